This design comes from an exercise in tuning for small area, a short achievable clock period and few clock cycles per item on the open sky130 flow, not from production work. RTL that was checked went through simulation tests only; none was proved equivalent to the original. Order is by start time. A run may have started before the one above it ended, and the first run may already hold edits. The series may have gaps, and a smaller design here may also do less where the tests do not look. Only the layout flow was run in runs 1 to 9, 21 to 24, 30, 35 to 39, 42, 43, 50, 52, 53, 56, 58 to 60, 67 and 68; the RTL was not checked for function there. No driver is modelled on the clock port, so clocking that relies on it looks cheaper here than on a real chip.

==> flow/design.v <==
`default_nettype none
module square_root32_element #(
		parameter P_IN_N = 4,
		parameter P_DFF = 1
	)(
		input wire iCLOCK,
		input wire inRESET,
		input wire iDATA_REQ,
		output wire oDATA_BUSY,
		input wire [P_IN_N/2-1:0] iDATA_P,
		input wire [31:0] iDATA_I,
		output wire oDATA_VALID,
		input wire iDATA_BUSY,
		output wire [P_IN_N/2-1:0] oDATA_P,
		output wire [31:0] oDATA_I
	);
	function [P_IN_N/2-1:0] func_cell_gen;
		input [P_IN_N/2-1:0] func_data_p;
		input [31:0] func_data_i;
		reg [P_IN_N-1:0] func_pri_data;
		begin
			func_pri_data = func_data_p * func_data_p;
			if(func_data_i[31:32-P_IN_N] >= func_pri_data)begin
				func_cell_gen = func_data_p;
			end
			else begin
				func_cell_gen = {func_data_p[P_IN_N/2-1:1], 1'b0};
			end
		end
	endfunction
	generate 
		if(P_DFF)begin
			reg b_buffer_req;
			reg [P_IN_N/2-1:0] b_buffer_p;
			reg [31:0] b_buffer_i;
			always@(posedge iCLOCK or negedge inRESET)begin
				if(!inRESET)begin
					b_buffer_req <= 1'b0;
				end
				else if(iDATA_BUSY)begin
					b_buffer_req <= b_buffer_req;
				end
				else begin
					b_buffer_req <= iDATA_REQ;
				end
			end
			always@(posedge iCLOCK or negedge inRESET)begin
				if(!inRESET)begin
					b_buffer_p <= {P_IN_N/2{1'b0}};
				end
				else if(iDATA_BUSY)begin
					b_buffer_p <= b_buffer_p;
				end
				else begin
					b_buffer_p <= func_cell_gen(iDATA_P, iDATA_I);
				end
			end
			always@(posedge iCLOCK or negedge inRESET)begin
				if(!inRESET)begin
					b_buffer_i <= 32'h0;
				end 
				else if(iDATA_BUSY)begin
					b_buffer_i <= b_buffer_i;
				end
				else begin
					b_buffer_i <= iDATA_I;
				end
			end
			assign oDATA_VALID = b_buffer_req;
			assign oDATA_P = b_buffer_p;
			assign oDATA_I = b_buffer_i;
		end
		else begin
			assign oDATA_VALID = iDATA_REQ;
			assign oDATA_P = func_cell_gen(iDATA_P, iDATA_I);
			assign oDATA_I = iDATA_I;
		end
	endgenerate
	assign oDATA_BUSY = iDATA_BUSY;
endmodule
`default_nettype wire 
`default_nettype none 
module square_root32(
		input wire iCLOCK,
		input wire inRESET,
		input wire iDATA_REQ,
		output wire oDATA_BUSY,
		input wire [31:0] iDATA,
		output wire oDATA_VALID,
		input wire iDATA_BUSY,
		output wire [15:0] oDATA
	);
	localparam P_L_ELEMENTS0_DFF = 0;
	localparam P_L_ELEMENTS1_DFF = 1;
	localparam P_L_ELEMENTS2_DFF = 0;
	localparam P_L_ELEMENTS3_DFF = 1;
	localparam P_L_ELEMENTS4_DFF = 0;
	localparam P_L_ELEMENTS5_DFF = 1;
	localparam P_L_ELEMENTS6_DFF = 0;
	localparam P_L_ELEMENTS7_DFF = 1;
	localparam P_L_ELEMENTS8_DFF = 0;
	localparam P_L_ELEMENTS9_DFF = 1;
	localparam P_L_ELEMENTS10_DFF = 0;
	localparam P_L_ELEMENTS11_DFF = 1;
	localparam P_L_ELEMENTS12_DFF = 0;
	localparam P_L_ELEMENTS13_DFF = 1;
	localparam P_L_ELEMENTS14_DFF = 0;
	localparam P_L_ELEMENTS15_DFF = 1;
	wire [15:0] elements_out_valid;
	wire [15:0] element_out_busy;
	wire [0:0] element_out_p0;
	wire [1:0] element_out_p1;
	wire [2:0] element_out_p2;
	wire [3:0] element_out_p3;
	wire [4:0] element_out_p4;
	wire [5:0] element_out_p5;
	wire [6:0] element_out_p6;
	wire [7:0] element_out_p7;
	wire [8:0] element_out_p8;
	wire [9:0] element_out_p9;
	wire [10:0] element_out_p10;
	wire [11:0] element_out_p11;
	wire [12:0] element_out_p12;
	wire [13:0] element_out_p13;
	wire [14:0] element_out_p14;
	wire [15:0] element_out_p15;
	wire [31:0] element_out_i[0:15];
	square_root32_element #(2, P_L_ELEMENTS0_DFF) SQUARE_ELEMENTS0(
		.iCLOCK(iCLOCK),
		.inRESET(inRESET),
		.iDATA_REQ(iDATA_REQ),
		.oDATA_BUSY(oDATA_BUSY),
		.iDATA_P(1'b1),
		.iDATA_I(iDATA),
		.oDATA_VALID(elements_out_valid[0]),
		.iDATA_BUSY(element_out_busy[0]),
		.oDATA_P(element_out_p0),
		.oDATA_I(element_out_i[0])
	);
	square_root32_element #(4, P_L_ELEMENTS1_DFF) SQUARE_ELEMENTS1(
		.iCLOCK(iCLOCK),
		.inRESET(inRESET),
		.iDATA_REQ(elements_out_valid[0]),
		.oDATA_BUSY(element_out_busy[0]),
		.iDATA_P({element_out_p0, 1'b1}),
		.iDATA_I(element_out_i[0]),
		.oDATA_VALID(elements_out_valid[1]),
		.iDATA_BUSY(element_out_busy[1]),
		.oDATA_P(element_out_p1),
		.oDATA_I(element_out_i[1])
	);
	square_root32_element #(6, P_L_ELEMENTS2_DFF) SQUARE_ELEMENTS2(
		.iCLOCK(iCLOCK),
		.inRESET(inRESET),
		.iDATA_REQ(elements_out_valid[1]),
		.oDATA_BUSY(element_out_busy[1]),
		.iDATA_P({element_out_p1, 1'b1}),
		.iDATA_I(element_out_i[1]),
		.oDATA_VALID(elements_out_valid[2]),
		.iDATA_BUSY(element_out_busy[2]),
		.oDATA_P(element_out_p2),
		.oDATA_I(element_out_i[2])
	);
	square_root32_element #(8, P_L_ELEMENTS3_DFF) SQUARE_ELEMENTS3(
		.iCLOCK(iCLOCK),
		.inRESET(inRESET),
		.iDATA_REQ(elements_out_valid[2]),
		.oDATA_BUSY(element_out_busy[2]),
		.iDATA_P({element_out_p2, 1'b1}),
		.iDATA_I(element_out_i[2]),
		.oDATA_VALID(elements_out_valid[3]),
		.iDATA_BUSY(element_out_busy[3]),
		.oDATA_P(element_out_p3),
		.oDATA_I(element_out_i[3])
	);
	square_root32_element #(10, P_L_ELEMENTS4_DFF) SQUARE_ELEMENTS4(
		.iCLOCK(iCLOCK),
		.inRESET(inRESET),
		.iDATA_REQ(elements_out_valid[3]),
		.oDATA_BUSY(element_out_busy[3]),
		.iDATA_P({element_out_p3, 1'b1}),
		.iDATA_I(element_out_i[3]),
		.oDATA_VALID(elements_out_valid[4]),
		.iDATA_BUSY(element_out_busy[4]),
		.oDATA_P(element_out_p4),
		.oDATA_I(element_out_i[4])
	);
	square_root32_element #(12, P_L_ELEMENTS5_DFF) SQUARE_ELEMENTS5(
		.iCLOCK(iCLOCK),
		.inRESET(inRESET),
		.iDATA_REQ(elements_out_valid[4]),
		.oDATA_BUSY(element_out_busy[4]),
		.iDATA_P({element_out_p4, 1'b1}),
		.iDATA_I(element_out_i[4]),
		.oDATA_VALID(elements_out_valid[5]),
		.iDATA_BUSY(element_out_busy[5]),
		.oDATA_P(element_out_p5),
		.oDATA_I(element_out_i[5])
	);
	square_root32_element #(14, P_L_ELEMENTS6_DFF) SQUARE_ELEMENTS6(
		.iCLOCK(iCLOCK),
		.inRESET(inRESET),
		.iDATA_REQ(elements_out_valid[5]),
		.oDATA_BUSY(element_out_busy[5]),
		.iDATA_P({element_out_p5, 1'b1}),
		.iDATA_I(element_out_i[5]),
		.oDATA_VALID(elements_out_valid[6]),
		.iDATA_BUSY(element_out_busy[6]),
		.oDATA_P(element_out_p6),
		.oDATA_I(element_out_i[6])
	);
	square_root32_element #(16, P_L_ELEMENTS7_DFF) SQUARE_ELEMENTS7(
		.iCLOCK(iCLOCK),
		.inRESET(inRESET),
		.iDATA_REQ(elements_out_valid[6]),
		.oDATA_BUSY(element_out_busy[6]),
		.iDATA_P({element_out_p6, 1'b1}),
		.iDATA_I(element_out_i[6]),
		.oDATA_VALID(elements_out_valid[7]),
		.iDATA_BUSY(element_out_busy[7]),
		.oDATA_P(element_out_p7),
		.oDATA_I(element_out_i[7])
	);
	square_root32_element #(18, P_L_ELEMENTS8_DFF) SQUARE_ELEMENTS8(
		.iCLOCK(iCLOCK),
		.inRESET(inRESET),
		.iDATA_REQ(elements_out_valid[7]),
		.oDATA_BUSY(element_out_busy[7]),
		.iDATA_P({element_out_p7, 1'b1}),
		.iDATA_I(element_out_i[7]),
		.oDATA_VALID(elements_out_valid[8]),
		.iDATA_BUSY(element_out_busy[8]),
		.oDATA_P(element_out_p8),
		.oDATA_I(element_out_i[8])
	);
	square_root32_element #(20, P_L_ELEMENTS9_DFF) SQUARE_ELEMENTS9(
		.iCLOCK(iCLOCK),
		.inRESET(inRESET),
		.iDATA_REQ(elements_out_valid[8]),
		.oDATA_BUSY(element_out_busy[8]),
		.iDATA_P({element_out_p8, 1'b1}),
		.iDATA_I(element_out_i[8]),
		.oDATA_VALID(elements_out_valid[9]),
		.iDATA_BUSY(element_out_busy[9]),
		.oDATA_P(element_out_p9),
		.oDATA_I(element_out_i[9])
	);
	square_root32_element #(22, P_L_ELEMENTS10_DFF) SQUARE_ELEMENTS10(
		.iCLOCK(iCLOCK),
		.inRESET(inRESET),
		.iDATA_REQ(elements_out_valid[9]),
		.oDATA_BUSY(element_out_busy[9]),
		.iDATA_P({element_out_p9, 1'b1}),
		.iDATA_I(element_out_i[9]),
		.oDATA_VALID(elements_out_valid[10]),
		.iDATA_BUSY(element_out_busy[10]),
		.oDATA_P(element_out_p10),
		.oDATA_I(element_out_i[10])
	);
	square_root32_element #(24, P_L_ELEMENTS11_DFF) SQUARE_ELEMENTS11(
		.iCLOCK(iCLOCK),
		.inRESET(inRESET),
		.iDATA_REQ(elements_out_valid[10]),
		.oDATA_BUSY(element_out_busy[10]),
		.iDATA_P({element_out_p10, 1'b1}),
		.iDATA_I(element_out_i[10]),
		.oDATA_VALID(elements_out_valid[11]),
		.iDATA_BUSY(element_out_busy[11]),
		.oDATA_P(element_out_p11),
		.oDATA_I(element_out_i[11])
	);
	square_root32_element #(26, P_L_ELEMENTS12_DFF) SQUARE_ELEMENTS12(
		.iCLOCK(iCLOCK),
		.inRESET(inRESET),
		.iDATA_REQ(elements_out_valid[11]),
		.oDATA_BUSY(element_out_busy[11]),
		.iDATA_P({element_out_p11, 1'b1}),
		.iDATA_I(element_out_i[11]),
		.oDATA_VALID(elements_out_valid[12]),
		.iDATA_BUSY(element_out_busy[12]),
		.oDATA_P(element_out_p12),
		.oDATA_I(element_out_i[12])
	);
	square_root32_element #(28, P_L_ELEMENTS13_DFF) SQUARE_ELEMENTS13(
		.iCLOCK(iCLOCK),
		.inRESET(inRESET),
		.iDATA_REQ(elements_out_valid[12]),
		.oDATA_BUSY(element_out_busy[12]),
		.iDATA_P({element_out_p12, 1'b1}),
		.iDATA_I(element_out_i[12]),
		.oDATA_VALID(elements_out_valid[13]),
		.iDATA_BUSY(element_out_busy[13]),
		.oDATA_P(element_out_p13),
		.oDATA_I(element_out_i[13])
	);
	square_root32_element #(30, P_L_ELEMENTS14_DFF) SQUARE_ELEMENTS14(
		.iCLOCK(iCLOCK),
		.inRESET(inRESET),
		.iDATA_REQ(elements_out_valid[13]),
		.oDATA_BUSY(element_out_busy[13]),
		.iDATA_P({element_out_p13, 1'b1}),
		.iDATA_I(element_out_i[13]),
		.oDATA_VALID(elements_out_valid[14]),
		.iDATA_BUSY(element_out_busy[14]),
		.oDATA_P(element_out_p14),
		.oDATA_I(element_out_i[14])
	);
	square_root32_element #(32, P_L_ELEMENTS15_DFF) SQUARE_ELEMENTS15(
		.iCLOCK(iCLOCK),
		.inRESET(inRESET),
		.iDATA_REQ(elements_out_valid[14]),
		.oDATA_BUSY(element_out_busy[14]),
		.iDATA_P({element_out_p14, 1'b1}),
		.iDATA_I(element_out_i[14]),
		.oDATA_VALID(elements_out_valid[15]),
		.iDATA_BUSY(element_out_busy[15]),
		.oDATA_P(element_out_p15),
		.oDATA_I(element_out_i[15])
	);
	assign oDATA_VALID = elements_out_valid[15];
	assign element_out_busy[15] = iDATA_BUSY;
	assign oDATA = element_out_p15;
endmodule
`default_nettype wire 
==> flow/run.sh <==
#!/bin/bash
# synth_recipe.tcl (not shown) runs the flow's synth.tcl, then flattens the netlist and writes it again
# the make line also repeats each setting of config.mk as NAME=value (left out here)
make -C /OpenROAD-flow-scripts/flow DESIGN_CONFIG=/design/flow/config.mk WORK_HOME=/design/flow/orfs CLKGATE_MAP_FILE= SYNTH_SCRIPT=/design/flow/synth_recipe.tcl finish
==> flow/config.mk <==
export PLATFORM = sky130hd
export DESIGN_NAME = square_root32
export DESIGN_NICKNAME = square_root32
export VERILOG_FILES = /design/flow/design.v
export SDC_FILE = /design/flow/constraint.sdc
export NUM_CORES = 4
export LEC_CHECK = 0
export CAP_MARGIN = 20
export CORE_MARGIN = 2
export CORE_UTILIZATION = 40
export SLEW_MARGIN = 20
==> flow/constraint.sdc <==
create_clock -name core_clock -period 15.0 [get_ports {iCLOCK}]
set_input_delay 3.0000 -clock core_clock [delete_from_list [all_inputs] [get_ports {iCLOCK}]]
set_output_delay 3.0000 -clock core_clock [all_outputs]
set_load 0.01 [all_outputs]
==> results of run 1 <==
[area by class of cell]
cell class | count | area, um2
repair buffers | 132 | 1140
clock inverters | 18 | 226
flip-flops and latches | 304 | 7610
fillers | 11400 | 66400
diodes | 1 | 2.50
clock buffers | 50 | 1060
well taps | 1536 | 1920
multi-input cells | 3438 | 35900
inverters | 973 | 3660
[kinds of logic after synthesis]
logic type | Yosys count | synth area share
buffers and inverters | 1083 | 0.0857
adders and majority gates | 1418 | 0.474
AOI/OAI and AO/OA | 678 | 0.0925
DFF | 304 | 0.160
muxes | 250 | 0.0592
and+or+nand+nor | 849 | 0.0838
xor gates and xnor gates | 243 | 0.0448
[per-stage QoR]
| stage | cells | hold slack [ns] | area (um2) | util |
|---|---|---|---|---|
| 2_1_floorplan | 4825 | 0.475 | 47500 | - |
| 3_3_place_gp | 6374 | 0.469 | 50100 | 0.425 |
| 3_5_place_dp | 6374 | 0.473 | 50100 | 0.425 |
| 4_1_cts | 6442 | 0.486 | 51400 | 0.436 |
| 5_1_grt | 6451 | 0.508 | 51500 | 0.437 |
| 6_report | 6452 | 0.480 | 51500 | 0.437 |
[worst min-delay path, stage by stage, from the launching register on]
cell                      delay, ns
sky130_fd_sc_hd__dfrtp_1       0.34
sky130_fd_sc_hd__nand2_1       0.05
sky130_fd_sc_hd__o21ai_0       0.06
[metal layers]
metal / GRT usage / share of wire
met4: 0.0476 / 0.026
met1: 0.255 / 0.46
met3: 0.0185 / 0.036
met2: 0.324 / 0.48
met5: 0 / 0
[cell usage after synthesis (all sizes together), types with 93 or more instances]
| master | count | area, um2 |
|---|---|---|
| a21oi | 194 | 997 |
| clkbuf | 98 | 368 |
| inv | 959 | 3600 |
| nand2 | 287 | 1080 |
| nor2 | 219 | 822 |
| fa | 639 | 12800 |
| a21o | 107 | 805 |
| xor2 | 93 | 815 |
| dfrtp | 304 | 7610 |
| ha | 779 | 9750 |
| xnor2 | 150 | 1310 |
| o21ai | 166 | 835 |
| mux2 | 248 | 2790 |
[path summary, 6_finish.rpt]
path	startpoint	endpoint	depth (start not counted)
worst max-delay path	SQUARE_ELEMENTS13.genblk1.b_buffer_p[0]$_DFFE_PN0N_	SQUARE_ELEMENTS15.genblk1.b_buffer_p[0]$_DFFE_PN0N_	57
worst min-delay path	SQUARE_ELEMENTS15.genblk1.b_buffer_p[5]$_DFFE_PN0N_	SQUARE_ELEMENTS15.genblk1.b_buffer_p[5]$_DFFE_PN0N_	2
worst max register to register	SQUARE_ELEMENTS13.genblk1.b_buffer_p[0]$_DFFE_PN0N_	SQUARE_ELEMENTS15.genblk1.b_buffer_p[0]$_DFFE_PN0N_	57
worst min register to register	SQUARE_ELEMENTS15.genblk1.b_buffer_p[5]$_DFFE_PN0N_	SQUARE_ELEMENTS15.genblk1.b_buffer_p[5]$_DFFE_PN0N_	2
max in group asynchronous	inRESET	SQUARE_ELEMENTS15.genblk1.b_buffer_p[6]$_DFFE_PN0N_	3
min in group asynchronous	inRESET	SQUARE_ELEMENTS9.genblk1.b_buffer_p[7]$_DFFE_PN0N_	1
[sequential cells by signal (all words and copies together) (netlist names), 8 cells and up]
register / count
SQUARE_ELEMENTS1.genblk1.b_buffer_i: 32
SQUARE_ELEMENTS11.genblk1.b_buffer_i: 32
SQUARE_ELEMENTS13.genblk1.b_buffer_i: 32
SQUARE_ELEMENTS3.genblk1.b_buffer_i: 32
SQUARE_ELEMENTS5.genblk1.b_buffer_i: 32
SQUARE_ELEMENTS7.genblk1.b_buffer_i: 32
SQUARE_ELEMENTS9.genblk1.b_buffer_i: 32
SQUARE_ELEMENTS15.genblk1.b_buffer_p: 16
SQUARE_ELEMENTS13.genblk1.b_buffer_p: 14
SQUARE_ELEMENTS11.genblk1.b_buffer_p: 12
SQUARE_ELEMENTS9.genblk1.b_buffer_p: 10
SQUARE_ELEMENTS7.genblk1.b_buffer_p: 8
[what timing repair did]
action                     CTS  global route
setup buffers                0             9
gates resized for setup      2            28
setup endpoints to repair    1             1
hold buffers                 0             0
cloned                       0             0
pin swaps                    0             7
[cell usage in the layout, fill, tap and decap left out, drive strengths merged, types with 26 or more instances in the layout]
cell,n
inv,962
ha,779
fa,639
dfrtp,304
nand2,287
mux2,248
nor2,219
a21oi,194
o21ai,166
xnor2,150
a21o,107
xor2,93
buf,81
and2,71
o21a,54
clkdlybuf4s50,51
nor3,50
clkbuf,50
nand3,42
nand2b,37
nand4,30
nor2b,28
o21bai,26
==> run summary, run 1 <==
The worst-skew pair later-pin latency is 0.58 ns. Summed over all failing endpoints, the final setup total negative slack is 0 ns. The worst max-slew margin expressed relative to the limit is 0.351. Detailed routing inserted a total of 32800 vias. The count of mapped cells out of synthesis came out at about 4800.

The final setup slack of the worst path is 0.707 ns. In this design, the critical path's most frequently occurring cell is sky130_fd_sc_hd__fa_1. At the worst endpoint, the arrival time is 14.75 ns.

The largest net degree at the start of global routing came out at 102. The detail-routed net length per standard cell came out at 17.3 um. The area of the placeable core is 0.118 mm2. The residual overflow from global routing is 0. For this run, the total global-route usage over all layers was measured as 0.189.

The wire length of the first global-routing pass is 183000 um. The H-tree was split into 2 levels. After synthesis the netlist holds a flip-flop and latch count of ~300. The number of different library cells in the post-synthesis netlist is 88.

The number of maximum-capacitance constraint violations is 0. The initial cell density of the core came out at 0.403. The post-layout net count is 6340. The row count came out at ~130.

The min-delay analysis places its worst path in the category flip-flop to flip-flop. The count of final max-slew check failures is 0. The setup slack after placement came out at -0.00171 ns.

The startpoint-to-endpoint class of the critical path is flip-flop to flip-flop. Among cell families on the critical path, the largest total delay comes from adder cells. The clock transition at the registers of the reported paths is 0.06 ns. The clock passes through at most 3 buffers. Setup slack on the worst reg-to-reg path comes out at 0.71 ns. The final number of hold-violating endpoints came out at 0. Derived from the worst setup path, the maximum achievable clock frequency is 0.0700 GHz.

The final period utilization came out at 0.953. The remaining design rule violation count came out at 0. The mean instance size in the synthesized netlist came out at 9.85 um2. The data required time of the worst path is 15.45 ns.

The number of failing setup endpoints in the final timing report came out at 0. The minimum period implied by the final worst setup slack is 14.29 ns. The count of buffers added on input and output ports is 53. The post-synth design cell area is 0.0475 mm2. Counting flops with an async set or reset pin after synthesis yields a share of 1.00.

The warning count from the yosys run is 18. The sum of buffers and inverters on the critical path came out at 11. The chip width is 349 um. The clock tree from TritonCTS is done. For this run, the slowest stage of the critical path takes 0.62 ns.

The die covers 0.122 mm2. The synthesized netlist net count came out at 6279. The cell type of the slowest stage on the worst timing path is sky130_fd_sc_hd__fa_2. The final setup skew is around 0.023 ns. Among all flip-flop cells after synthesis, the most frequent one is sky130_fd_sc_hd__dfrtp_1. STA classifies the critical path endpoint as a flip-flop. The congestion estimate from routability-driven global placement came to 0.911. After the first detailed-routing iteration, the DRC count stood at 1573. The total half-perimeter wirelength after legalization and detailed placement is 93100 um. The ratio of cells with drive above 1 in the final layout came out at 0.0940. Summed over all layers, the routed wires come to 112000 um. In this run the remaining antenna-violating nets after routing total 0.

The number of clock sinks seen by CTS is 304. The via count of the first global-routing pass came out at 34300. Relative to the synthesized area, the layout overhead comes to 8.42%. STA classifies the critical path startpoint as a flip-flop. In this run the count of I/O pins placed on the die edge is 54. The fraction of the yosys area taken by sequential cells is 0.160. The pre-antenna-repair detailed-routing pass consisted of 5 iterations. The slew at the pin with the worst max-slew slack came out at 0.973 ns.

The maximum net fanout on the critical path is 11. Counting flops with a built-in enable in the synthesized netlist gives 0. Dividing the detail-routed via count by the number of cells gives 5.09. The clock tree root buffer cell is sky130_fd_sc_hd__clkbuf_16. The number of clock buffers inserted by TritonCTS is 37. The flow ran to the end and the layout has no timing, DRC or antenna violations. The height of the die is 349 um. The number of antenna violations at the first check in global routing is 3.
Power of run 1 is left out: the tool's default activity adds up to more than one toggle a clock period on the data nets, which glitch-free logic cannot reach.
==> run 2: changes to the inputs <==
==> flow/design.v (replaced) <==
`default_nettype none
module square_root32(
		input wire iCLOCK,
		input wire inRESET,
		input wire iDATA_REQ,
		output wire oDATA_BUSY,
		input wire [31:0] iDATA,
		output wire oDATA_VALID,
		input wire iDATA_BUSY,
		output wire [15:0] oDATA
	);
	reg b_skid_valid;
	reg [15:0] b_skid_data;
	reg b_out_valid;
	reg [15:0] b_out_data;
	wire adv = !b_skid_valid;
	reg b_v1;
	reg b_v2;
	reg b_v3;
	reg b_v4;
	reg b_v5;
	reg b_v6;
	reg b_v7;
	reg b_v8;
	wire [31:0] x0;
	reg [0:0] q1;
	reg [1:0] r1;
	reg [29:0] x1;
	wire [1:0] q2;
	wire [2:0] r2;
	wire [27:0] x2;
	reg [2:0] q3;
	reg [3:0] r3;
	reg [25:0] x3;
	wire [3:0] q4;
	wire [4:0] r4;
	wire [23:0] x4;
	reg [4:0] q5;
	reg [5:0] r5;
	reg [21:0] x5;
	wire [5:0] q6;
	wire [6:0] r6;
	wire [19:0] x6;
	reg [6:0] q7;
	reg [7:0] r7;
	reg [17:0] x7;
	wire [7:0] q8;
	wire [8:0] r8;
	wire [15:0] x8;
	reg [8:0] q9;
	reg [9:0] r9;
	reg [13:0] x9;
	wire [9:0] q10;
	wire [10:0] r10;
	wire [11:0] x10;
	reg [10:0] q11;
	reg [11:0] r11;
	reg [9:0] x11;
	wire [11:0] q12;
	wire [12:0] r12;
	wire [7:0] x12;
	reg [12:0] q13;
	reg [13:0] r13;
	reg [5:0] x13;
	wire [13:0] q14;
	wire [14:0] r14;
	wire [3:0] x14;
	reg [14:0] q15;
	reg [15:0] r15;
	reg [1:0] x15;
	wire [15:0] q16;
	assign x0 = iDATA;
	wire ge0 = (x0[31:30] != 2'b00);
	always @(posedge iCLOCK) begin
		if (adv) begin
			q1 <= {ge0};
			r1 <= (ge0 ? (x0[31:30] - 2'd1) : x0[31:30]);
			x1 <= x0[29:0];
		end
	end
	wire [3:0] t1 = {r1, x1[29:28]};
	wire [4:0] d1 = {1'b0, t1} - {2'b00, q1, 2'b01};
	wire ge1 = !d1[4];
	assign q2 = {q1, ge1};
	assign r2 = (ge1 ? d1[2:0] : t1[2:0]);
	assign x2 = x1[27:0];
	wire [4:0] t2 = {r2, x2[27:26]};
	wire [5:0] d2 = {1'b0, t2} - {2'b00, q2, 2'b01};
	wire ge2 = !d2[5];
	always @(posedge iCLOCK) begin
		if (adv) begin
			q3 <= {q2, ge2};
			r3 <= (ge2 ? d2[3:0] : t2[3:0]);
			x3 <= x2[25:0];
		end
	end
	wire [5:0] t3 = {r3, x3[25:24]};
	wire [6:0] d3 = {1'b0, t3} - {2'b00, q3, 2'b01};
	wire ge3 = !d3[6];
	assign q4 = {q3, ge3};
	assign r4 = (ge3 ? d3[4:0] : t3[4:0]);
	assign x4 = x3[23:0];
	wire [6:0] t4 = {r4, x4[23:22]};
	wire [7:0] d4 = {1'b0, t4} - {2'b00, q4, 2'b01};
	wire ge4 = !d4[7];
	always @(posedge iCLOCK) begin
		if (adv) begin
			q5 <= {q4, ge4};
			r5 <= (ge4 ? d4[5:0] : t4[5:0]);
			x5 <= x4[21:0];
		end
	end
	wire [7:0] t5 = {r5, x5[21:20]};
	wire [8:0] d5 = {1'b0, t5} - {2'b00, q5, 2'b01};
	wire ge5 = !d5[8];
	assign q6 = {q5, ge5};
	assign r6 = (ge5 ? d5[6:0] : t5[6:0]);
	assign x6 = x5[19:0];
	wire [8:0] t6 = {r6, x6[19:18]};
	wire [9:0] d6 = {1'b0, t6} - {2'b00, q6, 2'b01};
	wire ge6 = !d6[9];
	always @(posedge iCLOCK) begin
		if (adv) begin
			q7 <= {q6, ge6};
			r7 <= (ge6 ? d6[7:0] : t6[7:0]);
			x7 <= x6[17:0];
		end
	end
	wire [9:0] t7 = {r7, x7[17:16]};
	wire [10:0] d7 = {1'b0, t7} - {2'b00, q7, 2'b01};
	wire ge7 = !d7[10];
	assign q8 = {q7, ge7};
	assign r8 = (ge7 ? d7[8:0] : t7[8:0]);
	assign x8 = x7[15:0];
	wire [10:0] t8 = {r8, x8[15:14]};
	wire [11:0] d8 = {1'b0, t8} - {2'b00, q8, 2'b01};
	wire ge8 = !d8[11];
	always @(posedge iCLOCK) begin
		if (adv) begin
			q9 <= {q8, ge8};
			r9 <= (ge8 ? d8[9:0] : t8[9:0]);
			x9 <= x8[13:0];
		end
	end
	wire [11:0] t9 = {r9, x9[13:12]};
	wire [12:0] d9 = {1'b0, t9} - {2'b00, q9, 2'b01};
	wire ge9 = !d9[12];
	assign q10 = {q9, ge9};
	assign r10 = (ge9 ? d9[10:0] : t9[10:0]);
	assign x10 = x9[11:0];
	wire [12:0] t10 = {r10, x10[11:10]};
	wire [13:0] d10 = {1'b0, t10} - {2'b00, q10, 2'b01};
	wire ge10 = !d10[13];
	always @(posedge iCLOCK) begin
		if (adv) begin
			q11 <= {q10, ge10};
			r11 <= (ge10 ? d10[11:0] : t10[11:0]);
			x11 <= x10[9:0];
		end
	end
	wire [13:0] t11 = {r11, x11[9:8]};
	wire [14:0] d11 = {1'b0, t11} - {2'b00, q11, 2'b01};
	wire ge11 = !d11[14];
	assign q12 = {q11, ge11};
	assign r12 = (ge11 ? d11[12:0] : t11[12:0]);
	assign x12 = x11[7:0];
	wire [14:0] t12 = {r12, x12[7:6]};
	wire [15:0] d12 = {1'b0, t12} - {2'b00, q12, 2'b01};
	wire ge12 = !d12[15];
	always @(posedge iCLOCK) begin
		if (adv) begin
			q13 <= {q12, ge12};
			r13 <= (ge12 ? d12[13:0] : t12[13:0]);
			x13 <= x12[5:0];
		end
	end
	wire [15:0] t13 = {r13, x13[5:4]};
	wire [16:0] d13 = {1'b0, t13} - {2'b00, q13, 2'b01};
	wire ge13 = !d13[16];
	assign q14 = {q13, ge13};
	assign r14 = (ge13 ? d13[14:0] : t13[14:0]);
	assign x14 = x13[3:0];
	wire [16:0] t14 = {r14, x14[3:2]};
	wire [17:0] d14 = {1'b0, t14} - {2'b00, q14, 2'b01};
	wire ge14 = !d14[17];
	always @(posedge iCLOCK) begin
		if (adv) begin
			q15 <= {q14, ge14};
			r15 <= (ge14 ? d14[15:0] : t14[15:0]);
			x15 <= x14[1:0];
		end
	end
	wire [17:0] t15 = {r15, x15[1:0]};
	wire [18:0] d15 = {1'b0, t15} - {2'b00, q15, 2'b01};
	wire ge15 = !d15[18];
	wire [15:0] res = {q15, ge15};
	always @(posedge iCLOCK or negedge inRESET) begin
		if (!inRESET) b_v1 <= 1'b0;
		else if (adv) b_v1 <= iDATA_REQ;
	end
	always @(posedge iCLOCK or negedge inRESET) begin
		if (!inRESET) b_v2 <= 1'b0;
		else if (adv) b_v2 <= b_v1;
	end
	always @(posedge iCLOCK or negedge inRESET) begin
		if (!inRESET) b_v3 <= 1'b0;
		else if (adv) b_v3 <= b_v2;
	end
	always @(posedge iCLOCK or negedge inRESET) begin
		if (!inRESET) b_v4 <= 1'b0;
		else if (adv) b_v4 <= b_v3;
	end
	always @(posedge iCLOCK or negedge inRESET) begin
		if (!inRESET) b_v5 <= 1'b0;
		else if (adv) b_v5 <= b_v4;
	end
	always @(posedge iCLOCK or negedge inRESET) begin
		if (!inRESET) b_v6 <= 1'b0;
		else if (adv) b_v6 <= b_v5;
	end
	always @(posedge iCLOCK or negedge inRESET) begin
		if (!inRESET) b_v7 <= 1'b0;
		else if (adv) b_v7 <= b_v6;
	end
	always @(posedge iCLOCK or negedge inRESET) begin
		if (!inRESET) b_v8 <= 1'b0;
		else if (adv) b_v8 <= b_v7;
	end
	wire out_free = !b_out_valid || !iDATA_BUSY;
	always @(posedge iCLOCK or negedge inRESET) begin
		if (!inRESET) begin
			b_out_valid <= 1'b0;
			b_skid_valid <= 1'b0;
		end else if (out_free) begin
			b_out_valid <= b_skid_valid || b_v8;
			b_skid_valid <= 1'b0;
		end else if (!b_skid_valid) begin
			b_skid_valid <= b_v8;
		end
	end
	always @(posedge iCLOCK) begin
		if (out_free) b_out_data <= b_skid_valid ? b_skid_data : res;
		if (!b_skid_valid) b_skid_data <= res;
	end
	assign oDATA_BUSY = b_skid_valid;
	assign oDATA_VALID = b_out_valid;
	assign oDATA = b_out_data;
endmodule
`default_nettype wire
==> run 2 against run 1 <==
Against the previous run: non-clock buffer count down 75; synthesized cell count down 71%; maximum frequency up 140%; count of clock-buffer cells in the layout down 8; global-route usage down 4.2 points; critical path type unchanged; cell area down 64%; clock skew up 0.0087 ns.
==> run summary, run 2 <==
The post-synth design cell area came out at around 0.016 mm2. The largest net degree at the start of global routing came out at about 130. The root buffer cell chosen for the clock tree is sky130_fd_sc_hd__clkbuf_16. The count of final max-slew check failures is 0. The overall fraction of global-route tracks in use is 0.147.

The worst setup path is launched from a flip-flop. The final cell count without fillers is 2041. The cell area after placement came out at 0.0176 mm2. The final setup slack of the worst path is between 9 and 10 ns. The final setup skew came out at 0.0315 ns. Hold is met by 0.403 ns.

The mean instance size in the synthesized netlist came out at 11.7 um2. The setup TNS came out at 0 ns. The remaining antenna violation count is 0. In this run the critical register-to-register path is captured at r15[13]$_DFFE_PN_. Broken down by cell family, the worst path's largest delay share belongs to compound AO/OA/AOI/OAI gates. The clock transition at the registers of the reported paths came out at roughly 0.060 ns.

The synthesized netlist net count came out at approximately 1600. The start of the worst register-to-register path is x13[4]$_DFFE_PN_. The run finished with no timing, DRC or antenna violations.

The H-tree was split into 2 levels. At the pin with the least slew margin, the transition time is 0.922 ns. The cell count after placement is 1977. The worst register-to-register path has a depth of 17. The initialized floorplan defines 74 standard-cell rows. The endpoint of the worst hold-timing path is x3[1]$_DFFE_PN_. The worst hold path startpoint is x1[1]$_DFFE_PN_. The number of maximum-capacitance constraint violations came out at 0. The ratio of cells with drive above 1 in the final layout is 0.0848. Once layout is done, the placed cells without fillers occupy 0.0188 mm2. The maximum net fanout on the critical path came out at 21. The count of mapped cells out of synthesis came out at 1410. The area added between synthesis and finish came out at 13.7%. The total die area is about 0.043 mm2.

For this design, the CTS-stage hold fixing added 0 buffers. The height of the die is 207 um. The remaining design rule violation count came out at 0. The final design utilization is 0.460. The initial utilization of the core area, before any placement, comes to 0.405. The share of synthesized area in the top cell type comes to 0.510.

The final wirelength came out at 31800 um. Dividing the detail-routed via count by the number of cells gives between 5 and 6. The worst hold path belongs to the class flip-flop to flip-flop. Pin placement for this block handled 54 I/O pins. The setup fix buffers added after clock tree synthesis is 0.

For this run, asynchronously set or reset flops after synthesis account for 0.0327. Dividing the detail-routed wire length by the instance count gives 15.6 um. The number of flip-flops in the largest register is 30. The count of port buffers added during placement is 53.
## run 2: metal layers
metal,track usage,vias to the layer above,wire length (um)
met4,0.0544,0,804
met1,0.200,5108,15100
met3,0.0253,56,1260
met5,0,-,0
li1,-,5369,-
met2,0.236,189,14700
## run 2: cells by family (layout without fill, tap and decap cells)
kind of cell / Yosys count / in the layout / synth area share
compound gates: 358 / 358 / 0.148
simple gates: 325 / 325 / 0.0955
flops: 306 / 306 / 0.544
buf+inv: 168 / 267 / 0.0403
fa+ha+maj: 133 / 133 / 0.101
xor+xnor: 79 / 79 / 0.0420
mux: 41 / 41 / 0.0284
## run 2: worst max-delay path by stage
stage                            from  slack (ns)  cells past startpoint                       to
2_1_floorplan  b_skid_valid$_DFF_PN0_        8.05                      5  b_out_data[0]$_DFFE_PN_
3_3_place_gp         x13[4]$_DFFE_PN_        9.29                     17        r15[13]$_DFFE_PN_
3_5_place_dp         x13[4]$_DFFE_PN_        9.25                     17        r15[13]$_DFFE_PN_
4_1_cts              x13[4]$_DFFE_PN_        9.18                     17        r15[13]$_DFFE_PN_
5_1_grt              q13[5]$_DFFE_PN_        8.70                     17        r15[13]$_DFFE_PN_
6_report             x13[4]$_DFFE_PN_        9.15                     17        r15[13]$_DFFE_PN_
## run 2: cell type report
class	instances	area, um2	share of cell area
repair buffers	57	561	0.0299
multi-input cells	936	6850	0.365
clock inverters	22	169	0.00901
inverters	146	568	0.0303
well taps	532	666	0.0355
flip-flops and latches	306	8980	0.479
clock buffers	42	966	0.0515
Power of run 2 is left out for the same reason.
==> run 3: changes to the inputs <==
--- a/flow/config.mk
+++ b/flow/config.mk
@@ -7,2 +7,3 @@
 export LEC_CHECK = 0
+export ABC_CLOCK_PERIOD_IN_PS = 2000
 export CAP_MARGIN = 20
==> run 3 against run 2 <==
Against the previous run: sequential share of layout area stayed put; maximum frequency stayed put; count of clock-buffer cells in the layout stayed put; die area stayed put; critical path type unchanged; still clean on timing, DRC and antenna; area after synthesis stayed put; cell count stayed put.
==> run summary, run 3 <==
The chip width is between 200 and 250 um. Summed over all layers, the global routing overflow is 0. The final number of hold-violating endpoints is 0. The number of antenna violations at the first check in global routing came out at 0. In the final layout, the registers with the most flip-flops are x1 (30), x3 (26), x5 (22).

The cell type of the slowest stage on the worst timing path is sky130_fd_sc_hd__nand2_1. The synthesis-stage register bit count came out at 306. The final period utilization is 0.390. The kind of cell with the highest combined delay on the critical path is compound AO/OA/AOI/OAI gates. The height of the die came out at 207 um.

In this run the cell area measured after placement is about 0.018 mm2. The minimum period implied by the final worst setup slack is between 5 and 6 ns. The type of element launching the critical path is a flip-flop. The area added between synthesis and finish is 13.7%. The number of primary I/O pins came out at 54. The ratio of cells with drive above 1 in the final layout came out at 0.0848. The most common cell in the synthesized netlist is sky130_fd_sc_hd__edfxtp_1.

The worst hold path belongs to the class flip-flop to flip-flop. The maximum single-stage delay on the critical path is 0.60 ns. The worst register-to-register path has a setup slack of 9.15 ns. The highest attainable clock frequency is 0.171 GHz. Of the synthesized area, sequential elements account for 0.544. The synthesized netlist net count is 1579.

The final setup skew is approximately 0.032 ns. The final antenna diode count came out at 0. The number of buffers added to fix hold violations after cts is 0.

The number of maximum-capacitance constraint violations came out at 0. The detail-routed net length per standard cell is 15.6 um. The data arrival time of the critical path is 6.13 ns. The maximum level of the CTS H-tree came out at 2. The slew at the pin with the worst max-slew slack is 0.922 ns. The initial cell density of the core is 0.405. In the synthesized netlist the dominant register cell turns out to be sky130_fd_sc_hd__edfxtp_1. The flow ran to the end and the layout has no timing, DRC or antenna violations. The largest net degree at the start of global routing came out at 129. The number of synthesized flops with an enable pin is 280. The detailed-router iteration count before antenna repair is 5. The number of clock sinks seen by CTS came out at 306.

The worst-skew pair later-pin latency came out at 0.55 ns. The via count of the first global-routing pass came to 10400. The overall fraction of global-route tracks in use is 0.147. In the layout the commonest cells are 280 x sky130_fd_sc_hd__edfxtp_1, 140 x sky130_fd_sc_hd__inv_1, 133 x sky130_fd_sc_hd__ha_1. Summing all flip-flop and latch instances after layout gives 0.00898 mm2.

By area the synthesized netlist is led by sky130_fd_sc_hd__edfxtp_1 51%, sky130_fd_sc_hd__ha_1 10%, sky130_fd_sc_hd__inv_1 3.2%. The final standard cell area without fillers is between 0.015 and 0.02 mm2. The post-layout net count is around 1700. For this run, the number of Yosys warnings is 1.

After detailed routing, the total wire length is 31800 um. The maximum net fanout on the critical path came out at 21.
[run 3: cell counts after synthesis]
No cell type changed its count.
[run 3: area by class of cell]
class | instances | area share
clock buffers | 42 | 0.0515
clock inverters | 22 | 0.00901
inverters | 146 | 0.0303
multi-input cells | 936 | 0.365
flip-flops and latches | 306 | 0.479
well taps | 532 | 0.0355
repair buffers | 57 | 0.0299
[run 3: final timing paths]
path                                   from                      end  cells after the start
setup / recovery           x13[4]$_DFFE_PN_        r15[13]$_DFFE_PN_                     17
hold / removal              x1[1]$_DFFE_PN_          x3[1]$_DFFE_PN_                      0
setup reg to reg           x13[4]$_DFFE_PN_        r15[13]$_DFFE_PN_                     17
hold reg to reg             x1[1]$_DFFE_PN_          x3[1]$_DFFE_PN_                      0
max in group asynchronous           inRESET         b_v7$_DFFE_PN0N_                      1
min in group asynchronous           inRESET  b_out_valid$_DFFE_PN0N_                      1
[run 3: per-stage QoR]
stage	instances	setup slack, ns	utilization
after floorplan	1410	8.05	-
after global placement	1977	9.29	0.433
after detailed placement	1977	9.25	0.433
after CTS	2041	9.18	0.460
after global routing	2041	8.70	0.460
final	2041	9.15	0.460
[run 3: cells by family after synthesis]
group | share of synthesized area
AOI/OAI and AO/OA | 0.148
DFF | 0.544
muxes | 0.0284
adders and majority gates | 0.101
and+or+nand+nor | 0.0955
buffers and inverters | 0.0403
xor gates and xnor gates | 0.0420
[run 3: per-layer routing]
layer	vias to the layer above	global-route usage	routed length [um]
met5	-	0	0
met4	0	0.0544	804
met3	56	0.0253	1260
li1	5369	-	-
met2	189	0.236	14700
met1	5108	0.200	15100
Power of run 3 is left out for the same reason.
==> run 4: changes to the inputs <==
--- a/flow/design.v
+++ b/flow/design.v
@@ -21,5 +21,2 @@
 	reg b_v5;
-	reg b_v6;
-	reg b_v7;
-	reg b_v8;
 	wire [31:0] x0;
@@ -31,11 +28,11 @@
 	wire [27:0] x2;
-	reg [2:0] q3;
-	reg [3:0] r3;
-	reg [25:0] x3;
-	wire [3:0] q4;
-	wire [4:0] r4;
-	wire [23:0] x4;
-	reg [4:0] q5;
-	reg [5:0] r5;
-	reg [21:0] x5;
+	wire [2:0] q3;
+	wire [3:0] r3;
+	wire [25:0] x3;
+	reg [3:0] q4;
+	reg [4:0] r4;
+	reg [23:0] x4;
+	wire [4:0] q5;
+	wire [5:0] r5;
+	wire [21:0] x5;
 	wire [5:0] q6;
@@ -49,11 +46,11 @@
 	wire [15:0] x8;
-	reg [8:0] q9;
-	reg [9:0] r9;
-	reg [13:0] x9;
-	wire [9:0] q10;
-	wire [10:0] r10;
-	wire [11:0] x10;
-	reg [10:0] q11;
-	reg [11:0] r11;
-	reg [9:0] x11;
+	wire [8:0] q9;
+	wire [9:0] r9;
+	wire [13:0] x9;
+	reg [9:0] q10;
+	reg [10:0] r10;
+	reg [11:0] x10;
+	wire [10:0] q11;
+	wire [11:0] r11;
+	wire [9:0] x11;
 	wire [11:0] q12;
@@ -67,5 +64,5 @@
 	wire [3:0] x14;
-	reg [14:0] q15;
-	reg [15:0] r15;
-	reg [1:0] x15;
+	wire [14:0] q15;
+	wire [15:0] r15;
+	wire [1:0] x15;
 	wire [15:0] q16;
@@ -89,9 +86,5 @@
 	wire ge2 = !d2[5];
-	always @(posedge iCLOCK) begin
-		if (adv) begin
-			q3 <= {q2, ge2};
-			r3 <= (ge2 ? d2[3:0] : t2[3:0]);
-			x3 <= x2[25:0];
-		end
-	end
+	assign q3 = {q2, ge2};
+	assign r3 = (ge2 ? d2[3:0] : t2[3:0]);
+	assign x3 = x2[25:0];
 	wire [5:0] t3 = {r3, x3[25:24]};
@@ -99,5 +92,9 @@
 	wire ge3 = !d3[6];
-	assign q4 = {q3, ge3};
-	assign r4 = (ge3 ? d3[4:0] : t3[4:0]);
-	assign x4 = x3[23:0];
+	always @(posedge iCLOCK) begin
+		if (adv) begin
+			q4 <= {q3, ge3};
+			r4 <= (ge3 ? d3[4:0] : t3[4:0]);
+			x4 <= x3[23:0];
+		end
+	end
 	wire [6:0] t4 = {r4, x4[23:22]};
@@ -105,9 +102,5 @@
 	wire ge4 = !d4[7];
-	always @(posedge iCLOCK) begin
-		if (adv) begin
-			q5 <= {q4, ge4};
-			r5 <= (ge4 ? d4[5:0] : t4[5:0]);
-			x5 <= x4[21:0];
-		end
-	end
+	assign q5 = {q4, ge4};
+	assign r5 = (ge4 ? d4[5:0] : t4[5:0]);
+	assign x5 = x4[21:0];
 	wire [7:0] t5 = {r5, x5[21:20]};
@@ -137,9 +130,5 @@
 	wire ge8 = !d8[11];
-	always @(posedge iCLOCK) begin
-		if (adv) begin
-			q9 <= {q8, ge8};
-			r9 <= (ge8 ? d8[9:0] : t8[9:0]);
-			x9 <= x8[13:0];
-		end
-	end
+	assign q9 = {q8, ge8};
+	assign r9 = (ge8 ? d8[9:0] : t8[9:0]);
+	assign x9 = x8[13:0];
 	wire [11:0] t9 = {r9, x9[13:12]};
@@ -147,5 +136,9 @@
 	wire ge9 = !d9[12];
-	assign q10 = {q9, ge9};
-	assign r10 = (ge9 ? d9[10:0] : t9[10:0]);
-	assign x10 = x9[11:0];
+	always @(posedge iCLOCK) begin
+		if (adv) begin
+			q10 <= {q9, ge9};
+			r10 <= (ge9 ? d9[10:0] : t9[10:0]);
+			x10 <= x9[11:0];
+		end
+	end
 	wire [12:0] t10 = {r10, x10[11:10]};
@@ -153,9 +146,5 @@
 	wire ge10 = !d10[13];
-	always @(posedge iCLOCK) begin
-		if (adv) begin
-			q11 <= {q10, ge10};
-			r11 <= (ge10 ? d10[11:0] : t10[11:0]);
-			x11 <= x10[9:0];
-		end
-	end
+	assign q11 = {q10, ge10};
+	assign r11 = (ge10 ? d10[11:0] : t10[11:0]);
+	assign x11 = x10[9:0];
 	wire [13:0] t11 = {r11, x11[9:8]};
@@ -185,9 +174,5 @@
 	wire ge14 = !d14[17];
-	always @(posedge iCLOCK) begin
-		if (adv) begin
-			q15 <= {q14, ge14};
-			r15 <= (ge14 ? d14[15:0] : t14[15:0]);
-			x15 <= x14[1:0];
-		end
-	end
+	assign q15 = {q14, ge14};
+	assign r15 = (ge14 ? d14[15:0] : t14[15:0]);
+	assign x15 = x14[1:0];
 	wire [17:0] t15 = {r15, x15[1:0]};
@@ -216,14 +201,2 @@
 	end
-	always @(posedge iCLOCK or negedge inRESET) begin
-		if (!inRESET) b_v6 <= 1'b0;
-		else if (adv) b_v6 <= b_v5;
-	end
-	always @(posedge iCLOCK or negedge inRESET) begin
-		if (!inRESET) b_v7 <= 1'b0;
-		else if (adv) b_v7 <= b_v6;
-	end
-	always @(posedge iCLOCK or negedge inRESET) begin
-		if (!inRESET) b_v8 <= 1'b0;
-		else if (adv) b_v8 <= b_v7;
-	end
 	wire out_free = !b_out_valid || !iDATA_BUSY;
@@ -234,6 +207,6 @@
 		end else if (out_free) begin
-			b_out_valid <= b_skid_valid || b_v8;
+			b_out_valid <= b_skid_valid || b_v5;
 			b_skid_valid <= 1'b0;
 		end else if (!b_skid_valid) begin
-			b_skid_valid <= b_v8;
+			b_skid_valid <= b_v5;
 		end
==> run 4 against run 3 <==
Against the previous run: still clean on timing, DRC and antenna; routed wire length shrank 13%; maximum frequency shrank 25%; cell area shrank 19%; critical path depth grew 8; synthesized cell count shrank 10%; die area shrank 19%; via count shrank 12%; sequential share of layout area shrank 8.8 points; area after synthesis shrank 20%; register-to-register slack lost 2.0 ns; cell count shrank 12%; critical path type unchanged.
==> run summary, run 4 <==
The run finished with no timing, DRC or antenna violations. The area of the placeable core is 0.0325 mm2. The cell type of the slowest stage on the worst timing path is sky130_fd_sc_hd__a2111oi_4.

The ratio of cells with drive above 1 in the final layout is 0.0845. The height of the die came out at 186 um. Summing every instance area after synthesis gives 0.0132 mm2. Ranked by total cell area, the synthesized netlist is headed by sky130_fd_sc_hd__edfxtp_1 41%, sky130_fd_sc_hd__ha_1 13%, sky130_fd_sc_hd__xnor2_1 4.0%. Among all cell types in the netlist, the one instantiated most often is sky130_fd_sc_hd__edfxtp_1. The final period utilization came out at 0.520.

The final antenna diode count came out at 0. STA puts the critical path data required time at between 15 and 20 ns. The number of failing setup endpoints in the final timing report came out at 0. The cell depth of the worst setup path came out at 25. The final cell count without fillers came out at 1791. The largest registers in the layout are x1 (30), x4 (24), x7 (18).

In the global route stage, met1 resource usage came out at 0.226. The highest metal layer carrying signal wires in the routed design is met4. Summed over all layers, the routed wires come to 27800 um. The total overflow left after global routing is 0. The share of the Yosys chip area taken by registers is 0.448. The share of synthesized area in the top cell type comes to 0.411.

The detail-routed net length per standard cell came out at approximately 16 um. For the worst flop-to-flop path, the logic depth is 25. The biggest area contributor in the post-synthesis netlist is sky130_fd_sc_hd__edfxtp_1. The routability-driven placement congestion ratio is slightly below 0.9.

The count of mapped cells out of synthesis came out at about 1300. The number of antenna violations at the first check in global routing came out at 0. Entering global routing, the biggest net connects 86 pins.

The startpoint-to-endpoint class of the critical path is flip-flop to flip-flop. Detailed routing placed a total of ~960 um of wire on met3. The final setup slack of the worst path is between 7 and 8 ns.

The tightest hold margin is roughly 0.42 ns. For the worst-skew pair, the clock arrives at the later sink with an insertion delay of 0.55 ns. The number of buffers added to fix hold violations after cts came out at 0.

The detailed-router iteration count before antenna repair is 5. STA classifies the critical path endpoint as a flip-flop. The number of clock sinks seen by CTS came out at 204. The maximum net fanout on the critical path came out at 19.

The number of maximum-capacitance constraint violations came out at 0. Leaving out fill and tap cells, the most frequent cell in the layout is sky130_fd_sc_hd__edfxtp_1. The number of nets handed over by synthesis was 1434. The slew at the pin with the worst max-slew slack came out at 1.08 ns. In this run, synthesis inferred 181 flip-flops with an integrated enable. Prior to clock tree synthesis, the placed netlist has a worst setup slack of 7.22 ns.

The number of vias per cell came out at 5.28. The chip width is 186 um. The met2 routed wirelength came out at roughly 13000 um. The highest attainable clock frequency came out at ~0.13 GHz. The worst max-slew margin expressed relative to the limit came out at 0.282.
## run 4: cell types whose count changed in the layout (fill, tap and decap cells not counted), moves of 12 or more
cell	change
sky130_fd_sc_hd__edfxtp_1	-99
sky130_fd_sc_hd__a21o_1	+17
sky130_fd_sc_hd__o31ai_1	-12
sky130_fd_sc_hd__xnor2_1	+18
sky130_fd_sc_hd__o21a_1	-23
sky130_fd_sc_hd__inv_1	-46
## run 4: kinds of logic (layout without fill, tap and decap cells)
family | count (synthesis) | in the layout | share of synthesized area
DFF | 204 | 204 | 0.448
buffers and inverters | 118 | 202 | 0.0339
xor gates and xnor gates | 95 | 95 | 0.0628
muxes | 46 | 46 | 0.0391
AOI/OAI and AO/OA | 339 | 339 | 0.170
adders and majority gates | 133 | 133 | 0.126
and+or+nand+nor | 330 | 330 | 0.120
## run 4: cell type report
cell class	count	area (um2)
clock buffers	32	726
flip-flops and latches	204	5930
fillers	3052	17300
clock inverters	14	174
well taps	442	553
inverters	98	377
repair buffers	58	568
multi-input cells	943	6860
## run 4: path summary, 6_finish.rpt
path	slack [ns]	endpoint	startpoint
min in group asynchronous	2.70	b_v4$_DFFE_PN0N_	inRESET
max in group asynchronous	12.07	b_v3$_DFFE_PN0N_	inRESET
worst max register to register	7.19	r13[11]$_DFFE_PN_	q10[9]$_DFFE_PN_
worst max-delay path	7.19	r13[11]$_DFFE_PN_	q10[9]$_DFFE_PN_
worst min register to register	0.42	x7[0]$_DFFE_PN_	x4[0]$_DFFE_PN_
worst min-delay path	0.42	x7[0]$_DFFE_PN_	x4[0]$_DFFE_PN_
Power of run 4 is left out for the same reason.
==> run 5: changes to the inputs <==
==> flow/design.v: back to that of run 2 <==
==> flow/flow/run.sh (new file) <==
#!/bin/bash
# Standard layout, unchanged; tool output goes to standard.log.
bash standard.sh > standard.log 2>&1
==> flow/standard.sh (new file) <==
#!/bin/bash
# synth_recipe.tcl (not shown) runs the flow's synth.tcl, then flattens the netlist and writes it again
# the make line also repeats each setting of config.mk as NAME=value (left out here)
make -C /OpenROAD-flow-scripts/flow DESIGN_CONFIG=/design/flow/config.mk WORK_HOME=/design/flow/orfs CLKGATE_MAP_FILE= SYNTH_SCRIPT=/design/flow/synth_recipe.tcl "${@:-finish}"
--- a/flow/config.mk
+++ b/flow/config.mk
@@ -7,3 +7,2 @@
 export LEC_CHECK = 0
-export ABC_CLOCK_PERIOD_IN_PS = 2000
 export CAP_MARGIN = 20
removed: flow/run.sh
==> run 5 against run 4 <==
Against the previous run: utilization shrank 0.65 points; worst setup slack gained 2.0 ns; critical path depth shrank 8.
==> run summary, run 5 <==
The run finished with no timing, DRC or antenna violations. The remaining antenna violation count came out at 0. The count of final max-slew check failures is 0. The minimum period implied by the final worst setup slack came out at ~5.9 ns. The fraction of the yosys area taken by sequential cells came out at 0.544.

The area of the placeable core is 0.0407 mm2. The tool flagged a number of max-cap violations equal to 0. On the critical path the largest part of the delay comes from compound AO/OA/AOI/OAI gates. The number of different library cells in the post-synthesis netlist came out at 93. The sum of buffers and inverters on the critical path is 3. The number of design-rule violations left by the first detailed-router iteration is 651. x1 holds more flip-flops than any other register. The worst-skew pair later-pin latency is 0.55 ns. The number of vias per cell came out at 5.25.

The setup TNS is 0 ns. Static timing analysis puts the maximum clock frequency at between 0.15 and 0.2 GHz. The async set or reset register ratio after synthesis came out at 0.0327. The area occupied by multi-input gates is 0.00685 mm2.

The routed length on met1 is roughly 15000 um. The vias after detailed routing came out at 10700. The total half-perimeter wirelength after legalization and detailed placement came out at ~23000 um. STA classifies the critical path startpoint as a flip-flop. After clock tree synthesis, the repair step resized 0 gates. The data arrival time of the critical path is 6.13 ns. The largest net degree at the start of global routing came out at 129. The row count is 74.

Yosys mapped a number of flops with a built-in enable equal to 280. The largest registers in the layout are x1 (30), x3 (26), x5 (22). The area share of the largest cell type after synthesis came out at 0.510.

The die is ~210 um wide. The setup fix buffers added after clock tree synthesis is 0. STA classifies the critical path endpoint as a flip-flop.

The warning count from the yosys run came out at 1. The mean instance size in the synthesized netlist is 11.7 um2. For this run, design rule violations remaining after detail routing come to 0. The maximum level of the CTS H-tree came out at 2. The most used flip-flop cell after synthesis is sky130_fd_sc_hd__edfxtp_1. The tree is rooted in a sky130_fd_sc_hd__clkbuf_16. The number of antenna violations at the first check in global routing came to 0. The cell type of the slowest stage on the worst timing path is sky130_fd_sc_hd__nand2_1. The met3 wirelength from detailed routing came out at around 1300 um.

The area added between synthesis and finish came out at 13.7%. The post-synth design cell area is around 0.016 mm2. For this run, the total global-route usage over all layers was measured as 0.147. The height of the die is 207 um.

Ranked by instance count, the synthesized netlist is headed by 280 x sky130_fd_sc_hd__edfxtp_1, 141 x sky130_fd_sc_hd__inv_1, 133 x sky130_fd_sc_hd__ha_1, 94 x sky130_fd_sc_hd__a21oi_1, 94 x sky130_fd_sc_hd__nand2_1. The count of mapped cells out of synthesis is around 1400. The ratio of cells with drive above 1 in the final layout is 0.0848. The largest total area in the synthesized netlist belongs to sky130_fd_sc_hd__edfxtp_1.
[run 5: final cells by class]
class | count | share of cell area
Sequential cell | 306 | 0.479
Clock inverter | 22 | 0.00901
Timing Repair Buffer | 57 | 0.0299
Tap cell | 532 | 0.0355
Inverter | 146 | 0.0303
Clock buffer | 42 | 0.0515
Multi-Input combinational cell | 936 | 0.365
[run 5: layer usage]
layer  up-vias  global-route usage
li1       5369                   -
met1      5108               0.200
met2       189               0.236
met3        56              0.0253
met4         0              0.0544
met5         -                   0
[run 5: cell families after synthesis]
group | Yosys count | synth area share
DFF | 306 | 0.544
AOI/OAI and AO/OA | 358 | 0.148
adders and majority gates | 133 | 0.101
xor gates and xnor gates | 79 | 0.0420
muxes | 41 | 0.0284
buffers and inverters | 168 | 0.0403
and+or+nand+nor | 325 | 0.0955
[run 5: per-stage QoR]
| step | worst slack [ns] | utilization | cell area (um2) | cells |
|---|---|---|---|---|
| floorplan | 8.05 | - | 16500 | 1410 |
| global placement | 9.29 | 0.433 | 17600 | 1977 |
| detailed placement | 9.25 | 0.433 | 17600 | 1977 |
| CTS | 9.18 | 0.460 | 18800 | 2041 |
| global route | 8.70 | 0.460 | 18800 | 2041 |
| finish | 9.15 | 0.460 | 18800 | 2041 |
[run 5: final timing paths]
check,end,slack (ns),depth (start not counted)
hold / removal,x3[1]$_DFFE_PN_,0.40,0
min in group asynchronous,b_out_valid$_DFFE_PN0N_,2.77,1
hold reg to reg,x3[1]$_DFFE_PN_,0.40,0
setup reg to reg,r15[13]$_DFFE_PN_,9.15,17
setup / recovery,r15[13]$_DFFE_PN_,9.15,17
max in group asynchronous,b_v7$_DFFE_PN0N_,11.93,1
Power of run 5 is left out for the same reason.
==> run 6: changes to the inputs <==
==> flow/flow/run.sh (replaced) <==
#!/bin/bash
# Standard layout with a larger setup margin for ORFS's timing repair, so that
# repair works towards a shorter achieved period; constraints are unchanged.
bash standard.sh SETUP_SLACK_MARGIN=10.5 finish > standard.log 2>&1
==> run 6 against run 5 <==
Against the previous run: critical path type is now flip-flop to output pin; still clean; cell area increased by 3.5%; hold slack better by 0.0062 ns; synthesized cell count unchanged; cell count up 1.7%; global-route usage rose by 0.53 points; sequential share of layout area down 1.6 points; flip-flop and latch count stayed put; via count increased by 1.7%; register-to-register slack improved by 1.5 ns; count of clock-buffer cells in the layout down 1; maximum frequency up 33%.
==> run summary, run 6 <==
The final period utilization came out at 0.293. The final wirelength is 33000 um. The overall fraction of global-route tracks in use came out at 0.152.

The final setup slack of the worst path is about 11 ns. By area, the combinational part of the netlist is dominated by compound AO/OA/AOI/OAI gates. Ranked by total cell area, the synthesized netlist is headed by sky130_fd_sc_hd__edfxtp_1 51%, sky130_fd_sc_hd__ha_1 10%, sky130_fd_sc_hd__inv_1 3.2%.

The critical path in this run is classified as flip-flop to output pin. In this run the most critical hold path is launched from x3[13]$_DFFE_PN_. The number of antenna violations at the first check in global routing was 0. The met2 routed wirelength is approximately 16000 um. The wire length of the first global-routing pass came out at roughly 54000 um. The residual overflow from global routing came out at 0. The synthesized design contains 280 enable-type register cells. The detail-routed net length per standard cell came out at 15.9 um.

The kind of cell with the highest combined delay along the critical path is buffers and inverters. The detailed router finished its first iteration with roughly 520 violations. The setup slack after placement came out at 9.24 ns. The maximum level of the CTS H-tree came out at 2. The count of final max-slew check failures came out at 0.

For the worst setup path, the data arrival time is about 1.4 ns. The vias after detailed routing is 10900. In this design, the stage delay of the slowest critical-path cell is 0.43 ns. The synthesized design spends more area on one cell type than any other, namely sky130_fd_sc_hd__edfxtp_1. The minimum period implied by the final worst setup slack came out at 4.40 ns. The worst register-to-register path ends at r15[13]$_DFFE_PN_. The register ranked first by flip-flop count is x1.

Setup violations remaining at the end of the flow were counted as 0. The post-layout net count is ~1700. The initial cell density of the core came out at 0.405. The height of the die is between 200 and 250 um. The number of nets handed over by synthesis was 1579.

The area added between synthesis and finish is 17.7%. The largest buffer count on any clock path is 3. The routed design uses 1350 um of met3 wire.

The xor and xnor fraction of the mapped netlist area is 0.0420. The routability-driven placement congestion ratio came out at 0.850. The run finished with no timing, DRC or antenna violations. Across all register-to-register paths, the minimum setup slack is ~11 ns. The number of clock sinks seen by CTS is ~310. The area share of the largest cell type after synthesis came out at 0.510. The worst max-slew margin expressed relative to the limit is 0.347. In the final routing, the length of wire on met1 measures 15100 um. The slew at the pin with the worst max-slew slack came out at 0.979 ns. Clock tree synthesis selected as its root buffer the cell sky130_fd_sc_hd__clkbuf_16. The area of the placeable core came out at 0.0407 mm2. The final number of hold-violating endpoints is 0. The setup fix buffers added after clock tree synthesis is 24.

The final design utilization is 0.477. The startpoint identified for the worst register-to-register timing path is q13[0]$_DFFE_PN_.
==> run 6: cell counts after synthesis <==
Identical to the previous run, type by type.
==> run 6: kinds of logic (layout without fill, tap and decap cells) <==
group,Yosys count,in the layout
compound gates,358,358
xor+xnor,79,79
fa+ha+maj,133,133
buf+inv,168,301
flops,306,306
mux,41,41
simple gates,325,326
==> run 6: per-stage QoR <==
stage	instances	cell area, um2	hold WS, ns
global route	2076	19400	0.415
finish	2076	19400	0.409
CTS	2063	19000	0.410
detailed placement	1977	17600	0.405
global placement	1977	17600	0.401
floorplan	1410	16500	0.400
==> run 6: metal layers <==
layer | up-vias | GRT usage
met5 | - | 0
met4 | 0 | 0.0559
met3 | 67 | 0.0291
met2 | 207 | 0.251
met1 | 5177 | 0.200
li1 | 5458 | -
==> run 6: worst max-delay path by stage <==
stage                                 from                 to  slack (ns)  cells after the start
floorplan           b_skid_valid$_DFF_PN0_       q1$_DFFE_PN_        9.97                      3
global placement          x13[4]$_DFFE_PN_  r15[13]$_DFFE_PN_        9.26                     17
detailed placement        x13[4]$_DFFE_PN_  r15[13]$_DFFE_PN_        9.24                     17
CTS                        q7[0]$_DFFE_PN_    r9[3]$_DFFE_PN_       10.50                     15
global route               q7[0]$_DFFE_PN_    r9[4]$_DFFE_PN_       10.47                     18
finish              b_skid_valid$_DFF_PN0_         oDATA_BUSY       10.60                      2
==> run 6: final cells by class <==
cell class                      count  area (um2)  area share
Clock buffer                       41         898      0.0463
Clock inverter                     19         180     0.00928
Inverter                          146         582      0.0300
Multi-Input combinational cell    937        7180       0.370
Sequential cell                   306        8980       0.463
Tap cell                          532         666      0.0343
Timing Repair Buffer               95         923      0.0476
Power of run 6 is left out for the same reason.
==> run 7: changes to the inputs <==
==> flow/flow/run.sh (replaced) <==
#!/bin/bash
# Standard layout with a larger setup margin for ORFS's timing repair, so that
# repair works towards a shorter achieved period; constraints are unchanged.
bash standard.sh SETUP_SLACK_MARGIN=11.0 finish > standard.log 2>&1
==> run 7 against run 6 <==
Against the previous run: first-iteration DRC count is 23% higher; die area stayed put; register-to-register slack better by 0.19 ns; via count is 4.8% higher; count of clock-buffer cells in the layout is 5 higher; routed wire length is 7.2% higher; area after synthesis stayed put; hold slack worse by 0.0069 ns.
==> run summary, run 7 <==
The flow ran to the end and the layout has no timing, DRC or antenna violations. The slew at the pin with the worst max-slew slack is 1.06 ns. The routed length on met1 came out at 15700 um. The async set or reset register ratio after synthesis is 0.0327. The floorplan step defined a die boundary enclosing 0.0429 mm2. The startpoint-to-endpoint class of the critical path is flip-flop to flip-flop. The tightest hold margin is 0.402 ns. CTS placed an instance of sky130_fd_sc_hd__clkbuf_16 at the clock tree root.

The detailed-router iteration count before antenna repair is 5. STA puts the critical path data required time at around 15 ns. The path with the worst hold slack has its endpoint at x7[5]$_DFFE_PN_. TritonCTS built the clock tree.

Along the worst hold path, the cell count comes to 0. The worst min-delay path class is flip-flop to flip-flop. On the critical path, the stage with the largest delay is an instance of sky130_fd_sc_hd__edfxtp_1. The critical path starts at q11[0]$_DFFE_PN_.

The warning count from the yosys run came out at 1. The setup TNS is 0 ns. The worst register-to-register path ends at r13[8]$_DFFE_PN_. The minimum period implied by the final worst setup slack is 4.17 ns. The final setup skew came out at 0.0234 ns.

The minimum setup slack among reg-to-reg paths came out at 10.83 ns. After clock tree synthesis, the clock-pin slew on the worst setup and hold paths is ~0.06 ns. The post-synth design cell area came out at between 0.015 and 0.02 mm2. The type of element launching the critical path is a flip-flop.

The vias after detailed routing is ~11000. The final number of hold-violating endpoints is 0. After detailed routing, the number of remaining DRC violations is 0. Counting instances in the post-synthesis netlist gives the leading cell types as 280 x sky130_fd_sc_hd__edfxtp_1, 141 x sky130_fd_sc_hd__inv_1, 133 x sky130_fd_sc_hd__ha_1, 94 x sky130_fd_sc_hd__a21oi_1, 94 x sky130_fd_sc_hd__nand2_1. The number of design-rule violations left by the first detailed-router iteration is 642. The H-tree was split into 2 levels. The via count of the first global-routing pass is between 10000 and 15000. The initial cell density of the core is 0.405. The synthesized netlist net count is approximately 1600. The top cell types in the final layout, fill and taps aside, are 280 x sky130_fd_sc_hd__edfxtp_1, 127 x sky130_fd_sc_hd__inv_1, 116 x sky130_fd_sc_hd__buf_4. The fraction of the yosys area taken by sequential cells came out at 0.544. 0 antenna diodes ended up in the layout. The detail-routed net length per standard cell came out at 16.2 um. The maximum single-stage delay on the critical path came out at 0.45 ns. The final wirelength came out at 35400 um. The highest attainable clock frequency is 0.240 GHz. After detailed routing, the met2 layer carries 17400 um of wire. The count of final max-slew check failures is 0. The number of clock sinks seen by CTS came out at 306. Yosys mapped a number of flops with a built-in enable equal to 280.

STA classifies the critical path endpoint as a flip-flop. Compared with the post-synthesis result, the final layout area differs by 28.9%. The area of the placeable core came out at 0.0407 mm2. For this run, the leading register cell type out of synthesis is sky130_fd_sc_hd__edfxtp_1.
[run 7: cell counts after synthesis]
No cell type changed its count.
[run 7: cells by family after synthesis]
| logic type | share of synthesized area |
|---|---|
| compound gates | 0.148 |
| simple gates | 0.0955 |
| flops | 0.544 |
| buf+inv | 0.0403 |
| fa+ha+maj | 0.101 |
| xor+xnor | 0.0420 |
| mux | 0.0284 |
[run 7: area by class of cell]
cell class / count / area (um2) / area share
Clock buffer: 46 / 981 / 0.0462
Clock inverter: 19 / 180 / 0.00848
Inverter: 146 / 608 / 0.0286
Multi-Input combinational cell: 938 / 8180 / 0.385
Sequential cell: 306 / 8980 / 0.423
Tap cell: 532 / 666 / 0.0313
Timing Repair Buffer: 192 / 1630 / 0.0765
Timing Repair inverter: 3 / 30.0 / 0.00141
[run 7: what timing repair did]
item,CTS,global route
setup endpoints to repair,77,82
gates resized for setup,198,170
buffers inserted,65,70
gates cloned,4,2
hold buffers,0,0
pin swaps,38,88
hold endpoints to repair,0,0
[run 7: per-layer routing]
| layer | vias up | track usage |
|---|---|---|
| met5 | - | 0 |
| met4 | 0 | 0.0581 |
| li1 | 5669 | - |
| met3 | 71 | 0.0277 |
| met2 | 242 | 0.261 |
| met1 | 5448 | 0.205 |
[run 7: per-stage QoR]
step                instance area, um2  cells  setup slack (ns)  utilization
global route                     21200   2182             10.66        0.522
finish                           21200   2182             10.83        0.522
detailed placement               17700   1976              9.93        0.435
global placement                 17700   1976             10.06        0.435
floorplan                        16700   1410              9.97            -
CTS                              19900   2110             10.85        0.489
Power of run 7 is left out for the same reason.
==> run 8: changes to the inputs <==
==> flow/flow/run.sh (replaced) <==
#!/bin/bash
# Standard layout with a larger setup margin for ORFS's timing repair, so that
# repair works towards a shorter achieved period; constraints are unchanged.
bash standard.sh SETUP_SLACK_MARGIN=11.6 finish > standard.log 2>&1
==> run 8 against run 7 <==
Against the previous run: flip-flop and latch count unchanged; hold slack lost 0.0036 ns; count of clock-buffer cells in the layout grew 4; die area unchanged; routed wire length rose by 6.5%; register-to-register slack got worse by 0.02 ns; clock skew up 0.0056 ns; global-route usage increased by 1.4 points; worst setup slack lost 0.017 ns; maximum frequency is 0.40% lower; via count rose by 3.1%.
==> run summary, run 8 <==
The area share of the largest cell type after synthesis is 0.510. The synthesis-stage register bit count came out at 306. The slew at the pin with the worst max-slew slack came out at 1.14 ns. The die is a little over 200 um wide. The data required time of the worst path is around 15 ns.

The minimum period implied by the final worst setup slack came out at about 4.2 ns. The run finished with no timing, DRC or antenna violations. The number of cells traversed by the worst register-to-register path came out at 18. The final setup slack of the worst path is 10.81 ns. TritonCTS built the clock tree. The number of flip-flops in the largest register is 30. In the final layout, the registers with the most flip-flops are x1 (30), x3 (26), x5 (22). After synthesis, the cell types taking the most area are sky130_fd_sc_hd__edfxtp_1 51%, sky130_fd_sc_hd__ha_1 10%, sky130_fd_sc_hd__inv_1 3.2%. The count of mapped cells out of synthesis came out at 1410. Ranked by flip-flop count, first place goes to x1. The remaining antenna violation count is 0.

The path class of the tightest hold or removal check is flip-flop to flip-flop. The maximum net fanout on the critical path is 6. Before antenna repair, the detailed router went through 5 iterations. The overall fraction of global-route tracks in use is 0.171. The height of the die is 207 um.

The largest buffer count on any clock path came out at 3. The critical path capture point type is a flip-flop. The final antenna diode count is 0. The fraction of the yosys area taken by sequential cells came out at 0.544. The area added between synthesis and finish came out at 33.3%. Prior to clock tree synthesis, the placed netlist has a worst setup slack of 9.80 ns. The critical register-to-register path endpoint is r13[12]$_DFFE_PN_. Summing over every cut layer, the via total after detailed routing is around 12000. Clock skew on the completed layout was measured at 0.0290 ns. The remaining design rule violation count came out at 0. The termination of the worst setup path is r13[12]$_DFFE_PN_. By startpoint and endpoint, the worst setup path is classified as flip-flop to flip-flop. At the end of routability-driven placement, the weighted congestion stood at between 0.8 and 0.9.

Of all the cell area in the finished design, non-clock buffers hold 0.0903. The core region is between 0.04 and 0.05 mm2. The worst-skew pair later-pin latency came out at 0.55 ns. When the netlist entered floorplanning its net count stood at 1579. The multi-input gate share of the layout cell area is 0.391. For this run the aggregate overflow at the end of global routing stands at 0. Setup violations remaining at the end of the flow were counted as 0. The cell depth of the worst setup path is 18. The count of final max-slew check failures is 0. The number of clock buffers inserted by TritonCTS came out at 36. Registers represent a cell area share of 0.408. The clock buffer and inverter area fraction after layout is 0.0511. The start point of the critical path is q11[0]$_DFFE_PN_. The final sequential cell count came out at 306. Ranked by instance count, the synthesized netlist is headed by 280 x sky130_fd_sc_hd__edfxtp_1, 141 x sky130_fd_sc_hd__inv_1, 133 x sky130_fd_sc_hd__ha_1, 94 x sky130_fd_sc_hd__a21oi_1, 94 x sky130_fd_sc_hd__nand2_1.
run 8: cell counts after synthesis:
Identical to the previous run, type by type.
run 8: routing by layer:
layer  vias up  track usage  wire length [um]
li1       5750            -                 -
met4         0       0.0626              1230
met2       308        0.297             18800
met3        91       0.0288              1710
met5         -            0                 0
met1      5635        0.212             16000
run 8: timing repair:
item / 4_1_cts / 5_1_grt
buffers inserted: 134 / 35
gates resized for setup: 307 / 98
hold endpoints to repair: 0 / 0
pin swaps: 103 / 68
endpoints found under the setup margin: 104 / 90
cloned: 10 / 0
run 8: how the worst min path moves through the flow:
| stage | start | end | slack, ns | cells after the start |
|---|---|---|---|---|
| 3_5_place_dp | x9[1]$_DFFE_PN_ | x11[1]$_DFFE_PN_ | 0.40 | 0 |
| 4_1_cts | x3[0]$_DFFE_PN_ | x5[0]$_DFFE_PN_ | 0.40 | 0 |
| 5_1_grt | x1[3]$_DFFE_PN_ | x3[3]$_DFFE_PN_ | 0.41 | 0 |
| 3_3_place_gp | x5[3]$_DFFE_PN_ | x7[3]$_DFFE_PN_ | 0.40 | 0 |
| 6_report | x3[1]$_DFFE_PN_ | x5[1]$_DFFE_PN_ | 0.40 | 0 |
| 2_1_floorplan | x9[0]$_DFFE_PN_ | x11[0]$_DFFE_PN_ | 0.40 | 0 |
run 8: logic make-up after synthesis:
| group | synth area share |
|---|---|
| xor+xnor | 0.0420 |
| mux | 0.0284 |
| simple gates | 0.0955 |
| flops | 0.544 |
| compound gates | 0.148 |
| fa+ha+maj | 0.101 |
| buf+inv | 0.0403 |
Power of run 8 is left out for the same reason.
==> run 9: changes to the inputs <==
==> flow/flow/run.sh (replaced) <==
#!/bin/bash
bash standard.sh SETUP_SLACK_MARGIN=10.5 CORE_UTILIZATION=65 BUFFER_PORTS_ARGS='-buffer_cell sky130_fd_sc_hd__buf_2' finish > standard.log 2>&1
==> run 9 against run 8 <==
Against the previous run: critical path depth unchanged; global-route usage up 7.3 points; clock skew down 0.014 ns; largest cell class unchanged.
==> run summary, run 9 <==
The clock passes through at most 3 buffers. The final setup skew is 0.0152 ns. The final number of hold-violating endpoints came out at 0. The count of port buffers added during placement is 53. The cell depth of the worst setup path came out at 18. The floorplan has 58 rows.

sky130_fd_sc_hd__edfxtp_1 is the most common cell in the netlist. The number of different library cells in the post-synthesis netlist is 93. The maximum net fanout on the critical path came out at 10. Tracing the worst setup path back leads to its startpoint at r9[0]$_DFFE_PN_. The routed design has 32500 um of wire. After floorplanning, the core was sized to cover 0.0250 mm2. The data required time of the worst path is around 15 ns. Relative to the synthesized area, the layout overhead comes to 14.7%. The run finished with no timing, DRC or antenna violations. 54 I/O pins were placed. The termination of the worst setup path is r11[4]$_DFFE_PN_.

The largest total area in the synthesized netlist belongs to sky130_fd_sc_hd__edfxtp_1. For this design, the CTS-stage hold fixing added 0 buffers. The detailed-router iteration count before antenna repair is 5. The synthesized netlist net count came out at 1579. The slew at the pin with the worst max-slew slack came out at ~1.1 ns. The count of mapped cells out of synthesis came out at 1410. The fraction of the yosys area taken by sequential cells is 0.544. The async set or reset register ratio after synthesis is 0.0327. The start of the worst register-to-register path is r9[0]$_DFFE_PN_. TritonCTS built the clock tree. Based on the critical path, the design can be clocked at up to 0.226 GHz.

The cell count after placement is 1776. The die is 163 um tall. The number of filler instances in the final layout is 1634. The library cells used most frequently in the layout, excluding fill and tap cells, are 280 x sky130_fd_sc_hd__edfxtp_1, 136 x sky130_fd_sc_hd__inv_1, 119 x sky130_fd_sc_hd__ha_1. For this run, the total global-route usage over all layers was measured as 0.243. Of the available clock period, the critical path in the final layout requires 0.295.

The remaining antenna violation count came out at 0. The tightest hold margin is 0.414 ns. The count of final max-slew check failures was 0. The post-layout net count is around 1700. In the final routed layout, each cell accounts on average for 17.3 um. For this block, the via count after detailed routing is 11100. Counting flops per register, the top entry is x1. The number of synthesized flops with an enable pin came out at 280. The setup TNS came out at 0 ns. The number of cells traversed by the worst register-to-register path came out at 18.

After detailed routing, the number of remaining DRC violations is 0. The clock transition at the registers of the reported paths is ~0.060 ns. Entering global routing, the biggest net connects 85 pins. The HPWL after detailed placement is 23000 um. The warning count from the yosys run came out at 1.
## run 9: layout make-up
class	instances	area, um2	area share
Sequential cell	306	8980	0.475
Tap cell	330	413	0.0218
Clock buffer	37	830	0.0439
Inverter	146	598	0.0316
Timing Repair Buffer	100	629	0.0333
Multi-Input combinational cell	937	7280	0.385
Clock inverter	19	188	0.00992
## run 9: what timing repair did
item | 4_1_cts | 5_1_grt
endpoints found under the hold margin | 0 | 0
setup buffers | 18 | 24
endpoints found under the setup margin | 49 | 54
pin swaps | 7 | 18
gates resized for setup | 28 | 71
cloned | 0 | 1
## run 9: how the worst min path moves through the flow
stage,from,endpoint,slack [ns],depth (start not counted)
2_1_floorplan,x9[0]$_DFFE_PN_,x11[0]$_DFFE_PN_,0.40,0
3_3_place_gp,x5[2]$_DFFE_PN_,x7[2]$_DFFE_PN_,0.40,0
3_5_place_dp,x11[3]$_DFFE_PN_,x13[3]$_DFFE_PN_,0.40,0
4_1_cts,x5[8]$_DFFE_PN_,x7[8]$_DFFE_PN_,0.42,0
5_1_grt,x9[4]$_DFFE_PN_,x11[4]$_DFFE_PN_,0.42,0
6_report,x7[7]$_DFFE_PN_,x9[7]$_DFFE_PN_,0.41,0
## run 9: kinds of logic after synthesis
kind of cell,after synthesis,synth area share
muxes,41,0.0284
buffers and inverters,168,0.0403
and+or+nand+nor,325,0.0955
adders and majority gates,133,0.101
xor gates and xnor gates,79,0.0420
DFF,306,0.544
AOI/OAI and AO/OA,358,0.148
## run 9: layer usage
layer	global-route usage	up-vias	wire, um
li1	-	5468	-
met1	0.365	5175	15300
met2	0.376	342	14400
met3	0.0356	69	1990
met4	0.0607	0	841
met5	0	-	0
Power of run 9 is left out for the same reason.
==> run 10: changes to the inputs <==
--- a/flow/design.v
+++ b/flow/design.v
@@ -23,13 +23,12 @@
 	reg b_v7;
-	reg b_v8;
 	wire [31:0] x0;
-	reg [0:0] q1;
-	reg [1:0] r1;
-	reg [29:0] x1;
-	wire [1:0] q2;
-	wire [2:0] r2;
-	wire [27:0] x2;
-	reg [2:0] q3;
-	reg [3:0] r3;
-	reg [25:0] x3;
+	wire [0:0] q1;
+	wire [1:0] r1;
+	wire [29:0] x1;
+	reg [1:0] q2;
+	reg [2:0] r2;
+	reg [27:0] x2;
+	wire [2:0] q3;
+	wire [3:0] r3;
+	wire [25:0] x3;
 	wire [3:0] q4;
@@ -73,9 +72,5 @@
 	wire ge0 = (x0[31:30] != 2'b00);
-	always @(posedge iCLOCK) begin
-		if (adv) begin
-			q1 <= {ge0};
-			r1 <= (ge0 ? (x0[31:30] - 2'd1) : x0[31:30]);
-			x1 <= x0[29:0];
-		end
-	end
+	assign q1 = {ge0};
+	assign r1 = (ge0 ? (x0[31:30] - 2'd1) : x0[31:30]);
+	assign x1 = x0[29:0];
 	wire [3:0] t1 = {r1, x1[29:28]};
@@ -83,5 +78,9 @@
 	wire ge1 = !d1[4];
-	assign q2 = {q1, ge1};
-	assign r2 = (ge1 ? d1[2:0] : t1[2:0]);
-	assign x2 = x1[27:0];
+	always @(posedge iCLOCK) begin
+		if (adv) begin
+			q2 <= {q1, ge1};
+			r2 <= (ge1 ? d1[2:0] : t1[2:0]);
+			x2 <= x1[27:0];
+		end
+	end
 	wire [4:0] t2 = {r2, x2[27:26]};
@@ -89,9 +88,5 @@
 	wire ge2 = !d2[5];
-	always @(posedge iCLOCK) begin
-		if (adv) begin
-			q3 <= {q2, ge2};
-			r3 <= (ge2 ? d2[3:0] : t2[3:0]);
-			x3 <= x2[25:0];
-		end
-	end
+	assign q3 = {q2, ge2};
+	assign r3 = (ge2 ? d2[3:0] : t2[3:0]);
+	assign x3 = x2[25:0];
 	wire [5:0] t3 = {r3, x3[25:24]};
@@ -224,6 +219,2 @@
 	end
-	always @(posedge iCLOCK or negedge inRESET) begin
-		if (!inRESET) b_v8 <= 1'b0;
-		else if (adv) b_v8 <= b_v7;
-	end
 	wire out_free = !b_out_valid || !iDATA_BUSY;
@@ -234,6 +225,6 @@
 		end else if (out_free) begin
-			b_out_valid <= b_skid_valid || b_v8;
+			b_out_valid <= b_skid_valid || b_v7;
 			b_skid_valid <= 1'b0;
 		end else if (!b_skid_valid) begin
-			b_skid_valid <= b_v8;
+			b_skid_valid <= b_v7;
 		end
==> flow/flow/run.sh (replaced) <==
#!/bin/bash
bash standard.sh SETUP_SLACK_MARGIN=10.5 finish > standard.log 2>&1
==> run 10 against run 9 <==
Against the previous run: highest routed layer unchanged; area after synthesis decreased by 8.4%; count of clock-buffer cells in the layout unchanged; utilization decreased by 27 points; cell count increased by 5.5%; critical endpoint is now oDATA_BUSY; clock skew decreased by 0.0043 ns; worst setup slack got worse by 0.013 ns; synthesized cell count decreased by 6.0%; critical path depth decreased by 16; non-clock buffer count increased by 6; maximum frequency decreased by 0.29%.
==> run summary, run 10 <==
The row count is 71. The remaining antenna violation count is 0. After detailed routing, the wire length on met1 is approximately 12000 um.

The wire length of the first global-routing pass came out at 47500 um. The minimum period implied by the final worst setup slack is 4.44 ns. The maximum single-stage delay on the critical path came out at 0.42 ns. For this run, the leading register cell type out of synthesis is sky130_fd_sc_hd__edfxtp_1. The total half-perimeter wirelength after legalization and detailed placement came out at 20300 um.

The total die area is 0.0393 mm2. The area share of the largest cell type after synthesis is 0.491. By area the synthesized netlist is led by sky130_fd_sc_hd__edfxtp_1 49%, sky130_fd_sc_hd__ha_1 11%, sky130_fd_sc_hd__xnor2_1 3.8%. The run finished with no timing, DRC or antenna violations. The post-synth design cell area is 0.0151 mm2. The via count of the first global-routing pass is between 9000 and 10000. The most frequent standard cell in the layout excluding fill and tap cells is sky130_fd_sc_hd__edfxtp_1. The kind of cell with the highest combined delay along the critical path is buffers and inverters.

The detailed-router iteration count before antenna repair is 4. The number of primary I/O pins came out at 54. The remaining design rule violation count is 0. The fraction of the yosys area taken by sequential cells came out at 0.527. The met2 routed wirelength is ~15000 um. The worst max-slew margin expressed relative to the limit is 0.262. The core region is ~0.037 mm2. Measured along the y axis, the die boundary spans between 150 and 200 um. The largest net degree at the start of global routing came out at ~180. The number of antenna violations at the first check in global routing came out at 0. The final period utilization is 0.296.

Summed over all instances, the cell type with the most area after synthesis is sky130_fd_sc_hd__edfxtp_1. The worst setup path is of the flip-flop to output pin kind. The final number of hold-violating endpoints came out at 0. In this run, synthesis inferred 247 flip-flops with an integrated enable. CTS built an H-tree with a depth of 1.

The routability-driven placement congestion ratio is around 0.93. Setup total negative slack on the finished layout was measured at 0 ns. TritonCTS built the clock tree.

For the pin with the worst max-slew slack, the measured transition is 1.11 ns. The number of clock buffers inserted by TritonCTS came out at 31. The cell type of the slowest stage on the worst timing path is sky130_fd_sc_hd__dfrtp_2.

For the worst setup path, the data arrival time is 1.44 ns. The highest routing layer actually used is met4. The number of failing setup endpoints in the final timing report is 0. The final antenna diode count came out at 0.

The met2 capacity usage during global routing is 0.275. The worst min-delay path class is flip-flop to flip-flop. The warning count from the yosys run is 1. In this run, post-CTS hold repair placed 0 buffers.

The count of port buffers added during placement came out at 53. By instance count, the leading cell after synthesis is sky130_fd_sc_hd__edfxtp_1. The final setup slack of the worst path is 10.56 ns.
[run 10: repair_timing]
action                                  4_1_cts  5_1_grt
endpoints found under the setup margin       64       61
pin swaps                                    17       17
resized for setup                            49       62
buffers inserted                             28       20
endpoints found under the hold margin         0        0
cloned                                        2        3
[run 10: layout make-up]
cell class              instances  area [um2]
clock buffers                  37         818
clock inverters                19         189
fillers                      3353       19200
inverters                     117         455
multi-input cells             916        7040
flip-flops and latches        272        7960
well taps                     511         639
repair buffers                106        1040
repair inverters                1        6.26
[run 10: metrics by stage]
stage / area [um2] / std cells
5_1_grt: 18200 / 1979
6_report: 18200 / 1979
2_1_floorplan: 15100 / 1325
4_1_cts: 17700 / 1956
3_5_place_dp: 16200 / 1870
3_3_place_gp: 16200 / 1870
[run 10: logic make-up after synthesis]
group,share of synthesized area
flops,0.527
buf+inv,0.0364
simple gates,0.0997
mux,0.0335
fa+ha+maj,0.110
xor+xnor,0.0590
compound gates,0.134
[run 10: path summary, 6_finish.rpt]
| check | startpoint | end | slack, ns | cells after the start |
|---|---|---|---|---|
| hold / removal | x7[4]$_DFFE_PN_ | x9[4]$_DFFE_PN_ | 0.41 | 0 |
| setup / recovery | b_skid_valid$_DFF_PN0_ | oDATA_BUSY | 10.56 | 2 |
| hold reg to reg | x7[4]$_DFFE_PN_ | x9[4]$_DFFE_PN_ | 0.41 | 0 |
| setup reg to reg | x13[4]$_DFFE_PN_ | r15[0]$_DFFE_PN_ | 10.57 | 19 |
| max in group asynchronous | inRESET | b_skid_valid$_DFF_PN0_ | 11.97 | 1 |
| min in group asynchronous | inRESET | b_out_valid$_DFFE_PN0N_ | 2.72 | 1 |
Testbench counts for the RTL of run 10, summed over its fixed seeds: cycles 12,064, items 12,000.
Power of run 10 is left out for the same reason.
==> run 11: changes to the inputs <==
==> flow/flow/run.sh (replaced) <==
#!/bin/bash
bash standard.sh SETUP_SLACK_MARGIN=10.8 CORE_UTILIZATION=65 BUFFER_PORTS_ARGS='-buffer_cell sky130_fd_sc_hd__buf_2' finish > standard.log 2>&1
==> run 11 against run 10 <==
Against the previous run: still clean on timing, DRC and antenna; count of clock-buffer cells in the layout fell by 2; flip-flop and latch count did not move; hold slack improved by 0.00082 ns; global-route usage rose by 10 points; sequential share of layout area fell by 0.27 points; utilization rose by 32 points; critical endpoint is now r15[12]$_DFFE_PN_.
==> run summary, run 11 <==
The final number of hold-violating endpoints is 0. In this run the post-CTS setup repair buffer count came out at 43. STA classifies the critical path startpoint as a flip-flop. Measured on the finished design, the core utilization comes to 0.804.

The largest registers in the layout are x2 (28), x5 (22), x7 (18). The data arrival time of the critical path came out at 4.74 ns. sky130_fd_sc_hd__edfxtp_1 is the most common cell in the netlist. Headroom to the max-slew limit came out at 0.259. For this run, the number of standard cells in the final layout without fillers is roughly 1800.

The initialized floorplan defines between 50 and 60 standard-cell rows. The cell type with the highest aggregate area in the netlist is sky130_fd_sc_hd__edfxtp_1. The total half-perimeter wirelength after legalization and detailed placement is 20700 um. The ratio of cells with drive above 1 in the final layout is 0.256. CTS placed an instance of sky130_fd_sc_hd__clkbuf_16 at the clock tree root. The minimum setup slack among reg-to-reg paths is 10.55 ns. Dividing the detail-routed via count by the number of cells gives 5.99. In this run the critical register-to-register path is captured at r15[12]$_DFFE_PN_. The number of buffers added to fix hold violations after cts came out at 0.

The number of design-rule violations left by the first detailed-router iteration is 656. After clock tree synthesis, the clock-pin slew on the worst setup and hold paths is 0.06 ns. At the end of routability-driven placement, the weighted congestion stood at ~0.9.

The number of clock buffers inserted by TritonCTS is 28. The final antenna diode count is 0. The number of antenna violations at the first check in global routing is 0. The start point of the critical path is x13[4]$_DFFE_PN_.

The synthesized netlist net count came out at approximately 1500. The warning count from the yosys run came out at 1. The termination of the worst setup path is r15[12]$_DFFE_PN_.

In this run the remaining antenna-violating nets after routing total 0. The number of maximum-capacitance constraint violations is 0. The post-cts repair resize count came out at 78. The post-layout net count came out at 1646. The worst-skew pair later-pin latency came out at 0.55 ns. The slew at the pin with the worst max-slew slack came out at 1.11 ns. The count of mapped cells out of synthesis came out at 1325. The floorplan step defined a core boundary enclosing about 0.023 mm2. The synthesis-stage register bit count is 272. The commonest cells after synthesis are 247 x sky130_fd_sc_hd__edfxtp_1, 133 x sky130_fd_sc_hd__ha_1, 113 x sky130_fd_sc_hd__inv_1, 108 x sky130_fd_sc_hd__nand2_1. The remaining design rule violation count is 0. The cell type of the slowest stage on the worst timing path is sky130_fd_sc_hd__edfxtp_1.

The flow ran to the end and the layout has no timing, DRC or antenna violations. For this configuration, the core starts out at a cell density of 0.665. The data required time of the worst path is 15.29 ns.

In this run the worst hold path is classified as flip-flop to flip-flop. The number of different library cells in the post-synthesis netlist came out at 82. The total die area came out at 0.0245 mm2. The minimum period implied by the final worst setup slack came out at 4.45 ns. The startpoint-to-endpoint class of the critical path is flip-flop to flip-flop. The setup slack after placement is a little under 10 ns.
run 11: changes by cell type in the layout (fill, tap and decap cells not counted), sizes merged, moves of 3 or more:
| cell | previous run | this run |
|---|---|---|
| clkdlybuf4s50 | 51 | 0 |
| clkinvlp | 5 | 2 |
| clkinv | 11 | 14 |
| buf | 51 | 142 |
| clkbuf | 38 | 35 |
| inv | 118 | 115 |
run 11: layout make-up:
| class | count | area, um2 | share of cell area |
|---|---|---|---|
| Clock buffer | 35 | 727 | 0.0398 |
| Sequential cell | 272 | 7960 | 0.436 |
| Multi-Input combinational cell | 916 | 7510 | 0.411 |
| Inverter | 117 | 480 | 0.0263 |
| Clock inverter | 17 | 174 | 0.00952 |
| Tap cell | 285 | 357 | 0.0195 |
| Timing Repair Buffer | 142 | 1060 | 0.0580 |
run 11: cells by family (layout without fill, tap and decap cells):
| group | Yosys count | in the layout | synth area share |
|---|---|---|---|
| AOI/OAI and AO/OA | 311 | 312 | 0.134 |
| xor gates and xnor gates | 101 | 101 | 0.0590 |
| adders and majority gates | 133 | 133 | 0.110 |
| buffers and inverters | 139 | 311 | 0.0364 |
| DFF | 272 | 272 | 0.527 |
| muxes | 45 | 45 | 0.0335 |
| and+or+nand+nor | 324 | 325 | 0.0997 |
run 11: routing by layer:
| layer | vias up | GRT usage | part of all wire |
|---|---|---|---|
| met4 | 0 | 0.0743 | 0.039 |
| met3 | 97 | 0.0288 | 0.038 |
| met5 | - | 0 | 0 |
| met2 | 297 | 0.467 | 0.52 |
| li1 | 5148 | - | - |
| met1 | 5137 | 0.303 | 0.40 |
Power of run 11 is left out for the same reason.
==> run 12: changes to the inputs <==
==> flow/flow/run.sh (replaced) <==
#!/bin/bash
bash standard.sh SETUP_SLACK_MARGIN=11.1 CORE_UTILIZATION=65 BUFFER_PORTS_ARGS='-buffer_cell sky130_fd_sc_hd__buf_2' finish > standard.log 2>&1
==> run 12 against run 11 <==
Against the previous run: utilization increased by 5.2 points; non-clock buffer count increased by 59; flip-flop and latch count unchanged; via count rose by 4.2%; count of clock-buffer cells in the layout down 4; worst setup slack gained 0.067 ns; die area did not move; hold slack got worse by 0.019 ns; cell count rose by 3.4%; critical path depth is 1 higher; routed wire length increased by 12%; first-iteration DRC count is 36% higher.
==> run summary, run 12 <==
The worst-skew pair later-pin latency is 0.56 ns. OpenSTA, run right after detailed placement, puts the worst setup slack at 10.09 ns. The final setup slack of the worst path is 10.62 ns. The critical path capture point type is a flip-flop. For the worst setup path, the data required time is 15.30 ns. The setup TNS came out at 0 ns.

The async set or reset register ratio after synthesis came out at 0.0331. The floorplan step set the die width to between 150 and 200 um. For this run, the leading register cell type out of synthesis is sky130_fd_sc_hd__edfxtp_1. The clock transition at the registers of the reported paths came out at 0.07 ns. STA classifies the critical path startpoint as a flip-flop. The largest buffer count on any clock path came out at 3. Leaving out fill and tap cells, the most frequent cell in the layout is sky130_fd_sc_hd__edfxtp_1. The final cell count without fillers came out at around 1800. The synthesized netlist net count came out at 1494.

The warning count from the yosys run is 1. The final design utilization came out at 0.856. The residual overflow from global routing is 0. The number of cells traversed by the worst register-to-register path is 21.

The total die area came out at 0.0245 mm2. The xor and xnor fraction of the mapped netlist area is 0.0590. The clock tree from TritonCTS is done. After clock tree synthesis, the repair step resized 115 gates. The worst max-slew margin expressed relative to the limit is 0.287.

The number of design-rule violations left by the first detailed-router iteration came out at 890. The detailed-router iteration count before antenna repair is 5. The path class of the tightest hold or removal check is flip-flop to flip-flop.

The instance count along the most critical hold path came out at 0. The slew at the pin with the worst max-slew slack is 1.07 ns. The mean instance size in the synthesized netlist came out at roughly 11 um2.

The final layout contains routed wiring with a total length of around 37000 um. The maximum net fanout on the critical path is 7. Across the run, the number of max-cap violations was 0.

Summed over all nets, the half-perimeter wirelength after detailed placement is 20900 um. The via count of the first global-routing pass was 11000. The number of clock sinks seen by CTS came out at 272.

In the final layout, the registers with the most flip-flops are x2 (28), x5 (22), x7 (18). The core region is 0.0227 mm2. The post-layout net count came out at 1707. The count of buffers added on input and output ports is 53. The number of primary I/O pins is between 50 and 60. The remaining design rule violation count is 0. The flow ran to the end and the layout has no timing, DRC or antenna violations. After clock tree synthesis, the setup repair step added 96 buffers. The initial cell density of the core came out at 0.665.

The overall fraction of global-route tracks in use is 0.275. The sum of buffers and inverters on the critical path is 4. The repair_antennas step left the layout with diodes totalling 0. Routability-driven placement finished with a final weighted congestion of around 0.89.
## run 12: cell type report
class                      count  area, um2  share of cell area
multi-input combinational    917       8100               0.417
clock buffer                  31        733              0.0377
timing repair buffer         201       1560              0.0802
inverter                     117        472              0.0243
clock inverter                21        240              0.0124
tap                          285        357              0.0183
timing repair inverter         1       6.26            0.000322
sequential                   272       7960               0.410
## run 12: per-layer routing
metal,global-route usage,vias up,wire (um)
met1,0.302,5342,14000
met3,0.0371,128,1290
met2,0.521,375,19900
met4,0.135,0,1810
met5,0,-,0
li1,-,5280,-
## run 12: cells by family (layout without fill, tap and decap cells)
group           after synthesis  after routing
simple gates                324            325
buf+inv                     139            371
mux                          45             45
flops                       272            272
fa+ha+maj                   133            133
xor+xnor                    101            101
compound gates              311            313
## run 12: worst max path at each step
| stage | from | to | slack (ns) | depth (start not counted) |
|---|---|---|---|---|
| 2_1_floorplan | b_skid_valid$_DFF_PN0_ | q11[0]$_DFFE_PN_ | 10.56 | 2 |
| 3_3_place_gp | x13[4]$_DFFE_PN_ | r15[10]$_DFFE_PN_ | 10.20 | 19 |
| 3_5_place_dp | q13[1]$_DFFE_PN_ | r15[15]$_DFFE_PN_ | 10.09 | 20 |
| 4_1_cts | q13[0]$_DFFE_PN_ | r15[15]$_DFFE_PN_ | 10.67 | 20 |
| 5_1_grt | r13[0]$_DFFE_PN_ | r15[2]$_DFFE_PN_ | 10.51 | 19 |
| 6_report | r13[1]$_DFFE_PN_ | r15[2]$_DFFE_PN_ | 10.62 | 21 |
Power of run 12 is left out for the same reason.
==> run 13: changes to the inputs <==
==> flow/flow/run.sh (replaced) <==
#!/bin/bash
bash standard.sh SETUP_SLACK_MARGIN=10.5 ABC_AREA=1 finish > standard.log 2>&1
==> run 13 against run 12 <==
Against the previous run: count of clock-buffer cells in the layout up 8; maximum frequency down 0.85%; routed wire length down 11%; non-clock buffer count down 142.
==> run summary, run 13 <==
The number of maximum-capacitance constraint violations came out at 0. The xor and xnor fraction of the mapped netlist area came out at 0.0421. The number of antenna violations at the first check in global routing came out at 0. In the layout the commonest cells are 432 x sky130_fd_sc_hd__nand2_1, 247 x sky130_fd_sc_hd__edfxtp_1, 213 x sky130_fd_sc_hd__inv_1.

The worst setup path is captured at an output pin. The residual overflow from global routing is 0. The detail-routed net length per standard cell is 14.3 um. The main combinational cell family by area after synthesis is simple AND/OR/NAND/NOR gates. Dividing the synthesized area by the synthesized cell count gives 9.36 um2. The worst min-delay path class is flip-flop to flip-flop. The worst-skew pair later-pin latency came out at roughly 0.58 ns. The finished cells cover ~0.018 mm2. The final number of hold-violating endpoints is 0. The critical path in this run is classified as flip-flop to output pin. From bottom edge to top edge, the die measures 203 um.

The run finished with no timing, DRC or antenna violations. The count of final max-slew check failures is 0. After synthesis, the most frequently instantiated cells are 432 x sky130_fd_sc_hd__nand2_1, 247 x sky130_fd_sc_hd__edfxtp_1, 215 x sky130_fd_sc_hd__inv_1, 133 x sky130_fd_sc_hd__ha_1, 107 x sky130_fd_sc_hd__nand3_1.

The warning count from the yosys run came out at 1. The setup slack after placement is between 10 and 15 ns. In this run the most critical hold path is launched from x5[13]$_DFFE_PN_. Together, buffers and inverters on the worst path number 1. The vias after detailed routing came out at about 11000.

The largest registers in the layout are x2 (28), x5 (22), x7 (18). The setup TNS is 0 ns. In the post-route analysis, the smallest setup slack over all paths is 10.58 ns. The slowest stage of the critical path belongs to the cell sky130_fd_sc_hd__clkdlybuf4s50_1. The number of cells traversed by the worst register-to-register path is 16. The most used flip-flop cell after synthesis is sky130_fd_sc_hd__edfxtp_1. The final cell count without fillers is ~2300. The chip width came out at between 200 and 250 um. The ratio of cells with drive above 1 in the final layout came out at 0.0605.

The instance count along the most critical hold path came out at 0. For the worst setup path, the data required time is between 10 and 15 ns. The number of clock buffers inserted by TritonCTS came out at 31. The row count is 72. The number of flip-flops in the largest register came out at 28. CTS placed an instance of sky130_fd_sc_hd__clkbuf_16 at the clock tree root. Timing would allow up to 0.226 GHz. The area added between synthesis and finish is 13.2%.

The via count of the first global-routing pass is roughly 11000. The slew at the pin with the worst max-slew slack is a little over 0.9 ns. Yosys mapped a number of flops with a built-in enable equal to 247. Including well taps, the total number of placed cells is 2243. The congestion estimate from routability-driven global placement came to between 0.8 and 0.9. The post-synth design cell area came out at ~0.016 mm2. The clock arrives with approximately 0.0097 ns of skew.

The worst max-slew margin expressed relative to the limit came out at 0.382. The area of the placeable core came out at between 0.03 and 0.04 mm2.
-- run 13: cell types whose count changed after synthesis, moves of 12 or more --
cell,before,now
sky130_fd_sc_hd__nand2_1,108,432
sky130_fd_sc_hd__inv_1,113,215
sky130_fd_sc_hd__nand3_1,13,107
sky130_fd_sc_hd__o21ai_0,58,106
sky130_fd_sc_hd__xnor2_1,65,25
sky130_fd_sc_hd__mux2_2,33,0
sky130_fd_sc_hd__nor2_1,103,80
sky130_fd_sc_hd__o21a_1,26,3
sky130_fd_sc_hd__a21o_1,25,8
sky130_fd_sc_hd__xor2_1,35,51
sky130_fd_sc_hd__nor2b_1,13,0
sky130_fd_sc_hd__nor3_1,24,12
-- run 13: final timing paths --
kind	endpoint	slack [ns]
max	oDATA[11]	10.58
min	x7[13]$_DFFE_PN_	0.41
max reg2reg	r11[0]$_DFFE_PN_	10.84
min reg2reg	x7[13]$_DFFE_PN_	0.41
max in group asynchronous	b_v7$_DFFE_PN0N_	12.01
min in group asynchronous	b_v4$_DFFE_PN0N_	2.71
-- run 13: per-layer routing --
metal,vias to the layer above,track usage,routed length [um]
li1,5908,-,-
met1,5242,0.219,15600
met2,248,0.267,14900
met3,62,0.0270,1550
met4,0,0.0542,882
met5,-,0,0
-- run 13: layout make-up --
class | instances | area [um2]
clock buffers | 39 | 878
repair buffers | 59 | 577
inverters | 223 | 865
multi-input cells | 1174 | 6850
flip-flops and latches | 272 | 7960
clock inverters | 19 | 130
well taps | 518 | 648
fillers | 3699 | 20900
-- run 13: what timing repair did --
action,in CTS,in global routing
setup endpoints to repair,1,10
resized for setup,1,8
cloned,0,0
setup buffers,0,3
Power of run 13 is left out for the same reason.
==> run 14: changes to the inputs <==
==> flow/flow/run.sh (replaced) <==
#!/bin/bash
bash standard.sh SETUP_SLACK_MARGIN=10.5 CORE_UTILIZATION=60 finish > standard.log 2>&1
==> run 14 against run 13 <==
Against the previous run: still clean; count of clock-buffer cells in the layout is 6 higher; largest cell class unchanged; routed wire length is 6.3% lower; cell area is 1.3% higher.
==> run summary, run 14 <==
The run finished with no timing, DRC or antenna violations. The data required time of the worst path is about 15 ns. The count of port buffers added during placement is 53. The cell area after placement is 0.0160 mm2. For this configuration, the core starts out at a cell density of 0.605. The number of flip-flops in the largest register came out at 28.

The area share of the largest cell type after synthesis came out at 0.491. In the final routed layout, each cell accounts on average for 17.0 um. Among all stages on the critical path, the largest delay is contributed by sky130_fd_sc_hd__nor4b_1.

The final setup slack of the worst path is 10.45 ns. TritonCTS built the clock tree. The total die area came out at 0.0265 mm2. For the final routed database, the setup TNS stands at 0 ns.

The final setup skew is roughly 0.011 ns. Ranked by total cell area, the synthesized netlist is headed by sky130_fd_sc_hd__edfxtp_1 49%, sky130_fd_sc_hd__ha_1 11%, sky130_fd_sc_hd__xnor2_1 3.8%. Setup violations remaining at the end of the flow were counted as 0. The total overflow left after global routing is 0.

The via count of the first global-routing pass came out at between 10000 and 15000. The final layout contains routed wiring with a total length of a little over 30000 um. The most used flip-flop cell after synthesis is sky130_fd_sc_hd__edfxtp_1. The worst hold path begins at x7[0]$_DFFE_PN_. The maximum single-stage delay on the critical path came out at roughly 0.57 ns.

Buffers inserted to repair hold after CTS numbered 0. In the routed layout, each cell is associated on average with a via count of 5.68. Among the stages of the critical path, the cell type that occurs most often is sky130_fd_sc_hd__nor2_1. CTS built an H-tree with a depth of 1. Ranked by instance count, the synthesized netlist is headed by 247 x sky130_fd_sc_hd__edfxtp_1, 133 x sky130_fd_sc_hd__ha_1, 113 x sky130_fd_sc_hd__inv_1, 108 x sky130_fd_sc_hd__nand2_1. The largest net degree at the start of global routing came out at 186.

The number of antenna violations at the first check in global routing came to 0. Synthesis produced a netlist whose cell count is 1325. For hold timing, the worst endpoint is x9[0]$_DFFE_PN_.

The number of maximum-capacitance constraint violations came out at 0. The final cell count without fillers came out at about 1800. The post-synth design cell area came out at between 0.015 and 0.02 mm2. For this run, the share of the core covered by cells in the final layout is 0.726.

54 I/O pins were placed. The final period utilization came out at 0.303. The number of clock buffers inserted by TritonCTS is 29.

The synthesis-stage register bit count is 272. The minimum setup slack among reg-to-reg paths is 10.45 ns. The number of different library cells in the post-synthesis netlist is 82.

The maximum net fanout on the critical path is 6. The largest registers in the layout are x2 (28), x5 (22), x7 (18). The overall fraction of global-route tracks in use is 0.220. In the detailed route, the total length drawn on met3 is 1020 um.

The most common cell in the synthesized netlist is sky130_fd_sc_hd__edfxtp_1. The die is between 150 and 200 um tall. The largest buffer count on any clock path came out at 3.

The remaining design rule violation count is 0.
[run 14: kinds of logic (layout without fill, tap and decap cells)]
kind of cell	count (synthesis)	in the layout	synth area share
xor+xnor	101	101	0.0590
mux	45	45	0.0335
buf+inv	139	296	0.0364
compound gates	311	311	0.134
simple gates	324	325	0.0997
flops	272	272	0.527
fa+ha+maj	133	133	0.110
[run 14: metal layers]
layer  vias up  GRT usage
met1      4904      0.254
li1       5099          -
met3        69     0.0239
met5         -          0
met2       219      0.422
met4         0     0.0732
[run 14: area by class of cell]
cell class	instances	area, um2
clock buffer	45	816
timing repair inverter	1	6.26
tap	330	413
inverter	117	469
sequential	272	7960
timing repair buffer	124	1160
multi-input combinational	915	7220
fill	1735	6830
clock inverter	9	87.6
[run 14: how the worst max path moves through the flow]
stage,startpoint,end,cells after the start
6_report,q13[3]$_DFFE_PN_,r15[15]$_DFFE_PN_,20
4_1_cts,q13[1]$_DFFE_PN_,r15[10]$_DFFE_PN_,17
3_5_place_dp,r13[0]$_DFFE_PN_,r15[15]$_DFFE_PN_,18
2_1_floorplan,q13[0]$_DFFE_PN_,r15[10]$_DFFE_PN_,18
3_3_place_gp,r13[0]$_DFFE_PN_,r15[11]$_DFFE_PN_,18
5_1_grt,r13[3]$_DFFE_PN_,r15[15]$_DFFE_PN_,19
[run 14: what timing repair did]
action                                  CTS  global route
buffers inserted                         33            29
gates resized for setup                  63            91
gates cloned                              3             2
pin swaps                                13            24
endpoints found under the setup margin   63            57
Power of run 14 is left out for the same reason.
==> run 15: changes to the inputs <==
==> flow/flow/run.sh (replaced) <==
#!/bin/bash
bash standard.sh SETUP_SLACK_MARGIN=10.2 ABC_AREA=1 finish > standard.log 2>&1
==> run 15 against run 14 <==
Against the previous run: highest routed layer unchanged; utilization shrank 27 points; hold slack lost 0.0019 ns; non-clock buffer count shrank 68; die area grew 55%; global-route usage shrank 5.7 points; clock skew shrank 0.00090 ns; area after synthesis grew 4.7%; count of clock-buffer cells in the layout shrank 6; still clean; sequential share of layout area grew 0.64 points.
==> run summary, run 15 <==
The final number of hold-violating endpoints came out at 0. In this run the cell area measured after placement is 0.0169 mm2. The number of buffers added to fix hold violations after cts came out at 0. The flow ran to the end and the layout has no timing, DRC or antenna violations.

Among cell families on the critical path, the largest total delay comes from buffers and inverters. The number of primary I/O pins is 54. The number of flip-flops in the largest register came out at 28.

The warning count from the yosys run came out at 1. The maximum level of the CTS H-tree is 1. The vias after detailed routing is around 11000. The post-cts repair resize count came out at 0. The complex-gate fraction of the synthesized area was 0.0974.

Of the total synthesized cell area, the portion taken by XOR and XNOR cells is 0.0421. The most common cell in the synthesized netlist is sky130_fd_sc_hd__nand2_1. After synthesis, the largest family of logic cells by area is simple AND/OR/NAND/NOR gates. The worst setup path is launched from a flip-flop. After floorplanning, the core was sized to cover 0.0388 mm2. The root buffer cell chosen for the clock tree is sky130_fd_sc_hd__clkbuf_16. The final standard cell area without fillers came out at roughly 0.018 mm2. The cell type of the slowest stage on the worst timing path is sky130_fd_sc_hd__clkdlybuf4s50_1. The first global-routing pass estimated 54400 um of wire.

The share of synthesized area in the top cell type comes to 0.469. The routability-driven placement congestion ratio is 0.876. For the worst flop-to-flop path, the logic depth is 20. The number of different library cells used by synthesis comes to 59. The first detailed-routing pass ran for 5 iterations.

The clock transition at the registers of the reported paths came out at ~0.060 ns. After synthesis, the cell types taking the most area are sky130_fd_sc_hd__edfxtp_1 47%, sky130_fd_sc_hd__ha_1 11%, sky130_fd_sc_hd__nand2_1 10%. After detailed routing, the number of vias per cell comes to roughly 5. The final setup skew came out at 0.00995 ns. The synthesized netlist net count is about 1900.

The simple-gate share of the synthesized area is 0.188. Measured along the y axis, the die boundary spans 203 um. The count of final max-slew check failures was 0.

The number of design-rule violations left by the first detailed-router iteration is 526. The critical path is of the flip-flop to output pin type. The adder-cell area share of the yosys netlist is 0.105. TritonCTS built the clock tree.

The remaining design rule violation count is 0. In the global route stage, overall resource usage came out at 0.163. After synthesis, the share of flip-flops with an asynchronous set or reset is 0.0331. The mean instance size in the synthesized netlist is 9.36 um2.

The largest net degree at the start of global routing came out at 99. The register ranked first by flip-flop count is x2. In the final routed layout, each cell accounts on average for 14.3 um. The maximum net fanout on the critical path came out at 2. Dividing the final minimum period by the clock period gives 0.298. In the final layout, the registers with the most flip-flops are x2 (28), x5 (22), x7 (18). The setup fix buffers added after clock tree synthesis is 0.
run 15: changes by cell type after synthesis, moves of 33 or more:
cell / change
sky130_fd_sc_hd__inv_1: +102
sky130_fd_sc_hd__mux2_2: -33
sky130_fd_sc_hd__nand2_1: +324
sky130_fd_sc_hd__nand3_1: +94
sky130_fd_sc_hd__o21ai_0: +48
sky130_fd_sc_hd__xnor2_1: -40
run 15: path summary, 6_finish.rpt:
path,slack [ns],to,startpoint
setup / recovery,10.53,oDATA_BUSY,b_skid_valid$_DFF_PN0_
hold / removal,0.41,x7[13]$_DFFE_PN_,x5[13]$_DFFE_PN_
setup reg to reg,10.85,r15[3]$_DFFE_PN_,q13[11]$_DFFE_PN_
hold reg to reg,0.41,x7[13]$_DFFE_PN_,x5[13]$_DFFE_PN_
max in group asynchronous,12.01,b_v7$_DFFE_PN0N_,inRESET
min in group asynchronous,2.71,b_v4$_DFFE_PN0N_,inRESET
run 15: cell type report:
type                    instances  area, um2
fillers                      3697      21000
inverters                     223        857
repair buffers                 56        553
clock buffers                  39        878
multi-input cells            1174       6840
clock inverters                19        130
well taps                     518        648
flip-flops and latches        272       7960
run 15: metrics by stage:
stage | util | setup WS (ns) | instances
floorplan | - | 11.11 | 1690
global placement | 0.434 | 10.59 | 2243
detailed placement | 0.434 | 10.56 | 2243
CTS | 0.460 | 10.48 | 2301
global route | 0.460 | 10.45 | 2301
finish | 0.460 | 10.53 | 2301
run 15: routing by layer:
layer	wire, um	vias to the layer above	track usage
met4	919	0	0.0542
met1	15400	5233	0.219
met2	14800	269	0.267
met3	1670	67	0.0270
li1	-	5901	-
met5	0	-	0
Power of run 15 is left out for the same reason.
==> run 16: changes to the inputs <==
==> flow/flow/run.sh (replaced) <==
#!/bin/bash
bash standard.sh SETUP_SLACK_MARGIN=10.8 ABC_AREA=1 finish > standard.log 2>&1
==> run 16 against run 15 <==
Against the previous run: still clean; routed wire length up 0.91%; die area unchanged; first-iteration DRC count down 1.5%; register-to-register slack better by 0.19 ns; worst setup slack better by 0.32 ns; global-route usage unchanged; cell area up 0.31%.
==> run summary, run 16 <==
The run finished with no timing, DRC or antenna violations. The number of clock sinks seen by CTS is between 200 and 300. The number of failing setup endpoints in the final timing report is 0. The endpoint of the worst hold-timing path is x7[13]$_DFFE_PN_. The worst setup path is captured at an output pin. The area share of the largest cell type after synthesis came out at 0.469. The remaining design rule violation count came out at 0.

The number of cells traversed by the worst register-to-register path came out at 17. The cell depth of the worst setup path is 1. The slew at the pin with the worst max-slew slack came out at 0.928 ns. The height of the die is roughly 200 um.

The via count of the first global-routing pass came out at 11000. The fraction of the yosys area taken by sequential cells came out at 0.503. The number of filler instances in the final layout came out at 3702.

In the layout the commonest cells are 429 x sky130_fd_sc_hd__nand2_1, 247 x sky130_fd_sc_hd__edfxtp_1, 211 x sky130_fd_sc_hd__inv_1. The detail-routed net length per standard cell is roughly 14 um. The number of clock buffers inserted by TritonCTS is 31. The vias after detailed routing came out at 11500. In this run the tool buffered the top-level ports with 53 buffer cells. The detailed-router iteration count before antenna repair is 6. The sum of buffers and inverters on the critical path is 1. Among all stages on the critical path, the largest delay is contributed by sky130_fd_sc_hd__edfxtp_1. The warning count from the yosys run came out at 1. The synthesized netlist net count came out at 1859. The register with the most flip-flops in the final layout is x2. The worst hold path was traced through 0 stages. After detailed routing, the total wire length is 33100 um.

The number of antenna diodes in the final layout is 0. Counting instances in the post-synthesis netlist gives the leading cell types as 432 x sky130_fd_sc_hd__nand2_1, 247 x sky130_fd_sc_hd__edfxtp_1, 215 x sky130_fd_sc_hd__inv_1, 133 x sky130_fd_sc_hd__ha_1, 107 x sky130_fd_sc_hd__nand3_1. The largest registers in the layout are x2 (28), x5 (22), x7 (18). The maximum net fanout on the critical path came out at 1. The highest attainable clock frequency is 0.241 GHz. The number of synthesized flops with an enable pin came out at approximately 250. The final period utilization is 0.276. The cell family contributing the most delay on the critical path is flip-flops.

The chip width came out at 203 um. The tightest hold margin is 0.410 ns. The most common cell in the synthesized netlist is sky130_fd_sc_hd__nand2_1. The final number of hold-violating endpoints is 0. The number of design-rule violations left by the first detailed-router iteration came out at 518. The minimum period implied by the final worst setup slack came out at 4.14 ns. In the synthesized netlist, the number of instances is 1690.

The detail route stage leaves a number of antenna-violating nets equal to 0. The final setup skew came out at 0.00941 ns. The data required time of the worst path is 12.00 ns. The startpoint-to-endpoint class of the critical path is flip-flop to output pin. The maximum level of the CTS H-tree came out at 1. Leaving out fill and tap cells, the most frequent cell in the layout is sky130_fd_sc_hd__nand2_1. At the end of routability-driven placement, the weighted congestion stood at 0.876.
## run 16: cell counts after synthesis
Identical to the previous run, type by type.
## run 16: layer usage
layer,vias up,routed length (um),share of wire,global-route usage
met1,5285,15600,0.47,0.219
met3,68,1580,0.048,0.0270
met4,0,875,0.026,0.0542
met2,254,15100,0.45,0.267
li1,5925,-,-,-
met5,-,0,0,0
## run 16: cells by family (layout without fill, tap and decap cells)
family          count (synthesis)  in the layout  share of synthesized area
simple gates                  692            692                      0.188
fa+ha+maj                     133            133                      0.105
buf+inv                       244            347                     0.0638
flops                         272            272                      0.503
xor+xnor                       76             76                     0.0421
compound gates                273            273                     0.0974
## run 16: layout make-up
class,count,area (um2),share of cell area
sequential,272,7960,0.444
multi-input combinational,1174,6890,0.384
clock buffer,39,878,0.0490
inverter,223,868,0.0484
tap,518,648,0.0361
timing repair buffer,65,549,0.0306
clock inverter,19,130,0.00726
timing repair inverter,1,7.51,0.000419
## run 16: metrics by stage
step           cells  setup WS (ns)  cell area, um2
3_5_place_dp    2243          10.56           16900
5_1_grt         2311          10.77           17900
4_1_cts         2301          10.76           17800
2_1_floorplan   1690          11.11           15800
3_3_place_gp    2243          10.59           16900
6_report        2311          10.86           17900
## run 16: what timing repair did
item                       4_1_cts  5_1_grt
gates resized for setup         60       36
setup endpoints to repair       18       67
setup buffers                    0        9
hold buffers                     0        0
cloned                           0        1
pin swaps                        0        2
Power of run 16 is left out for the same reason.
==> run 17: changes to the inputs <==
==> flow/flow/run.sh (replaced) <==
#!/bin/bash
bash standard.sh SETUP_SLACK_MARGIN=11.0 ABC_AREA=1 finish > standard.log 2>&1
==> run 17 against run 16 <==
Against the previous run: die area stayed put; via count is 0.73% higher; sequential share of layout area is 0.52 points lower; clock skew hardly changed; critical endpoint is now oDATA_BUSY; largest cell class unchanged; highest routed layer unchanged.
==> run summary, run 17 <==
The number of different library cells used by synthesis comes to 59. The residual overflow from global routing is 0. The minimum period implied by the final worst setup slack is 4.09 ns. The multi-input combinational cell count came out at about 1200. Hold timing on the final database bottoms out at a slack of approximately 0.4 ns. The run finished with no timing, DRC or antenna violations.

The number of antenna violations at the first check in global routing came out at 0. The clock buffer and inverter area fraction after layout is 0.0556. The area share of the largest cell type after synthesis came out at 0.469. The cell area after placement is 0.0169 mm2. The number of placed instances, taps included, is 2243. The row count is just over 70. The number of failing setup endpoints in the final timing report came out at 0. The tool flagged a number of max-cap violations equal to 0.

The data arrival time of the critical path is 1.09 ns. The remaining antenna violation count came out at 0. The die covers 0.0411 mm2. The register with the most flip-flops in the final layout is x2. Measured along the y axis, the die boundary spans 203 um. Of all cell types, the one taking the most synthesized area is sky130_fd_sc_hd__edfxtp_1.

The setup slack after placement is 10.56 ns. The async set or reset register ratio after synthesis came out at 0.0331. The register area came out at 0.00796 mm2. The highest attainable clock frequency is between 0.2 and 0.25 GHz. The largest net degree at the start of global routing is 99. The tap cell count is 518. The detail-routed net length per standard cell is 14.4 um. The final setup slack of the worst path is ~11 ns. The area of the placeable core is 0.0388 mm2. The top cell class by occupied area is sequential cells. The final standard cell area without fillers is 0.0181 mm2. The post-layout net count is about 2000. The number of primary I/O pins came out at 54.

The worst-skew pair later-pin latency is between 0.5 and 0.6 ns. The setup fix buffers added after clock tree synthesis is 2. The number of synthesized flops with an enable pin is 247.

The startpoint-to-endpoint class of the critical path is flip-flop to output pin. The worst min-delay path class is flip-flop to flip-flop. The largest buffer count on any clock path came out at 3. By count the netlist is led by 432 x sky130_fd_sc_hd__nand2_1, 247 x sky130_fd_sc_hd__edfxtp_1, 215 x sky130_fd_sc_hd__inv_1, 133 x sky130_fd_sc_hd__ha_1, 107 x sky130_fd_sc_hd__nand3_1. The total half-perimeter wirelength after legalization and detailed placement came out at about 25000 um. Leaving out fill and tap cells, the most frequent cell in the layout is sky130_fd_sc_hd__nand2_1. The number of non-clock inverters came out at 225.

For this configuration, the core starts out at a cell density of 0.407. The number of ordinary and repair buffers in the finished layout is 83. The slew at the pin with the worst max-slew slack came out at 0.932 ns. The count of port buffers added during placement came out at 53. The synthesized netlist net count is 1859. The mean instance size in the synthesized netlist came out at 9.36 um2. The maximum net fanout on the critical path came out at 2. The count of mapped cells out of synthesis came out at 1690. The multi-input gate share of the layout cell area is 0.384. The first global-routing pass estimated approximately 55000 um of wire. The number of design-rule violations left by the first detailed-router iteration is 554. The setup TNS came out at 0 ns.

The final period utilization is 0.273. The final design utilization is 0.467. The clock tree from TritonCTS is done. The critical path capture point type is an output pin.

The number of buffers added to fix hold violations after cts came out at 0. In this design, the largest share of critical-path delay is due to flip-flops. The post-synth design cell area is 0.0158 mm2. The warning count from the yosys run is 1. The slowest stage of the critical path is the sky130_fd_sc_hd__dfrtp_1 cell. The detailed-router iteration count before antenna repair came out at 7. The area occupied by multi-input gates came out at 0.00697 mm2. The overall fraction of global-route tracks in use is 0.163.

The share of the Yosys chip area taken by registers is 0.503. The fraction of final cell area spent on non-clock buffers in this run is 0.0367. The final number of hold-violating endpoints is 0. The ratio of cells with drive above 1 in the final layout is 0.0938.
[run 17: worst paths after layout]
check / startpoint / end / cells after the start / slack [ns]
max: b_skid_valid$_DFF_PN0_ / oDATA_BUSY / 1 / 10.91
min: x5[13]$_DFFE_PN_ / x7[13]$_DFFE_PN_ / 0 / 0.41
max reg2reg: q13[11]$_DFFE_PN_ / r15[3]$_DFFE_PN_ / 18 / 11.17
min reg2reg: x5[13]$_DFFE_PN_ / x7[13]$_DFFE_PN_ / 0 / 0.41
max in group asynchronous: inRESET / b_v7$_DFFE_PN0N_ / 1 / 12.01
min in group asynchronous: inRESET / b_v4$_DFFE_PN0N_ / 1 / 2.71
[run 17: worst register-to-register path, delay by kind of cell (launching register included)]
family | cells | cell delay [ns]
adder cells (fa/ha/maj) | 2 | 0.72
AO/OA/AOI/OAI | 5 | 0.97
buffers and inverters | 3 | 0.47
AND/OR/NAND/NOR | 8 | 1.00
flip-flops | 1 | 0.43
[run 17: logic make-up (layout without fill, tap and decap cells)]
logic type | after synthesis | count (layout) | share of synthesized area
simple gates | 692 | 692 | 0.188
xor+xnor | 76 | 76 | 0.0421
fa+ha+maj | 133 | 133 | 0.105
buf+inv | 244 | 366 | 0.0638
flops | 272 | 272 | 0.503
compound gates | 273 | 273 | 0.0974
[run 17: layer usage]
layer,up-vias,global-route usage,routed length [um]
met5,-,0,0
met4,0,0.0555,968
met3,70,0.0270,1590
met2,239,0.268,15300
met1,5342,0.219,15700
li1,5965,-,-
Power of run 17 is left out for the same reason.
==> run 18: changes to the inputs <==
==> flow/flow/run.sh (replaced) <==
#!/bin/bash
bash standard.sh SETUP_SLACK_MARGIN=11.3 ABC_AREA=1 finish > standard.log 2>&1
==> run 18 against run 17 <==
Against the previous run: global-route usage is 0.36 points higher; register-to-register slack gained 0.24 ns; cell area is 5.2% higher; non-clock buffer count is 36 higher; still clean; die area unchanged; via count up 2.3%; critical endpoint is now oDATA[10]; maximum frequency rose by 1.3%; cell count grew 1.6%; area after synthesis did not move; largest cell class unchanged; worst setup slack better by 0.053 ns; synthesized cell count is the same.
==> run summary, run 18 <==
The die is 203 um tall. The slowest stage of the critical path is the sky130_fd_sc_hd__edfxtp_1 cell. The final antenna diode count is 0.

The ratio of cells with drive above 1 in the final layout is 0.157. Sorting the synthesized cells by how often they occur yields 432 x sky130_fd_sc_hd__nand2_1, 247 x sky130_fd_sc_hd__edfxtp_1, 215 x sky130_fd_sc_hd__inv_1, 133 x sky130_fd_sc_hd__ha_1, 107 x sky130_fd_sc_hd__nand3_1. The area share of the largest cell type after synthesis is 0.469. TritonCTS built the clock tree.

The async set or reset register ratio after synthesis came out at 0.0331. The number of design-rule violations left by the first detailed-router iteration is 620. The tree built by TritonCTS fans out to between 200 and 300 sinks.

The maximum level of the CTS H-tree is 2. In this run the tightest slew margin relative to its limit is 0.316. The wire length of the first global-routing pass is 54800 um. The path with the worst hold slack has its endpoint at x9[5]$_DFFE_PN_. The final cell count without fillers is 2367. The number of antenna violations at the first check in global routing is 0. For this configuration, the core starts out at a cell density of 0.407. The worst-skew pair later-pin latency is 0.54 ns. sky130_fd_sc_hd__edfxtp_1 takes more of the synthesized area than any other cell. For this design the top-level I/O count stands at 54.

Counting flops per register, the top entry is x2. The run finished with no timing, DRC or antenna violations. The largest net degree at the start of global routing came out at approximately 100. The number of filler instances in the final layout is 3583.

The detail-routed net length per standard cell came out at 14.8 um. The critical path capture point type is an output pin. The post-layout net count came out at approximately 2000. The area added between synthesis and finish came out at 20.6%.

Hold is met by about 0.4 ns. The worst hold path was traced through 0 stages. The total half-perimeter wirelength after legalization and detailed placement is 25300 um. The mean instance size in the synthesized netlist is between 9 and 10 um2. The number of synthesized flops with an enable pin came out at 247. The row count came out at 72. The tightest min-delay check is of the flip-flop to flip-flop type. The register with the most flip-flops in the layout has 28 of them. The detailed-router iteration count before antenna repair is 7. Of the total synthesized cell area, the portion taken by full adders, half adders and majority gates is 0.105. The startpoint identified for the worst register-to-register timing path is q11[9]$_DFFE_PN_.

Clock tree synthesis selected as its root buffer the cell sky130_fd_sc_hd__clkbuf_16. Based on the critical path, the design can be clocked at up to 0.248 GHz. The cell family contributing the most delay on the critical path is flip-flops. The number of clock buffers inserted by TritonCTS is 34. After synthesis, the largest family of logic cells by area is simple AND/OR/NAND/NOR gates.

The largest registers in the layout are x2 (28), x5 (22), x7 (18). The final standard cell area without fillers came out at around 0.019 mm2. Summing over every cut layer, the via total after detailed routing is 11900. The multiplexer share of the synthesized area came out at 0. The library cell used most frequently in the layout, excluding fill and tap cells, is sky130_fd_sc_hd__nand2_1.
==> run 18: cell count changes in the layout (fill, tap and decap cells not counted), sizes merged <==
cell,delta
bufinv,+5
dlygate4sd2,+2
clkbuf,+1
nand2,+1
clkdlybuf4s50,-2
buf,+36
clkinv,-6
==> run 18: how the worst max path moves through the flow <==
stage | start | endpoint | slack (ns) | cells past startpoint
CTS | b_out_valid$_DFFE_PN0N_ | oDATA_VALID | 10.92 | 1
detailed placement | iDATA[29] | r2[0]$_DFFE_PN_ | 10.71 | 6
global placement | iDATA[29] | r2[2]$_DFFE_PN_ | 10.71 | 5
global route | b_out_data[5]$_DFFE_PN_ | oDATA[5] | 10.92 | 1
finish | b_out_data[10]$_DFFE_PN_ | oDATA[10] | 10.96 | 1
floorplan | iDATA[28] | r2[0]$_DFFE_PN_ | 11.30 | 5
==> run 18: layout make-up <==
type                       instances  area (um2)  area share
sequential                       272        7960       0.417
multi-input combinational       1175        7460       0.391
timing repair buffer             119         946      0.0496
clock buffer                      40         905      0.0474
inverter                         223         882      0.0462
tap                              518         648      0.0340
clock inverter                    19         265      0.0139
timing repair inverter             1        7.51    0.000394
==> run 18: routing by layer <==
layer  up-vias  share of wire  global-route usage
met4         0          0.034              0.0701
met1      5507           0.45               0.222
met3        71          0.050              0.0284
li1       6033              -                   -
met2       270           0.46               0.269
met5         -              0                   0
==> run 18: repair_timing <==
action | in CTS | in global routing
hold endpoints to repair | 0 | 0
resized for setup | 119 | 112
pin swaps | 8 | 26
endpoints found under the setup margin | 83 | 88
cloned | 1 | 1
buffers inserted | 18 | 45
Power of run 18 is left out for the same reason.
==> run 19: changes to the inputs <==
==> flow/flow/run.sh (replaced) <==
#!/bin/bash
bash standard.sh SETUP_SLACK_MARGIN=10.9 BUFFER_PORTS_ARGS='-buffer_cell sky130_fd_sc_hd__buf_1' finish > standard.log 2>&1
--- a/flow/config.mk
+++ b/flow/config.mk
@@ -7,2 +7,3 @@
 export LEC_CHECK = 0
+export ABC_AREA = 1
 export CAP_MARGIN = 20
==> run 19 against run 18 <==
Against the previous run: still clean on timing, DRC and antenna; largest cell class unchanged; via count shrank 2.9%; maximum frequency shrank 4.2%; cell count shrank 1.7%; critical path type unchanged; cell area shrank 6.4%; sequential share of layout area grew 2.8 points.
==> run summary, run 19 <==
After global routing the overflow that remains totals 0. Of the cells placed in the final design, the portion with a size suffix greater than 1 is 0.0851. The total die area came out at 0.0411 mm2.

The final setup slack of the worst path came out at 10.78 ns. The maximum single-stage delay on the critical path is about 0.42 ns. The share of the Yosys chip area taken by registers is 0.503. The total half-perimeter wirelength after legalization and detailed placement came out at 25300 um. The post-synth design cell area is 0.0158 mm2. Measured against its own limit, the worst slew margin works out to 0.400. Detailed routing placed a total of 16200 um of wire on met2. The maximum level of the CTS H-tree came out at 1.

The area share of the largest cell type after synthesis is 0.469. The register area came out at about 0.008 mm2. The clock transition at the registers of the reported paths is 0.06 ns. The number of buffers added to fix hold violations after cts is 0.

Counting instances in the post-synthesis netlist gives the leading cell types as 432 x sky130_fd_sc_hd__nand2_1, 247 x sky130_fd_sc_hd__edfxtp_1, 215 x sky130_fd_sc_hd__inv_1, 133 x sky130_fd_sc_hd__ha_1, 107 x sky130_fd_sc_hd__nand3_1. The met1 track demand over resource in global routing came out at 0.219. The number of primary I/O pins came out at 54. In the global route stage, met2 resource usage came out at 0.283. met2 is the most crowded layer. The number of antenna violations at the first check in global routing was 1. The number of failing setup endpoints in the final timing report came out at 0. The row count came out at 72. The final design utilization is 0.460. The number of filler instances in the final layout is 3661. The setup TNS came out at 0 ns. The final cell count without fillers is 2327.

The area added between synthesis and finish is 13.0%. CTS placed an instance of sky130_fd_sc_hd__clkbuf_16 at the clock tree root. The largest buffer count on any clock path came out at 3. The number of maximum-capacitance constraint violations came out at 0. The final number of hold-violating endpoints was 0.

Routed signal wires occupy layers up through met5. The via count of the first global-routing pass is 11200. TritonCTS built the clock tree.

In the synthesized netlist the dominant register cell turns out to be sky130_fd_sc_hd__edfxtp_1. The flow ran to the end and the layout has no timing, DRC or antenna violations. The async set or reset register ratio after synthesis is 0.0331.

The largest registers in the layout are x2 (28), x5 (22), x7 (18). The critical path is of the flip-flop to output pin type. The routed length on met1 is ~16000 um. The setup slack after placement is 10.68 ns. The minimum period implied by the final worst setup slack came out at 4.22 ns. After detailed routing, the number of vias per cell comes to 4.96. The routability-driven placement congestion ratio is slightly above 0.9. Across the routed clock network, the largest skew measured is 0.0213 ns. Together, buffers and inverters on the worst path number 2. The chip width is 203 um.

The height of the die came out at approximately 200 um.
-- run 19: cell families (layout without fill, tap and decap cells) --
| group | count (synthesis) | after routing | synth area share |
|---|---|---|---|
| buf+inv | 244 | 363 | 0.0638 |
| flops | 272 | 272 | 0.503 |
| xor+xnor | 76 | 76 | 0.0421 |
| fa+ha+maj | 133 | 133 | 0.105 |
| compound gates | 273 | 273 | 0.0974 |
| simple gates | 692 | 692 | 0.188 |
-- run 19: worst paths after layout --
check | from | cells past startpoint | slack, ns | endpoint
max in group asynchronous | inRESET | 1 | 12.31 | b_skid_valid$_DFF_PN0_
worst min-delay path | x2[1]$_DFFE_PN_ | 0 | 0.41 | x5[1]$_DFFE_PN_
min in group asynchronous | inRESET | 1 | 2.35 | b_skid_valid$_DFF_PN0_
worst max-delay path | b_skid_valid$_DFF_PN0_ | 2 | 10.78 | oDATA_BUSY
worst max register to register | q13[10]$_DFFE_PN_ | 18 | 11.18 | r15[3]$_DFFE_PN_
worst min register to register | x2[1]$_DFFE_PN_ | 0 | 0.41 | x5[1]$_DFFE_PN_
-- run 19: what timing repair did --
item	4_1_cts	5_1_grt
buffers inserted	9	15
pin swaps	0	6
resized for setup	14	50
cloned	2	1
setup endpoints to repair	36	74
-- run 19: final cells by class --
cell class              count  area share
multi-input cells        1174       0.389
well taps                 518      0.0363
flip-flops and latches    272       0.446
repair inverters            1    0.000420
inverters                 223      0.0486
repair buffers             82      0.0286
clock buffers              41      0.0455
clock inverters            16     0.00623
Power of run 19 is left out for the same reason.
==> run 20: changes to the inputs <==
==> flow/flow/run.sh (replaced) <==
#!/bin/bash
bash standard.sh SETUP_SLACK_MARGIN=10.9 finish > standard.log 2>&1
--- a/flow/config.mk
+++ b/flow/config.mk
@@ -11,2 +11,3 @@
 export CORE_UTILIZATION = 40
+export CTS_BUF_LIST = sky130_fd_sc_hd__clkbuf_8
 export SLEW_MARGIN = 20
==> run 20 against run 19 <==
Against the previous run: non-clock buffer count fell by 6; worst setup slack improved by 0.10 ns; routed wire length fell by 1.2%; critical path depth fell by 1; hold slack improved by 0.0031 ns; global-route usage barely moved; die area did not move; cell count rose by 0.90%; utilization rose by 0.10 points; critical path type unchanged; flip-flop and latch count did not move; maximum frequency rose by 2.4%; synthesized cell count did not move; largest cell class unchanged.
==> run summary, run 20 <==
The most common cell in the synthesized netlist is sky130_fd_sc_hd__nand2_1. Entering global routing, the biggest net connects 99 pins. The initial utilization of the core area, before any placement, comes to 0.407. The largest registers in the layout are x2 (28), x5 (22), x7 (18). The startpoint identified for the worst register-to-register timing path is q13[11]$_DFFE_PN_.

The first TritonRoute pass finished after 5 iterations. Counting flops per register, the top entry is x2. On the final layout, the worst clock skew is 0.0338 ns. For this run, the leading register cell type out of synthesis is sky130_fd_sc_hd__edfxtp_1.

The height of the die came out at 203 um. Buffers inserted during clock tree synthesis total 48. The flow ran to the end and the layout has no timing, DRC or antenna violations. The number of buffers added to fix hold violations after cts came out at 0. The highest attainable clock frequency came out at 0.243 GHz. For hold timing, the worst endpoint is x5[14]$_DFFE_PN_. The largest buffer count on any clock path came out at 3.

For this design, the slowest cell found on the critical path is sky130_fd_sc_hd__dfrtp_1. The met2 routed wirelength came out at 15200 um. The count of port buffers added during placement is between 50 and 60. Using the TritonRoute via totals, the vias-per-cell ratio works out to 4.97. After detailed routing, the number of remaining DRC violations is 0. The total die area is 0.0411 mm2.

The data required time of the worst path is 12.00 ns. The min-delay analysis places its worst path in the category flip-flop to flip-flop. The met3 wirelength from detailed routing is between 1500 and 2000 um. The commonest cells after synthesis are 432 x sky130_fd_sc_hd__nand2_1, 247 x sky130_fd_sc_hd__edfxtp_1, 215 x sky130_fd_sc_hd__inv_1, 133 x sky130_fd_sc_hd__ha_1, 107 x sky130_fd_sc_hd__nand3_1. Adding up every negative setup slack in the final design gives 0 ns. The instance count along the most critical hold path is 0.

The sum of buffers and inverters on the critical path is 1. The number of ordinary and repair buffers in the finished layout is 76. Ranked by total area, the top cell class in this layout is sequential cells.

The warning count from the yosys run is 1. The count of mapped cells out of synthesis is 1690. The ratio of cells with drive above 1 in the final layout is 0.0934. The overall fraction of global-route tracks in use is 0.166. The vias after detailed routing is around 12000.

The library cell used most frequently in the layout, excluding fill and tap cells, is sky130_fd_sc_hd__nand2_1. STA classifies the critical path startpoint as a flip-flop. The final sequential cell count came out at 272. The detail-routed net length per standard cell came out at 14.4 um. Multi-input logic gates represent a cell area share of 0.387. The synthesis-stage register bit count came out at 272.

The area added between synthesis and finish came out at 13.2%. The total half-perimeter wirelength after legalization and detailed placement is 25200 um. The clock transition at the registers of the reported paths is about 0.06 ns. The worst hold path startpoint is x2[14]$_DFFE_PN_. The maximum level of the CTS H-tree is 2. The library cells used most frequently in the layout, excluding fill and tap cells, are 429 x sky130_fd_sc_hd__nand2_1, 247 x sky130_fd_sc_hd__edfxtp_1, 224 x sky130_fd_sc_hd__inv_1. The sequential cells in the finished layout cover a total of 0.00796 mm2.
==> run 20: cell counts after synthesis <==
Identical to the previous run, type by type.
==> run 20: metal layers <==
metal  up-vias  GRT usage
met3        82     0.0302
met5         -          0
met4         0     0.0774
met1      5333      0.219
met2       259      0.267
li1       5985          -
==> run 20: worst max-delay path by stage <==
stage | startpoint | endpoint | slack, ns | cells past startpoint
global placement | iDATA[28] | r2[0]$_DFFE_PN_ | 10.59 | 6
CTS | b_skid_valid$_DFF_PN0_ | oDATA_BUSY | 10.80 | 1
finish | b_skid_valid$_DFF_PN0_ | oDATA_BUSY | 10.88 | 1
global route | b_out_data[10]$_DFFE_PN_ | oDATA[10] | 10.82 | 1
floorplan | iDATA[28] | r2[0]$_DFFE_PN_ | 11.11 | 5
detailed placement | iDATA[28] | r2[0]$_DFFE_PN_ | 10.56 | 6
==> run 20: what timing repair did <==
| item | CTS | global route |
|---|---|---|
| setup endpoints to repair | 36 | 79 |
| buffers inserted | 2 | 18 |
| gates cloned | 0 | 2 |
| pin swaps | 0 | 6 |
| resized for setup | 81 | 34 |
==> run 20: stage by stage <==
step                std cells   util  worst slack [ns]  hold WS, ns
floorplan                1690      -             11.11        0.400
CTS                      2328  0.455             10.80        0.414
finish                   2348  0.461             10.88        0.416
global placement         2243  0.434             10.59        0.401
global route             2348  0.461             10.82        0.418
detailed placement       2243  0.434             10.56        0.405
==> run 20: cells by family after synthesis <==
kind of cell	after synthesis	share of synthesized area
DFF	272	0.503
xor gates and xnor gates	76	0.0421
AOI/OAI and AO/OA	273	0.0974
adders and majority gates	133	0.105
buffers and inverters	244	0.0638
and+or+nand+nor	692	0.188
Power of run 20 is left out for the same reason.
==> run 21: changes to the inputs <==
--- a/flow/design.v
+++ b/flow/design.v
@@ -22,3 +22,2 @@
 	reg b_v6;
-	reg b_v7;
 	wire [31:0] x0;
@@ -42,29 +41,29 @@
 	wire [19:0] x6;
-	reg [6:0] q7;
-	reg [7:0] r7;
-	reg [17:0] x7;
-	wire [7:0] q8;
-	wire [8:0] r8;
-	wire [15:0] x8;
-	reg [8:0] q9;
-	reg [9:0] r9;
-	reg [13:0] x9;
-	wire [9:0] q10;
-	wire [10:0] r10;
-	wire [11:0] x10;
-	reg [10:0] q11;
-	reg [11:0] r11;
-	reg [9:0] x11;
-	wire [11:0] q12;
-	wire [12:0] r12;
-	wire [7:0] x12;
-	reg [12:0] q13;
-	reg [13:0] r13;
-	reg [5:0] x13;
-	wire [13:0] q14;
-	wire [14:0] r14;
-	wire [3:0] x14;
-	reg [14:0] q15;
-	reg [15:0] r15;
-	reg [1:0] x15;
+	wire [6:0] q7;
+	wire [7:0] r7;
+	wire [17:0] x7;
+	reg [7:0] q8;
+	reg [8:0] r8;
+	reg [15:0] x8;
+	wire [8:0] q9;
+	wire [9:0] r9;
+	wire [13:0] x9;
+	reg [9:0] q10;
+	reg [10:0] r10;
+	reg [11:0] x10;
+	wire [10:0] q11;
+	wire [11:0] r11;
+	wire [9:0] x11;
+	reg [11:0] q12;
+	reg [12:0] r12;
+	reg [7:0] x12;
+	wire [12:0] q13;
+	wire [13:0] r13;
+	wire [5:0] x13;
+	reg [13:0] q14;
+	reg [14:0] r14;
+	reg [3:0] x14;
+	wire [14:0] q15;
+	wire [15:0] r15;
+	wire [1:0] x15;
 	wire [15:0] q16;
@@ -116,9 +115,5 @@
 	wire ge6 = !d6[9];
-	always @(posedge iCLOCK) begin
-		if (adv) begin
-			q7 <= {q6, ge6};
-			r7 <= (ge6 ? d6[7:0] : t6[7:0]);
-			x7 <= x6[17:0];
-		end
-	end
+	assign q7 = {q6, ge6};
+	assign r7 = (ge6 ? d6[7:0] : t6[7:0]);
+	assign x7 = x6[17:0];
 	wire [9:0] t7 = {r7, x7[17:16]};
@@ -126,5 +121,9 @@
 	wire ge7 = !d7[10];
-	assign q8 = {q7, ge7};
-	assign r8 = (ge7 ? d7[8:0] : t7[8:0]);
-	assign x8 = x7[15:0];
+	always @(posedge iCLOCK) begin
+		if (adv) begin
+			q8 <= {q7, ge7};
+			r8 <= (ge7 ? d7[8:0] : t7[8:0]);
+			x8 <= x7[15:0];
+		end
+	end
 	wire [10:0] t8 = {r8, x8[15:14]};
@@ -132,9 +131,5 @@
 	wire ge8 = !d8[11];
-	always @(posedge iCLOCK) begin
-		if (adv) begin
-			q9 <= {q8, ge8};
-			r9 <= (ge8 ? d8[9:0] : t8[9:0]);
-			x9 <= x8[13:0];
-		end
-	end
+	assign q9 = {q8, ge8};
+	assign r9 = (ge8 ? d8[9:0] : t8[9:0]);
+	assign x9 = x8[13:0];
 	wire [11:0] t9 = {r9, x9[13:12]};
@@ -142,5 +137,9 @@
 	wire ge9 = !d9[12];
-	assign q10 = {q9, ge9};
-	assign r10 = (ge9 ? d9[10:0] : t9[10:0]);
-	assign x10 = x9[11:0];
+	always @(posedge iCLOCK) begin
+		if (adv) begin
+			q10 <= {q9, ge9};
+			r10 <= (ge9 ? d9[10:0] : t9[10:0]);
+			x10 <= x9[11:0];
+		end
+	end
 	wire [12:0] t10 = {r10, x10[11:10]};
@@ -148,9 +147,5 @@
 	wire ge10 = !d10[13];
-	always @(posedge iCLOCK) begin
-		if (adv) begin
-			q11 <= {q10, ge10};
-			r11 <= (ge10 ? d10[11:0] : t10[11:0]);
-			x11 <= x10[9:0];
-		end
-	end
+	assign q11 = {q10, ge10};
+	assign r11 = (ge10 ? d10[11:0] : t10[11:0]);
+	assign x11 = x10[9:0];
 	wire [13:0] t11 = {r11, x11[9:8]};
@@ -158,5 +153,9 @@
 	wire ge11 = !d11[14];
-	assign q12 = {q11, ge11};
-	assign r12 = (ge11 ? d11[12:0] : t11[12:0]);
-	assign x12 = x11[7:0];
+	always @(posedge iCLOCK) begin
+		if (adv) begin
+			q12 <= {q11, ge11};
+			r12 <= (ge11 ? d11[12:0] : t11[12:0]);
+			x12 <= x11[7:0];
+		end
+	end
 	wire [14:0] t12 = {r12, x12[7:6]};
@@ -164,9 +163,5 @@
 	wire ge12 = !d12[15];
-	always @(posedge iCLOCK) begin
-		if (adv) begin
-			q13 <= {q12, ge12};
-			r13 <= (ge12 ? d12[13:0] : t12[13:0]);
-			x13 <= x12[5:0];
-		end
-	end
+	assign q13 = {q12, ge12};
+	assign r13 = (ge12 ? d12[13:0] : t12[13:0]);
+	assign x13 = x12[5:0];
 	wire [15:0] t13 = {r13, x13[5:4]};
@@ -174,5 +169,9 @@
 	wire ge13 = !d13[16];
-	assign q14 = {q13, ge13};
-	assign r14 = (ge13 ? d13[14:0] : t13[14:0]);
-	assign x14 = x13[3:0];
+	always @(posedge iCLOCK) begin
+		if (adv) begin
+			q14 <= {q13, ge13};
+			r14 <= (ge13 ? d13[14:0] : t13[14:0]);
+			x14 <= x13[3:0];
+		end
+	end
 	wire [16:0] t14 = {r14, x14[3:2]};
@@ -180,9 +179,5 @@
 	wire ge14 = !d14[17];
-	always @(posedge iCLOCK) begin
-		if (adv) begin
-			q15 <= {q14, ge14};
-			r15 <= (ge14 ? d14[15:0] : t14[15:0]);
-			x15 <= x14[1:0];
-		end
-	end
+	assign q15 = {q14, ge14};
+	assign r15 = (ge14 ? d14[15:0] : t14[15:0]);
+	assign x15 = x14[1:0];
 	wire [17:0] t15 = {r15, x15[1:0]};
@@ -215,6 +210,2 @@
 	end
-	always @(posedge iCLOCK or negedge inRESET) begin
-		if (!inRESET) b_v7 <= 1'b0;
-		else if (adv) b_v7 <= b_v6;
-	end
 	wire out_free = !b_out_valid || !iDATA_BUSY;
@@ -225,6 +216,6 @@
 		end else if (out_free) begin
-			b_out_valid <= b_skid_valid || b_v7;
+			b_out_valid <= b_skid_valid || b_v6;
 			b_skid_valid <= 1'b0;
 		end else if (!b_skid_valid) begin
-			b_skid_valid <= b_v7;
+			b_skid_valid <= b_v6;
 		end
==> run 21 against run 20 <==
Against the previous run: still clean; routed wire length down 4.6%; worst setup slack worse by 0.14 ns; critical path depth up 23; maximum frequency down 3.2%; first-iteration DRC count up 27%; non-clock buffer count up 32; area after synthesis down 7.8%; sequential share of layout area down 4.3 points; utilization up 2.3 points; highest routed layer unchanged.
==> run summary, run 21 <==
The critical register-to-register path endpoint is r8[4]$_DFFE_PN_. Counting instances in the post-synthesis netlist gives the leading cell types as 373 x sky130_fd_sc_hd__nand2_1, 214 x sky130_fd_sc_hd__edfxtp_1, 205 x sky130_fd_sc_hd__inv_1, 133 x sky130_fd_sc_hd__ha_1, 126 x sky130_fd_sc_hd__o21ai_0. The final period utilization came out at 0.284. The worst-skew pair later-pin latency came out at 0.60 ns. The data required time of the worst path came out at 15.35 ns. The final number of hold-violating endpoints came out at 0. Across all register-to-register paths, the minimum setup slack is between 10 and 15 ns. The number of clock buffers inserted by TritonCTS is 43. At the end of the flow the core is filled with cells to 0.484.

The kind of cell with the highest combined delay along the critical path is buffers and inverters. For this run, the register share of the synthesized area comes to 0.477. The most congested layer reported by global routing is met2. The area of the placeable core came out at 0.0357 mm2. In this run the worst setup path terminates at r8[4]$_DFFE_PN_.

The number of different library cells used by synthesis comes to between 50 and 60. The initial cell density of the core came out at 0.408. Counting every instance in the synthesized netlist gives between 1500 and 2000. The mean instance size in the synthesized netlist came out at 9.11 um2.

The finished cells cover ~0.017 mm2. The first global-routing pass estimated about 52000 um of wire. The area share of the largest cell type after synthesis came out at 0.441. The met1 track demand over resource in global routing is 0.219. The clock tree synthesis step divided the H-tree into 2 levels. CTS placed an instance of sky130_fd_sc_hd__clkbuf_8 at the clock tree root. The clock transition at the registers of the reported paths came out at about 0.070 ns. The largest registers in the layout are x2 (28), x5 (22).

The largest total area in the synthesized netlist belongs to sky130_fd_sc_hd__edfxtp_1. The run finished with no timing, DRC or antenna violations. The via count of the first global-routing pass came out at 10800. Timing analysis after detailed placement gives a worst setup slack of 10.18 ns.

The number of primary I/O pins is 54. The met3 track demand over resource in global routing is 0.0347. After synthesis, the cell types taking the most area are sky130_fd_sc_hd__edfxtp_1 44%, sky130_fd_sc_hd__ha_1 11%, sky130_fd_sc_hd__nand2_1 9.6%. TritonCTS built the clock tree. The remaining antenna violation count came out at 0. The post-synth design cell area is 0.0146 mm2.

In the layout the commonest cells are 367 x sky130_fd_sc_hd__nand2_1, 214 x sky130_fd_sc_hd__edfxtp_1, 202 x sky130_fd_sc_hd__inv_1. After synthesis, the share of flip-flops with an asynchronous set or reset is 0.0336. The die is 195 um tall.

The most frequent standard cell in the layout excluding fill and tap cells is sky130_fd_sc_hd__nand2_1. By startpoint and endpoint, the worst setup path is classified as flip-flop to flip-flop. The worst max-slew margin expressed relative to the limit came out at 0.326. The maximum net fanout on the critical path came out at 6.

The final antenna diode count came out at 0. The ratio of cells with drive above 1 in the final layout came out at 0.153. In this run the worst hold path is classified as flip-flop to flip-flop. The highest attainable clock frequency is 0.235 GHz.

The number of maximum-capacitance constraint violations is 0. After layout, the worst setup slack is ~11 ns.
[run 21: timing repair]
item,CTS,global route
setup endpoints to repair,62,68
gates cloned,3,0
pin swaps,31,28
gates resized for setup,149,46
setup buffers,36,17
[run 21: cell families after synthesis]
family | after synthesis | share of synthesized area
AO/OA/AOI/OAI | 282 | 0.107
buffers and inverters | 229 | 0.0610
flip-flops | 238 | 0.477
XOR/XNOR | 78 | 0.0479
AND/OR/NAND/NOR | 640 | 0.193
adder cells (fa/ha/maj) | 133 | 0.114
[run 21: how the worst min path moves through the flow]
stage	depth (start not counted)	slack (ns)	from	endpoint
6_report	0	0.40	x8[2]$_DFFE_PN_	x10[2]$_DFFE_PN_
2_1_floorplan	0	0.40	x8[0]$_DFFE_PN_	x10[0]$_DFFE_PN_
3_3_place_gp	0	0.40	x2[17]$_DFFE_PN_	x5[17]$_DFFE_PN_
4_1_cts	0	0.40	x8[2]$_DFFE_PN_	x10[2]$_DFFE_PN_
5_1_grt	0	0.42	x5[2]$_DFFE_PN_	x8[2]$_DFFE_PN_
3_5_place_dp	0	0.40	x8[3]$_DFFE_PN_	x10[3]$_DFFE_PN_
[run 21: final cells by class]
class                      count  area, um2
timing repair inverter         3       18.8
fill                        3374      18400
tap                          461        577
multi-input combinational   1133       7210
inverter                     214        840
clock buffer                  44        606
clock inverter                36        221
timing repair buffer         108        881
sequential                   238       6950
[run 21: routing by layer]
layer	wire length, um	share of wire	vias up
met2	15100	0.47	221
li1	-	-	5769
met5	0	0	-
met1	14900	0.46	5149
met3	1520	0.047	50
met4	626	0.019	0
Power of run 21 is left out for the same reason.
==> run 22: changes to the inputs <==
--- a/flow/design.v
+++ b/flow/design.v
@@ -177,11 +177,9 @@
 	wire [16:0] t14 = {r14, x14[3:2]};
-	wire [17:0] d14 = {1'b0, t14} - {2'b00, q14, 2'b01};
-	wire ge14 = !d14[17];
-	assign q15 = {q14, ge14};
-	assign r15 = (ge14 ? d14[15:0] : t14[15:0]);
-	assign x15 = x14[1:0];
-	wire [17:0] t15 = {r15, x15[1:0]};
-	wire [18:0] d15 = {1'b0, t15} - {2'b00, q15, 2'b01};
-	wire ge15 = !d15[18];
-	wire [15:0] res = {q15, ge15};
+	wire [18:0] t15s = {t14, x14[1:0]};
+	wire ge14 = t14 >= {q14, 2'b01};
+	wire ge15_0 = t15s >= {q14, 3'b001};
+	wire [19:0] k15_1 = {q14, 4'b0000} + {q14, 3'b000} + 20'd9;
+	wire ge15_1 = {1'b0, t15s} >= k15_1;
+	wire ge15 = ge14 ? ge15_1 : ge15_0;
+	wire [15:0] res = {q14, ge14, ge15};
 	always @(posedge iCLOCK or negedge inRESET) begin
==> run 22 against run 21 <==
Against the previous run: count of clock-buffer cells in the layout is 2 higher; critical path type is now flip-flop to output pin; highest routed layer unchanged; largest cell class unchanged; cell count rose by 1.1%; non-clock buffer count grew 8.
==> run summary, run 22 <==
The run finished with no timing, DRC or antenna violations. The worst register-to-register path ends at r8[1]$_DFFE_PN_. By count the netlist is led by 357 x sky130_fd_sc_hd__nand2_1, 214 x sky130_fd_sc_hd__edfxtp_1, 196 x sky130_fd_sc_hd__inv_1, 163 x sky130_fd_sc_hd__ha_1, 113 x sky130_fd_sc_hd__o21ai_0. Synthesis handed over a netlist of 1614 instances. In the layout the commonest cells are 342 x sky130_fd_sc_hd__nand2_1, 214 x sky130_fd_sc_hd__edfxtp_1, 192 x sky130_fd_sc_hd__inv_1. The xor and xnor fraction of the mapped netlist area is 0.0495. The final cell count without fillers came out at 2261. The initial utilization of the core area, before any placement, comes to 0.408.

Data on the critical path arrives at its endpoint at 1.25 ns. The worst hold path startpoint is x8[1]$_DFFE_PN_. The floorplan has 70 rows. The register with the most flip-flops in the layout has 28 of them. STA classifies the critical path endpoint as an output pin. The worst max-slew margin expressed relative to the limit is 0.333.

The adder-cell area share of the yosys netlist came out at 0.137. The routability-driven placement congestion ratio came out at 0.831. The cell area after placement is 0.0161 mm2. The critical path starts at b_skid_valid$_DFF_PN0_. The total half-perimeter wirelength after legalization and detailed placement came out at 24100 um. The detail-routed net length per standard cell came out at 14.9 um. The most used flip-flop cell after synthesis is sky130_fd_sc_hd__edfxtp_1. The number of cells traversed by the worst register-to-register path came out at 27.

The count of port buffers added during placement is 53. The setup TNS is 0 ns. The final number of hold-violating endpoints came out at 0.

In this run, the number of DRC markers left after iteration 0 of detailed routing was 660. The via count of the first global-routing pass is 11100. The cell count after placement came out at 2120.

The overall fraction of global-route tracks in use came out at 0.170. The synthesized netlist contains between 50 and 60 unique library cells. Max-cap violations in this run came to 0. The slew at the pin with the worst max-slew slack is 1.00 ns. The area occupied by multi-input gates is around 0.0077 mm2. The maximum level of the CTS H-tree is 2.

The total die area is 0.0391 mm2. The startpoint identified for the worst register-to-register timing path is r5[1]$_DFFE_PN_. The worst setup path is of the flip-flop to output pin kind.

In this run, post-CTS repair resized a total of around 130 instances. The clock arrives with 0.0418 ns of skew. For this run, asynchronously set or reset flops after synthesis account for 0.0336. The simple-gate share of the synthesized area is 0.184. In this run the count of I/O pins placed on the die edge is 54. The maximum net fanout on the critical path is 2.

The clock tree root buffer cell is sky130_fd_sc_hd__clkbuf_8. The vias after detailed routing is 11500. The complex-gate fraction of the synthesized area came out at 0.108. The data required time of the worst path came out at 12.00 ns.

The height of the die is 198 um. The final period utilization came out at 0.283.
-- run 22: cell types whose count changed after synthesis, moves of 3 or more --
| cell | delta |
|---|---|
| sky130_fd_sc_hd__xnor2_1 | +4 |
| sky130_fd_sc_hd__o21ai_1 | +7 |
| sky130_fd_sc_hd__nand2_1 | -16 |
| sky130_fd_sc_hd__a21oi_1 | +14 |
| sky130_fd_sc_hd__nand3_1 | -6 |
| sky130_fd_sc_hd__ha_1 | +30 |
| sky130_fd_sc_hd__o21ai_0 | -13 |
| sky130_fd_sc_hd__a31oi_1 | -5 |
| sky130_fd_sc_hd__inv_1 | -9 |
| sky130_fd_sc_hd__a21o_1 | +4 |
| sky130_fd_sc_hd__nor2_1 | -3 |
| sky130_fd_sc_hd__nand3_2 | +3 |
-- run 22: metal layers --
metal / vias to the layer above / part of all wire / GRT usage
met3: 86 / 0.054 / 0.0359
met4: 0 / 0.039 / 0.0741
met1: 5270 / 0.45 / 0.220
met5: - / 0 / 0
li1: 5873 / - / -
met2: 270 / 0.45 / 0.277
-- run 22: layout make-up --
cell class | count | share of cell area
Multi-Input combinational cell | 1158 | 0.429
Sequential cell | 238 | 0.388
Timing Repair Buffer | 116 | 0.0567
Inverter | 202 | 0.0449
Clock buffer | 46 | 0.0354
Tap cell | 468 | 0.0327
Clock inverter | 28 | 0.0108
Timing Repair inverter | 5 | 0.00210
-- run 22: worst max-delay path: stages, from the launching register on --
cell	delay (ns)
sky130_fd_sc_hd__dfrtp_2	0.42
sky130_fd_sc_hd__buf_12	0.13
sky130_fd_sc_hd__buf_6	0.11
Power of run 22 is left out for the same reason.
==> run 23: changes to the inputs <==
--- a/flow/design.v
+++ b/flow/design.v
@@ -109,11 +109,12 @@
 	wire ge5 = !d5[8];
-	assign q6 = {q5, ge5};
-	assign r6 = (ge5 ? d5[6:0] : t5[6:0]);
-	assign x6 = x5[19:0];
-	wire [8:0] t6 = {r6, x6[19:18]};
-	wire [9:0] d6 = {1'b0, t6} - {2'b00, q6, 2'b01};
-	wire ge6 = !d6[9];
-	assign q7 = {q6, ge6};
-	assign r7 = (ge6 ? d6[7:0] : t6[7:0]);
-	assign x7 = x6[17:0];
+	wire [9:0] u5 = {t5, x5[19:18]};
+	wire [10:0] e5 = {1'b0, u5} - {2'b00, q5, 3'b001};
+	wire [9:0] k5 = {q5, 4'b0000} + {q5, 3'b000} + 9;
+	wire [10:0] f5 = {1'b0, u5} - {1'b0, k5};
+	wire g0_5 = !e5[10];
+	wire g1_5 = !f5[10];
+	wire ge6 = ge5 ? g1_5 : g0_5;
+	assign q7 = {q5, ge5, ge6};
+	assign r7 = (ge5 ? (g1_5 ? f5[7:0] : {d5[5:0], x5[19:18]}) : (g0_5 ? e5[7:0] : u5[7:0]));
+	assign x7 = x5[17:0];
 	wire [9:0] t7 = {r7, x7[17:16]};
@@ -177,9 +178,11 @@
 	wire [16:0] t14 = {r14, x14[3:2]};
-	wire [18:0] t15s = {t14, x14[1:0]};
-	wire ge14 = t14 >= {q14, 2'b01};
-	wire ge15_0 = t15s >= {q14, 3'b001};
-	wire [19:0] k15_1 = {q14, 4'b0000} + {q14, 3'b000} + 20'd9;
-	wire ge15_1 = {1'b0, t15s} >= k15_1;
-	wire ge15 = ge14 ? ge15_1 : ge15_0;
-	wire [15:0] res = {q14, ge14, ge15};
+	wire [17:0] d14 = {1'b0, t14} - {2'b00, q14, 2'b01};
+	wire ge14 = !d14[17];
+	assign q15 = {q14, ge14};
+	assign r15 = (ge14 ? d14[15:0] : t14[15:0]);
+	assign x15 = x14[1:0];
+	wire [17:0] t15 = {r15, x15[1:0]};
+	wire [18:0] d15 = {1'b0, t15} - {2'b00, q15, 2'b01};
+	wire ge15 = !d15[18];
+	wire [15:0] res = {q15, ge15};
 	always @(posedge iCLOCK or negedge inRESET) begin
==> run 23 against run 22 <==
Against the previous run: critical path type unchanged; die area rose by 2.8%; flip-flop and latch count is the same; critical endpoint unchanged; sequential share of layout area about the same; highest routed layer unchanged; still clean; critical path depth shrank 1.
==> run summary, run 23 <==
The largest single stage delay on the critical path is ~0.48 ns. The number of cells traversed by the worst register-to-register path is 23. The number of antenna violations at the first check in global routing came out at 0. TritonCTS built the clock tree. The number of maximum-capacitance constraint violations came out at 0. The count of final max-slew check failures came out at 0. Across every metal layer, demand over resource in global routing totals 0.178. After routing the design area is 0.0179 mm2. The cell count after placement came out at 2325. The critical register-to-register path endpoint is r8[4]$_DFFE_PN_. The multiplexer share of the synthesized area is 0. In the post-synthesis netlist, the cell with the most instances is sky130_fd_sc_hd__nand2_1.

The path with the worst hold slack has its endpoint at x8[2]$_DFFE_PN_. The clock reaches the later pin of the worst-skew pair after 0.63 ns. The largest net degree at the start of global routing came out at 190. In this run the critical register-to-register path is launched from q5[3]$_DFFE_PN_. The final antenna diode count is 0. The synthesized netlist occupies a cell area of 0.0154 mm2. The largest registers in the layout are x2 (28), x5 (22). The largest total area in the synthesized netlist belongs to sky130_fd_sc_hd__edfxtp_1.

The area added between synthesis and finish is 16.1%. The worst hold path startpoint is x5[2]$_DFFE_PN_. The number of clock sinks seen by CTS is 238. The remaining antenna violation count is 0.

The wire length of the first global-routing pass came out at between 50000 and 60000 um. The library cells used most frequently in the layout, excluding fill and tap cells, are 461 x sky130_fd_sc_hd__nand2_1, 246 x sky130_fd_sc_hd__inv_1, 214 x sky130_fd_sc_hd__edfxtp_1. The multi-input combinational cells in the finished layout cover a total of 0.00772 mm2. The count of mapped cells out of synthesis came out at 1783. After detailed routing, the number of remaining DRC violations is 0.

The total die area came out at 0.0402 mm2. In this run the worst path has a maximum fanout of 2. The signal on the critical path passes through buf_6. Of the total synthesized cell area, the portion taken by full adders, half adders and majority gates is 0.128. The complex-gate fraction of the synthesized area is 0.0964. After synthesis, the cell types taking the most area are sky130_fd_sc_hd__edfxtp_1 42%, sky130_fd_sc_hd__ha_1 12%, sky130_fd_sc_hd__nand2_1 11%. The final design utilization is 0.474. The number of clock buffers inserted by TritonCTS came out at 44. The initial cell density of the core is 0.408. The setup slack after placement came out at 10.49 ns. The largest individual stage delay along the critical path comes from the cell sky130_fd_sc_hd__dfrtp_4. The run finished with no timing, DRC or antenna violations. In the post-route analysis, the smallest setup slack over all paths is between 10 and 15 ns.

The vias after detailed routing came out at roughly 12000. The number of vias per cell is 4.99. The count of port buffers added during placement is 53. In the final timing run, aggregate negative setup slack is 0 ns. The cell area after placement came out at 0.0165 mm2. The setup path with the least slack is of type flip-flop to output pin. The warning count from the yosys run came out at 1.
[run 23: final cells by class]
type                            instances  area share
Multi-Input combinational cell       1276       0.431
Sequential cell                       238       0.388
Inverter                              246      0.0532
Timing Repair Buffer                   94      0.0430
Clock buffer                           49      0.0376
Tap cell                              511      0.0357
Clock inverter                         30      0.0107
Timing Repair inverter                  3     0.00126
[run 23: worst max-delay path by stage]
stage	start	end	slack, ns	cells after the start
2_1_floorplan	b_skid_valid$_DFF_PN0_	b_out_data[0]$_DFFE_PN_	10.83	4
3_3_place_gp	q5[2]$_DFFE_PN_	r8[0]$_DFFE_PN_	10.49	24
3_5_place_dp	q5[2]$_DFFE_PN_	r8[7]$_DFFE_PN_	10.49	24
4_1_cts	b_skid_valid$_DFF_PN0_	oDATA_BUSY	10.74	1
5_1_grt	b_skid_valid$_DFF_PN0_	oDATA_BUSY	10.74	1
6_report	b_skid_valid$_DFF_PN0_	oDATA_BUSY	10.78	1
[run 23: cells by family (layout without fill, tap and decap cells)]
group / count (synthesis) / after routing
compound gates: 271 / 271
xor+xnor: 72 / 72
fa+ha+maj: 155 / 155
buf+inv: 270 / 422
flops: 238 / 238
simple gates: 777 / 778
[run 23: repair_timing]
| action | CTS | global route |
|---|---|---|
| gates resized for setup | 97 | 63 |
| setup buffers | 16 | 23 |
| setup endpoints to repair | 70 | 79 |
| cloned | 1 | 3 |
| pin swaps | 4 | 16 |
[run 23: layer usage]
layer	vias to the layer above	part of all wire	global-route usage	wire [um]
li1	6264	-	-	-
met1	5587	0.48	0.246	17300
met4	0	0.030	0.0722	1080
met3	70	0.049	0.0325	1770
met5	-	0	0	0
met2	289	0.44	0.278	15900
Power of run 23 is left out for the same reason.
==> run 24: changes to the inputs <==
--- a/flow/design.v
+++ b/flow/design.v
@@ -26,3 +26,4 @@
 	wire [29:0] x1;
-	reg [1:0] q2;
+	reg [1:0] qn2;
+	wire [1:0] q2 = ~qn2;
 	reg [2:0] r2;
@@ -35,3 +36,4 @@
 	wire [23:0] x4;
-	reg [4:0] q5;
+	reg [4:0] qn5;
+	wire [4:0] q5 = ~qn5;
 	reg [5:0] r5;
@@ -44,3 +46,4 @@
 	wire [17:0] x7;
-	reg [7:0] q8;
+	reg [7:0] qn8;
+	wire [7:0] q8 = ~qn8;
 	reg [8:0] r8;
@@ -50,3 +53,4 @@
 	wire [13:0] x9;
-	reg [9:0] q10;
+	reg [9:0] qn10;
+	wire [9:0] q10 = ~qn10;
 	reg [10:0] r10;
@@ -56,3 +60,4 @@
 	wire [9:0] x11;
-	reg [11:0] q12;
+	reg [11:0] qn12;
+	wire [11:0] q12 = ~qn12;
 	reg [12:0] r12;
@@ -62,3 +67,4 @@
 	wire [5:0] x13;
-	reg [13:0] q14;
+	reg [13:0] qn14;
+	wire [13:0] q14 = ~qn14;
 	reg [14:0] r14;
@@ -79,3 +85,3 @@
 		if (adv) begin
-			q2 <= {q1, ge1};
+			qn2 <= ~{q1, ge1};
 			r2 <= (ge1 ? d1[2:0] : t1[2:0]);
@@ -101,3 +107,3 @@
 		if (adv) begin
-			q5 <= {q4, ge4};
+			qn5 <= ~{q4, ge4};
 			r5 <= (ge4 ? d4[5:0] : t4[5:0]);
@@ -109,12 +115,11 @@
 	wire ge5 = !d5[8];
-	wire [9:0] u5 = {t5, x5[19:18]};
-	wire [10:0] e5 = {1'b0, u5} - {2'b00, q5, 3'b001};
-	wire [9:0] k5 = {q5, 4'b0000} + {q5, 3'b000} + 9;
-	wire [10:0] f5 = {1'b0, u5} - {1'b0, k5};
-	wire g0_5 = !e5[10];
-	wire g1_5 = !f5[10];
-	wire ge6 = ge5 ? g1_5 : g0_5;
-	assign q7 = {q5, ge5, ge6};
-	assign r7 = (ge5 ? (g1_5 ? f5[7:0] : {d5[5:0], x5[19:18]}) : (g0_5 ? e5[7:0] : u5[7:0]));
-	assign x7 = x5[17:0];
+	assign q6 = {q5, ge5};
+	assign r6 = (ge5 ? d5[6:0] : t5[6:0]);
+	assign x6 = x5[19:0];
+	wire [8:0] t6 = {r6, x6[19:18]};
+	wire [9:0] d6 = {1'b0, t6} - {2'b00, q6, 2'b01};
+	wire ge6 = !d6[9];
+	assign q7 = {q6, ge6};
+	assign r7 = (ge6 ? d6[7:0] : t6[7:0]);
+	assign x7 = x6[17:0];
 	wire [9:0] t7 = {r7, x7[17:16]};
@@ -124,3 +129,3 @@
 		if (adv) begin
-			q8 <= {q7, ge7};
+			qn8 <= ~{q7, ge7};
 			r8 <= (ge7 ? d7[8:0] : t7[8:0]);
@@ -140,3 +145,3 @@
 		if (adv) begin
-			q10 <= {q9, ge9};
+			qn10 <= ~{q9, ge9};
 			r10 <= (ge9 ? d9[10:0] : t9[10:0]);
@@ -156,3 +161,3 @@
 		if (adv) begin
-			q12 <= {q11, ge11};
+			qn12 <= ~{q11, ge11};
 			r12 <= (ge11 ? d11[12:0] : t11[12:0]);
@@ -172,3 +177,3 @@
 		if (adv) begin
-			q14 <= {q13, ge13};
+			qn14 <= ~{q13, ge13};
 			r14 <= (ge13 ? d13[14:0] : t13[14:0]);
==> run 24 against run 23 <==
Against the previous run: flip-flop and latch count did not move; synthesized cell count fell by 16%; sequential share of layout area rose by 1.4 points; critical endpoint unchanged; die area fell by 7.6%; clock skew fell by 0.032 ns; utilization rose by 1.6 points; via count fell by 11%; register-to-register slack got worse by 0.32 ns; largest cell class unchanged; global-route usage fell by 0.41 points; critical path depth rose by 1; cell count fell by 12%; still clean; critical path type unchanged; area after synthesis fell by 7.7%.
==> run summary, run 24 <==
The critical register-to-register path endpoint is r8[5]$_DFFE_PN_. Multi-input combinational cells in the finished layout were counted as about 1100. The global routing stage identified its most utilized layer as met2. The commonest cells after synthesis are 345 x sky130_fd_sc_hd__nand2_1, 214 x sky130_fd_sc_hd__edfxtp_1, 146 x sky130_fd_sc_hd__inv_1, 134 x sky130_fd_sc_hd__ha_1, 127 x sky130_fd_sc_hd__o21ai_0. The final design utilization came out at 0.490. Of the post-synthesis cell area, the dominant cell type holds 0.451. The worst hold path passes through 0 cells. The congestion estimate from routability-driven global placement came to between 0.8 and 0.9. In this run the most critical hold path is launched from x5[14]$_DFFE_PN_.

The row count came out at 69. For this run, the post-layout net count is about 1800. The die is 193 um tall. The detailed router placed 10900 vias in this run. The clock tree root buffer cell is sky130_fd_sc_hd__clkbuf_8. The area of the placeable core came out at roughly 0.035 mm2.

The synthesis-stage register bit count is 238. The largest buffer count on any clock path came out at 3. The via count of the first global-routing pass is 10600. The final standard cell area without fillers is 0.0173 mm2. The number of filler instances in the final layout is 3252. The slew at the pin with the worst max-slew slack came out at 0.819 ns.

By area the synthesized netlist is led by sky130_fd_sc_hd__edfxtp_1 45%, sky130_fd_sc_hd__ha_1 12%, sky130_fd_sc_hd__nand2_1 9.1%. The largest net degree at the start of global routing came out at 116. Leaving out fill and tap cells, the most frequent cells in the layout are 327 x sky130_fd_sc_hd__nand2_1, 214 x sky130_fd_sc_hd__edfxtp_1, 147 x sky130_fd_sc_hd__inv_1. The multi-input gate share of the layout cell area came out at 0.411. The run finished with no timing, DRC or antenna violations. The final sequential cell count came out at roughly 240. The overall fraction of global-route tracks in use is 0.174.

The met3 wirelength from detailed routing came out at 1650 um. The number of failing setup endpoints in the final timing report is 0. The area added between synthesis and finish came out at 21.4%. The number of buffers added to fix hold violations after cts is 0. After detailed routing, the number of remaining DRC violations is 0. The number of placed instances, taps included, is about 2000. Dividing the detail-routed wire length by the instance count gives between 10 and 15 um. The area share of buffers outside the clock network came out at 0.0680. The maximum net fanout on the critical path is 2.

Pin placement for this block handled 54 I/O pins. The maximum level of the CTS H-tree came out at 2. The most used flip-flop cell after synthesis is sky130_fd_sc_hd__edfxtp_1. The number of clock buffers inserted by TritonCTS came out at 44.

The number of different library cells in the post-synthesis netlist came out at 53. The final setup slack of the worst path is approximately 11 ns. Clock buffers in the final layout number 46. The async set or reset register ratio after synthesis is 0.0336. The tap cell count came out at 461. The met1 track demand over resource in global routing came out at 0.227.

After routing, the total negative slack on setup checks comes to 0 ns. The count of port buffers added during placement is 53.
[run 24: cell types whose count changed in the layout (fill, tap and decap cells not counted), moves of 7 or more]
cell	before	now
sky130_fd_sc_hd__o21ai_1	12	29
sky130_fd_sc_hd__nand2_2	16	24
sky130_fd_sc_hd__ha_4	6	13
sky130_fd_sc_hd__buf_4	39	70
sky130_fd_sc_hd__o21ai_2	5	15
sky130_fd_sc_hd__nand2_1	461	327
sky130_fd_sc_hd__inv_1	246	147
sky130_fd_sc_hd__ha_1	142	119
sky130_fd_sc_hd__nand3_1	129	73
sky130_fd_sc_hd__xor2_1	47	54
sky130_fd_sc_hd__a21oi_1	102	91
sky130_fd_sc_hd__nor2_1	91	69
sky130_fd_sc_hd__o21ai_0	94	106
[run 24: critical path, cell delays in order (launching register included)]
cell and delay [ns]:
sky130_fd_sc_hd__dfrtp_2 0.42, sky130_fd_sc_hd__buf_12 0.13, sky130_fd_sc_hd__buf_6 0.11
[run 24: cells by family (layout without fill, tap and decap cells)]
| kind of cell | count (synthesis) | after routing | synth area share |
|---|---|---|---|
| flops | 238 | 238 | 0.488 |
| buf+inv | 173 | 369 | 0.0477 |
| compound gates | 312 | 312 | 0.122 |
| xor+xnor | 83 | 83 | 0.0521 |
| simple gates | 566 | 567 | 0.173 |
| fa+ha+maj | 134 | 134 | 0.118 |
[run 24: repair_timing]
action | CTS | global route
gates cloned | 6 | 1
pin swaps | 30 | 34
buffers inserted | 49 | 28
resized for setup | 158 | 57
setup endpoints to repair | 70 | 78
hold endpoints to repair | 0 | 0
Power of run 24 is left out for the same reason.
==> run 25: changes to the inputs <==
--- a/flow/design.v
+++ b/flow/design.v
@@ -22,2 +22,3 @@
 	reg b_v6;
+	reg b_v7;
 	wire [31:0] x0;
@@ -43,33 +44,34 @@
 	wire [19:0] x6;
-	wire [6:0] q7;
-	wire [7:0] r7;
-	wire [17:0] x7;
-	reg [7:0] qn8;
-	wire [7:0] q8 = ~qn8;
-	reg [8:0] r8;
-	reg [15:0] x8;
-	wire [8:0] q9;
-	wire [9:0] r9;
-	wire [13:0] x9;
-	reg [9:0] qn10;
-	wire [9:0] q10 = ~qn10;
-	reg [10:0] r10;
-	reg [11:0] x10;
-	wire [10:0] q11;
-	wire [11:0] r11;
-	wire [9:0] x11;
-	reg [11:0] qn12;
-	wire [11:0] q12 = ~qn12;
-	reg [12:0] r12;
-	reg [7:0] x12;
-	wire [12:0] q13;
-	wire [13:0] r13;
-	wire [5:0] x13;
-	reg [13:0] qn14;
-	wire [13:0] q14 = ~qn14;
-	reg [14:0] r14;
-	reg [3:0] x14;
-	wire [14:0] q15;
-	wire [15:0] r15;
-	wire [1:0] x15;
+	reg [6:0] qn7;
+	wire [6:0] q7 = ~qn7;
+	reg [7:0] r7;
+	reg [17:0] x7;
+	wire [7:0] q8;
+	wire [8:0] r8;
+	wire [15:0] x8;
+	reg [8:0] qn9;
+	wire [8:0] q9 = ~qn9;
+	reg [9:0] r9;
+	reg [13:0] x9;
+	wire [9:0] q10;
+	wire [10:0] r10;
+	wire [11:0] x10;
+	reg [10:0] qn11;
+	wire [10:0] q11 = ~qn11;
+	reg [11:0] r11;
+	reg [9:0] x11;
+	wire [11:0] q12;
+	wire [12:0] r12;
+	wire [7:0] x12;
+	reg [12:0] qn13;
+	wire [12:0] q13 = ~qn13;
+	reg [13:0] r13;
+	reg [5:0] x13;
+	wire [13:0] q14;
+	wire [14:0] r14;
+	wire [3:0] x14;
+	reg [14:0] qn15;
+	wire [14:0] q15 = ~qn15;
+	reg [15:0] r15;
+	reg [1:0] x15;
 	wire [15:0] q16;
@@ -121,5 +123,9 @@
 	wire ge6 = !d6[9];
-	assign q7 = {q6, ge6};
-	assign r7 = (ge6 ? d6[7:0] : t6[7:0]);
-	assign x7 = x6[17:0];
+	always @(posedge iCLOCK) begin
+		if (adv) begin
+			qn7 <= ~{q6, ge6};
+			r7 <= (ge6 ? d6[7:0] : t6[7:0]);
+			x7 <= x6[17:0];
+		end
+	end
 	wire [9:0] t7 = {r7, x7[17:16]};
@@ -127,9 +133,5 @@
 	wire ge7 = !d7[10];
-	always @(posedge iCLOCK) begin
-		if (adv) begin
-			qn8 <= ~{q7, ge7};
-			r8 <= (ge7 ? d7[8:0] : t7[8:0]);
-			x8 <= x7[15:0];
-		end
-	end
+	assign q8 = {q7, ge7};
+	assign r8 = (ge7 ? d7[8:0] : t7[8:0]);
+	assign x8 = x7[15:0];
 	wire [10:0] t8 = {r8, x8[15:14]};
@@ -137,5 +139,9 @@
 	wire ge8 = !d8[11];
-	assign q9 = {q8, ge8};
-	assign r9 = (ge8 ? d8[9:0] : t8[9:0]);
-	assign x9 = x8[13:0];
+	always @(posedge iCLOCK) begin
+		if (adv) begin
+			qn9 <= ~{q8, ge8};
+			r9 <= (ge8 ? d8[9:0] : t8[9:0]);
+			x9 <= x8[13:0];
+		end
+	end
 	wire [11:0] t9 = {r9, x9[13:12]};
@@ -143,9 +149,5 @@
 	wire ge9 = !d9[12];
-	always @(posedge iCLOCK) begin
-		if (adv) begin
-			qn10 <= ~{q9, ge9};
-			r10 <= (ge9 ? d9[10:0] : t9[10:0]);
-			x10 <= x9[11:0];
-		end
-	end
+	assign q10 = {q9, ge9};
+	assign r10 = (ge9 ? d9[10:0] : t9[10:0]);
+	assign x10 = x9[11:0];
 	wire [12:0] t10 = {r10, x10[11:10]};
@@ -153,5 +155,9 @@
 	wire ge10 = !d10[13];
-	assign q11 = {q10, ge10};
-	assign r11 = (ge10 ? d10[11:0] : t10[11:0]);
-	assign x11 = x10[9:0];
+	always @(posedge iCLOCK) begin
+		if (adv) begin
+			qn11 <= ~{q10, ge10};
+			r11 <= (ge10 ? d10[11:0] : t10[11:0]);
+			x11 <= x10[9:0];
+		end
+	end
 	wire [13:0] t11 = {r11, x11[9:8]};
@@ -159,9 +165,5 @@
 	wire ge11 = !d11[14];
-	always @(posedge iCLOCK) begin
-		if (adv) begin
-			qn12 <= ~{q11, ge11};
-			r12 <= (ge11 ? d11[12:0] : t11[12:0]);
-			x12 <= x11[7:0];
-		end
-	end
+	assign q12 = {q11, ge11};
+	assign r12 = (ge11 ? d11[12:0] : t11[12:0]);
+	assign x12 = x11[7:0];
 	wire [14:0] t12 = {r12, x12[7:6]};
@@ -169,5 +171,9 @@
 	wire ge12 = !d12[15];
-	assign q13 = {q12, ge12};
-	assign r13 = (ge12 ? d12[13:0] : t12[13:0]);
-	assign x13 = x12[5:0];
+	always @(posedge iCLOCK) begin
+		if (adv) begin
+			qn13 <= ~{q12, ge12};
+			r13 <= (ge12 ? d12[13:0] : t12[13:0]);
+			x13 <= x12[5:0];
+		end
+	end
 	wire [15:0] t13 = {r13, x13[5:4]};
@@ -175,9 +181,5 @@
 	wire ge13 = !d13[16];
-	always @(posedge iCLOCK) begin
-		if (adv) begin
-			qn14 <= ~{q13, ge13};
-			r14 <= (ge13 ? d13[14:0] : t13[14:0]);
-			x14 <= x13[3:0];
-		end
-	end
+	assign q14 = {q13, ge13};
+	assign r14 = (ge13 ? d13[14:0] : t13[14:0]);
+	assign x14 = x13[3:0];
 	wire [16:0] t14 = {r14, x14[3:2]};
@@ -185,5 +187,9 @@
 	wire ge14 = !d14[17];
-	assign q15 = {q14, ge14};
-	assign r15 = (ge14 ? d14[15:0] : t14[15:0]);
-	assign x15 = x14[1:0];
+	always @(posedge iCLOCK) begin
+		if (adv) begin
+			qn15 <= ~{q14, ge14};
+			r15 <= (ge14 ? d14[15:0] : t14[15:0]);
+			x15 <= x14[1:0];
+		end
+	end
 	wire [17:0] t15 = {r15, x15[1:0]};
@@ -216,2 +222,6 @@
 	end
+	always @(posedge iCLOCK or negedge inRESET) begin
+		if (!inRESET) b_v7 <= 1'b0;
+		else if (adv) b_v7 <= b_v6;
+	end
 	wire out_free = !b_out_valid || !iDATA_BUSY;
@@ -222,6 +232,6 @@
 		end else if (out_free) begin
-			b_out_valid <= b_skid_valid || b_v6;
+			b_out_valid <= b_skid_valid || b_v7;
 			b_skid_valid <= 1'b0;
 		end else if (!b_skid_valid) begin
-			b_skid_valid <= b_v6;
+			b_skid_valid <= b_v7;
 		end
==> run 25 against run 24 <==
Against the previous run: non-clock buffer count decreased by 55; maximum frequency increased by 2.6%; clock skew decreased by 0.0025 ns; first-iteration DRC count increased by 22%; critical endpoint is now oDATA[3]; synthesized cell count increased by 3.5%; cell count increased by 2.9%.
==> run summary, run 25 <==
The run finished with no timing, DRC or antenna violations. The minimum setup slack among reg-to-reg paths is roughly 11 ns. The count of final max-slew check failures is 0. The warning count from the yosys run came out at 1. The worst-skew pair later-pin latency is ~0.61 ns. The tightest hold margin is just over 0.4 ns. The instance count along the most critical hold path came out at 0. The number of design-rule violations left by the first detailed-router iteration came out at 710. The worst max-slew margin expressed relative to the limit came out at 0.425.

The largest net degree at the start of global routing is 126. The area added between synthesis and finish came out at 16.3%. The chip width is 199 um.

For the pin with the worst max-slew slack, the measured transition is 0.862 ns. Counting every instance in the synthesized netlist gives 1559. In the global route stage, overall resource usage came out at 0.164. In this run the post-CTS setup repair buffer count came out at 5.

In the final layout, the registers with the most flip-flops are x2 (28), x5 (22), x7 (18). The worst setup path is captured at an output pin. The post-synth design cell area is around 0.015 mm2. The wire length of the first global-routing pass is 51600 um. After synthesis the netlist holds a flip-flop and latch count of 272. The ratio of cells with drive above 1 in the final layout is 0.116.

The number of maximum-capacitance constraint violations is 0. The clock tree root buffer cell is sky130_fd_sc_hd__clkbuf_8. The cell count after placement came out at 2108. The detail-routed net length per standard cell came out at 14.6 um. The path class of the tightest hold or removal check is flip-flop to flip-flop. The synthesized design spends more area on one cell type than any other, namely sky130_fd_sc_hd__edfxtp_1. The minimum period implied by the final worst setup slack came out at 4.11 ns. TritonCTS built the clock tree.

The signal on the critical path passes through buf_2. The fraction of the yosys area taken by sequential cells came out at 0.523. The final antenna diode count is 0.

The worst hold path terminates at x5[12]$_DFFE_PN_. The setup slack after placement came out at about 11 ns. The post-layout net count came out at roughly 1800. The final number of hold-violating endpoints came out at 0. In the routed design, unresolved DRC markers number 0. In this run the mean area of a mapped cell was 9.76 um2.

The via count of the first global-routing pass came to 10500. The routability-driven placement congestion ratio came out at 0.881. After synthesis, the share of flip-flops with an asynchronous set or reset is 0.0331. The number of flip-flops in the largest register is 28.

The number of nets in the synthesized netlist is 1728. The library cells used most frequently in the layout, excluding fill and tap cells, are 377 x sky130_fd_sc_hd__nand2_1, 247 x sky130_fd_sc_hd__edfxtp_1, 163 x sky130_fd_sc_hd__inv_1. The number of clock buffers inserted by TritonCTS is 48. The final period utilization came out at 0.274. For this run, the leading register cell type out of synthesis is sky130_fd_sc_hd__edfxtp_1. The highest attainable clock frequency is 0.243 GHz.
==> run 25: cell types whose count changed in the layout (fill, tap and decap cells not counted), sizes merged, moves of 6 or more <==
cell	before	now
nand3	83	96
edfxtp	214	247
nand2	360	384
xor2	56	46
buf	98	44
inv	164	175
clkbuf	46	54
o21ai	155	131
a21oi	105	99
o21bai	10	17
==> run 25: per-layer routing <==
layer	track usage	part of all wire	up-vias
met5	0	0	-
met4	0.0699	0.026	0
met3	0.0283	0.043	67
met2	0.268	0.47	221
met1	0.214	0.46	5111
li1	-	-	5685
==> run 25: cell families after synthesis <==
kind of cell,Yosys count,share of synthesized area
AO/OA/AOI/OAI,290,0.106
XOR/XNOR,71,0.0409
adder cells (fa/ha/maj),133,0.109
buffers and inverters,183,0.0481
flip-flops,272,0.523
AND/OR/NAND/NOR,610,0.172
==> run 25: how the worst max path moves through the flow <==
stage                                        from               to  cells after the start  slack [ns]
final                     b_out_data[3]$_DFFE_PN_         oDATA[3]                      1       10.89
after global placement                  iDATA[28]  r2[0]$_DFFE_PN_                      6       10.61
after CTS                 b_out_data[3]$_DFFE_PN_         oDATA[3]                      1       10.81
after detailed placement                iDATA[28]  r2[0]$_DFFE_PN_                      6       10.56
after floorplan                         iDATA[28]  r2[0]$_DFFE_PN_                      5       11.13
after global routing      b_out_data[3]$_DFFE_PN_         oDATA[3]                      1       10.82
==> run 25: layout make-up <==
type,count,area [um2]
flip-flops and latches,272,7960
repair inverters,3,20.0
fillers,3540,19900
repair buffers,80,638
inverters,165,667
clock inverters,37,274
multi-input cells,1106,6760
well taps,511,639
clock buffers,53,729
Testbench counts for the RTL of run 25, summed over its fixed seeds: cycles 12,064, items 12,000.
Power of run 25 is left out for the same reason.
==> run 26: changes to the inputs <==
--- a/flow/config.mk
+++ b/flow/config.mk
@@ -11,3 +11,5 @@
 export CORE_UTILIZATION = 40
-export CTS_BUF_LIST = sky130_fd_sc_hd__clkbuf_8
+export CTS_BUF_LIST = sky130_fd_sc_hd__clkbuf_16
+export CTS_CLUSTER_DIAMETER = 60
+export CTS_CLUSTER_SIZE = 20
 export SLEW_MARGIN = 20
==> run 26 against run 25 <==
Against the previous run: utilization grew 0.067 points; die area is the same; largest cell class unchanged; non-clock buffer count grew 6; first-iteration DRC count shrank 1.4%; critical endpoint unchanged; synthesized cell count is the same; critical path type unchanged; sequential share of layout area shrank 0.064 points; area after synthesis is the same.
==> run summary, run 26 <==
The run finished with no timing, DRC or antenna violations. The final antenna diode count is 0. Among all flip-flop cells after synthesis, the most frequent one is sky130_fd_sc_hd__edfxtp_1. The cell type with the highest aggregate area in the netlist is sky130_fd_sc_hd__edfxtp_1.

Derived from the worst setup path, the maximum achievable clock frequency is 0.244 GHz. The simple-gate share of the synthesized area came out at 0.172. The minimum period implied by the final worst setup slack came out at just over 4 ns.

By area, the combinational part of the netlist is dominated by simple AND/OR/NAND/NOR gates. In this run the worst hold path is classified as flip-flop to flip-flop. The final standard cell area without fillers came out at 0.0177 mm2. After layout, the worst setup slack is approximately 11 ns. Of the total synthesized cell area, the portion taken by full adders, half adders and majority gates is 0.109. Entering global routing, the biggest net connects about 130 pins.

The initial utilization of the core area, before any placement, comes to 0.405. The routed length on met1 came out at 15000 um. The xor and xnor fraction of the mapped netlist area is 0.0409. For this run, global-route usage on met1 was measured as 0.215. The detailed router used layers up to and including met4. The ratio of cells with drive above 1 in the final layout is 0.104. The routability-driven placement congestion ratio came out at 0.881. The area growth from synthesis to layout is 16.4%.

The synthesis-stage register bit count came out at 272. The chip width is roughly 200 um. In the final routed layout, each cell accounts on average for 14.5 um. The met2 routed wirelength is 14900 um. The overall fraction of global-route tracks in use came out at 0.160.

The largest registers in the layout are x2 (28), x5 (22), x7 (18). The count of nets left with antenna violations once routing finished came out at 0. The final wirelength came out at approximately 32000 um. The number of antenna violations at the first check in global routing is 0. The fraction of the yosys area taken by sequential cells is 0.523.

Excluding fillers, the count of instances in the completed layout stands at 2192. The global routing stage identified its most utilized layer as met2. The warning count from the yosys run is 1. The count of final max-slew check failures came out at 0. The tree is rooted in a sky130_fd_sc_hd__clkbuf_16. The floorplan has a little over 70 rows.

The cell type of the slowest stage on the worst timing path is sky130_fd_sc_hd__edfxtp_1. Ranked by instance count, the synthesized netlist is headed by 381 x sky130_fd_sc_hd__nand2_1, 247 x sky130_fd_sc_hd__edfxtp_1, 155 x sky130_fd_sc_hd__inv_1, 133 x sky130_fd_sc_hd__ha_1, 116 x sky130_fd_sc_hd__o21ai_0. The largest buffer count on any clock path came out at 3. In this run, synthesis inferred between 200 and 250 flip-flops with an integrated enable. Counting flops with an async set or reset pin after synthesis yields a share of 0.0331. The number of clock sinks seen by CTS came out at 272. The post-synth design cell area came out at about 0.015 mm2. Detailed routing placed a total of between 1000 and 1500 um of wire on met3. The total overflow left after global routing is 0. The synthesized netlist net count is around 1700. After synthesis, the share of cell area in mux cells is 0.

Among cell families on the critical path, the largest total delay comes from flip-flops.
-- run 26: changes by cell type in the layout (fill, tap and decap cells not counted), sizes merged --
cell	previous run	this run
clkbuf	54	27
clkinv	19	9
buf	44	51
inv	175	171
bufinv	4	1
clkinvlp	7	9
-- run 26: layout make-up --
class | count | area [um2] | area share
Inverter | 165 | 664 | 0.0375
Timing Repair Buffer | 86 | 698 | 0.0394
Tap cell | 511 | 639 | 0.0361
Clock inverter | 22 | 314 | 0.0177
Sequential cell | 272 | 7960 | 0.449
Timing Repair inverter | 3 | 20.0 | 0.00113
Multi-Input combinational cell | 1106 | 6740 | 0.381
Clock buffer | 27 | 676 | 0.0381
-- run 26: timing repair --
item,CTS,global route
pin swaps,2,10
setup endpoints to repair,44,81
hold buffers,0,0
gates resized for setup,85,62
setup buffers,5,25
gates cloned,1,4
-- run 26: per-stage QoR --
stage                     utilization  hold slack, ns
final                           0.471           0.410
after global routing            0.471           0.411
after CTS                       0.460           0.410
after detailed placement        0.434           0.405
after global placement          0.434           0.401
after floorplan                     -           0.400
-- run 26: worst paths after layout --
kind | start | to | slack (ns) | cells after the start
setup / recovery | b_out_data[3]$_DFFE_PN_ | oDATA[3] | 10.91 | 1
hold / removal | x7[5]$_DFFE_PN_ | x9[5]$_DFFE_PN_ | 0.41 | 0
setup reg to reg | qn13[1]$_DFFE_PN_ | r15[12]$_DFFE_PN_ | 11.10 | 20
hold reg to reg | x7[5]$_DFFE_PN_ | x9[5]$_DFFE_PN_ | 0.41 | 0
max in group asynchronous | inRESET | b_v7$_DFFE_PN0N_ | 12.00 | 1
min in group asynchronous | inRESET | b_v4$_DFFE_PN0N_ | 2.71 | 1
Power of run 26 is left out for the same reason.
==> run 27: changes to the inputs <==
--- a/flow/config.mk
+++ b/flow/config.mk
@@ -12,4 +12,4 @@
 export CTS_BUF_LIST = sky130_fd_sc_hd__clkbuf_16
-export CTS_CLUSTER_DIAMETER = 60
-export CTS_CLUSTER_SIZE = 20
+export CTS_CLUSTER_DIAMETER = 80
+export CTS_CLUSTER_SIZE = 28
 export SLEW_MARGIN = 20
==> run 27 against run 26 <==
Against the previous run: register-to-register slack lost 0.03 ns; cell count decreased by 0.82%; utilization decreased by 1.1 points; count of clock-buffer cells in the layout shrank 9; sequential share of layout area is 1.0 points higher; first-iteration DRC count shrank 16%; area after synthesis is the same; via count shrank 0.75%; critical path depth is the same; maximum frequency is 0.79% higher; critical path type unchanged; largest cell class unchanged; highest routed layer unchanged.
==> run summary, run 27 <==
The minimum period implied by the final worst setup slack is 4.06 ns. The number of cells traversed by the worst register-to-register path is 25. The cell count after synthesis came out at approximately 1600.

The area share of buffers outside the clock network came out at 0.0392. Counting instances, the worst hold path has a depth of 0. TritonCTS built the clock tree. On the worst path, the slowest cell contributes a delay of about 0.39 ns. The complex-gate fraction of the synthesized area came to 0.106. The clock transition at the registers of the reported paths came out at approximately 0.090 ns. The number of clock sinks seen by CTS is 272.

The number of primary I/O pins is 54. The run finished with no timing, DRC or antenna violations. The mean instance size in the synthesized netlist is slightly below 10 um2. STA classifies the critical path startpoint as a flip-flop. The critical register-to-register path endpoint is r5[2]$_DFFE_PN_. Synthesis instantiated 50 different standard cells from the library. Of the total synthesized cell area, the portion taken by full adders, half adders and majority gates is 0.109. The largest net degree at the start of global routing is 126. Walking the worst path, the cells encountered are buf_2. The row count came out at between 70 and 80. Of the total standard cell area in the layout, the multi-input combinational portion is 0.387. The multiplexer share of the synthesized area came out at 0. The setup slack after placement came out at around 11 ns. The detailed-router iteration count before antenna repair came out at 5.

The main combinational cell family by area after synthesis is simple AND/OR/NAND/NOR gates. The layout clock buffer count came out at 18. The area added between synthesis and finish is 13.8%. More flip-flops sit in one register than any other, and that register is x2.

The count of final max-slew check failures was 0. The setup TNS came out at 0 ns. Together, buffers and inverters on the worst path number 1. For the final database, setup skew stands at ~0.015 ns. The cell type with the highest aggregate area in the netlist is sky130_fd_sc_hd__edfxtp_1. The number of design-rule violations left by the first detailed-router iteration is 589. On the critical path, the stage with the largest delay is an instance of sky130_fd_sc_hd__edfxtp_1. CTS built an H-tree with a depth of 1. The remaining antenna violation count is 0.

The most common cell in the synthesized netlist is sky130_fd_sc_hd__nand2_1. Yosys mapped a number of flops with a built-in enable equal to 247. In this run the worst path has a maximum fanout of 1.

In this run the critical register-to-register path is launched from qn2[1]$_DFFE_PN_. The async set or reset register ratio after synthesis came out at 0.0331. The worst max-slew margin expressed relative to the limit came out at 0.433. For flop-to-flop paths, the worst setup slack is 11.07 ns. The remaining design rule violation count is 0.

Once layout is done, the placed cells without fillers occupy about 0.017 mm2. Of the total synthesized cell area, the portion taken by XOR and XNOR cells is 0.0409. Setup violations remaining at the end of the flow were counted as 0. Registers represent a cell area share of 0.460.
## run 27: cell count changes in the layout (fill, tap and decap cells not counted), sizes merged
cell / change
clkinvlp: -2
clkbuf: -9
buf: -1
clkinv: -6
## run 27: worst reg2reg max path, delay by kind of cell, from the launching register on
family / cells / cell delay (ns)
and+or+nand+nor: 11 / 1.06
AOI/OAI and AO/OA: 7 / 1.01
adders and majority gates: 3 / 0.89
DFF: 1 / 0.41
buffers and inverters: 4 / 0.33
## run 27: per-layer routing
metal | wire length, um | global-route usage | vias to the layer above
li1 | - | - | 5617
met1 | 14700 | 0.212 | 5003
met2 | 14700 | 0.267 | 207
met3 | 1150 | 0.0171 | 46
met4 | 646 | 0.0390 | 0
met5 | 0 | 0 | -
## run 27: worst max-delay path by stage
stage | start | end | slack, ns | cells past startpoint
global route | qn2[1]$_DFFE_PN_ | r5[5]$_DFFE_PN_ | 10.81 | 25
finish | b_out_data[3]$_DFFE_PN_ | oDATA[3] | 10.94 | 1
floorplan | iDATA[28] | r2[0]$_DFFE_PN_ | 11.13 | 5
global placement | iDATA[28] | r2[0]$_DFFE_PN_ | 10.61 | 6
detailed placement | iDATA[28] | r2[0]$_DFFE_PN_ | 10.56 | 6
CTS | b_out_data[3]$_DFFE_PN_ | oDATA[3] | 10.90 | 1
## run 27: timing repair
| item | in CTS | in global routing |
|---|---|---|
| gates resized for setup | 84 | 59 |
| gates cloned | 1 | 4 |
| setup buffers | 6 | 23 |
| pin swaps | 2 | 9 |
| endpoints found under the setup margin | 44 | 62 |
## run 27: logic make-up after synthesis
logic type | after synthesis
xor+xnor | 71
flops | 272
fa+ha+maj | 133
compound gates | 290
buf+inv | 183
simple gates | 610
Power of run 27 is left out for the same reason.
==> run 28: changes to the inputs <==
--- a/flow/config.mk
+++ b/flow/config.mk
@@ -12,4 +12,4 @@
 export CTS_BUF_LIST = sky130_fd_sc_hd__clkbuf_16
-export CTS_CLUSTER_DIAMETER = 80
-export CTS_CLUSTER_SIZE = 28
+export CTS_CLUSTER_DIAMETER = 90
+export CTS_CLUSTER_SIZE = 34
 export SLEW_MARGIN = 20
==> run 28 against run 27 <==
Against the previous run: hold slack improved by 0.011 ns; maximum frequency increased by 0.17%; utilization decreased by 0.24 points; synthesized cell count unchanged; global-route usage about the same; critical path type unchanged; via count decreased by 0.57%; critical path depth unchanged; critical endpoint unchanged.
==> run summary, run 28 <==
In the final layout, the share of cells above drive strength 1 is 0.0907. The count of mapped cells out of synthesis is 1559. The count of port buffers added during placement is 53.

The final number of hold-violating endpoints came out at 0. For this run, the leading register cell type out of synthesis is sky130_fd_sc_hd__edfxtp_1. The mean instance size in the synthesized netlist came out at 9.76 um2. The worst hold path startpoint is x2[20]$_DFFE_PN_. The data required time of the worst path is 12.00 ns. The post-layout net count came out at 1814. The number of clock sinks seen by CTS came out at 272. The number of vias per cell is 4.99. The overall fraction of global-route tracks in use is 0.156. The fraction of the yosys area taken by sequential cells came out at 0.523. The register ranked first by flip-flop count is x2. Ranked by instance count, the synthesized netlist is headed by 381 x sky130_fd_sc_hd__nand2_1, 247 x sky130_fd_sc_hd__edfxtp_1, 155 x sky130_fd_sc_hd__inv_1, 133 x sky130_fd_sc_hd__ha_1, 116 x sky130_fd_sc_hd__o21ai_0. For this block, the routed nets add up to 31200 um of wire. Synthesis instantiated 50 different standard cells from the library.

The data arrival time of the critical path came out at roughly 1.1 ns. The maximum net fanout on the critical path came out at 1. The register with the most flip-flops in the layout has 28 of them.

The async set or reset register ratio after synthesis is 0.0331. Detailed routing inserted a total of 10800 vias. The first global-routing pass estimated 50200 um of wire. The setup TNS is 0 ns. In the layout the commonest cells are 377 x sky130_fd_sc_hd__nand2_1, 247 x sky130_fd_sc_hd__edfxtp_1, 150 x sky130_fd_sc_hd__inv_1. The final setup skew came out at ~0.029 ns. The critical path capture point type is an output pin.

The routed design could run at a clock period as short as about 4.1 ns. The clock tree root buffer cell is sky130_fd_sc_hd__clkbuf_16. The warning count from the yosys run is 1.

The setup slack after placement is approximately 11 ns. The final standard cell area without fillers came out at 0.0172 mm2. At the end of routability-driven placement, the weighted congestion stood at slightly below 0.9.

For the pin with the worst max-slew slack, the measured transition is ~0.85 ns. After clock tree synthesis, the flow added hold-fix buffers numbering 0. The synthesized design spends more area on one cell type than any other, namely sky130_fd_sc_hd__edfxtp_1.

The worst setup path is launched from a flip-flop. The largest net degree at the start of global routing is 126. The flow ran to the end and the layout has no timing, DRC or antenna violations. The via count of the first global-routing pass is about 10000. The number of maximum-capacitance constraint violations came out at 0. The final setup slack of the worst path is 10.95 ns. The number of antenna violations at the first check in global routing is 0. The sum of buffers and inverters on the critical path came out at 1. The final antenna diode count came out at 0. The library cell used most frequently in the layout, excluding fill and tap cells, is sky130_fd_sc_hd__nand2_1. The count of final max-slew check failures came to 0.

The maximum level of the CTS H-tree is 1. For this run, design rule violations remaining after detail routing come to 0.
run 28: cell counts after synthesis:
No cell type changed its count.
run 28: final timing paths:
check	slack, ns	to	cells past startpoint
min reg2reg	0.43	x5[20]$_DFFE_PN_	0
min in group asynchronous	2.76	b_v1$_DFFE_PN0N_	1
max in group asynchronous	11.95	b_v7$_DFFE_PN0N_	1
max reg2reg	11.09	r5[5]$_DFFE_PN_	25
min	0.43	x5[20]$_DFFE_PN_	0
max	10.95	oDATA[3]	1
run 28: final cells by class:
type / count / area, um2
tap: 511 / 639
multi-input combinational: 1106 / 6720
fill: 3543 / 20300
inverter: 165 / 664
clock buffer: 15 / 375
clock inverter: 11 / 191
timing repair buffer: 82 / 656
sequential: 272 / 7960
timing repair inverter: 3 / 20.0
run 28: cells by family after synthesis:
family / after synthesis / synth area share
AO/OA/AOI/OAI: 290 / 0.106
XOR/XNOR: 71 / 0.0409
adder cells (fa/ha/maj): 133 / 0.109
buffers and inverters: 183 / 0.0481
flip-flops: 272 / 0.523
AND/OR/NAND/NOR: 610 / 0.172
run 28: layer usage:
layer	global-route usage	vias to the layer above	share of wire	routed length, um
met3	0.0171	43	0.036	1130
met4	0.0384	0	0.020	619
li1	-	5591	-	-
met2	0.265	204	0.47	14600
met5	0	-	0	0
met1	0.212	4973	0.48	14900
run 28: what timing repair did:
action,in CTS,in global routing
pin swaps,2,10
setup buffers,6,20
cloned,1,4
gates resized for setup,83,65
setup endpoints to repair,42,63
Power of run 28 is left out for the same reason.
==> run 29: changes to the inputs <==
--- a/flow/config.mk
+++ b/flow/config.mk
@@ -10,6 +10,6 @@
 export CORE_MARGIN = 2
-export CORE_UTILIZATION = 40
+export CORE_UTILIZATION = 55
 export CTS_BUF_LIST = sky130_fd_sc_hd__clkbuf_16
-export CTS_CLUSTER_DIAMETER = 90
-export CTS_CLUSTER_SIZE = 34
+export CTS_CLUSTER_DIAMETER = 80
+export CTS_CLUSTER_SIZE = 28
 export SLEW_MARGIN = 20
==> run 29 against run 28 <==
Against the previous run: critical path type unchanged; cell area shrank 1.1%; critical path depth unchanged; worst setup slack worse by 0.0094 ns.
==> run summary, run 29 <==
STA classifies the critical path endpoint as an output pin. The post-layout net count is between 1500 and 2000. The post-cts repair resize count is 86. After clock tree synthesis, the setup repair step added 6 buffers.

The count of port buffers added during placement is 53. The vias after detailed routing came out at 10900. sky130_fd_sc_hd__nand2_1 is the most common cell in the netlist. In this run the top signal layer used is met4. The number of synthesized flops with an enable pin is 247.

The final antenna diode count is 0. In the final layout, the registers with the most flip-flops are x2 (28), x5 (22), x7 (18). The met3 wirelength from detailed routing came out at 1170 um. The adder-cell area share of the yosys netlist is 0.109.

The final period utilization came out at 0.271. Tracing the worst setup path back leads to its startpoint at b_out_data[7]$_DFFE_PN_. The average instance in the mapped netlist occupies about 9.8 um2.

The multiplexer share of the synthesized area came out at 0. The number of clock buffers inserted by TritonCTS came out at 16. The synthesized netlist net count came out at 1728. The area of the placeable core came out at 0.0270 mm2. Walking the worst path, the cells encountered are buf_2. The height of the die came out at 170 um.

The warning count from the yosys run came out at 1. The met2 routed wirelength came out at 14300 um. At the pin with the least slew margin, the transition time is approximately 0.8 ns. For this design the top-level I/O count stands at 54. The met3 track demand over resource in global routing is 0.0235. The mapped netlist covers 0.0152 mm2. The maximum level of the CTS H-tree came out at 1. By count the netlist is led by 381 x sky130_fd_sc_hd__nand2_1, 247 x sky130_fd_sc_hd__edfxtp_1, 155 x sky130_fd_sc_hd__inv_1, 133 x sky130_fd_sc_hd__ha_1, 116 x sky130_fd_sc_hd__o21ai_0. For this run, the register share of the synthesized area comes to 0.523. On the critical path the largest part of the delay comes from flip-flops.

The worst hold path begins at x2[5]$_DFFE_PN_. The top cell types in the final layout, fill and taps aside, are 377 x sky130_fd_sc_hd__nand2_1, 247 x sky130_fd_sc_hd__edfxtp_1, 153 x sky130_fd_sc_hd__inv_1. Across the run, the number of max-cap violations was 0. The flow ran to the end and the layout has no timing, DRC or antenna violations. After detailed routing, the total wire length is about 30000 um. The xor and xnor fraction of the mapped netlist area came out at 0.0409.

The largest buffer count on any clock path is 3. By area, the combinational part of the netlist is dominated by simple AND/OR/NAND/NOR gates. The clock transition at the registers of the reported paths is 0.10 ns. At the worst endpoint, the required time is between 10 and 15 ns. For this run, the detailed router's first-pass iteration total came to 5. The routability-driven placement congestion ratio is 0.905. The final number of hold-violating endpoints came out at 0. Among all flip-flop cells after synthesis, the most frequent one is sky130_fd_sc_hd__edfxtp_1.

TritonCTS built the clock tree. The smallest clock period supported by the final layout is computed as 4.06 ns. From synthesis to final layout, the design area changed by 12.0%.
run 29: cell counts after synthesis:
Identical to the previous run, type by type.
run 29: through the flow:
| step | cells | area, um2 | hold slack (ns) | setup WS, ns | utilization |
|---|---|---|---|---|---|
| 2_1_floorplan | 1559 | 15200 | 0.400 | 11.13 | - |
| 3_3_place_gp | 1938 | 16100 | 0.401 | 10.62 | 0.595 |
| 3_5_place_dp | 1938 | 16100 | 0.405 | 10.56 | 0.595 |
| 4_1_cts | 1972 | 16600 | 0.423 | 10.90 | 0.615 |
| 5_1_grt | 2002 | 17000 | 0.430 | 10.89 | 0.631 |
| 6_report | 2002 | 17000 | 0.416 | 10.94 | 0.631 |
run 29: worst paths after layout:
path	end	slack, ns	depth (start not counted)
min in group asynchronous	b_out_valid$_DFFE_PN0N_	2.76	1
hold / removal	x5[5]$_DFFE_PN_	0.42	0
max in group asynchronous	b_v5$_DFFE_PN0N_	11.93	1
setup reg to reg	r15[3]$_DFFE_PN_	11.10	20
hold reg to reg	x5[5]$_DFFE_PN_	0.42	0
setup / recovery	oDATA[7]	10.94	1
run 29: kinds of logic after synthesis:
| group | Yosys count |
|---|---|
| flops | 272 |
| fa+ha+maj | 133 |
| xor+xnor | 71 |
| simple gates | 610 |
| buf+inv | 183 |
| compound gates | 290 |
run 29: layout make-up:
class | count | area [um2]
fill | 2246 | 9980
sequential | 272 | 7960
multi-input combinational | 1106 | 6720
timing repair buffer | 86 | 688
inverter | 165 | 663
tap | 341 | 427
clock buffer | 17 | 425
clock inverter | 11 | 128
timing repair inverter | 4 | 27.5
Power of run 29 is left out for the same reason.
==> run 30: changes to the inputs <==
==> flow/design.v: back to that of run 24 <==
==> run 30 against run 29 <==
Against the previous run: cell area decreased by 0.51%; synthesized cell count decreased by 3.4%; critical path depth is 25 higher; critical endpoint is now r8[3]$_DFFE_PN_; cell count fell by 0.25%; non-clock buffer count up 59; maximum frequency fell by 8.0%; via count rose by 0.44%; global-route usage is 1.8 points higher.
==> run summary, run 30 <==
The number of design-rule violations left by the first detailed-router iteration is around 680. The via count of the first global-routing pass is 9969. The row count came out at 58.

After clock tree synthesis, the clock-pin slew on the worst setup and hold paths is 0.10 ns. In this run the number of H-tree levels came out at 1. The count of final max-slew check failures is 0.

The final design utilization is 0.670. The number of antenna violations at the first check in global routing was 0. The synthesis-stage register bit count is about 240. The main combinational cell family by area after synthesis is simple AND/OR/NAND/NOR gates. The clock drives 238 sinks. The data arrival time of the critical path came out at 4.70 ns.

The die covers 0.0272 mm2. The routability-driven placement congestion ratio came out at approximately 0.9. TritonCTS built the clock tree. The area added between synthesis and finish came out at 19.1%.

The largest buffer count on any clock path is 3. The wire length of the first global-routing pass came out at 49300 um. Of the available clock period, the critical path in the final layout requires 0.295. The area share of the largest cell type after synthesis came out at 0.451. The worst hold path passes through 0 cells. For the worst flop-to-flop path, the logic depth is 26. The clock reaches the later pin of the worst-skew pair after roughly 0.52 ns. The most used flip-flop cell after synthesis is sky130_fd_sc_hd__edfxtp_1. The number of different library cells in the post-synthesis netlist is 53. The flow ran to the end and the layout has no timing, DRC or antenna violations. The number of synthesized flops with an enable pin is 214.

The endpoint identified for the worst register-to-register timing path is r8[3]$_DFFE_PN_. Summing all placed instances gives a cell area of roughly 0.015 mm2. Of the total synthesized cell area, the portion taken by AND, OR, NAND and NOR gates is 0.173. After the flow finishes, the layout carries non-filler instances totaling 1997. In the final layout, the registers with the most flip-flops are x2 (28), x5 (22).

The number of primary I/O pins came out at 54. The warning count from the yosys run came out at 1. The detail-routed net length per standard cell came out at between 15 and 20 um. The remaining antenna violation count came out at 0.

The worst min-delay path class is flip-flop to flip-flop. The post-synth design cell area came out at 0.0142 mm2. The termination of the worst setup path is r8[3]$_DFFE_PN_. The area of the placeable core is 0.0253 mm2. In the synthesized netlist, the cells that appear most often are 345 x sky130_fd_sc_hd__nand2_1, 214 x sky130_fd_sc_hd__edfxtp_1, 146 x sky130_fd_sc_hd__inv_1, 134 x sky130_fd_sc_hd__ha_1, 127 x sky130_fd_sc_hd__o21ai_0. The largest net degree at the start of global routing came out at 127. The start point of the critical path is qn5[0]$_DFFE_PN_. The final setup skew is 0.0303 ns. The cell count after placement is 1873. In the synthesized netlist the async set-or-reset flop fraction comes to 0.0336. The critical path capture point type is a flip-flop. The endpoint of the worst hold-timing path is x5[16]$_DFFE_PN_. The slew at the pin with the worst max-slew slack is 0.964 ns.
run 30: cell count changes in the layout (fill, tap and decap cells not counted), sizes merged, moves of 3 or more:
cell    before  now
a21o        11    8
a21oi       99  105
a221oi       4    0
buf         51  110
edfxtp     247  214
inv        166  155
nand2      384  360
nand3       96   84
nor3        14   10
o211ai       4    7
o21ai      131  155
o21bai      17   10
or2         16   12
xor2        46   56
run 30: final cells by class:
cell class | count | area, um2 | area share
Multi-Input combinational cell | 1097 | 7240 | 0.427
Sequential cell | 238 | 6950 | 0.410
Timing Repair Buffer | 145 | 1170 | 0.0688
Inverter | 154 | 637 | 0.0376
Tap cell | 330 | 413 | 0.0243
Clock buffer | 15 | 375 | 0.0221
Clock inverter | 11 | 135 | 0.00797
Timing Repair inverter | 7 | 48.8 | 0.00288
run 30: critical path: cells and delay by family, from the launching register on:
family | cells | cell delay (ns)
buffers and inverters | 8 | 1.06
AO/OA/AOI/OAI | 7 | 1.04
flip-flops | 1 | 0.47
adder cells (fa/ha/maj) | 3 | 0.80
AND/OR/NAND/NOR | 7 | 0.59
XOR/XNOR | 1 | 0.24
run 30: what timing repair did:
item	in CTS	in global routing
setup buffers	54	35
hold buffers	0	0
setup endpoints to repair	68	61
cloned	4	5
pin swaps	37	43
resized for setup	151	88
run 30: metal layers:
layer	up-vias	wire, um	global-route usage
li1	5584	-	-
met1	5073	15200	0.331
met2	233	14600	0.369
met3	56	1180	0.0213
met4	0	969	0.0597
met5	-	0	0
Power of run 30 is left out for the same reason.
==> run 31: changes to the inputs <==
==> flow/design.v: back to that of run 25 <==
--- a/flow/config.mk
+++ b/flow/config.mk
@@ -8,2 +8,3 @@
 export ABC_AREA = 1
+export ABC_CLOCK_PERIOD_IN_PS = 4000
 export CAP_MARGIN = 20
==> run 31 against run 30 <==
Against the previous run: still clean; cell count grew 0.25%; cell area rose by 0.52%; synthesized cell count rose by 3.5%; global-route usage is 1.8 points lower; first-iteration DRC count grew 20%; sequential share of layout area up 5.8 points; area after synthesis is 6.8% higher; worst setup slack improved by 0.36 ns; critical path type is now flip-flop to output pin; critical endpoint is now oDATA[7]; largest cell class is now sequential cells.
==> run summary, run 31 <==
The cell type with the highest aggregate area in the netlist is sky130_fd_sc_hd__edfxtp_1. The flow ran to the end and the layout has no timing, DRC or antenna violations. In this run the worst setup path terminates at oDATA[7].

Measured against its own limit, the worst slew margin works out to 0.454. The area added between synthesis and finish came out at 12.0%. Once the clock tree was built, the resizer swapped 86 gates to a different size. At the end of the flow, the number of nets in the layout was 1820.

The via count of the first global-routing pass is slightly above 10000. The maximum net fanout on the critical path came out at 1. Counting the fill cells in the layout gives 2246. After clock tree synthesis, the clock-pin slew on the worst setup and hold paths is 0.10 ns.

The data required time of the worst path came out at around 12 ns. The row count is 60. The routability-driven placement congestion ratio is 0.905. The number of design-rule violations left by the first detailed-router iteration came out at 820. The final number of hold-violating endpoints is 0. The highest attainable clock frequency is about 0.25 GHz. In this run the remaining antenna-violating nets after routing total 0. The data arrival time of the critical path is 1.06 ns. The die is 170 um wide.

The detailed-router iteration count before antenna repair is 5. The met2 routed wirelength is between 10000 and 15000 um. The setup TNS is 0 ns. The count of final max-slew check failures is 0. In this run, distinct cell masters in the synthesized netlist total 50. The mean instance size in the synthesized netlist came out at between 9 and 10 um2. The count of port buffers added during placement came out at 53.

The number of cells traversed by the worst register-to-register path is 20. The type of element launching the critical path is a flip-flop. The residual overflow from global routing came out at 0. The most critical setup path has its startpoint at b_out_data[7]$_DFFE_PN_.

The final antenna diode count came out at 0. The total half-perimeter wirelength after legalization and detailed placement came out at 22800 um. The number of maximum-capacitance constraint violations is 0.

The worst hold path begins at x2[5]$_DFFE_PN_. The critical path is of the flip-flop to output pin type. The maximum single-stage delay on the critical path came out at 0.39 ns. The number of antenna violations at the first check in global routing was 0. Measured along the y axis, the die boundary spans 170 um.

Detailed routing inserted a total of 10900 vias. The number of primary I/O pins is 54. The worst hold path belongs to the class flip-flop to flip-flop.

Entering global routing, the biggest net connects 117 pins. Ranked by flip-flop count, first place goes to x2. Summed over all layers, the routed wires come to approximately 30000 um. The met3 wirelength from detailed routing is 1170 um. In the final routed layout, each cell accounts on average for 15.2 um. The top cell types in the final layout, fill and taps aside, are 377 x sky130_fd_sc_hd__nand2_1, 247 x sky130_fd_sc_hd__edfxtp_1, 153 x sky130_fd_sc_hd__inv_1. By area the synthesized netlist is led by sky130_fd_sc_hd__edfxtp_1 49%, sky130_fd_sc_hd__ha_1 11%, sky130_fd_sc_hd__nand2_1 9.4%.
## run 31: worst min path at each step
| stage | end | slack, ns | cells after the start |
|---|---|---|---|
| finish | x5[5]$_DFFE_PN_ | 0.42 | 0 |
| global route | x5[5]$_DFFE_PN_ | 0.43 | 0 |
| CTS | x11[4]$_DFFE_PN_ | 0.42 | 0 |
| detailed placement | x11[1]$_DFFE_PN_ | 0.40 | 0 |
| global placement | x7[15]$_DFFE_PN_ | 0.40 | 0 |
| floorplan | x11[0]$_DFFE_PN_ | 0.40 | 0 |
## run 31: per-layer routing
metal / global-route usage / vias up
li1: - / 5624
met1: 0.293 / 5045
met2: 0.353 / 192
met3: 0.0235 / 37
met4: 0.0539 / 0
met5: 0 / -
## run 31: kinds of logic (layout without fill, tap and decap cells)
group                    count (synthesis)  in the layout  synth area share
flip-flops                             272            272             0.523
AND/OR/NAND/NOR                        610            612             0.172
AO/OA/AOI/OAI                          290            290             0.106
adder cells (fa/ha/maj)                133            133             0.109
XOR/XNOR                                71             71            0.0409
buffers and inverters                  183            283            0.0481
## run 31: per-stage QoR
step           instance area, um2   util
6_report                    17000  0.631
3_5_place_dp                16100  0.595
3_3_place_gp                16100  0.595
5_1_grt                     17000  0.631
4_1_cts                     16600  0.615
2_1_floorplan               15200      -
## run 31: area by class of cell
class | instances | area, um2 | area share
multi-input combinational | 1106 | 6720 | 0.394
clock inverter | 11 | 128 | 0.00749
clock buffer | 17 | 425 | 0.0250
tap | 341 | 427 | 0.0250
timing repair buffer | 86 | 688 | 0.0404
inverter | 165 | 663 | 0.0389
sequential | 272 | 7960 | 0.467
timing repair inverter | 4 | 27.5 | 0.00161
Testbench counts for the RTL of run 31, summed over its fixed seeds: cycles 12,064, items 12,000.
Power of run 31 is left out for the same reason.
==> run 32: changes to the inputs <==
==> flow/flow/run.sh (replaced) <==
#!/bin/bash
bash standard.sh SETUP_SLACK_MARGIN=11.1 finish > standard.log 2>&1
--- a/flow/config.mk
+++ b/flow/config.mk
@@ -8,3 +8,2 @@
 export ABC_AREA = 1
-export ABC_CLOCK_PERIOD_IN_PS = 4000
 export CAP_MARGIN = 20
==> run 32 against run 31 <==
Against the previous run: cell area increased by 3.9%; non-clock buffer count is 40 higher; register-to-register slack better by 0.18 ns; die area is the same; utilization is 2.5 points higher; clock skew up 0.00067 ns; still clean; area after synthesis unchanged.
==> run summary, run 32 <==
The final number of hold-violating endpoints was 0. The xor and xnor fraction of the mapped netlist area is 0.0409. The first global-routing pass estimated 49600 um of wire.

The vias after detailed routing came out at 11200. In this run the standard cell core region covers 0.0270 mm2. The post-layout net count is about 1900. The complex-gate fraction of the synthesized area came out at 0.106. The async set or reset register ratio after synthesis is 0.0331.

Walking the worst path, the cells encountered are buf_2. The remaining antenna violation count came out at 0. The via count of the first global-routing pass is 10200.

The cell type with the highest aggregate area in the netlist is sky130_fd_sc_hd__edfxtp_1. The most used flip-flop cell after synthesis is sky130_fd_sc_hd__edfxtp_1. The maximum net fanout on the critical path is 1. At the worst endpoint, the required time is 12.00 ns. The mean instance size in the synthesized netlist is 9.76 um2.

The number of primary I/O pins is 54. The adder-cell area share of the yosys netlist came out at 0.109. The maximum level of the CTS H-tree is 1. The routability-driven placement congestion ratio is 0.905. At the later pin of the worst-skew pair, clock insertion delay measures roughly 0.52 ns.

The largest buffer count on any clock path is 3. The routed design could run at a clock period as short as 4.06 ns. The number of clock buffers inserted by TritonCTS is 16. The detail-routed net length per standard cell came out at 15.4 um. The number of antenna violations at the first check in global routing is 0.

After synthesis, the cell types taking the most area are sky130_fd_sc_hd__edfxtp_1 49%, sky130_fd_sc_hd__ha_1 11%, sky130_fd_sc_hd__nand2_1 9.4%. The most common cell in the synthesized netlist is sky130_fd_sc_hd__nand2_1. The remaining design rule violation count came out at 0. The overall fraction of global-route tracks in use is 0.213. The cell count after placement came out at 1938. The number of different library cells in the post-synthesis netlist is 50.

The clock arrives with about 0.028 ns of skew. In this run the clock root is driven by a sky130_fd_sc_hd__clkbuf_16. The number of synthesized flops with an enable pin came out at approximately 250. The maximum single-stage delay on the critical path came out at 0.39 ns. The worst max-slew margin expressed relative to the limit is 0.459. The final period utilization is 0.271.

The simple-gate share of the synthesized area is 0.172. The number of maximum-capacitance constraint violations came out at 0. The slew at the pin with the worst max-slew slack came out at 0.812 ns. Clock-pin slew was measured on the worst setup and hold paths at 0.10 ns. Buffers inserted to repair hold after CTS numbered 0. Ranked by flip-flop count, first place goes to x2. The multiplexer share of the synthesized area is 0. In the layout the commonest cells are 375 x sky130_fd_sc_hd__nand2_1, 247 x sky130_fd_sc_hd__edfxtp_1, 151 x sky130_fd_sc_hd__inv_1. The run finished with no timing, DRC or antenna violations. For the final routed database, the setup TNS stands at 0 ns. The main combinational cell family by area after synthesis is simple AND/OR/NAND/NOR gates.
run 32: cell count changes in the layout (fill, tap and decap cells not counted), moves of 6 or more:
| cell | previous run | this run |
|---|---|---|
| sky130_fd_sc_hd__ha_1 | 129 | 113 |
| sky130_fd_sc_hd__ha_4 | 4 | 18 |
| sky130_fd_sc_hd__buf_4 | 33 | 72 |
| sky130_fd_sc_hd__a21oi_1 | 92 | 86 |
| sky130_fd_sc_hd__o21ai_0 | 94 | 87 |
run 32: layout make-up:
type	instances	area (um2)
Tap cell	341	427
Fill cell	2168	9320
Clock buffer	17	425
Timing Repair inverter	4	30.0
Clock inverter	11	128
Timing Repair Buffer	126	1000
Multi-Input combinational cell	1107	7050
Inverter	165	688
Sequential cell	272	7960
run 32: final timing paths:
kind                                           end  cells after the start  slack [ns]                    start
max                                       oDATA[7]                      1       10.94  b_out_data[7]$_DFFE_PN_
min                                x5[5]$_DFFE_PN_                      0        0.41          x2[5]$_DFFE_PN_
max reg2reg                        r5[2]$_DFFE_PN_                     23       11.28         qn2[0]$_DFFE_PN_
min reg2reg                        x5[5]$_DFFE_PN_                      0        0.41          x2[5]$_DFFE_PN_
max in group asynchronous         b_v5$_DFFE_PN0N_                      1       11.93                  inRESET
min in group asynchronous  b_out_valid$_DFFE_PN0N_                      1        2.76                  inRESET
run 32: what timing repair did:
item,4_1_cts,5_1_grt
buffers inserted,18,52
endpoints found under the setup margin,64,89
cloned,3,4
gates resized for setup,109,101
pin swaps,7,35
run 32: routing by layer:
metal	GRT usage	vias to the layer above	wire length, um
met5	0	-	0
met4	0.0531	0	719
met3	0.0237	48	1190
met2	0.358	219	14900
met1	0.298	5223	14600
li1	-	5707	-
Power of run 32 is left out for the same reason.
==> run 33: changes to the inputs <==
==> flow/flow/run.sh (replaced) <==
#!/bin/bash
bash standard.sh SETUP_SLACK_MARGIN=10.9 BUFFER_PORTS_ARGS='-buffer_cell sky130_fd_sc_hd__buf_1' finish > standard.log 2>&1
==> run 33 against run 32 <==
Against the previous run: still clean; maximum frequency increased by 0.84%; non-clock buffer count decreased by 43; routed wire length decreased by 0.94%; critical path type unchanged; critical endpoint is now oDATA[6].
==> run summary, run 33 <==
The total die area is slightly below 0.03 mm2. The number of different library cells in the post-synthesis netlist came out at 50. For this floorplan the total number of well-tap instances is 341.

The remaining antenna violation count came out at 0. The wire length of the first global-routing pass is around 50000 um. The fraction of the yosys area taken by sequential cells came out at 0.523. For this run, the number of Yosys warnings is 1.

The remaining design rule violation count came out at 0. In this run, CTS created clock tree buffers numbering 16. Of the available clock period, the critical path in the final layout requires 0.269. The most used flip-flop cell after synthesis is sky130_fd_sc_hd__edfxtp_1.

The routed length on met1 is approximately 15000 um. The xor and xnor fraction of the mapped netlist area came out at 0.0409. By area, the class that comes first in the final layout consists of sequential cells. The number of filler instances in the final layout came out at 2277.

The number of buffers and inverters on the critical path is 1. The ratio of cells with drive above 1 in the final layout came out at 0.0833. The startpoint-to-endpoint class of the critical path is flip-flop to output pin. The path class of the tightest hold or removal check is flip-flop to flip-flop. The met2 routed wirelength is 14700 um. For this design, the sink count on the clock tree is 272. The final antenna diode count came out at 0. The start of the worst register-to-register path is qn2[0]$_DFFE_PN_. The final number of hold-violating endpoints came out at 0. The vias after detailed routing is 10800. The worst hold path begins at x2[17]$_DFFE_PN_. Across the run, the number of max-cap violations was 0. The post-synth design cell area came out at 0.0152 mm2. The overall fraction of global-route tracks in use came out at 0.215. The worst max-slew margin expressed relative to the limit is 0.371. The most frequent standard cell in the layout excluding fill and tap cells is sky130_fd_sc_hd__nand2_1. By area the synthesized netlist is led by sky130_fd_sc_hd__edfxtp_1 49%, sky130_fd_sc_hd__ha_1 11%, sky130_fd_sc_hd__nand2_1 9.4%. The total half-perimeter wirelength after legalization and detailed placement is 22900 um. By count the netlist is led by 381 x sky130_fd_sc_hd__nand2_1, 247 x sky130_fd_sc_hd__edfxtp_1, 155 x sky130_fd_sc_hd__inv_1, 133 x sky130_fd_sc_hd__ha_1, 116 x sky130_fd_sc_hd__o21ai_0. The adder-cell area share of the yosys netlist is 0.109. The number of failing setup endpoints in the final timing report is 0. The run finished with no timing, DRC or antenna violations.

The highest routing layer actually used is met4. The maximum single-stage delay on the critical path is between 0.3 and 0.4 ns. The library cells used most frequently in the layout, excluding fill and tap cells, are 375 x sky130_fd_sc_hd__nand2_1, 247 x sky130_fd_sc_hd__edfxtp_1, 153 x sky130_fd_sc_hd__inv_1. For the final routed database, the setup TNS stands at 0 ns.

The via count of the first global-routing pass came out at 10200. On the final layout, the worst hold slack is ~0.42 ns. The cell type of the slowest stage on the worst timing path is sky130_fd_sc_hd__edfxtp_1. The number of design-rule violations left by the first detailed-router iteration is roughly 710. The biggest area contributor in the post-synthesis netlist is sky130_fd_sc_hd__edfxtp_1.

The data required time of the worst path came out at 12.00 ns. The number of ordinary and repair buffers in the finished layout is just over 80. The number of antenna violations at the first check in global routing is 0.
## run 33: cell counts after synthesis
Identical to the previous run, type by type.
## run 33: per-stage QoR
| step | util | instance area, um2 | worst slack, ns | instances |
|---|---|---|---|---|
| after floorplan | - | 15200 | 11.13 | 1559 |
| after global placement | 0.583 | 15800 | 10.61 | 1937 |
| after detailed placement | 0.583 | 15800 | 10.56 | 1937 |
| after CTS | 0.608 | 16400 | 10.91 | 1975 |
| after global routing | 0.624 | 16900 | 10.87 | 1997 |
| final | 0.624 | 16900 | 10.97 | 1997 |
## run 33: cells by family after synthesis
logic type               Yosys count
flip-flops                       272
XOR/XNOR                          71
AO/OA/AOI/OAI                    290
adder cells (fa/ha/maj)          133
buffers and inverters            183
AND/OR/NAND/NOR                  610
## run 33: final timing paths
kind / to / slack (ns) / depth (start not counted)
min in group asynchronous: b_out_valid$_DFFE_PN0N_ / 2.42 / 1
worst min register to register: x5[17]$_DFFE_PN_ / 0.42 / 0
worst max-delay path: oDATA[6] / 10.97 / 1
worst min-delay path: x5[17]$_DFFE_PN_ / 0.42 / 0
worst max register to register: r5[1]$_DFFE_PN_ / 11.11 / 25
max in group asynchronous: b_v6$_DFFE_PN0N_ / 12.22 / 1
## run 33: per-layer routing
metal | vias to the layer above | track usage
li1 | 5605 | -
met1 | 5006 | 0.301
met2 | 191 | 0.363
met3 | 37 | 0.0244
met4 | 0 | 0.0457
met5 | - | 0
## run 33: what timing repair did
item	CTS	global route
pin swaps	3	13
resized for setup	13	85
hold buffers	0	0
cloned	0	4
setup buffers	10	17
setup endpoints to repair	27	63
Power of run 33 is left out for the same reason.
==> run 34: changes to the inputs <==
==> flow/flow/run.sh (replaced) <==
#!/bin/bash
bash standard.sh SETUP_SLACK_MARGIN=10.8 finish > standard.log 2>&1
==> run 34 against run 33 <==
Against the previous run: critical path depth stayed put; register-to-register slack worse by 0.13 ns; global-route usage shrank 0.50 points; critical path type unchanged; highest routed layer unchanged.
==> run summary, run 34 <==
The vias after detailed routing came out at 10900. The library cell used most frequently in the layout, excluding fill and tap cells, is sky130_fd_sc_hd__nand2_1. The register with the most flip-flops in the layout has 28 of them. The setup TNS came out at 0 ns. The final number of hold-violating endpoints came out at 0. Among cell families on the critical path, the largest total delay comes from flip-flops. For this run, the total global-route usage over all layers was measured as 0.210. The count of final max-slew check failures came out at 0. The number of ordinary and repair buffers in the finished layout is between 80 and 90. Multi-input combinational cells in the finished layout were counted as 1104. The area share of the largest cell type after synthesis came out at 0.487. The final standard cell area without fillers is 0.0170 mm2. The warning count from the yosys run is 1. The layout clock buffer count came out at 17. The remaining design rule violation count is 0. Across the run, the number of max-cap violations was 0. The number of filler instances in the final layout came out at 2234. The number of non-clock inverters came out at 168. The detailed-router iteration count before antenna repair is 5. The via count of the first global-routing pass came out at 10100. The initial cell density of the core came out at 0.563. The biggest area contributor in the post-synthesis netlist is sky130_fd_sc_hd__edfxtp_1. Measured on the final layout, the clock distribution area share stands at 0.0325. By area the synthesized netlist is led by sky130_fd_sc_hd__edfxtp_1 49%, sky130_fd_sc_hd__ha_1 11%, sky130_fd_sc_hd__nand2_1 9.4%. Clock-pin slew was measured on the worst setup and hold paths at 0.10 ns. In this run the vertical extent of the chip is around 170 um. In the synthesized netlist the dominant register cell turns out to be sky130_fd_sc_hd__edfxtp_1. The largest net degree at the start of global routing is about 120. The largest registers in the layout are x2 (28), x5 (22), x7 (18).

The number of clock sinks seen by CTS came out at around 270. The total half-perimeter wirelength after legalization and detailed placement is 22800 um. The number of antenna violations at the first check in global routing came out at 0. The data required time of the worst path is 12.00 ns. The count of nets left with antenna violations once routing finished came out at 0. Among all stages on the critical path, the largest delay is contributed by sky130_fd_sc_hd__edfxtp_1. From left edge to right edge, the die measures 170 um. The clock tree from TritonCTS is done.

The flow ran to the end and the layout has no timing, DRC or antenna violations. The final wirelength is between 30000 and 40000 um. The mean instance size in the synthesized netlist is 9.76 um2. The number of clock buffers inserted by TritonCTS is 16.

The path class of the tightest hold or removal check is flip-flop to flip-flop. Of the total standard cell area in the layout, the multi-input combinational portion is 0.391. The count of mapped cells out of synthesis is 1559. The residual overflow from global routing came out at 0. The number of failing setup endpoints in the final timing report is 0. The row count is 60. The tree is rooted in a sky130_fd_sc_hd__clkbuf_16. The final period utilization came out at 0.278.
==> run 34: path summary, 6_finish.rpt <==
path                                          start                       to  slack (ns)  cells past startpoint
max                        b_out_data[10]$_DFFE_PN_                oDATA[10]       10.83                      1
min                                 x2[5]$_DFFE_PN_          x5[5]$_DFFE_PN_        0.41                      0
max reg2reg                       qn13[4]$_DFFE_PN_        r15[13]$_DFFE_PN_       10.98                     22
min reg2reg                         x2[5]$_DFFE_PN_          x5[5]$_DFFE_PN_        0.41                      0
max in group asynchronous                   inRESET         b_v5$_DFFE_PN0N_       11.93                      1
min in group asynchronous                   inRESET  b_out_valid$_DFFE_PN0N_        2.77                      1
==> run 34: cell families (layout without fill, tap and decap cells) <==
family	Yosys count	count (layout)	synth area share
AND/OR/NAND/NOR	610	610	0.172
AO/OA/AOI/OAI	290	290	0.106
flip-flops	272	272	0.523
buffers and inverters	183	279	0.0481
adder cells (fa/ha/maj)	133	133	0.109
XOR/XNOR	71	71	0.0409
==> run 34: per-layer routing <==
metal / share of wire / vias up / GRT usage
met5: 0 / - / 0
met4: 0.025 / 0 / 0.0554
met3: 0.040 / 40 / 0.0237
met2: 0.47 / 206 / 0.352
met1: 0.47 / 5025 / 0.292
li1: - / 5601 / -
==> run 34: timing repair <==
item / CTS / global route
endpoints found under the setup margin: 37 / 65
gates cloned: 0 / 3
pin swaps: 0 / 8
gates resized for setup: 30 / 63
setup buffers: 2 / 25
endpoints found under the hold margin: 0 / 0
Power of run 34 is left out for the same reason.
==> run 35: too many edits to list; what changed since run 34 <==
flow/design.v: 247 -> 1328 lines; modules unchanged: 0
  square_root32: edited, 245 -> 1326 lines, not shown
==> flow/flow/run.sh (replaced) <==
#!/bin/bash
bash standard.sh SETUP_SLACK_MARGIN=10.9 BUFFER_PORTS_ARGS='-buffer_cell sky130_fd_sc_hd__buf_1' finish > standard.log 2>&1
==> run 35 against run 34 <==
Against the previous run: still clean on timing, DRC and antenna; via count rose by 10%; first-iteration DRC count rose by 12%; area after synthesis fell by 1.5%; utilization fell by 3.2 points; clock skew fell by 0.012 ns; hold slack got worse by 0.0019 ns; worst setup slack improved by 0.16 ns; flip-flop and latch count fell by 34; register-to-register slack improved by 0.24 ns; cell count rose by 17%; critical path depth did not move; routed wire length rose by 7.0%; critical path type unchanged; largest cell class unchanged.
==> run summary, run 35 <==
The run finished with no timing, DRC or antenna violations. In this run the number of cells on the critical path is 1. The number of design-rule violations left by the first detailed-router iteration came out at slightly below 1000. Counting flops and latches in the post-synthesis netlist gives 238. In the layout the commonest cells are 625 x sky130_fd_sc_hd__nand2_1, 268 x sky130_fd_sc_hd__inv_1, 214 x sky130_fd_sc_hd__edfxtp_1. Setup total negative slack on the finished layout was measured at 0 ns.

Summed over all nets, the half-perimeter wirelength after detailed placement is 24900 um. The critical path is of the flip-flop to output pin type. The async set or reset register ratio after synthesis is 0.0336. The number of maximum-capacitance constraint violations came out at 0. The number of clock sinks seen by CTS is 238. The count of port buffers added during placement came out at 53.

In this run, placement finished with an instance count of 2312. Setup violations remaining at the end of the flow were counted as 0. The critical path capture point type is an output pin. The floorplan step defined a core boundary enclosing 0.0269 mm2. The row count is 60. Pin placement for this block handled 54 I/O pins. Using the TritonRoute via totals, the vias-per-cell ratio works out to just over 5. Sorting the synthesized cells by area gives the leading types as sky130_fd_sc_hd__edfxtp_1 43%, sky130_fd_sc_hd__nand2_1 16%, sky130_fd_sc_hd__inv_1 6.7%. Once placement finished, the instance area stood at 0.0155 mm2. The number of different library cells in the post-synthesis netlist is 49. The fraction of the yosys area taken by sequential cells came out at 0.464. The maximum net fanout on the critical path is 1. On the final layout, the worst clock skew is 0.0150 ns. The final wirelength came out at 32400 um. The post-synth design cell area is 0.0150 mm2. The total die area is 0.0286 mm2. The register with the most flip-flops in the layout has 28 of them. The final cell count without fillers came out at 2337.

The number of antenna violations at the first check in global routing came to 0. Global routing finished with a remaining overflow of 0. Summing all multi-input logic gate instances after layout gives ~0.0069 mm2. The cell type of the slowest stage on the worst timing path is sky130_fd_sc_hd__edfxtp_1. Tracing the worst setup path back leads to its startpoint at b_out_data[10]$_DFFE_PN_. The count of final max-slew check failures is 0. After clock tree synthesis, the clock-pin slew on the worst setup and hold paths is about 0.1 ns. In the synthesized netlist the dominant register cell turns out to be sky130_fd_sc_hd__edfxtp_1.

The instance count along the most critical hold path is 0. Once detail routing completed, the nets flagged for antenna violations numbered 0. The number of buffers and inverters on the critical path is 1. The minimum period implied by the final worst setup slack came out at 4.01 ns. sky130_fd_sc_hd__edfxtp_1 takes more of the synthesized area than any other cell. At the end of routability-driven placement, the weighted congestion stood at 0.922. The final antenna diode count came out at 0. Across all hold checks on the routed design, the worst slack comes to 0.412 ns. The number of cells traversed by the worst register-to-register path is 26. When the netlist entered floorplanning its net count stood at roughly 2000.

The register area came out at 0.00695 mm2.
run 35: changes by cell type in the layout (fill, tap and decap cells not counted), sizes merged, moves of 19 or more:
cell	previous run	this run
edfxtp	247	214
nor2	74	180
o21ai	131	150
inv	167	286
buf	30	57
clkdlybuf4s50	35	0
nand3	94	146
ha	133	28
a21oi	99	50
nand2	384	644
run 35: what timing repair did:
item / 4_1_cts / 5_1_grt
resized for setup: 1 / 11
buffers inserted: 0 / 1
setup endpoints to repair: 16 / 49
run 35: logic make-up after synthesis:
| family | share of synthesized area |
|---|---|
| adder cells (fa/ha/maj) | 0.0240 |
| XOR/XNOR | 0.0485 |
| buffers and inverters | 0.0784 |
| AO/OA/AOI/OAI | 0.0877 |
| flip-flops | 0.464 |
| AND/OR/NAND/NOR | 0.296 |
| multiplexers | 0.00134 |
run 35: area by class of cell:
cell class | instances | share of cell area
clock buffers | 15 | 0.0234
clock inverters | 9 | 0.00515
inverters | 283 | 0.0669
multi-input cells | 1394 | 0.431
flip-flops and latches | 238 | 0.433
well taps | 341 | 0.0266
repair buffers | 57 | 0.0143
run 35: metrics by stage:
stage	setup WS [ns]	util
2_1_floorplan	11.13	-
3_3_place_gp	10.82	0.578
3_5_place_dp	10.70	0.578
4_1_cts	10.94	0.595
5_1_grt	10.90	0.597
6_report	10.99	0.597
run 35: per-layer routing:
metal / track usage / up-vias / part of all wire
met5: 0 / - / 0
met4: 0.0613 / 0 / 0.027
met3: 0.0229 / 43 / 0.035
met2: 0.370 / 219 / 0.44
met1: 0.332 / 5363 / 0.50
li1: - / 6386 / -
Power of run 35 is left out for the same reason.
--- run 36: outline of the changes from run 35 ---
flow/design.v: 1328 -> 996 lines; modules unchanged: 0
  square_root32: edited, 1326 -> 994 lines, not shown
==> run 36 against run 35 <==
Against the previous run: global-route usage fell by 3.2 points; cell count fell by 5.2%; still clean on timing, DRC and antenna; area after synthesis rose by 3.7%; hold slack improved by 0.0058 ns.
==> run summary, run 36 <==
The flow ran to the end and the layout has no timing, DRC or antenna violations. The total half-perimeter wirelength after legalization and detailed placement came out at around 21000 um. Counting instances in the post-synthesis netlist gives the leading cell types as 566 x sky130_fd_sc_hd__nand2_1, 266 x sky130_fd_sc_hd__inv_1, 247 x sky130_fd_sc_hd__edfxtp_1, 136 x sky130_fd_sc_hd__nand3_1, 125 x sky130_fd_sc_hd__nor2_1. The die covers a little under 0.03 mm2. The critical path goes through buf_1. The largest registers in the layout are x2 (28), x5 (22), x7 (18). Dividing the detail-routed wire length by the instance count gives roughly 13 um. Entering global routing, the biggest net connects 153 pins.

Synthesis produced 1777 cells. For this run, design rule violations remaining after detail routing come to 0. The number of vias per cell came out at between 5 and 6. The post-layout net count is between 1500 and 2000.

The highest attainable clock frequency is 0.248 GHz. The count of final max-slew check failures came out at 0. The tree is rooted in a sky130_fd_sc_hd__clkbuf_16. The startpoint identified for the worst hold timing path is x13[1]$_DFFE_PN_. Together, buffers and inverters on the worst path number 1. After synthesis, the share of cell area in mux cells is 0.00153. At the worst endpoint, the required time is 12.00 ns. The most frequent standard cell in the layout excluding fill and tap cells is sky130_fd_sc_hd__nand2_1. The simple-gate share of the synthesized area is 0.256. The adder-cell area share of the yosys netlist is 0.0535. The complex-gate fraction of the synthesized area came to 0.0630. The number of filler instances in the final layout came out at 2470.

The ratio of cells with drive above 1 in the final layout came out at 0.0620. The area of the placeable core came out at 0.0278 mm2. The worst max-slew margin expressed relative to the limit is 0.305.

The initialized floorplan defines 61 standard-cell rows. The final wirelength is ~28000 um. After synthesis, the largest family of logic cells by area is simple AND/OR/NAND/NOR gates.

For this run the aggregate overflow at the end of global routing stands at 0. Counting flops with an async set or reset pin after synthesis yields a share of 0.0331. The slew at the pin with the worst max-slew slack is 1.04 ns. The number of synthesized flops with an enable pin came out at between 200 and 250. The data arrival time of the critical path came out at 1.03 ns.

The number of flip-flops in the largest register came out at 28. The vias after detailed routing is 11100. Setup violations remaining at the end of the flow were counted as 0. Across every metal layer, demand over resource in global routing totals 0.197. In this run the critical register-to-register path is captured at r15[3]$_DFFE_PN_. The number of buffers added to fix hold violations after cts came out at 0. The post-synth design cell area is 0.0155 mm2.

The share of the Yosys chip area taken by registers is 0.512. The synthesis-stage register bit count is 272. The worst setup path is launched from a flip-flop. For the final database, setup skew stands at 0.0136 ns. sky130_fd_sc_hd__nand2_1 is the most common cell in the netlist. Of the total synthesized cell area, the portion taken by XOR and XNOR cells is 0.0361. The setup TNS is 0 ns.
[run 36: changes by cell type after synthesis, sizes merged, moves of 5 or more]
cell,delta
xnor2,-6
fa,+24
a21boi,-6
o21ai,-48
xor2,-13
nor2,-50
buf,+7
edfxtp,+33
o21bai,-6
nand2,-57
a21oi,-9
nor3,-5
[run 36: logic make-up after synthesis]
logic type,Yosys count
mux,2
simple gates,920
fa+ha+maj,52
compound gates,165
xor+xnor,64
buf+inv,302
flops,272
[run 36: repair_timing]
action                                 in CTS  in global routing
setup buffers                               0                  2
setup endpoints to repair                   0                 24
endpoints found under the hold margin       0                  0
resized for setup                           0                  5
[run 36: stage by stage]
stage / worst slack (ns) / instances / util / hold slack [ns] / instance area, um2
final: 10.97 / 2216 / 0.600 / 0.418 / 16700
after global routing: 10.90 / 2216 / 0.600 / 0.433 / 16700
after CTS: 10.94 / 2213 / 0.598 / 0.426 / 16600
after detailed placement: 10.95 / 2187 / 0.579 / 0.405 / 16100
after global placement: 11.00 / 2187 / 0.579 / 0.401 / 16100
after floorplan: 11.13 / 1777 / - / 0.400 / 15500
[run 36: routing by layer]
layer | global-route usage | vias to the layer above | share of wire
met5 | 0 | - | 0
met4 | 0.0471 | 0 | 0.023
met3 | 0.0252 | 40 | 0.029
met2 | 0.319 | 139 | 0.45
met1 | 0.284 | 5085 | 0.50
li1 | - | 5866 | -
[run 36: area by class of cell]
class,count,area [um2],area share
clock buffer,17,425,0.0255
multi-input combinational,1203,6390,0.383
clock inverter,9,116,0.00698
inverter,279,1050,0.0633
tap,378,473,0.0284
timing repair buffer,58,258,0.0155
sequential,272,7960,0.477
Power of run 36 is left out for the same reason.
## Run 37: large edit since run 36, in outline
flow/design.v: 996 -> 1318 lines; modules unchanged: 0
  square_root32: edited, 994 -> 1316 lines, not shown
==> run 37 against run 36 <==
Against the previous run: still clean on timing, DRC and antenna; cell area is 4.4% lower; critical path depth stayed put; synthesized cell count is 9.0% higher; flip-flop and latch count is 68 lower; routed wire length is 19% higher.
==> run summary, run 37 <==
The number of primary I/O pins came out at 54. The minimum period implied by the final worst setup slack came out at between 4 and 5 ns. The pre-antenna-repair detailed-routing pass consisted of 7 iterations.

Clock tree synthesis selected as its root buffer the cell sky130_fd_sc_hd__clkbuf_16. From bottom edge to top edge, the die measures 164 um. The final standard cell area without fillers is 0.0159 mm2. TritonCTS built the clock tree. Routability-driven placement finished with a final weighted congestion of 0.919. The cell area that synthesis handed to floorplanning was roughly 0.014 mm2.

For this run, the number of Yosys warnings is 1. In this run, distinct cell masters in the synthesized netlist total 49. The detail-routed net length per standard cell is 13.9 um. The count of final max-slew check failures came to 0. The count of nets left with antenna violations once routing finished came out at 0.

Counting flops and latches in the post-synthesis netlist gives 204. The sum of buffers and inverters on the critical path is 1. The critical path is of the flip-flop to output pin type.

The cell area after placement is 0.0147 mm2. After synthesis, the cell types taking the most area are sky130_fd_sc_hd__edfxtp_1 38%, sky130_fd_sc_hd__nand2_1 18%, sky130_fd_sc_hd__inv_1 7.6%. The clock arrives with approximately 0.029 ns of skew. For the worst-skew pair, the clock arrives at the later sink with an insertion delay of 0.49 ns. The critical path goes through buf_6. The flow ran to the end and the layout has no timing, DRC or antenna violations.

The final period utilization came out at 0.274. The final antenna diode count is 0. The most common cell in the synthesized netlist is sky130_fd_sc_hd__nand2_1. For this run, the share of the core covered by cells in the final layout is 0.633. Yosys mapped a number of flops with a built-in enable equal to 181. Hold repair after CTS inserted 0 buffers. Counting every instance in the synthesized netlist gives 1937. The maximum single-stage delay on the critical path came out at 0.50 ns. After legalization and detailed placement, the total HPWL measured 24800 um. The row count came out at between 50 and 60. The area added between synthesis and finish is 12.8%. The data required time of the worst path came out at ~12 ns. The remaining design rule violation count came out at 0. For this block, the initial DRC count from the detailed router was around 940. The via count of the first global-routing pass came out at 10800. A synthesized cell averages 7.30 um2.

The initial cell density of the core is 0.562. The vias after detailed routing came out at 12500. Across all hold checks on the routed design, the worst slack comes to 0.415 ns. The number of clock buffers inserted by TritonCTS is 13. The maximum level of the CTS H-tree is 1. The worst max-slew margin expressed relative to the limit is 0.333. The fraction of the yosys area taken by sequential cells is 0.419.

Counting every net in the synthesized netlist gives between 2000 and 2500. After global routing the overflow that remains totals 0. Setup slack closes at 10.89 ns.
run 37: layout make-up:
type	count	area [um2]
Fill cell	2232	9230
Multi-Input combinational cell	1416	7260
Sequential cell	204	5930
Inverter	303	1190
Timing Repair Buffer	118	732
Tap cell	330	413
Clock buffer	13	325
Clock inverter	8	97.6
run 37: repair_timing:
action                     in CTS  in global routing
setup endpoints to repair      47                 55
pin swaps                       0                 20
cloned                          1                  5
setup buffers                  17                 46
resized for setup              24                 61
run 37: logic make-up (layout without fill, tap and decap cells):
group                    Yosys count  in the layout  share of synthesized area
buffers and inverters            323            442                     0.0901
XOR/XNOR                          77             77                     0.0477
AO/OA/AOI/OAI                    231            231                     0.0929
AND/OR/NAND/NOR                 1073           1079                      0.324
adder cells (fa/ha/maj)           29             29                     0.0257
flip-flops                       204            204                      0.419
run 37: metal layers:
metal	share of wire	vias to the layer above	track usage
met5	0	-	0
met4	0.014	0	0.0399
met3	0.046	30	0.0199
met2	0.45	308	0.395
met1	0.49	5660	0.357
li1	-	6520	-
run 37: path summary, 6_finish.rpt:
kind,from,endpoint,slack [ns],cells after the start
setup / recovery,b_skid_valid$_DFF_PN0_,oDATA_BUSY,10.89,1
hold / removal,x3[13]$_DFFE_PN_,x6[13]$_DFFE_PN_,0.41,0
setup reg to reg,x9[12]$_DFFE_PN_,r12[7]$_DFFE_PN_,11.13,27
hold reg to reg,x3[13]$_DFFE_PN_,x6[13]$_DFFE_PN_,0.41,0
max in group asynchronous,inRESET,b_skid_valid$_DFF_PN0_,12.32,1
min in group asynchronous,inRESET,b_out_valid$_DFFE_PN0N_,2.39,1
Power of run 37 is left out for the same reason.
==> run 38: changes to the inputs <==
--- a/flow/design.v
+++ b/flow/design.v
@@ -25,9 +25,9 @@
 	wire [29:0] x1;
-	wire [1:0] q2;
-	wire [2:0] r2;
-	wire [27:0] x2;
-	reg [2:0] qn3;
-	wire [2:0] q3 = ~qn3;
-	reg [3:0] r3;
-	reg [25:0] x3;
+	reg [1:0] qn2;
+	wire [1:0] q2 = ~qn2;
+	reg [2:0] r2;
+	reg [27:0] x2;
+	wire [2:0] q3;
+	wire [3:0] r3;
+	wire [25:0] x3;
 	wire [3:0] q4;
@@ -35,9 +35,9 @@
 	wire [23:0] x4;
-	wire [4:0] q5;
-	wire [5:0] r5;
-	wire [21:0] x5;
-	reg [5:0] qn6;
-	wire [5:0] q6 = ~qn6;
-	reg [6:0] r6;
-	reg [19:0] x6;
+	reg [4:0] qn5;
+	wire [4:0] q5 = ~qn5;
+	reg [5:0] r5;
+	reg [21:0] x5;
+	wire [5:0] q6;
+	wire [6:0] r6;
+	wire [19:0] x6;
 	wire [6:0] q7;
@@ -45,9 +45,9 @@
 	wire [17:0] x7;
-	wire [7:0] q8;
-	wire [8:0] r8;
-	wire [15:0] x8;
-	reg [8:0] qn9;
-	wire [8:0] q9 = ~qn9;
-	reg [9:0] r9;
-	reg [13:0] x9;
+	reg [7:0] qn8;
+	wire [7:0] q8 = ~qn8;
+	reg [8:0] r8;
+	reg [15:0] x8;
+	wire [8:0] q9;
+	wire [9:0] r9;
+	wire [13:0] x9;
 	wire [9:0] q10;
@@ -55,9 +55,9 @@
 	wire [11:0] x10;
-	wire [10:0] q11;
-	wire [11:0] r11;
-	wire [9:0] x11;
-	reg [11:0] qn12;
-	wire [11:0] q12 = ~qn12;
-	reg [12:0] r12;
-	reg [7:0] x12;
+	reg [10:0] qn11;
+	wire [10:0] q11 = ~qn11;
+	reg [11:0] r11;
+	reg [9:0] x11;
+	wire [11:0] q12;
+	wire [12:0] r12;
+	wire [7:0] x12;
 	wire [12:0] q13;
@@ -97,5 +97,9 @@
 	wire ge1 = !d1[4];
-	assign q2 = {q1, ge1};
-	assign r2 = (ge1 ? d1[2:0] : t1[2:0]);
-	assign x2 = x1[27:0];
+	always @(posedge iCLOCK) begin
+		if (adv) begin
+			qn2 <= ~{q1, ge1};
+			r2 <= (ge1 ? d1[2:0] : t1[2:0]);
+			x2 <= x1[27:0];
+		end
+	end
 	wire [4:0] t2 = {r2, x2[27:26]};
@@ -126,9 +130,5 @@
 	wire ge2 = !d2[5];
-	always @(posedge iCLOCK) begin
-		if (adv) begin
-			qn3 <= ~{q2, ge2};
-			r3 <= (ge2 ? d2[3:0] : t2[3:0]);
-			x3 <= x2[25:0];
-		end
-	end
+	assign q3 = {q2, ge2};
+	assign r3 = (ge2 ? d2[3:0] : t2[3:0]);
+	assign x3 = x2[25:0];
 	wire [5:0] t3 = {r3, x3[25:24]};
@@ -209,5 +209,9 @@
 	wire ge4 = !d4[7];
-	assign q5 = {q4, ge4};
-	assign r5 = (ge4 ? d4[5:0] : t4[5:0]);
-	assign x5 = x4[21:0];
+	always @(posedge iCLOCK) begin
+		if (adv) begin
+			qn5 <= ~{q4, ge4};
+			r5 <= (ge4 ? d4[5:0] : t4[5:0]);
+			x5 <= x4[21:0];
+		end
+	end
 	wire [7:0] t5 = {r5, x5[21:20]};
@@ -259,9 +263,5 @@
 	wire ge5 = !d5[8];
-	always @(posedge iCLOCK) begin
-		if (adv) begin
-			qn6 <= ~{q5, ge5};
-			r6 <= (ge5 ? d5[6:0] : t5[6:0]);
-			x6 <= x5[19:0];
-		end
-	end
+	assign q6 = {q5, ge5};
+	assign r6 = (ge5 ? d5[6:0] : t5[6:0]);
+	assign x6 = x5[19:0];
 	wire [8:0] t6 = {r6, x6[19:18]};
@@ -390,5 +390,9 @@
 	wire ge7 = !d7[10];
-	assign q8 = {q7, ge7};
-	assign r8 = (ge7 ? d7[8:0] : t7[8:0]);
-	assign x8 = x7[15:0];
+	always @(posedge iCLOCK) begin
+		if (adv) begin
+			qn8 <= ~{q7, ge7};
+			r8 <= (ge7 ? d7[8:0] : t7[8:0]);
+			x8 <= x7[15:0];
+		end
+	end
 	wire [10:0] t8 = {r8, x8[15:14]};
@@ -467,9 +471,5 @@
 	wire ge8 = !d8[11];
-	always @(posedge iCLOCK) begin
-		if (adv) begin
-			qn9 <= ~{q8, ge8};
-			r9 <= (ge8 ? d8[9:0] : t8[9:0]);
-			x9 <= x8[13:0];
-		end
-	end
+	assign q9 = {q8, ge8};
+	assign r9 = (ge8 ? d8[9:0] : t8[9:0]);
+	assign x9 = x8[13:0];
 	wire [11:0] t9 = {r9, x9[13:12]};
@@ -652,5 +652,9 @@
 	wire ge10 = !d10[13];
-	assign q11 = {q10, ge10};
-	assign r11 = (ge10 ? d10[11:0] : t10[11:0]);
-	assign x11 = x10[9:0];
+	always @(posedge iCLOCK) begin
+		if (adv) begin
+			qn11 <= ~{q10, ge10};
+			r11 <= (ge10 ? d10[11:0] : t10[11:0]);
+			x11 <= x10[9:0];
+		end
+	end
 	wire [13:0] t11 = {r11, x11[9:8]};
@@ -756,9 +760,5 @@
 	wire ge11 = !d11[14];
-	always @(posedge iCLOCK) begin
-		if (adv) begin
-			qn12 <= ~{q11, ge11};
-			r12 <= (ge11 ? d11[12:0] : t11[12:0]);
-			x12 <= x11[7:0];
-		end
-	end
+	assign q12 = {q11, ge11};
+	assign r12 = (ge11 ? d11[12:0] : t11[12:0]);
+	assign x12 = x11[7:0];
 	wire [14:0] t12 = {r12, x12[7:6]};
==> run 38 against run 37 <==
Against the previous run: still clean; sequential share of layout area down 3.6 points; register-to-register slack got worse by 0.14 ns; first-iteration DRC count rose by 38%; die area grew 3.6%; global-route usage grew 2.3 points; maximum frequency decreased by 1.2%; via count is 9.3% higher; largest cell class unchanged.
==> run summary, run 38 <==
The run finished with no timing, DRC or antenna violations. The mean instance size in the synthesized netlist is between 7 and 8 um2. The number of antenna violations at the first check in global routing is 1.

In this run the tightest slew margin relative to its limit is 0.416. The clock tree root buffer cell is sky130_fd_sc_hd__clkbuf_16. The remaining antenna violation count came out at 0. The via count of the first global-routing pass came to 11800. The setup slack after placement came out at roughly 10 ns. In the synthesized netlist, the cells that appear most often are 726 x sky130_fd_sc_hd__nand2_1, 267 x sky130_fd_sc_hd__inv_1, 181 x sky130_fd_sc_hd__edfxtp_1, 176 x sky130_fd_sc_hd__nand3_1, 153 x sky130_fd_sc_hd__nor2_1.

In the post-synthesis netlist, the cell with the most instances is sky130_fd_sc_hd__nand2_1. The largest buffer count on any clock path is 3. The largest registers in the layout are x2 (28), x5 (22). The cell count after placement is ~2400.

On the final layout, the worst hold slack is 0.421 ns. Leaving out fill and tap cells, the most frequent cell in the layout is sky130_fd_sc_hd__nand2_1. Buffers placed on the I/O ports in this run total 53. The final standard cell area without fillers came out at 0.0177 mm2. The routed design has 39100 um of wire. During I/O placement, the number of pins put on the boundary was 54.

Leaving out fill and tap cells, the most frequent cells in the layout are 667 x sky130_fd_sc_hd__nand2_1, 258 x sky130_fd_sc_hd__inv_1, 181 x sky130_fd_sc_hd__edfxtp_1. The final design utilization came out at 0.676. The data required time of the worst path is 12.00 ns.

The register ranked first by flip-flop count is x2. For the pin with the worst max-slew slack, the measured transition is 0.876 ns. The maximum level of the CTS H-tree came out at 1. The clock tree from TritonCTS is done. The overall fraction of global-route tracks in use is 0.265.

The setup TNS came out at 0 ns. The sum of buffers and inverters on the critical path is 2. The cell family contributing the most delay on the critical path is flip-flops. The worst-skew pair later-pin latency is around 0.5 ns. Derived from the worst setup path, the maximum achievable clock frequency is ~0.24 GHz. The detailed-router iteration count before antenna repair is 17. STA puts the critical path data arrival time at approximately 1.2 ns. The minimum period implied by the final worst setup slack came out at 4.16 ns. The detail-routed net length per standard cell came out at 15.3 um.

The cell depth of the worst setup path is 2. The vias after detailed routing came out at about 14000. Counting cells, the worst reg-to-reg path comes to 29. The number of flip-flops in the largest register came out at 28. Of the synthesized area, sequential elements account for 0.405. The count of final max-slew check failures is 0. The min-delay analysis places its worst path in the category flip-flop to flip-flop.

Across the run, the number of max-cap violations was 0. The ratio of cells with drive above 1 in the final layout is 0.195. The chip width is 167 um.

For this design, the sink count on the clock tree is 204. The final antenna diode count is 0. The number of buffers added to fix hold violations after cts is 0.
## run 38: repair_timing
item                       CTS  global route
setup buffers               46            80
setup endpoints to repair   40            42
pin swaps                    6            61
cloned                       5             6
gates resized for setup     24           201
## run 38: how the worst min path moves through the flow
stage / start / end / slack (ns) / cells after the start
floorplan: x8[0]$_DFFE_PN_ / x11[0]$_DFFE_PN_ / 0.40 / 0
global placement: x8[2]$_DFFE_PN_ / x11[2]$_DFFE_PN_ / 0.40 / 0
finish: x5[1]$_DFFE_PN_ / x8[1]$_DFFE_PN_ / 0.42 / 0
global route: x8[0]$_DFFE_PN_ / x11[0]$_DFFE_PN_ / 0.43 / 0
CTS: x2[18]$_DFFE_PN_ / x5[18]$_DFFE_PN_ / 0.42 / 0
detailed placement: x2[18]$_DFFE_PN_ / x5[18]$_DFFE_PN_ / 0.40 / 0
## run 38: metal layers
layer | vias up | routed length, um
li1 | 6948 | -
met1 | 6221 | 17300
met2 | 458 | 18100
met3 | 56 | 2840
met4 | 0 | 797
met5 | - | 0
## run 38: cell type report
cell class	count	area (um2)
Fill cell	2214	8470
Sequential cell	204	5930
Clock inverter	9	135
Timing Repair Buffer	184	1360
Multi-Input combinational cell	1514	8340
Clock buffer	15	375
Inverter	287	1100
Tap cell	335	419
## run 38: kinds of logic (layout without fill, tap and decap cells)
family | after synthesis | count (layout) | synth area share
compound gates | 196 | 196 | 0.0795
xor+xnor | 72 | 72 | 0.0430
fa+ha+maj | 30 | 30 | 0.0256
buf+inv | 311 | 495 | 0.0859
flops | 204 | 204 | 0.405
simple gates | 1207 | 1216 | 0.361
Power of run 38 is left out for the same reason.
==> run 39: changes to the inputs <==
--- a/flow/design.v
+++ b/flow/design.v
@@ -35,9 +35,9 @@
 	wire [23:0] x4;
-	reg [4:0] qn5;
-	wire [4:0] q5 = ~qn5;
-	reg [5:0] r5;
-	reg [21:0] x5;
-	wire [5:0] q6;
-	wire [6:0] r6;
-	wire [19:0] x6;
+	wire [4:0] q5;
+	wire [5:0] r5;
+	wire [21:0] x5;
+	reg [5:0] qn6;
+	wire [5:0] q6 = ~qn6;
+	reg [6:0] r6;
+	reg [19:0] x6;
 	wire [6:0] q7;
@@ -45,9 +45,9 @@
 	wire [17:0] x7;
-	reg [7:0] qn8;
-	wire [7:0] q8 = ~qn8;
-	reg [8:0] r8;
-	reg [15:0] x8;
-	wire [8:0] q9;
-	wire [9:0] r9;
-	wire [13:0] x9;
+	wire [7:0] q8;
+	wire [8:0] r8;
+	wire [15:0] x8;
+	reg [8:0] qn9;
+	wire [8:0] q9 = ~qn9;
+	reg [9:0] r9;
+	reg [13:0] x9;
 	wire [9:0] q10;
@@ -55,9 +55,9 @@
 	wire [11:0] x10;
-	reg [10:0] qn11;
-	wire [10:0] q11 = ~qn11;
-	reg [11:0] r11;
-	reg [9:0] x11;
-	wire [11:0] q12;
-	wire [12:0] r12;
-	wire [7:0] x12;
+	wire [10:0] q11;
+	wire [11:0] r11;
+	wire [9:0] x11;
+	reg [11:0] qn12;
+	wire [11:0] q12 = ~qn12;
+	reg [12:0] r12;
+	reg [7:0] x12;
 	wire [12:0] q13;
@@ -209,9 +209,5 @@
 	wire ge4 = !d4[7];
-	always @(posedge iCLOCK) begin
-		if (adv) begin
-			qn5 <= ~{q4, ge4};
-			r5 <= (ge4 ? d4[5:0] : t4[5:0]);
-			x5 <= x4[21:0];
-		end
-	end
+	assign q5 = {q4, ge4};
+	assign r5 = (ge4 ? d4[5:0] : t4[5:0]);
+	assign x5 = x4[21:0];
 	wire [7:0] t5 = {r5, x5[21:20]};
@@ -263,5 +259,9 @@
 	wire ge5 = !d5[8];
-	assign q6 = {q5, ge5};
-	assign r6 = (ge5 ? d5[6:0] : t5[6:0]);
-	assign x6 = x5[19:0];
+	always @(posedge iCLOCK) begin
+		if (adv) begin
+			qn6 <= ~{q5, ge5};
+			r6 <= (ge5 ? d5[6:0] : t5[6:0]);
+			x6 <= x5[19:0];
+		end
+	end
 	wire [8:0] t6 = {r6, x6[19:18]};
@@ -390,9 +390,5 @@
 	wire ge7 = !d7[10];
-	always @(posedge iCLOCK) begin
-		if (adv) begin
-			qn8 <= ~{q7, ge7};
-			r8 <= (ge7 ? d7[8:0] : t7[8:0]);
-			x8 <= x7[15:0];
-		end
-	end
+	assign q8 = {q7, ge7};
+	assign r8 = (ge7 ? d7[8:0] : t7[8:0]);
+	assign x8 = x7[15:0];
 	wire [10:0] t8 = {r8, x8[15:14]};
@@ -471,5 +467,9 @@
 	wire ge8 = !d8[11];
-	assign q9 = {q8, ge8};
-	assign r9 = (ge8 ? d8[9:0] : t8[9:0]);
-	assign x9 = x8[13:0];
+	always @(posedge iCLOCK) begin
+		if (adv) begin
+			qn9 <= ~{q8, ge8};
+			r9 <= (ge8 ? d8[9:0] : t8[9:0]);
+			x9 <= x8[13:0];
+		end
+	end
 	wire [11:0] t9 = {r9, x9[13:12]};
@@ -652,9 +652,5 @@
 	wire ge10 = !d10[13];
-	always @(posedge iCLOCK) begin
-		if (adv) begin
-			qn11 <= ~{q10, ge10};
-			r11 <= (ge10 ? d10[11:0] : t10[11:0]);
-			x11 <= x10[9:0];
-		end
-	end
+	assign q11 = {q10, ge10};
+	assign r11 = (ge10 ? d10[11:0] : t10[11:0]);
+	assign x11 = x10[9:0];
 	wire [13:0] t11 = {r11, x11[9:8]};
@@ -760,5 +756,9 @@
 	wire ge11 = !d11[14];
-	assign q12 = {q11, ge11};
-	assign r12 = (ge11 ? d11[12:0] : t11[12:0]);
-	assign x12 = x11[7:0];
+	always @(posedge iCLOCK) begin
+		if (adv) begin
+			qn12 <= ~{q11, ge11};
+			r12 <= (ge11 ? d11[12:0] : t11[12:0]);
+			x12 <= x11[7:0];
+		end
+	end
 	wire [14:0] t12 = {r12, x12[7:6]};
==> run 39 against run 38 <==
Against the previous run: via count shrank 4.5%; routed wire length decreased by 7.1%; worst setup slack better by 0.059 ns; critical path type unchanged; register-to-register slack improved by 0.18 ns; maximum frequency up 1.4%; synthesized cell count decreased by 0.40%; area after synthesis increased by 1.3%; critical path depth shrank 1; die area rose by 1.3%; still clean; utilization is 5.1 points lower; largest cell class unchanged.
==> run summary, run 39 <==
The number of antenna violations at the first check in global routing is 0. The sum of buffers and inverters on the critical path came out at 1. Clock tree synthesis selected as its root buffer the cell sky130_fd_sc_hd__clkbuf_16. The data required time of the worst path is 12.00 ns. The area share of the largest cell type after synthesis came out at 0.366.

The register area came out at 0.00593 mm2. The via count of the first global-routing pass came to 11700. The wire length of the first global-routing pass is 57300 um. The run finished with no timing, DRC or antenna violations. The worst pin sits at a relative slew slack of 0.383.

The height of the die came out at 168 um. The critical path capture point type is an output pin. The main combinational cell family by area after synthesis is simple AND/OR/NAND/NOR gates. Of the available clock period, the critical path in the final layout requires 0.273. The chip width came out at 168 um.

The met2 capacity usage during global routing came out at 0.399. The number of flip-flops in the largest register is 28. The kind of cell with the highest combined delay along the critical path is flip-flops. After synthesis, the most frequently instantiated cells are 653 x sky130_fd_sc_hd__nand2_1, 273 x sky130_fd_sc_hd__inv_1, 181 x sky130_fd_sc_hd__edfxtp_1, 166 x sky130_fd_sc_hd__nand3_1, 161 x sky130_fd_sc_hd__nor2_1. The total die area is 0.0283 mm2.

The critical path is of the flip-flop to output pin type. For this run, the total global-route usage over all layers was measured as 0.248. The worst setup path is launched from a flip-flop. In this run the worst path has a maximum fanout of 3. The remaining antenna violation count is 0. The number of buffers added to fix hold violations after cts is 0. The area added between synthesis and finish is 12.4%. The final setup slack of the worst path is 10.90 ns. The number of placed instances, taps included, is 2383. On the worst path, the slowest cell contributes a delay of around 0.5 ns. The slowest stage of the critical path is the sky130_fd_sc_hd__dfrtp_4 cell. The complex-gate fraction of the synthesized area was 0.0847. In the global route stage, met1 resource usage came out at 0.353. The final standard cell area without fillers came out at around 0.017 mm2. The longest clock path from root to sink contains 3 buffers. The minimum period implied by the final worst setup slack is 4.10 ns. Of all flip-flops after synthesis, the portion carrying an async set or reset was 0.0343. The highest attainable clock frequency came out at 0.244 GHz. The slew at the pin with the worst max-slew slack came out at 0.925 ns. The final antenna diode count came out at 0.

In the final routed layout, each cell accounts on average for 14.6 um. The setup slack after placement is between 10 and 15 ns. TritonCTS built the clock tree. The number of failing setup endpoints in the final timing report came out at 0. The xor and xnor fraction of the mapped netlist area came out at 0.0427. The number of clock buffers inserted by TritonCTS is 14. The warning count from the yosys run is 1. Leaving out fill and tap cells, the most frequent cells in the layout are 637 x sky130_fd_sc_hd__nand2_1, 267 x sky130_fd_sc_hd__inv_1, 181 x sky130_fd_sc_hd__edfxtp_1.

The most used flip-flop cell after synthesis is sky130_fd_sc_hd__edfxtp_1.
run 39: changes by cell type after synthesis, moves of 7 or more:
cell	before	now
sky130_fd_sc_hd__a21oi_1	38	45
sky130_fd_sc_hd__nand3b_1	6	14
sky130_fd_sc_hd__nand2_2	37	53
sky130_fd_sc_hd__nand2_1	726	653
sky130_fd_sc_hd__nand3_1	176	166
sky130_fd_sc_hd__nor2_1	153	161
run 39: what timing repair did:
item | CTS | global route
resized for setup | 13 | 52
pin swaps | 4 | 13
gates cloned | 2 | 3
buffers inserted | 17 | 61
setup endpoints to repair | 49 | 52
run 39: layout make-up:
cell class | instances | area share
clock buffer | 15 | 0.0225
clock inverter | 9 | 0.00765
inverter | 300 | 0.0689
multi-input combinational | 1488 | 0.471
sequential | 204 | 0.355
tap | 341 | 0.0256
timing repair buffer | 133 | 0.0493
run 39: per-layer routing:
metal  vias to the layer above  part of all wire
li1                       6805                 -
met1                      5875              0.47
met2                       333              0.45
met3                        57             0.055
met4                         0             0.023
met5                         -                 0
run 39: path summary, 6_finish.rpt:
check	start	to	slack, ns	cells past startpoint
max in group asynchronous	inRESET	b_skid_valid$_DFF_PN0_	12.31	1
worst min-delay path	x2[1]$_DFFE_PN_	x6[1]$_DFFE_PN_	0.41	0
worst min register to register	x2[1]$_DFFE_PN_	x6[1]$_DFFE_PN_	0.41	0
worst max-delay path	b_skid_valid$_DFF_PN0_	oDATA_BUSY	10.90	1
min in group asynchronous	inRESET	b_out_valid$_DFFE_PN0N_	2.37	1
worst max register to register	r9[3]$_DFFE_PN_	r12[7]$_DFFE_PN_	11.17	28
Power of run 39 is left out for the same reason.
==> run 40: too many edits to list; what changed since run 39 <==
flow/design.v: 1318 -> 908 lines; modules unchanged: 0
  square_root32: edited, 1316 -> 906 lines, not shown
==> run 40 against run 39 <==
Against the previous run: still clean; first-iteration DRC count is 55% lower; die area is 6.1% lower; register-to-register slack worse by 0.03 ns; hold slack better by 0.0062 ns; critical path depth stayed put.
==> run summary, run 40 <==
The detail-routed net length per standard cell is approximately 13 um. The slew at the pin with the worst max-slew slack came out at between 0.9 and 1 ns. Setup violations remaining at the end of the flow were counted as 0. Entering global routing, the biggest net connects 141 pins. The startpoint identified for the worst register-to-register timing path is x5[20]$_DFFE_PN_. Port buffering added 53 buffers. For this run, the total global-route usage over all layers was measured as 0.190.

In the global route stage, met2 resource usage came out at 0.390. The number of vias per cell came out at roughly 5. The commonest cells after synthesis are 424 x sky130_fd_sc_hd__nand2_1, 252 x sky130_fd_sc_hd__inv_1, 214 x sky130_fd_sc_hd__edfxtp_1, 105 x sky130_fd_sc_hd__nand3_1, 105 x sky130_fd_sc_hd__o21ai_0.

The number of cells traversed by the worst register-to-register path came out at 24. The worst register-to-register path has a setup slack of 11.14 ns. In this run, distinct cell masters in the synthesized netlist total 50. The register with the most flip-flops in the layout has 28 of them.

For this run, global-route usage on met1 was measured as 0.200. The row count came out at 58. Of the cells placed in the final design, the portion with a size suffix greater than 1 is 0.0626.

In this run the worst hold path is classified as flip-flop to flip-flop. The endpoint identified for the worst register-to-register timing path is r8[7]$_DFFE_PN_. The number of clock buffers inserted by TritonCTS is 15. The fraction of the yosys area taken by sequential cells came out at 0.499.

The worst setup path is captured at an output pin. The met3 track demand over resource in global routing came out at 0.0223. The number of maximum-capacitance constraint violations came out at 0. The synthesis-stage register bit count came out at around 240. The worst max-slew margin expressed relative to the limit came out at 0.374. The area share of the largest cell type after synthesis is 0.461.

The flow ran to the end and the layout has no timing, DRC or antenna violations. The height of the die is 163 um. In the synthesized netlist the dominant register cell turns out to be sky130_fd_sc_hd__edfxtp_1. In this design, the largest share of critical-path delay is due to flip-flops. The routed layout has 9720 vias. The maximum single-stage delay on the critical path is 0.41 ns. The post-synth design cell area is 0.0139 mm2. The setup TNS came out at 0 ns.

After clock tree synthesis, the clock-pin slew on the worst setup and hold paths is 0.10 ns. The final antenna diode count came out at 0. The initial cell density of the core came out at 0.556.

The routability-driven placement congestion ratio came out at 0.869. The count of final max-slew check failures is 0. The number of synthesized flops with an enable pin came out at 214.

In this run the number of cells on the critical path is 1. The most frequent standard cell in the layout excluding fill and tap cells is sky130_fd_sc_hd__nand2_1. The number of primary I/O pins came out at 54.

The maximum net fanout on the critical path came out at 1. The critical path goes through buf_1. The register area is 0.00695 mm2. The worst setup path is launched from a flip-flop. In this run the worst setup path terminates at oDATA[2].
[run 40: changes by cell type in the layout (fill, tap and decap cells not counted), sizes merged, moves of 34 or more]
cell   change
buf       -71
fa        +42
inv       -34
nand2    -263
nand3     -89
nand4     -44
nor2      -72
[run 40: cell type report]
type | count | area share
sequential | 238 | 0.462
multi-input combinational | 1028 | 0.391
inverter | 262 | 0.0663
tap | 330 | 0.0275
clock buffer | 15 | 0.0250
timing repair buffer | 61 | 0.0172
clock inverter | 10 | 0.0108
[run 40: kinds of logic after synthesis]
kind of cell	Yosys count	share of synthesized area
adders and majority gates	70	0.0855
AOI/OAI and AO/OA	205	0.0807
buffers and inverters	283	0.0817
xor gates and xnor gates	64	0.0403
and+or+nand+nor	689	0.213
DFF	238	0.499
[run 40: per-layer routing]
| metal | part of all wire | vias to the layer above |
|---|---|---|
| met2 | 0.57 | 89 |
| li1 | - | 5116 |
| met3 | 0.020 | 28 |
| met1 | 0.39 | 4487 |
| met5 | 0 | - |
| met4 | 0.022 | 0 |
[run 40: stage by stage]
stage / hold WS [ns] / util / worst slack, ns / cells
after CTS: 0.411 / 0.597 / 10.92 / 1938
after floorplan: 0.400 / - / 11.13 / 1549
after global routing: 0.410 / 0.600 / 10.82 / 1944
after detailed placement: 0.405 / 0.575 / 10.94 / 1913
final: 0.419 / 0.600 / 10.96 / 1944
after global placement: 0.400 / 0.575 / 10.97 / 1913
[run 40: timing repair]
item	4_1_cts	5_1_grt
hold endpoints to repair	0	0
gates resized for setup	0	9
endpoints found under the setup margin	0	32
setup buffers	0	6
Testbench counts for the RTL of run 40, summed over its fixed seeds: cycles 12,056, items 12,000.
Power of run 40 is left out for the same reason.
--- run 41: outline of the changes from run 40 ---
flow/design.v: 908 -> 986 lines; modules unchanged: 0
  square_root32: edited, 906 -> 984 lines, not shown
==> run 41 against run 40 <==
Against the previous run: still clean on timing, DRC and antenna; register-to-register slack better by 0.10 ns; critical path depth stayed put; global-route usage is 0.68 points higher; die area is 2.3% higher; first-iteration DRC count is 24% higher; clock skew is 0.0095 ns lower; critical path type unchanged.
==> run summary, run 41 <==
The run finished with no timing, DRC or antenna violations. The maximum net fanout on the critical path came out at 1. The via count of the first global-routing pass came out at 9400. The count of mapped cells out of synthesis is 1692. The largest buffer count on any clock path came out at 3. The final setup skew came out at 0.0199 ns. The number of flip-flops in the largest register is 28. By area, the combinational part of the netlist is dominated by simple AND/OR/NAND/NOR gates. The post-layout net count is 1838.

The most frequent standard cell in the layout excluding fill and tap cells is sky130_fd_sc_hd__nand2_1. The maximum single-stage delay on the critical path came out at roughly 0.39 ns. The count of port buffers added during placement came out at 53. The number of failing setup endpoints in the final timing report is 0.

The complex-gate fraction of the synthesized area came out at 0.0716. The mean instance size in the synthesized netlist came out at 8.42 um2. The maximum level of the CTS H-tree is 1. Counting both buffers and inverters, the worst setup path holds a total of 1. The tree is rooted in a sky130_fd_sc_hd__clkbuf_16. The chip width came out at 165 um. Of the total synthesized cell area, the portion taken by XOR and XNOR cells is 0.0424. The number of maximum-capacitance constraint violations came out at 0. Timing analysis after detailed placement gives a worst setup slack of 10.85 ns.

Timing would allow up to between 0.2 and 0.25 GHz. The worst max-slew margin expressed relative to the limit is 0.398. After detailed routing, the met3 layer carries 619 um of wire. The total half-perimeter wirelength after legalization and detailed placement came out at 20400 um.

The number of clock buffers inserted by TritonCTS came out at 14. Of the post-synthesis cell area, the dominant cell type holds 0.451. Yosys attributes the largest share of cell area to sky130_fd_sc_hd__edfxtp_1 45%, sky130_fd_sc_hd__nand2_1 14%, sky130_fd_sc_hd__inv_1 6.8%. TritonCTS built the clock tree. The register ranked first by flip-flop count is x2. The final cell count without fillers came out at roughly 2100. The worst register-to-register path begins at x5[20]$_DFFE_PN_. Of the cells placed in the final design, the portion with a size suffix greater than 1 is 0.0620.

The final number of hold-violating endpoints was 0. The height of the die is between 150 and 200 um. The residual overflow from global routing is 0. Signal routing reaches up to met4. The row count is 58.

The adder-cell area share of the yosys netlist came out at 0.0569. Of all cell types, the one taking the most synthesized area is sky130_fd_sc_hd__edfxtp_1. The number of synthesized flops with an enable pin came out at 214.

For this run, the total global-route usage over all layers was measured as 0.196. The number of placed instances, taps included, is 2056. The area of the placeable core came out at between 0.02 and 0.03 mm2. In the synthesized netlist, the cells that appear most often are 518 x sky130_fd_sc_hd__nand2_1, 257 x sky130_fd_sc_hd__inv_1, 214 x sky130_fd_sc_hd__edfxtp_1, 128 x sky130_fd_sc_hd__nor2_1, 113 x sky130_fd_sc_hd__nand3_1. The critical path capture point type is an output pin. The routability-driven placement congestion ratio is 0.877. The fraction of the yosys area taken by sequential cells is 0.487.
run 41: cell count changes after synthesis, sizes merged, moves of 6 or more:
cell,change
a21oi,-11
fa,-19
inv,+10
nand2,+90
nand3,+17
nand3b,+9
nand4,+6
nor2,+34
o21ai,-9
xnor2,-10
xor2,+15
run 41: final timing paths:
path                                                to  slack [ns]  cells past startpoint
worst max-delay path                          oDATA[3]       10.98                      1
worst min-delay path                  x10[7]$_DFFE_PN_        0.41                      0
worst max register to register         r8[0]$_DFFE_PN_       11.24                     23
worst min register to register        x10[7]$_DFFE_PN_        0.41                      0
max in group asynchronous             b_v5$_DFFE_PN0N_       12.30                      1
min in group asynchronous       b_skid_valid$_DFF_PN0_        2.40                      1
run 41: final cells by class:
| type | instances | area, um2 | area share |
|---|---|---|---|
| Sequential cell | 238 | 6950 | 0.453 |
| Multi-Input combinational cell | 1160 | 6180 | 0.404 |
| Inverter | 273 | 1040 | 0.0676 |
| Tap cell | 330 | 413 | 0.0270 |
| Clock buffer | 15 | 375 | 0.0245 |
| Timing Repair Buffer | 64 | 282 | 0.0184 |
| Clock inverter | 8 | 85.1 | 0.00555 |
run 41: layer usage:
layer | track usage | up-vias
li1 | - | 5561
met3 | 0.0226 | 43
met2 | 0.371 | 129
met5 | 0 | -
met1 | 0.234 | 4739
met4 | 0.0577 | 0
run 41: repair_timing:
item	in CTS	in global routing
pin swaps	0	0
hold endpoints to repair	0	0
buffers inserted	0	9
setup endpoints to repair	8	39
gates resized for setup	1	7
Testbench counts for the RTL of run 41, summed over its fixed seeds: cycles 12,056, items 12,000.
Power of run 41 is left out for the same reason.
==> run 42: too many edits to list; what changed since run 41 <==
flow/design.v: 986 -> 1124 lines; modules unchanged: 0
  square_root32: edited, 984 -> 1122 lines, not shown
==> run 42 against run 41 <==
Against the previous run: still clean; worst setup slack worse by 0.090 ns; critical path depth stayed put; highest routed layer unchanged; cell count is 16% higher; synthesized cell count is 12% higher; flip-flop and latch count is 34 lower; count of clock-buffer cells in the layout stayed put; die area hardly changed; clock skew hardly changed; cell area is 12% higher; non-clock buffer count is 131 higher; sequential share of layout area is 11 points lower; register-to-register slack worse by 0.28 ns.
==> run summary, run 42 <==
The vias after detailed routing is 12900. The slowest stage of the critical path is the sky130_fd_sc_hd__dfrtp_4 cell. STA classifies the critical path startpoint as a flip-flop. The count of final max-slew check failures is 0. The worst pin sits at a relative slew slack of 0.359. The final number of hold-violating endpoints is 0.

The largest buffer count on any clock path came out at 3. Counting every instance in the synthesized netlist gives 1887. The clock transition at the registers of the reported paths is approximately 0.10 ns. The wire length of the first global-routing pass is approximately 57000 um.

The number of clock buffers inserted by TritonCTS came out at 15. The largest single stage delay on the critical path is ~0.49 ns. After synthesis, the most frequently instantiated cells are 660 x sky130_fd_sc_hd__nand2_1, 266 x sky130_fd_sc_hd__inv_1, 181 x sky130_fd_sc_hd__edfxtp_1, 134 x sky130_fd_sc_hd__nor2_1, 133 x sky130_fd_sc_hd__nand3_1. The synthesis-stage register bit count came out at 204. The top cell types in the final layout, fill and taps aside, are 610 x sky130_fd_sc_hd__nand2_1, 260 x sky130_fd_sc_hd__inv_1, 181 x sky130_fd_sc_hd__edfxtp_1. In this run the worst setup path begins at b_skid_valid$_DFF_PN0_.

The slew at the pin with the worst max-slew slack is 0.962 ns. Max-cap violations in this run came to 0. The post-cts repair resize count came out at 35.

The endpoint of the worst hold-timing path is x8[6]$_DFFE_PN_. The total half-perimeter wirelength after legalization and detailed placement is 26100 um. The biggest area contributor in the post-synthesis netlist is sky130_fd_sc_hd__edfxtp_1. The number of synthesized flops with an enable pin came out at 181.

The chip width is 165 um. The tightest min-delay check is of the flip-flop to flip-flop type. The remaining antenna violation count is 0.

The number of design-rule violations left by the first detailed-router iteration is around 1200. The area added between synthesis and finish came out at 20.6%. The setup fix buffers added after clock tree synthesis came out at 46. The detail-routed net length per standard cell came out at between 15 and 20 um. The largest registers in the layout are x2 (28), x5 (22). The number of failing setup endpoints in the final timing report came out at 0. The largest net degree at the start of global routing came out at 100. Counting both buffers and inverters, the worst setup path holds a total of 1. The cell depth of the worst setup path is 1.

The final setup skew came out at 0.0198 ns. The count of port buffers added during placement is between 50 and 60. The total die area came out at between 0.02 and 0.03 mm2. The number of clock sinks seen by CTS is between 200 and 250.

The number of cells traversed by the worst register-to-register path is 30. The fraction of the yosys area taken by sequential cells is 0.416. In this run, distinct cell masters in the synthesized netlist total 54. The final period utilization is 0.274. In this run the worst path has a maximum fanout of 2. Routability-driven placement finished with a final weighted congestion of between 0.9 and 1.

The minimum period implied by the final worst setup slack is between 4 and 5 ns. The run finished with no timing, DRC or antenna violations. The cell area that synthesis handed to floorplanning was 0.0143 mm2.

After routing, the total negative slack on setup checks comes to 0 ns.
[run 42: stage by stage]
stage | util | worst slack [ns] | hold slack, ns | std cells
floorplan | - | 11.07 | 0.400 | 1887
global placement | 0.581 | 10.20 | 0.400 | 2249
detailed placement | 0.581 | 10.09 | 0.405 | 2249
CTS | 0.625 | 10.86 | 0.417 | 2328
global route | 0.679 | 10.65 | 0.414 | 2426
finish | 0.679 | 10.89 | 0.414 | 2426
[run 42: cell families (layout without fill, tap and decap cells)]
family / count (synthesis) / after routing / share of synthesized area
adder cells (fa/ha/maj): 45 / 45 / 0.0474
XOR/XNOR: 64 / 64 / 0.0393
buffers and inverters: 315 / 513 / 0.0894
AO/OA/AOI/OAI: 187 / 187 / 0.0733
flip-flops: 204 / 204 / 0.416
AND/OR/NAND/NOR: 1072 / 1083 / 0.335
[run 42: layout make-up]
cell class,count,area [um2]
Tap cell,330,413
Inverter,293,1130
Clock inverter,10,154
Sequential cell,204,5930
Multi-Input combinational cell,1379,7870
Clock buffer,15,375
Timing Repair Buffer,195,1300
Fill cell,2119,8140
[run 42: worst register-to-register path, delay by kind of cell, from the launching register on]
family | cells | cell delay, ns
compound gates | 5 | 0.61
fa+ha+maj | 1 | 0.20
buf+inv | 5 | 0.71
flops | 1 | 0.53
simple gates | 19 | 1.77
[run 42: routing by layer]
metal,up-vias,wire length (um),GRT usage
met4,0,1250,0.0909
met2,380,17900,0.454
met1,5948,16000,0.354
met5,-,0,0
met3,83,1990,0.0264
li1,6533,-,-
Power of run 42 is left out for the same reason.
--- run 43: outline of the changes from run 42 ---
flow/design.v: 1124 -> 898 lines; modules unchanged: 0
  square_root32: edited, 1122 -> 896 lines, not shown
==> run 43 against run 42 <==
Against the previous run: global-route usage down 3.8 points; utilization up 5.2 points; clock skew about the same; hold slack worse by 0.0026 ns; worst setup slack worse by 0.35 ns; flip-flop and latch count unchanged; die area down 11%; routed wire length down 17%; first-iteration DRC count down 54%; register-to-register slack worse by 0.42 ns; critical path type is now flip-flop to flip-flop; area after synthesis down 12%; non-clock buffer count up 35.
==> run summary, run 43 <==
For this run, the detailed router's first-pass iteration total came to 6. The area added between synthesis and finish came out at 31.0%. The data arrival time of the critical path came out at 4.70 ns.

By area the synthesized netlist is led by sky130_fd_sc_hd__edfxtp_1 43%, sky130_fd_sc_hd__nand2_1 13%, sky130_fd_sc_hd__inv_1 6.3%. The height of the die came out at 155 um. The number of filler instances in the final layout came out at 1585. The number of buffers added to fix hold violations after cts is 0.

The minimum period implied by the final worst setup slack is around 4.5 ns. The largest buffer count on any clock path is 3. The setup check on the worst reg-to-reg path leaves a slack of 10.54 ns. The critical path capture point type is a flip-flop. The run finished with no timing, DRC or antenna violations.

In this design, the critical path's most frequently occurring cell is sky130_fd_sc_hd__nand2_2. The via count of the first global-routing pass is 9657. By instance count, the leading cell after synthesis is sky130_fd_sc_hd__nand2_1. By startpoint and endpoint, the worst setup path is classified as flip-flop to flip-flop.

The clock tree root buffer cell is sky130_fd_sc_hd__clkbuf_16. Along the worst path, the maximum fanout reaches 10. The number of synthesized flops with an enable pin is ~180. The maximum single-stage delay on the critical path is 0.74 ns. The cell type of the slowest stage on the worst timing path is sky130_fd_sc_hd__edfxtp_1. The min-delay analysis places its worst path in the category flip-flop to flip-flop. The final layout contains routed wiring with a total length of 30900 um. Measured against its own limit, the worst slew margin works out to 0.408. The register area is roughly 0.006 mm2. The chip width is 155 um. During placement, the flow inserted port buffers numbering 53. The number of different library cells in the post-synthesis netlist is 50. The area occupied by multi-input gates came out at 0.00713 mm2.

The cell count after placement came out at about 1800. The highest routing layer actually used is met4. The met2 capacity usage during global routing came out at 0.428. The repair_antennas step left the layout with diodes totalling 0. The number of antenna violations at the first check in global routing came out at 0. The ratio of cells with drive above 1 in the final layout is 0.323. Sorting the synthesized cells by how often they occur yields 449 x sky130_fd_sc_hd__nand2_1, 213 x sky130_fd_sc_hd__inv_1, 181 x sky130_fd_sc_hd__edfxtp_1, 100 x sky130_fd_sc_hd__o21ai_0, 80 x sky130_fd_sc_hd__nor2_1. Dividing the detail-routed via count by the number of cells gives 5.34. The count of mapped cells out of synthesis came out at between 1000 and 1500.

For the worst setup path, the data required time is 15.24 ns. The detail-routed net length per standard cell is 15.5 um. The worst setup path is launched from a flip-flop. After routing the design area is between 0.015 and 0.02 mm2. After legalization and detailed placement, the total HPWL measured approximately 18000 um. The most frequent standard cell in the layout excluding fill and tap cells is sky130_fd_sc_hd__nand2_1. x2 holds more flip-flops than any other register. Across the routed clock network, the largest skew measured is 0.0198 ns.

The largest registers in the layout are x2 (28), x5 (22). The residual overflow from global routing came out at 0. The cell type with the highest aggregate area in the netlist is sky130_fd_sc_hd__edfxtp_1.
run 43: cell types whose count changed in the layout (fill, tap and decap cells not counted), sizes merged, moves of 24 or more:
cell,delta
nand2,-223
nand3,-89
nor2,-63
inv,-60
buf,+33
nand4,-29
o21ai,+24
run 43: cell type report:
| class | count | area share |
|---|---|---|
| sequential | 204 | 0.359 |
| multi-input combinational | 1014 | 0.432 |
| inverter | 233 | 0.0572 |
| clock buffer | 13 | 0.0197 |
| timing repair inverter | 1 | 0.000682 |
| clock inverter | 8 | 0.00478 |
| tap | 285 | 0.0216 |
| timing repair buffer | 230 | 0.105 |
run 43: logic make-up after synthesis:
logic type,count (synthesis),synth area share
and+or+nand+nor,665,0.221
buffers and inverters,253,0.0803
DFF,204,0.471
AOI/OAI and AO/OA,198,0.0878
xor gates and xnor gates,72,0.0501
adders and majority gates,67,0.0886
muxes,2,0.00159
run 43: what timing repair did:
action	in CTS	in global routing
pin swaps	77	114
setup buffers	108	62
gates resized for setup	180	244
setup endpoints to repair	41	49
gates cloned	9	4
run 43: final timing paths:
kind                                   from                      end  cells after the start
max in group asynchronous           inRESET  b_out_valid$_DFFE_PN0N_                      1
min reg2reg                 x5[7]$_DFFE_PN_          x8[7]$_DFFE_PN_                      0
min                         x5[7]$_DFFE_PN_          x8[7]$_DFFE_PN_                      0
max reg2reg                qn8[5]$_DFFE_PN_        r11[10]$_DFFE_PN_                     30
min in group asynchronous           inRESET         b_v3$_DFFE_PN0N_                      1
max                        qn8[5]$_DFFE_PN_        r11[10]$_DFFE_PN_                     30
Power of run 43 is left out for the same reason.
==> run 44: changes to the inputs <==
--- a/flow/design.v
+++ b/flow/design.v
@@ -21,2 +21,3 @@
 	reg b_v5;
+	reg b_v6;
 	wire [31:0] x0;
@@ -52,12 +53,13 @@
 	wire [13:0] x9;
-	wire [9:0] q10;
-	wire [10:0] r10;
-	wire [11:0] x10;
-	reg [10:0] qn11;
-	wire [10:0] q11 = ~qn11;
-	reg [11:0] r11;
-	reg [9:0] x11;
-	wire [11:0] q12;
-	wire [12:0] r12;
-	wire [7:0] x12;
+	reg [9:0] qn10;
+	wire [9:0] q10 = ~qn10;
+	reg [10:0] r10;
+	reg [11:0] x10;
+	wire [10:0] q11;
+	wire [11:0] r11;
+	wire [9:0] x11;
+	reg [11:0] qn12;
+	wire [11:0] q12 = ~qn12;
+	reg [12:0] r12;
+	reg [7:0] x12;
 	wire [12:0] q13;
@@ -419,5 +421,9 @@
 	wire ge9 = !d9[12];
-	assign q10 = {q9, ge9};
-	assign r10 = (ge9 ? d9[10:0] : t9[10:0]);
-	assign x10 = x9[11:0];
+	always @(posedge iCLOCK) begin
+		if (adv) begin
+			qn10 <= ~{q9, ge9};
+			r10 <= (ge9 ? d9[10:0] : t9[10:0]);
+			x10 <= x9[11:0];
+		end
+	end
 	wire [12:0] t10 = {r10, x10[11:10]};
@@ -478,9 +484,5 @@
 	wire ge10 = !d10[13];
-	always @(posedge iCLOCK) begin
-		if (adv) begin
-			qn11 <= ~{q10, ge10};
-			r11 <= (ge10 ? d10[11:0] : t10[11:0]);
-			x11 <= x10[9:0];
-		end
-	end
+	assign q11 = {q10, ge10};
+	assign r11 = (ge10 ? d10[11:0] : t10[11:0]);
+	assign x11 = x10[9:0];
 	wire [13:0] t11 = {r11, x11[9:8]};
@@ -546,5 +548,9 @@
 	wire ge11 = !d11[14];
-	assign q12 = {q11, ge11};
-	assign r12 = (ge11 ? d11[12:0] : t11[12:0]);
-	assign x12 = x11[7:0];
+	always @(posedge iCLOCK) begin
+		if (adv) begin
+			qn12 <= ~{q11, ge11};
+			r12 <= (ge11 ? d11[12:0] : t11[12:0]);
+			x12 <= x11[7:0];
+		end
+	end
 	wire [14:0] t12 = {r12, x12[7:6]};
@@ -877,2 +883,6 @@
 	end
+	always @(posedge iCLOCK or negedge inRESET) begin
+		if (!inRESET) b_v6 <= 1'b0;
+		else if (adv) b_v6 <= b_v5;
+	end
 	wire out_free = !b_out_valid || !iDATA_BUSY;
@@ -883,6 +893,6 @@
 		end else if (out_free) begin
-			b_out_valid <= b_skid_valid || b_v5;
+			b_out_valid <= b_skid_valid || b_v6;
 			b_skid_valid <= 1'b0;
 		end else if (!b_skid_valid) begin
-			b_skid_valid <= b_v5;
+			b_skid_valid <= b_v6;
 		end
==> flow/flow/run.sh (replaced) <==
#!/bin/bash
bash standard.sh SETUP_SLACK_MARGIN=11.0 BUFFER_PORTS_ARGS='-buffer_cell sky130_fd_sc_hd__buf_1' finish > standard.log 2>&1
==> run 44 against run 43 <==
Against the previous run: flip-flop and latch count rose by 34; cell count shrank 1.8%; via count is 8.1% lower; cell area shrank 8.0%; sequential share of layout area increased by 9.8 points; maximum frequency grew 11%; worst setup slack improved by 0.43 ns; die area up 10%; routed wire length shrank 19%.
==> run summary, run 44 <==
Among all flip-flop cells after synthesis, the most frequent one is sky130_fd_sc_hd__edfxtp_1. The worst hold path terminates at x8[11]$_DFFE_PN_. The number of different library cells in the post-synthesis netlist is 50.

The complex-gate fraction of the synthesized area is 0.0807. The floorplan step defined a die boundary enclosing roughly 0.027 mm2. The met2 routed wirelength is 14300 um. The remaining design rule violation count is 0. The setup TNS is 0 ns. For this run, asynchronously set or reset flops after synthesis account for 0.0336. The worst max-slew margin expressed relative to the limit is 0.379.

The flow ran to the end and the layout has no timing, DRC or antenna violations. The clock tree root buffer cell is sky130_fd_sc_hd__clkbuf_16. In this run the core area contains 58 standard-cell rows. The slowest stage of the critical path belongs to the cell sky130_fd_sc_hd__edfxtp_1.

In this run the number of cells on the critical path is 1. In the finished design, the share of the clock period the worst path needs comes to 0.269. The clock tree from TritonCTS is done.

The number of flip-flops in the largest register is 28. Of the total synthesized cell area, the portion taken by XOR and XNOR cells is 0.0403. The maximum level of the CTS H-tree is 1.

The met3 wirelength from detailed routing came out at 551 um. The number of cells traversed by the worst register-to-register path is 24. The data required time of the worst path came out at 12.00 ns. The number of maximum-capacitance constraint violations is 0. Pin placement for this block handled between 50 and 60 I/O pins. The number of filler instances in the final layout is 2221. The area of the placeable core is 0.0250 mm2. After synthesis, the most frequently instantiated cells are 424 x sky130_fd_sc_hd__nand2_1, 252 x sky130_fd_sc_hd__inv_1, 214 x sky130_fd_sc_hd__edfxtp_1, 105 x sky130_fd_sc_hd__nand3_1, 105 x sky130_fd_sc_hd__o21ai_0. The synthesized netlist net count came out at 1655. The final number of hold-violating endpoints came out at 0.

Synthesis produced a netlist whose cell count is 1549. The worst register-to-register path ends at r8[7]$_DFFE_PN_. The initial cell density of the core came out at 0.556. The largest net degree at the start of global routing came out at 141. The number of clock sinks seen by CTS came out at ~240. Traced cell by cell, the critical path runs through clkbuf_2. The area share of the largest cell type after synthesis came out at 0.461. The wire length of the first global-routing pass is between 40000 and 50000 um. For this run, the total global-route usage over all layers was measured as 0.189.

The most frequent standard cell in the layout excluding fill and tap cells is sky130_fd_sc_hd__nand2_1. The final setup skew is 0.0288 ns. The number of failing setup endpoints in the final timing report came out at 0.

By area, the combinational part of the netlist is dominated by simple AND/OR/NAND/NOR gates. In the final routed layout, each cell accounts on average for 12.8 um. For the finished layout, the period the worst path requires is 4.04 ns. After synthesis the cells add up to between 0.01 and 0.015 mm2. The warning count from the yosys run is 1.

More flip-flops sit in one register than any other, and that register is x2. The die is ~160 um tall.
[run 44: area by class of cell]
type	instances	area, um2	share of cell area
tap	330	413	0.0272
multi-input combinational	1030	5960	0.392
clock buffer	15	375	0.0247
inverter	262	997	0.0657
timing repair buffer	68	333	0.0219
sequential	238	6950	0.457
clock inverter	10	163	0.0107
[run 44: per-layer routing]
| metal | up-vias | global-route usage |
|---|---|---|
| li1 | 5136 | - |
| met1 | 4490 | 0.199 |
| met2 | 93 | 0.391 |
| met3 | 32 | 0.0223 |
| met4 | 0 | 0.0491 |
| met5 | - | 0 |
[run 44: stage by stage]
| step | cells | worst slack [ns] | util | cell area, um2 |
|---|---|---|---|---|
| 3_5_place_dp | 1913 | 10.94 | 0.575 | 14400 |
| 5_1_grt | 1953 | 10.91 | 0.607 | 15200 |
| 4_1_cts | 1940 | 10.92 | 0.598 | 15000 |
| 3_3_place_gp | 1913 | 10.97 | 0.575 | 14400 |
| 6_report | 1953 | 10.96 | 0.607 | 15200 |
| 2_1_floorplan | 1549 | 11.13 | - | 13900 |
[run 44: cells by family (layout without fill, tap and decap cells)]
logic type / count (synthesis) / in the layout
compound gates: 205 / 205
buf+inv: 283 / 355
simple gates: 689 / 691
fa+ha+maj: 70 / 70
flops: 238 / 238
xor+xnor: 64 / 64
[run 44: timing repair]
action	in CTS	in global routing
gates resized for setup	0	37
hold buffers	0	0
endpoints found under the hold margin	0	0
pin swaps	0	4
buffers inserted	2	11
cloned	0	2
endpoints found under the setup margin	18	62
Testbench counts for the RTL of run 44, summed over its fixed seeds: cycles 12,056, items 12,000.
Power of run 44 is left out for the same reason.
==> run 45: changes to the inputs <==
==> flow/flow/run.sh (replaced) <==
#!/bin/bash
bash standard.sh SETUP_SLACK_MARGIN=10.75 BUFFER_PORTS_ARGS='-buffer_cell sky130_fd_sc_hd__buf_1' finish > standard.log 2>&1
==> run 45 against run 44 <==
Against the previous run: still clean; sequential share of layout area up 0.65 points; hold slack about the same; critical path depth unchanged; area after synthesis unchanged; via count down 0.56%; die area unchanged; synthesized cell count unchanged; largest cell class unchanged; highest routed layer unchanged.
==> run summary, run 45 <==
The number of design-rule violations left by the first detailed-router iteration is 388. The count of final max-slew check failures is 0. The total die area is 0.0266 mm2.

The endpoint of the worst hold-timing path is x8[14]$_DFFE_PN_. The library cells used most frequently in the layout, excluding fill and tap cells, are 423 x sky130_fd_sc_hd__nand2_1, 251 x sky130_fd_sc_hd__inv_1, 214 x sky130_fd_sc_hd__edfxtp_1. The worst max-slew margin expressed relative to the limit came out at 0.378.

The row count came out at 58. The critical register-to-register path endpoint is r8[7]$_DFFE_PN_. The post-synth design cell area is 0.0139 mm2. The number of different library cells in the post-synthesis netlist came out at 50. The final number of hold-violating endpoints came out at 0.

The largest buffer count on any clock path is 3. The type of element launching the critical path is a flip-flop. The register with the most flip-flops in the layout has 28 of them.

In this run the count of I/O pins placed on the die edge is 54. The ratio of cells with drive above 1 in the final layout came out at 0.0590. Clock-pin slew was measured on the worst setup and hold paths at approximately 0.10 ns. The maximum single-stage delay on the critical path is 0.40 ns. The minimum setup slack among reg-to-reg paths came out at 11.02 ns. When the netlist entered floorplanning its net count stood at 1655.

The setup slack after placement is 10.94 ns. The kind of cell with the highest combined delay on the critical path is flip-flops. The via count of the first global-routing pass is 9365. At the later pin of the worst-skew pair, clock insertion delay measures 0.51 ns.

Of the available clock period, the critical path in the final layout requires 0.268. For this run, the number of Yosys warnings is 1. The area share of the largest cell type after synthesis came out at 0.461. The final standard cell area without fillers came out at 0.0150 mm2. Across the routed clock network, the largest skew measured is 0.0288 ns. The maximum net fanout on the critical path came out at 1. The sum of buffers and inverters on the critical path came out at 1.

The chip width came out at 163 um. The mean instance size in the synthesized netlist is 8.99 um2. The min-delay analysis places its worst path in the category flip-flop to flip-flop.

After the last flow step, the layout net total stands at between 1500 and 2000. The count of port buffers added during placement is 53. The minimum period implied by the final worst setup slack is 4.02 ns. The most used flip-flop cell after synthesis is sky130_fd_sc_hd__edfxtp_1. The routability-driven placement congestion ratio is 0.869. The highest attainable clock frequency is 0.249 GHz. The final setup slack of the worst path came out at between 10 and 15 ns. For this run the aggregate overflow at the end of global routing stands at 0.

The clock tree from TritonCTS is done. Summing all placed instances gives a cell area of 0.0144 mm2. The flow ran to the end and the layout has no timing, DRC or antenna violations. The number of clock buffers inserted by TritonCTS came out at 15. The detailed-router iteration count before antenna repair is 5. On the critical path, the stage with the largest delay is an instance of sky130_fd_sc_hd__edfxtp_1. The register ranked first by flip-flop count is x2.
## run 45: per-layer routing
metal  wire length, um  part of all wire
met1              9600              0.39
met2             13900              0.57
met3               542             0.022
met4               507             0.021
met5                 0                 0
## run 45: worst max-delay path by stage
stage	slack [ns]	endpoint	startpoint
finish	10.98	oDATA[2]	b_out_data[2]$_DFFE_PN_
CTS	10.92	oDATA[2]	b_out_data[2]$_DFFE_PN_
global placement	10.97	b_out_data[2]$_DFFE_PN_	iDATA_BUSY
floorplan	11.13	r2[0]$_DFFE_PN_	iDATA[28]
detailed placement	10.94	b_out_data[2]$_DFFE_PN_	iDATA_BUSY
global route	10.72	r8[7]$_DFFE_PN_	qn5[3]$_DFFE_PN_
## run 45: area by class of cell
class / count / area (um2)
inverter: 262 / 997
tap: 330 / 413
clock inverter: 10 / 163
clock buffer: 15 / 375
multi-input combinational: 1028 / 5850
fill: 2240 / 10100
sequential: 238 / 6950
timing repair buffer: 57 / 229
## run 45: metrics by stage
stage	utilization	hold slack (ns)
finish	0.598	0.418
floorplan	-	0.400
detailed placement	0.575	0.405
global route	0.598	0.410
CTS	0.597	0.411
global placement	0.575	0.400
## run 45: cell families after synthesis
family	Yosys count	share of synthesized area
compound gates	205	0.0807
flops	238	0.499
fa+ha+maj	70	0.0855
xor+xnor	64	0.0403
simple gates	689	0.213
buf+inv	283	0.0817
## run 45: what timing repair did
item | CTS | global route
buffers inserted | 0 | 2
hold buffers | 0 | 0
gates resized for setup | 0 | 3
setup endpoints to repair | 0 | 12
Power of run 45 is left out for the same reason.
==> run 46: changes to the inputs <==
==> flow/flow/run.sh (replaced) <==
#!/bin/bash
bash standard.sh SETUP_SLACK_MARGIN=10.9 BUFFER_PORTS_ARGS='-buffer_cell sky130_fd_sc_hd__buf_1' finish > standard.log 2>&1
--- a/flow/config.mk
+++ b/flow/config.mk
@@ -10,3 +10,3 @@
 export CORE_MARGIN = 2
-export CORE_UTILIZATION = 55
+export CORE_UTILIZATION = 68
 export CTS_BUF_LIST = sky130_fd_sc_hd__clkbuf_16
==> run 46 against run 45 <==
Against the previous run: still clean; register-to-register slack improved by 0.12 ns; die area decreased by 19%; sequential share of layout area increased by 0.48 points; first-iteration DRC count increased by 54%; cell count decreased by 3.0%; routed wire length decreased by 1.6%; utilization increased by 14 points; worst setup slack improved by 0.019 ns; cell area decreased by 1.0%; critical endpoint unchanged.
==> run summary, run 46 <==
The flow ran to the end and the layout has no timing, DRC or antenna violations. The final period utilization came out at 0.267. The library cell used most frequently in the layout, excluding fill and tap cells, is sky130_fd_sc_hd__nand2_1. In the final layout, the registers with the most flip-flops are x2 (28), x5 (22).

The startpoint-to-endpoint class of the critical path is flip-flop to output pin. The number of synthesized flops with an enable pin came out at 214. The data arrival time of the critical path came out at 1.00 ns. The filler cells instantiated in the layout total roughly 1500. The clock tree root buffer cell is sky130_fd_sc_hd__clkbuf_16. In this run the number of cells on the critical path is 1. The ratio of cells with drive above 1 in the final layout came out at 0.0596. The number of different library cells in the post-synthesis netlist came out at 50. The row count is 52.

The routability-driven placement congestion ratio came out at 0.855. The final standard cell area without fillers is 0.0148 mm2. The detail-routed net length per standard cell is 12.8 um.

The highest metal layer carrying signal wires in the routed design is met4. For this run, the leading register cell type out of synthesis is sky130_fd_sc_hd__edfxtp_1. The warning count from the yosys run is 1. The overall fraction of global-route tracks in use came out at 0.227. The cell family contributing the most delay on the critical path is flip-flops.

The tightest hold margin is 0.426 ns. At the pin with the least slew margin, the transition time is 0.990 ns. Yosys instantiated no cell more often than sky130_fd_sc_hd__nand2_1. Entering global routing, the biggest net connects 127 pins. The met3 wirelength from detailed routing came out at 972 um. The top cell types in the final layout, fill and taps aside, are 423 x sky130_fd_sc_hd__nand2_1, 252 x sky130_fd_sc_hd__inv_1, 214 x sky130_fd_sc_hd__edfxtp_1. The minimum setup slack among reg-to-reg paths is 11.14 ns. The count of mapped cells out of synthesis came out at between 1500 and 2000.

The register area is 0.00695 mm2. In the routed layout, each cell is associated on average with a via count of 5.18. The cell area after placement is 0.0143 mm2. The number of antenna violations at the first check in global routing came out at 0.

The residual overflow from global routing is 0. The register ranked first by flip-flop count is x2. The remaining antenna violation count came out at 0. The critical register-to-register path endpoint is r8[7]$_DFFE_PN_.

The initial cell density of the core came out at 0.690. In this run the critical register-to-register path is launched from qn5[0]$_DFFE_PN_. The sum of buffers and inverters on the critical path came out at 1. The routed layout has 9750 vias. The remaining design rule violation count came out at 0. Summed over all layers, the routed wires come to between 20000 and 25000 um.

Measured along the x axis, the die boundary spans 147 um. In this run the most critical hold path is launched from x5[5]$_DFFE_PN_. After clock tree synthesis, the clock-pin slew on the worst setup and hold paths is 0.10 ns. The area share of the largest cell type after synthesis is 0.461.

Measured in cells, the most critical reg-to-reg path has a length of 22. The detailed-router iteration count before antenna repair is 4.
-- run 46: cells by family after synthesis --
kind of cell,share of synthesized area
AO/OA/AOI/OAI,0.0807
flip-flops,0.499
AND/OR/NAND/NOR,0.213
adder cells (fa/ha/maj),0.0855
XOR/XNOR,0.0403
buffers and inverters,0.0817
-- run 46: metrics by stage --
stage | utilization | instances | setup slack, ns
after floorplan | - | 1549 | 11.13
final | 0.735 | 1882 | 11.00
after global placement | 0.711 | 1854 | 11.00
after CTS | 0.730 | 1874 | 10.97
after detailed placement | 0.711 | 1854 | 10.99
after global routing | 0.735 | 1882 | 10.89
-- run 46: worst max-delay path by stage --
stage / start / to / slack [ns]
after floorplan: iDATA[28] / r2[0]$_DFFE_PN_ / 11.13
after global placement: iDATA[28] / r2[0]$_DFFE_PN_ / 11.00
after detailed placement: iDATA[28] / r2[0]$_DFFE_PN_ / 10.99
after CTS: b_out_data[2]$_DFFE_PN_ / oDATA[2] / 10.97
final: b_out_data[2]$_DFFE_PN_ / oDATA[2] / 11.00
after global routing: x5[20]$_DFFE_PN_ / r8[7]$_DFFE_PN_ / 10.89
-- run 46: layer usage --
metal / GRT usage / vias to the layer above
met5: 0 / -
met4: 0.0510 / 0
met1: 0.327 / 4429
met2: 0.378 / 180
met3: 0.0270 / 34
li1: - / 5107
-- run 46: what timing repair did --
item | 4_1_cts | 5_1_grt
setup buffers | 0 | 8
resized for setup | 0 | 6
setup endpoints to repair | 0 | 25
-- run 46: final cells by class --
cell class,count,area share
clock buffer,13,0.0219
clock inverter,7,0.00439
inverter,262,0.0673
multi-input combinational,1028,0.396
sequential,238,0.469
tap,270,0.0228
timing repair buffer,64,0.0190
Power of run 46 is left out for the same reason.
==> run 47: changes to the inputs <==
--- a/flow/config.mk
+++ b/flow/config.mk
@@ -7,6 +7,6 @@
 export LEC_CHECK = 0
-export ABC_AREA = 1
+export ABC_AREA = 0
 export CAP_MARGIN = 20
 export CORE_MARGIN = 2
-export CORE_UTILIZATION = 68
+export CORE_UTILIZATION = 55
 export CTS_BUF_LIST = sky130_fd_sc_hd__clkbuf_16
==> run 47 against run 46 <==
Against the previous run: still clean; maximum frequency down 22%; cell count fell by 1.3%; non-clock buffer count increased by 127; worst setup slack got worse by 1.1 ns; count of clock-buffer cells in the layout is 4 higher; area after synthesis is 4.0% higher; register-to-register slack lost 1.3 ns; sequential share of layout area down 7.6 points; cell area grew 20%; largest cell class is now multi-input combinational cells.
==> run summary, run 47 <==
In this run the most used layer during global routing was met2. The floorplan step defined a core boundary enclosing 0.0260 mm2. The share of synthesized area in the top cell type comes to 0.444. The chip width came out at 166 um. The number of synthesized flops with an enable pin came out at 214.

The most common cell in the synthesized netlist is sky130_fd_sc_hd__edfxtp_1. The row count came out at 59. The final period utilization is 0.342. The largest single stage delay on the critical path is 0.45 ns.

CTS placed an instance of sky130_fd_sc_hd__clkbuf_16 at the clock tree root. Ranked by total cell area, the synthesized netlist is headed by sky130_fd_sc_hd__edfxtp_1 44%, sky130_fd_sc_hd__fa_1 5.8%, sky130_fd_sc_hd__xnor2_1 5.1%. The maximum net fanout on the critical path came out at 6. The number of different library cells in the post-synthesis netlist is 83. The number of flip-flops in the largest register is 28. The total die area came out at 0.0276 mm2. The worst register-to-register path ends at r8[3]$_DFFE_PN_.

The library cells used most frequently in the layout, excluding fill and tap cells, are 214 x sky130_fd_sc_hd__edfxtp_1, 117 x sky130_fd_sc_hd__inv_1, 117 x sky130_fd_sc_hd__buf_4. STA classifies the critical path endpoint as a flip-flop. The flow ran to the end and the layout has no timing, DRC or antenna violations.

In this design, the critical path's most frequently occurring cell is sky130_fd_sc_hd__inv_2. The final wirelength came out at 30600 um. The sum of buffers and inverters on the critical path is 3. The clock tree from TritonCTS is done.

The remaining antenna violation count came out at 0. In this run the worst setup path begins at x5[20]$_DFFE_PN_. The highest routing layer actually used is met4. The number of filler instances in the final layout came out at 1943. sky130_fd_sc_hd__edfxtp_1 takes more of the synthesized area than any other cell. The data required time of the worst path came out at 15.24 ns.

For this run, global-route usage on met3 was measured as 0.0238. Among cell families on the critical path, the largest total delay comes from compound AO/OA/AOI/OAI gates. The met2 capacity usage during global routing is 0.378.

The register area is ~0.0070 mm2. The minimum period implied by the final worst setup slack came out at 5.13 ns. The number of failing setup endpoints in the final timing report came out at 0. Counting instances in the post-synthesis netlist gives the leading cell types as 214 x sky130_fd_sc_hd__edfxtp_1, 136 x sky130_fd_sc_hd__inv_1, 101 x sky130_fd_sc_hd__nand2_1, 93 x sky130_fd_sc_hd__nor2_1, 85 x sky130_fd_sc_hd__xnor2_1. The minimum setup slack among reg-to-reg paths is 9.87 ns. Among all stages on the critical path, the largest delay is contributed by sky130_fd_sc_hd__a221o_2. The post-cts repair resize count is 133. The number of cells traversed by the worst register-to-register path is 24. Port buffering added 53 buffers. The vias after detailed routing is 10600.

The worst-skew pair later-pin latency is ~0.50 ns. The routability-driven placement congestion ratio came out at 0.850. At the pin with the least slew margin, the transition time is 1.05 ns. Data on the critical path arrives at its endpoint at 5.37 ns.

Counting flops with an async set or reset pin after synthesis yields a share of 0.0336. The highest attainable clock frequency came out at 0.195 GHz. The worst hold path startpoint is x8[8]$_DFFE_PN_.
-- run 47: cell count changes after synthesis, moves of 24 or more --
cell                       delta
sky130_fd_sc_hd__xnor2_1     +62
sky130_fd_sc_hd__a21oi_1     +34
sky130_fd_sc_hd__o21ai_0     -49
sky130_fd_sc_hd__maj3_1      +28
sky130_fd_sc_hd__nor3_1      +24
sky130_fd_sc_hd__nand2_1    -323
sky130_fd_sc_hd__clkbuf_1    +29
sky130_fd_sc_hd__inv_1      -116
sky130_fd_sc_hd__nand3_1     -84
-- run 47: cell families after synthesis --
group	Yosys count	share of synthesized area
and+or+nand+nor	313	0.0991
buffers and inverters	191	0.0515
AOI/OAI and AO/OA	352	0.166
muxes	45	0.0333
xor gates and xnor gates	112	0.0677
adders and majority gates	100	0.103
DFF	238	0.480
-- run 47: through the flow --
step | worst slack, ns | util | std cells | area, um2 | hold slack (ns)
4_1_cts | 9.91 | 0.657 | 1812 | 17100 | 0.422
3_5_place_dp | 9.12 | 0.585 | 1691 | 15200 | 0.405
2_1_floorplan | 9.91 | - | 1351 | 14800 | 0.400
6_report | 9.87 | 0.682 | 1858 | 17700 | 0.420
3_3_place_gp | 9.34 | 0.585 | 1691 | 15200 | 0.401
5_1_grt | 9.60 | 0.682 | 1858 | 17700 | 0.430
-- run 47: final cells by class --
class / count / area share
multi-input combinational: 923 / 0.443
sequential: 238 / 0.392
timing repair buffer: 191 / 0.0763
inverter: 142 / 0.0320
clock buffer: 17 / 0.0240
tap: 335 / 0.0237
clock inverter: 11 / 0.00812
timing repair inverter: 1 / 0.000282
Power of run 47 is left out for the same reason.
==> run 48: changes to the inputs <==
--- a/flow/config.mk
+++ b/flow/config.mk
@@ -7,6 +7,6 @@
 export LEC_CHECK = 0
-export ABC_AREA = 0
+export ABC_AREA = 1
 export CAP_MARGIN = 20
 export CORE_MARGIN = 2
-export CORE_UTILIZATION = 55
+export CORE_UTILIZATION = 78
 export CTS_BUF_LIST = sky130_fd_sc_hd__clkbuf_16
==> run 48 against run 47 <==
Against the previous run: still clean; hold slack hardly changed; utilization is 17 points higher; first-iteration DRC count is 14% higher; sequential share of layout area is 7.8 points higher; area after synthesis is 3.9% lower; count of clock-buffer cells in the layout is 4 lower; die area is 32% lower; via count is 2.0% lower; maximum frequency is 28% higher; cell area is 17% lower; synthesized cell count is 15% higher; non-clock buffer count is 126 lower; critical endpoint is now oDATA[14]; largest cell class is now sequential cells; highest routed layer unchanged.
==> run summary, run 48 <==
The residual overflow from global routing is 0. In this run the critical register-to-register path is captured at r8[7]$_DFFE_PN_. The start of the worst register-to-register path is x5[20]$_DFFE_PN_.

The warning count from the yosys run came out at 1. The complex-gate fraction of the synthesized area is 0.0807. The detail-routed net length per standard cell is 14.4 um. Setup violations remaining at the end of the flow were counted as 0. Of the cells placed in the final design, the portion with a size suffix greater than 1 is 0.0589.

At the later pin of the worst-skew pair, clock insertion delay measures 0.49 ns. The wire length of the first global-routing pass came out at 43700 um. The minimum setup slack among reg-to-reg paths came out at 11.10 ns.

54 I/O pins were placed. The simple-gate share of the synthesized area came out at 0.213. The number of clock buffers inserted by TritonCTS came out at 13.

The most frequent standard cell in the layout excluding fill and tap cells is sky130_fd_sc_hd__nand2_1. The overall fraction of global-route tracks in use is 0.291. By startpoint and endpoint, the worst setup path is classified as flip-flop to output pin.

The initial cell density of the core came out at 0.802. Grouping stages by cell kind, the critical path spends the most delay in flip-flops. In the final layout, the registers with the most flip-flops are x2 (28), x5 (22).

By instance count, the leading cell after synthesis is sky130_fd_sc_hd__nand2_1. The fraction of the yosys area taken by sequential cells came out at 0.499. After routing, the total negative slack on setup checks comes to 0 ns.

When the netlist entered floorplanning its net count stood at 1655. Each instance of the synthesized netlist takes up on average 8.99 um2. Walking the worst path, the cells encountered are buf_1. The number of antenna violations at the first check in global routing is 0.

The largest total area in the synthesized netlist belongs to sky130_fd_sc_hd__edfxtp_1. Timing would allow up to 0.248 GHz. The data required time of the worst path is 12.00 ns.

In this run the tightest slew margin relative to its limit is 0.388. The final antenna diode count came out at 0. The final number of hold-violating endpoints is 0. The maximum level of the CTS H-tree is 1. The first routing iteration left 853 violations. The worst min-delay path class is flip-flop to flip-flop.

The critical path capture point type is an output pin. The vias after detailed routing came out at 10400. The run finished with no timing, DRC or antenna violations. For the worst setup path, the data arrival time is 1.02 ns. After legalization and detailed placement, the total HPWL measured 19500 um. The number of flip-flops in the largest register came out at 28. The final standard cell area without fillers came out at 0.0148 mm2.

The worst hold path startpoint is x2[2]$_DFFE_PN_. After synthesis the netlist holds a flip-flop and latch count of 238. Routability-driven placement finished with a final weighted congestion of roughly 0.9. The number of maximum-capacitance constraint violations came out at 0.

The register ranked first by flip-flop count is x2. TritonCTS built the clock tree.
run 48: cell count changes after synthesis, sizes merged, moves of 21 or more:
cell / previous run / this run
o21ai: 62 / 132
maj3: 30 / 0
clkbuf: 37 / 8
xnor2: 85 / 23
mux2: 22 / 0
nand2: 101 / 448
a211oi: 21 / 0
nor3: 27 / 4
nand3: 21 / 111
a21oi: 86 / 50
mux2i: 23 / 0
inv: 140 / 261
run 48: final cells by class:
| type | count | area (um2) |
|---|---|---|
| timing repair buffer | 65 | 289 |
| tap | 225 | 282 |
| sequential | 238 | 6950 |
| fill | 972 | 2570 |
| multi-input combinational | 1028 | 5880 |
| clock inverter | 6 | 61.3 |
| inverter | 262 | 993 |
| clock buffer | 13 | 325 |
run 48: logic make-up (layout without fill, tap and decap cells):
kind of cell             Yosys count  after routing
AO/OA/AOI/OAI                    205            205
adder cells (fa/ha/maj)           70             70
AND/OR/NAND/NOR                  689            689
buffers and inverters            283            346
flip-flops                       238            238
XOR/XNOR                          64             64
run 48: routing by layer:
metal,share of wire,global-route usage,vias up
li1,-,-,5116
met1,0.41,0.378,4801
met5,0,0,-
met2,0.50,0.516,412
met4,0.026,0.0893,0
met3,0.067,0.0335,67
run 48: what timing repair did:
action | in CTS | in global routing
setup buffers | 0 | 10
resized for setup | 0 | 9
setup endpoints to repair | 0 | 35
run 48: through the flow:
step,worst slack (ns),instances,hold slack (ns),utilization
floorplan,11.13,1549,0.400,-
global placement,11.01,1808,0.401,0.823
detailed placement,10.96,1808,0.405,0.823
CTS,10.96,1827,0.425,0.845
global route,10.80,1837,0.432,0.852
finish,10.98,1837,0.420,0.852
Power of run 48 is left out for the same reason.
==> run 49: changes to the inputs <==
==> flow/flow/run.sh (replaced) <==
#!/bin/bash
# The standard layout (standard.sh, unchanged synthesis and steps), with:
# - a larger setup margin for ORFS's timing repair, so that repair works
#   towards a shorter achieved period;
# - port buffers of the smallest buffer cell (repair upsizes them as needed);
bash standard.sh SETUP_SLACK_MARGIN=11.1 BUFFER_PORTS_ARGS='-buffer_cell sky130_fd_sc_hd__buf_1' POST_CTS_TCL="$(pwd)/flow/flatten_clk.tcl" finish > standard.log 2>&1
==> flow/flow/flatten_clk.tcl (new file) <==
# Remove the clock tree's intermediate level: the root clock buffer then
# drives the leaf clock buffers directly. Every register keeps the same
# number of buffers (two) between the clock port and its clock pin.
set block [ord::get_db_block]
set root [$block findInst clkbuf_0_iCLOCK]
set rootnet [[$root findITerm X] getNet]
set mids {}
foreach it [$rootnet getITerms] {
  set inst [$it getInst]
  if {$inst eq $root} continue
  if {[string match "clkbuf_leaf_*" [$inst getName]]} continue
  lappend mids $inst
}
foreach inst $mids {
  if {![string match "clkbuf_*" [$inst getName]]} { error "unexpected load [$inst getName] on the root clock net" }
  set onet [[$inst findITerm X] getNet]
  set loads {}
  foreach it [$onet getITerms] { if {[$it getInst] ne $inst} { lappend loads $it } }
  set dummies {}
  foreach it $loads {
    if {[string match "clkload*" [[$it getInst] getName]]} { lappend dummies [$it getInst]; continue }
    if {![string match "clkbuf_leaf_*" [[$it getInst] getName]]} { error "unexpected load [[$it getInst] getName]" }
    $it disconnect
    $it connect $rootnet
  }
  puts "flatten_clk: removed [$inst getName], moved [llength $loads] leaf buffers to [$rootnet getName]"
  foreach d $dummies {
    puts "flatten_clk: removed dummy load [$d getName]"
    odb::dbInst_destroy $d
  }
  odb::dbInst_destroy $inst
  odb::dbNet_destroy $onet
}
--- a/flow/config.mk
+++ b/flow/config.mk
@@ -10,3 +10,3 @@
 export CORE_MARGIN = 2
-export CORE_UTILIZATION = 78
+export CORE_UTILIZATION = 68
 export CTS_BUF_LIST = sky130_fd_sc_hd__clkbuf_16
==> run 49 against run 48 <==
Against the previous run: cell area up 1.1%; register-to-register slack better by 0.20 ns; routed wire length down 8.0%; critical path depth unchanged; highest routed layer unchanged; global-route usage down 5.6 points; largest cell class unchanged; first-iteration DRC count down 28%; still clean.
==> run summary, run 49 <==
The data required time of the worst path is 12.00 ns. The height of the die came out at about 150 um. Subtracting the final worst setup slack from the clock period gives 3.94 ns. Dividing the final minimum period by the clock period gives 0.263.

The worst hold path begins at x5[5]$_DFFE_PN_. The setup TNS came out at 0 ns. The routability-driven placement congestion ratio came out at 0.855.

The startpoint-to-endpoint class of the critical path is flip-flop to output pin. The worst hold path was traced through 0 stages. The start of the worst register-to-register path is qn5[0]$_DFFE_PN_. Static timing analysis puts the maximum clock frequency at 0.254 GHz.

The remaining antenna violation count is 0. In the synthesized netlist, the cells that appear most often are 424 x sky130_fd_sc_hd__nand2_1, 252 x sky130_fd_sc_hd__inv_1, 214 x sky130_fd_sc_hd__edfxtp_1, 105 x sky130_fd_sc_hd__nand3_1, 105 x sky130_fd_sc_hd__o21ai_0. STA classifies the critical path endpoint as an output pin.

The sum of buffers and inverters on the critical path is 1. The overall fraction of global-route tracks in use came out at 0.235. Measured along the x axis, the die boundary spans 147 um. The post-layout net count came out at 1726. The biggest area contributor in the post-synthesis netlist is sky130_fd_sc_hd__edfxtp_1. The setup check on the worst reg-to-reg path leaves a slack of 11.30 ns. The async set or reset register ratio after synthesis came out at 0.0336.

Measured on the finished design, the core utilization comes to 0.741. The number of different library cells in the post-synthesis netlist came out at 50. Traced cell by cell, the critical path runs through clkbuf_2.

The detailed-router iteration count before antenna repair came out at 5. The final cell count without fillers came out at 1894. The register area is 0.00695 mm2. The setup slack after placement came out at roughly 11 ns. The later pin in the worst-skew pair is clocked with a latency of 0.43 ns. After detailed routing, the total wire length is 24400 um.

The register with the most flip-flops in the layout has 28 of them. The synthesized netlist net count came out at roughly 1700. The final setup slack of the worst path came out at 11.06 ns. The via count of the first global-routing pass is 8870. The cell area after placement came out at 0.0143 mm2. The slowest stage of the critical path is the sky130_fd_sc_hd__edfxtp_1 cell.

The number of antenna violations at the first check in global routing came out at 0. Dividing the detail-routed wire length by the instance count gives 12.9 um. The number of cells traversed by the worst register-to-register path came out at 21. The library cell used most frequently in the layout, excluding fill and tap cells, is sky130_fd_sc_hd__nand2_1. The synthesized design contains about 210 enable-type register cells. The kind of cell with the highest combined delay on the critical path is flip-flops. In the final layout, the registers with the most flip-flops are x2 (28), x5 (22). 0 antenna diodes ended up in the layout. The run finished with no timing, DRC or antenna violations. The total half-perimeter wirelength after legalization and detailed placement is approximately 18000 um. The number of clock sinks seen by CTS came out at 238. The fraction of the yosys area taken by sequential cells came out at 0.499. The maximum net fanout on the critical path came out at 1.
## run 49: cell counts after synthesis
Identical to the previous run, type by type.
## run 49: metal layers
| metal | global-route usage | share of wire | vias up |
|---|---|---|---|
| met5 | 0 | 0 | - |
| met4 | 0.0933 | 0.022 | 0 |
| met3 | 0.0326 | 0.041 | 37 |
| met2 | 0.381 | 0.47 | 208 |
| met1 | 0.327 | 0.47 | 4442 |
| li1 | - | - | 5132 |
## run 49: cells by family (layout without fill, tap and decap cells)
group	Yosys count	in the layout	share of synthesized area
AO/OA/AOI/OAI	205	205	0.0807
XOR/XNOR	64	64	0.0403
adder cells (fa/ha/maj)	70	70	0.0855
buffers and inverters	283	358	0.0817
flip-flops	238	238	0.499
AND/OR/NAND/NOR	689	689	0.213
## run 49: how the worst max path moves through the flow
stage,startpoint,endpoint,slack [ns],depth (start not counted)
after detailed placement,iDATA[28],r2[0]$_DFFE_PN_,10.99,6
after floorplan,iDATA[28],r2[0]$_DFFE_PN_,11.13,5
final,b_out_data[2]$_DFFE_PN_,oDATA[2],11.06,1
after global routing,b_out_data[2]$_DFFE_PN_,oDATA[2],11.01,1
after global placement,iDATA[28],r2[0]$_DFFE_PN_,11.00,6
## run 49: area by class of cell
cell class,instances,area share
Multi-Input combinational cell,1028,0.396
Clock inverter,6,0.00377
Clock buffer,11,0.0184
Inverter,262,0.0669
Tap cell,270,0.0226
Sequential cell,238,0.465
Timing Repair Buffer,79,0.0278
Power of run 49 is left out for the same reason.
--- run 50: outline of the changes from run 49 ---
flow/design.v: 908 -> 960 lines; modules unchanged: 0
  square_root32: edited, 906 -> 958 lines, not shown
==> flow/flow/run.sh (replaced) <==
#!/bin/bash
# The standard layout (standard.sh, unchanged synthesis and steps), with:
# - a larger setup margin for ORFS's timing repair, so that repair works
#   towards a shorter achieved period;
# - port buffers of the smallest buffer cell (repair upsizes them as needed);
bash standard.sh SETUP_SLACK_MARGIN=11.0 BUFFER_PORTS_ARGS='-buffer_cell sky130_fd_sc_hd__buf_1' POST_CTS_TCL="$(pwd)/flow/flatten_clk.tcl" finish > standard.log 2>&1
==> run 50 against run 49 <==
Against the previous run: worst setup slack got worse by 0.057 ns; hold slack worse by 0.020 ns; cell count rose by 3.1%; sequential share of layout area shrank 0.57 points; utilization rose by 0.67 points; flip-flop and latch count did not move; highest routed layer unchanged.
==> run summary, run 50 <==
The flow ran to the end and the layout has no timing, DRC or antenna violations. The number of nets in the synthesized netlist is between 1500 and 2000. The highest attainable clock frequency came out at 0.250 GHz. The clock tree from TritonCTS is done. Walking the worst path, the cells encountered are clkbuf_2.

The detailed router finished its first iteration with 727 violations. The number of antenna violations at the first check in global routing came out at 0. The cell area after placement came out at between 0.01 and 0.015 mm2. The library cell used most frequently in the layout, excluding fill and tap cells, is sky130_fd_sc_hd__nand2_1. Counting both buffers and inverters, the worst setup path holds a total of 1. The simple-gate share of the synthesized area is 0.241. The total half-perimeter wirelength after legalization and detailed placement is approximately 20000 um. For the pin with the worst max-slew slack, the measured transition is ~1.0 ns.

The complex-gate fraction of the synthesized area was 0.0733. The synthesis-stage register bit count came out at 238. Of the total synthesized cell area, the portion taken by full adders, half adders and majority gates is 0.0734. The data required time of the worst path is about 12 ns.

The fraction of the yosys area taken by sequential cells is 0.495. Of the cells placed in the final design, the portion with a size suffix greater than 1 is 0.0719. Of all cell types, the one taking the most synthesized area is sky130_fd_sc_hd__edfxtp_1.

Ranked by instance count, the synthesized netlist is headed by 492 x sky130_fd_sc_hd__nand2_1, 248 x sky130_fd_sc_hd__inv_1, 214 x sky130_fd_sc_hd__edfxtp_1, 115 x sky130_fd_sc_hd__nand3_1, 109 x sky130_fd_sc_hd__o21ai_0. The largest net degree at the start of global routing is 149. The number of synthesized flops with an enable pin is 214. The met2 routed wirelength came out at ~12000 um. The area share of the largest cell type after synthesis is 0.458. The met3 wirelength from detailed routing came out at 1200 um. After routing, the total negative slack on setup checks comes to 0 ns. The final design utilization is 0.748. The multiplexer share of the synthesized area came out at 0. The maximum single-stage delay on the critical path came out at 0.41 ns. The critical path is of the flip-flop to output pin type.

The met1 track demand over resource in global routing is 0.352. The first global-routing pass estimated about 44000 um of wire. Among all flip-flop cells after synthesis, the most frequent one is sky130_fd_sc_hd__edfxtp_1. The cell depth of the worst setup path is 1. The initial cell density of the core is 0.694. The routed length on met1 is 12400 um. The number of flip-flops in the largest register is 28. In the global route stage, met3 resource usage came out at 0.0448.

The count of mapped cells out of synthesis is between 1500 and 2000. The die covers ~0.022 mm2. The final period utilization is 0.266. The net count of the finished layout is 1774. Sorting the synthesized cells by area gives the leading types as sky130_fd_sc_hd__edfxtp_1 46%, sky130_fd_sc_hd__nand2_1 13%, sky130_fd_sc_hd__inv_1 6.6%.

The cell type of the slowest stage on the worst timing path is sky130_fd_sc_hd__edfxtp_1. The area of the placeable core is 0.0202 mm2. The most congested layer reported by global routing is met2. The detail-routed net length per standard cell is 13.6 um. The number of filler instances in the final layout is 1528.
==> run 50: cell count changes after synthesis, moves of 4 or more <==
cell                      before  now
sky130_fd_sc_hd__nand4_1       6   22
sky130_fd_sc_hd__inv_1       252  248
sky130_fd_sc_hd__nor3_1        3    7
sky130_fd_sc_hd__buf_2         3    9
sky130_fd_sc_hd__fa_1         42   34
sky130_fd_sc_hd__nand2_1     424  492
sky130_fd_sc_hd__o21ai_0     105  109
sky130_fd_sc_hd__or2_2         8   14
sky130_fd_sc_hd__nand3_2       5   12
sky130_fd_sc_hd__nand3_1     105  115
sky130_fd_sc_hd__nor2_1       91   85
sky130_fd_sc_hd__o21ai_1      22    3
sky130_fd_sc_hd__nand2_2      19   12
sky130_fd_sc_hd__a21oi_1      49   44
==> run 50: final timing paths <==
kind	from	to	slack (ns)
max in group asynchronous	inRESET	b_v2$_DFFE_PN0N_	12.23
worst min register to register	x2[18]$_DFFE_PN_	x5[18]$_DFFE_PN_	0.41
worst min-delay path	x2[18]$_DFFE_PN_	x5[18]$_DFFE_PN_	0.41
min in group asynchronous	inRESET	b_out_valid$_DFFE_PN0N_	2.46
worst max-delay path	b_out_data[10]$_DFFE_PN_	oDATA[10]	11.00
worst max register to register	x5[21]$_DFFE_PN_	r8[7]$_DFFE_PN_	11.32
==> run 50: cell type report <==
type | count | area share
clock buffers | 12 | 0.0199
clock inverters | 8 | 0.00562
inverters | 260 | 0.0662
multi-input cells | 1095 | 0.405
flip-flops and latches | 238 | 0.459
well taps | 270 | 0.0223
repair buffers | 69 | 0.0213
Power of run 50 is left out for the same reason.
==> run 51: changes to the inputs <==
==> flow/design.v: back to that of run 40 <==
==> flow/flow/run.sh (replaced) <==
#!/bin/bash
# The standard layout (standard.sh, unchanged synthesis and steps), with:
# - a larger setup margin for ORFS's timing repair, so that repair works
#   towards a shorter achieved period;
# - port buffers of the smallest buffer cell (repair upsizes them as needed);
bash standard.sh SETUP_SLACK_MARGIN=10.9 BUFFER_PORTS_ARGS='-buffer_cell sky130_fd_sc_hd__buf_1' POST_CTS_TCL="$(pwd)/flow/flatten_clk.tcl" finish > standard.log 2>&1
==> run 51 against run 50 <==
Against the previous run: cell area is 2.4% lower; cell count is 3.7% lower; maximum frequency grew 1.5%; non-clock buffer count fell by 5; first-iteration DRC count is 11% lower; register-to-register slack got worse by 0.18 ns; area after synthesis fell by 0.86%; worst setup slack gained 0.060 ns; largest cell class unchanged; sequential share of layout area grew 1.1 points; via count fell by 6.2%; count of clock-buffer cells in the layout down 1; hold slack improved by 0.020 ns.
==> run summary, run 51 <==
The run finished with no timing, DRC or antenna violations. The final setup skew is 0.0177 ns. The cell type of the slowest stage on the worst timing path is sky130_fd_sc_hd__edfxtp_1.

The number of antenna violations at the first check in global routing was 0. The synthesized design contains 238 register bits. The largest single stage delay on the critical path is between 0.3 and 0.4 ns. The final antenna diode count is 0. The mean instance size in the synthesized netlist is 8.99 um2. The area added between synthesis and finish is 6.02%.

The top cell class by occupied area is sequential cells. The slew at the pin with the worst max-slew slack came out at a little under 1 ns. In the final layout, the share of cells above drive strength 1 is 0.0578. The number of ordinary and repair buffers in the finished layout came out at 64.

The number of maximum-capacitance constraint violations came out at 0. The overall fraction of global-route tracks in use is 0.235. The count of final max-slew check failures came out at 0.

The final number of hold-violating endpoints came out at 0. The worst max-slew margin expressed relative to the limit came out at 0.346. Counting every net in the synthesized netlist gives 1655. The number of different library cells in the post-synthesis netlist is 50. The final period utilization came out at 0.262. Measured along the y axis, the die boundary spans 147 um. In this run the worst setup path terminates at oDATA[2]. The number of filler instances in the final layout is 1517. The startpoint identified for the worst register-to-register timing path is qn5[0]$_DFFE_PN_. The wire length of the first global-routing pass is 40700 um. The tightest hold margin came out at 0.426 ns. After synthesis, the cell types taking the most area are sky130_fd_sc_hd__edfxtp_1 46%, sky130_fd_sc_hd__nand2_1 11%, sky130_fd_sc_hd__inv_1 6.8%. Leaving out fill and tap cells, the most frequent cells in the layout are 423 x sky130_fd_sc_hd__nand2_1, 252 x sky130_fd_sc_hd__inv_1, 214 x sky130_fd_sc_hd__edfxtp_1.

The largest net degree at the start of global routing came out at between 100 and 150. The net count of the finished layout is 1711. The adder-cell area share of the yosys netlist is 0.0855. 54 I/O pins were placed. Multi-input logic gates represent a cell area share of 0.397. Non-clock inverters in the final layout number about 260. The startpoint-to-endpoint class of the critical path is flip-flop to output pin.

The minimum period implied by the final worst setup slack came out at 3.94 ns. The final design utilization came out at 0.732. The number of failing setup endpoints in the final timing report came out at 0. In this run the most used layer during global routing was met2. The library cell used most frequently in the layout, excluding fill and tap cells, is sky130_fd_sc_hd__nand2_1.

The start point of the critical path is b_out_data[2]$_DFFE_PN_. The count of port buffers added during placement came out at 53. In this run the number of cells on the critical path is 1. For this block, the routed nets add up to 24100 um of wire. The vias after detailed routing came out at 9805. TritonCTS built the clock tree. The met2 capacity usage during global routing is 0.379. Among all flip-flop cells after synthesis, the most frequent one is sky130_fd_sc_hd__edfxtp_1.
-- run 51: cell types whose count changed in the layout (fill, tap and decap cells not counted), moves of 4 or more --
| cell | previous run | this run |
|---|---|---|
| sky130_fd_sc_hd__nand2_1 | 484 | 423 |
| sky130_fd_sc_hd__o21ai_1 | 4 | 22 |
| sky130_fd_sc_hd__nand4_1 | 22 | 6 |
| sky130_fd_sc_hd__nand3_2 | 12 | 3 |
| sky130_fd_sc_hd__fa_1 | 34 | 42 |
| sky130_fd_sc_hd__nand3_1 | 113 | 105 |
| sky130_fd_sc_hd__inv_1 | 245 | 252 |
| sky130_fd_sc_hd__nor2_1 | 85 | 91 |
| sky130_fd_sc_hd__or2_2 | 14 | 8 |
| sky130_fd_sc_hd__a21oi_1 | 44 | 49 |
| sky130_fd_sc_hd__buf_4 | 16 | 11 |
| sky130_fd_sc_hd__nand2_2 | 14 | 18 |
-- run 51: worst min-delay path by stage --
| stage | startpoint | to | slack (ns) | cells after the start |
|---|---|---|---|---|
| finish | x5[5]$_DFFE_PN_ | x8[5]$_DFFE_PN_ | 0.43 | 0 |
| global route | x5[4]$_DFFE_PN_ | x8[4]$_DFFE_PN_ | 0.43 | 0 |
| detailed placement | x8[4]$_DFFE_PN_ | x10[4]$_DFFE_PN_ | 0.40 | 0 |
| global placement | x5[3]$_DFFE_PN_ | x8[3]$_DFFE_PN_ | 0.40 | 0 |
| floorplan | x8[0]$_DFFE_PN_ | x10[0]$_DFFE_PN_ | 0.40 | 0 |
-- run 51: per-layer routing --
layer,share of wire,vias up
li1,-,5106
met1,0.47,4466
met4,0.023,0
met3,0.039,39
met2,0.47,194
met5,0,-
Testbench counts for the RTL of run 51, summed over its fixed seeds: cycles 12,056, items 12,000.
Power of run 51 is left out for the same reason.
==> run 52: changes to the inputs <==
--- a/flow/design.v
+++ b/flow/design.v
@@ -26,5 +26,5 @@
 	wire [29:0] x1;
-	reg [1:0] qn2;
-	wire [1:0] q2 = ~qn2;
-	reg [2:0] r2;
+	reg [1:0] q2;
+	reg [2:0] rn2;
+	wire [2:0] r2 = ~rn2;
 	reg [27:0] x2;
@@ -36,5 +36,5 @@
 	wire [23:0] x4;
-	reg [4:0] qn5;
-	wire [4:0] q5 = ~qn5;
-	reg [5:0] r5;
+	reg [4:0] q5;
+	reg [5:0] rn5;
+	wire [5:0] r5 = ~rn5;
 	reg [21:0] x5;
@@ -46,5 +46,5 @@
 	wire [17:0] x7;
-	reg [7:0] qn8;
-	wire [7:0] q8 = ~qn8;
-	reg [8:0] r8;
+	reg [7:0] q8;
+	reg [8:0] rn8;
+	wire [8:0] r8 = ~rn8;
 	reg [15:0] x8;
@@ -53,5 +53,5 @@
 	wire [13:0] x9;
-	reg [9:0] qn10;
-	wire [9:0] q10 = ~qn10;
-	reg [10:0] r10;
+	reg [9:0] q10;
+	reg [10:0] rn10;
+	wire [10:0] r10 = ~rn10;
 	reg [11:0] x10;
@@ -60,5 +60,5 @@
 	wire [9:0] x11;
-	reg [11:0] qn12;
-	wire [11:0] q12 = ~qn12;
-	reg [12:0] r12;
+	reg [11:0] q12;
+	reg [12:0] rn12;
+	wire [12:0] r12 = ~rn12;
 	reg [7:0] x12;
@@ -67,5 +67,5 @@
 	wire [5:0] x13;
-	reg [13:0] qn14;
-	wire [13:0] q14 = ~qn14;
-	reg [14:0] r14;
+	reg [13:0] q14;
+	reg [14:0] rn14;
+	wire [14:0] r14 = ~rn14;
 	reg [3:0] x14;
@@ -99,4 +99,4 @@
 		if (adv) begin
-			qn2 <= ~{q1, ge1};
-			r2 <= (ge1 ? d1[2:0] : t1[2:0]);
+			q2 <= {q1, ge1};
+			rn2 <= ~(ge1 ? d1[2:0] : t1[2:0]);
 			x2 <= x1[27:0];
@@ -185,4 +185,4 @@
 		if (adv) begin
-			qn5 <= ~{q4, ge4};
-			r5 <= (ge4 ? d4[5:0] : t4[5:0]);
+			q5 <= {q4, ge4};
+			rn5 <= ~(ge4 ? d4[5:0] : t4[5:0]);
 			x5 <= x4[21:0];
@@ -314,4 +314,4 @@
 		if (adv) begin
-			qn8 <= ~{q7, ge7};
-			r8 <= (ge7 ? d7[8:0] : t7[8:0]);
+			q8 <= {q7, ge7};
+			rn8 <= ~(ge7 ? d7[8:0] : t7[8:0]);
 			x8 <= x7[15:0];
@@ -423,4 +423,4 @@
 		if (adv) begin
-			qn10 <= ~{q9, ge9};
-			r10 <= (ge9 ? d9[10:0] : t9[10:0]);
+			q10 <= {q9, ge9};
+			rn10 <= ~(ge9 ? d9[10:0] : t9[10:0]);
 			x10 <= x9[11:0];
@@ -550,4 +550,4 @@
 		if (adv) begin
-			qn12 <= ~{q11, ge11};
-			r12 <= (ge11 ? d11[12:0] : t11[12:0]);
+			q12 <= {q11, ge11};
+			rn12 <= ~(ge11 ? d11[12:0] : t11[12:0]);
 			x12 <= x11[7:0];
@@ -697,4 +697,4 @@
 		if (adv) begin
-			qn14 <= ~{q13, ge13};
-			r14 <= (ge13 ? d13[14:0] : t13[14:0]);
+			q14 <= {q13, ge13};
+			rn14 <= ~(ge13 ? d13[14:0] : t13[14:0]);
 			x14 <= x13[3:0];
==> run 52 against run 51 <==
Against the previous run: still clean; clock skew down 0.0086 ns; routed wire length up 0.49%; sequential share of layout area increased by 0.093 points; utilization up 1.8 points; hold slack got worse by 0.0070 ns; die area shrank 1.4%; global-route usage rose by 0.26 points; synthesized cell count shrank 2.6%; register-to-register slack got worse by 0.09 ns; critical path type unchanged; highest routed layer unchanged.
==> run summary, run 52 <==
The run finished with no timing, DRC or antenna violations. The highest routing layer actually used is met4. The synthesis-stage register bit count is approximately 240.

The number of cells on the worst reg-to-reg path is 25. The wire length of the first global-routing pass is approximately 40000 um. Detailed placement finished with a half-perimeter wire length of between 15000 and 20000 um. The first routing iteration left 656 violations.

The cell area after placement is 0.0141 mm2. The largest total area in the synthesized netlist belongs to sky130_fd_sc_hd__edfxtp_1. The clock period could shrink to 4.03 ns. For this run, the register share of the synthesized area comes to 0.506.

The routability-driven placement congestion ratio is 0.860. The final wirelength is 24300 um. The worst max-slew margin expressed relative to the limit came out at 0.298.

The top cell types in the final layout, fill and taps aside, are 460 x sky130_fd_sc_hd__nand2_1, 214 x sky130_fd_sc_hd__edfxtp_1, 202 x sky130_fd_sc_hd__inv_1. The number of flip-flops in the largest register came out at 28. Final hold analysis gives a worst-case slack of roughly 0.42 ns. Clock-pin slew was measured on the worst setup and hold paths at about 0.10 ns.

The post-layout net count is 1677. The number of maximum-capacitance constraint violations is 0. Setup violations remaining at the end of the flow were counted as 0. The remaining antenna violation count is 0.

The sum of buffers and inverters on the critical path is 1. The synthesized netlist net count came out at 1614. The worst setup path is launched from a flip-flop. The slew at the pin with the worst max-slew slack came out at approximately 1.1 ns. For hold timing, the worst endpoint is x5[3]$_DFFE_PN_. For this configuration, the core starts out at a cell density of 0.698. Counting every instance in the synthesized netlist gives 1508. The detail-routed net length per standard cell is 13.2 um. The routed layout has 9672 vias. The number of antenna violations at the first check in global routing came to 0.

For this run, the slowest stage of the critical path takes 0.48 ns. The mean instance size in the synthesized netlist is 9.10 um2. The final period utilization is 0.269. The data arrival time of the critical path is 1.03 ns.

The count of port buffers added during placement is 53. The count of final max-slew check failures is 0. The area share of the largest cell type after synthesis is 0.468. The number of different library cells in the post-synthesis netlist is 52.

The final standard cell area without fillers is 0.0147 mm2. The ratio of cells with drive above 1 in the final layout came out at 0.0742. The most critical setup path has its endpoint at oDATA_BUSY.

The worst setup path is captured at an output pin. The met2 routed wirelength came out at 11400 um. The signal on the critical path passes through buf_1.

The core region is 0.0197 mm2. The routed length on met1 is 11200 um. Entering global routing, the biggest net connects ~160 pins. The via count of the first global-routing pass is 8892. The warning count from the yosys run is 1. In this run the critical register-to-register path is captured at rn8[7]$_DFFE_PN_. In the post-synthesis netlist, the biggest area contributors are sky130_fd_sc_hd__edfxtp_1 47%, sky130_fd_sc_hd__nand2_1 13%, sky130_fd_sc_hd__fa_1 6.1%. In this run the most critical hold path is launched from x2[3]$_DFFE_PN_.

The start point of the critical path is b_skid_valid$_DFF_PN0_. The number of vias per cell came out at 5.25. The repair_antennas step left the layout with diodes totalling 0. The height of the die came out at around 150 um. The setup TNS came out at 0 ns.

The cell count after placement is 1806. On the critical path the largest part of the delay comes from flip-flops. The final setup skew is 0.00909 ns. The highest attainable clock frequency is 0.248 GHz. The chip width came out at 146 um.

The number of synthesized flops with an enable pin came out at roughly 210. Ranked by flip-flop count, first place goes to x2. The post-synth design cell area is 0.0137 mm2. The clock reaches the later pin of the worst-skew pair after 0.42 ns. The worst setup path is of the flip-flop to output pin kind.

The minimum setup slack among reg-to-reg paths is about 11 ns. The data required time of the worst path is 12.00 ns.
## run 52: cell count changes after synthesis, sizes merged, moves of 3 or more
cell | before | now
a31oi | 6 | 3
xnor2 | 23 | 26
or2 | 9 | 22
a21oi | 50 | 31
nand3 | 111 | 101
nand4 | 6 | 11
o21ai | 132 | 121
nor3 | 4 | 1
nor2 | 99 | 88
nand2 | 448 | 486
a21boi | 3 | 0
inv | 261 | 214
xor2 | 41 | 44
## run 52: metrics by stage
step                      setup WS (ns)  utilization
final                             10.97        0.750
after global routing              10.80        0.750
after detailed placement          10.58        0.719
after global placement            10.68        0.719
after floorplan                   11.01            -
## run 52: area by class of cell
class	instances	area [um2]	area share
multi-input cells	1034	5950	0.403
clock inverters	7	80.1	0.00543
repair buffers	71	339	0.0230
well taps	265	332	0.0225
clock buffers	11	275	0.0187
flip-flops and latches	238	6950	0.471
inverters	215	818	0.0555
## run 52: cells by family after synthesis
logic type                 Yosys count  share of synthesized area
and+or+nand+nor                    726                      0.227
buffers and inverters              236                     0.0683
muxes                                1                   0.000730
DFF                                238                      0.506
AOI/OAI and AO/OA                  167                     0.0656
adders and majority gates           70                     0.0868
xor gates and xnor gates            70                     0.0447
## run 52: metal layers
layer / GRT usage / up-vias
met3: 0.0491 / 41
li1: - / 5011
met5: 0 / -
met4: 0.0791 / 0
met2: 0.381 / 193
met1: 0.328 / 4427
Power of run 52 is left out for the same reason.
==> run 53: changes to the inputs <==
--- a/flow/design.v
+++ b/flow/design.v
@@ -26,3 +26,4 @@
 	wire [29:0] x1;
-	reg [1:0] q2;
+	reg [1:0] qn2;
+	wire [1:0] q2 = ~qn2;
 	reg [2:0] rn2;
@@ -36,3 +37,4 @@
 	wire [23:0] x4;
-	reg [4:0] q5;
+	reg [4:0] qn5;
+	wire [4:0] q5 = ~qn5;
 	reg [5:0] rn5;
@@ -46,3 +48,4 @@
 	wire [17:0] x7;
-	reg [7:0] q8;
+	reg [7:0] qn8;
+	wire [7:0] q8 = ~qn8;
 	reg [8:0] rn8;
@@ -53,3 +56,4 @@
 	wire [13:0] x9;
-	reg [9:0] q10;
+	reg [9:0] qn10;
+	wire [9:0] q10 = ~qn10;
 	reg [10:0] rn10;
@@ -60,3 +64,4 @@
 	wire [9:0] x11;
-	reg [11:0] q12;
+	reg [11:0] qn12;
+	wire [11:0] q12 = ~qn12;
 	reg [12:0] rn12;
@@ -67,3 +72,4 @@
 	wire [5:0] x13;
-	reg [13:0] q14;
+	reg [13:0] qn14;
+	wire [13:0] q14 = ~qn14;
 	reg [14:0] rn14;
@@ -99,3 +105,3 @@
 		if (adv) begin
-			q2 <= {q1, ge1};
+			qn2 <= ~{q1, ge1};
 			rn2 <= ~(ge1 ? d1[2:0] : t1[2:0]);
@@ -185,3 +191,3 @@
 		if (adv) begin
-			q5 <= {q4, ge4};
+			qn5 <= ~{q4, ge4};
 			rn5 <= ~(ge4 ? d4[5:0] : t4[5:0]);
@@ -314,3 +320,3 @@
 		if (adv) begin
-			q8 <= {q7, ge7};
+			qn8 <= ~{q7, ge7};
 			rn8 <= ~(ge7 ? d7[8:0] : t7[8:0]);
@@ -423,3 +429,3 @@
 		if (adv) begin
-			q10 <= {q9, ge9};
+			qn10 <= ~{q9, ge9};
 			rn10 <= ~(ge9 ? d9[10:0] : t9[10:0]);
@@ -550,3 +556,3 @@
 		if (adv) begin
-			q12 <= {q11, ge11};
+			qn12 <= ~{q11, ge11};
 			rn12 <= ~(ge11 ? d11[12:0] : t11[12:0]);
@@ -697,3 +703,3 @@
 		if (adv) begin
-			q14 <= {q13, ge13};
+			qn14 <= ~{q13, ge13};
 			rn14 <= ~(ge13 ? d13[14:0] : t13[14:0]);
==> run 53 against run 52 <==
Against the previous run: via count rose by 0.88%; cell count up 0.65%; maximum frequency rose by 1.5%; first-iteration DRC count is 25% lower; largest cell class unchanged; flip-flop and latch count stayed put; critical endpoint is now rn8[7]$_DFFE_PN_; worst setup slack gained 0.061 ns; still clean; utilization shrank 2.0 points; non-clock buffer count fell by 12; routed wire length grew 1.7%; sequential share of layout area is 0.34 points higher.
==> run summary, run 53 <==
The run finished with no timing, DRC or antenna violations. For this run, the number of Yosys warnings is 1. The area added between synthesis and finish is 6.35%. Of the total synthesized cell area, the portion taken by full adders, half adders and majority gates is 0.0866. The share of synthesized area in the top cell type comes to 0.467. The remaining antenna violation count is 0. Counting flops with a built-in enable in the synthesized netlist gives 214. Together, buffers and inverters on the worst path number 3. The final period utilization is 0.265.

Counting every net in the synthesized netlist gives 1630. The final number of hold-violating endpoints was 0. After detailed routing, the number of remaining DRC violations is 0. Once placement completed, the tool counted placed cells totaling 1831. By count the netlist is led by 442 x sky130_fd_sc_hd__nand2_1, 235 x sky130_fd_sc_hd__inv_1, 214 x sky130_fd_sc_hd__edfxtp_1, 115 x sky130_fd_sc_hd__o21ai_0, 97 x sky130_fd_sc_hd__nor2_1. The ratio of cells with drive above 1 in the final layout came out at 0.0524. The complex-gate fraction of the synthesized area came out at 0.0709. The height of the die came out at 146 um. STA classifies the critical path startpoint as a flip-flop.

The synthesis-stage register bit count is around 240. The final design utilization is 0.730. On the worst path, the slowest cell contributes a delay of around 0.49 ns. The cell area after placement came out at 0.0142 mm2. The worst pin sits at a relative slew slack of 0.326. The final wirelength came out at 24700 um.

For this run, the leading register cell type out of synthesis is sky130_fd_sc_hd__edfxtp_1. In the post-synthesis netlist, the biggest area contributors are sky130_fd_sc_hd__edfxtp_1 47%, sky130_fd_sc_hd__nand2_1 12%, sky130_fd_sc_hd__inv_1 6.4%. The count of final max-slew check failures is 0. The first global-routing pass estimated 41500 um of wire. The maximum net fanout on the critical path came out at 18.

The congestion estimate from routability-driven global placement came to 0.914. Dividing the synthesized area by the synthesized cell count gives 9.03 um2. The xor and xnor fraction of the mapped netlist area came out at 0.0439.

In the global route stage, overall resource usage came out at 0.243. The total area inside the core boundary comes to 0.0200 mm2. In this run the count of I/O pins placed on the die edge is 54. From left edge to right edge, the die measures 146 um. At the end of the flow, the number of nets in the layout was 1684. The via count of the first global-routing pass was 9165. Counting flops per register, the top entry is x2. The register with the most flip-flops in the layout has 28 of them. The clock tree from TritonCTS is done.

The startpoint-to-endpoint class of the critical path is flip-flop to flip-flop. The library cells used most frequently in the layout, excluding fill and tap cells, are 442 x sky130_fd_sc_hd__nand2_1, 236 x sky130_fd_sc_hd__inv_1, 214 x sky130_fd_sc_hd__edfxtp_1. The highest attainable clock frequency is about 0.25 GHz. The number of antenna violations at the first check in global routing is 0.

The number of cells on the worst reg-to-reg path is 26. STA classifies the critical path endpoint as a flip-flop. The multiplexer share of the synthesized area is 0.

Summed over all instances, the cell type with the most area after synthesis is sky130_fd_sc_hd__edfxtp_1.
[run 53: cell type report]
class                           count  area (um2)  share of cell area
Clock inverter                      7        63.8             0.00436
Timing Repair Buffer               59         244              0.0167
Multi-Input combinational cell   1022        5830               0.398
Clock buffer                       11         275              0.0188
Tap cell                          270         338              0.0231
Inverter                          246         935              0.0639
Sequential cell                   238        6950               0.475
[run 53: routing by layer]
| layer | up-vias | GRT usage | share of wire |
|---|---|---|---|
| li1 | 5026 | - | - |
| met1 | 4544 | 0.273 | 0.41 |
| met2 | 149 | 0.458 | 0.53 |
| met3 | 38 | 0.0506 | 0.030 |
| met4 | 0 | 0.0811 | 0.029 |
| met5 | - | 0 | 0 |
[run 53: logic make-up after synthesis]
family          after synthesis
simple gates                701
buf+inv                     264
flops                       238
compound gates              182
fa+ha+maj                    70
xor+xnor                     69
[run 53: worst paths after layout]
| check | from | end |
|---|---|---|
| max in group asynchronous | inRESET | b_v6$_DFFE_PN0N_ |
| worst max-delay path | qn5[0]$_DFFE_PN_ | rn8[7]$_DFFE_PN_ |
| min in group asynchronous | inRESET | b_v2$_DFFE_PN0N_ |
| worst max register to register | qn5[0]$_DFFE_PN_ | rn8[7]$_DFFE_PN_ |
| worst min-delay path | x2[3]$_DFFE_PN_ | x5[3]$_DFFE_PN_ |
| worst min register to register | x2[3]$_DFFE_PN_ | x5[3]$_DFFE_PN_ |
Power of run 53 is left out for the same reason.
==> run 54: changes to the inputs <==
--- a/flow/design.v
+++ b/flow/design.v
@@ -28,4 +28,3 @@
 	wire [1:0] q2 = ~qn2;
-	reg [2:0] rn2;
-	wire [2:0] r2 = ~rn2;
+	reg [2:0] r2;
 	reg [27:0] x2;
@@ -39,4 +38,3 @@
 	wire [4:0] q5 = ~qn5;
-	reg [5:0] rn5;
-	wire [5:0] r5 = ~rn5;
+	reg [5:0] r5;
 	reg [21:0] x5;
@@ -50,4 +48,3 @@
 	wire [7:0] q8 = ~qn8;
-	reg [8:0] rn8;
-	wire [8:0] r8 = ~rn8;
+	reg [8:0] r8;
 	reg [15:0] x8;
@@ -58,4 +55,3 @@
 	wire [9:0] q10 = ~qn10;
-	reg [10:0] rn10;
-	wire [10:0] r10 = ~rn10;
+	reg [10:0] r10;
 	reg [11:0] x10;
@@ -66,4 +62,3 @@
 	wire [11:0] q12 = ~qn12;
-	reg [12:0] rn12;
-	wire [12:0] r12 = ~rn12;
+	reg [12:0] r12;
 	reg [7:0] x12;
@@ -74,4 +69,3 @@
 	wire [13:0] q14 = ~qn14;
-	reg [14:0] rn14;
-	wire [14:0] r14 = ~rn14;
+	reg [14:0] r14;
 	reg [3:0] x14;
@@ -106,3 +100,3 @@
 			qn2 <= ~{q1, ge1};
-			rn2 <= ~(ge1 ? d1[2:0] : t1[2:0]);
+			r2 <= (ge1 ? d1[2:0] : t1[2:0]);
 			x2 <= x1[27:0];
@@ -192,3 +186,3 @@
 			qn5 <= ~{q4, ge4};
-			rn5 <= ~(ge4 ? d4[5:0] : t4[5:0]);
+			r5 <= (ge4 ? d4[5:0] : t4[5:0]);
 			x5 <= x4[21:0];
@@ -321,3 +315,3 @@
 			qn8 <= ~{q7, ge7};
-			rn8 <= ~(ge7 ? d7[8:0] : t7[8:0]);
+			r8 <= (ge7 ? d7[8:0] : t7[8:0]);
 			x8 <= x7[15:0];
@@ -430,3 +424,3 @@
 			qn10 <= ~{q9, ge9};
-			rn10 <= ~(ge9 ? d9[10:0] : t9[10:0]);
+			r10 <= (ge9 ? d9[10:0] : t9[10:0]);
 			x10 <= x9[11:0];
@@ -557,3 +551,3 @@
 			qn12 <= ~{q11, ge11};
-			rn12 <= ~(ge11 ? d11[12:0] : t11[12:0]);
+			r12 <= (ge11 ? d11[12:0] : t11[12:0]);
 			x12 <= x11[7:0];
@@ -704,3 +698,3 @@
 			qn14 <= ~{q13, ge13};
-			rn14 <= ~(ge13 ? d13[14:0] : t13[14:0]);
+			r14 <= (ge13 ? d13[14:0] : t13[14:0]);
 			x14 <= x13[3:0];
--- a/flow/config.mk
+++ b/flow/config.mk
@@ -14,2 +14,3 @@
 export CTS_CLUSTER_SIZE = 28
+export PLACE_DENSITY = 0.8
 export SLEW_MARGIN = 20
==> run 54 against run 53 <==
Against the previous run: non-clock buffer count increased by 11; cell count rose by 1.7%; area after synthesis rose by 1.2%; maximum frequency fell by 2.9%; routed wire length is 2.7% higher; utilization grew 0.94 points; via count is 3.1% higher; count of clock-buffer cells in the layout grew 1; sequential share of layout area is 0.90 points lower; critical path depth down 24; synthesized cell count is 1.6% higher.
==> run summary, run 54 <==
The flow ran to the end and the layout has no timing, DRC or antenna violations. The area share of buffers outside the clock network is 0.0266. In the final routed layout, each cell accounts on average for 13.4 um. The number of filler instances in the final layout came out at 1485. The first global-routing pass estimated between 40000 and 50000 um of wire.

The worst max-slew margin expressed relative to the limit is 0.390. The number of vias per cell came out at 5.34. The instance count along the most critical hold path is 0.

The final wirelength is approximately 25000 um. The cell type with the highest aggregate area in the netlist is sky130_fd_sc_hd__edfxtp_1. Once detail routing completed, the nets flagged for antenna violations numbered 0. The critical path capture point type is an output pin. The total half-perimeter wirelength after legalization and detailed placement is between 15000 and 20000 um. The synthesis-stage register bit count is between 200 and 250. The count of mapped cells out of synthesis came out at between 1500 and 2000. The number of design-rule violations left by the first detailed-router iteration is 692. The smallest clock period supported by the final layout is computed as approximately 4 ns. The post-synth design cell area came out at about 0.014 mm2. Of all nets on the critical path, the largest fanout is 2.

The highest attainable clock frequency came out at 0.245 GHz. The start of the worst register-to-register path is qn5[0]$_DFFE_PN_. The floorplan step set the die width to 147 um. The mean instance size in the synthesized netlist is 8.99 um2. The final sequential cell count is 238. Setup violations remaining at the end of the flow were counted as 0. Summed over all layers, the global routing overflow is 0.

The number of non-clock inverters is 262. In the post-synthesis netlist, the biggest area contributors are sky130_fd_sc_hd__edfxtp_1 46%, sky130_fd_sc_hd__nand2_1 11%, sky130_fd_sc_hd__inv_1 6.8%. The slew at the pin with the worst max-slew slack came out at roughly 0.9 ns. The multi-input gate share of the layout cell area came out at 0.393. Of the cells placed in the final design, the portion with a size suffix greater than 1 is 0.0625. The die is 147 um tall. The register with the most flip-flops in the layout has 28 of them. The number of antenna violations at the first check in global routing came out at 0. The fraction of the yosys area taken by sequential cells is 0.499. The minimum setup slack among reg-to-reg paths came out at 11.11 ns.

The worst setup path is launched from a flip-flop. The most common cell in the synthesized netlist is sky130_fd_sc_hd__nand2_1. The data arrival time of the critical path came out at between 1 and 1.5 ns. The maximum single-stage delay on the critical path came out at 0.44 ns. The setup TNS is 0 ns.

In the final design, more cell area goes to sequential cells than to any other class. Row generation in the floorplan step produced 52 rows. The register area came out at 0.00695 mm2. 0 antenna diodes ended up in the layout. The overall fraction of global-route tracks in use is 0.246. The area of the placeable core came out at around 0.020 mm2.

The layout clock buffer count is 12. The number of maximum-capacitance constraint violations is 0.
-- run 54: cell count changes after synthesis, sizes merged, moves of 5 or more --
cell	delta
a21oi	+32
inv	+17
nand2	-16
o21ai	-14
nand3	+10
xor2	-8
nand4	-6
or2	-5
-- run 54: kinds of logic after synthesis --
kind of cell             after synthesis  synth area share
AND/OR/NAND/NOR                      689             0.213
buffers and inverters                283            0.0817
flip-flops                           238             0.499
AO/OA/AOI/OAI                        205            0.0807
adder cells (fa/ha/maj)               70            0.0855
XOR/XNOR                              64            0.0403
-- run 54: worst max path at each step --
stage	slack, ns	endpoint	cells after the start
after floorplan	11.13	r2[0]$_DFFE_PN_	5
after global placement	11.01	r2[0]$_DFFE_PN_	6
after detailed placement	10.91	r2[0]$_DFFE_PN_	6
after global routing	10.84	r8[7]$_DFFE_PN_	22
final	10.91	oDATA_BUSY	2
-- run 54: through the flow --
step           instances  hold WS (ns)  area (um2)  setup slack [ns]   util
6_report            1885         0.425       14900             10.91  0.739
5_1_grt             1885         0.432       14900             10.84  0.739
3_5_place_dp        1853         0.405       14300             10.91  0.711
3_3_place_gp        1853         0.400       14300             11.01  0.711
2_1_floorplan       1549         0.400       13900             11.13      -
-- run 54: metal layers --
metal  global-route usage  up-vias  wire [um]
li1                     -     5132          -
met1                0.334     4621      11400
met2                0.413      261      12300
met3               0.0432       44       1150
met4               0.0731        0        472
met5                    0        -          0
-- run 54: worst max-delay path, delay by kind of cell, from the launching register on --
| kind | cells | cell delay, ns |
|---|---|---|
| flops | 1 | 0.44 |
| buf+inv | 2 | 0.24 |
Testbench counts for the RTL of run 54, summed over its fixed seeds: cycles 12,056, items 12,000.
Power of run 54 is left out for the same reason.
==> run 55: changes to the inputs <==
--- a/flow/config.mk
+++ b/flow/config.mk
@@ -12,5 +12,4 @@
 export CTS_BUF_LIST = sky130_fd_sc_hd__clkbuf_16
-export CTS_CLUSTER_DIAMETER = 80
-export CTS_CLUSTER_SIZE = 28
-export PLACE_DENSITY = 0.8
+export CTS_CLUSTER_DIAMETER = 70
+export CTS_CLUSTER_SIZE = 22
 export SLEW_MARGIN = 20
==> run 55 against run 54 <==
Against the previous run: still clean on timing, DRC and antenna; area after synthesis unchanged; maximum frequency increased by 3.6%; sequential share of layout area increased by 0.18 points; clock skew decreased by 0.0065 ns; routed wire length decreased by 2.9%; count of clock-buffer cells in the layout increased by 2; critical path depth decreased by 1; non-clock buffer count decreased by 6; cell count unchanged; register-to-register slack improved by 0.04 ns; synthesized cell count unchanged; critical path type unchanged; highest routed layer unchanged.
==> run summary, run 55 <==
The number of antenna violations at the first check in global routing came out at 0. The wire length of the first global-routing pass is 41500 um. The chip width is approximately 150 um.

The via count of the first global-routing pass came out at 9044. In the post-synthesis netlist, the cell with the most instances is sky130_fd_sc_hd__nand2_1. Hold timing on the final database bottoms out at a slack of 0.422 ns. The detail-routed net length per standard cell is 13.0 um.

The largest total area in the synthesized netlist belongs to sky130_fd_sc_hd__edfxtp_1. The worst setup path is launched from a flip-flop. The final antenna diode count is 0.

The remaining design rule violation count came out at 0. In this run the critical register-to-register path is captured at r8[7]$_DFFE_PN_. The instance count along the most critical hold path is 0. The startpoint-to-endpoint class of the critical path is flip-flop to output pin. The maximum single-stage delay on the critical path came out at 0.37 ns. The number of clock sinks seen by CTS is ~240. STA puts the critical path data required time at 12.00 ns. The number of failing setup endpoints in the final timing report came out at 0.

Ranked by total cell area, the synthesized netlist is headed by sky130_fd_sc_hd__edfxtp_1 46%, sky130_fd_sc_hd__nand2_1 11%, sky130_fd_sc_hd__inv_1 6.8%. The initial cell density of the core came out at 0.690. The final period utilization came out at 0.263. TritonCTS built the clock tree.

The highest attainable clock frequency came out at 0.253 GHz. The number of maximum-capacitance constraint violations is 0. Timing analysis after detailed placement gives a worst setup slack of 10.99 ns.

The detailed-router iteration count before antenna repair is 6. The library cell used most frequently in the layout, excluding fill and tap cells, is sky130_fd_sc_hd__nand2_1. The final design utilization is 0.736.

The maximum net fanout on the critical path is 1. The flow ran to the end and the layout has no timing, DRC or antenna violations. The residual overflow from global routing came out at 0.

Pin placement for this block handled 54 I/O pins. Compared with the post-synthesis result, the final layout area differs by 6.66%. The final setup slack of the worst path came out at 11.05 ns. The largest registers in the layout are x2 (28), x5 (22). The number of design-rule violations left by the first detailed-router iteration is 582.

The final cell count without fillers came out at 1885. The total die area came out at 0.0216 mm2. The routed layout has 9905 vias. The overall fraction of global-route tracks in use is 0.241. The count of final max-slew check failures is 0. The worst hold path startpoint is x10[5]$_DFFE_PN_. The fraction of the yosys area taken by sequential cells is 0.499. The synthesis-stage register bit count came out at 238.

The number of vias per cell came out at 5.25. The clock transition at the registers of the reported paths came out at 0.09 ns. In this run, distinct cell masters in the synthesized netlist total 50. The area of the placeable core came out at between 0.02 and 0.025 mm2. The critical path capture point type is an output pin.
==> run 55: cell count changes in the layout (fill, tap and decap cells not counted), sizes merged <==
cell,previous run,this run
inv,264,267
bufbuf,2,0
clkinv,1,3
buf,68,64
bufinv,1,0
clkbuf,12,14
==> run 55: how the worst max path moves through the flow <==
| stage | from | to | slack (ns) | cells after the start |
|---|---|---|---|---|
| after global routing | x5[20]$_DFFE_PN_ | r8[7]$_DFFE_PN_ | 10.88 | 24 |
| after detailed placement | iDATA[28] | r2[0]$_DFFE_PN_ | 10.99 | 6 |
| final | b_out_data[13]$_DFFE_PN_ | oDATA[13] | 11.05 | 1 |
| after floorplan | iDATA[28] | r2[0]$_DFFE_PN_ | 11.13 | 5 |
| after global placement | iDATA[28] | r2[0]$_DFFE_PN_ | 11.00 | 6 |
==> run 55: layout make-up <==
class | count | area (um2) | area share
Sequential cell | 238 | 6950 | 0.468
Inverter | 262 | 997 | 0.0671
Tap cell | 270 | 338 | 0.0227
Clock inverter | 9 | 70.1 | 0.00472
Clock buffer | 14 | 350 | 0.0236
Timing Repair Buffer | 64 | 282 | 0.0190
Multi-Input combinational cell | 1028 | 5870 | 0.395
==> run 55: logic make-up after synthesis <==
family / count (synthesis) / share of synthesized area
compound gates: 205 / 0.0807
fa+ha+maj: 70 / 0.0855
xor+xnor: 64 / 0.0403
simple gates: 689 / 0.213
buf+inv: 283 / 0.0817
flops: 238 / 0.499
==> run 55: per-layer routing <==
metal,track usage,share of wire
met4,0.0822,0.020
met3,0.0506,0.046
met5,0,0
met2,0.392,0.47
met1,0.327,0.46
Power of run 55 is left out for the same reason.
--- run 56: outline of the changes from run 55 ---
flow/design.v: 908 -> 946 lines; modules unchanged: 0
  square_root32: edited, 906 -> 944 lines, not shown
--- a/flow/config.mk
+++ b/flow/config.mk
@@ -12,4 +12,4 @@
 export CTS_BUF_LIST = sky130_fd_sc_hd__clkbuf_16
-export CTS_CLUSTER_DIAMETER = 70
-export CTS_CLUSTER_SIZE = 22
+export CTS_CLUSTER_DIAMETER = 80
+export CTS_CLUSTER_SIZE = 28
 export SLEW_MARGIN = 20
==> run 56 against run 55 <==
Against the previous run: synthesized cell count shrank 3.7%; cell count shrank 3.1%; register-to-register slack gained 0.02 ns; cell area decreased by 0.83%; worst setup slack lost 0.15 ns; area after synthesis fell by 2.1%.
==> run summary, run 56 <==
The count of mapped cells out of synthesis is 1491. After synthesis, the most frequently instantiated cells are 421 x sky130_fd_sc_hd__nand2_1, 221 x sky130_fd_sc_hd__inv_1, 214 x sky130_fd_sc_hd__edfxtp_1, 121 x sky130_fd_sc_hd__o21ai_0, 95 x sky130_fd_sc_hd__nor2_1. The final number of hold-violating endpoints came out at 0. Relative to the synthesized area, the layout overhead comes to 8.03%. In the layout the commonest cells are 420 x sky130_fd_sc_hd__nand2_1, 220 x sky130_fd_sc_hd__inv_1, 214 x sky130_fd_sc_hd__edfxtp_1. The total half-perimeter wirelength after legalization and detailed placement came out at 18600 um. The kind of cell with the highest combined delay along the critical path is flip-flops. The setup TNS came out at 0 ns. The number of failing setup endpoints in the final timing report is 0.

At the worst endpoint, the arrival time is 1.09 ns. The core region is 0.0196 mm2. The min-delay analysis places its worst path in the category flip-flop to flip-flop.

After synthesis the netlist holds a flip-flop and latch count of 238. Measured along the y axis, the die boundary spans 146 um. Among all flip-flop cells after synthesis, the most frequent one is sky130_fd_sc_hd__edfxtp_1.

In this run the most critical hold path is launched from x10[7]$_DFFE_PN_. The number of filler instances in the final layout is roughly 1400. By area the synthesized netlist is led by sky130_fd_sc_hd__edfxtp_1 47%, sky130_fd_sc_hd__nand2_1 12%, sky130_fd_sc_hd__inv_1 6.1%. After floorplanning, the core was divided into 51 placement rows. The chip width is 146 um. The final period utilization came out at 0.273. Leaving out fill and tap cells, the most frequent cell in the layout is sky130_fd_sc_hd__nand2_1.

The start point of the critical path is b_skid_valid$_DFF_PN0_. The initial cell density of the core is 0.696. The number of clock sinks seen by CTS came out at 238. The minimum period implied by the final worst setup slack came out at roughly 4.1 ns.

The via count of the first global-routing pass is 9223. The run finished with no timing, DRC or antenna violations. The critical path capture point type is an output pin. The number of maximum-capacitance constraint violations is 0. The async set or reset register ratio after synthesis is 0.0336.

The startpoint-to-endpoint class of the critical path is flip-flop to output pin. The number of flip-flops in the largest register came out at 28. For this run, the total global-route usage over all layers was measured as 0.254. The clock transition at the registers of the reported paths is 0.10 ns. The number of different library cells in the post-synthesis netlist came out at 55. Summed over all layers, the routed wires come to ~26000 um. In the final layout, the registers with the most flip-flops are x2 (28), x6 (20). Routability-driven placement finished with a final weighted congestion of 0.868. The maximum net fanout on the critical path came out at 2. Summing all multi-input logic gate instances after layout gives between 0.005 and 0.006 mm2.

In this run the count of I/O pins placed on the die edge is 54. The vias after detailed routing came out at just under 10000. The count of final max-slew check failures came out at 0. The number of vias per cell came out at 5.40. The mean instance size in the synthesized netlist is 9.14 um2. The worst max-slew margin expressed relative to the limit is 0.440. The fraction of the yosys area taken by sequential cells is 0.510. The remaining design rule violation count is 0.
==> run 56: metal layers <==
metal  part of all wire  up-vias  track usage
met5                  0        -            0
met4              0.017        0       0.0652
met3              0.048       42       0.0561
met2               0.49      218        0.419
met1               0.45     4621        0.345
li1                   -     4988            -
==> run 56: per-stage QoR <==
step                setup WS (ns)  std cells  cell area, um2  utilization
floorplan                   11.13       1491           13600            -
global placement            11.00       1794           14100        0.719
detailed placement          10.92       1794           14100        0.719
global route                10.87       1827           14700        0.752
finish                      10.91       1827           14700        0.752
==> run 56: final timing paths <==
check                                          end  slack (ns)  cells after the start
max                                     oDATA_BUSY       10.91                      2
min                               x12[7]$_DFFE_PN_        0.41                      0
max reg2reg                        r6[0]$_DFFE_PN_       11.17                     26
min reg2reg                       x12[7]$_DFFE_PN_        0.41                      0
max in group asynchronous  b_out_valid$_DFFE_PN0N_       12.20                      1
min in group asynchronous         b_v3$_DFFE_PN0N_        2.48                      1
==> run 56: area by class of cell <==
cell class	count	share of cell area
sequential	238	0.472
multi-input combinational	1002	0.392
inverter	235	0.0609
timing repair buffer	66	0.0251
tap	265	0.0225
clock buffer	12	0.0204
clock inverter	9	0.00756
==> run 56: cell families (layout without fill, tap and decap cells) <==
logic type      count (synthesis)  count (layout)  share of synthesized area
buf+inv                       252             322                     0.0724
simple gates                  652             653                      0.207
compound gates                216             216                     0.0846
xor+xnor                       64              64                     0.0421
mux                             2               2                    0.00147
fa+ha+maj                      67              67                     0.0830
flops                         238             238                      0.510
Power of run 56 is left out for the same reason.
==> run 57: changes to the inputs <==
==> flow/design.v: back to that of run 40 <==
==> flow/flow/run.sh (replaced) <==
#!/bin/bash
# The standard layout (standard.sh, unchanged synthesis and steps), with:
# - a larger setup margin for ORFS's timing repair, so that repair works
#   towards a shorter achieved period;
# - port buffers of the smallest buffer cell (repair upsizes them as needed);
bash standard.sh SETUP_SLACK_MARGIN=11.0 BUFFER_PORTS_ARGS='-buffer_cell sky130_fd_sc_hd__buf_1' POST_CTS_TCL="$(pwd)/flow/flatten_clk.tcl" finish > standard.log 2>&1
==> run 57 against run 56 <==
Against the previous run: synthesized cell count grew 3.9%; clock skew grew 0.0020 ns; worst setup slack improved by 0.16 ns; flip-flop and latch count stayed put; area after synthesis rose by 2.1%; routed wire length down 5.7%; count of clock-buffer cells in the layout decreased by 1; highest routed layer unchanged.
==> run summary, run 57 <==
Data on the critical path is required at its endpoint by 12.00 ns. The post-synth design cell area came out at around 0.014 mm2. Ranked by total cell area, the synthesized netlist is headed by sky130_fd_sc_hd__edfxtp_1 46%, sky130_fd_sc_hd__nand2_1 11%, sky130_fd_sc_hd__inv_1 6.8%. Of the total synthesized cell area, the portion taken by full adders, half adders and majority gates is 0.0855. The total half-perimeter wirelength after legalization and detailed placement is 18000 um.

The via count of the first global-routing pass came out at 8859. The post-layout net count came out at approximately 1700. Counting every net in the synthesized netlist gives ~1700.

The cell count after placement is 1854. The routed layout has 9784 vias. For this configuration, the core starts out at a cell density of 0.690.

The minimum period implied by the final worst setup slack is roughly 3.9 ns. The worst max-slew margin expressed relative to the limit is 0.346. For this block, the routed nets add up to roughly 24000 um of wire. The count of final max-slew check failures is 0. Ranked by flip-flop count, first place goes to x2. The global routing stage identified its most utilized layer as met2. The final setup slack of the worst path is 11.06 ns. The run finished with no timing, DRC or antenna violations. The count of port buffers added during placement came out at between 50 and 60. On the final layout, the worst hold slack is 0.426 ns. The total die area is 0.0216 mm2. By count the netlist is led by 424 x sky130_fd_sc_hd__nand2_1, 252 x sky130_fd_sc_hd__inv_1, 214 x sky130_fd_sc_hd__edfxtp_1, 105 x sky130_fd_sc_hd__nand3_1, 105 x sky130_fd_sc_hd__o21ai_0. The worst setup path is captured at an output pin. The setup slack after placement is 10.99 ns. The overall fraction of global-route tracks in use is 0.235. In this run the remaining antenna-violating nets after routing total 0. The complex-gate fraction of the synthesized area was 0.0807. The min-delay analysis places its worst path in the category flip-flop to flip-flop. The largest registers in the layout are x2 (28), x5 (22). The die is about 150 um tall. Setup violations remaining at the end of the flow were counted as 0. The simple-gate share of the synthesized area is 0.213.

The number of primary I/O pins came out at 54. The remaining design rule violation count came out at 0. The final cell count without fillers is 1884. The number of flip-flops in the largest register came out at 28.

The first detailed-routing pass took 5 iterations. The number of design-rule violations left by the first detailed-router iteration came out at 622. The multiplexer share of the synthesized area is 0. The fraction of the yosys area taken by sequential cells came out at 0.499. Counting flops and latches in the post-synthesis netlist gives 238. The startpoint-to-endpoint class of the critical path is flip-flop to output pin. The row count came out at 52. The sum of buffers and inverters on the critical path came out at 1. The area of the placeable core is around 0.020 mm2. The number of synthesized flops with an enable pin is around 210. The cell type of the slowest stage on the worst timing path is sky130_fd_sc_hd__edfxtp_1.

The most frequent standard cell in the layout excluding fill and tap cells is sky130_fd_sc_hd__nand2_1.
run 57: changes by cell type after synthesis, moves of 4 or more:
cell	delta
sky130_fd_sc_hd__o21ai_1	+6
sky130_fd_sc_hd__nand3b_1	+4
sky130_fd_sc_hd__nor2_2	+6
sky130_fd_sc_hd__nor2_1	-4
sky130_fd_sc_hd__nand3_1	+31
sky130_fd_sc_hd__inv_1	+31
sky130_fd_sc_hd__nand2_2	+7
sky130_fd_sc_hd__inv_2	-4
sky130_fd_sc_hd__o21ai_0	-16
run 57: path summary, 6_finish.rpt:
| check | start | end | slack (ns) | depth (start not counted) |
|---|---|---|---|---|
| setup reg to reg | qn5[1]$_DFFE_PN_ | r8[6]$_DFFE_PN_ | 11.23 | 23 |
| min in group asynchronous | inRESET | b_v1$_DFFE_PN0N_ | 2.47 | 1 |
| max in group asynchronous | inRESET | b_v6$_DFFE_PN0N_ | 12.23 | 1 |
| setup / recovery | b_out_data[2]$_DFFE_PN_ | oDATA[2] | 11.06 | 1 |
| hold reg to reg | x2[0]$_DFFE_PN_ | x5[0]$_DFFE_PN_ | 0.43 | 0 |
| hold / removal | x2[0]$_DFFE_PN_ | x5[0]$_DFFE_PN_ | 0.43 | 0 |
run 57: final cells by class:
cell class                      instances  area (um2)
Clock buffer                           11         275
Clock inverter                          6        56.3
Fill cell                            1509        5350
Inverter                              262         997
Multi-Input combinational cell       1028        5880
Sequential cell                       238        6950
Tap cell                              270         338
Timing Repair Buffer                   69         319
Testbench counts for the RTL of run 57, summed over its fixed seeds: cycles 12,056, items 12,000.
Power of run 57 is left out for the same reason.
==> run 58: changes to the inputs <==
--- a/flow/design.v
+++ b/flow/design.v
@@ -36,9 +36,9 @@
 	wire [23:0] x4;
-	reg [4:0] qn5;
-	wire [4:0] q5 = ~qn5;
-	reg [5:0] r5;
-	reg [21:0] x5;
-	wire [5:0] q6;
-	wire [6:0] r6;
-	wire [19:0] x6;
+	wire [4:0] q5;
+	wire [5:0] r5;
+	wire [21:0] x5;
+	reg [5:0] qn6;
+	wire [5:0] q6 = ~qn6;
+	reg [6:0] r6;
+	reg [19:0] x6;
 	wire [6:0] q7;
@@ -137,8 +137,10 @@
 	wire h3_4p = h3_2p & h3_1p;
-	wire h3_5g = h3_3g | (h3_3p & h3_4g);
-	wire h3_5p = h3_3p & h3_4p;
-	wire h3_6g = (t3[2] & sn3[2]) | ((t3[2] | sn3[2]) & h3_1g);
-	wire h3_6p = (t3[2] | sn3[2]) & h3_1p;
-	wire h3_7g = (t3[4] & sn3[4]) | ((t3[4] | sn3[4]) & h3_4g);
-	wire h3_7p = (t3[4] | sn3[4]) & h3_4p;
+	wire h3_5g = h3_3g | (h3_3p & h3_2g);
+	wire h3_5p = h3_3p & h3_2p;
+	wire h3_6g = h3_5g | (h3_5p & h3_1g);
+	wire h3_6p = h3_5p & h3_1p;
+	wire h3_7g = (t3[2] & sn3[2]) | ((t3[2] | sn3[2]) & h3_1g);
+	wire h3_7p = (t3[2] | sn3[2]) & h3_1p;
+	wire h3_8g = (t3[4] & sn3[4]) | ((t3[4] | sn3[4]) & h3_4g);
+	wire h3_8p = (t3[4] | sn3[4]) & h3_4p;
 	wire [6:0] d3;
@@ -147,6 +149,6 @@
 	assign d3[2] = t3[2] ^ (sn3[2] ^ h3_1g);
-	assign d3[3] = t3[3] ^ (sn3[3] ^ h3_6g);
+	assign d3[3] = t3[3] ^ (sn3[3] ^ h3_7g);
 	assign d3[4] = t3[4] ^ (sn3[4] ^ h3_4g);
-	assign d3[5] = t3[5] ^ (sn3[5] ^ h3_7g);
-	assign d3[6] = ~h3_5g;
+	assign d3[5] = t3[5] ^ (sn3[5] ^ h3_8g);
+	assign d3[6] = ~h3_6g;
 	wire ge3 = !d3[6];
@@ -165,10 +167,12 @@
 	wire h4_4p = h4_2p & h4_1p;
-	wire h4_5g = h4_3g | (h4_3p & h4_4g);
-	wire h4_5p = h4_3p & h4_4p;
-	wire h4_6g = (t4[2] & sn4[2]) | ((t4[2] | sn4[2]) & h4_1g);
-	wire h4_6p = (t4[2] | sn4[2]) & h4_1p;
-	wire h4_7g = (t4[4] & sn4[4]) | ((t4[4] | sn4[4]) & h4_4g);
-	wire h4_7p = (t4[4] | sn4[4]) & h4_4p;
-	wire h4_8g = (t4[6] & sn4[6]) | ((t4[6] | sn4[6]) & h4_5g);
-	wire h4_8p = (t4[6] | sn4[6]) & h4_5p;
+	wire h4_5g = h4_3g | (h4_3p & h4_2g);
+	wire h4_5p = h4_3p & h4_2p;
+	wire h4_6g = h4_5g | (h4_5p & h4_1g);
+	wire h4_6p = h4_5p & h4_1p;
+	wire h4_7g = (t4[2] & sn4[2]) | ((t4[2] | sn4[2]) & h4_1g);
+	wire h4_7p = (t4[2] | sn4[2]) & h4_1p;
+	wire h4_8g = (t4[4] & sn4[4]) | ((t4[4] | sn4[4]) & h4_4g);
+	wire h4_8p = (t4[4] | sn4[4]) & h4_4p;
+	wire h4_9g = (t4[6] & sn4[6]) | ((t4[6] | sn4[6]) & h4_6g);
+	wire h4_9p = (t4[6] | sn4[6]) & h4_6p;
 	wire [7:0] d4;
@@ -177,15 +181,11 @@
 	assign d4[2] = t4[2] ^ (sn4[2] ^ h4_1g);
-	assign d4[3] = t4[3] ^ (sn4[3] ^ h4_6g);
+	assign d4[3] = t4[3] ^ (sn4[3] ^ h4_7g);
 	assign d4[4] = t4[4] ^ (sn4[4] ^ h4_4g);
-	assign d4[5] = t4[5] ^ (sn4[5] ^ h4_7g);
-	assign d4[6] = t4[6] ^ (sn4[6] ^ h4_5g);
-	assign d4[7] = ~h4_8g;
+	assign d4[5] = t4[5] ^ (sn4[5] ^ h4_8g);
+	assign d4[6] = t4[6] ^ (sn4[6] ^ h4_6g);
+	assign d4[7] = ~h4_9g;
 	wire ge4 = !d4[7];
-	always @(posedge iCLOCK) begin
-		if (adv) begin
-			qn5 <= ~{q4, ge4};
-			r5 <= (ge4 ? d4[5:0] : t4[5:0]);
-			x5 <= x4[21:0];
-		end
-	end
+	assign q5 = {q4, ge4};
+	assign r5 = (ge4 ? d4[5:0] : t4[5:0]);
+	assign x5 = x4[21:0];
 	wire [7:0] t5 = {r5, x5[21:20]};
@@ -202,14 +202,16 @@
 	wire h5_5p = h5_2p & h5_1p;
-	wire h5_6g = h5_4g | (h5_4p & h5_3g);
-	wire h5_6p = h5_4p & h5_3p;
-	wire h5_7g = h5_6g | (h5_6p & h5_5g);
-	wire h5_7p = h5_6p & h5_5p;
-	wire h5_8g = h5_3g | (h5_3p & h5_5g);
-	wire h5_8p = h5_3p & h5_5p;
-	wire h5_9g = (t5[2] & sn5[2]) | ((t5[2] | sn5[2]) & h5_1g);
-	wire h5_9p = (t5[2] | sn5[2]) & h5_1p;
-	wire h5_10g = (t5[4] & sn5[4]) | ((t5[4] | sn5[4]) & h5_5g);
-	wire h5_10p = (t5[4] | sn5[4]) & h5_5p;
-	wire h5_11g = (t5[6] & sn5[6]) | ((t5[6] | sn5[6]) & h5_8g);
-	wire h5_11p = (t5[6] | sn5[6]) & h5_8p;
+	wire h5_6g = h5_3g | (h5_3p & h5_2g);
+	wire h5_6p = h5_3p & h5_2p;
+	wire h5_7g = h5_4g | (h5_4p & h5_3g);
+	wire h5_7p = h5_4p & h5_3p;
+	wire h5_8g = h5_6g | (h5_6p & h5_1g);
+	wire h5_8p = h5_6p & h5_1p;
+	wire h5_9g = h5_7g | (h5_7p & h5_5g);
+	wire h5_9p = h5_7p & h5_5p;
+	wire h5_10g = (t5[2] & sn5[2]) | ((t5[2] | sn5[2]) & h5_1g);
+	wire h5_10p = (t5[2] | sn5[2]) & h5_1p;
+	wire h5_11g = (t5[4] & sn5[4]) | ((t5[4] | sn5[4]) & h5_5g);
+	wire h5_11p = (t5[4] | sn5[4]) & h5_5p;
+	wire h5_12g = (t5[6] & sn5[6]) | ((t5[6] | sn5[6]) & h5_8g);
+	wire h5_12p = (t5[6] | sn5[6]) & h5_8p;
 	wire [8:0] d5;
@@ -218,12 +220,16 @@
 	assign d5[2] = t5[2] ^ (sn5[2] ^ h5_1g);
-	assign d5[3] = t5[3] ^ (sn5[3] ^ h5_9g);
+	assign d5[3] = t5[3] ^ (sn5[3] ^ h5_10g);
 	assign d5[4] = t5[4] ^ (sn5[4] ^ h5_5g);
-	assign d5[5] = t5[5] ^ (sn5[5] ^ h5_10g);
+	assign d5[5] = t5[5] ^ (sn5[5] ^ h5_11g);
 	assign d5[6] = t5[6] ^ (sn5[6] ^ h5_8g);
-	assign d5[7] = t5[7] ^ (sn5[7] ^ h5_11g);
-	assign d5[8] = ~h5_7g;
+	assign d5[7] = t5[7] ^ (sn5[7] ^ h5_12g);
+	assign d5[8] = ~h5_9g;
 	wire ge5 = !d5[8];
-	assign q6 = {q5, ge5};
-	assign r6 = (ge5 ? d5[6:0] : t5[6:0]);
-	assign x6 = x5[19:0];
+	always @(posedge iCLOCK) begin
+		if (adv) begin
+			qn6 <= ~{q5, ge5};
+			r6 <= (ge5 ? d5[6:0] : t5[6:0]);
+			x6 <= x5[19:0];
+		end
+	end
 	wire [8:0] t6 = {r6, x6[19:18]};
==> run 58 against run 57 <==
Against the previous run: still clean; synthesized cell count fell by 5.4%; clock skew about the same; first-iteration DRC count grew 7.7%; cell count decreased by 3.9%; die area decreased by 2.9%; count of clock-buffer cells in the layout up 1; sequential share of layout area rose by 0.34 points; utilization up 2.1 points; maximum frequency down 3.6%; non-clock buffer count rose by 7; cell area down 0.73%; routed wire length increased by 3.6%; highest routed layer unchanged.
==> run summary, run 58 <==
The flow ran to the end and the layout has no timing, DRC or antenna violations. The count of mapped cells out of synthesis came out at 1465. The complex-gate fraction of the synthesized area came out at 0.0863. The number of filler instances in the final layout is 1367. The area added between synthesis and finish is 8.88%. The met3 track demand over resource in global routing came out at 0.0487. The number of antenna violations at the first check in global routing came to 0.

For this run, the slowest stage of the critical path takes 0.42 ns. The minimum period implied by the final worst setup slack is 4.08 ns. TritonCTS built the clock tree. The most used flip-flop cell after synthesis is sky130_fd_sc_hd__edfxtp_1. The final sequential cell count is 238. The tap cell count is around 270. The register ranked first by flip-flop count is x2. The number of flip-flops in the largest register came out at 28. The async set or reset register ratio after synthesis came out at 0.0336. By startpoint and endpoint, the worst setup path is classified as flip-flop to output pin.

The data required time of the worst path is approximately 12 ns. The number of clock sinks seen by CTS is between 200 and 250. The via count of the first global-routing pass is slightly below 9000. The type of element launching the critical path is a flip-flop. The clock transition at the registers of the reported paths is approximately 0.1 ns. The largest individual stage delay along the critical path comes from the cell sky130_fd_sc_hd__dfrtp_1. Counting every net in the synthesized netlist gives 1569. The detailed-router iteration count before antenna repair came out at 5.

The library cell used most frequently in the layout, excluding fill and tap cells, is sky130_fd_sc_hd__nand2_1. The total half-perimeter wirelength after legalization and detailed placement is 18000 um. 986 cells are multi-input combinational gates. The residual overflow from global routing is 0.

The overall fraction of global-route tracks in use is 0.241. The number of design-rule violations left by the first detailed-router iteration is 670. The worst setup path is captured at an output pin. In the final layout, the multi-input gates occupy 0.00574 mm2.

The final setup skew is roughly 0.017 ns. 54 I/O pins were placed. The number of ordinary and repair buffers in the finished layout came out at between 70 and 80. Setup violations remaining at the end of the flow were counted as 0.

The number of non-clock inverters came out at 226. Yosys instantiated no cell more often than sky130_fd_sc_hd__nand2_1. The fraction of final cell area spent on non-clock buffers in this run is 0.0305.

The number of maximum-capacitance constraint violations is 0. The ratio of cells with drive above 1 in the final layout came out at 0.0841. The synthesis-stage register bit count came out at 238. The routability-driven placement congestion ratio is 0.870. For met2 alone, demand over resource in global routing was 0.433. The initial utilization of the core area, before any placement, comes to 0.694. Of the total synthesized cell area, the portion taken by XOR and XNOR cells is 0.0415. The multi-input gate share of the layout cell area is 0.390. The layout clock buffer count came out at 12.
run 58: cell types whose count changed in the layout (fill, tap and decap cells not counted), sizes merged, moves of 3 or more:
cell    before  now
nor2        99   95
clkbuf      11   14
and2         1    4
or2          9   25
a22o         0    3
xnor2       23   16
nand3      111   78
inv        265  230
buf         69   72
xor2        41   48
nand2      448  421
nand4        6    0
o21ai      132  140
run 58: metrics by stage:
stage | setup WS, ns | utilization | hold WS, ns | area (um2)
floorplan | 11.13 | - | 0.400 | 13500
global placement | 10.89 | 0.718 | 0.401 | 14000
detailed placement | 10.85 | 0.718 | 0.405 | 14000
global route | 10.87 | 0.756 | 0.434 | 14700
finish | 10.92 | 0.756 | 0.428 | 14700
run 58: logic make-up (layout without fill, tap and decap cells):
kind of cell             Yosys count  count (layout)
adder cells (fa/ha/maj)           68              68
AO/OA/AOI/OAI                    215             215
multiplexers                       2               2
buffers and inverters            243             321
XOR/XNOR                          64              64
flip-flops                       238             238
AND/OR/NAND/NOR                  635             637
run 58: final timing paths:
kind	startpoint	to	slack, ns	depth (start not counted)
min in group asynchronous	inRESET	b_v4$_DFFE_PN0N_	2.48	1
max in group asynchronous	inRESET	b_skid_valid$_DFF_PN0_	12.20	1
worst max register to register	x2[26]$_DFFE_PN_	r6[4]$_DFFE_PN_	11.20	29
worst max-delay path	b_skid_valid$_DFF_PN0_	oDATA_BUSY	10.92	2
worst min register to register	x6[3]$_DFFE_PN_	x8[3]$_DFFE_PN_	0.43	0
worst min-delay path	x6[3]$_DFFE_PN_	x8[3]$_DFFE_PN_	0.43	0
Power of run 58 is left out for the same reason.
==> run 59: changes to the inputs <==
==> flow/design.v: back to that of run 56 <==
==> run 59 against run 58 <==
Against the previous run: still clean on timing, DRC and antenna; critical path depth did not move; routed wire length increased by 4.3%; first-iteration DRC count down 4.9%; cell count up 1.7%.
==> run summary, run 59 <==
The via count of the first global-routing pass came out at between 9000 and 10000. The maximum net fanout on the critical path is 2. The chip width came out at between 100 and 150 um. The clock drives 238 sinks.

The share of the Yosys chip area taken by registers is 0.510. The slew at the pin with the worst max-slew slack is 0.836 ns. The minimum period implied by the final worst setup slack came out at between 4 and 5 ns. The met3 wirelength from detailed routing came out at 1340 um. Compared with the post-synthesis result, the final layout area differs by 9.13%. The area share of the largest cell type after synthesis is 0.471. After legalization and detailed placement, the total HPWL measured 18600 um. The overall fraction of global-route tracks in use came out at 0.254. The synthesis-stage register bit count came out at 238. The row count is between 50 and 60.

The number of antenna violations at the first check in global routing came to 0. When the netlist entered floorplanning its net count stood at about 1600. The register with the most flip-flops in the layout has 28 of them. In the finished design, the share of the clock period the worst path needs comes to 0.273. Yosys attributes the largest share of cell area to sky130_fd_sc_hd__edfxtp_1 47%, sky130_fd_sc_hd__nand2_1 12%, sky130_fd_sc_hd__inv_1 6.1%.

The wire length of the first global-routing pass is 43300 um. After clock tree synthesis, the clock-pin slew on the worst setup and hold paths is approximately 0.10 ns. After detailed routing, the number of vias per cell comes to 5.39. The instance count along the most critical hold path came out at 0. In this run the critical register-to-register path is launched from qn2[0]$_DFFE_PN_. The worst-skew pair later-pin latency is between 0.4 and 0.5 ns.

STA classifies the critical path startpoint as a flip-flop. The residual overflow from global routing is 0. For this block, the initial DRC count from the detailed router was 637.

The final antenna diode count came out at 0. The critical path in this run is classified as flip-flop to output pin. The post-layout net count came out at 1671. The count of final max-slew check failures came out at 0. Once detail routing completed, the nets flagged for antenna violations numbered 0.

TritonCTS built the clock tree. The largest net degree at the start of global routing came out at 116. The warning count from the yosys run is 1. The run finished with no timing, DRC or antenna violations. The vias after detailed routing is a little under 10000. The post-synth design cell area came out at 0.0136 mm2. Routability-driven placement finished with a final weighted congestion of ~0.87.

The start point of the critical path is b_skid_valid$_DFF_PN0_. The detail-routed net length per standard cell is 14.2 um. Headroom to the max-slew limit came out at 0.440. Wires add up to 26200 um.

The highest routing layer actually used is met4. After synthesis, the most frequently instantiated cells are 421 x sky130_fd_sc_hd__nand2_1, 221 x sky130_fd_sc_hd__inv_1, 214 x sky130_fd_sc_hd__edfxtp_1, 121 x sky130_fd_sc_hd__o21ai_0, 95 x sky130_fd_sc_hd__nor2_1. For this configuration, the core starts out at a cell density of 0.696. The final design utilization is 0.759. The floorplan step defined a core boundary enclosing 0.0196 mm2.
## run 59: worst paths after layout
kind                       slack (ns)                 endpoint
min reg2reg                      0.41         x12[7]$_DFFE_PN_
min in group asynchronous        2.48         b_v2$_DFFE_PN0N_
max                             10.90               oDATA_BUSY
max reg2reg                     11.24          r6[4]$_DFFE_PN_
max in group asynchronous       12.20  b_out_valid$_DFFE_PN0N_
min                              0.41         x12[7]$_DFFE_PN_
## run 59: layer usage
metal | track usage | up-vias
met3 | 0.0561 | 42
met4 | 0.0652 | 0
li1 | - | 5018
met2 | 0.420 | 234
met1 | 0.345 | 4623
met5 | 0 | -
## run 59: logic make-up after synthesis
kind of cell / share of synthesized area
AOI/OAI and AO/OA: 0.0846
xor gates and xnor gates: 0.0421
adders and majority gates: 0.0830
buffers and inverters: 0.0724
DFF: 0.510
muxes: 0.00147
and+or+nand+nor: 0.207
## run 59: layout make-up
class                   count  area [um2]  area share
clock buffers              12         300      0.0202
clock inverters             9         111     0.00748
inverters                 235         902      0.0606
multi-input cells        1004        5830       0.392
flip-flops and latches    238        6950       0.467
well taps                 265         332      0.0223
repair buffers             77         459      0.0309
## run 59: metrics by stage
stage	setup slack (ns)	cell area (um2)	std cells
2_1_floorplan	11.13	13600	1491
3_3_place_gp	11.00	14100	1794
3_5_place_dp	10.92	14100	1794
5_1_grt	10.87	14900	1840
6_report	10.90	14900	1840
## run 59: worst max-delay path, stage by stage, from the launching register on
cell                      delay (ns)
sky130_fd_sc_hd__dfrtp_1        0.42
sky130_fd_sc_hd__buf_12         0.14
sky130_fd_sc_hd__buf_6          0.11
Power of run 59 is left out for the same reason.
==> run 60: too many edits to list; what changed since run 59 <==
flow/design.v: 946 -> 913 lines; modules unchanged: 0
  square_root32: edited, 944 -> 911 lines, not shown
==> flow/flow/run.sh (replaced) <==
#!/bin/bash
# The standard layout (standard.sh, unchanged synthesis and steps), with:
# - a larger setup margin for ORFS's timing repair, so that repair works
#   towards a shorter achieved period;
# - port buffers of the smallest buffer cell (repair upsizes them as needed);
bash standard.sh SETUP_SLACK_MARGIN=10.9 BUFFER_PORTS_ARGS='-buffer_cell sky130_fd_sc_hd__buf_1' POST_CTS_TCL="$(pwd)/flow/flatten_clk.tcl" finish > standard.log 2>&1
==> run 60 against run 59 <==
Against the previous run: non-clock buffer count decreased by 13; area after synthesis rose by 2.3%; via count rose by 0.21%; maximum frequency rose by 3.0%; count of clock-buffer cells in the layout unchanged; utilization is 2.2 points lower; flip-flop and latch count is 1 higher; cell count up 2.4%; critical path depth down 1; sequential share of layout area increased by 0.18 points; still clean; die area is 2.2% higher.
==> run summary, run 60 <==
After synthesis, the mean cell area works out to 8.99 um2. In this run the vertical extent of the chip is 147 um. The number of different library cells in the post-synthesis netlist is 48. The synthesized netlist net count came out at about 1700. The number of clock sinks seen by CTS is ~240. Adding up every negative setup slack in the final design gives 0 ns.

The top cell types in the final layout, fill and taps aside, are 421 x sky130_fd_sc_hd__nand2_1, 246 x sky130_fd_sc_hd__inv_1, 214 x sky130_fd_sc_hd__edfxtp_1. The maximum net fanout on the critical path is 2. Across the run, the number of max-cap violations was 0. The minimum setup slack among reg-to-reg paths is 11.15 ns. The critical path goes through buf_1. The sum of buffers and inverters on the critical path came out at 1.

The worst max-slew margin expressed relative to the limit is 0.370. The detailed-router iteration count before antenna repair came out at 7. The number of antenna violations at the first check in global routing came out at 0. In the final layout, the share of cells above drive strength 1 is 0.0669. STA classifies the critical path endpoint as an output pin. The cell type with the highest aggregate area in the netlist is sky130_fd_sc_hd__edfxtp_1. The final period utilization is 0.265. For this design, the slowest cell found on the critical path is sky130_fd_sc_hd__dfrtp_1. Counting flops per register, the top entry is x2. The register with the most flip-flops in the layout has 28 of them.

The most used flip-flop cell after synthesis is sky130_fd_sc_hd__edfxtp_1. The final number of hold-violating endpoints came out at 0. The remaining antenna violation count came out at 0.

The area added between synthesis and finish is 6.67%. The setup path with the least slack is of type flip-flop to output pin. The area share of the largest cell type after synthesis is 0.461. The detail-routed net length per standard cell came out at 13.2 um.

The data arrival time of the critical path came out at 0.98 ns. The flow ran to the end and the layout has no timing, DRC or antenna violations. The remaining design rule violation count came out at 0. For the worst flop-to-flop path, the logic depth is 23. The data required time of the worst path is 12.00 ns.

The largest registers in the layout are x2 (28), x5 (22). The residual overflow from global routing came out at 0. The count of mapped cells out of synthesis came out at 1552. The clock tree from TritonCTS is done. The fraction of the yosys area taken by sequential cells came out at 0.500. By instance count, the leading cell after synthesis is sky130_fd_sc_hd__nand2_1. The area of the placeable core is 0.0202 mm2.

The largest net degree at the start of global routing is 150. For this block, the routed nets add up to 24900 um of wire. The worst-skew pair later-pin latency came out at 0.43 ns. The final antenna diode count came out at 0. Across all hold checks on the routed design, the worst slack comes to roughly 0.43 ns. The critical register-to-register path endpoint is r14[13]$_DFFE_PN_. The number of failing setup endpoints in the final timing report is 0.

The floorplan has 52 rows.
==> run 60: worst max-delay path by stage <==
| stage | startpoint | end | slack (ns) | cells past startpoint |
|---|---|---|---|---|
| 3_3_place_gp | iDATA[28] | r2[0]$_DFFE_PN_ | 11.00 | 6 |
| 6_report | b_busy$_DFF_PN0_ | oDATA_BUSY | 11.02 | 1 |
| 3_5_place_dp | iDATA[28] | r2[0]$_DFFE_PN_ | 10.96 | 6 |
| 5_1_grt | qn14[1]$_DFFE_PN_ | b_out_data[0]$_DFFE_PN_ | 10.91 | 18 |
| 2_1_floorplan | iDATA[28] | r2[0]$_DFFE_PN_ | 11.13 | 5 |
==> run 60: final cells by class <==
class	count	area, um2	share of cell area
inverter	264	1000	0.0673
multi-input combinational	1028	5890	0.396
clock buffer	12	300	0.0202
tap	270	338	0.0227
sequential	239	6970	0.469
timing repair buffer	64	282	0.0189
clock inverter	7	88.8	0.00597
==> run 60: layer usage <==
layer | GRT usage | wire (um)
met1 | 0.326 | 11300
met2 | 0.409 | 12000
met3 | 0.0450 | 1100
met4 | 0.0841 | 504
met5 | 0 | 0
==> run 60: cell families (layout without fill, tap and decap cells) <==
logic type      Yosys count  in the layout  synth area share
compound gates          203            203            0.0806
xor+xnor                 65             65            0.0408
fa+ha+maj                70             70            0.0854
buf+inv                 285            347            0.0806
flops                   239            239             0.500
simple gates            690            690             0.213
==> run 60: per-stage QoR <==
stage                     std cells  cell area (um2)  setup slack, ns   util
after floorplan                1552            13900            11.13      -
after global placement         1856            14400            11.00  0.713
after detailed placement       1856            14400            10.96  0.713
after global routing           1884            14900            10.91  0.738
final                          1884            14900            11.02  0.738
Power of run 60 is left out for the same reason.
==> run 61: changes to the inputs <==
--- a/flow/design.v
+++ b/flow/design.v
@@ -36,9 +36,9 @@
 	wire [23:0] x4;
-	reg [4:0] qn5;
-	wire [4:0] q5 = ~qn5;
-	reg [5:0] r5;
-	reg [21:0] x5;
-	wire [5:0] q6;
-	wire [6:0] r6;
-	wire [19:0] x6;
+	wire [4:0] q5;
+	wire [5:0] r5;
+	wire [21:0] x5;
+	reg [5:0] qn6;
+	wire [5:0] q6 = ~qn6;
+	reg [6:0] r6;
+	reg [19:0] x6;
 	wire [6:0] q7;
@@ -137,8 +137,10 @@
 	wire h3_4p = h3_2p & h3_1p;
-	wire h3_5g = h3_3g | (h3_3p & h3_4g);
-	wire h3_5p = h3_3p & h3_4p;
-	wire h3_6g = (t3[2] & sn3[2]) | ((t3[2] | sn3[2]) & h3_1g);
-	wire h3_6p = (t3[2] | sn3[2]) & h3_1p;
-	wire h3_7g = (t3[4] & sn3[4]) | ((t3[4] | sn3[4]) & h3_4g);
-	wire h3_7p = (t3[4] | sn3[4]) & h3_4p;
+	wire h3_5g = h3_3g | (h3_3p & h3_2g);
+	wire h3_5p = h3_3p & h3_2p;
+	wire h3_6g = h3_5g | (h3_5p & h3_1g);
+	wire h3_6p = h3_5p & h3_1p;
+	wire h3_7g = (t3[2] & sn3[2]) | ((t3[2] | sn3[2]) & h3_1g);
+	wire h3_7p = (t3[2] | sn3[2]) & h3_1p;
+	wire h3_8g = (t3[4] & sn3[4]) | ((t3[4] | sn3[4]) & h3_4g);
+	wire h3_8p = (t3[4] | sn3[4]) & h3_4p;
 	wire [6:0] d3;
@@ -147,6 +149,6 @@
 	assign d3[2] = t3[2] ^ (sn3[2] ^ h3_1g);
-	assign d3[3] = t3[3] ^ (sn3[3] ^ h3_6g);
+	assign d3[3] = t3[3] ^ (sn3[3] ^ h3_7g);
 	assign d3[4] = t3[4] ^ (sn3[4] ^ h3_4g);
-	assign d3[5] = t3[5] ^ (sn3[5] ^ h3_7g);
-	assign d3[6] = ~h3_5g;
+	assign d3[5] = t3[5] ^ (sn3[5] ^ h3_8g);
+	assign d3[6] = ~h3_6g;
 	wire ge3 = !d3[6];
@@ -165,10 +167,12 @@
 	wire h4_4p = h4_2p & h4_1p;
-	wire h4_5g = h4_3g | (h4_3p & h4_4g);
-	wire h4_5p = h4_3p & h4_4p;
-	wire h4_6g = (t4[2] & sn4[2]) | ((t4[2] | sn4[2]) & h4_1g);
-	wire h4_6p = (t4[2] | sn4[2]) & h4_1p;
-	wire h4_7g = (t4[4] & sn4[4]) | ((t4[4] | sn4[4]) & h4_4g);
-	wire h4_7p = (t4[4] | sn4[4]) & h4_4p;
-	wire h4_8g = (t4[6] & sn4[6]) | ((t4[6] | sn4[6]) & h4_5g);
-	wire h4_8p = (t4[6] | sn4[6]) & h4_5p;
+	wire h4_5g = h4_3g | (h4_3p & h4_2g);
+	wire h4_5p = h4_3p & h4_2p;
+	wire h4_6g = h4_5g | (h4_5p & h4_1g);
+	wire h4_6p = h4_5p & h4_1p;
+	wire h4_7g = (t4[2] & sn4[2]) | ((t4[2] | sn4[2]) & h4_1g);
+	wire h4_7p = (t4[2] | sn4[2]) & h4_1p;
+	wire h4_8g = (t4[4] & sn4[4]) | ((t4[4] | sn4[4]) & h4_4g);
+	wire h4_8p = (t4[4] | sn4[4]) & h4_4p;
+	wire h4_9g = (t4[6] & sn4[6]) | ((t4[6] | sn4[6]) & h4_6g);
+	wire h4_9p = (t4[6] | sn4[6]) & h4_6p;
 	wire [7:0] d4;
@@ -177,15 +181,11 @@
 	assign d4[2] = t4[2] ^ (sn4[2] ^ h4_1g);
-	assign d4[3] = t4[3] ^ (sn4[3] ^ h4_6g);
+	assign d4[3] = t4[3] ^ (sn4[3] ^ h4_7g);
 	assign d4[4] = t4[4] ^ (sn4[4] ^ h4_4g);
-	assign d4[5] = t4[5] ^ (sn4[5] ^ h4_7g);
-	assign d4[6] = t4[6] ^ (sn4[6] ^ h4_5g);
-	assign d4[7] = ~h4_8g;
+	assign d4[5] = t4[5] ^ (sn4[5] ^ h4_8g);
+	assign d4[6] = t4[6] ^ (sn4[6] ^ h4_6g);
+	assign d4[7] = ~h4_9g;
 	wire ge4 = !d4[7];
-	always @(posedge iCLOCK) begin
-		if (adv) begin
-			qn5 <= ~{q4, ge4};
-			r5 <= (ge4 ? d4[5:0] : t4[5:0]);
-			x5 <= x4[21:0];
-		end
-	end
+	assign q5 = {q4, ge4};
+	assign r5 = (ge4 ? d4[5:0] : t4[5:0]);
+	assign x5 = x4[21:0];
 	wire [7:0] t5 = {r5, x5[21:20]};
@@ -202,14 +202,16 @@
 	wire h5_5p = h5_2p & h5_1p;
-	wire h5_6g = h5_4g | (h5_4p & h5_3g);
-	wire h5_6p = h5_4p & h5_3p;
-	wire h5_7g = h5_6g | (h5_6p & h5_5g);
-	wire h5_7p = h5_6p & h5_5p;
-	wire h5_8g = h5_3g | (h5_3p & h5_5g);
-	wire h5_8p = h5_3p & h5_5p;
-	wire h5_9g = (t5[2] & sn5[2]) | ((t5[2] | sn5[2]) & h5_1g);
-	wire h5_9p = (t5[2] | sn5[2]) & h5_1p;
-	wire h5_10g = (t5[4] & sn5[4]) | ((t5[4] | sn5[4]) & h5_5g);
-	wire h5_10p = (t5[4] | sn5[4]) & h5_5p;
-	wire h5_11g = (t5[6] & sn5[6]) | ((t5[6] | sn5[6]) & h5_8g);
-	wire h5_11p = (t5[6] | sn5[6]) & h5_8p;
+	wire h5_6g = h5_3g | (h5_3p & h5_2g);
+	wire h5_6p = h5_3p & h5_2p;
+	wire h5_7g = h5_4g | (h5_4p & h5_3g);
+	wire h5_7p = h5_4p & h5_3p;
+	wire h5_8g = h5_6g | (h5_6p & h5_1g);
+	wire h5_8p = h5_6p & h5_1p;
+	wire h5_9g = h5_7g | (h5_7p & h5_5g);
+	wire h5_9p = h5_7p & h5_5p;
+	wire h5_10g = (t5[2] & sn5[2]) | ((t5[2] | sn5[2]) & h5_1g);
+	wire h5_10p = (t5[2] | sn5[2]) & h5_1p;
+	wire h5_11g = (t5[4] & sn5[4]) | ((t5[4] | sn5[4]) & h5_5g);
+	wire h5_11p = (t5[4] | sn5[4]) & h5_5p;
+	wire h5_12g = (t5[6] & sn5[6]) | ((t5[6] | sn5[6]) & h5_8g);
+	wire h5_12p = (t5[6] | sn5[6]) & h5_8p;
 	wire [8:0] d5;
@@ -218,12 +220,16 @@
 	assign d5[2] = t5[2] ^ (sn5[2] ^ h5_1g);
-	assign d5[3] = t5[3] ^ (sn5[3] ^ h5_9g);
+	assign d5[3] = t5[3] ^ (sn5[3] ^ h5_10g);
 	assign d5[4] = t5[4] ^ (sn5[4] ^ h5_5g);
-	assign d5[5] = t5[5] ^ (sn5[5] ^ h5_10g);
+	assign d5[5] = t5[5] ^ (sn5[5] ^ h5_11g);
 	assign d5[6] = t5[6] ^ (sn5[6] ^ h5_8g);
-	assign d5[7] = t5[7] ^ (sn5[7] ^ h5_11g);
-	assign d5[8] = ~h5_7g;
+	assign d5[7] = t5[7] ^ (sn5[7] ^ h5_12g);
+	assign d5[8] = ~h5_9g;
 	wire ge5 = !d5[8];
-	assign q6 = {q5, ge5};
-	assign r6 = (ge5 ? d5[6:0] : t5[6:0]);
-	assign x6 = x5[19:0];
+	always @(posedge iCLOCK) begin
+		if (adv) begin
+			qn6 <= ~{q5, ge5};
+			r6 <= (ge5 ? d5[6:0] : t5[6:0]);
+			x6 <= x5[19:0];
+		end
+	end
 	wire [8:0] t6 = {r6, x6[19:18]};
==> flow/flow/run.sh (replaced) <==
#!/bin/bash
# The standard layout (standard.sh, unchanged synthesis and steps), with:
# - a larger setup margin for ORFS's timing repair, so that repair works
#   towards a shorter achieved period;
# - port buffers of the smallest buffer cell (repair upsizes them as needed);
bash standard.sh SETUP_SLACK_MARGIN=11.05 BUFFER_PORTS_ARGS='-buffer_cell sky130_fd_sc_hd__buf_1' POST_CTS_TCL="$(pwd)/flow/flatten_clk.tcl" finish > standard.log 2>&1
==> run 61 against run 60 <==
Against the previous run: area after synthesis is 1.9% lower; worst setup slack lost 0.0080 ns; synthesized cell count is 5.3% lower; critical path depth is the same; first-iteration DRC count down 27%; via count shrank 2.9%; sequential share of layout area grew 0.68 points; clock skew decreased by 0.012 ns; flip-flop and latch count did not move; register-to-register slack improved by 0.20 ns.
==> run summary, run 61 <==
The setup TNS is 0 ns. The run finished with no timing, DRC or antenna violations. Walking the worst path, the cells encountered are clkbuf_2.

The height of the die is 146 um. The most used flip-flop cell after synthesis is sky130_fd_sc_hd__edfxtp_1. The number of cells traversed by the worst register-to-register path came out at 19. Max-cap violations in this run came to 0. After detailed routing, the average wire length per cell comes to 13.8 um. In this run, placement finished with an instance count of 1771. The area share of buffers outside the clock network is 0.0192. The cell type with the highest aggregate area in the netlist is sky130_fd_sc_hd__edfxtp_1. Along the worst hold path, the cell count comes to 0. The multi-input combinational cell count came out at 980. The tightest hold margin is 0.421 ns.

The count of final max-slew check failures is 0. Ranked by total area, the top cell class in this layout is sequential cells. The routability-driven placement congestion ratio came out at between 0.8 and 0.9. At the pin with the least slew margin, the transition time is 0.936 ns. The share of the Yosys chip area taken by registers is 0.510. Multi-input logic gates represent a cell area share of 0.392. The minimum period implied by the final worst setup slack came out at between 3 and 4 ns. The initial cell density of the core came out at 0.698. 0 antenna diodes ended up in the layout. For this run, the number of standard cells in the final layout without fillers is 1800. The number of vias per cell is 5.36. The post-layout net count came out at between 1500 and 2000. The setup path with the least slack is of type flip-flop to output pin. The cell type of the slowest stage on the worst timing path is sky130_fd_sc_hd__edfxtp_1. Counting every instance in the synthesized netlist gives ~1500. The clock drives 239 sinks.

For this run, design rule violations remaining after detail routing come to 0. More flip-flops sit in one register than any other, and that register is x2. The number of design-rule violations left by the first detailed-router iteration is 518. The final wirelength is 24800 um. At the worst endpoint, the arrival time is 0.98 ns. The detailed router placed 9647 vias in this run. The number of filler instances in the final layout is 1392. Of the cells placed in the final design, the portion with a size suffix greater than 1 is 0.0834. The residual overflow from global routing is 0.

The synthesized netlist net count came out at 1573. The commonest cells after synthesis are 395 x sky130_fd_sc_hd__nand2_1, 215 x sky130_fd_sc_hd__inv_1, 214 x sky130_fd_sc_hd__edfxtp_1, 109 x sky130_fd_sc_hd__o21ai_0, 88 x sky130_fd_sc_hd__nor2_1. Once layout is complete, the utilization of the core stands at 0.748. The register with the most flip-flops in the layout has 28 of them. The warning count from the yosys run came out at 1. STA classifies the critical path endpoint as an output pin. The die is about 150 um wide. sky130_fd_sc_hd__nand2_1 is the most common cell in the netlist. Non-clock inverters in the final layout number ~230. The synthesis-stage register bit count came out at 239.
## run 61: cell types whose count changed after synthesis, sizes merged, moves of 4 or more
cell   before  now
a21oi      49   53
a31oi       8    4
inv       262  231
nand2     442  417
nand3     109   80
nor2      101   88
o21ai     133  141
or2        14   20
xnor2      21   17
## run 61: logic make-up (layout without fill, tap and decap cells)
| group | count (synthesis) | in the layout | synth area share |
|---|---|---|---|
| buf+inv | 250 | 316 | 0.0734 |
| mux | 2 | 2 | 0.00146 |
| xor+xnor | 64 | 64 | 0.0410 |
| fa+ha+maj | 68 | 68 | 0.0841 |
| simple gates | 628 | 628 | 0.202 |
| flops | 239 | 239 | 0.510 |
| compound gates | 218 | 218 | 0.0884 |
## run 61: path summary, 6_finish.rpt
path | end | startpoint | slack [ns]
setup / recovery | oDATA[3] | b_out_data[3]$_DFFE_PN_ | 11.02
hold / removal | x8[7]$_DFFE_PN_ | x6[7]$_DFFE_PN_ | 0.42
setup reg to reg | r14[11]$_DFFE_PN_ | qn12[11]$_DFFE_PN_ | 11.35
hold reg to reg | x8[7]$_DFFE_PN_ | x6[7]$_DFFE_PN_ | 0.42
max in group asynchronous | b_busy$_DFF_PN0_ | inRESET | 12.22
min in group asynchronous | b_v5$_DFFE_PN0N_ | inRESET | 2.47
## run 61: per-layer routing
metal / routed length (um) / track usage / up-vias / share of wire
li1: - / - / 4907 / -
met1: 10100 / 0.288 / 4488 / 0.41
met2: 13000 / 0.447 / 195 / 0.52
met3: 898 / 0.0392 / 57 / 0.036
met4: 763 / 0.105 / 0 / 0.031
met5: 0 / 0 / - / 0
Testbench counts for the RTL of run 61, summed over its fixed seeds: cycles 12,056, items 12,000.
Power of run 61 is left out for the same reason.
==> run 62: changes to the inputs <==
==> flow/flow/run.sh (replaced) <==
#!/bin/bash
# The standard layout (standard.sh, unchanged synthesis and steps), with:
# - a larger setup margin for ORFS's timing repair, so that repair works
#   towards a shorter achieved period;
# - port buffers of the smallest buffer cell (repair upsizes them as needed);
bash standard.sh SETUP_SLACK_MARGIN=10.9 BUFFER_PORTS_ARGS='-buffer_cell sky130_fd_sc_hd__buf_1' POST_CTS_TCL="$(pwd)/flow/flatten_clk.tcl" finish > standard.log 2>&1
==> run 62 against run 61 <==
Against the previous run: critical endpoint unchanged; hold slack improved by 0.00088 ns; critical path type unchanged; global-route usage barely moved; first-iteration DRC count fell by 1.5%; largest cell class unchanged; area after synthesis did not move; highest routed layer unchanged; cell area fell by 0.73%; synthesized cell count did not move; via count fell by 0.72%.
==> run summary, run 62 <==
Yosys attributes the largest share of cell area to sky130_fd_sc_hd__edfxtp_1 47%, sky130_fd_sc_hd__nand2_1 11%, sky130_fd_sc_hd__inv_1 5.9%. The termination of the worst setup path is oDATA[3]. The count of final max-slew check failures is 0. The number of maximum-capacitance constraint violations came out at 0. Yosys mapped a number of flops with a built-in enable equal to ~210. Counting flops per register, the top entry is x2. The final period utilization came out at 0.266. In this design, the stage delay of the slowest critical-path cell is 0.41 ns.

The pre-antenna-repair detailed-routing pass consisted of 5 iterations. The worst hold path terminates at x6[13]$_DFFE_PN_. The cell depth of the worst setup path came out at 1. Clock tree synthesis found a total of 239 sinks.

The maximum net fanout on the critical path came out at 1. For the pin with the worst max-slew slack, the measured transition is 0.923 ns. The minimum setup slack among reg-to-reg paths came out at 11.25 ns. Leaving out fill and tap cells, the most frequent cells in the layout are 395 x sky130_fd_sc_hd__nand2_1, 215 x sky130_fd_sc_hd__inv_1, 214 x sky130_fd_sc_hd__edfxtp_1. The flow ran to the end and the layout has no timing, DRC or antenna violations. Dividing the synthesized area by the synthesized cell count gives 9.31 um2.

Among all flip-flop cells after synthesis, the most frequent one is sky130_fd_sc_hd__edfxtp_1. The met2 capacity usage during global routing is 0.447. The post-layout net count is 1625. STA classifies the critical path endpoint as an output pin. The sum of buffers and inverters on the critical path came out at 1. The endpoint identified for the worst register-to-register timing path is b_out_data[0]$_DFFE_PN_. The library cell used most frequently in the layout, excluding fill and tap cells, is sky130_fd_sc_hd__nand2_1. 0 antenna diodes ended up in the layout.

The routed layout has 9578 vias. The number of antenna violations at the first check in global routing came out at 0. The commonest cells after synthesis are 395 x sky130_fd_sc_hd__nand2_1, 215 x sky130_fd_sc_hd__inv_1, 214 x sky130_fd_sc_hd__edfxtp_1, 109 x sky130_fd_sc_hd__o21ai_0, 88 x sky130_fd_sc_hd__nor2_1. The core region is a little under 0.02 mm2. The number of failing setup endpoints in the final timing report came out at 0. Entering global routing, the biggest net connects roughly 130 pins.

The number of different library cells in the post-synthesis netlist came out at 55. The chip width is 146 um. The height of the die came out at about 150 um. The warning count from the yosys run came out at 1. Synthesis handed over a netlist of 1469 instances. The async set or reset register ratio after synthesis is 0.0377. The count of port buffers added during placement came out at between 50 and 60. The final wirelength came out at 24500 um. Compared with the post-synthesis result, the final layout area differs by 6.39%.

Traced cell by cell, the critical path runs through buf_1. The total die area came out at 0.0213 mm2. At the end of routability-driven placement, the weighted congestion stood at 0.860. Headroom to the max-slew limit came out at 0.385. Broken down by cell family, the worst path's largest delay share belongs to flip-flops. Yosys instantiated no cell more often than sky130_fd_sc_hd__nand2_1. The start of the worst register-to-register path is x14[2]$_DFFE_PN_.

The via count of the first global-routing pass is 9300.
## run 62: changes by cell type in the layout (fill, tap and decap cells not counted), sizes merged
cell / previous run / this run
clkbuf: 25 / 13
buf: 50 / 55
## run 62: layout make-up
class / count / area [um2] / share of cell area
clock buffer: 13 / 325 / 0.0224
clock inverter: 9 / 118 / 0.00808
inverter: 232 / 888 / 0.0610
multi-input combinational: 980 / 5710 / 0.392
sequential: 239 / 6970 / 0.479
tap: 265 / 332 / 0.0228
timing repair buffer: 55 / 214 / 0.0147
## run 62: through the flow
stage / area, um2 / util / std cells / worst slack, ns / hold slack (ns)
global placement: 14100 / 0.720 / 1771 / 10.94 / 0.400
global route: 14600 / 0.743 / 1793 / 10.91 / 0.426
floorplan: 13700 / - / 1469 / 11.13 / 0.400
detailed placement: 14100 / 0.720 / 1771 / 10.89 / 0.405
finish: 14600 / 0.743 / 1793 / 11.01 / 0.422
## run 62: routing by layer
metal | up-vias | wire [um]
met5 | - | 0
met4 | 0 | 714
met3 | 55 | 734
met2 | 176 | 13000
met1 | 4454 | 10100
li1 | 4893 | -
## run 62: cells by family after synthesis
group,after synthesis,share of synthesized area
fa+ha+maj,68,0.0841
mux,2,0.00146
buf+inv,250,0.0734
simple gates,628,0.202
compound gates,218,0.0884
xor+xnor,64,0.0410
flops,239,0.510
Power of run 62 is left out for the same reason.
==> run 63: changes to the inputs <==
--- a/flow/config.mk
+++ b/flow/config.mk
@@ -10,3 +10,3 @@
 export CORE_MARGIN = 2
-export CORE_UTILIZATION = 68
+export CORE_UTILIZATION = 80
 export CTS_BUF_LIST = sky130_fd_sc_hd__clkbuf_16
==> run 63 against run 62 <==
Against the previous run: still clean on timing, DRC and antenna; routed wire length is 7.9% higher; maximum frequency is 1.3% higher; flip-flop and latch count stayed put; clock skew is 0.0065 ns higher; non-clock buffer count is 2 higher; synthesized cell count stayed put; register-to-register slack worse by 0.18 ns; die area is 15% lower; via count is 4.8% higher; highest routed layer unchanged.
==> run summary, run 63 <==
The flow ran to the end and the layout has no timing, DRC or antenna violations. The largest registers in the layout are x2 (28), x6 (20). The post-layout net count came out at 1624. The area of the placeable core is around 0.017 mm2. The register area is 0.00697 mm2.

In the post-synthesis netlist, the biggest area contributors are sky130_fd_sc_hd__edfxtp_1 47%, sky130_fd_sc_hd__nand2_1 11%, sky130_fd_sc_hd__inv_1 5.9%. The final antenna diode count came out at 0. In the post-synthesis netlist, the cell with the most instances is sky130_fd_sc_hd__nand2_1. The maximum net fanout on the critical path came out at 2. The cell type of the slowest stage on the worst timing path is sky130_fd_sc_hd__dfrtp_1. For this run, the leading register cell type out of synthesis is sky130_fd_sc_hd__edfxtp_1. The ratio of cells with drive above 1 in the final layout is 0.0663. TritonCTS built the clock tree.

At the pin with the least slew margin, the transition time is 0.801 ns. The final number of hold-violating endpoints is 0. Dividing the final minimum period by the clock period gives 0.263. The largest single stage delay on the critical path is around 0.4 ns.

The met3 wirelength from detailed routing came out at ~1200 um. The area added between synthesis and finish came out at 5.19%. In the routed layout, each cell is associated on average with a via count of 5.76. The minimum period implied by the final worst setup slack is 3.94 ns. The fraction of the yosys area taken by sequential cells came out at 0.510. The instance count along the most critical hold path is 0. The worst max-slew margin expressed relative to the limit came out at 0.465. The number of flip-flops in the largest register is 28.

Summed over all nets, wire length on met2 after detailed routing comes to 14600 um. The post-synth design cell area is 0.0137 mm2. After global routing the overflow that remains totals 0. Together, buffers and inverters on the worst path number 1. The vias after detailed routing came out at ~10000. The number of filler instances in the final layout is 887.

The detail-routed net length per standard cell came out at 15.2 um. The met2 capacity usage during global routing is 0.582. By startpoint and endpoint, the worst setup path is classified as flip-flop to output pin. After clock tree synthesis, the clock-pin slew on the worst setup and hold paths is around 0.11 ns.

The largest net degree at the start of global routing is 117. The setup TNS came out at 0 ns. The met3 track demand over resource in global routing came out at 0.0556. Leaving out fill and tap cells, the most frequent cell in the layout is sky130_fd_sc_hd__nand2_1.

The number of primary I/O pins is 54. The routed length on met1 came out at 9440 um. The die is 135 um wide. The worst hold path belongs to the class flip-flop to flip-flop. The overall fraction of global-route tracks in use came out at 0.303. Of the post-synthesis cell area, the dominant cell type holds 0.470.

The highest routing layer actually used is met4. The highest attainable clock frequency came out at 0.254 GHz. STA puts the critical path data arrival time at 0.94 ns.

The number of design-rule violations left by the first detailed-router iteration came out at between 900 and 1000.
run 63: path summary, 6_finish.rpt:
| kind | from | to | slack (ns) |
|---|---|---|---|
| setup / recovery | b_out_valid$_DFFE_PN0N_ | oDATA_VALID | 11.06 |
| hold / removal | x6[10]$_DFFE_PN_ | x8[10]$_DFFE_PN_ | 0.43 |
| setup reg to reg | x8[14]$_DFFE_PN_ | r10[9]$_DFFE_PN_ | 11.07 |
| hold reg to reg | x6[10]$_DFFE_PN_ | x8[10]$_DFFE_PN_ | 0.43 |
| max in group asynchronous | inRESET | b_out_valid$_DFFE_PN0N_ | 12.16 |
| min in group asynchronous | inRESET | b_v4$_DFFE_PN0N_ | 2.51 |
run 63: kinds of logic after synthesis:
group           after synthesis  share of synthesized area
compound gates              218                     0.0884
xor+xnor                     64                     0.0410
fa+ha+maj                    68                     0.0841
buf+inv                     250                     0.0734
flops                       239                      0.510
mux                           2                    0.00146
simple gates                628                      0.202
run 63: cell type report:
type                       instances  share of cell area
tap                              220              0.0191
multi-input combinational        980               0.398
clock inverter                     5             0.00165
clock buffer                      10              0.0174
timing repair buffer              57              0.0173
sequential                       239               0.484
inverter                         232              0.0617
run 63: stage by stage:
stage	hold WS, ns	utilization	std cells	area, um2	setup slack (ns)
finish	0.427	0.865	1743	14400	11.06
global route	0.432	0.865	1743	14400	10.91
detailed placement	0.405	0.845	1727	14100	10.89
global placement	0.400	0.845	1727	14100	10.98
floorplan	0.400	-	1469	13700	11.13
Power of run 63 is left out for the same reason.
==> run 64: changes to the inputs <==
--- a/flow/config.mk
+++ b/flow/config.mk
@@ -10,3 +10,3 @@
 export CORE_MARGIN = 2
-export CORE_UTILIZATION = 80
+export CORE_UTILIZATION = 74
 export CTS_BUF_LIST = sky130_fd_sc_hd__clkbuf_16
==> run 64 against run 63 <==
Against the previous run: area after synthesis did not move; highest routed layer unchanged; maximum frequency fell by 0.51%; utilization decreased by 6.5 points; critical path depth stayed put; first-iteration DRC count fell by 27%; hold slack lost 0.0060 ns; sequential share of layout area shrank 0.067 points; global-route usage shrank 4.2 points; cell count grew 0.52%.
==> run summary, run 64 <==
At the pin with the least slew margin, the transition time is 0.999 ns. The tightest min-delay check is of the flip-flop to flip-flop type. The worst max-slew margin expressed relative to the limit came out at 0.334. The number of cells traversed by the worst register-to-register path came out at 23. The commonest cells after synthesis are 395 x sky130_fd_sc_hd__nand2_1, 215 x sky130_fd_sc_hd__inv_1, 214 x sky130_fd_sc_hd__edfxtp_1, 109 x sky130_fd_sc_hd__o21ai_0, 88 x sky130_fd_sc_hd__nor2_1.

The maximum single-stage delay on the critical path came out at 0.37 ns. The area share of the largest cell type after synthesis came out at 0.470. The cell type of the slowest stage on the worst timing path is sky130_fd_sc_hd__dfrtp_1.

In this run the critical register-to-register path is launched from x10[10]$_DFFE_PN_. The worst setup path is of the flip-flop to output pin kind. After synthesis, the mean cell area works out to just over 9 um2.

The total overflow left after global routing is 0. The clock transition at the registers of the reported paths came out at 0.10 ns. The fraction of the yosys area taken by sequential cells came out at 0.510.

The wire length of the first global-routing pass came out at 40900 um. The clock drives 239 sinks. The number of flip-flops in the largest register came out at 28. The initial utilization of the core area, before any placement, comes to 0.759. The register ranked first by flip-flop count is x2.

In the layout the commonest cells are 395 x sky130_fd_sc_hd__nand2_1, 218 x sky130_fd_sc_hd__inv_1, 214 x sky130_fd_sc_hd__edfxtp_1. The maximum net fanout on the critical path came out at 2. The register area came out at 0.00697 mm2.

Port buffering added 53 buffers. The endpoint of the worst hold-timing path is x10[6]$_DFFE_PN_. For the worst-skew pair, the clock arrives at the later sink with an insertion delay of 0.43 ns. The synthesis-stage register bit count is ~240.

The met2 capacity usage during global routing is 0.496. In this run, synthesis inferred 214 flip-flops with an integrated enable. Across all layers, the routed design uses 9592 vias.

The endpoint identified for the worst register-to-register timing path is r12[7]$_DFFE_PN_. The met3 track demand over resource in global routing came out at 0.0540. TritonCTS built the clock tree. The post-layout net count is 1623. The largest registers in the layout are x2 (28), x6 (20). Counting every net in the synthesized netlist gives 1573. The post-synth design cell area came out at between 0.01 and 0.015 mm2. The instance count along the most critical hold path came out at 0. The async set or reset register ratio after synthesis is 0.0377.

The cell type with the highest aggregate area in the netlist is sky130_fd_sc_hd__edfxtp_1. 0 antenna diodes ended up in the layout. After floorplanning, the core was sized to cover 0.0180 mm2. The number of failing setup endpoints in the final timing report came out at 0.

The library cell used most frequently in the layout, excluding fill and tap cells, is sky130_fd_sc_hd__nand2_1. The flow ran to the end and the layout has no timing, DRC or antenna violations. The overall fraction of global-route tracks in use is 0.261.

The remaining antenna violation count is 0. The final wirelength came out at around 24000 um. The highest attainable clock frequency is 0.252 GHz. For this run, the number of Yosys warnings is 1.
run 64: cell types whose count changed in the layout (fill, tap and decap cells not counted), sizes merged:
cell    change
buf         -2
clkbuf      +1
clkinv      +1
run 64: layout make-up:
type | count | share of cell area
clock inverters | 6 | 0.00391
flip-flops and latches | 239 | 0.484
well taps | 229 | 0.0199
clock buffers | 11 | 0.0191
multi-input cells | 980 | 0.397
repair buffers | 55 | 0.0148
inverters | 232 | 0.0616
run 64: metal layers:
layer	up-vias	routed length, um
li1	4890	-
met1	4439	9360
met2	207	13300
met3	56	805
met4	0	827
met5	-	0
run 64: cells by family (layout without fill, tap and decap cells):
family                     Yosys count  after routing  share of synthesized area
AOI/OAI and AO/OA                  218            218                     0.0884
xor gates and xnor gates            64             64                     0.0410
adders and majority gates           68             68                     0.0841
buffers and inverters              250            304                     0.0734
DFF                                239            239                      0.510
muxes                                2              2                    0.00146
and+or+nand+nor                    628            628                      0.202
run 64: how the worst max path moves through the flow:
stage	slack, ns	endpoint
6_report	11.04	oDATA_VALID
5_1_grt	10.91	r12[7]$_DFFE_PN_
3_5_place_dp	10.96	r2[0]$_DFFE_PN_
3_3_place_gp	10.98	b_out_data[2]$_DFFE_PN_
2_1_floorplan	11.13	r2[0]$_DFFE_PN_
run 64: per-stage QoR:
step | setup slack (ns) | instances | utilization | instance area (um2) | hold slack (ns)
final | 11.04 | 1752 | 0.800 | 14400 | 0.421
after global routing | 10.91 | 1752 | 0.800 | 14400 | 0.428
after detailed placement | 10.96 | 1734 | 0.780 | 14100 | 0.405
after global placement | 10.98 | 1734 | 0.780 | 14100 | 0.400
after floorplan | 11.13 | 1469 | - | 13700 | 0.400
Power of run 64 is left out for the same reason.
==> run 65: changes to the inputs <==
--- a/flow/config.mk
+++ b/flow/config.mk
@@ -14,2 +14,3 @@
 export CTS_CLUSTER_SIZE = 28
+export GPL_ROUTABILITY_DRIVEN = 0
 export SLEW_MARGIN = 20
==> run 65 against run 64 <==
Against the previous run: count of clock-buffer cells in the layout unchanged; flip-flop and latch count unchanged; via count unchanged; cell area unchanged; worst setup slack unchanged; maximum frequency unchanged; hold slack unchanged; register-to-register slack about the same; clock skew unchanged; global-route usage unchanged; critical path type unchanged; highest routed layer unchanged.
==> run summary, run 65 <==
By area, the combinational part of the netlist is dominated by simple AND/OR/NAND/NOR gates. The total half-perimeter wirelength after legalization and detailed placement is around 18000 um. The number of flip-flops in the largest register is 28. The largest net degree at the start of global routing is 124.

Dividing the detail-routed via count by the number of cells gives ~5.5. Of the total synthesized cell area, the portion taken by full adders, half adders and majority gates is 0.0841. The number of antenna violations at the first check in global routing came out at 0. The slew at the pin with the worst max-slew slack came out at 0.999 ns. The setup TNS came out at 0 ns. The final period utilization is 0.264.

Of all nets on the critical path, the largest fanout is 2. The cell type of the slowest stage on the worst timing path is sky130_fd_sc_hd__dfrtp_1. The initial cell density of the core is 0.759. The cell family contributing the most delay on the critical path is flip-flops.

The remaining design rule violation count came out at 0. The number of clock sinks seen by CTS is 239. The register ranked first by flip-flop count is x2. The overall fraction of global-route tracks in use is 0.261.

The via count of the first global-routing pass is 9360. The final number of hold-violating endpoints came to 0. The commonest cells after synthesis are 395 x sky130_fd_sc_hd__nand2_1, 215 x sky130_fd_sc_hd__inv_1, 214 x sky130_fd_sc_hd__edfxtp_1, 109 x sky130_fd_sc_hd__o21ai_0, 88 x sky130_fd_sc_hd__nor2_1. The async set or reset register ratio after synthesis came out at 0.0377. The total die area is 0.0196 mm2. The minimum period implied by the final worst setup slack is 3.96 ns. The residual overflow from global routing came out at 0.

After synthesis, the cell types taking the most area are sky130_fd_sc_hd__edfxtp_1 47%, sky130_fd_sc_hd__nand2_1 11%, sky130_fd_sc_hd__inv_1 5.9%. The post-synth design cell area came out at 0.0137 mm2. In the layout the commonest cells are 395 x sky130_fd_sc_hd__nand2_1, 218 x sky130_fd_sc_hd__inv_1, 214 x sky130_fd_sc_hd__edfxtp_1.

The min-delay analysis places its worst path in the category flip-flop to flip-flop. The number of buffers and inverters on the critical path is 1. The number of design-rule violations left by the first detailed-router iteration is 673.

STA classifies the critical path startpoint as a flip-flop. Leaving out fill and tap cells, the most frequent cell in the layout is sky130_fd_sc_hd__nand2_1. The ratio of cells with drive above 1 in the final layout came out at 0.0663. The chip width came out at 140 um. The count of port buffers added during placement is 53. The complex-gate fraction of the synthesized area is 0.0884.

The multiplexer share of the synthesized area is 0.00146. The final design utilization came out at 0.800. The final antenna diode count came out at 0.

The flow ran to the end and the layout has no timing, DRC or antenna violations. TritonCTS built the clock tree. The number of failing setup endpoints in the final timing report is 0. The share of synthesized area in the top cell type comes to 0.470. The row count came out at a little under 50.

The height of the die came out at 140 um. Max-cap violations in this run came to 0. The final wirelength came out at 24300 um. For this run, the detailed router's first-pass iteration total came to 5.
[run 65: cell counts after synthesis]
No cell type changed its count.
[run 65: path summary, 6_finish.rpt]
check / from / end / slack (ns) / depth (start not counted)
hold / removal: x8[6]$_DFFE_PN_ / x10[6]$_DFFE_PN_ / 0.42 / 0
max in group asynchronous: inRESET / b_skid_valid$_DFF_PN0_ / 12.13 / 1
hold reg to reg: x8[6]$_DFFE_PN_ / x10[6]$_DFFE_PN_ / 0.42 / 0
setup / recovery: b_out_valid$_DFFE_PN0N_ / oDATA_VALID / 11.04 / 1
setup reg to reg: x10[10]$_DFFE_PN_ / r12[7]$_DFFE_PN_ / 11.23 / 23
min in group asynchronous: inRESET / b_v4$_DFFE_PN0N_ / 2.50 / 1
[run 65: cell type report]
cell class              instances  area [um2]
clock buffers                  11         275
clock inverters                 6        56.3
well taps                     229         287
fillers                      1165        3610
inverters                     232         888
multi-input cells             980        5720
repair buffers                 55         214
flip-flops and latches        239        6970
[run 65: through the flow]
step | instance area (um2) | std cells | worst slack [ns]
2_1_floorplan | 13700 | 1469 | 11.13
3_3_place_gp | 14100 | 1734 | 10.98
3_5_place_dp | 14100 | 1734 | 10.96
5_1_grt | 14400 | 1752 | 10.91
6_report | 14400 | 1752 | 11.04
[run 65: layer usage]
metal,share of wire,wire (um),vias up,track usage
met1,0.38,9360,4439,0.280
met4,0.034,827,0,0.108
li1,-,-,4890,-
met2,0.55,13300,207,0.496
met5,0,0,-,0
met3,0.033,805,56,0.0540
Power of run 65 is left out for the same reason.
==> run 66: changes to the inputs <==
--- a/flow/config.mk
+++ b/flow/config.mk
@@ -12,5 +12,4 @@
 export CTS_BUF_LIST = sky130_fd_sc_hd__clkbuf_16
-export CTS_CLUSTER_DIAMETER = 80
-export CTS_CLUSTER_SIZE = 28
-export GPL_ROUTABILITY_DRIVEN = 0
+export CTS_CLUSTER_DIAMETER = 70
+export CTS_CLUSTER_SIZE = 32
 export SLEW_MARGIN = 20
==> run 66 against run 65 <==
Against the previous run: still clean on timing, DRC and antenna; critical path depth stayed put; synthesized cell count is the same; area after synthesis unchanged; maximum frequency shrank 0.12%; register-to-register slack improved by 0.07 ns; clock skew shrank 0.0095 ns; via count up 0.18%.
==> run summary, run 66 <==
The flow ran to the end and the layout has no timing, DRC or antenna violations. STA classifies the critical path startpoint as a flip-flop. The fraction of final cell area spent on non-clock buffers in this run is 0.0147. For the final database, setup skew stands at around 0.013 ns.

The data arrival time of the critical path came out at 0.97 ns. The count of port buffers added during placement came out at 53. The post-synth design cell area is 0.0137 mm2. The synthesized netlist net count is about 1600. The number of non-clock inverters came out at 232. The total half-perimeter wirelength after legalization and detailed placement is approximately 18000 um. The row count is 49. For this run, asynchronously set or reset flops after synthesis account for 0.0377. The final sequential cell count is between 200 and 250. After detailed routing, the total wire length is ~24000 um. The worst max-slew margin expressed relative to the limit is 0.330. The layout clock buffer count is 12. The area of the placeable core is roughly 0.018 mm2. The setup slack after placement came out at 10.96 ns. The number of synthesized flops with an enable pin came out at 214.

The register area is 0.00697 mm2. The signal on the critical path passes through buf_1. x2 holds more flip-flops than any other register. Hold timing on the final database bottoms out at a slack of 0.424 ns. In this run the worst path has a maximum fanout of 2. The multi-input gate share of the layout cell area is 0.395. The overall fraction of global-route tracks in use is 0.259.

For the pin with the worst max-slew slack, the measured transition is roughly 1 ns. In this run, distinct cell masters in the synthesized netlist total 55. The clock buffer and inverter area fraction after layout is 0.0288. The residual overflow from global routing is 0. Averaged over all synthesized cells, the footprint is 9.31 um2. The first global-routing pass estimated 40900 um of wire. Across all layers, the routed design uses 9609 vias. The setup path with the least slack is of type flip-flop to output pin. The cell count after placement is 1734. After clock tree synthesis, the clock-pin slew on the worst setup and hold paths is 0.10 ns. Of the synthesized area, sequential elements account for 0.510. The synthesis-stage register bit count came out at around 240.

In the layout the commonest cells are 394 x sky130_fd_sc_hd__nand2_1, 216 x sky130_fd_sc_hd__inv_1, 214 x sky130_fd_sc_hd__edfxtp_1. The total die area came out at 0.0196 mm2. Entering global routing, the biggest net connects 124 pins. The number of failing setup endpoints in the final timing report is 0. The ratio of cells with drive above 1 in the final layout came out at 0.0707.

The number of flip-flops in the largest register came out at 28. The final period utilization is 0.264. Once layout is complete, the cells apart from fillers number about 1800. The number of primary I/O pins came out at 54. The minimum period implied by the final worst setup slack is 3.97 ns. Registers represent a cell area share of 0.481.
==> run 66: changes by cell type in the layout (fill, tap and decap cells not counted), sizes merged <==
cell	before	now
clkbuf	11	12
clkinv	1	3
inv	237	238
==> run 66: logic make-up (layout without fill, tap and decap cells) <==
kind of cell               count (synthesis)  count (layout)  synth area share
AOI/OAI and AO/OA                        218             218            0.0884
xor gates and xnor gates                  64              64            0.0410
adders and majority gates                 68              68            0.0841
buffers and inverters                    250             308            0.0734
DFF                                      239             239             0.510
muxes                                      2               2           0.00146
and+or+nand+nor                          628             628             0.202
==> run 66: per-layer routing <==
metal / track usage / share of wire / wire [um] / up-vias
met5: 0 / 0 / 0 / -
met4: 0.123 / 0.038 / 901 / 0
met3: 0.0421 / 0.029 / 695 / 57
met2: 0.492 / 0.55 / 13200 / 198
met1: 0.281 / 0.38 / 9210 / 4458
li1: - / - / - / 4896
==> run 66: path summary, 6_finish.rpt <==
check | startpoint | end | slack (ns) | cells past startpoint
worst max-delay path | b_out_valid$_DFFE_PN0N_ | oDATA_VALID | 11.03 | 1
worst min-delay path | x2[13]$_DFFE_PN_ | x6[13]$_DFFE_PN_ | 0.42 | 0
max in group asynchronous | inRESET | b_skid_valid$_DFF_PN0_ | 12.13 | 1
worst max register to register | x10[10]$_DFFE_PN_ | r12[7]$_DFFE_PN_ | 11.30 | 23
worst min register to register | x2[13]$_DFFE_PN_ | x6[13]$_DFFE_PN_ | 0.42 | 0
min in group asynchronous | inRESET | b_v4$_DFFE_PN0N_ | 2.50 | 1
Power of run 66 is left out for the same reason.
==> run 67: changes to the inputs <==
--- a/flow/design.v
+++ b/flow/design.v
@@ -137,10 +137,8 @@
 	wire h3_4p = h3_2p & h3_1p;
-	wire h3_5g = h3_3g | (h3_3p & h3_2g);
-	wire h3_5p = h3_3p & h3_2p;
-	wire h3_6g = h3_5g | (h3_5p & h3_1g);
-	wire h3_6p = h3_5p & h3_1p;
-	wire h3_7g = (t3[2] & sn3[2]) | ((t3[2] | sn3[2]) & h3_1g);
-	wire h3_7p = (t3[2] | sn3[2]) & h3_1p;
-	wire h3_8g = (t3[4] & sn3[4]) | ((t3[4] | sn3[4]) & h3_4g);
-	wire h3_8p = (t3[4] | sn3[4]) & h3_4p;
+	wire h3_5g = h3_3g | (h3_3p & h3_4g);
+	wire h3_5p = h3_3p & h3_4p;
+	wire h3_6g = (t3[2] & sn3[2]) | ((t3[2] | sn3[2]) & h3_1g);
+	wire h3_6p = (t3[2] | sn3[2]) & h3_1p;
+	wire h3_7g = (t3[4] & sn3[4]) | ((t3[4] | sn3[4]) & h3_4g);
+	wire h3_7p = (t3[4] | sn3[4]) & h3_4p;
 	wire [6:0] d3;
@@ -149,6 +147,6 @@
 	assign d3[2] = t3[2] ^ (sn3[2] ^ h3_1g);
-	assign d3[3] = t3[3] ^ (sn3[3] ^ h3_7g);
+	assign d3[3] = t3[3] ^ (sn3[3] ^ h3_6g);
 	assign d3[4] = t3[4] ^ (sn3[4] ^ h3_4g);
-	assign d3[5] = t3[5] ^ (sn3[5] ^ h3_8g);
-	assign d3[6] = ~h3_6g;
+	assign d3[5] = t3[5] ^ (sn3[5] ^ h3_7g);
+	assign d3[6] = ~h3_5g;
 	wire ge3 = !d3[6];
@@ -167,12 +165,10 @@
 	wire h4_4p = h4_2p & h4_1p;
-	wire h4_5g = h4_3g | (h4_3p & h4_2g);
-	wire h4_5p = h4_3p & h4_2p;
-	wire h4_6g = h4_5g | (h4_5p & h4_1g);
-	wire h4_6p = h4_5p & h4_1p;
-	wire h4_7g = (t4[2] & sn4[2]) | ((t4[2] | sn4[2]) & h4_1g);
-	wire h4_7p = (t4[2] | sn4[2]) & h4_1p;
-	wire h4_8g = (t4[4] & sn4[4]) | ((t4[4] | sn4[4]) & h4_4g);
-	wire h4_8p = (t4[4] | sn4[4]) & h4_4p;
-	wire h4_9g = (t4[6] & sn4[6]) | ((t4[6] | sn4[6]) & h4_6g);
-	wire h4_9p = (t4[6] | sn4[6]) & h4_6p;
+	wire h4_5g = h4_3g | (h4_3p & h4_4g);
+	wire h4_5p = h4_3p & h4_4p;
+	wire h4_6g = (t4[2] & sn4[2]) | ((t4[2] | sn4[2]) & h4_1g);
+	wire h4_6p = (t4[2] | sn4[2]) & h4_1p;
+	wire h4_7g = (t4[4] & sn4[4]) | ((t4[4] | sn4[4]) & h4_4g);
+	wire h4_7p = (t4[4] | sn4[4]) & h4_4p;
+	wire h4_8g = (t4[6] & sn4[6]) | ((t4[6] | sn4[6]) & h4_5g);
+	wire h4_8p = (t4[6] | sn4[6]) & h4_5p;
 	wire [7:0] d4;
@@ -181,7 +177,7 @@
 	assign d4[2] = t4[2] ^ (sn4[2] ^ h4_1g);
-	assign d4[3] = t4[3] ^ (sn4[3] ^ h4_7g);
+	assign d4[3] = t4[3] ^ (sn4[3] ^ h4_6g);
 	assign d4[4] = t4[4] ^ (sn4[4] ^ h4_4g);
-	assign d4[5] = t4[5] ^ (sn4[5] ^ h4_8g);
-	assign d4[6] = t4[6] ^ (sn4[6] ^ h4_6g);
-	assign d4[7] = ~h4_9g;
+	assign d4[5] = t4[5] ^ (sn4[5] ^ h4_7g);
+	assign d4[6] = t4[6] ^ (sn4[6] ^ h4_5g);
+	assign d4[7] = ~h4_8g;
 	wire ge4 = !d4[7];
@@ -202,16 +198,14 @@
 	wire h5_5p = h5_2p & h5_1p;
-	wire h5_6g = h5_3g | (h5_3p & h5_2g);
-	wire h5_6p = h5_3p & h5_2p;
-	wire h5_7g = h5_4g | (h5_4p & h5_3g);
-	wire h5_7p = h5_4p & h5_3p;
-	wire h5_8g = h5_6g | (h5_6p & h5_1g);
-	wire h5_8p = h5_6p & h5_1p;
-	wire h5_9g = h5_7g | (h5_7p & h5_5g);
-	wire h5_9p = h5_7p & h5_5p;
-	wire h5_10g = (t5[2] & sn5[2]) | ((t5[2] | sn5[2]) & h5_1g);
-	wire h5_10p = (t5[2] | sn5[2]) & h5_1p;
-	wire h5_11g = (t5[4] & sn5[4]) | ((t5[4] | sn5[4]) & h5_5g);
-	wire h5_11p = (t5[4] | sn5[4]) & h5_5p;
-	wire h5_12g = (t5[6] & sn5[6]) | ((t5[6] | sn5[6]) & h5_8g);
-	wire h5_12p = (t5[6] | sn5[6]) & h5_8p;
+	wire h5_6g = h5_4g | (h5_4p & h5_3g);
+	wire h5_6p = h5_4p & h5_3p;
+	wire h5_7g = h5_6g | (h5_6p & h5_5g);
+	wire h5_7p = h5_6p & h5_5p;
+	wire h5_8g = h5_3g | (h5_3p & h5_5g);
+	wire h5_8p = h5_3p & h5_5p;
+	wire h5_9g = (t5[2] & sn5[2]) | ((t5[2] | sn5[2]) & h5_1g);
+	wire h5_9p = (t5[2] | sn5[2]) & h5_1p;
+	wire h5_10g = (t5[4] & sn5[4]) | ((t5[4] | sn5[4]) & h5_5g);
+	wire h5_10p = (t5[4] | sn5[4]) & h5_5p;
+	wire h5_11g = (t5[6] & sn5[6]) | ((t5[6] | sn5[6]) & h5_8g);
+	wire h5_11p = (t5[6] | sn5[6]) & h5_8p;
 	wire [8:0] d5;
@@ -220,8 +214,8 @@
 	assign d5[2] = t5[2] ^ (sn5[2] ^ h5_1g);
-	assign d5[3] = t5[3] ^ (sn5[3] ^ h5_10g);
+	assign d5[3] = t5[3] ^ (sn5[3] ^ h5_9g);
 	assign d5[4] = t5[4] ^ (sn5[4] ^ h5_5g);
-	assign d5[5] = t5[5] ^ (sn5[5] ^ h5_11g);
+	assign d5[5] = t5[5] ^ (sn5[5] ^ h5_10g);
 	assign d5[6] = t5[6] ^ (sn5[6] ^ h5_8g);
-	assign d5[7] = t5[7] ^ (sn5[7] ^ h5_12g);
-	assign d5[8] = ~h5_9g;
+	assign d5[7] = t5[7] ^ (sn5[7] ^ h5_11g);
+	assign d5[8] = ~h5_7g;
 	wire ge5 = !d5[8];
--- a/flow/config.mk
+++ b/flow/config.mk
@@ -12,4 +12,4 @@
 export CTS_BUF_LIST = sky130_fd_sc_hd__clkbuf_16
-export CTS_CLUSTER_DIAMETER = 70
-export CTS_CLUSTER_SIZE = 32
+export CTS_CLUSTER_DIAMETER = 80
+export CTS_CLUSTER_SIZE = 28
 export SLEW_MARGIN = 20
==> run 67 against run 66 <==
Against the previous run: clock skew grew 0.0078 ns; cell count grew 0.34%; first-iteration DRC count grew 12%; still clean on timing, DRC and antenna; global-route usage grew 1.5 points.
==> run summary, run 67 <==
The run finished with no timing, DRC or antenna violations. Entering global routing, the biggest net connects approximately 120 pins. The multiplexer share of the synthesized area came out at 0.00147.

Counting I/O delays and the setup requirement, the final critical path takes 3.96 ns. The number of primary I/O pins is 54. The number of clock sinks seen by CTS came out at between 200 and 250.

Averaged over all synthesized cells, the footprint is between 9 and 10 um2. The number of flip-flops in the largest register came out at 28. The final design utilization is 0.810.

Input and output buffers added on the ports amount to 53. The met3 wirelength from detailed routing is about 880 um. The signal on the critical path passes through buf_1.

Of all nets on the critical path, the largest fanout is 1. The maximum single-stage delay on the critical path is 0.40 ns. The area of the placeable core came out at 0.0180 mm2. The met2 routed wirelength is about 14000 um. The number of non-clock inverters came out at between 200 and 250. The vias after detailed routing is 9867. The kind of cell with the highest combined delay on the critical path is flip-flops.

The tap cell count came out at about 230. The cell type with the highest aggregate area in the netlist is sky130_fd_sc_hd__edfxtp_1. The synthesized design contains 239 register bits.

The area share of buffers outside the clock network came out at 0.0244. For this run, the number of Yosys warnings is 1. The chip width came out at between 100 and 150 um. The total half-perimeter wirelength after legalization and detailed placement is 18600 um. The residual overflow from global routing is 0. After layout, the worst setup slack is 11.04 ns. The ratio of cells with drive above 1 in the final layout came out at 0.0874.

The multi-input combinational cell count came out at 971. The complex-gate fraction of the synthesized area came to 0.0883. The number of antenna violations at the first check in global routing was 0.

The number of design-rule violations left by the first detailed-router iteration is roughly 660. The number of maximum-capacitance constraint violations came out at 0. The most used flip-flop cell after synthesis is sky130_fd_sc_hd__edfxtp_1. The critical path is of the flip-flop to output pin type. The number of vias per cell is 5.60. The count of final max-slew check failures came out at 0. The final period utilization is 0.264. The clock tree from TritonCTS is done. The routability-driven placement congestion ratio came out at 0.888.

The largest registers in the layout are x2 (28), x6 (20). The highest attainable clock frequency is 0.253 GHz. Clock-pin slew was measured on the worst setup and hold paths at 0.10 ns.

Of the total standard cell area in the layout, the multi-input combinational portion is 0.394. Setup violations remaining at the end of the flow were counted as 0. The most frequent standard cell in the layout excluding fill and tap cells is sky130_fd_sc_hd__nand2_1.

The post-layout net count is 1634. The number of ordinary and repair buffers in the finished layout is 74.
-- run 67: cell count changes after synthesis, moves of 3 or more --
cell	change
sky130_fd_sc_hd__xnor2_1	+6
sky130_fd_sc_hd__nor2_4	+3
sky130_fd_sc_hd__nand2_1	-13
sky130_fd_sc_hd__nand4_1	+8
sky130_fd_sc_hd__a21oi_1	-4
sky130_fd_sc_hd__a31oi_1	+6
sky130_fd_sc_hd__and2_1	-3
sky130_fd_sc_hd__nand2_2	+6
sky130_fd_sc_hd__inv_2	+4
sky130_fd_sc_hd__nand3_1	-13
-- run 67: worst paths after layout --
kind,from,end,slack [ns],depth (start not counted)
worst min-delay path,x2[11]$_DFFE_PN_,x6[11]$_DFFE_PN_,0.41,0
min in group asynchronous,inRESET,b_v4$_DFFE_PN0N_,2.49,1
worst max register to register,x2[26]$_DFFE_PN_,r6[5]$_DFFE_PN_,11.06,26
worst max-delay path,b_out_data[6]$_DFFE_PN_,oDATA[6],11.04,1
max in group asynchronous,inRESET,b_out_valid$_DFFE_PN0N_,12.20,1
worst min register to register,x2[11]$_DFFE_PN_,x6[11]$_DFFE_PN_,0.41,0
-- run 67: through the flow --
step / cell area, um2 / std cells / hold WS (ns)
6_report: 14600 / 1762 / 0.412
5_1_grt: 14600 / 1762 / 0.410
3_5_place_dp: 14100 / 1726 / 0.405
3_3_place_gp: 14100 / 1726 / 0.400
2_1_floorplan: 13700 / 1459 / 0.400
-- run 67: per-layer routing --
| metal | global-route usage | up-vias |
|---|---|---|
| met3 | 0.0444 | 89 |
| met4 | 0.128 | 0 |
| met1 | 0.318 | 4631 |
| li1 | - | 4897 |
| met5 | 0 | - |
| met2 | 0.499 | 250 |
Power of run 67 is left out for the same reason.
==> run 68: changes to the inputs <==
--- a/flow/design.v
+++ b/flow/design.v
@@ -108,10 +108,16 @@
 	wire h2_1p = (t2[1] | sn2[1]) & 1'b0;
-	wire h2_2g = (t2[3] & sn2[3]) | ((t2[3] | sn2[3]) & (t2[2] & sn2[2]));
-	wire h2_2p = (t2[3] | sn2[3]) & (t2[2] | sn2[2]);
-	wire h2_3g = h2_2g | (h2_2p & h2_1g);
-	wire h2_3p = h2_2p & h2_1p;
-	wire h2_4g = (t2[2] & sn2[2]) | ((t2[2] | sn2[2]) & h2_1g);
-	wire h2_4p = (t2[2] | sn2[2]) & h2_1p;
-	wire h2_5g = (t2[4] & sn2[4]) | ((t2[4] | sn2[4]) & h2_3g);
-	wire h2_5p = (t2[4] | sn2[4]) & h2_3p;
+	wire h2_2g = (t2[2] & sn2[2]) | ((t2[2] | sn2[2]) & (t2[1] & sn2[1]));
+	wire h2_2p = (t2[2] | sn2[2]) & (t2[1] | sn2[1]);
+	wire h2_3g = (t2[3] & sn2[3]) | ((t2[3] | sn2[3]) & (t2[2] & sn2[2]));
+	wire h2_3p = (t2[3] | sn2[3]) & (t2[2] | sn2[2]);
+	wire h2_4g = (t2[4] & sn2[4]) | ((t2[4] | sn2[4]) & (t2[3] & sn2[3]));
+	wire h2_4p = (t2[4] | sn2[4]) & (t2[3] | sn2[3]);
+	wire h2_5g = h2_2g | (h2_2p & (t2[0] | sn2[0]));
+	wire h2_5p = h2_2p & 1'b0;
+	wire h2_6g = h2_3g | (h2_3p & h2_1g);
+	wire h2_6p = h2_3p & h2_1p;
+	wire h2_7g = h2_4g | (h2_4p & h2_2g);
+	wire h2_7p = h2_4p & h2_2p;
+	wire h2_8g = h2_7g | (h2_7p & (t2[0] | sn2[0]));
+	wire h2_8p = h2_7p & 1'b0;
 	wire [5:0] d2;
@@ -120,5 +126,5 @@
 	assign d2[2] = t2[2] ^ (sn2[2] ^ h2_1g);
-	assign d2[3] = t2[3] ^ (sn2[3] ^ h2_4g);
-	assign d2[4] = t2[4] ^ (sn2[4] ^ h2_3g);
-	assign d2[5] = ~h2_5g;
+	assign d2[3] = t2[3] ^ (sn2[3] ^ h2_5g);
+	assign d2[4] = t2[4] ^ (sn2[4] ^ h2_6g);
+	assign d2[5] = ~h2_8g;
 	wire ge2 = !d2[5];
@@ -131,14 +137,22 @@
 	wire h3_1p = (t3[1] | sn3[1]) & 1'b0;
-	wire h3_2g = (t3[3] & sn3[3]) | ((t3[3] | sn3[3]) & (t3[2] & sn3[2]));
-	wire h3_2p = (t3[3] | sn3[3]) & (t3[2] | sn3[2]);
-	wire h3_3g = (t3[5] & sn3[5]) | ((t3[5] | sn3[5]) & (t3[4] & sn3[4]));
-	wire h3_3p = (t3[5] | sn3[5]) & (t3[4] | sn3[4]);
-	wire h3_4g = h3_2g | (h3_2p & h3_1g);
-	wire h3_4p = h3_2p & h3_1p;
-	wire h3_5g = h3_3g | (h3_3p & h3_4g);
-	wire h3_5p = h3_3p & h3_4p;
-	wire h3_6g = (t3[2] & sn3[2]) | ((t3[2] | sn3[2]) & h3_1g);
-	wire h3_6p = (t3[2] | sn3[2]) & h3_1p;
-	wire h3_7g = (t3[4] & sn3[4]) | ((t3[4] | sn3[4]) & h3_4g);
-	wire h3_7p = (t3[4] | sn3[4]) & h3_4p;
+	wire h3_2g = (t3[2] & sn3[2]) | ((t3[2] | sn3[2]) & (t3[1] & sn3[1]));
+	wire h3_2p = (t3[2] | sn3[2]) & (t3[1] | sn3[1]);
+	wire h3_3g = (t3[3] & sn3[3]) | ((t3[3] | sn3[3]) & (t3[2] & sn3[2]));
+	wire h3_3p = (t3[3] | sn3[3]) & (t3[2] | sn3[2]);
+	wire h3_4g = (t3[4] & sn3[4]) | ((t3[4] | sn3[4]) & (t3[3] & sn3[3]));
+	wire h3_4p = (t3[4] | sn3[4]) & (t3[3] | sn3[3]);
+	wire h3_5g = (t3[5] & sn3[5]) | ((t3[5] | sn3[5]) & (t3[4] & sn3[4]));
+	wire h3_5p = (t3[5] | sn3[5]) & (t3[4] | sn3[4]);
+	wire h3_6g = h3_2g | (h3_2p & (t3[0] | sn3[0]));
+	wire h3_6p = h3_2p & 1'b0;
+	wire h3_7g = h3_3g | (h3_3p & h3_1g);
+	wire h3_7p = h3_3p & h3_1p;
+	wire h3_8g = h3_4g | (h3_4p & h3_2g);
+	wire h3_8p = h3_4p & h3_2p;
+	wire h3_9g = h3_5g | (h3_5p & h3_3g);
+	wire h3_9p = h3_5p & h3_3p;
+	wire h3_10g = h3_8g | (h3_8p & (t3[0] | sn3[0]));
+	wire h3_10p = h3_8p & 1'b0;
+	wire h3_11g = h3_9g | (h3_9p & h3_1g);
+	wire h3_11p = h3_9p & h3_1p;
 	wire [6:0] d3;
@@ -148,5 +162,5 @@
 	assign d3[3] = t3[3] ^ (sn3[3] ^ h3_6g);
-	assign d3[4] = t3[4] ^ (sn3[4] ^ h3_4g);
-	assign d3[5] = t3[5] ^ (sn3[5] ^ h3_7g);
-	assign d3[6] = ~h3_5g;
+	assign d3[4] = t3[4] ^ (sn3[4] ^ h3_7g);
+	assign d3[5] = t3[5] ^ (sn3[5] ^ h3_10g);
+	assign d3[6] = ~h3_11g;
 	wire ge3 = !d3[6];
@@ -159,16 +173,28 @@
 	wire h4_1p = (t4[1] | sn4[1]) & 1'b0;
-	wire h4_2g = (t4[3] & sn4[3]) | ((t4[3] | sn4[3]) & (t4[2] & sn4[2]));
-	wire h4_2p = (t4[3] | sn4[3]) & (t4[2] | sn4[2]);
-	wire h4_3g = (t4[5] & sn4[5]) | ((t4[5] | sn4[5]) & (t4[4] & sn4[4]));
-	wire h4_3p = (t4[5] | sn4[5]) & (t4[4] | sn4[4]);
-	wire h4_4g = h4_2g | (h4_2p & h4_1g);
-	wire h4_4p = h4_2p & h4_1p;
-	wire h4_5g = h4_3g | (h4_3p & h4_4g);
-	wire h4_5p = h4_3p & h4_4p;
-	wire h4_6g = (t4[2] & sn4[2]) | ((t4[2] | sn4[2]) & h4_1g);
-	wire h4_6p = (t4[2] | sn4[2]) & h4_1p;
-	wire h4_7g = (t4[4] & sn4[4]) | ((t4[4] | sn4[4]) & h4_4g);
-	wire h4_7p = (t4[4] | sn4[4]) & h4_4p;
-	wire h4_8g = (t4[6] & sn4[6]) | ((t4[6] | sn4[6]) & h4_5g);
-	wire h4_8p = (t4[6] | sn4[6]) & h4_5p;
+	wire h4_2g = (t4[2] & sn4[2]) | ((t4[2] | sn4[2]) & (t4[1] & sn4[1]));
+	wire h4_2p = (t4[2] | sn4[2]) & (t4[1] | sn4[1]);
+	wire h4_3g = (t4[3] & sn4[3]) | ((t4[3] | sn4[3]) & (t4[2] & sn4[2]));
+	wire h4_3p = (t4[3] | sn4[3]) & (t4[2] | sn4[2]);
+	wire h4_4g = (t4[4] & sn4[4]) | ((t4[4] | sn4[4]) & (t4[3] & sn4[3]));
+	wire h4_4p = (t4[4] | sn4[4]) & (t4[3] | sn4[3]);
+	wire h4_5g = (t4[5] & sn4[5]) | ((t4[5] | sn4[5]) & (t4[4] & sn4[4]));
+	wire h4_5p = (t4[5] | sn4[5]) & (t4[4] | sn4[4]);
+	wire h4_6g = (t4[6] & sn4[6]) | ((t4[6] | sn4[6]) & (t4[5] & sn4[5]));
+	wire h4_6p = (t4[6] | sn4[6]) & (t4[5] | sn4[5]);
+	wire h4_7g = h4_2g | (h4_2p & (t4[0] | sn4[0]));
+	wire h4_7p = h4_2p & 1'b0;
+	wire h4_8g = h4_3g | (h4_3p & h4_1g);
+	wire h4_8p = h4_3p & h4_1p;
+	wire h4_9g = h4_4g | (h4_4p & h4_2g);
+	wire h4_9p = h4_4p & h4_2p;
+	wire h4_10g = h4_5g | (h4_5p & h4_3g);
+	wire h4_10p = h4_5p & h4_3p;
+	wire h4_11g = h4_6g | (h4_6p & h4_4g);
+	wire h4_11p = h4_6p & h4_4p;
+	wire h4_12g = h4_9g | (h4_9p & (t4[0] | sn4[0]));
+	wire h4_12p = h4_9p & 1'b0;
+	wire h4_13g = h4_10g | (h4_10p & h4_1g);
+	wire h4_13p = h4_10p & h4_1p;
+	wire h4_14g = h4_11g | (h4_11p & h4_7g);
+	wire h4_14p = h4_11p & h4_7p;
 	wire [7:0] d4;
@@ -177,7 +203,7 @@
 	assign d4[2] = t4[2] ^ (sn4[2] ^ h4_1g);
-	assign d4[3] = t4[3] ^ (sn4[3] ^ h4_6g);
-	assign d4[4] = t4[4] ^ (sn4[4] ^ h4_4g);
-	assign d4[5] = t4[5] ^ (sn4[5] ^ h4_7g);
-	assign d4[6] = t4[6] ^ (sn4[6] ^ h4_5g);
-	assign d4[7] = ~h4_8g;
+	assign d4[3] = t4[3] ^ (sn4[3] ^ h4_7g);
+	assign d4[4] = t4[4] ^ (sn4[4] ^ h4_8g);
+	assign d4[5] = t4[5] ^ (sn4[5] ^ h4_12g);
+	assign d4[6] = t4[6] ^ (sn4[6] ^ h4_13g);
+	assign d4[7] = ~h4_14g;
 	wire ge4 = !d4[7];
@@ -190,22 +216,34 @@
 	wire h5_1p = (t5[1] | sn5[1]) & 1'b0;
-	wire h5_2g = (t5[3] & sn5[3]) | ((t5[3] | sn5[3]) & (t5[2] & sn5[2]));
-	wire h5_2p = (t5[3] | sn5[3]) & (t5[2] | sn5[2]);
-	wire h5_3g = (t5[5] & sn5[5]) | ((t5[5] | sn5[5]) & (t5[4] & sn5[4]));
-	wire h5_3p = (t5[5] | sn5[5]) & (t5[4] | sn5[4]);
-	wire h5_4g = (t5[7] & sn5[7]) | ((t5[7] | sn5[7]) & (t5[6] & sn5[6]));
-	wire h5_4p = (t5[7] | sn5[7]) & (t5[6] | sn5[6]);
-	wire h5_5g = h5_2g | (h5_2p & h5_1g);
-	wire h5_5p = h5_2p & h5_1p;
-	wire h5_6g = h5_4g | (h5_4p & h5_3g);
-	wire h5_6p = h5_4p & h5_3p;
-	wire h5_7g = h5_6g | (h5_6p & h5_5g);
-	wire h5_7p = h5_6p & h5_5p;
-	wire h5_8g = h5_3g | (h5_3p & h5_5g);
-	wire h5_8p = h5_3p & h5_5p;
-	wire h5_9g = (t5[2] & sn5[2]) | ((t5[2] | sn5[2]) & h5_1g);
-	wire h5_9p = (t5[2] | sn5[2]) & h5_1p;
-	wire h5_10g = (t5[4] & sn5[4]) | ((t5[4] | sn5[4]) & h5_5g);
-	wire h5_10p = (t5[4] | sn5[4]) & h5_5p;
-	wire h5_11g = (t5[6] & sn5[6]) | ((t5[6] | sn5[6]) & h5_8g);
-	wire h5_11p = (t5[6] | sn5[6]) & h5_8p;
+	wire h5_2g = (t5[2] & sn5[2]) | ((t5[2] | sn5[2]) & (t5[1] & sn5[1]));
+	wire h5_2p = (t5[2] | sn5[2]) & (t5[1] | sn5[1]);
+	wire h5_3g = (t5[3] & sn5[3]) | ((t5[3] | sn5[3]) & (t5[2] & sn5[2]));
+	wire h5_3p = (t5[3] | sn5[3]) & (t5[2] | sn5[2]);
+	wire h5_4g = (t5[4] & sn5[4]) | ((t5[4] | sn5[4]) & (t5[3] & sn5[3]));
+	wire h5_4p = (t5[4] | sn5[4]) & (t5[3] | sn5[3]);
+	wire h5_5g = (t5[5] & sn5[5]) | ((t5[5] | sn5[5]) & (t5[4] & sn5[4]));
+	wire h5_5p = (t5[5] | sn5[5]) & (t5[4] | sn5[4]);
+	wire h5_6g = (t5[6] & sn5[6]) | ((t5[6] | sn5[6]) & (t5[5] & sn5[5]));
+	wire h5_6p = (t5[6] | sn5[6]) & (t5[5] | sn5[5]);
+	wire h5_7g = (t5[7] & sn5[7]) | ((t5[7] | sn5[7]) & (t5[6] & sn5[6]));
+	wire h5_7p = (t5[7] | sn5[7]) & (t5[6] | sn5[6]);
+	wire h5_8g = h5_2g | (h5_2p & (t5[0] | sn5[0]));
+	wire h5_8p = h5_2p & 1'b0;
+	wire h5_9g = h5_3g | (h5_3p & h5_1g);
+	wire h5_9p = h5_3p & h5_1p;
+	wire h5_10g = h5_4g | (h5_4p & h5_2g);
+	wire h5_10p = h5_4p & h5_2p;
+	wire h5_11g = h5_5g | (h5_5p & h5_3g);
+	wire h5_11p = h5_5p & h5_3p;
+	wire h5_12g = h5_6g | (h5_6p & h5_4g);
+	wire h5_12p = h5_6p & h5_4p;
+	wire h5_13g = h5_7g | (h5_7p & h5_5g);
+	wire h5_13p = h5_7p & h5_5p;
+	wire h5_14g = h5_10g | (h5_10p & (t5[0] | sn5[0]));
+	wire h5_14p = h5_10p & 1'b0;
+	wire h5_15g = h5_11g | (h5_11p & h5_1g);
+	wire h5_15p = h5_11p & h5_1p;
+	wire h5_16g = h5_12g | (h5_12p & h5_8g);
+	wire h5_16p = h5_12p & h5_8p;
+	wire h5_17g = h5_13g | (h5_13p & h5_9g);
+	wire h5_17p = h5_13p & h5_9p;
 	wire [8:0] d5;
@@ -214,8 +252,8 @@
 	assign d5[2] = t5[2] ^ (sn5[2] ^ h5_1g);
-	assign d5[3] = t5[3] ^ (sn5[3] ^ h5_9g);
-	assign d5[4] = t5[4] ^ (sn5[4] ^ h5_5g);
-	assign d5[5] = t5[5] ^ (sn5[5] ^ h5_10g);
-	assign d5[6] = t5[6] ^ (sn5[6] ^ h5_8g);
-	assign d5[7] = t5[7] ^ (sn5[7] ^ h5_11g);
-	assign d5[8] = ~h5_7g;
+	assign d5[3] = t5[3] ^ (sn5[3] ^ h5_8g);
+	assign d5[4] = t5[4] ^ (sn5[4] ^ h5_9g);
+	assign d5[5] = t5[5] ^ (sn5[5] ^ h5_14g);
+	assign d5[6] = t5[6] ^ (sn5[6] ^ h5_15g);
+	assign d5[7] = t5[7] ^ (sn5[7] ^ h5_16g);
+	assign d5[8] = ~h5_17g;
 	wire ge5 = !d5[8];
==> run 68 against run 67 <==
Against the previous run: sequential share of layout area shrank 0.13 points; count of clock-buffer cells in the layout is the same; largest cell class unchanged; still clean; cell count grew 1.8%; cell area grew 0.27%; hold slack gained 0.014 ns; flip-flop and latch count is the same; utilization grew 0.22 points; global-route usage grew 0.20 points; critical endpoint is now oDATA[1]; critical path type unchanged; synthesized cell count grew 2.2%; via count grew 1.0%; die area shrank 0.25%; routed wire length grew 0.71%.
==> run summary, run 68 <==
After detailed routing, the number of vias per cell comes to 5.56. For this run, the number of Yosys warnings is 1. The count of mapped cells out of synthesis is 1491.

The number of different library cells in the post-synthesis netlist is 55. In this run the worst path has a maximum fanout of 1. The fraction of the yosys area taken by sequential cells came out at 0.512.

Of all cell types, the one taking the most synthesized area is sky130_fd_sc_hd__edfxtp_1. The data arrival time of the critical path came out at between 0.9 and 1 ns. In the final layout, the share of cells above drive strength 1 is 0.0709. The number of clock sinks seen by CTS came out at 239. For hold timing, the worst endpoint is x8[5]$_DFFE_PN_.

The number of failing setup endpoints in the final timing report is 0. The first global-routing pass estimated 43300 um of wire. The cell area after placement came out at approximately 0.014 mm2. The number of antenna violations at the first check in global routing came out at 0. The number of design-rule violations left by the first detailed-router iteration is 571.

The initial cell density of the core came out at 0.756. At the pin with the least slew margin, the transition time is 0.818 ns. After floorplanning, the core was sized to cover 0.0180 mm2. The final period utilization came out at 0.266. Ranked by flip-flop count, first place goes to x2. The worst min-delay path class is flip-flop to flip-flop. The via count of the first global-routing pass was 9615. The final setup slack of the worst path came out at 11.01 ns. Tracing the worst setup path back leads to its startpoint at b_out_data[1]$_DFFE_PN_. Along the worst hold path, the cell count comes to 0. Clock-pin slew was measured on the worst setup and hold paths at 0.10 ns.

The number of flip-flops in the largest register came out at 28. The setup slack after placement is 10.92 ns. The sum of buffers and inverters on the critical path came out at 1. By instance count, the leading cell after synthesis is sky130_fd_sc_hd__nand2_1. The row count came out at 49. The most frequent standard cell in the layout excluding fill and tap cells is sky130_fd_sc_hd__nand2_1.

The worst-skew pair later-pin latency is 0.44 ns. The flow ran to the end and the layout has no timing, DRC or antenna violations. The mean instance size in the synthesized netlist came out at 9.14 um2.

The minimum setup slack among reg-to-reg paths came out at 11.23 ns. The maximum single-stage delay on the critical path came out at 0.41 ns. Entering global routing, the biggest net connects 117 pins.

The final antenna diode count is 0. After synthesis, the share of flip-flops with an asynchronous set or reset is 0.0377. The congestion estimate from routability-driven global placement came to 0.897. The total half-perimeter wirelength after legalization and detailed placement came out at 18900 um. The number of maximum-capacitance constraint violations came out at 0. The final setup skew came out at 0.0196 ns.

The area share of the largest cell type after synthesis is 0.471. The number of cells traversed by the worst register-to-register path came out at 22. Walking the worst path, the cells encountered are buf_1. After layout, the minimum clock period comes to approximately 4.0 ns.

In this run, synthesis produced a sequential element count of 239. Summing all non-filler instances in the final layout gives an area of 0.0146 mm2. Headroom to the max-slew limit came out at 0.453. The synthesized netlist net count is 1594.

The count of final max-slew check failures is 0. Timing would allow up to 0.251 GHz. Among all stages on the critical path, the largest delay is contributed by sky130_fd_sc_hd__edfxtp_1.

Wires add up to 25900 um. The termination of the worst setup path is oDATA[1]. The worst register-to-register path ends at r12[11]$_DFFE_PN_. The post-synth design cell area is 0.0136 mm2.

The detail-routed net length per standard cell is approximately 14 um. The total die area came out at 0.0195 mm2. After detailed routing, the number of remaining DRC violations is 0. By startpoint and endpoint, the worst setup path is classified as flip-flop to output pin.

The data required time of the worst path came out at 12.00 ns. The setup TNS came out at 0 ns. 54 I/O pins were placed. In the final layout, the registers with the most flip-flops are x2 (28), x6 (20). The type of element launching the critical path is a flip-flop. Broken down by cell family, the worst path's largest delay share belongs to flip-flops. The remaining antenna violation count is 0.
-- run 68: final cells by class --
type / instances / area [um2]
well taps: 229 / 287
flip-flops and latches: 239 / 6970
inverters: 226 / 867
multi-input cells: 1008 / 5820
fillers: 1150 / 3380
clock buffers: 11 / 275
repair buffers: 73 / 362
clock inverters: 8 / 66.3
-- run 68: per-stage QoR --
step / cells / util / hold slack (ns)
floorplan: 1491 / - / 0.400
global placement: 1756 / 0.779 / 0.400
detailed placement: 1756 / 0.779 / 0.405
global route: 1794 / 0.813 / 0.430
finish: 1794 / 0.813 / 0.427
-- run 68: logic make-up (layout without fill, tap and decap cells) --
kind of cell | after synthesis | in the layout | synth area share
simple gates | 659 | 660 | 0.209
buf+inv | 245 | 318 | 0.0694
flops | 239 | 239 | 0.512
compound gates | 216 | 216 | 0.0850
fa+ha+maj | 67 | 67 | 0.0830
xor+xnor | 63 | 63 | 0.0405
mux | 2 | 2 | 0.00147
-- run 68: per-layer routing --
metal / global-route usage / up-vias / part of all wire
met5: 0 / - / 0
met4: 0.0974 / 0 / 0.022
met3: 0.0602 / 51 / 0.047
met2: 0.474 / 242 / 0.51
met1: 0.350 / 4677 / 0.42
li1: - / 4997 / -
Power of run 68 is left out for the same reason.
==> run 69: changes to the inputs <==
==> flow/design.v: back to that of run 61 <==
==> flow/flow/run.sh (replaced) <==
#!/bin/bash
# The standard layout (standard.sh, unchanged synthesis and steps), with:
# - a larger setup margin for ORFS's timing repair, so that repair works
#   towards a shorter achieved period;
# - port buffers of the smallest buffer cell (repair upsizes them as needed);
bash standard.sh SETUP_SLACK_MARGIN=10.7 BUFFER_PORTS_ARGS='-buffer_cell sky130_fd_sc_hd__buf_1' POST_CTS_TCL="$(pwd)/flow/flatten_clk.tcl" finish > standard.log 2>&1
==> run 69 against run 68 <==
Against the previous run: global-route usage is 1.6 points lower; worst setup slack improved by 0.032 ns; first-iteration DRC count grew 16%; die area up 0.37%; hold slack worse by 0.0053 ns; synthesized cell count fell by 1.5%; non-clock buffer count fell by 19; still clean; cell area down 1.7%.
==> run summary, run 69 <==
Summing all non-filler instances in the final layout gives an area of ~0.014 mm2. The worst hold path was traced through 0 stages. Dividing the final minimum period by the clock period gives 0.264. The most used flip-flop cell after synthesis is sky130_fd_sc_hd__edfxtp_1. Counting both buffers and inverters, the worst setup path holds a total of 1. The highest attainable clock frequency came out at ~0.25 GHz.

The critical path goes through buf_1. The setup TNS is 0 ns. The initial cell density of the core came out at 0.759.

The vias after detailed routing is 9587. The maximum single-stage delay on the critical path is between 0.3 and 0.4 ns. The synthesized design spends more area on one cell type than any other, namely sky130_fd_sc_hd__edfxtp_1. The minimum setup slack among reg-to-reg paths came out at 11.11 ns. The worst register-to-register path begins at x8[14]$_DFFE_PN_.

The cell area after placement is between 0.01 and 0.015 mm2. The count of final max-slew check failures is 0. In the layout the commonest cells are 395 x sky130_fd_sc_hd__nand2_1, 218 x sky130_fd_sc_hd__inv_1, 214 x sky130_fd_sc_hd__edfxtp_1. The wire length of the first global-routing pass came out at 40900 um.

The area share of the largest cell type after synthesis came out at 0.470. Counting every net in the synthesized netlist gives roughly 1600. The number of cells traversed by the worst register-to-register path came out at 21. The final wirelength is 24200 um. In the final layout, the multi-input gates occupy approximately 0.0057 mm2. The worst setup path is captured at an output pin.

Dividing the detail-routed via count by the number of cells gives ~5.5. The mean instance size in the synthesized netlist came out at around 9.3 um2. The register area is between 0.006 and 0.007 mm2.

The floorplan step set the die height to 140 um. The flow ran to the end and the layout has no timing, DRC or antenna violations. By area, sequential cells come first. The slowest stage of the critical path belongs to the cell sky130_fd_sc_hd__dfrtp_1.

Before antenna repair, the detailed router went through 5 iterations. The via count of the first global-routing pass is 9360. The overall fraction of global-route tracks in use came out at 0.261. The worst hold path terminates at x10[6]$_DFFE_PN_. The critical path in this run is classified as flip-flop to output pin.

The ratio of cells with drive above 1 in the final layout is 0.0650. The tap cell count came out at 229. The chip width came out at 140 um. After synthesis, the netlist uses 55 different library cells. The cell depth of the worst setup path came out at 1.

Relative to the synthesized area, the layout overhead comes to 5.20%. The most common cell in the synthesized netlist is sky130_fd_sc_hd__nand2_1. The async set or reset register ratio after synthesis came out at 0.0377. The clock buffer and inverter area fraction after layout is 0.0230. The worst-skew pair later-pin latency came out at 0.42 ns. The multi-input combinational cell count is 980. The fraction of the yosys area taken by sequential cells is 0.510. By count the netlist is led by 395 x sky130_fd_sc_hd__nand2_1, 215 x sky130_fd_sc_hd__inv_1, 214 x sky130_fd_sc_hd__edfxtp_1, 109 x sky130_fd_sc_hd__o21ai_0, 88 x sky130_fd_sc_hd__nor2_1.
-- run 69: changes by cell type in the layout (fill, tap and decap cells not counted), moves of 6 or more --
cell | before | now
sky130_fd_sc_hd__nand2_1 | 421 | 395
sky130_fd_sc_hd__o21ai_2 | 1 | 7
sky130_fd_sc_hd__o21ai_0 | 120 | 109
sky130_fd_sc_hd__a21oi_1 | 53 | 47
sky130_fd_sc_hd__nand3_1 | 66 | 73
sky130_fd_sc_hd__buf_4 | 19 | 1
sky130_fd_sc_hd__nor2_1 | 96 | 87
sky130_fd_sc_hd__o21ai_1 | 14 | 25
-- run 69: kinds of logic (layout without fill, tap and decap cells) --
group / count (synthesis) / after routing / share of synthesized area
adder cells (fa/ha/maj): 68 / 68 / 0.0841
buffers and inverters: 250 / 303 / 0.0734
flip-flops: 239 / 239 / 0.510
multiplexers: 2 / 2 / 0.00146
AND/OR/NAND/NOR: 628 / 628 / 0.202
AO/OA/AOI/OAI: 218 / 218 / 0.0884
XOR/XNOR: 64 / 64 / 0.0410
-- run 69: stage by stage --
step	setup slack (ns)	hold slack [ns]	utilization	cells
after global routing	10.84	0.428	0.798	1751
after global placement	10.98	0.400	0.780	1734
after detailed placement	10.96	0.405	0.780	1734
final	11.04	0.421	0.798	1751
after floorplan	11.13	0.400	-	1469
-- run 69: layer usage --
layer	up-vias	track usage	routed length, um
li1	4885	-	-
met2	198	0.496	13300
met5	-	0	0
met3	60	0.0540	798
met1	4444	0.280	9220
met4	0	0.108	847
Testbench counts for the RTL of run 69, summed over its fixed seeds: cycles 12,056, items 12,000.
Power of run 69 is left out for the same reason.
==> run 70: changes to the inputs <==
==> flow/flow/run.sh (replaced) <==
#!/bin/bash
# The standard layout (standard.sh, unchanged synthesis and steps), with:
# - a larger setup margin for ORFS's timing repair, so that repair works
#   towards a shorter achieved period;
# - port buffers of the smallest buffer cell (repair upsizes them as needed);
bash standard.sh SETUP_SLACK_MARGIN=10.5 BUFFER_PORTS_ARGS='-buffer_cell sky130_fd_sc_hd__buf_1' POST_CTS_TCL="$(pwd)/flow/flatten_clk.tcl" finish > standard.log 2>&1
==> run 70 against run 69 <==
Against the previous run: cell count stayed put; clock skew hardly changed; count of clock-buffer cells in the layout stayed put; non-clock buffer count stayed put; sequential share of layout area hardly changed; routed wire length is 0.32% higher; register-to-register slack hardly changed; maximum frequency hardly changed; global-route usage stayed put; first-iteration DRC count is 1.5% higher; critical path depth stayed put.
==> run summary, run 70 <==
The run finished with no timing, DRC or antenna violations. The async set or reset register ratio after synthesis is 0.0377. The met1 track demand over resource in global routing is 0.280. The number of different library cells in the post-synthesis netlist is 55.

The largest registers in the layout are x2 (28), x6 (20). 0 antenna diodes ended up in the layout. Setup violations remaining at the end of the flow were counted as 0.

In this run the tightest slew margin relative to its limit is 0.329. Relative to the synthesized area, the layout overhead comes to 5.19%. The remaining design rule violation count came out at 0. The synthesis-stage register bit count came out at 239. Among cell families on the critical path, the largest total delay comes from flip-flops.

The count of port buffers added during placement is between 50 and 60. In this run the top signal layer used is met4. The total half-perimeter wirelength after legalization and detailed placement came out at between 15000 and 20000 um. The share of the Yosys chip area taken by registers is 0.510. Data on the critical path is required at its endpoint by around 12 ns.

The startpoint-to-endpoint class of the critical path is flip-flop to output pin. The most congested layer reported by global routing is met2. The area occupied by multi-input gates came out at 0.00570 mm2. The final period utilization is 0.264. The mean instance size in the synthesized netlist came out at between 9 and 10 um2. The total die area came out at roughly 0.02 mm2. The startpoint identified for the worst register-to-register timing path is x8[14]$_DFFE_PN_. The routed length on met1 came out at 9300 um. The critical path capture point type is an output pin.

The sequential cells in the finished layout cover a total of about 0.007 mm2. The via count of the first global-routing pass is 9360. The remaining antenna violation count is 0. Traced cell by cell, the critical path runs through buf_1. By count the netlist is led by 395 x sky130_fd_sc_hd__nand2_1, 215 x sky130_fd_sc_hd__inv_1, 214 x sky130_fd_sc_hd__edfxtp_1, 109 x sky130_fd_sc_hd__o21ai_0, 88 x sky130_fd_sc_hd__nor2_1.

The sum of buffers and inverters on the critical path is 1. The synthesized netlist net count is approximately 1600. Among all stages on the critical path, the largest delay is contributed by sky130_fd_sc_hd__edfxtp_1. The worst hold path startpoint is x12[2]$_DFFE_PN_. The number of maximum-capacitance constraint violations came out at 0. The chip width came out at 140 um. The area of the placeable core came out at 0.0180 mm2. The most common cell in the synthesized netlist is sky130_fd_sc_hd__nand2_1.

The register with the most flip-flops in the layout has 28 of them. The met2 capacity usage during global routing is 0.496. By area the synthesized netlist is led by sky130_fd_sc_hd__edfxtp_1 47%, sky130_fd_sc_hd__nand2_1 11%, sky130_fd_sc_hd__inv_1 5.9%. The met2 routed wirelength came out at ~13000 um. The clock tree from TritonCTS is done. The largest net degree at the start of global routing is 124. The congestion estimate from routability-driven global placement came to 0.839.

The count of final max-slew check failures is 0. The first global-routing pass estimated 40900 um of wire. The number of antenna violations at the first check in global routing came to 0.
-- run 70: changes by cell type in the layout (fill, tap and decap cells not counted) --
cell                     previous run  this run
sky130_fd_sc_hd__nor2_1            87        88
sky130_fd_sc_hd__nor2_2             1         0
-- run 70: layout make-up --
class / count / share of cell area
Tap cell: 229 / 0.0199
Clock buffer: 11 / 0.0191
Sequential cell: 239 / 0.485
Clock inverter: 6 / 0.00391
Inverter: 232 / 0.0617
Multi-Input combinational cell: 980 / 0.396
Timing Repair Buffer: 54 / 0.0143
-- run 70: metrics by stage --
stage / instances / hold WS (ns) / area (um2) / utilization / worst slack [ns]
after floorplan: 1469 / 0.400 / 13700 / - / 11.13
after global routing: 1751 / 0.428 / 14400 / 0.798 / 10.69
after global placement: 1734 / 0.400 / 14100 / 0.780 / 10.98
after detailed placement: 1734 / 0.405 / 14100 / 0.780 / 10.96
final: 1751 / 0.424 / 14400 / 0.798 / 11.04
-- run 70: logic make-up after synthesis --
family	after synthesis	share of synthesized area
XOR/XNOR	64	0.0410
AND/OR/NAND/NOR	628	0.202
adder cells (fa/ha/maj)	68	0.0841
flip-flops	239	0.510
AO/OA/AOI/OAI	218	0.0884
multiplexers	2	0.00146
buffers and inverters	250	0.0734
-- run 70: how the worst max path moves through the flow --
stage | endpoint | slack, ns | cells past startpoint
2_1_floorplan | r2[0]$_DFFE_PN_ | 11.13 | 5
5_1_grt | r8[2]$_DFFE_PN_ | 10.69 | 21
3_5_place_dp | r2[0]$_DFFE_PN_ | 10.96 | 6
3_3_place_gp | b_out_data[2]$_DFFE_PN_ | 10.98 | 2
6_report | oDATA[4] | 11.04 | 1
Power of run 70 is left out for the same reason.

-- static timing again, ports no longer ideal --
In the flow no input, the clock included, has a driving cell. The finished layouts below were timed again as built, in two steps.
Step 1, drivers: a clkbuf_16 drives iCLOCK and a buf_2 each remaining input, both assumed.
Step 2 moves the port delays by t, midway between the first and last clock arrival at a register: inputs arrive t later, outputs are due t later. That takes back most of the time a late clock gives input paths.
Three values: no drivers, after step 1, after step 2; two values: the first two.
run	t, ns	setup WS [ns]	worst hold slack (ns)	worst register clock-pin slew, ns
run 1	0.646	0.707 / 0.707 / 0.707	0.480 / 0.480 / 0.480	0.07 / 0.07
run 2	0.588	9.149 / 9.149 / 9.149	0.403 / 0.403 / 0.403	0.06 / 0.06
run 3	0.588	9.149 / 9.149 / 9.149	0.403 / 0.403 / 0.403	0.06 / 0.06
run 4	0.580	7.195 / 7.195 / 7.195	0.416 / 0.416 / 0.416	0.06 / 0.06
run 5	0.588	9.149 / 9.149 / 9.149	0.403 / 0.403 / 0.403	0.06 / 0.06
run 6	0.580	10.604 / 10.550 / 10.638	0.409 / 0.409 / 0.409	0.06 / 0.06
run 7	0.593	10.828 / 10.828 / 10.679	0.402 / 0.402 / 0.402	0.06 / 0.06
run 8	0.592	10.811 / 10.811 / 10.811	0.399 / 0.399 / 0.399	0.07 / 0.07
run 9	0.599	10.570 / 10.570 / 10.570	0.414 / 0.414 / 0.414	0.07 / 0.07
run 10	0.623	10.558 / 10.508 / 10.568	0.414 / 0.414 / 0.414	0.06 / 0.06
run 11	0.594	10.550 / 10.550 / 10.550	0.415 / 0.415 / 0.415	0.06 / 0.06
run 12	0.593	10.618 / 10.618 / 10.618	0.396 / 0.396 / 0.396	0.07 / 0.07
run 13	0.625	10.580 / 10.527 / 10.554	0.410 / 0.410 / 0.410	0.07 / 0.07
run 14	0.601	10.454 / 10.454 / 10.454	0.412 / 0.412 / 0.412	0.06 / 0.06
run 15	0.623	10.534 / 10.480 / 10.555	0.410 / 0.410 / 0.410	0.07 / 0.07
run 16	0.624	10.855 / 10.802 / 10.553	0.410 / 0.410 / 0.410	0.07 / 0.07
run 17	0.623	10.907 / 10.854 / 10.555	0.410 / 0.410 / 0.410	0.07 / 0.07
run 18	0.580	10.961 / 10.906 / 10.872	0.396 / 0.396 / 0.396	0.06 / 0.06
run 19	0.615	10.783 / 10.732 / 10.922	0.413 / 0.413 / 0.413	0.07 / 0.07
run 20	0.642	10.883 / 10.834 / 10.556	0.416 / 0.416 / 0.416	0.07 / 0.07
run 21	0.633	10.745 / 10.745 / 10.576	0.395 / 0.395 / 0.395	0.07 / 0.07
run 22	0.629	10.752 / 10.703 / 10.570	0.381 / 0.381 / 0.381	0.07 / 0.07
run 23	0.651	10.784 / 10.733 / 10.526	0.386 / 0.386 / 0.386	0.06 / 0.06
run 24	0.621	10.784 / 10.735 / 10.561	0.415 / 0.415 / 0.415	0.06 / 0.06
run 25	0.643	10.892 / 10.844 / 10.566	0.410 / 0.410 / 0.410	0.07 / 0.07
run 26	0.617	10.907 / 10.858 / 10.566	0.410 / 0.410 / 0.410	0.08 / 0.08
run 27	0.564	10.939 / 10.891 / 10.569	0.417 / 0.417 / 0.417	0.10 / 0.10
run 28	0.551	10.946 / 10.897 / 10.581	0.429 / 0.429 / 0.429	0.12 / 0.12
run 29	0.558	10.936 / 10.886 / 10.551	0.416 / 0.416 / 0.416	0.10 / 0.10
run 30	0.550	10.581 / 10.581 / 10.553	0.411 / 0.411 / 0.411	0.10 / 0.10
run 31	0.558	10.936 / 10.886 / 10.551	0.416 / 0.416 / 0.416	0.10 / 0.10
run 32	0.559	10.935 / 10.885 / 10.635	0.414 / 0.414 / 0.414	0.10 / 0.10
run 33	0.544	10.969 / 10.919 / 10.932	0.423 / 0.423 / 0.423	0.11 / 0.11
run 34	0.558	10.829 / 10.779 / 10.551	0.414 / 0.414 / 0.414	0.10 / 0.10
run 35	0.538	10.989 / 10.942 / 10.956	0.412 / 0.412 / 0.412	0.10 / 0.10
run 36	0.558	10.969 / 10.916 / 10.965	0.418 / 0.418 / 0.418	0.10 / 0.10
run 37	0.520	10.892 / 10.843 / 10.377	0.415 / 0.415 / 0.415	0.11 / 0.11
run 38	0.537	10.843 / 10.793 / 10.983	0.421 / 0.421 / 0.421	0.11 / 0.11
run 39	0.541	10.902 / 10.849 / 10.953	0.412 / 0.412 / 0.412	0.11 / 0.11
run 40	0.542	10.964 / 10.918 / 10.949	0.419 / 0.419 / 0.419	0.10 / 0.10
run 41	0.531	10.980 / 10.932 / 10.937	0.411 / 0.411 / 0.411	0.10 / 0.10
run 42	0.536	10.890 / 10.841 / 10.958	0.414 / 0.414 / 0.414	0.10 / 0.10
run 43	0.522	10.538 / 10.538 / 10.538	0.411 / 0.411 / 0.411	0.10 / 0.10
run 44	0.542	10.963 / 10.916 / 10.948	0.418 / 0.418 / 0.418	0.10 / 0.10
run 45	0.542	10.977 / 10.931 / 10.948	0.418 / 0.418 / 0.418	0.10 / 0.10
run 46	0.524	10.996 / 10.952 / 10.980	0.426 / 0.426 / 0.426	0.11 / 0.11
run 47	0.542	9.868 / 9.868 / 9.868	0.420 / 0.420 / 0.420	0.10 / 0.10
run 48	0.530	10.975 / 10.930 / 10.974	0.420 / 0.420 / 0.420	0.11 / 0.11
run 49	0.467	11.060 / 11.016 / 10.988	0.426 / 0.426 / 0.426	0.11 / 0.11
run 50	0.469	11.003 / 10.958 / 10.961	0.406 / 0.406 / 0.406	0.10 / 0.10
run 51	0.467	11.063 / 11.019 / 10.988	0.426 / 0.426 / 0.426	0.11 / 0.11
run 52	0.463	10.968 / 10.925 / 10.976	0.419 / 0.419 / 0.419	0.10 / 0.10
run 53	0.457	11.029 / 10.991 / 10.859	0.425 / 0.425 / 0.425	0.11 / 0.11
run 54	0.456	10.912 / 10.868 / 10.912	0.425 / 0.425 / 0.425	0.10 / 0.10
run 55	0.487	11.052 / 11.007 / 10.994	0.422 / 0.422 / 0.422	0.09 / 0.09
run 56	0.474	10.906 / 10.862 / 10.954	0.411 / 0.411 / 0.411	0.10 / 0.10
run 57	0.467	11.062 / 11.019 / 10.988	0.426 / 0.426 / 0.426	0.11 / 0.11
run 58	0.455	10.916 / 10.872 / 10.903	0.428 / 0.428 / 0.428	0.11 / 0.11
run 59	0.475	10.904 / 10.860 / 10.945	0.412 / 0.412 / 0.412	0.10 / 0.10
run 60	0.470	11.025 / 10.980 / 10.965	0.428 / 0.428 / 0.428	0.11 / 0.11
run 61	0.481	11.017 / 10.970 / 10.926	0.421 / 0.421 / 0.421	0.10 / 0.10
run 62	0.485	11.007 / 10.960 / 10.934	0.422 / 0.422 / 0.422	0.10 / 0.10
run 63	0.454	11.060 / 11.016 / 10.879	0.427 / 0.427 / 0.427	0.11 / 0.11
run 64	0.459	11.039 / 10.998 / 10.883	0.421 / 0.421 / 0.421	0.11 / 0.11
run 65	0.459	11.039 / 10.998 / 10.883	0.421 / 0.421 / 0.421	0.11 / 0.11
run 66	0.471	11.035 / 10.993 / 10.959	0.424 / 0.424 / 0.424	0.10 / 0.10
run 67	0.463	11.041 / 10.993 / 10.917	0.412 / 0.412 / 0.412	0.11 / 0.11
run 68	0.472	11.011 / 10.966 / 10.930	0.427 / 0.427 / 0.427	0.11 / 0.11
run 69	0.455	11.044 / 11.002 / 10.878	0.421 / 0.421 / 0.421	0.10 / 0.10
run 70	0.458	11.044 / 11.002 / 10.876	0.424 / 0.424 / 0.424	0.11 / 0.11
After both steps every run listed still meets setup and hold. For run 37, which loses most, drivers alone change the setup slack by -0.049 ns; drivers and shift together by -0.515 ns.
